This design comes from an exercise in tuning for small area, a short achievable clock period and few clock cycles per item on the open sky130 flow, not from production work. Where RTL was checked, it was by simulation tests only, not by an equivalence proof against the original. Order is by start time. A run may have started before the one above it ended, and the first run may already hold edits. The series may have gaps, and a smaller design here may also do less where the tests do not look. The RTL of runs 8 to 24, 31 and 35 to 37 was laid out without a check of its function. Power and IR drop assume default switching activity.

$ cat flow/design.v
package mem_types;
    localparam NUM_SETS = 32;
    localparam NUM_ISETS= 32;
    typedef struct packed {  
        logic [(31-($clog2(NUM_SETS)+5)):00] tag;
        logic [($clog2(NUM_SETS)-1):00] set_addr;
        logic [04:00] offset;
        logic   [31:0]  ufp_addr;
        logic   [3:0]   ufp_rmask;
        logic   [3:0]   ufp_wmask;
        logic   [31:0]  ufp_wdata;
    } cache_t;
    typedef struct packed {  
        logic [(31-($clog2(NUM_ISETS)+5)):00] tag;
        logic [($clog2(NUM_ISETS)-1):00] set_addr;
        logic [04:00] offset;
        logic   [31:0]  ufp_addr;
        logic   [3:0]   ufp_rmask;
        logic   [3:0]   ufp_wmask;
        logic   [31:0]  ufp_wdata;
    } icache_t;
endpackage : mem_types
package rv32i_types;
    localparam NUM_ARCH_REG = 32;
    localparam NUM_ROB_ENTRIES = 8;
    localparam NUM_PHYS_REG = NUM_ROB_ENTRIES+ 32;
    localparam PHYS_REG_IDX = $clog2(NUM_PHYS_REG) - 1;
    localparam ARCH_REG_IDX = $clog2(NUM_ARCH_REG) - 1;
    localparam NUM_RS_ENTRIES = 2;
    localparam ST_Q_ENTRIES = 2;  
    localparam LD_RS_ENTRIES = 2;  
    localparam BRANCH_PRED_M = 1;
    localparam NUM_ORDER = 10;
    typedef struct packed {
        logic valid;
        logic [63:0] order;
        logic [31:0] inst;
        logic [ARCH_REG_IDX:0] rs1_addr, rs2_addr, rd_addr;
        logic [31:0] rs1_rdata, rs2_rdata, rd_wdata;
        logic [31:0] pc_rdata;
        logic [31:0] pc_wdata;
        logic [31:0] mem_addr;
        logic [3:0] mem_rmask;
        logic [3:0] mem_wmask;
        logic [31:0] mem_rdata;
        logic [31:0] mem_wdata;
    } rvfi_t;
    typedef struct packed {
        logic [ARCH_REG_IDX:0] rd;
        logic [PHYS_REG_IDX:0] pd;
        logic valid;
        logic [$clog2(NUM_ROB_ENTRIES)-1:0] rob_entry_idx;
        logic [31:0] rs1_value, rs2_value, value;
        logic [6:0]  opcode;
        logic [31:0] pc;
        logic [31:0] calculated_pc_next;
        logic [31:0] mem_addr;
        logic [3:0]  mem_rmask;
        logic [3:0]  mem_wmask;
        logic [31:0]  mem_rdata;
        logic [31:0]  mem_wdata;
    } cdb_entry_t; 
    typedef struct packed {
        logic   [31:0]  inst;  
        logic   [31:0]  pc;
        logic   [31:0]  pc_next;  
        logic           valid;  
        logic   [PHYS_REG_IDX:0]   ps1_s, ps2_s, pd_s;
        logic   [ARCH_REG_IDX:0]  rd_s, rs1_s, rs2_s;
        logic   ps1_valid, ps2_valid;
        logic   [2:0]   funct3;
        logic   [6:0]   funct7;
        logic   [6:0]   opcode;
        logic   [31:0]  imm;
        logic   [63:0]  order;
        logic   [BRANCH_PRED_M - 1:0]   br_hist;
        logic           regf_we;
    } decode_rename_to_dispatch_t;  
    typedef struct packed {
        logic [PHYS_REG_IDX:0] pd;
        logic [ARCH_REG_IDX:0] rs1, rs2, rd;
        logic           write_en;  
    } decode_rename_to_RAT_t;  
    typedef struct packed {
        logic [PHYS_REG_IDX:0] ps1, ps2;
        logic ps1_valid, ps2_valid;
    } RAT_to_decode_rename_t;  
    typedef struct packed {
        logic [ARCH_REG_IDX:0] rd;
        logic [PHYS_REG_IDX:0] pd;
        logic [31:0] pc;
        logic [31:0] pc_next;
        logic [63:0] order;
        logic [6:0] opcode;
        logic [31:0] calculated_pc_next;
        logic   [BRANCH_PRED_M - 1:0]   br_hist;
    } dispatch_to_ROB_only_data_t;  
    typedef struct packed {
        dispatch_to_ROB_only_data_t dispatch_to_ROB_only_data;  
        rvfi_t rvfi;
        logic enqueue_rob;
    } dispatch_to_ROB_t;
    typedef struct packed {
        logic commit;
        dispatch_to_ROB_only_data_t dispatch_data;
        rvfi_t rvfi;
    } ROB_entry_t;
    typedef struct packed {
        logic [($clog2(NUM_ROB_ENTRIES)-1):0] rob_entry_idx;
        logic is_rob_full;
    } ROB_to_dispatch_t;  
    typedef struct packed {
        ROB_entry_t rob_entry;
        logic is_rob_empty;
    } ROB_to_RRF_t;
    typedef struct packed {
        logic dequeue;
    } RRF_to_ROB_t;
    typedef struct packed {
        logic ps1_valid, ps2_valid;
        logic [PHYS_REG_IDX:0] ps1, ps2, pd;
        logic [ARCH_REG_IDX:0] rd;
        logic [2:0] funct3;
        logic [6:0] funct7;
        logic [6:0] opcode;
        logic [31:0] imm;
        logic [$clog2(NUM_ROB_ENTRIES)-1:0] rob_entry_idx;
        logic [31:0] pc;
        logic valid;
    } dispatch_to_rs_t;
    typedef struct packed {
        logic ps1_valid, ps2_valid;
        logic [PHYS_REG_IDX:0] ps1, ps2, pd;
        logic [ARCH_REG_IDX:0] rd;
        logic [2:0] funct3;
        logic [6:0] opcode;
        logic [31:0] imm;
        logic [$clog2(NUM_ROB_ENTRIES)-1:0] rob_entry_idx;
        logic [31:0] pc;
        logic valid;
    } dispatch_to_lsq_t;
    typedef struct packed {
        logic ps1_valid, ps2_valid;
        logic [PHYS_REG_IDX:0] ps1, ps2, pd;
        logic [ARCH_REG_IDX:0] rd;
        logic [2:0] funct3;
        logic [6:0] funct7;
        logic [6:0] opcode;
        logic [31:0] imm;
        logic [$clog2(NUM_ROB_ENTRIES)-1:0] rob_entry_idx;
        logic [31:0] pc;
        logic valid;
    } rs_to_alu_t;
       typedef struct packed {
        logic ps1_valid, ps2_valid;
        logic [PHYS_REG_IDX:0] ps1, ps2, pd;
        logic [ARCH_REG_IDX:0] rd;
        logic [2:0] funct3;
        logic [6:0] funct7;
        logic [6:0] opcode;
        logic [31:0] imm;
        logic [$clog2(NUM_ROB_ENTRIES)-1:0] rob_entry_idx;
        logic [31:0] pc;
        logic valid;
    } rs_to_br_t;
    typedef struct packed {
        logic ps1_valid, ps2_valid;
        logic [PHYS_REG_IDX:0] ps1, ps2, pd;
        logic [ARCH_REG_IDX:0] rd;
        logic [2:0] funct3;
        logic [6:0] funct7;
        logic [6:0] opcode;
        logic [31:0] imm;
        logic [$clog2(NUM_ROB_ENTRIES)-1:0] rob_entry_idx;
        logic [31:0] pc;
        logic valid;
    } rs_to_mult_t;
    typedef struct packed {
        logic ps1_valid, ps2_valid;
        logic [PHYS_REG_IDX:0] ps1, ps2, pd;
        logic [ARCH_REG_IDX:0] rd;
        logic [2:0] funct3;
        logic [6:0] funct7;
        logic [6:0] opcode;
        logic [31:0] imm;
        logic [$clog2(NUM_ROB_ENTRIES)-1:0] rob_entry_idx;
        logic [31:0] pc;
        logic valid;
    } rs_to_div_t;
    typedef struct packed {
        logic [PHYS_REG_IDX:0] pd;
        logic [ARCH_REG_IDX:0] rd;
        logic [2:0] funct3;
        logic [6:0] opcode;
        logic [$clog2(NUM_ROB_ENTRIES)-1:0] rob_entry_idx;
        logic [31:0] pc;
        logic valid;
    } mult_pipe_t;
    typedef struct packed {
        rs_to_alu_t data;
        logic [NUM_ORDER:0] order;
    } ALU_RS_entry_t;
    typedef struct packed {
        rs_to_alu_t data;
        logic [NUM_ORDER:0] order;
    } MUL_RS_entry_t;
    typedef struct packed {
        rs_to_br_t data;
        logic [NUM_ORDER:0] order;
    } BR_RS_entry_t;
    typedef struct packed {
        dispatch_to_lsq_t data;
        logic valid;
    } lsq_entry_t;
    typedef struct packed {
       logic   [31:0]  inst;
       logic   [31:0]  pc;
       logic   [31:0]  pc_next;
       logic   [63:0]  order;
       logic           valid;  
    } fetch_to_queue;  
    typedef enum logic [6:0] {
        op_b_lui       = 7'b0110111,  
        op_b_auipc     = 7'b0010111,  
        op_b_jal       = 7'b1101111,  
        op_b_jalr      = 7'b1100111,  
        op_b_br        = 7'b1100011,  
        op_b_load      = 7'b0000011,  
        op_b_store     = 7'b0100011,  
        op_b_imm       = 7'b0010011,  
        op_b_reg       = 7'b0110011   
    } rv32i_opcode;
    typedef enum logic [6:0] {
        base           = 7'b0000000,
        variant        = 7'b0100000,
        mult           = 7'b0000001
    } funct7_t;
    typedef enum logic [2:0] {
        arith_f3_add   = 3'b000,  
        arith_f3_sll   = 3'b001,
        arith_f3_slt   = 3'b010,
        arith_f3_sltu  = 3'b011,
        arith_f3_xor   = 3'b100,
        arith_f3_sr    = 3'b101,  
        arith_f3_or    = 3'b110,
        arith_f3_and   = 3'b111
    } arith_f3_t;
    typedef enum logic [2:0] {
        load_f3_lb     = 3'b000,
        load_f3_lh     = 3'b001,
        load_f3_lw     = 3'b010,
        load_f3_lbu    = 3'b100,
        load_f3_lhu    = 3'b101
    } load_f3_t;
    typedef enum logic [2:0] {
        store_f3_sb    = 3'b000,
        store_f3_sh    = 3'b001,
        store_f3_sw    = 3'b010
    } store_f3_t;
    typedef enum logic [2:0] { 
        branch_f3_beq  = 3'b000,
        branch_f3_bne  = 3'b001,
        branch_f3_blt  = 3'b100,
        branch_f3_bge  = 3'b101,
        branch_f3_bltu = 3'b110,
        branch_f3_bgeu = 3'b111
    } branch_f3_t;
    typedef enum logic [2:0] {
        alu_op_add     = 3'b000,
        alu_op_sll     = 3'b001,
        alu_op_sra     = 3'b010,
        alu_op_sub     = 3'b011,
        alu_op_xor     = 3'b100,
        alu_op_srl     = 3'b101,
        alu_op_or      = 3'b110,
        alu_op_and     = 3'b111
    } alu_ops;
    typedef enum logic [2:0] {
        mul_op_mul      = 3'b000,
        mul_op_mulh     = 3'b001,
        mul_op_mulhsu   = 3'b010,
        mul_op_mulhu    = 3'b011,
        mul_op_div      = 3'b100,
        mul_op_divu     = 3'b101,
        mul_op_rem      = 3'b110,
        mul_op_remu     = 3'b111
    } mul_ops;
    typedef union packed {
        logic [31:0] word;
        struct packed {
            logic [11:0] i_imm;
            logic [4:0]  rs1;
            logic [2:0]  funct3;
            logic [4:0]  rd;
            rv32i_opcode opcode;
        } i_type;
        struct packed {
            logic [6:0]  funct7;
            logic [4:0]  rs2;
            logic [4:0]  rs1;
            logic [2:0]  funct3;
            logic [4:0]  rd;
            rv32i_opcode opcode;
        } r_type;
        struct packed {
            logic [11:5] imm_s_top;
            logic [4:0]  rs2;
            logic [4:0]  rs1;
            logic [2:0]  funct3;
            logic [4:0]  imm_s_bot;
            rv32i_opcode opcode;
        } s_type;
        struct packed {
            logic [11:5] imm_s_top;
            logic [4:0]  rs2;
            logic [4:0]  rs1;
            logic [2:0]  funct3;
            logic [4:0]  imm_s_bot;
            rv32i_opcode opcode;
        } b_type;
        struct packed {
            logic [31:12] imm;
            logic [4:0]   rd;
            rv32i_opcode  opcode;
        } j_type;
    } instr_t;
endpackage : rv32i_types
module div_seq (
    input  logic        clk,
    input  logic        rst,
    input  logic        start,
    input  logic [32:0] a,
    input  logic [32:0] b,
    output logic        complete,
    output logic [32:0] quotient,
    output logic [32:0] remainder,
    output logic        divide_by_0
);
logic [5:0]  cnt;
logic [32:0] q_reg;      
logic [32:0] r_reg;      
logic [32:0] d_reg;      
logic        neg_q, neg_r, dbz;
logic [32:0] a_save;
logic [33:0] r_shift;
logic [34:0] r_sub;
assign r_shift = {r_reg, q_reg[32]};
assign r_sub   = {1'b0, r_shift} - {2'b00, d_reg};
always_ff @(posedge clk) begin
    if (rst) begin
        cnt <= '0;
    end else if (start) begin
        cnt    <= 6'd33;
        q_reg  <= a[32] ? (~a + 33'd1) : a;
        d_reg  <= b[32] ? (~b + 33'd1) : b;
        r_reg  <= '0;
        neg_q  <= a[32] ^ b[32];
        neg_r  <= a[32];
        dbz    <= (b == '0);
        a_save <= a;
    end else if (cnt != '0) begin
        cnt <= cnt - 6'd1;
        if (r_sub[34]) begin
            r_reg <= r_shift[32:0];
            q_reg <= {q_reg[31:0], 1'b0};
        end else begin
            r_reg <= r_sub[32:0];
            q_reg <= {q_reg[31:0], 1'b1};
        end
    end
end
assign complete    = (cnt == '0);
assign divide_by_0 = dbz;
assign quotient    = dbz ? '1 : (neg_q ? (~q_reg + 33'd1) : q_reg);
assign remainder   = dbz ? a_save : (neg_r ? (~r_reg + 33'd1) : r_reg);
endmodule
module divider_exec #(
    parameter NUM_STAGES = 33
)(
    input   rv32i_types::rs_to_div_t rs_to_div,
    input   logic [31: 0]   ps1_value,
    input   logic [31: 0]   ps2_value,
    input   logic           clk, rst,
    input   logic           cdb_arb_dequeue,           
    input   logic           res_station_select_from_RS,        
    output  rv32i_types::cdb_entry_t div_queue_result,
    output  logic           div_queue_is_full_to_CDB,       
    output  logic           div_is_ready_to_RS             
);
logic   [31: 0] div_queue_result_value;
rv32i_types::rs_to_div_t div_to_cdb_arb;
enum logic [1:0] {
    busy,
    not_busy = 2'b01,
    reset
} state;
logic [32:0] op_a;
logic [32:0] op_b;
logic [32:0] quotient;
logic [32:0] remainder;
logic divide_by_zero;
struct packed {
    rv32i_types::rs_to_div_t data;
    logic [31:0] ps1_value_shadow;
    logic [31:0] ps2_value_shadow;
} shadow_input;
logic shadow_overflow_flag;
assign shadow_overflow_flag = (shadow_input.ps1_value_shadow == 32'h80000000) && (shadow_input.ps2_value_shadow == '1);
logic div_is_done;
assign div_queue_is_full_to_CDB = div_is_done && state == busy;
always_ff @ (posedge clk) begin
    if(rst) begin
        state <= reset;
    end else begin
        case(state)
            busy: begin
                state <= cdb_arb_dequeue ? not_busy : state;
            end
            not_busy: begin
                state <= res_station_select_from_RS ? busy : state;
                shadow_input.data <= rs_to_div;
                shadow_input.ps1_value_shadow <= ps1_value;
                shadow_input.ps2_value_shadow <= ps2_value;
            end
            default: begin  
                state <= div_is_done ? not_busy : state;
                shadow_input <= '0;
            end
        endcase
    end
end
always_comb begin
    op_a = '0;
    op_b = '0;
    if(!rst) begin
        unique case(rs_to_div.funct3[0])
            1'b0: begin
                op_a = {ps1_value[31], ps1_value};
                op_b = {ps2_value[31], ps2_value};
            end
            1'b1: begin
                op_a = {1'b0, ps1_value};
                op_b = {1'b0, ps2_value};
            end
        endcase
    end
end
div_seq div_ip (
                .clk(clk),
                .rst(rst),
                .start(res_station_select_from_RS),
                .a(op_a),
                .b(op_b),
                .complete(div_is_done),
                .quotient(quotient),
                .remainder(remainder),
                .divide_by_0(divide_by_zero)
            );
always_comb begin
    div_to_cdb_arb = '0;
    div_is_ready_to_RS = '0; 
    div_queue_result_value = '0;
    if(!rst) begin
        unique case(state)
            busy: begin
                div_to_cdb_arb = shadow_input.data;
                div_is_ready_to_RS = '0;
            end
            not_busy: begin
                div_to_cdb_arb = '0;
                div_is_ready_to_RS = '1;            
            end
            default: begin
                div_to_cdb_arb = '0;
                div_is_ready_to_RS = '0;            
            end
        endcase
        unique case(shadow_input.data.funct3[1:0])
            2'b00: begin
                div_queue_result_value = divide_by_zero ? '1 : quotient[31:0];
                div_queue_result_value = shadow_overflow_flag ? 32'h80000000 : div_queue_result_value;
            end
            2'b01: begin
                div_queue_result_value = divide_by_zero ? '1 : quotient[31:0];
            end
            2'b10:begin
                div_queue_result_value = remainder[31:0];
                div_queue_result_value = shadow_overflow_flag ? 0 : div_queue_result_value;
            end
            2'b11: begin
                div_queue_result_value = remainder[31:0];
            end
        endcase
    end
    div_queue_result                = '0;
    div_queue_result.rd             = shadow_input.data.rd;
    div_queue_result.pd             = shadow_input.data.pd;
    div_queue_result.valid          = shadow_input.data.valid;
    div_queue_result.rob_entry_idx  = shadow_input.data.rob_entry_idx;
    div_queue_result.rs1_value      = shadow_input.ps1_value_shadow;
    div_queue_result.rs2_value      = shadow_input.ps2_value_shadow;
    div_queue_result.value          = div_queue_result_value;
    div_queue_result.pc            = shadow_input.data.pc;
    div_queue_result.calculated_pc_next = shadow_input.data.pc + 32'd4;
    div_queue_result.opcode        = shadow_input.data.opcode;
    div_queue_result.mem_addr      = '0;
    div_queue_result.mem_rmask     = '0;
    div_queue_result.mem_wmask     = '0;
    div_queue_result.mem_rdata     = '0;
    div_queue_result.mem_wdata     = '0;
end
endmodule
module div_unit
(
    input  logic        clk,
    input  logic        rst,
    input  logic        issue,           
    input  logic [2:0]  funct3,          
    input  logic [6:0]  opcode,
    input  logic [4:0]  rd,
    input  logic [5:0]  pd,
    input  logic [2:0]  rob_idx,
    input  logic [31:0] pc,
    input  logic [31:0] ps1_value,
    input  logic [31:0] ps2_value,
    output logic        ready,           
    input  logic        cdb_dequeue,     
    output logic        res_valid,
    output logic [4:0]  res_rd,
    output logic [5:0]  res_pd,
    output logic [2:0]  res_rob_idx,
    output logic [31:0] res_value,
    output logic [31:0] res_rs1_value,
    output logic [31:0] res_rs2_value,
    output logic [31:0] res_pc,
    output logic [31:0] res_pc_next,
    output logic [6:0]  res_opcode
);
rv32i_types::rs_to_div_t rs;
rv32i_types::cdb_entry_t res;
always_comb begin
    rs               = '0;
    rs.valid         = issue;
    rs.funct3        = funct3;
    rs.opcode        = opcode;
    rs.rd            = rd;
    rs.pd            = pd;
    rs.rob_entry_idx = rob_idx;
    rs.pc            = pc;
end
divider_exec div (
    .rs_to_div                  (rs),
    .ps1_value                  (ps1_value),
    .ps2_value                  (ps2_value),
    .clk                        (clk),
    .rst                        (rst),
    .cdb_arb_dequeue            (cdb_dequeue),
    .res_station_select_from_RS (issue),
    .div_queue_result           (res),
    .div_queue_is_full_to_CDB   (res_valid),
    .div_is_ready_to_RS         (ready)
);
assign res_rd        = res.rd;
assign res_pd        = res.pd;
assign res_rob_idx   = res.rob_entry_idx;
assign res_value     = res.value;
assign res_rs1_value = res.rs1_value;
assign res_rs2_value = res.rs2_value;
assign res_pc        = res.pc;
assign res_pc_next   = res.calculated_pc_next;
assign res_opcode    = res.opcode;
endmodule
$ cat flow/run.sh
#!/bin/bash
# synth_recipe.tcl (not shown) runs the flow's synth.tcl, then flattens the netlist and writes it again
# the make line also repeats each setting of config.mk as NAME=value (left out here)
make -C /OpenROAD-flow-scripts/flow DESIGN_CONFIG=/design/flow/config.mk WORK_HOME=/design/flow/orfs CLKGATE_MAP_FILE= SYNTH_SCRIPT=/design/flow/synth_recipe.tcl finish
$ cat flow/config.mk
export PLATFORM = sky130hd
export DESIGN_NAME = div_unit
export DESIGN_NICKNAME = div_unit
export VERILOG_FILES = /design/flow/design.v
export SDC_FILE = /design/flow/constraint.sdc
export NUM_CORES = 4
export LEC_CHECK = 0
export CAP_MARGIN = 20
export CORE_MARGIN = 2
export CORE_UTILIZATION = 40
export PLACE_DENSITY = 0.6
export SLEW_MARGIN = 20
$ cat flow/constraint.sdc
create_clock -name core_clock -period 5.5 [get_ports {clk}]
set_input_delay 1.1000 -clock core_clock [delete_from_list [all_inputs] [get_ports {clk}]]
set_output_delay 1.1000 -clock core_clock [all_outputs]
set_load 0.01 [all_outputs]
==> results of run 1 <==
layout make-up:
cell class              count  area [um2]  share of cell area
clock inverters            16         180             0.00874
multi-input cells        1213        7720               0.374
clock buffers              40         810              0.0393
inverters                  69         259              0.0126
flip-flops and latches    261        7760               0.376
repair buffers            326        3210               0.156
well taps                 539         674              0.0327
critical path: cells and delay by family (launching register included):
kind            cells  cell delay [ns]
buf+inv             1             0.62
flops               1             0.53
simple gates        5             1.87
compound gates      2             0.44
xor+xnor            1             0.15
routing by layer:
| layer | vias to the layer above | part of all wire | global-route usage |
|---|---|---|---|
| met3 | 87 | 0.056 | 0.0314 |
| met1 | 6374 | 0.44 | 0.312 |
| met2 | 429 | 0.47 | 0.373 |
| li1 | 6362 | - | - |
| met5 | - | 0 | 0 |
| met4 | 0 | 0.037 | 0.0814 |
power by group:
group	leakage, nW	internal [mW]	total, mW	switching [mW]
clock	0.489	1.22	2.06	0.843
sequential	2.51	2.66	3.03	0.370
combinational	4.67	1.20	2.60	1.40
total	7.67	5.07	7.69	2.61
synthesized netlist by cell type, types with 4 or more instances:
cell type / n / share of area
a211oi_1: 15 / 0.0067
a21o_1: 13 / 0.0058
a21oi_1: 105 / 0.031
a31oi_1: 6 / 0.0022
and2_1: 120 / 0.044
and3_1: 13 / 0.0048
and4_1: 5 / 0.0026
buf_1: 7 / 0.0016
buf_2: 7 / 0.0021
buf_4: 125 / 0.055
clkbuf_1: 60 / 0.013
dfxtp_1: 8 / 0.0095
edfxtp_1: 253 / 0.45
ha_1: 41 / 0.030
inv_1: 68 / 0.015
mux2_2: 5 / 0.0033
mux2i_1: 22 / 0.013
nand2_1: 107 / 0.024
nand2b_1: 16 / 0.0059
nand3_1: 25 / 0.0074
nand4_1: 21 / 0.0078
nand4b_1: 4 / 0.0021
nor2_1: 213 / 0.047
nor2b_1: 34 / 0.013
nor3_1: 27 / 0.0080
nor4_1: 23 / 0.0085
o21a_1: 15 / 0.0067
o21ai_0: 59 / 0.017
o21ai_1: 5 / 0.0015
o21bai_1: 5 / 0.0022
o22ai_1: 33 / 0.012
o31ai_1: 20 / 0.0089
o41ai_1: 6 / 0.0031
o41ai_2: 4 / 0.0038
or2_2: 4 / 0.0015
or3_1: 10 / 0.0037
or4_1: 11 / 0.0049
xnor2_1: 114 / 0.059
xor2_1: 62 / 0.032
placed cells by master (no fill, tap or decap), drive strengths merged, types with 8 or more instances in the layout:
cell type and n:
and3 13, a211oi 15, xnor2 114, nor3 30, nand2b 16, or4 13
nand4 21, nand3 25, a21oi 105, and2 120, clkbuf 40, nor2 213
clkinv 13, or3 11, xor2 62, inv 68, ha 41, o21a 18
buf 23, nor4 25, o31ai 23, o22ai 33, nand2 107, nor2b 34
a21o 13, mux2i 22, o21ai 67, edfxtp 253, clkdlybuf4s50 303, dfxtp 8
o41ai 10
worst paths after layout:
check,slack (ns),to,from,cells after the start
setup reg to reg,1.94,div.div_ip.r_reg[21]$_SDFFCE_PP0P_,div.div_ip.q_reg[32]$_DFFE_PP_,13
hold / removal,0.53,div.div_ip.cnt[4]$_SDFFE_PP0N_,div.div_ip.cnt[4]$_SDFFE_PP0N_,2
setup / recovery,0.24,res_value[31],div.div_ip.r_reg[2]$_SDFFCE_PP0P_,9
hold reg to reg,0.53,div.div_ip.cnt[4]$_SDFFE_PP0N_,div.div_ip.cnt[4]$_SDFFE_PP0N_,2
logic make-up after synthesis:
group | Yosys count
buf+inv | 268
compound gates | 319
simple gates | 649
fa+ha+maj | 42
mux | 27
flops | 261
xor+xnor | 176
metrics by stage:
stage               setup slack [ns]  power, mW   util  cell area, um2
detailed placement             0.824       5.65  0.469           19600
global route                  0.0750       8.08  0.492           20600
floorplan                     0.0799       4.73      -           16900
global placement               0.939       5.62  0.469           19600
CTS                            0.219       7.72  0.492           20600
finish                         0.235       7.69  0.492           20600
==> summary.txt, run 1 <==
Status = complete, no violations
Req. time, crit path = 4.40 ns
Leak = 7.67 nW
Die Wd = 210 um
Slew headroom = 0.340
Slowest-stage cell, CP = nor4_1
Cts hold-fix bufs = 0
First-pass GRT wire length = 77300 um
Residual DRC count = 0
I/O pin cnt = 307
First-pass DRT Iterations = 5
CP Cell Sequence = or3_1 -> nor4_1 -> nand4b_1 -> o31ai_1 -> xor2_1 -> nand2_1 -> a21oi_1 -> nor3_1 -> clkdlybuf4s50_1
# H-tree levels = 1
GR Util All Layers = 0.229
Routed wire per std cell = 20.6 um
PD cells = 373 mW/mm2
Vias = 13.3k
Core Area = 0.0419 mm2
Row count = 75
Layout Cells excl Fill = 2464
RePlAce Congestion = 0.924
Initial antenna violation count = 1
Final setup fails = 0
Post-synthesis adder-cell area fraction = 0.0315
Ant. Diodes = 0
Syn Area/Cell = 9.71 um2
Antenna-violating nets left = 0
Kind of end point of the critical path = output port
Initial drt markers = 1105
Yosys warning count = 3
Worst Setup Start Kind = register
Final hold vios = 0
Ratio of cells with drive above 1 in the final layout = 0.0535
Synth Area in Compound Gates = 0.121
Worst vdd ir = 240 uV
F_max = 0.190 GHz
EDFF count, synth = 253
Mux share of post-synthesis cell area = 0.0163
Tcrit/Tclk final = 0.957
CTS Buffer Depth = 3
Vias in the first global route = 12.8k
Sink Count = 261
Xor/xnor share of the synthesized area = 0.0911
Hold_ws = 0.533 ns
Die Span Y = 210 um
Number of CTS-inserted buffers = 31
Main synth FF type = edfxtp_1
Area Overhead vs Synth = 21.8%
RSZ-0062 raised after global routing = no
Setup Buffers After CTS = 0
Total grt overflow = 0
Post-CTS Resized = 0
Clock skew = 0.0127 ns
Post-layout min period = 5.26 ns
HP Class = reg2reg
Routed WL = 50600 um
Largest net degree at the start of global routing = 98
Sequential fraction of the synthesis area = 0.459
Worst skew pair latency = 0.58 ns
Worst Path Arrival = 4.16 ns
Flop and latch count out of synthesis = 261
Post-synthesis simple-gate area fraction = 0.194
Die area = 0.0440 mm2
Max reg flops = 119
Clock-pin slew on the worst setup and hold paths = 0.06 ns
Synthesized net count = 1908
Initial Util = 0.404
Yosys cell types = 69
Root buffer cell = clkbuf_16
Largest register by flop count = div.shadow_input
Post-synthesis cell count = 1742
TNS Setup = 0 ns
IO buf count = 305
Critical setup path kind = reg2out
Mapped Area = 0.0169 mm2
# placed instances = 2408
Max incr delay on CP = 0.66 ns
CTS tree = built
Post-layout nets = 2068
Vias per cell = 5.38
Largest family of logic cells by synthesized area = simple AND/OR/NAND/NOR gates
Post-detail-place hpwl = 38600 um
Max Slew Vio Count = 0
Maxcap violations = 0
CP Max Fanout = 8
# fillers = 3893
Synth async-reset ratio = 0
Tightest Pin Transition = 0.990 ns
Testbench counts, summed over its fixed seeds: cycles 112,000, ops 3,200.
==> inputs of run 2 (changes only) <==
--- a/flow/design.v
+++ b/flow/design.v
@@ -326,189 +326,4 @@
     } instr_t;
 endpackage : rv32i_types
-module div_seq (
-    input  logic        clk,
-    input  logic        rst,
-    input  logic        start,
-    input  logic [32:0] a,
-    input  logic [32:0] b,
-    output logic        complete,
-    output logic [32:0] quotient,
-    output logic [32:0] remainder,
-    output logic        divide_by_0
-);
-logic [5:0]  cnt;
-logic [32:0] q_reg;      
-logic [32:0] r_reg;      
-logic [32:0] d_reg;      
-logic        neg_q, neg_r, dbz;
-logic [32:0] a_save;
-logic [33:0] r_shift;
-logic [34:0] r_sub;
-assign r_shift = {r_reg, q_reg[32]};
-assign r_sub   = {1'b0, r_shift} - {2'b00, d_reg};
-always_ff @(posedge clk) begin
-    if (rst) begin
-        cnt <= '0;
-    end else if (start) begin
-        cnt    <= 6'd33;
-        q_reg  <= a[32] ? (~a + 33'd1) : a;
-        d_reg  <= b[32] ? (~b + 33'd1) : b;
-        r_reg  <= '0;
-        neg_q  <= a[32] ^ b[32];
-        neg_r  <= a[32];
-        dbz    <= (b == '0);
-        a_save <= a;
-    end else if (cnt != '0) begin
-        cnt <= cnt - 6'd1;
-        if (r_sub[34]) begin
-            r_reg <= r_shift[32:0];
-            q_reg <= {q_reg[31:0], 1'b0};
-        end else begin
-            r_reg <= r_sub[32:0];
-            q_reg <= {q_reg[31:0], 1'b1};
-        end
-    end
-end
-assign complete    = (cnt == '0);
-assign divide_by_0 = dbz;
-assign quotient    = dbz ? '1 : (neg_q ? (~q_reg + 33'd1) : q_reg);
-assign remainder   = dbz ? a_save : (neg_r ? (~r_reg + 33'd1) : r_reg);
-endmodule
-module divider_exec #(
-    parameter NUM_STAGES = 33
-)(
-    input   rv32i_types::rs_to_div_t rs_to_div,
-    input   logic [31: 0]   ps1_value,
-    input   logic [31: 0]   ps2_value,
-    input   logic           clk, rst,
-    input   logic           cdb_arb_dequeue,           
-    input   logic           res_station_select_from_RS,        
-    output  rv32i_types::cdb_entry_t div_queue_result,
-    output  logic           div_queue_is_full_to_CDB,       
-    output  logic           div_is_ready_to_RS             
-);
-logic   [31: 0] div_queue_result_value;
-rv32i_types::rs_to_div_t div_to_cdb_arb;
-enum logic [1:0] {
-    busy,
-    not_busy = 2'b01,
-    reset
-} state;
-logic [32:0] op_a;
-logic [32:0] op_b;
-logic [32:0] quotient;
-logic [32:0] remainder;
-logic divide_by_zero;
-struct packed {
-    rv32i_types::rs_to_div_t data;
-    logic [31:0] ps1_value_shadow;
-    logic [31:0] ps2_value_shadow;
-} shadow_input;
-logic shadow_overflow_flag;
-assign shadow_overflow_flag = (shadow_input.ps1_value_shadow == 32'h80000000) && (shadow_input.ps2_value_shadow == '1);
-logic div_is_done;
-assign div_queue_is_full_to_CDB = div_is_done && state == busy;
-always_ff @ (posedge clk) begin
-    if(rst) begin
-        state <= reset;
-    end else begin
-        case(state)
-            busy: begin
-                state <= cdb_arb_dequeue ? not_busy : state;
-            end
-            not_busy: begin
-                state <= res_station_select_from_RS ? busy : state;
-                shadow_input.data <= rs_to_div;
-                shadow_input.ps1_value_shadow <= ps1_value;
-                shadow_input.ps2_value_shadow <= ps2_value;
-            end
-            default: begin  
-                state <= div_is_done ? not_busy : state;
-                shadow_input <= '0;
-            end
-        endcase
-    end
-end
-always_comb begin
-    op_a = '0;
-    op_b = '0;
-    if(!rst) begin
-        unique case(rs_to_div.funct3[0])
-            1'b0: begin
-                op_a = {ps1_value[31], ps1_value};
-                op_b = {ps2_value[31], ps2_value};
-            end
-            1'b1: begin
-                op_a = {1'b0, ps1_value};
-                op_b = {1'b0, ps2_value};
-            end
-        endcase
-    end
-end
-div_seq div_ip (
-                .clk(clk),
-                .rst(rst),
-                .start(res_station_select_from_RS),
-                .a(op_a),
-                .b(op_b),
-                .complete(div_is_done),
-                .quotient(quotient),
-                .remainder(remainder),
-                .divide_by_0(divide_by_zero)
-            );
-always_comb begin
-    div_to_cdb_arb = '0;
-    div_is_ready_to_RS = '0; 
-    div_queue_result_value = '0;
-    if(!rst) begin
-        unique case(state)
-            busy: begin
-                div_to_cdb_arb = shadow_input.data;
-                div_is_ready_to_RS = '0;
-            end
-            not_busy: begin
-                div_to_cdb_arb = '0;
-                div_is_ready_to_RS = '1;            
-            end
-            default: begin
-                div_to_cdb_arb = '0;
-                div_is_ready_to_RS = '0;            
-            end
-        endcase
-        unique case(shadow_input.data.funct3[1:0])
-            2'b00: begin
-                div_queue_result_value = divide_by_zero ? '1 : quotient[31:0];
-                div_queue_result_value = shadow_overflow_flag ? 32'h80000000 : div_queue_result_value;
-            end
-            2'b01: begin
-                div_queue_result_value = divide_by_zero ? '1 : quotient[31:0];
-            end
-            2'b10:begin
-                div_queue_result_value = remainder[31:0];
-                div_queue_result_value = shadow_overflow_flag ? 0 : div_queue_result_value;
-            end
-            2'b11: begin
-                div_queue_result_value = remainder[31:0];
-            end
-        endcase
-    end
-    div_queue_result                = '0;
-    div_queue_result.rd             = shadow_input.data.rd;
-    div_queue_result.pd             = shadow_input.data.pd;
-    div_queue_result.valid          = shadow_input.data.valid;
-    div_queue_result.rob_entry_idx  = shadow_input.data.rob_entry_idx;
-    div_queue_result.rs1_value      = shadow_input.ps1_value_shadow;
-    div_queue_result.rs2_value      = shadow_input.ps2_value_shadow;
-    div_queue_result.value          = div_queue_result_value;
-    div_queue_result.pc            = shadow_input.data.pc;
-    div_queue_result.calculated_pc_next = shadow_input.data.pc + 32'd4;
-    div_queue_result.opcode        = shadow_input.data.opcode;
-    div_queue_result.mem_addr      = '0;
-    div_queue_result.mem_rmask     = '0;
-    div_queue_result.mem_wmask     = '0;
-    div_queue_result.mem_rdata     = '0;
-    div_queue_result.mem_wdata     = '0;
-end
-endmodule
 module div_unit
 (
@@ -537,36 +352,102 @@
     output logic [6:0]  res_opcode
 );
-rv32i_types::rs_to_div_t rs;
-rv32i_types::cdb_entry_t res;
-always_comb begin
-    rs               = '0;
-    rs.valid         = issue;
-    rs.funct3        = funct3;
-    rs.opcode        = opcode;
-    rs.rd            = rd;
-    rs.pd            = pd;
-    rs.rob_entry_idx = rob_idx;
-    rs.pc            = pc;
+function automatic logic [5:0] bitlen(input logic [31:0] x);
+    bitlen = 6'd0;
+    for (int i = 0; i < 32; i++)
+        if (x[i]) bitlen = i + 1;
+endfunction
+logic s_idle, s_setup, s_iter, s_fix, s_done;
+logic [31:0] a_r, b_r, pc_r;
+logic [6:0]  opcode_r;
+logic [4:0]  rd_r;
+logic [5:0]  pd_r;
+logic [2:0]  rob_r;
+logic        rem_r;       
+logic        sa_r, sb_r;  
+logic [5:0]  n_r;         
+logic [31:0] r_r;         
+logic [31:0] q_r;         
+logic        sgn_i, sa_i, sb_i, dbz_i, quick_i;
+logic [5:0]  la_i, lb_i;
+logic [6:0]  n_diff;
+logic [5:0]  n_i;
+assign sgn_i = ~funct3[0];
+assign sa_i  = sgn_i & ps1_value[31];
+assign sb_i  = sgn_i & ps2_value[31];
+assign dbz_i = (ps2_value == 32'd0);
+assign la_i  = bitlen(ps1_value ^ {32{sa_i}}) + {5'd0, sa_i};
+assign lb_i  = bitlen(ps2_value ^ {32{sb_i}});
+assign n_diff = {1'b0, la_i} - {1'b0, lb_i} + 7'd1;
+assign quick_i = dbz_i | n_diff[6] | (n_diff == 7'd0);
+assign n_i   = (n_diff[5] & ~n_diff[6]) ? 6'd32 : n_diff[5:0];
+logic [31:0] fx_in, fx_out;
+logic        fx_neg;
+assign fx_in  = s_setup ? a_r : (rem_r ? r_r : q_r);
+assign fx_neg = s_setup ? sa_r : (rem_r ? sa_r : (sa_r ^ sb_r));
+assign fx_out = (fx_in ^ {32{fx_neg}}) + {31'd0, fx_neg};
+logic [31:0] rot, lowmask;
+assign rot     = (fx_out >> n_r[4:0]) | (fx_out << (6'd32 - {1'b0, n_r[4:0]}));
+assign lowmask = 32'hffffffff >> n_r;
+logic [32:0] r_sh;
+logic [33:0] diff;
+logic        qbit;
+assign r_sh = {r_r, q_r[31]};
+assign diff = {1'b0, r_sh} + {2'b11, b_r ^ {32{~sb_r}}} + {33'd0, ~sb_r};
+assign qbit = ~diff[33];
+assign ready     = s_idle | (s_done & cdb_dequeue);
+assign res_valid = s_done;
+always_ff @(posedge clk) begin
+    if (rst) begin
+        s_idle  <= 1'b1;
+        s_setup <= 1'b0;
+        s_iter  <= 1'b0;
+        s_fix   <= 1'b0;
+        s_done  <= 1'b0;
+    end else begin
+        s_setup <= issue & ~quick_i;
+        s_iter  <= s_setup | (s_iter & (n_r != 6'd1));
+        s_fix   <= s_iter & (n_r == 6'd1);
+        s_done  <= (issue & quick_i) | s_fix | (s_done & ~cdb_dequeue);
+        s_idle  <= (s_idle & ~issue) | (s_done & cdb_dequeue & ~issue);
+    end
 end
-divider_exec div (
-    .rs_to_div                  (rs),
-    .ps1_value                  (ps1_value),
-    .ps2_value                  (ps2_value),
-    .clk                        (clk),
-    .rst                        (rst),
-    .cdb_arb_dequeue            (cdb_dequeue),
-    .res_station_select_from_RS (issue),
-    .div_queue_result           (res),
-    .div_queue_is_full_to_CDB   (res_valid),
-    .div_is_ready_to_RS         (ready)
-);
-assign res_rd        = res.rd;
-assign res_pd        = res.pd;
-assign res_rob_idx   = res.rob_entry_idx;
-assign res_value     = res.value;
-assign res_rs1_value = res.rs1_value;
-assign res_rs2_value = res.rs2_value;
-assign res_pc        = res.pc;
-assign res_pc_next   = res.calculated_pc_next;
-assign res_opcode    = res.opcode;
+always_ff @(posedge clk) begin
+    if (issue) begin
+        a_r      <= ps1_value;
+        b_r      <= ps2_value;
+        pc_r     <= pc;
+        opcode_r <= opcode;
+        rd_r     <= rd;
+        pd_r     <= pd;
+        rob_r    <= rob_idx;
+        rem_r    <= funct3[1];
+        sa_r     <= sa_i;
+        sb_r     <= sb_i;
+        n_r      <= n_i;
+    end else if (s_iter) begin
+        n_r      <= n_r - 6'd1;
+    end
+end
+always_ff @(posedge clk) begin
+    if (issue) begin
+        r_r <= funct3[1] ? ps1_value : {32{dbz_i}};
+    end else if (s_setup) begin
+        r_r <= rot & lowmask;
+        q_r <= rot & ~lowmask;
+    end else if (s_iter) begin
+        r_r <= qbit ? diff[31:0] : r_sh[31:0];
+        q_r <= {q_r[30:0], qbit};
+    end else if (s_fix) begin
+        r_r <= fx_out;
+    end
+end
+assign res_rd        = rd_r;
+assign res_pd        = pd_r;
+assign res_rob_idx   = rob_r;
+assign res_value     = r_r;
+assign res_rs1_value = a_r;
+assign res_rs2_value = b_r;
+assign res_pc        = pc_r;
+assign res_pc_next   = pc_r + 32'd4;
+assign res_opcode    = opcode_r;
 endmodule
==> summary.txt, run 2 <==
Post-layout min period = 5.31 ns
Initial antenna violation count = 3
Number of CTS-inserted buffers = 17
Main synth FF type = edfxtp_1
Post-detail-place hpwl = 74500 um
TNS Setup = 0 ns
Routed WL = 92200 um
Die Span Y = 220 um
Syn Area/Cell = 8.58 um2
RSZ-0062 raised after global routing = yes
PnR worst setup slack = 0.187 ns
RePlAce Congestion = 1.06
Most frequent cell after synthesis = nand2_1
Antenna-violating nets left = 0
Cts hold-fix bufs = 0
Most frequent cells in the layout = 309 x buf_4, 290 x clkdlybuf4s50_1, 216 x nand2_1
Slowest-stage cell, CP = or4_1
# placed instances = 3252
Tcrit/Tclk final = 0.966
Cell taking the most area after synthesis = edfxtp_1
CP Max Fanout = 7
PD cells = 433 mW/mm2
Die Wd = 220 um
EDFF count, synth = 190
Worst Setup Start Kind = register
Tightest Pin Transition = 1.03 ns
Final setup fails = 0
Kind of end point of the critical path = register
# H-tree levels = 4
HP Class = reg2reg
Routed wire per std cell = 28.0 um
Max Slew Vio Count = 0
Top Family by Delay on Critical Path = simple AND/OR/NAND/NOR gates
Yosys warning count = 1
Sink Count = 195
Die area = 0.0484 mm2
Design Power = 10.9 mW
Root buffer cell = clkbuf_16
Post-layout nets = 2851
Req. time, crit path = 5.75 ns
Worst Path Arrival = 5.56 ns
Row count = 79
Synth async-reset ratio = 0
Leak = 9.64 nW
F_max = 0.188 GHz
Layout Cells excl Fill = 3297
Area Overhead vs Synth = 34.9%
Largest net degree at the start of global routing = 64
Vias per cell = 6.24
# fillers = 4332
Total grt overflow = 0
Area share of the largest cell type after synthesis = 0.306
Maxcap violations = 0
Critical setup path kind = reg2reg
Max incr delay on CP = 0.68 ns
Buf/Inv on CP = 3
CP dominant cell by count = buf_4
Slew headroom = 0.308
CTS tree = built
IO buf count = 305
GR Util All Layers = 0.377
First-pass DRT Iterations = 6
CTS Buffer Depth = 2
Worst vdd ir = 255 uV
Synthesized net count = 2352
Ranking of synthesized cells by area = edfxtp_1 31%, xnor2_1 6.9%, a21oi_1 4.9%
Clock skew = 0.0168 ns
Initial drt markers = 2632
Vias = 20.6k
Initial Util = 0.403
Core Area = 0.0463 mm2
Mapped Area = 0.0187 mm2
Final hold vios = 0
CP Cell Sequence = buf_4 -> buf_4 -> mux2_2 -> mux2i_1 -> nand4_1 -> mux2_2 -> or3_1 -> or4_1 -> o211ai_2 -> buf_4 -> mux2i_2 -> mux2i_2 -> nor3_1 -> or4_1 -> a41o_1
Clock-pin slew on the worst setup and hold paths = 0.08 ns
Post-layout util = 0.544
First-pass GRT wire length = 131000 um
Residual DRC count = 0
Vias in the first global route = 19.4k
Synth cell count leaders = 220 x nand2_1, 212 x nor2_1, 190 x edfxtp_1
Post-synthesis cell count = 2174
Yosys cell types = 100
Ratio of cells with drive above 1 in the final layout = 0.195
Pre-CTS WS = -1.02 ns
Worst skew pair latency = 0.50 ns
Sequential fraction of the synthesis area = 0.311
I/O pin cnt = 307
Flop and latch count out of synthesis = 195
Commonest non-fill, non-tap cell in the layout = buf_4
Status = complete, no violations
-- run 2: stage by stage --
stage	hold WS [ns]	instance area, um2
2_1_floorplan	0.447	18700
3_3_place_gp	0.507	24200
3_5_place_dp	0.534	24200
4_1_cts	0.552	24900
5_1_grt	0.591	25200
6_report	0.555	25200
-- run 2: layer usage --
layer	GRT usage	routed length, um	vias to the layer above
met2	0.600	42200	1093
li1	-	-	9230
met1	0.477	36100	10011
met4	0.213	5790	2
met5	0	19	-
met3	0.0763	8120	227
-- run 2: cells by family (layout without fill, tap and decap cells) --
family | count (synthesis) | count (layout) | synth area share
AOI/OAI and AO/OA | 661 | 661 | 0.237
buffers and inverters | 194 | 706 | 0.0428
and+or+nand+nor | 761 | 761 | 0.194
muxes | 139 | 139 | 0.0975
xor gates and xnor gates | 170 | 170 | 0.0808
other | 0 | 4 | 0
DFF | 195 | 195 | 0.311
adders and majority gates | 54 | 54 | 0.0370
-- run 2: power breakdown --
group          switching (mW)  internal, mW
logic                    4.56          3.03
clock network           0.685         0.609
registers               0.184          1.85
total                    5.43          5.48
-- run 2: worst min-delay path, delay by kind of cell (launching register included) --
family             cells  cell delay [ns]
AOI/OAI and AO/OA      2             0.21
DFF                    1             0.32
-- run 2: final cells by class --
cell class / count / area, um2 / area share
tap: 607 / 759 / 0.0302
clock inverter: 15 / 161 / 0.00641
timing repair buffer: 616 / 5380 / 0.214
inverter: 58 / 220 / 0.00875
antenna: 4 / 10.0 / 0.000398
multi-input combinational: 1785 / 12400 / 0.493
clock buffer: 17 / 425 / 0.0169
sequential: 195 / 5810 / 0.231
-- run 2: timing repair --
item	4_1_cts	5_1_grt
endpoints found under the hold margin	0	0
gates resized for setup	24	75
pin swaps	21	31
buffers inserted	3	6
setup endpoints to repair	16	32
-- run 2: path summary, 6_finish.rpt --
path,start,endpoint,slack [ns],depth (start not counted)
hold reg to reg,s_idle$_SDFF_PP1_,s_idle$_SDFF_PP1_,0.55,2
setup reg to reg,rem_r$_DFFE_PP_,r_r[21]$_DFFE_PP_,0.19,15
setup / recovery,rem_r$_DFFE_PP_,r_r[21]$_DFFE_PP_,0.19,15
hold / removal,s_idle$_SDFF_PP1_,s_idle$_SDFF_PP1_,0.55,2
Testbench counts for the RTL of run 2, summed over its fixed seeds: cycles 31,479, ops 3,200.
==> inputs of run 3 (changes only) <==
--- a/flow/config.mk
+++ b/flow/config.mk
@@ -6,7 +6,9 @@
 export NUM_CORES = 4
 export LEC_CHECK = 0
+export ABC_CLOCK_PERIOD_IN_PS = 4000
 export CAP_MARGIN = 20
 export CORE_MARGIN = 2
 export CORE_UTILIZATION = 40
 export PLACE_DENSITY = 0.6
+export SETUP_SLACK_MARGIN = 1.5
 export SLEW_MARGIN = 20
==> summary.txt, run 3 <==
Routed wire per std cell = 28.9 um
Slowest-stage cell, CP = a221oi_2
Post-layout nets = 2912
Post-synthesis cell count = 2174
Main synth FF type = edfxtp_1
Core Area = 0.0463 mm2
# H-tree levels = 4
Clock-pin slew on the worst setup and hold paths = 0.08 ns
First-pass GRT wire length = 138000 um
Kind of end point of the critical path = register
Synth cell count leaders = 220 x nand2_1, 212 x nor2_1, 190 x edfxtp_1
Area share of the largest cell type after synthesis = 0.306
Synthesized net count = 2352
Tcrit/Tclk final = 0.966
Post-detail-place hpwl = 74700 um
Status = complete, no violations
Vias per cell = 6.37
Buf/Inv on CP = 1
Number of CTS-inserted buffers = 17
I/O pin cnt = 307
Root buffer cell = clkbuf_16
RePlAce Congestion = 1.03
Vias = 21.4k
Area Overhead vs Synth = 48.9%
Ranking of synthesized cells by area = edfxtp_1 31%, xnor2_1 6.9%, a21oi_1 4.9%
PD cells = 451 mW/mm2
Die Span Y = 220 um
Residual DRC count = 0
Cts hold-fix bufs = 0
Yosys cell types = 100
Worst vdd ir = 289 uV
Tightest Pin Transition = 1.04 ns
Initial Util = 0.403
Worst skew pair latency = 0.50 ns
Max incr delay on CP = 0.30 ns
Die area = 0.0484 mm2
Antenna-violating nets left = 0
Req. time, crit path = 5.76 ns
Multi-input gate area = 0.0142 mm2
CTS tree = built
Initial antenna violation count = 2
Top Family by Delay on Critical Path = compound AO/OA/AOI/OAI gates
Total grt overflow = 0
First-pass DRT Iterations = 6
Clock skew = 0.0180 ns
Sequential fraction of the synthesis area = 0.311
Final hold vios = 0
Worst Setup Start Kind = primary input
# fillers = 4097
Area occupied by registers = 0.00581 mm2
TNS Setup = 0 ns
CP Max Fanout = 3
Most frequent cell after synthesis = nand2_1
Ratio of cells with drive above 1 in the final layout = 0.300
IO buf count = 305
Commonest non-fill, non-tap cell in the layout = buf_4
Max Slew Vio Count = 0
Most frequent cells in the layout = 307 x buf_4, 272 x clkdlybuf4s50_1, 204 x nand2_1
Yosys warning count = 1
Critical setup path kind = in2reg
Design Power = 12.5 mW
Initial drt markers = 2700
Maxcap violations = 0
GR Util All Layers = 0.395
Row count = 79
Mapped Area = 0.0187 mm2
Worst Path Arrival = 5.57 ns
Slew headroom = 0.306
CTS Buffer Depth = 2
Vias in the first global route = 20.3k
Synth async-reset ratio = 0
HP Class = reg2reg
Syn Area/Cell = 8.58 um2
F_max = 0.188 GHz
Die Wd = 220 um
Cell taking the most area after synthesis = edfxtp_1
Final setup fails = 0
EDFF count, synth = 190
Post-layout min period = 5.32 ns
Flop and latch count out of synthesis = 195
RSZ-0062 raised after global routing = yes
Layout Cells excl Fill = 3355
Largest net degree at the start of global routing = 84
Routed WL = 96800 um
# placed instances = 3224
Leak = 10.5 nW
Sink Count = 195
[run 3: cell families (layout without fill, tap and decap cells)]
kind of cell	after synthesis	after routing	share of synthesized area
other	0	1	0
XOR/XNOR	170	170	0.0808
AO/OA/AOI/OAI	661	661	0.237
buffers and inverters	194	767	0.0428
flip-flops	195	195	0.311
AND/OR/NAND/NOR	761	761	0.194
adder cells (fa/ha/maj)	54	54	0.0370
multiplexers	139	139	0.0975
[run 3: what timing repair did]
item                                   CTS  global route
buffers inserted                        73            23
endpoints found under the hold margin    0             0
pin swaps                              133            99
setup endpoints to repair               91            81
cloned                                   2             0
resized for setup                      335           129
[run 3: cell type report]
cell class | count | area share
sequential | 195 | 0.209
timing repair buffer | 677 | 0.221
multi-input combinational | 1785 | 0.511
antenna | 1 | 0.0000901
clock buffer | 17 | 0.0153
tap | 607 | 0.0273
inverter | 58 | 0.00810
clock inverter | 15 | 0.00756
[run 3: metal layers]
metal / track usage / vias to the layer above / wire length, um
met2: 0.614 / 1248 / 43400
met4: 0.248 / 2 / 7020
met5: 0 / - / 8
met1: 0.507 / 10521 / 37900
met3: 0.0705 / 259 / 8510
li1: - / 9356 / -
[run 3: worst reg2reg max path, cell delays in order, from the launching register on]
cell and delay [ns]:
edfxtp_1 0.34, buf_6 0.16, buf_12 0.18, mux2_2 0.41, mux2i_2 0.35, nand4_1 0.28
mux2_4 0.36, or3_4 0.41, or4_4 0.51, o211ai_4 0.20, buf_6 0.17, buf_12 0.10
mux2i_4 0.08, buf_6 0.18, mux2i_4 0.24, nor3_2 0.07, or4_4 0.57, a41o_1 0.24
[run 3: final timing paths]
| path | endpoint | from | cells after the start | slack (ns) |
|---|---|---|---|---|
| min | s_idle$_SDFF_PP1_ | s_idle$_SDFF_PP1_ | 2 | 0.54 |
| max | n_r[4]$_DFFE_PP_ | ps1_value[1] | 26 | 0.18 |
| min reg2reg | s_idle$_SDFF_PP1_ | s_idle$_SDFF_PP1_ | 2 | 0.54 |
| max reg2reg | r_r[21]$_DFFE_PP_ | rem_r$_DFFE_PP_ | 17 | 0.44 |
[run 3: where the power goes]
part | internal (mW) | switching (mW) | leakage [nW]
Sequential | 1.85 | 0.232 | 1.89
Clock | 0.665 | 0.707 | 0.308
Combinational | 3.83 | 5.26 | 8.29
Total | 6.34 | 6.20 | 10.5
[run 3: metrics by stage]
step	setup WS, ns	hold slack (ns)	area (um2)	util
floorplan	0.145	0.447	19300	-
finish	0.185	0.537	27800	0.601
detailed placement	-0.771	0.519	24500	0.530
global route	-0.244	0.574	27800	0.601
global placement	-0.795	0.514	24500	0.530
CTS	0.259	0.542	27000	0.584
==> inputs of run 4 (changes only) <==
--- a/flow/config.mk
+++ b/flow/config.mk
@@ -6,9 +6,8 @@
 export NUM_CORES = 4
 export LEC_CHECK = 0
-export ABC_CLOCK_PERIOD_IN_PS = 4000
+export ABC_AREA = 1
 export CAP_MARGIN = 20
 export CORE_MARGIN = 2
 export CORE_UTILIZATION = 40
 export PLACE_DENSITY = 0.6
-export SETUP_SLACK_MARGIN = 1.5
 export SLEW_MARGIN = 20
==> summary.txt, run 4 <==
Status = complete, no violations
Vias = 19.0k
Multi-input gate area = 0.0107 mm2
First-pass DRT Iterations = 5
Max incr delay on CP = 0.33 ns
Worst vdd ir = 282 uV
Die Wd = 214 um
Tightest Pin Transition = 1.16 ns
Routed wire per std cell = 23.2 um
Residual DRC count = 0
Cts hold-fix bufs = 0
Largest net degree at the start of global routing = 91
Design Power = 9.36 mW
Post-synthesis adder-cell area fraction = 0.0392
F_max = 0.193 GHz
IO buf count = 305
CTS Buffer Depth = 2
Critical path origin = ps1_value[31]
GR Util All Layers = 0.332
Req. time, crit path = 5.74 ns
Area occupied by registers = 0.00581 mm2
Clock-pin slew on the worst setup and hold paths = 0.08 ns
Synth cell count leaders = 661 x nand2_1, 250 x nand3_1, 190 x edfxtp_1
Worst Min Path Start = s_fix$_SDFF_PP0_
Most frequent cells in the layout = 656 x nand2_1, 294 x clkdlybuf4s50_1, 243 x nand3_1
I/O pin cnt = 307
Hold_ws = 0.545 ns
Most frequent cell after synthesis = nand2_1
First-pass GRT wire length = 113000 um
Clock skew = 0.00839 ns
Largest family of logic cells by synthesized area = simple AND/OR/NAND/NOR gates
Kind of end point of the critical path = register
Worst skew pair latency = 0.49 ns
Flop and latch count out of synthesis = 195
Maxcap violations = 0
Post-detail-place hpwl = 64100 um
Slowest-stage cell, CP = ha_1
Ratio of cells with drive above 1 in the final layout = 0.104
CTS tree = built
Synthesized net count = 2630
Post-layout min period = 5.19 ns
Slew headroom = 0.221
Antenna-violating nets left = 0
# fillers = 4225
# H-tree levels = 4
EDFF count, synth = 190
Mux share of post-synthesis cell area = 0
R2r startpoint = rem_r$_DFFE_PP_
Yosys cell types = 66
Post-synthesis simple-gate area fraction = 0.302
CP Max Fanout = 5
Syn Area/Cell = 7.19 um2
Vias in the first global route = 17.6k
Sink Count = 195
Cell taking the most area after synthesis = edfxtp_1
Post-synthesis cell count = 2452
Tcrit/Tclk final = 0.944
Final hold vios = 0
Final setup fails = 0
HP Class = reg2reg
Core Area = 0.0433 mm2
Synth async-reset ratio = 0
Xor/xnor share of the synthesized area = 0.107
Root buffer cell = clkbuf_16
Synth Area in Compound Gates = 0.149
Leak = 9.49 nW
Vias per cell = 5.62
Area Overhead vs Synth = 28.8%
Worst Setup Start Kind = primary input
Die Span Y = 214 um
Row count = 76
Total grt overflow = 0
CP dominant cell by count = nand2_1
Ranking of synthesized cells by area = edfxtp_1 32%, nand2_1 14%, nand3_1 7.1%
Die area = 0.0458 mm2
Critical setup path kind = in2reg
Main synth FF type = edfxtp_1
Number of CTS-inserted buffers = 17
Mapped Area = 0.0176 mm2
Routed WL = 78700 um
Sequential fraction of the synthesis area = 0.329
Flop2flop setup slack = 0.41 ns
Area share of the largest cell type after synthesis = 0.323
Worst Path Arrival = 5.43 ns
Commonest non-fill, non-tap cell in the layout = nand2_1
PD cells = 412 mW/mm2
Max Slew Vio Count = 0
Yosys warning count = 1
Initial drt markers = 2108
Initial Util = 0.408
RePlAce Congestion = 1.01
Initial antenna violation count = 1
Post-layout nets = 2970
-- run 4: cell count changes in the layout (fill, tap and decap cells not counted), moves of 52 or more --
cell     delta
nand3_1   +187
buf_6      -52
buf_4     -183
o21ai_0    +69
xnor2_1    -67
xor2_1    +100
nand2_1   +452
inv_1     +133
-- run 4: area by class of cell --
| class | instances | area share |
|---|---|---|
| antenna | 1 | 0.000110 |
| clock buffer | 17 | 0.0187 |
| clock inverter | 15 | 0.00744 |
| inverter | 197 | 0.0331 |
| multi-input combinational | 1946 | 0.472 |
| sequential | 195 | 0.256 |
| tap | 585 | 0.0322 |
| timing repair buffer | 435 | 0.181 |
-- run 4: what timing repair did --
item                                    in CTS  in global routing
endpoints found under the setup margin       7                  9
gates resized for setup                     19                 48
setup buffers                                2                  5
pin swaps                                    3                 23
-- run 4: kinds of logic after synthesis --
kind of cell,after synthesis
AOI/OAI and AO/OA,470
adders and majority gates,54
and+or+nand+nor,1220
buffers and inverters,311
xor gates and xnor gates,202
DFF,195
-- run 4: per-layer routing --
metal,vias to the layer above,GRT usage,wire length (um)
met2,939,0.552,37300
met4,0,0.0953,2020
li1,8989,-,-
met5,-,0,0
met3,111,0.0605,6960
met1,9004,0.440,32400
-- run 4: path summary, 6_finish.rpt --
kind,end,depth (start not counted)
setup / recovery,n_r[1]$_DFFE_PP_,47
hold / removal,s_done$_SDFF_PP0_,2
setup reg to reg,q_r[0]$_DFFE_PP_,22
hold reg to reg,s_done$_SDFF_PP0_,2
-- run 4: critical path: cells and delay by family --
family                     cells  cell delay [ns]
adders and majority gates      4             0.93
AOI/OAI and AO/OA              3             0.36
and+or+nand+nor               35             2.28
xor gates and xnor gates       2             0.36
buffers and inverters          3             0.41
-- run 4: stage by stage --
step	utilization	setup WS, ns	TNS [ns]	cell area, um2	std cells
after floorplan	-	0.00487	0	17600	2452
after global placement	0.504	-0.982	-7.01	21800	3350
after detailed placement	0.504	-1.02	-7.25	21800	3350
after CTS	0.519	0.0929	0	22500	3384
after global routing	0.525	-0.106	-0.445	22700	3391
final	0.525	0.310	0	22700	3391
-- run 4: where the power goes --
| part | switching (mW) | total, mW | internal, mW |
|---|---|---|---|
| combinational | 4.07 | 5.98 | 1.92 |
| clock | 0.663 | 1.31 | 0.647 |
| sequential | 0.214 | 2.06 | 1.85 |
| total | 4.94 | 9.36 | 4.41 |
==> inputs of run 5 (changes only) <==
--- a/flow/design.v
+++ b/flow/design.v
@@ -380,5 +380,5 @@
 assign n_diff = {1'b0, la_i} - {1'b0, lb_i} + 7'd1;
 assign quick_i = dbz_i | n_diff[6] | (n_diff == 7'd0);
-assign n_i   = (n_diff[5] & ~n_diff[6]) ? 6'd32 : n_diff[5:0];
+assign n_i   = (n_diff[5] & ~n_diff[6]) ? 6'd32 : {n_diff[5:1] + {4'd0, n_diff[0]}, 1'b0};
 logic [31:0] fx_in, fx_out;
 logic        fx_neg;
@@ -386,13 +386,29 @@
 assign fx_neg = s_setup ? sa_r : (rem_r ? sa_r : (sa_r ^ sb_r));
 assign fx_out = (fx_in ^ {32{fx_neg}}) + {31'd0, fx_neg};
-logic [31:0] rot, lowmask;
-assign rot     = (fx_out >> n_r[4:0]) | (fx_out << (6'd32 - {1'b0, n_r[4:0]}));
+logic [31:0] rot1, rot2, rot3, rot, lowmask;
+assign rot1    = n_r[1] ? {fx_out[1:0],  fx_out[31:2]}  : fx_out;
+assign rot2    = n_r[2] ? {rot1[3:0],   rot1[31:4]}   : rot1;
+assign rot3    = n_r[3] ? {rot2[7:0],   rot2[31:8]}   : rot2;
+assign rot     = n_r[4] ? {rot3[15:0],  rot3[31:16]}  : rot3;
 assign lowmask = 32'hffffffff >> n_r;
-logic [32:0] r_sh;
-logic [33:0] diff;
-logic        qbit;
-assign r_sh = {r_r, q_r[31]};
-assign diff = {1'b0, r_sh} + {2'b11, b_r ^ {32{~sb_r}}} + {33'd0, ~sb_r};
-assign qbit = ~diff[33];
+logic [35:0] r4, nb1, nb2, d1, d2, d3, cs_s, cs_c;
+logic        c_b;
+logic [1:0]  qdig;
+logic [31:0] r_next;
+assign c_b  = ~sb_r;
+assign r4   = {2'b00, r_r, q_r[31:30]};
+assign nb1  = {4'b1111, b_r ^ {32{c_b}}};
+assign nb2  = {nb1[34:0], c_b};
+assign d1   = r4 + nb1 + {35'd0, c_b};
+assign d2   = r4 + nb2 + {35'd0, c_b};
+assign cs_s = r4 ^ nb1 ^ nb2;
+assign cs_c = {((r4[34:0] & nb1[34:0]) | (r4[34:0] & nb2[34:0]) | (nb1[34:0] & nb2[34:0])), c_b};
+assign d3   = cs_s + cs_c + {35'd0, c_b};
+always_comb begin
+    if (!d3[35])      begin qdig = 2'd3; r_next = d3[31:0]; end
+    else if (!d2[35]) begin qdig = 2'd2; r_next = d2[31:0]; end
+    else if (!d1[35]) begin qdig = 2'd1; r_next = d1[31:0]; end
+    else              begin qdig = 2'd0; r_next = r4[31:0]; end
+end
 assign ready     = s_idle | (s_done & cdb_dequeue);
 assign res_valid = s_done;
@@ -406,6 +422,6 @@
     end else begin
         s_setup <= issue & ~quick_i;
-        s_iter  <= s_setup | (s_iter & (n_r != 6'd1));
-        s_fix   <= s_iter & (n_r == 6'd1);
+        s_iter  <= s_setup | (s_iter & (n_r != 6'd2));
+        s_fix   <= s_iter & (n_r == 6'd2);
         s_done  <= (issue & quick_i) | s_fix | (s_done & ~cdb_dequeue);
         s_idle  <= (s_idle & ~issue) | (s_done & cdb_dequeue & ~issue);
@@ -426,5 +442,5 @@
         n_r      <= n_i;
     end else if (s_iter) begin
-        n_r      <= n_r - 6'd1;
+        n_r      <= n_r - 6'd2;
     end
 end
@@ -436,6 +452,6 @@
         q_r <= rot & ~lowmask;
     end else if (s_iter) begin
-        r_r <= qbit ? diff[31:0] : r_sh[31:0];
-        q_r <= {q_r[30:0], qbit};
+        r_r <= r_next;
+        q_r <= {q_r[29:0], qdig};
     end else if (s_fix) begin
         r_r <= fx_out;
==> summary.txt, run 5 <==
Tightest Pin Transition = 0.877 ns
Commonest non-fill, non-tap cell in the layout = nand2_1
I/O pin cnt = 307
Critical path origin = pc_r[2]$_DFFE_PP_
Initial drt markers = 2028
Worst Hold End = s_fix$_SDFF_PP0_
Residual DRC count = 0
Clock skew = 0.0193 ns
Maxcap violations = 0
Cts hold-fix bufs = 0
Routed WL = 90100 um
Sink Count = 194
Mapped Area = 0.0204 mm2
GR Util All Layers = 0.336
Post-layout min period = 5.15 ns
Max Slew Vio Count = 0
# placed instances = 3691
First-pass DRT Iterations = 6
RSZ-0062 raised after global routing = yes
CP Max Fanout = 5
Clock share of power = 0.114
Critical setup path kind = reg2out
Psw = 5.95 mW
Post-synthesis simple-gate area fraction = 0.247
Post-layout nets = 3323
R2r startpoint = sb_r$_DFFE_PP_
CP dominant cell by count = nand3_1
Synth cell count leaders = 553 x nand2_1, 229 x nand3_1, 210 x a21oi_1
CTS tree = built
Slowest-stage cell, CP = clkdlybuf4s50_1
# H-tree levels = 4
Slew headroom = 0.415
Row count = 82
Largest family of logic cells by synthesized area = simple AND/OR/NAND/NOR gates
Worst Min Path Start = s_iter$_SDFF_PP0_
Clock-pin slew on the worst setup and hold paths = 0.08 ns
Main synth FF type = edfxtp_1
First-pass GRT wire length = 131000 um
Layout Cells excl Fill = 3726
Synth async-reset ratio = 0
Final setup fails = 0
Antenna-violating nets left = 0
Worst Setup Start Kind = register
Most frequent cell after synthesis = nand2_1
Synth Area in Compound Gates = 0.172
Hold_ws = 0.478 ns
Flop2flop setup slack = 0.45 ns
Placed Instance Area = 0.0252 mm2
Status = complete, no violations
Initial Util = 0.407
Final hold vios = 0
FF-to-FF path depth = 23
Post-layout util = 0.517
Leak = 10.9 nW
Yosys warning count = 1
Hold path cells = 2
Core Area = 0.0503 mm2
Kind of end point of the critical path = output port
Ant. Diodes = 0
Cell taking the most area after synthesis = edfxtp_1
Yosys cell types = 69
RePlAce Congestion = 1.02
HP Class = reg2reg
Synthesized net count = 2925
Mux share of post-synthesis cell area = 0.00343
Post-synthesis cell count = 2643
Largest net degree at the start of global routing = 66
Sequential cell fraction of total power = 0.187
Max incr delay on CP = 0.56 ns
Power Internal = 5.29 mW
CP Cell Sequence = ha_1 -> nand3_1 -> nor3_1 -> nand3_1 -> nor4_1 -> buf_4 -> nand4_1 -> nor2_1 -> nand2_1 -> nor2_1 -> nand2_1 -> nor3_1 -> nand3_1 -> xnor2_1 -> clkdlybuf4s50_1
Total grt overflow = 0
Xor/xnor share of the synthesized area = 0.118
RR Endpoint = r_r[5]$_DFFE_PP_
Vias = 21.2k
Area Overhead vs Synth = 27.2%
Routed wire per std cell = 24.2 um
CTS Buffer Depth = 2
Die area = 0.0529 mm2
Area share of the largest cell type after synthesis = 0.278
Post-detail-place hpwl = 74200 um
Die Span Y = 230 um
Flop and latch count out of synthesis = 194
Most frequent cells in the layout = 545 x nand2_1, 294 x clkdlybuf4s50_1, 225 x nand3_1
Ratio of cells with drive above 1 in the final layout = 0.127
Sequential fraction of the synthesis area = 0.282
Number of CTS-inserted buffers = 17
Worst vdd ir = 264 uV
PD cells = 432 mW/mm2
IO buf count = 305
Post-synthesis adder-cell area fraction = 0.110
Combinational power share = 0.699
Req. time, crit path = 4.40 ns
Fin area = 0.0260 mm2
Ranking of synthesized cells by area = edfxtp_1 28%, nand2_1 10%, ha_1 7.5%
TNS Setup = 0 ns
EDFF count, synth = 189
Die Wd = 230 um
Root buffer cell = clkbuf_16
Initial antenna violation count = 3
Vias per cell = 5.69
Tcrit/Tclk final = 0.937
Vias in the first global route = 20.4k
Syn Area/Cell = 7.74 um2
Worst Path Arrival = 4.05 ns
F_max = 0.194 GHz
Switch share = 0.529
Worst skew pair latency = 0.50 ns
==> run 5: cell types whose count changed in the layout (fill, tap and decap cells not counted), sizes merged, moves of 16 or more <==
cell,change
buf,+48
o211ai,+37
ha,+71
a31oi,+16
fa,+33
nand2,-113
a21oi,+58
xnor2,+18
xor2,+32
inv,+23
==> run 5: through the flow <==
stage          power [mW]  worst slack (ns)
2_1_floorplan        7.03             0.185
3_3_place_gp         9.73            -0.678
3_5_place_dp         9.76            -0.755
4_1_cts              11.1           0.00495
5_1_grt              12.0           -0.0998
6_report             11.2             0.346
==> run 5: routing by layer <==
| layer | track usage | up-vias | wire [um] |
|---|---|---|---|
| met3 | 0.0806 | 151 | 7760 |
| met4 | 0.137 | 2 | 3750 |
| li1 | - | 9981 | - |
| met5 | 0 | - | 11 |
| met1 | 0.445 | 10140 | 38400 |
| met2 | 0.525 | 935 | 40200 |
==> run 5: kinds of logic (layout without fill, tap and decap cells) <==
| kind of cell | Yosys count | in the layout |
|---|---|---|
| multiplexers | 7 | 7 |
| flip-flops | 194 | 194 |
| XOR/XNOR | 252 | 252 |
| AND/OR/NAND/NOR | 1111 | 1111 |
| buffers and inverters | 320 | 731 |
| AO/OA/AOI/OAI | 601 | 601 |
| adder cells (fa/ha/maj) | 158 | 158 |
==> run 5: worst max path at each step <==
stage	endpoint	slack, ns	cells after the start
after floorplan	n_r[5]$_DFFE_PP_	0.19	43
after global placement	n_r[5]$_DFFE_PP_	-0.68	49
after detailed placement	n_r[5]$_DFFE_PP_	-0.76	47
after CTS	n_r[5]$_DFFE_PP_	0.005	51
after global routing	n_r[5]$_DFFE_PP_	-0.1	49
final	res_pc_next[30]	0.35	15
==> run 5: timing repair <==
| action | 4_1_cts | 5_1_grt |
|---|---|---|
| pin swaps | 3 | 16 |
| setup buffers | 0 | 3 |
| endpoints found under the setup margin | 7 | 9 |
| resized for setup | 16 | 49 |
==> run 5: layout make-up <==
type	instances	area, um2
fillers	4889	24300
multi-input cells	2129	13500
flip-flops and latches	194	5780
repair buffers	483	4480
well taps	672	841
inverters	216	830
clock buffers	18	429
clock inverters	14	165
==> run 5: power by group through the flow <==
stage | Clock (mW) | Combinational, mW | Sequential [mW]
floorplan | 0 | 4.94 | 2.09
global placement | 0 | 7.60 | 2.13
detailed placement | 0 | 7.62 | 2.13
CTS | 1.30 | 7.69 | 2.10
global route | 1.35 | 8.55 | 2.12
finish | 1.28 | 7.85 | 2.10
==> run 5: critical path: cells and delay by family (launching register included) <==
kind / cells / cell delay, ns
AND/OR/NAND/NOR: 11 / 2.02
buffers and inverters: 2 / 0.73
flip-flops: 1 / 0.42
adder cells (fa/ha/maj): 1 / 0.21
XOR/XNOR: 1 / 0.16
Testbench counts for the RTL of run 5, summed over its fixed seeds: cycles 19,868, ops 3,200.
==> inputs of run 6 (changes only) <==
--- a/flow/design.v
+++ b/flow/design.v
@@ -357,5 +357,5 @@
         if (x[i]) bitlen = i + 1;
 endfunction
-logic s_idle, s_setup, s_iter, s_fix, s_done;
+logic s_idle, s_setup, s_iter, s_done;
 logic [31:0] a_r, b_r, pc_r;
 logic [6:0]  opcode_r;
@@ -365,4 +365,5 @@
 logic        rem_r;       
 logic        sa_r, sb_r;  
+logic        quick_r;     
 logic [5:0]  n_r;         
 logic [31:0] r_r;         
@@ -384,5 +385,5 @@
 logic        fx_neg;
 assign fx_in  = s_setup ? a_r : (rem_r ? r_r : q_r);
-assign fx_neg = s_setup ? sa_r : (rem_r ? sa_r : (sa_r ^ sb_r));
+assign fx_neg = s_setup ? sa_r : (~quick_r & (rem_r ? sa_r : (sa_r ^ sb_r)));
 assign fx_out = (fx_in ^ {32{fx_neg}}) + {31'd0, fx_neg};
 logic [31:0] rot1, rot2, rot3, rot, lowmask;
@@ -418,11 +419,9 @@
         s_setup <= 1'b0;
         s_iter  <= 1'b0;
-        s_fix   <= 1'b0;
         s_done  <= 1'b0;
     end else begin
         s_setup <= issue & ~quick_i;
         s_iter  <= s_setup | (s_iter & (n_r != 6'd2));
-        s_fix   <= s_iter & (n_r == 6'd2);
-        s_done  <= (issue & quick_i) | s_fix | (s_done & ~cdb_dequeue);
+        s_done  <= (issue & quick_i) | (s_iter & (n_r == 6'd2)) | (s_done & ~cdb_dequeue);
         s_idle  <= (s_idle & ~issue) | (s_done & cdb_dequeue & ~issue);
     end
@@ -440,4 +439,5 @@
         sa_r     <= sa_i;
         sb_r     <= sb_i;
+        quick_r  <= quick_i;
         n_r      <= n_i;
     end else if (s_iter) begin
@@ -447,5 +447,6 @@
 always_ff @(posedge clk) begin
     if (issue) begin
-        r_r <= funct3[1] ? ps1_value : {32{dbz_i}};
+        r_r <= ps1_value;
+        q_r <= {32{dbz_i}};
     end else if (s_setup) begin
         r_r <= rot & lowmask;
@@ -454,6 +455,4 @@
         r_r <= r_next;
         q_r <= {q_r[29:0], qdig};
-    end else if (s_fix) begin
-        r_r <= fx_out;
     end
 end
@@ -461,5 +460,5 @@
 assign res_pd        = pd_r;
 assign res_rob_idx   = rob_r;
-assign res_value     = r_r;
+assign res_value     = fx_out;
 assign res_rs1_value = a_r;
 assign res_rs2_value = b_r;
==> flow/flow/run.sh (new file) <==
#!/bin/bash
export BUFFER_PORTS_ARGS="-buffer_cell sky130_fd_sc_hd__buf_1"
bash standard.sh > standard.log 2>&1
==> flow/standard.sh (new file) <==
#!/bin/bash
# synth_recipe.tcl (not shown) runs the flow's synth.tcl, then flattens the netlist and writes it again
# the make line also repeats each setting of config.mk as NAME=value (left out here)
make -C /OpenROAD-flow-scripts/flow DESIGN_CONFIG=/design/flow/config.mk WORK_HOME=/design/flow/orfs CLKGATE_MAP_FILE= SYNTH_SCRIPT=/design/flow/synth_recipe.tcl "${@:-finish}"
--- a/flow/config.mk
+++ b/flow/config.mk
@@ -11,3 +11,4 @@
 export CORE_UTILIZATION = 40
 export PLACE_DENSITY = 0.6
+export SETUP_SLACK_MARGIN = 0.3
 export SLEW_MARGIN = 20
removed: flow/run.sh
==> summary.txt, run 6 <==
Final hold vios = 0
Worst vdd ir = 305 uV
Slew headroom = 0.288
Post-layout min period = 5.29 ns
Sequential fraction of the synthesis area = 0.292
Area Overhead vs Synth = 16.7%
FF-to-FF path depth = 20
Vias in the first global route = 19.0k
Max incr delay on CP = 0.30 ns
Multi-input gate area = 0.0130 mm2
Maxcap violations = 0
I/O pin cnt = 307
Hold_ws = 0.495 ns
CP Max Fanout = 3
CTS Buffer Depth = 2
Synth cell count leaders = 659 x nand2_1, 262 x nand3_1, 208 x nor2_1
Row count = 81
Max Slew Vio Count = 0
Largest net degree at the start of global routing = 143
First-pass GRT wire length = 113000 um
Post-synthesis cell count = 2648
Flop and latch count out of synthesis = 194
Yosys cell types = 67
Core Area = 0.0490 mm2
Ratio of cells with drive above 1 in the final layout = 0.0910
Commonest non-fill, non-tap cell in the layout = nand2_1
Req. time, crit path = 5.69 ns
CTS tree = built
Worst Setup Start Kind = primary input
Xor/xnor share of the synthesized area = 0.116
Critical setup path kind = in2reg
Synth async-reset ratio = 0
Area occupied by registers = 0.00579 mm2
EDFF count, synth = 190
# H-tree levels = 4
Mapped Area = 0.0198 mm2
Layout Cells excl Fill = 3678
F_max = 0.189 GHz
Syn Area/Cell = 7.48 um2
Initial Util = 0.405
TNS Setup = 0 ns
Slowest-stage cell, CP = ha_1
PnR worst setup slack = 0.207 ns
# fillers = 4986
Yosys warning count = 1
PD cells = 624 mW/mm2
# placed instances = 3636
Tcrit/Tclk final = 0.962
Total grt overflow = 0
Design Power = 14.4 mW
Most frequent cells in the layout = 653 x nand2_1, 302 x buf_1, 259 x nand3_1
RSZ-0062 raised after global routing = yes
Die Wd = 227 um
Synthesized net count = 2930
Post-synthesis simple-gate area fraction = 0.271
Cell taking the most area after synthesis = edfxtp_1
Sink Count = 194
Number of CTS-inserted buffers = 17
Ranking of synthesized cells by area = edfxtp_1 29%, nand2_1 12%, ha_1 7.8%
Kind of end point of the critical path = register
HP Class = reg2reg
GR Util All Layers = 0.294
Die area = 0.0513 mm2
Initial drt markers = 1944
Area share of the largest cell type after synthesis = 0.288
Clock-pin slew on the worst setup and hold paths = 0.08 ns
Antenna-violating nets left = 0
First-pass DRT Iterations = 5
Post-layout nets = 3281
Tightest Pin Transition = 1.06 ns
Hold path cells = 2
Main synth FF type = edfxtp_1
Pre-CTS WS = -0.460 ns
Leak = 9.71 nW
Routed WL = 76200 um
Residual DRC count = 0
RePlAce Congestion = 0.981
Flop2flop setup slack = 0.59 ns
Post-synthesis adder-cell area fraction = 0.113
Routed wire per std cell = 20.7 um
CP dominant cell by count = nand2_1
IO buf count = 305
Largest family of logic cells by synthesized area = simple AND/OR/NAND/NOR gates
Root buffer cell = clkbuf_16
Clock skew = 0.0238 ns
Final setup fails = 0
Die Span Y = 227 um
Worst skew pair latency = 0.49 ns
Vias = 20.2k
Initial antenna violation count = 1
Synth Area in Compound Gates = 0.142
Most frequent cell after synthesis = nand2_1
Mux share of post-synthesis cell area = 0.00152
Status = complete, no violations
Post-detail-place hpwl = 61900 um
Worst Path Arrival = 5.48 ns
Vias per cell = 5.50
==> run 6: layout make-up <==
class                           instances  area share
Timing Repair Buffer                  430      0.0940
Multi-Input combinational cell       2151       0.560
Clock inverter                         13     0.00655
Tap cell                              664      0.0359
Clock buffer                           19      0.0187
Antenna cell                            2    0.000216
Inverter                              205      0.0340
Sequential cell                       194       0.250
==> run 6: final timing paths <==
kind,startpoint,endpoint
worst min register to register,s_iter$_SDFF_PP0_,s_iter$_SDFF_PP0_
worst min-delay path,s_iter$_SDFF_PP0_,s_iter$_SDFF_PP0_
worst max-delay path,funct3[0],n_r[5]$_DFFE_PP_
worst max register to register,sb_r$_DFFE_PP_,r_r[24]$_DFFE_PP_
==> run 6: per-stage QoR <==
step | instance area (um2) | utilization
after floorplan | 19800 | -
after global routing | 23100 | 0.472
after global placement | 22300 | 0.455
after CTS | 23000 | 0.471
final | 23100 | 0.472
after detailed placement | 22300 | 0.455
==> run 6: kinds of logic after synthesis <==
family | Yosys count
DFF | 194
muxes | 3
adders and majority gates | 158
and+or+nand+nor | 1245
buffers and inverters | 304
AOI/OAI and AO/OA | 493
xor gates and xnor gates | 251
==> run 6: power by group <==
group          internal, mW  switching, mW
registers              2.01          0.443
logic                  3.82           6.89
clock network         0.612          0.651
total                  6.45           7.99
==> run 6: critical path: cells and delay by family <==
kind / cells / cell delay (ns)
simple gates: 35 / 2.20
fa+ha+maj: 3 / 0.77
buf+inv: 6 / 0.52
compound gates: 4 / 0.43
xor+xnor: 2 / 0.42
==> run 6: timing repair <==
item | 4_1_cts | 5_1_grt
pin swaps | 18 | 20
cloned | 0 | 1
hold buffers | 0 | 0
resized for setup | 27 | 17
setup buffers | 6 | 1
endpoints found under the setup margin | 12 | 16
==> run 6: routing by layer <==
metal  track usage  vias to the layer above  share of wire
li1              -                     9773              -
met4        0.0963                        0          0.031
met3        0.0584                      121          0.083
met2         0.463                      906           0.45
met5             0                        -              0
met1         0.404                     9421           0.44
==> inputs of run 7 (changes only) <==
--- a/flow/design.v
+++ b/flow/design.v
@@ -357,4 +357,20 @@
         if (x[i]) bitlen = i + 1;
 endfunction
+function automatic logic [31:0] or_down(input logic [31:0] x);
+    or_down = x;
+    or_down = or_down | (or_down >> 1);
+    or_down = or_down | (or_down >> 2);
+    or_down = or_down | (or_down >> 4);
+    or_down = or_down | (or_down >> 8);
+    or_down = or_down | (or_down >> 16);
+endfunction
+function automatic logic [31:0] or_up(input logic [31:0] x);
+    or_up = x << 1;
+    or_up = or_up | (or_up << 1);
+    or_up = or_up | (or_up << 2);
+    or_up = or_up | (or_up << 4);
+    or_up = or_up | (or_up << 8);
+    or_up = or_up | (or_up << 16);
+endfunction
 logic s_idle, s_setup, s_iter, s_done;
 logic [31:0] a_r, b_r, pc_r;
@@ -366,31 +382,32 @@
 logic        sa_r, sb_r;  
 logic        quick_r;     
+logic [5:0]  lb_r;        
 logic [5:0]  n_r;         
 logic [31:0] r_r;         
 logic [31:0] q_r;         
 logic        sgn_i, sa_i, sb_i, dbz_i, quick_i;
-logic [5:0]  la_i, lb_i;
-logic [6:0]  n_diff;
-logic [5:0]  n_i;
+logic [31:0] ma_i, mb_i, pa_i;
 assign sgn_i = ~funct3[0];
 assign sa_i  = sgn_i & ps1_value[31];
 assign sb_i  = sgn_i & ps2_value[31];
 assign dbz_i = (ps2_value == 32'd0);
-assign la_i  = bitlen(ps1_value ^ {32{sa_i}}) + {5'd0, sa_i};
-assign lb_i  = bitlen(ps2_value ^ {32{sb_i}});
-assign n_diff = {1'b0, la_i} - {1'b0, lb_i} + 7'd1;
-assign quick_i = dbz_i | n_diff[6] | (n_diff == 7'd0);
-assign n_i   = (n_diff[5] & ~n_diff[6]) ? 6'd32 : {n_diff[5:1] + {4'd0, n_diff[0]}, 1'b0};
+assign ma_i  = ps1_value ^ {32{sa_i}};
+assign mb_i  = ps2_value ^ {32{sb_i}};
+assign pa_i  = or_down(ma_i);
+assign quick_i = dbz_i | (|(mb_i & ~(sa_i ? {pa_i[30:0], 1'b1} : pa_i)));
 logic [31:0] fx_in, fx_out;
 logic        fx_neg;
 assign fx_in  = s_setup ? a_r : (rem_r ? r_r : q_r);
 assign fx_neg = s_setup ? sa_r : (~quick_r & (rem_r ? sa_r : (sa_r ^ sb_r)));
-assign fx_out = (fx_in ^ {32{fx_neg}}) + {31'd0, fx_neg};
+assign fx_out = fx_in ^ ({32{fx_neg}} & or_up(fx_in));
+logic [5:0]  n_diff, n_set;
+assign n_diff = n_r - lb_r + 6'd1;
+assign n_set  = n_diff[5] ? 6'd32 : {n_diff[5:1] + {4'd0, n_diff[0]}, 1'b0};
 logic [31:0] rot1, rot2, rot3, rot, lowmask;
-assign rot1    = n_r[1] ? {fx_out[1:0],  fx_out[31:2]}  : fx_out;
-assign rot2    = n_r[2] ? {rot1[3:0],   rot1[31:4]}   : rot1;
-assign rot3    = n_r[3] ? {rot2[7:0],   rot2[31:8]}   : rot2;
-assign rot     = n_r[4] ? {rot3[15:0],  rot3[31:16]}  : rot3;
-assign lowmask = 32'hffffffff >> n_r;
+assign rot1    = n_set[1] ? {fx_out[1:0], fx_out[31:2]} : fx_out;
+assign rot2    = n_set[2] ? {rot1[3:0],   rot1[31:4]}   : rot1;
+assign rot3    = n_set[3] ? {rot2[7:0],   rot2[31:8]}   : rot2;
+assign rot     = n_set[4] ? {rot3[15:0],  rot3[31:16]}  : rot3;
+assign lowmask = 32'hffffffff >> n_set;
 logic [35:0] r4, nb1, nb2, d1, d2, d3, cs_s, cs_c;
 logic        c_b;
@@ -440,5 +457,8 @@
         sb_r     <= sb_i;
         quick_r  <= quick_i;
-        n_r      <= n_i;
+        lb_r     <= bitlen(mb_i);
+        n_r      <= bitlen(ma_i) + {5'd0, sa_i};
+    end else if (s_setup) begin
+        n_r      <= n_set;
     end else if (s_iter) begin
         n_r      <= n_r - 6'd2;
@@ -457,4 +477,6 @@
     end
 end
+logic [31:0] pc_carry;
+assign pc_carry = {~or_up(~{pc_r[31:2], 2'b11})};
 assign res_rd        = rd_r;
 assign res_pd        = pd_r;
@@ -464,5 +486,5 @@
 assign res_rs2_value = b_r;
 assign res_pc        = pc_r;
-assign res_pc_next   = pc_r + 32'd4;
+assign res_pc_next   = {pc_r[31:2] ^ pc_carry[31:2], pc_r[1:0]};
 assign res_opcode    = opcode_r;
 endmodule
==> summary.txt, run 7 <==
Sink Count = 201
Vias per cell = 5.60
CP Max Fanout = 22
Max incr delay on CP = 0.68 ns
Sequential cell fraction of total power = 0.173
Yosys cell types = 69
Post-layout min period = 4.90 ns
GR Util All Layers = 0.282
Antenna-violating nets left = 0
Yosys warning count = 1
CTS tree = built
Number of CTS-inserted buffers = 25
Clock share of power = 0.111
Initial drt markers = 1706
Kind of end point of the critical path = register
Psw = 7.75 mW
Routed WL = 73400 um
Req. time, crit path = 5.90 ns
Tightest Pin Transition = 1.06 ns
Mapped Area = 0.0194 mm2
Flop and latch count out of synthesis = 201
Syn Area/Cell = 7.73 um2
Area Overhead vs Synth = 14.5%
Routed wire per std cell = 21.3 um
Maxcap violations = 0
I/O pin cnt = 307
Most frequent cell after synthesis = nand2_1
PD cells = 641 mW/mm2
TNS Setup = 0 ns
Max Slew Vio Count = 0
Tcrit/Tclk final = 0.891
Combinational power share = 0.716
RePlAce Congestion = 0.994
Row count = 80
Largest net degree at the start of global routing = 74
Core Area = 0.0478 mm2
Post-detail-place hpwl = 60200 um
Post-layout util = 0.465
Sequential fraction of the synthesis area = 0.309
Vias in the first global route = 18.4k
Hold_ws = 0.480 ns
Post-layout nets = 3089
EDFF count, synth = 197
HP Class = reg2reg
Layout Cells excl Fill = 3451
Leak = 9.36 nW
Post-synthesis cell count = 2514
CTS Buffer Depth = 3
# placed instances = 3403
Clock skew = 0.0361 ns
Flop2flop setup slack = 0.60 ns
Ranking of synthesized cells by area = edfxtp_1 30%, nand2_1 12%, ha_1 7.3%
Final hold vios = 0
First-pass GRT wire length = 108000 um
Critical setup path kind = reg2reg
Die Wd = 224 um
# H-tree levels = 1
Root buffer cell = clkbuf_16
Power Internal = 6.51 mW
Area share of the largest cell type after synthesis = 0.305
Worst vdd ir = 359 uV
Switch share = 0.543
Clock-pin slew on the worst setup and hold paths = 0.06 ns
Final setup fails = 0
Commonest non-fill, non-tap cell in the layout = nand2_1
RSZ-0062 raised after global routing = no
Total grt overflow = 0
Initial antenna violation count = 0
Synthesized net count = 2786
Slew headroom = 0.291
Synth async-reset ratio = 0
Fin area = 0.0222 mm2
Die area = 0.0503 mm2
Slowest-stage cell, CP = xnor2_1
F_max = 0.204 GHz
Initial Util = 0.406
IO buf count = 305
First-pass DRT Iterations = 8
Vias = 19.3k
Status = complete, no violations
Synth cell count leaders = 603 x nand2_1, 224 x inv_1, 203 x a21oi_1
Die Span Y = 224 um
Worst skew pair latency = 0.57 ns
Residual DRC count = 0
CP Cell Sequence = buf_4 -> xnor2_1 -> ha_1 -> nand2_1 -> nor2_1 -> inv_1 -> nor3_1 -> a21oi_1 -> buf_4 -> inv_1 -> a31oi_1 -> o21ai_0 -> nand2_1 -> nand2_2 -> buf_4 -> o211ai_1 -> a221oi_1 -> a21oi_1 -> nand2_1
Placed Instance Area = 0.0214 mm2
Main synth FF type = edfxtp_1
Ratio of cells with drive above 1 in the final layout = 0.0635
Worst Setup Start Kind = register
Cell taking the most area after synthesis = edfxtp_1
Most frequent cells in the layout = 602 x nand2_1, 304 x buf_1, 224 x inv_1
Worst Path Arrival = 5.31 ns
run 7: cell count changes after synthesis, moves of 17 or more:
cell	previous run	this run
buf_2	23	6
nor2_1	208	135
o21ai_0	139	170
nand2_1	659	603
o21ai_1	20	44
inv_1	185	224
nand3_1	262	133
run 7: path summary, 6_finish.rpt:
kind | cells past startpoint | to | start
worst max register to register | 19 | r_r[19]$_DFFE_PP_ | sb_r$_DFFE_PP_
worst min-delay path | 2 | s_iter$_SDFF_PP0_ | s_iter$_SDFF_PP0_
worst min register to register | 2 | s_iter$_SDFF_PP0_ | s_iter$_SDFF_PP0_
worst max-delay path | 19 | r_r[19]$_DFFE_PP_ | sb_r$_DFFE_PP_
run 7: repair_timing:
action                                  4_1_cts  5_1_grt
setup buffers                                 2        0
gates cloned                                  0        0
hold buffers                                  0        0
resized for setup                             5        7
endpoints found under the setup margin       13        8
run 7: critical path: cells and delay by family (launching register included):
family,cells,cell delay [ns]
compound gates,6,1.49
simple gates,6,0.91
buf+inv,5,0.85
fa+ha+maj,1,0.33
flops,1,0.42
xor+xnor,1,0.68
run 7: power groups by stage:
stage | Combinational (mW) | Sequential (mW) | Clock (mW)
floorplan | 7.07 | 2.32 | 0
global placement | 9.92 | 2.50 | 0
finish | 10.2 | 2.47 | 1.59
global route | 11.2 | 2.49 | 1.68
detailed placement | 10.0 | 2.50 | 0
CTS | 10.1 | 2.47 | 1.61
run 7: area by class of cell:
class | instances | area (um2)
antenna | 1 | 2.50
tap | 615 | 769
clock buffer | 28 | 637
fill | 4806 | 25600
clock inverter | 17 | 151
inverter | 244 | 923
multi-input combinational | 1979 | 12100
timing repair buffer | 366 | 1660
sequential | 201 | 6000
run 7: per-stage QoR:
stage	setup WS [ns]	total power, mW
after floorplan	1.01	9.39
after global placement	0.244	12.4
after detailed placement	0.146	12.5
after CTS	0.453	14.1
after global routing	0.301	15.4
final	0.600	14.3
run 7: logic make-up (layout without fill, tap and decap cells):
kind of cell    Yosys count  count (layout)  share of synthesized area
other cells               0               1                          0
buf+inv                 334             655                     0.0719
fa+ha+maj               148             148                      0.109
xor+xnor                232             232                      0.105
simple gates            980             980                      0.214
mux                      18              18                    0.00927
flops                   201             201                      0.309
compound gates          601             601                      0.182
run 7: layer usage:
metal / global-route usage / vias to the layer above / part of all wire
met2: 0.482 / 850 / 0.47
met4: 0.0970 / 0 / 0.035
met3: 0.0350 / 115 / 0.076
li1: - / 9297 / -
met5: 0 / - / 0
met1: 0.369 / 9057 / 0.42
Testbench counts for the RTL of run 7, summed over its fixed seeds: cycles 17,896, ops 3,200.
==> inputs of run 8 (changes only) <==
--- a/flow/design.v
+++ b/flow/design.v
@@ -398,5 +398,5 @@
 logic [31:0] fx_in, fx_out;
 logic        fx_neg;
-assign fx_in  = s_setup ? a_r : (rem_r ? r_r : q_r);
+assign fx_in  = (s_setup | (quick_r & rem_r)) ? a_r : (rem_r ? r_r : q_r);
 assign fx_neg = s_setup ? sa_r : (~quick_r & (rem_r ? sa_r : (sa_r ^ sb_r)));
 assign fx_out = fx_in ^ ({32{fx_neg}} & or_up(fx_in));
@@ -467,5 +467,4 @@
 always_ff @(posedge clk) begin
     if (issue) begin
-        r_r <= ps1_value;
         q_r <= {32{dbz_i}};
     end else if (s_setup) begin
--- a/flow/config.mk
+++ b/flow/config.mk
@@ -11,4 +11,4 @@
 export CORE_UTILIZATION = 40
 export PLACE_DENSITY = 0.6
-export SETUP_SLACK_MARGIN = 0.3
+export SETUP_SLACK_MARGIN = 1.5
 export SLEW_MARGIN = 20
==> summary.txt, run 8 <==
Status = complete, no violations
Tightest Pin Transition = 0.953 ns
Most frequent cells in the layout = 485 x nand2_1, 270 x buf_1, 225 x inv_1
Worst vdd ir = 280 uV
Root buffer cell = clkbuf_16
Clock share of power = 0.152
Slowest-stage cell, CP = edfxtp_1
Die area = 0.0499 mm2
Cell taking the most area after synthesis = edfxtp_1
Hold path cells = 2
First-pass GRT wire length = 119000 um
Design Power = 10.8 mW
Largest net degree at the start of global routing = 73
Psw = 5.20 mW
RePlAce Congestion = 0.985
Antenna-violating nets left = 0
Ratio of cells with drive above 1 in the final layout = 0.280
Max Slew Vio Count = 0
Flop2flop setup slack = 1.13 ns
Core Area = 0.0476 mm2
Worst skew pair latency = 0.54 ns
RR Endpoint = q_r[0]$_DFFE_PP_
Total grt overflow = 0
Sequential cell fraction of total power = 0.188
Mapped Area = 0.0192 mm2
RSZ-0062 raised after global routing = yes
Vias per cell = 5.71
Synth async-reset ratio = 0
Row count = 80
Flop and latch count out of synthesis = 201
Leak = 11.4 nW
HP Class = reg2reg
Combinational power share = 0.660
Commonest non-fill, non-tap cell in the layout = nand2_1
Routed WL = 82300 um
CP dominant cell by count = buf_12
Worst Min Path Start = s_done$_SDFF_PP0_
Switch share = 0.483
Area Overhead vs Synth = 44.0%
Yosys cell types = 65
Initial Util = 0.404
GR Util All Layers = 0.313
Routed wire per std cell = 22.3 um
EDFF count, synth = 197
R2r startpoint = rem_r$_DFFE_PP_
Most frequent cell after synthesis = nand2_1
Max incr delay on CP = 0.38 ns
Clock-pin slew on the worst setup and hold paths = 0.06 ns
Ranking of synthesized cells by area = edfxtp_1 31%, nand2_1 11%, ha_1 7.3%
Sink Count = 201
Die Wd = 223 um
TNS Setup = 0 ns
Vias in the first global route = 20.3k
# H-tree levels = 1
Sequential fraction of the synthesis area = 0.311
F_max = 0.211 GHz
Yosys warning count = 1
# fillers = 4164
CP Cell Sequence = buf_6 -> a21oi_4 -> buf_12 -> buf_12 -> o211ai_1 -> o21ai_1 -> and2_1 -> nand3_1 -> inv_2 -> nand3_4 -> nor2_4 -> nand4_1 -> nand2_2 -> o21ai_2 -> xnor2_2 -> buf_2
Die Span Y = 223 um
Vias = 21.1k
Maxcap violations = 0
Synthesized net count = 2774
Req. time, crit path = 4.40 ns
IO buf count = 305
Critical setup path kind = reg2out
Tcrit/Tclk final = 0.861
CTS tree = built
Initial antenna violation count = 4
Power Internal = 5.56 mW
First-pass DRT Iterations = 6
Worst Setup Start Kind = register
WP depth = 16
PD cells = 388 mW/mm2
Top Family by Delay on Critical Path = simple AND/OR/NAND/NOR gates
Main synth FF type = edfxtp_1
Worst Hold End = s_done$_SDFF_PP0_
Post-layout min period = 4.73 ns
Kind of end point of the critical path = output port
Number of CTS-inserted buffers = 23
CP Max Fanout = 18
CTS Buffer Depth = 3
Initial drt markers = 1959
Post-synthesis cell count = 2502
Buf/Inv on CP = 5
Final setup fails = 0
Clock skew = 0.0176 ns
FF-to-FF path depth = 29
Post-layout nets = 3331
Synth cell count leaders = 555 x nand2_1, 240 x inv_1, 214 x nand3_1
Syn Area/Cell = 7.69 um2
Slew headroom = 0.365
Residual DRC count = 0
Worst Path Arrival = 3.63 ns
Area share of the largest cell type after synthesis = 0.307
I/O pin cnt = 307
Post-detail-place hpwl = 60400 um
Final hold vios = 0
## run 8: power groups by stage
stage | Combinational, mW | Sequential (mW) | Clock (mW)
floorplan | 3.61 | 2.00 | 0
global placement | 5.07 | 2.03 | 0
detailed placement | 5.11 | 2.03 | 0
CTS | 6.35 | 2.01 | 1.65
global route | 7.64 | 2.02 | 1.71
finish | 7.10 | 2.02 | 1.64
## run 8: repair_timing
action | CTS | global route
gates cloned | 14 | 3
gates resized for setup | 487 | 294
setup buffers | 182 | 71
setup endpoints to repair | 111 | 111
hold buffers | 0 | 0
pin swaps | 135 | 119
endpoints found under the hold margin | 0 | 0
## run 8: cell type report
| cell class | count | area, um2 | area share |
|---|---|---|---|
| Clock buffer | 25 | 583 | 0.0210 |
| Inverter | 253 | 990 | 0.0357 |
| Multi-Input combinational cell | 1961 | 14800 | 0.534 |
| Clock inverter | 15 | 205 | 0.00740 |
| Tap cell | 615 | 769 | 0.0278 |
| Timing Repair inverter | 2 | 12.5 | 0.000451 |
| Timing Repair Buffer | 617 | 4350 | 0.157 |
| Sequential cell | 201 | 6000 | 0.216 |
| Antenna cell | 1 | 2.50 | 0.0000903 |
## run 8: kinds of logic after synthesis
| kind of cell | count (synthesis) | synth area share |
|---|---|---|
| AOI/OAI and AO/OA | 560 | 0.172 |
| xor gates and xnor gates | 236 | 0.108 |
| adders and majority gates | 148 | 0.110 |
| buffers and inverters | 345 | 0.0719 |
| DFF | 201 | 0.311 |
| muxes | 6 | 0.00312 |
| and+or+nand+nor | 1006 | 0.224 |
## run 8: worst max path at each step
stage | start | to | slack [ns]
floorplan | sb_r$_DFFE_PP_ | r_r[28]$_DFFE_PP_ | 1.50
global placement | funct3[0] | s_done$_SDFF_PP0_ | 0.51
detailed placement | funct3[0] | s_done$_SDFF_PP0_ | 0.53
CTS | rem_r$_DFFE_PP_ | res_value[31] | 0.82
global route | rem_r$_DFFE_PP_ | res_value[29] | 0.67
finish | rem_r$_DFFE_PP_ | res_value[29] | 0.77
## run 8: tightest hold or removal path: stages (launching register included)
cell,delay [ns]
dfxtp_1,0.32
nand2_1,0.06
a31oi_1,0.06
## run 8: per-stage QoR
stage          cells  instance area [um2]  hold slack, ns  worst slack, ns  utilization
2_1_floorplan   2502                19300           0.454             1.50            -
3_3_place_gp    3379                21200           0.506            0.513        0.445
3_5_place_dp    3379                21200           0.503            0.525        0.445
4_1_cts         3615                25900           0.514            0.824        0.544
5_1_grt         3689                27700           0.553            0.670        0.582
6_report        3690                27700           0.503            0.767        0.582
## run 8: per-layer routing
metal / wire length, um / track usage / vias to the layer above
met5: 16 / 0 / -
met4: 4200 / 0.138 / 2
met3: 6160 / 0.0510 / 239
met2: 40400 / 0.550 / 934
met1: 31500 / 0.378 / 10155
li1: - / - / 9736
==> inputs of run 9 (changes only) <==
--- a/flow/config.mk
+++ b/flow/config.mk
@@ -11,4 +11,4 @@
 export CORE_UTILIZATION = 40
 export PLACE_DENSITY = 0.6
-export SETUP_SLACK_MARGIN = 1.5
+export SETUP_SLACK_MARGIN = 2.0
 export SLEW_MARGIN = 20
==> summary.txt, run 9 <==
Status = complete, no violations
CP Max Fanout = 12
I/O pin cnt = 307
Routed wire per std cell = 23.9 um
Clock skew = 0.0163 ns
F_max = 0.208 GHz
Die area = 0.0499 mm2
Row count = 80
Final setup fails = 0
Tcrit/Tclk final = 0.873
RSZ-0062 raised after global routing = yes
Post-layout nets = 3408
Layout Cells excl Fill = 3769
Routed WL = 90000 um
Main synth FF type = edfxtp_1
Synthesized net count = 2774
Ranking of synthesized cells by area = edfxtp_1 31%, nand2_1 11%, ha_1 7.3%
Maxcap violations = 0
Hold path cells = 2
Largest net degree at the start of global routing = 82
Sequential fraction of the synthesis area = 0.311
Commonest non-fill, non-tap cell in the layout = nand2_1
Worst skew pair latency = 0.55 ns
Sink Count = 201
R2r startpoint = rem_r$_DFFE_PP_
FF-to-FF path depth = 30
Die Wd = 223 um
Antenna-violating nets left = 0
CP Cell Sequence = buf_6 -> buf_6 -> bufbuf_16 -> nand2_2 -> o211ai_1 -> o21ai_1 -> nand2_2 -> nor2_4 -> nand2_4 -> nor2_8 -> nand3_4 -> nor2_4 -> nand4_1 -> buf_4 -> o21ai_4 -> xor2_2 -> buf_2
Kind of end point of the critical path = output port
Final hold vios = 0
PD cells = 392 mW/mm2
TNS Setup = 0 ns
Tightest Pin Transition = 1.20 ns
Most frequent cells in the layout = 469 x nand2_1, 259 x buf_1, 244 x buf_4
Worst Path Arrival = 3.70 ns
Design Power = 11.7 mW
Yosys cell types = 65
RePlAce Congestion = 1.02
Initial drt markers = 2171
Residual DRC count = 0
Ratio of cells with drive above 1 in the final layout = 0.333
Root buffer cell = clkbuf_16
Area share of the largest cell type after synthesis = 0.307
Vias in the first global route = 21.1k
RR Endpoint = q_r[31]$_DFFE_PP_
Leak = 12.3 nW
EDFF count, synth = 197
Max Slew Vio Count = 0
CTS tree = built
Flop and latch count out of synthesis = 201
Synth async-reset ratio = 0
Die Span Y = 223 um
First-pass GRT wire length = 127000 um
Flop2flop setup slack = 0.78 ns
Post-detail-place hpwl = 62700 um
Slew headroom = 0.195
Slowest-stage cell, CP = edfxtp_1
Initial Util = 0.404
Cell taking the most area after synthesis = edfxtp_1
Total grt overflow = 0
PnR worst setup slack = 0.698 ns
Pre-CTS WS = 0.450 ns
Post-layout min period = 4.80 ns
Req. time, crit path = 4.40 ns
Critical setup path kind = reg2out
Worst Hold End = s_done$_SDFF_PP0_
Initial antenna violation count = 1
Core Area = 0.0476 mm2
Most frequent cell after synthesis = nand2_1
Mapped Area = 0.0192 mm2
HP Class = reg2reg
IO buf count = 305
Post-synthesis cell count = 2502
Yosys warning count = 1
Synth cell count leaders = 555 x nand2_1, 240 x inv_1, 214 x nand3_1
Clock-pin slew on the worst setup and hold paths = 0.05 ns
Worst vdd ir = 293 uV
First-pass DRT Iterations = 8
Vias per cell = 5.83
# placed instances = 3370
Worst Min Path Start = s_iter$_SDFF_PP0_
# H-tree levels = 1
Cts hold-fix bufs = 0
Worst Setup Start Kind = register
Max incr delay on CP = 0.38 ns
CTS Buffer Depth = 3
GR Util All Layers = 0.335
Number of CTS-inserted buffers = 25
Syn Area/Cell = 7.69 um2
Vias = 22.0k
Area Overhead vs Synth = 54.8%
-- run 9: what timing repair did --
item	CTS	global route
endpoints found under the setup margin	122	121
setup buffers	231	94
pin swaps	167	182
gates cloned	21	8
gates resized for setup	627	316
-- run 9: cell type report --
class	count	area, um2
well taps	615	769
repair buffers	693	5370
fillers	3923	17900
flip-flops and latches	201	6000
diodes	1	2.50
repair inverters	2	12.5
inverters	253	995
multi-input cells	1960	15800
clock buffers	32	662
clock inverters	12	143
-- run 9: worst max-delay path by stage --
stage / start / end / slack, ns / cells past startpoint
6_report: rem_r$_DFFE_PP_ / res_value[27] / 0.70 / 17
3_3_place_gp: funct3[0] / s_done$_SDFF_PP0_ / 0.52 / 22
5_1_grt: rem_r$_DFFE_PP_ / res_value[27] / 0.56 / 21
3_5_place_dp: funct3[0] / s_done$_SDFF_PP0_ / 0.45 / 24
2_1_floorplan: sb_r$_DFFE_PP_ / r_r[30]$_DFFE_PP_ / 1.65 / 27
4_1_cts: rem_r$_DFFE_PP_ / res_value[29] / 0.85 / 19
-- run 9: power breakdown --
part / switching [mW] / leakage (nW) / internal (mW)
Combinational: 4.99 / 9.95 / 3.02
Sequential: 0.139 / 1.95 / 1.88
Clock: 0.673 / 0.391 / 0.988
Total: 5.80 / 12.3 / 5.88
-- run 9: metal layers --
metal	global-route usage	share of wire
met1	0.414	0.38
met2	0.567	0.48
met3	0.0664	0.085
met4	0.154	0.058
met5	0	0
-- run 9: worst max-delay path: cells and delay by family (launching register included) --
family / cells / cell delay (ns)
xor gates and xnor gates: 1 / 0.17
buffers and inverters: 5 / 0.93
and+or+nand+nor: 8 / 1.06
DFF: 1 / 0.38
AOI/OAI and AO/OA: 3 / 0.62
-- run 9: cell families after synthesis --
family          after synthesis  synth area share
xor+xnor                    236             0.108
simple gates               1006             0.224
fa+ha+maj                   148             0.110
compound gates              560             0.172
flops                       201             0.311
mux                           6           0.00312
buf+inv                     345            0.0719
-- run 9: through the flow --
stage	hold WS, ns	utilization	cell area [um2]
after floorplan	0.454	-	19800
final	0.522	0.625	29800
after detailed placement	0.517	0.451	21500
after global routing	0.531	0.625	29800
after global placement	0.513	0.451	21500
after CTS	0.522	0.577	27500
==> inputs of run 10 (changes only) <==
--- a/flow/design.v
+++ b/flow/design.v
@@ -374,5 +374,5 @@
 endfunction
 logic s_idle, s_setup, s_iter, s_done;
-logic [31:0] a_r, b_r, pc_r;
+logic [31:0] a_r, nb_r, pc_r;  
 logic [6:0]  opcode_r;
 logic [4:0]  rd_r;
@@ -382,4 +382,5 @@
 logic        sa_r, sb_r;  
 logic        quick_r;     
+logic        sel_a, sel_r, sel_q, neg_r;  
 logic [5:0]  lb_r;        
 logic [5:0]  n_r;         
@@ -398,6 +399,6 @@
 logic [31:0] fx_in, fx_out;
 logic        fx_neg;
-assign fx_in  = (s_setup | (quick_r & rem_r)) ? a_r : (rem_r ? r_r : q_r);
-assign fx_neg = s_setup ? sa_r : (~quick_r & (rem_r ? sa_r : (sa_r ^ sb_r)));
+assign fx_in  = ({32{sel_a}} & a_r) | ({32{sel_r}} & r_r) | ({32{sel_q}} & q_r);
+assign fx_neg = neg_r;
 assign fx_out = fx_in ^ ({32{fx_neg}} & or_up(fx_in));
 logic [5:0]  n_diff, n_set;
@@ -410,21 +411,21 @@
 assign rot     = n_set[4] ? {rot3[15:0],  rot3[31:16]}  : rot3;
 assign lowmask = 32'hffffffff >> n_set;
-logic [35:0] r4, nb1, nb2, d1, d2, d3, cs_s, cs_c;
+logic [34:0] r4, nb1, nb2, d1, d2, d3, cs_s, cs_c;
 logic        c_b;
 logic [1:0]  qdig;
 logic [31:0] r_next;
 assign c_b  = ~sb_r;
-assign r4   = {2'b00, r_r, q_r[31:30]};
-assign nb1  = {4'b1111, b_r ^ {32{c_b}}};
-assign nb2  = {nb1[34:0], c_b};
-assign d1   = r4 + nb1 + {35'd0, c_b};
-assign d2   = r4 + nb2 + {35'd0, c_b};
+assign r4   = {1'b0, r_r, q_r[31:30]};
+assign nb1  = {3'b111, nb_r};
+assign nb2  = {nb1[33:0], c_b};
+assign d1   = r4 + nb1 + {34'd0, c_b};
+assign d2   = r4 + nb2 + {34'd0, c_b};
 assign cs_s = r4 ^ nb1 ^ nb2;
-assign cs_c = {((r4[34:0] & nb1[34:0]) | (r4[34:0] & nb2[34:0]) | (nb1[34:0] & nb2[34:0])), c_b};
-assign d3   = cs_s + cs_c + {35'd0, c_b};
+assign cs_c = {((r4[33:0] & nb1[33:0]) | (r4[33:0] & nb2[33:0]) | (nb1[33:0] & nb2[33:0])), c_b};
+assign d3   = cs_s + cs_c + {34'd0, c_b};
 always_comb begin
-    if (!d3[35])      begin qdig = 2'd3; r_next = d3[31:0]; end
-    else if (!d2[35]) begin qdig = 2'd2; r_next = d2[31:0]; end
-    else if (!d1[35]) begin qdig = 2'd1; r_next = d1[31:0]; end
+    if (!d3[34])      begin qdig = 2'd3; r_next = d3[31:0]; end
+    else if (!d2[34]) begin qdig = 2'd2; r_next = d2[31:0]; end
+    else if (!d1[34]) begin qdig = 2'd1; r_next = d1[31:0]; end
     else              begin qdig = 2'd0; r_next = r4[31:0]; end
 end
@@ -447,5 +448,5 @@
     if (issue) begin
         a_r      <= ps1_value;
-        b_r      <= ps2_value;
+        nb_r     <= ps2_value ^ {32{~sb_i}};
         pc_r     <= pc;
         opcode_r <= opcode;
@@ -457,8 +458,16 @@
         sb_r     <= sb_i;
         quick_r  <= quick_i;
+        sel_a    <= ~quick_i | funct3[1];
+        sel_r    <= 1'b0;
+        sel_q    <= quick_i & ~funct3[1];
+        neg_r    <= ~quick_i & sa_i;
         lb_r     <= bitlen(mb_i);
         n_r      <= bitlen(ma_i) + {5'd0, sa_i};
     end else if (s_setup) begin
         n_r      <= n_set;
+        sel_a    <= 1'b0;
+        sel_r    <= rem_r;
+        sel_q    <= ~rem_r;
+        neg_r    <= rem_r ? sa_r : (sa_r ^ sb_r);
     end else if (s_iter) begin
         n_r      <= n_r - 6'd2;
@@ -483,5 +492,5 @@
 assign res_value     = fx_out;
 assign res_rs1_value = a_r;
-assign res_rs2_value = b_r;
+assign res_rs2_value = nb_r ^ {32{~sb_r}};
 assign res_pc        = pc_r;
 assign res_pc_next   = {pc_r[31:2] ^ pc_carry[31:2], pc_r[1:0]};
--- a/flow/config.mk
+++ b/flow/config.mk
@@ -11,4 +11,4 @@
 export CORE_UTILIZATION = 40
 export PLACE_DENSITY = 0.6
-export SETUP_SLACK_MARGIN = 2.0
+export SETUP_SLACK_MARGIN = 1.0
 export SLEW_MARGIN = 20
==> summary.txt, run 10 <==
CTS Buffer Depth = 3
Maxcap violations = 0
Initial Util = 0.404
PnR worst setup slack = 1.12 ns
RSZ-0062 raised after global routing = yes
Largest net degree at the start of global routing = 64
Post-layout min period = 4.38 ns
Tightest Pin Transition = 1.02 ns
Worst Path Arrival = 3.28 ns
Max Slew Vio Count = 0
Mapped Area = 0.0197 mm2
Worst vdd ir = 271 uV
Cts hold-fix bufs = 0
Post-synthesis cell count = 2547
EDFF count, synth = 199
Yosys cell types = 73
First-pass DRT Iterations = 6
Routed wire per std cell = 21.8 um
Die Wd = 226 um
Number of CTS-inserted buffers = 25
F_max = 0.229 GHz
I/O pin cnt = 307
Hold_ws = 0.532 ns
Xor/xnor share of the synthesized area = 0.113
Core Area = 0.0487 mm2
Synth cell count leaders = 649 x nand2_1, 200 x a21oi_1, 200 x inv_1
Largest family of logic cells by synthesized area = simple AND/OR/NAND/NOR gates
IO buf count = 305
Req. time, crit path = 4.40 ns
Post-detail-place hpwl = 62600 um
Tcrit/Tclk final = 0.796
Slowest-stage cell, CP = edfxtp_1
Clock-pin slew on the worst setup and hold paths = 0.06 ns
Most frequent cell after synthesis = nand2_1
Placed Instance Area = 0.0216 mm2
# fillers = 4942
Most frequent cells in the layout = 640 x nand2_1, 297 x buf_1, 199 x edfxtp_1
Sequential fraction of the synthesis area = 0.308
Worst skew pair latency = 0.55 ns
Routed WL = 78200 um
Kind of end point of the critical path = output port
Post-layout nets = 3173
Post-synthesis simple-gate area fraction = 0.241
Root buffer cell = clkbuf_16
Status = complete, no violations
Worst Setup Start Kind = register
Leak = 9.77 nW
Final hold vios = 0
Row count = 81
First-pass GRT wire length = 113000 um
CTS tree = built
Slew headroom = 0.317
Commonest non-fill, non-tap cell in the layout = nand2_1
Cell taking the most area after synthesis = edfxtp_1
Vias = 19.8k
Ranking of synthesized cells by area = edfxtp_1 30%, nand2_1 12%, ha_1 7.4%
Fin area = 0.0233 mm2
HP Class = reg2reg
Final setup fails = 0
Ratio of cells with drive above 1 in the final layout = 0.102
Flop and latch count out of synthesis = 204
CP Max Fanout = 7
Design Power = 8.91 mW
Antenna-violating nets left = 0
Pre-CTS WS = 0.601 ns
Critical setup path kind = reg2out
CP Cell Sequence = buf_12 -> nand2_4 -> nand3_4 -> nor2_4 -> nand4_4 -> inv_2 -> nand2_4 -> nor2_4 -> nand2_4 -> nor2_4 -> nand4_4 -> nor3_4 -> nand4_1 -> o21ai_2 -> buf_6 -> xor2_4 -> inv_2 -> buf_6
TNS Setup = 0 ns
Die Span Y = 226 um
Max incr delay on CP = 0.49 ns
Main synth FF type = edfxtp_1
Synthesized net count = 2825
Die area = 0.0511 mm2
Yosys warning count = 1
Area Overhead vs Synth = 18.1%
# H-tree levels = 1
Clock skew = 0.0198 ns
Syn Area/Cell = 7.74 um2
Initial antenna violation count = 0
Total grt overflow = 0
Mux share of post-synthesis cell area = 0.00559
Synth async-reset ratio = 0
Vias per cell = 5.52
Vias in the first global route = 18.9k
Post-synthesis adder-cell area fraction = 0.112
Sink Count = 204
PD cells = 383 mW/mm2
RePlAce Congestion = 0.970
Synth Area in Compound Gates = 0.156
Initial drt markers = 1519
GR Util All Layers = 0.295
Residual DRC count = 0
Area share of the largest cell type after synthesis = 0.303
## run 10: changes by cell type after synthesis, moves of 6 or more
cell / previous run / this run
nand2_1: 555 / 649
o211ai_1: 101 / 22
inv_1: 240 / 200
nand3_1: 214 / 174
a21oi_1: 174 / 200
o21ai_0: 162 / 188
nor2_1: 149 / 132
o21ai_1: 33 / 42
xor2_2: 1 / 10
buf_1: 18 / 10
buf_2: 20 / 12
nand2_2: 1 / 8
nand3_2: 1 / 7
## run 10: power breakdown
| part | internal (mW) | switching (mW) | total [mW] |
|---|---|---|---|
| Sequential | 1.92 | 0.206 | 2.12 |
| Clock | 0.897 | 0.697 | 1.59 |
| Combinational | 1.69 | 3.51 | 5.19 |
## run 10: timing repair
| item | 4_1_cts | 5_1_grt |
|---|---|---|
| setup endpoints to repair | 36 | 82 |
| cloned | 1 | 6 |
| gates resized for setup | 19 | 87 |
| setup buffers | 18 | 35 |
| pin swaps | 4 | 26 |
| hold endpoints to repair | 0 | 0 |
## run 10: per-layer routing
layer / track usage / vias to the layer above / wire length (um)
met3: 0.0396 / 179 / 4850
li1: - / 9386 / -
met1: 0.359 / 9394 / 31200
met4: 0.139 / 0 / 4280
met5: 0 / - / 0
met2: 0.515 / 802 / 37800
## run 10: layout make-up
type	count	area, um2	share of cell area
sequential	204	6080	0.261
timing repair buffer	403	2070	0.0888
multi-input combinational	2038	12700	0.544
timing repair inverter	2	12.5	0.000538
tap	664	831	0.0357
clock inverter	11	77.6	0.00333
antenna	1	2.50	0.000108
inverter	221	837	0.0360
clock buffer	34	699	0.0301
## run 10: cell families (layout without fill, tap and decap cells)
| group | after synthesis | count (layout) |
|---|---|---|
| simple gates | 1086 | 1087 |
| flops | 204 | 204 |
| mux | 11 | 11 |
| other cells | 0 | 1 |
| fa+ha+maj | 154 | 154 |
| xor+xnor | 242 | 242 |
| compound gates | 544 | 544 |
| buf+inv | 306 | 671 |
## run 10: final timing paths
kind	startpoint	end	slack (ns)	depth (start not counted)
setup / recovery	sel_q$_DFFE_PP_	res_value[27]	1.12	18
hold reg to reg	s_idle$_SDFF_PP1_	s_idle$_SDFF_PP1_	0.53	2
setup reg to reg	sb_r$_DFFE_PP_	r_r[7]$_DFFE_PP_	1.13	26
hold / removal	s_idle$_SDFF_PP1_	s_idle$_SDFF_PP1_	0.53	2
## run 10: worst max-delay path, delay by kind of cell, from the launching register on
family / cells / cell delay (ns)
buf+inv: 5 / 0.58
compound gates: 1 / 0.22
simple gates: 11 / 1.25
flops: 1 / 0.49
xor+xnor: 1 / 0.16
## run 10: stage by stage
stage / utilization / std cells
floorplan: - / 2547
global placement: 0.443 / 3472
detailed placement: 0.443 / 3472
CTS: 0.464 / 3536
global route: 0.477 / 3577
finish: 0.477 / 3578
==> inputs of run 11 (changes only) <==
--- a/flow/config.mk
+++ b/flow/config.mk
@@ -11,4 +11,4 @@
 export CORE_UTILIZATION = 40
 export PLACE_DENSITY = 0.6
-export SETUP_SLACK_MARGIN = 1.0
+export SETUP_SLACK_MARGIN = 1.3
 export SLEW_MARGIN = 20
==> summary.txt, run 11 <==
EDFF count, synth = 199
Most frequent cells in the layout = 627 x nand2_1, 287 x buf_1, 199 x edfxtp_1
Post-synthesis cell count = 2547
Yosys warning count = 1
Maxcap violations = 0
CTS Buffer Depth = 3
Ranking of synthesized cells by area = edfxtp_1 30%, nand2_1 12%, ha_1 7.4%
GR Util All Layers = 0.301
Tcrit/Tclk final = 0.776
Initial Util = 0.404
Core Area = 0.0487 mm2
Worst Min Path Start = s_done$_SDFF_PP0_
I/O pin cnt = 307
CP Max Fanout = 8
Clock-pin slew on the worst setup and hold paths = 0.05 ns
R2r startpoint = nb_r[0]$_DFFE_PP_
Post-layout util = 0.500
Main synth FF type = edfxtp_1
Yosys cell types = 73
First-pass DRT Iterations = 6
Post-detail-place hpwl = 62900 um
Vias in the first global route = 19.1k
Hold_ws = 0.510 ns
Worst skew pair latency = 0.55 ns
Antenna-violating nets left = 0
Flop and latch count out of synthesis = 204
HP Class = reg2reg
Leak = 10.3 nW
Post-layout nets = 3239
Worst vdd ir = 343 uV
Syn Area/Cell = 7.74 um2
Die Span Y = 226 um
Post-synthesis simple-gate area fraction = 0.241
Row count = 81
Die Wd = 226 um
Xor/xnor share of the synthesized area = 0.113
CTS tree = built
Fin area = 0.0244 mm2
Critical path origin = sel_a$_SDFFCE_PN0P_
# fillers = 4836
Synth async-reset ratio = 0
TNS Setup = 0 ns
Residual DRC count = 0
# placed instances = 3470
Ant. Diodes = 0
Kind of end point of the critical path = output port
Mapped Area = 0.0197 mm2
Number of CTS-inserted buffers = 25
Synthesized net count = 2825
Commonest non-fill, non-tap cell in the layout = nand2_1
Initial drt markers = 1848
Placed Instance Area = 0.0215 mm2
Mux share of post-synthesis cell area = 0.00559
Area share of the largest cell type after synthesis = 0.303
Die area = 0.0511 mm2
Tightest Pin Transition = 1.05 ns
Req. time, crit path = 4.40 ns
Largest family of logic cells by synthesized area = simple AND/OR/NAND/NOR gates
Initial antenna violation count = 2
Layout Cells excl Fill = 3644
Post-layout min period = 4.27 ns
Design Power = 9.42 mW
RePlAce Congestion = 0.965
Final hold vios = 0
Largest net degree at the start of global routing = 73
Max Slew Vio Count = 0
IO buf count = 305
Pre-CTS WS = 0.602 ns
Routed wire per std cell = 21.9 um
Vias per cell = 5.53
Worst Setup Start Kind = register
F_max = 0.234 GHz
Synth cell count leaders = 649 x nand2_1, 200 x a21oi_1, 200 x inv_1
Cts hold-fix bufs = 0
Synth Area in Compound Gates = 0.156
Slew headroom = 0.296
Post-synthesis adder-cell area fraction = 0.112
Critical setup path kind = reg2out
First-pass GRT wire length = 114000 um
Vias = 20.2k
Area Overhead vs Synth = 23.7%
Cell taking the most area after synthesis = edfxtp_1
Final setup fails = 0
# H-tree levels = 1
PD cells = 387 mW/mm2
Clock skew = 0.0212 ns
Routed WL = 79800 um
Most frequent cell after synthesis = nand2_1
Root buffer cell = clkbuf_16
RSZ-0062 raised after global routing = yes
Sink Count = 204
PnR worst setup slack = 1.23 ns
Worst Path Arrival = 3.17 ns
Total grt overflow = 0
Ratio of cells with drive above 1 in the final layout = 0.153
Sequential fraction of the synthesis area = 0.308
Status = complete, no violations
[run 11: layer usage]
| layer | up-vias | part of all wire | track usage |
|---|---|---|---|
| met3 | 219 | 0.063 | 0.0410 |
| met4 | 4 | 0.062 | 0.166 |
| met5 | - | 0.00036 | 0 |
| met2 | 839 | 0.49 | 0.518 |
| met1 | 9564 | 0.39 | 0.364 |
| li1 | 9537 | - | - |
[run 11: path summary, 6_finish.rpt]
check / to / slack (ns) / depth (start not counted)
setup reg to reg: r_r[14]$_DFFE_PP_ / 1.41 / 25
setup / recovery: res_value[31] / 1.23 / 12
hold reg to reg: s_done$_SDFF_PP0_ / 0.51 / 2
hold / removal: s_done$_SDFF_PP0_ / 0.51 / 2
[run 11: repair_timing]
item | 4_1_cts | 5_1_grt
pin swaps | 38 | 69
setup endpoints to repair | 84 | 92
gates resized for setup | 120 | 178
setup buffers | 55 | 61
gates cloned | 8 | 4
[run 11: power breakdown]
part	total (mW)	internal, mW	switching [mW]
sequential	2.11	1.92	0.199
clock	1.66	0.977	0.686
combinational	5.64	1.90	3.74
total	9.42	4.80	4.62
[run 11: area by class of cell]
| cell class | instances | area (um2) | area share |
|---|---|---|---|
| clock buffer | 30 | 644 | 0.0264 |
| clock inverter | 16 | 165 | 0.00678 |
| inverter | 221 | 848 | 0.0348 |
| multi-input combinational | 2041 | 13100 | 0.538 |
| sequential | 204 | 6080 | 0.249 |
| tap | 664 | 831 | 0.0341 |
| timing repair buffer | 465 | 2680 | 0.110 |
| timing repair inverter | 3 | 20.0 | 0.000822 |
[run 11: logic make-up (layout without fill, tap and decap cells)]
group                    after synthesis  after routing
XOR/XNOR                             242            242
multiplexers                          11             11
AO/OA/AOI/OAI                        544            545
AND/OR/NAND/NOR                     1086           1089
adder cells (fa/ha/maj)              154            154
flip-flops                           204            204
buffers and inverters                306            735
[run 11: worst max-delay path: stages (launching register included)]
cell,delay (ns)
edfxtp_1,0.43
buf_12,0.18
buf_12,0.13
nand2_1,0.07
nand3_1,0.23
nor2_1,0.29
inv_1,0.14
nor3_4,0.27
nand4_1,0.16
o21ai_2,0.25
nand2_2,0.10
xor2_2,0.19
buf_2,0.16
==> inputs of run 12 (changes only) <==
==> flow/design.v: back to that of run 8 <==
--- a/flow/config.mk
+++ b/flow/config.mk
@@ -10,5 +10,7 @@
 export CORE_MARGIN = 2
 export CORE_UTILIZATION = 40
+export CTS_BUF_LIST = sky130_fd_sc_hd__clkbuf_8 sky130_fd_sc_hd__clkbuf_16
+export CTS_CLUSTER_SIZE = 30
 export PLACE_DENSITY = 0.6
-export SETUP_SLACK_MARGIN = 1.3
+export SETUP_SLACK_MARGIN = 1.0
 export SLEW_MARGIN = 20
==> summary.txt, run 12 <==
Initial drt markers = 1646
Maxcap violations = 0
Post-layout min period = 4.89 ns
# H-tree levels = 1
Mux share of post-synthesis cell area = 0.00312
Ranking of synthesized cells by area = edfxtp_1 31%, nand2_1 11%, ha_1 7.3%
RSZ-0062 raised after global routing = yes
First-pass DRT Iterations = 6
Clock share of power = 0.154
Placed Instance Area = 0.0212 mm2
Switch share = 0.495
Vias in the first global route = 18.8k
EDFF count, synth = 197
Post-layout nets = 3157
Mapped Area = 0.0192 mm2
Routed WL = 76300 um
Core Area = 0.0476 mm2
Power Internal = 4.74 mW
Cts hold-fix bufs = 0
Ratio of cells with drive above 1 in the final layout = 0.136
Worst vdd ir = 241 uV
Die Span Y = 223 um
Combinational power share = 0.633
Flop and latch count out of synthesis = 201
Slew headroom = 0.278
Yosys warning count = 1
Synthesized net count = 2774
Vias per cell = 5.59
# fillers = 4687
Synth async-reset ratio = 0
Post-synthesis simple-gate area fraction = 0.224
Area share of the largest cell type after synthesis = 0.307
Clock skew = 0.0252 ns
Number of CTS-inserted buffers = 22
Commonest non-fill, non-tap cell in the layout = nand2_1
TNS Setup = 0 ns
Ant. Diodes = 0
PD cells = 392 mW/mm2
Most frequent cell after synthesis = nand2_1
RePlAce Congestion = 0.990
IO buf count = 305
Flop2flop setup slack = 0.68 ns
Area Overhead vs Synth = 24.3%
Final hold vios = 0
Worst Path Arrival = 3.79 ns
Post-detail-place hpwl = 61400 um
Status = complete, no violations
Hold_ws = 0.521 ns
Pre-CTS WS = 0.236 ns
Critical setup path kind = reg2out
Tightest Pin Transition = 1.08 ns
Vias = 19.6k
Die Wd = 223 um
Largest net degree at the start of global routing = 73
Yosys cell types = 65
Initial antenna violation count = 1
Row count = 80
GR Util All Layers = 0.291
RR Endpoint = q_r[31]$_DFFE_PP_
Leak = 9.98 nW
CTS Buffer Depth = 3
Syn Area/Cell = 7.69 um2
Routed wire per std cell = 21.7 um
Largest family of logic cells by synthesized area = simple AND/OR/NAND/NOR gates
Post-synthesis adder-cell area fraction = 0.110
Worst skew pair latency = 0.54 ns
Req. time, crit path = 4.40 ns
Most frequent cells in the layout = 544 x nand2_1, 291 x buf_1, 240 x inv_1
Psw = 4.65 mW
First-pass GRT wire length = 110000 um
CP Max Fanout = 17
Post-synthesis cell count = 2502
Root buffer cell = clkbuf_16
Initial Util = 0.404
Clock-pin slew on the worst setup and hold paths = 0.06 ns
Sequential fraction of the synthesis area = 0.311
Sequential cell fraction of total power = 0.213
Kind of end point of the critical path = output port
Tcrit/Tclk final = 0.889
F_max = 0.205 GHz
PnR worst setup slack = 0.613 ns
Die area = 0.0499 mm2
Final setup fails = 0
Fin area = 0.0239 mm2
I/O pin cnt = 307
FF-to-FF path depth = 25
Hold path cells = 2
Residual DRC count = 0
Synth cell count leaders = 555 x nand2_1, 240 x inv_1, 214 x nand3_1
CTS tree = built
Cell taking the most area after synthesis = edfxtp_1
Sink Count = 201
Worst Setup Start Kind = register
Worst Hold End = s_done$_SDFF_PP0_
Synth Area in Compound Gates = 0.172
Antenna-violating nets left = 0
R2r startpoint = rem_r$_DFFE_PP_
Xor/xnor share of the synthesized area = 0.108
Max Slew Vio Count = 0
HP Class = reg2reg
Total grt overflow = 0
Main synth FF type = edfxtp_1
Worst Min Path Start = s_iter$_SDFF_PP0_
run 12: cell types whose count changed in the layout (fill, tap and decap cells not counted), sizes merged, moves of 6 or more:
cell      change
nor3          -6
clkinv        -8
clkinvlp      -6
xor2          -8
a21oi        -26
clkbuf       -14
nand3        +34
nor2          +8
o21ai        -38
nand2       -101
o211ai       +80
inv          +41
run 12: power groups by stage:
stage                     clock (mW)  sequential, mW  combinational [mW]
after global routing            1.51            2.01                6.47
final                           1.45            2.00                5.94
after global placement             0            2.02                5.11
after floorplan                    0            2.00                3.59
after CTS                       1.47            1.99                5.35
after detailed placement           0            2.02                5.14
run 12: cells by family after synthesis:
| group | Yosys count |
|---|---|
| DFF | 201 |
| AOI/OAI and AO/OA | 560 |
| adders and majority gates | 148 |
| muxes | 6 |
| xor gates and xnor gates | 236 |
| buffers and inverters | 345 |
| and+or+nand+nor | 1006 |
run 12: per-layer routing:
metal / GRT usage / part of all wire
met1: 0.358 / 0.40
met2: 0.507 / 0.48
met3: 0.0551 / 0.070
met4: 0.109 / 0.042
met5: 0 / 0.00013
run 12: per-stage QoR:
stage | instances | util | total power, mW
3_3_place_gp | 3388 | 0.445 | 7.12
3_5_place_dp | 3388 | 0.445 | 7.16
6_report | 3512 | 0.502 | 9.39
4_1_cts | 3463 | 0.474 | 8.81
5_1_grt | 3512 | 0.502 | 9.99
2_1_floorplan | 2502 | - | 5.59
run 12: layout make-up:
cell class | count | area [um2] | area share
Clock buffer | 23 | 576 | 0.0241
Clock inverter | 13 | 106 | 0.00445
Inverter | 253 | 958 | 0.0401
Multi-Input combinational cell | 1956 | 13100 | 0.547
Sequential cell | 201 | 6000 | 0.251
Tap cell | 615 | 769 | 0.0322
Timing Repair Buffer | 451 | 2440 | 0.102
run 12: worst max-delay path by stage:
stage                          startpoint  cells after the start  slack, ns           endpoint
after floorplan            sb_r$_DFFE_PP_                     25       1.04  r_r[30]$_DFFE_PP_
after global placement     sb_r$_DFFE_PP_                     22       0.28  r_r[30]$_DFFE_PP_
after detailed placement   sb_r$_DFFE_PP_                     22       0.24  r_r[30]$_DFFE_PP_
after CTS                 rem_r$_DFFE_PP_                     19       0.72      res_value[31]
after global routing      rem_r$_DFFE_PP_                     14       0.54      res_value[27]
final                     rem_r$_DFFE_PP_                     14       0.61      res_value[27]
run 12: what timing repair did:
| item | 4_1_cts | 5_1_grt |
|---|---|---|
| gates resized for setup | 98 | 194 |
| buffers inserted | 39 | 47 |
| pin swaps | 19 | 49 |
| cloned | 0 | 2 |
| setup endpoints to repair | 61 | 89 |
run 12: critical path, stage by stage (launching register included):
cell      delay (ns)
edfxtp_1        0.37
buf_6           0.15
a21oi_4         0.40
buf_12          0.21
o211ai_1        0.25
o21ai_1         0.22
and2_1          0.20
nand3_1         0.10
inv_2           0.11
nand3_4         0.09
nor2_4          0.23
nand4_1         0.20
o21ai_2         0.25
xor2_2          0.25
buf_2           0.18
==> inputs of run 13 (changes only) <==
--- a/flow/config.mk
+++ b/flow/config.mk
@@ -6,10 +6,8 @@
 export NUM_CORES = 4
 export LEC_CHECK = 0
-export ABC_AREA = 1
+export ABC_AREA = 0
 export CAP_MARGIN = 20
 export CORE_MARGIN = 2
 export CORE_UTILIZATION = 40
-export CTS_BUF_LIST = sky130_fd_sc_hd__clkbuf_8 sky130_fd_sc_hd__clkbuf_16
-export CTS_CLUSTER_SIZE = 30
 export PLACE_DENSITY = 0.6
 export SETUP_SLACK_MARGIN = 1.0
==> summary.txt, run 13 <==
Status = complete, no violations
HP Class = reg2reg
Row count = 84
Design Power = 11.8 mW
Total grt overflow = 0
Synth Area in Compound Gates = 0.257
Placed Instance Area = 0.0235 mm2
Flop and latch count out of synthesis = 201
Area Overhead vs Synth = 21.3%
I/O pin cnt = 307
Main synth FF type = edfxtp_1
First-pass GRT wire length = 127000 um
Die Span Y = 234 um
Synth cell count leaders = 228 x nor2_1, 205 x nand2_1, 197 x edfxtp_1
Slew headroom = 0.138
Multi-input gate area = 0.0152 mm2
Sink Count = 201
Core Area = 0.0524 mm2
Commonest non-fill, non-tap cell in the layout = buf_1
Tcrit/Tclk final = 0.852
GR Util All Layers = 0.305
Post-layout nets = 3073
Worst Path Arrival = 4.99 ns
PD cells = 457 mW/mm2
Post-synthesis adder-cell area fraction = 0.0997
CTS tree = built
F_max = 0.213 GHz
Leak = 9.65 nW
Clock skew = 0.0328 ns
Fin area = 0.0257 mm2
Initial drt markers = 2447
Mapped Area = 0.0212 mm2
Vias per cell = 6.27
RePlAce Congestion = 0.977
Number of CTS-inserted buffers = 25
Yosys cell types = 103
Initial Util = 0.404
Area share of the largest cell type after synthesis = 0.279
Req. time, crit path = 5.80 ns
# fillers = 4943
Kind of end point of the critical path = register
Vias = 22.0k
Syn Area/Cell = 8.63 um2
Die Wd = 234 um
Routed wire per std cell = 25.0 um
TNS Setup = 0 ns
Cts hold-fix bufs = 0
Post-synthesis cell count = 2458
Root buffer cell = clkbuf_16
Post-synthesis simple-gate area fraction = 0.196
Area occupied by registers = 0.00600 mm2
CP Max Fanout = 13
Post-layout min period = 4.69 ns
CTS Buffer Depth = 3
Max Slew Vio Count = 0
Final setup fails = 0
Vias in the first global route = 20.4k
Synthesized net count = 2730
Most frequent cells in the layout = 301 x buf_1, 224 x nor2_1, 203 x nand2_1
EDFF count, synth = 197
Worst Setup Start Kind = register
Residual DRC count = 0
Routed WL = 87800 um
Largest net degree at the start of global routing = 71
Ratio of cells with drive above 1 in the final layout = 0.145
# placed instances = 3405
Largest family of logic cells by synthesized area = compound AO/OA/AOI/OAI gates
Cell taking the most area after synthesis = edfxtp_1
Final hold vios = 0
Worst vdd ir = 384 uV
Worst skew pair latency = 0.57 ns
Clock-pin slew on the worst setup and hold paths = 0.06 ns
Ranking of synthesized cells by area = edfxtp_1 28%, ha_1 6.7%, xnor2_1 5.9%
Maxcap violations = 0
IO buf count = 305
Sequential fraction of the synthesis area = 0.283
Mux share of post-synthesis cell area = 0.0389
Die area = 0.0549 mm2
Post-detail-place hpwl = 68000 um
First-pass DRT Iterations = 6
Antenna-violating nets left = 0
Initial antenna violation count = 3
Critical setup path kind = reg2reg
# H-tree levels = 1
Synth async-reset ratio = 0
Xor/xnor share of the synthesized area = 0.0804
Most frequent cell after synthesis = nor2_1
Hold_ws = 0.538 ns
Yosys warning count = 1
RSZ-0062 raised after global routing = yes
Tightest Pin Transition = 1.28 ns
Layout Cells excl Fill = 3510
[run 13: changes by cell type in the layout (fill, tap and decap cells not counted), sizes merged, moves of 34 or more]
cell / change
mux2i: +45
nand3: -143
o21ai: -62
xor2: -86
inv: -178
nand2b: +46
nand2: -353
xnor2: +43
and3: +34
nor2: +73
a21o: +58
o211ai: -66
nor3: +48
[run 13: cell families (layout without fill, tap and decap cells)]
kind of cell,count (synthesis),in the layout
adder cells (fa/ha/maj),148,148
buffers and inverters,220,580
AND/OR/NAND/NOR,838,839
XOR/XNOR,193,193
flip-flops,201,201
AO/OA/AOI/OAI,783,783
other,0,3
multiplexers,75,75
[run 13: area by class of cell]
class | instances | share of cell area
clock buffer | 31 | 0.0252
clock inverter | 14 | 0.00414
sequential | 201 | 0.233
inverter | 79 | 0.0117
timing repair buffer | 456 | 0.0991
tap | 688 | 0.0335
multi-input combinational | 2038 | 0.593
antenna | 3 | 0.000292
[run 13: through the flow]
step | utilization | worst slack (ns)
CTS | 0.473 | 0.868
global placement | 0.447 | 0.163
finish | 0.490 | 0.812
floorplan | - | 0.997
detailed placement | 0.447 | 0.117
global route | 0.490 | 0.685
[run 13: what timing repair did]
action | in CTS | in global routing
cloned | 2 | 2
setup buffers | 20 | 32
pin swaps | 16 | 35
setup endpoints to repair | 81 | 70
gates resized for setup | 86 | 116
[run 13: metal layers]
metal | GRT usage | part of all wire
met2 | 0.476 | 0.45
met5 | 0 | 0.00013
met1 | 0.415 | 0.41
met4 | 0.133 | 0.049
met3 | 0.0517 | 0.086
[run 13: power breakdown]
group	total, mW	internal [mW]	switching, mW
Combinational	8.04	3.07	4.97
Sequential	2.13	1.94	0.187
Clock	1.59	0.884	0.711
Total	11.8	5.89	5.86
[run 13: final timing paths]
kind / from / to / slack [ns] / cells past startpoint
worst max-delay path: sb_r$_DFFE_PP_ / r_r[12]$_DFFE_PP_ / 0.81 / 19
worst min-delay path: s_iter$_SDFF_PP0_ / s_iter$_SDFF_PP0_ / 0.54 / 2
worst max register to register: sb_r$_DFFE_PP_ / r_r[12]$_DFFE_PP_ / 0.81 / 19
worst min register to register: s_iter$_SDFF_PP0_ / s_iter$_SDFF_PP0_ / 0.54 / 2
[run 13: critical path, cell delays in order, from the launching register on]
cell,delay [ns]
edfxtp_1,0.43
buf_12,0.19
buf_12,0.16
xnor2_4,0.15
fa_1,0.59
ha_4,0.22
a21o_1,0.17
a21o_1,0.18
a211oi_2,0.25
nor2_1,0.07
o21a_1,0.20
o211ai_1,0.16
buf_4,0.16
a211oi_4,0.07
o2111a_2,0.32
a31oi_4,0.34
nand2_4,0.12
buf_12,0.18
a211o_1,0.25
a22o_1,0.22
==> inputs of run 14 (changes only) <==
--- a/flow/config.mk
+++ b/flow/config.mk
@@ -6,5 +6,5 @@
 export NUM_CORES = 4
 export LEC_CHECK = 0
-export ABC_AREA = 0
+export ABC_AREA = 1
 export CAP_MARGIN = 20
 export CORE_MARGIN = 2
==> summary.txt, run 14 <==
Post-layout min period = 4.88 ns
Critical setup path kind = reg2out
RR Endpoint = q_r[31]$_DFFE_PP_
Max Slew Vio Count = 0
Row count = 80
HP Class = reg2reg
Residual DRC count = 0
Final setup fails = 0
Yosys cell types = 65
Tightest Pin Transition = 1.09 ns
CP Max Fanout = 17
Routed wire per std cell = 21.7 um
Commonest non-fill, non-tap cell in the layout = nand2_1
Initial antenna violation count = 1
Synthesized net count = 2774
I/O pin cnt = 307
Largest net degree at the start of global routing = 73
Number of CTS-inserted buffers = 22
Leak = 9.96 nW
Most frequent cell after synthesis = nand2_1
F_max = 0.205 GHz
Worst skew pair latency = 0.54 ns
Die Wd = 223 um
Core Area = 0.0476 mm2
Final hold vios = 0
Req. time, crit path = 4.40 ns
Cts hold-fix bufs = 0
Fin area = 0.0239 mm2
Vias per cell = 5.57
CTS Buffer Depth = 3
Post-detail-place hpwl = 61400 um
IO buf count = 305
Slew headroom = 0.274
First-pass GRT wire length = 110000 um
Most frequent cells in the layout = 544 x nand2_1, 291 x buf_1, 234 x inv_1
EDFF count, synth = 197
Mapped Area = 0.0192 mm2
Main synth FF type = edfxtp_1
CTS tree = built
Vias = 19.6k
# H-tree levels = 1
Tcrit/Tclk final = 0.888
Sequential fraction of the synthesis area = 0.311
Placed Instance Area = 0.0212 mm2
Cell taking the most area after synthesis = edfxtp_1
Flop2flop setup slack = 0.71 ns
First-pass DRT Iterations = 5
Maxcap violations = 0
Post-synthesis cell count = 2502
Yosys warning count = 1
GR Util All Layers = 0.291
Vias in the first global route = 18.8k
Critical path origin = rem_r$_DFFE_PP_
Antenna-violating nets left = 0
Worst Min Path Start = s_done$_SDFF_PP0_
TNS Setup = 0 ns
Synth async-reset ratio = 0
Ant. Diodes = 0
Slowest-stage cell, CP = a21oi_4
Hold path cells = 2
Ratio of cells with drive above 1 in the final layout = 0.136
Initial Util = 0.404
FF-to-FF path depth = 25
PD cells = 393 mW/mm2
Initial drt markers = 1666
Die area = 0.0499 mm2
Syn Area/Cell = 7.69 um2
Worst vdd ir = 241 uV
RePlAce Congestion = 0.990
R2r startpoint = rem_r$_DFFE_PP_
Worst Hold End = s_done$_SDFF_PP0_
Ranking of synthesized cells by area = edfxtp_1 31%, nand2_1 11%, ha_1 7.3%
Clock-pin slew on the worst setup and hold paths = 0.06 ns
RSZ-0062 raised after global routing = yes
Worst Setup Start Kind = register
Die Span Y = 223 um
Flop and latch count out of synthesis = 201
Worst Path Arrival = 3.78 ns
Status = complete, no violations
Total grt overflow = 0
Area Overhead vs Synth = 24.3%
Root buffer cell = clkbuf_16
Kind of end point of the critical path = output port
Sink Count = 201
Area share of the largest cell type after synthesis = 0.307
CP Cell Sequence = buf_6 -> a21oi_4 -> buf_12 -> o211ai_1 -> o21ai_1 -> and2_1 -> nand3_1 -> inv_2 -> nand3_4 -> nor2_4 -> nand4_1 -> o21ai_2 -> xor2_2 -> buf_2
Routed WL = 76300 um
Synth cell count leaders = 555 x nand2_1, 240 x inv_1, 214 x nand3_1
Post-layout nets = 3157
Max incr delay on CP = 0.40 ns
Clock skew = 0.0233 ns
## run 14: cell types whose count changed in the layout (fill, tap and decap cells not counted), moves of 31 or more
| cell | change |
|---|---|
| nand2_1 | +341 |
| inv_1 | +158 |
| nand3_1 | +110 |
| nor2_1 | -87 |
| xor2_1 | +74 |
| o211ai_1 | +66 |
| a21o_1 | -58 |
| nor3_1 | -51 |
| xnor2_1 | -44 |
| nand2b_1 | -41 |
| mux2i_1 | -34 |
| and3_1 | -31 |
## run 14: final cells by class
class	instances	area, um2
fill	4685	23700
timing repair buffer	451	2440
clock inverter	7	83.8
multi-input combinational	1956	13100
tap	615	769
clock buffer	29	598
sequential	201	6000
inverter	253	958
## run 14: logic make-up (layout without fill, tap and decap cells)
family,count (synthesis),in the layout,share of synthesized area
AND/OR/NAND/NOR,1006,1006,0.224
AO/OA/AOI/OAI,560,560,0.172
buffers and inverters,345,740,0.0719
XOR/XNOR,236,236,0.108
flip-flops,201,201,0.311
adder cells (fa/ha/maj),148,148,0.110
multiplexers,6,6,0.00312
## run 14: metal layers
| metal | up-vias | track usage | routed length, um |
|---|---|---|---|
| li1 | 9360 | - | - |
| met2 | 720 | 0.507 | 36900 |
| met4 | 2 | 0.109 | 3250 |
| met1 | 9332 | 0.358 | 30800 |
| met3 | 152 | 0.0551 | 5250 |
| met5 | - | 0 | 10 |
## run 14: worst max-delay path by stage
stage	cells after the start	end	slack [ns]
2_1_floorplan	25	r_r[30]$_DFFE_PP_	1.04
3_3_place_gp	22	r_r[30]$_DFFE_PP_	0.28
3_5_place_dp	22	r_r[30]$_DFFE_PP_	0.24
4_1_cts	19	res_value[31]	0.72
5_1_grt	14	res_value[27]	0.54
6_report	14	res_value[27]	0.62
## run 14: report_power, final
part / internal (mW) / leakage [nW] / switching (mW)
Sequential: 1.88 / 1.95 / 0.121
Clock: 0.850 / 0.328 / 0.608
Combinational: 2.03 / 7.68 / 3.91
## run 14: timing repair
item                                    CTS  global route
pin swaps                                19            49
resized for setup                        98           194
cloned                                    0             2
buffers inserted                         39            47
endpoints found under the setup margin   61            89
## run 14: per-stage QoR
step	util	power [mW]	worst slack (ns)	hold WS, ns	std cells
after floorplan	-	5.59	1.04	0.454	2502
after global placement	0.445	7.12	0.283	0.502	3388
after detailed placement	0.445	7.16	0.236	0.503	3388
after CTS	0.474	8.82	0.721	0.523	3463
after global routing	0.502	10.0	0.543	0.538	3512
final	0.502	9.39	0.619	0.520	3512
## run 14: critical path: cells and delay by family (launching register included)
family	cells	cell delay, ns
DFF	1	0.37
buffers and inverters	4	0.65
and+or+nand+nor	5	0.82
xor gates and xnor gates	1	0.26
AOI/OAI and AO/OA	4	1.12
==> inputs of run 15 (changes only) <==
--- a/flow/design.v
+++ b/flow/design.v
@@ -374,5 +374,5 @@
 endfunction
 logic s_idle, s_setup, s_iter, s_done;
-logic [31:0] a_r, b_r, pc_r;
+logic [31:0] a_r, nb_r, pc_r;  
 logic [6:0]  opcode_r;
 logic [4:0]  rd_r;
@@ -381,5 +381,5 @@
 logic        rem_r;       
 logic        sa_r, sb_r;  
-logic        quick_r;     
+logic        sel_a, sel_r, sel_q, neg_r;  
 logic [5:0]  lb_r;        
 logic [5:0]  n_r;         
@@ -398,6 +398,6 @@
 logic [31:0] fx_in, fx_out;
 logic        fx_neg;
-assign fx_in  = (s_setup | (quick_r & rem_r)) ? a_r : (rem_r ? r_r : q_r);
-assign fx_neg = s_setup ? sa_r : (~quick_r & (rem_r ? sa_r : (sa_r ^ sb_r)));
+assign fx_in  = ({32{sel_a}} & a_r) | ({32{sel_r}} & r_r) | ({32{sel_q}} & q_r);
+assign fx_neg = neg_r;
 assign fx_out = fx_in ^ ({32{fx_neg}} & or_up(fx_in));
 logic [5:0]  n_diff, n_set;
@@ -405,26 +405,26 @@
 assign n_set  = n_diff[5] ? 6'd32 : {n_diff[5:1] + {4'd0, n_diff[0]}, 1'b0};
 logic [31:0] rot1, rot2, rot3, rot, lowmask;
-assign rot1    = n_set[1] ? {fx_out[1:0], fx_out[31:2]} : fx_out;
+assign rot1    = n_set[1] ? {q_r[1:0], q_r[31:2]} : q_r;
 assign rot2    = n_set[2] ? {rot1[3:0],   rot1[31:4]}   : rot1;
 assign rot3    = n_set[3] ? {rot2[7:0],   rot2[31:8]}   : rot2;
 assign rot     = n_set[4] ? {rot3[15:0],  rot3[31:16]}  : rot3;
 assign lowmask = 32'hffffffff >> n_set;
-logic [35:0] r4, nb1, nb2, d1, d2, d3, cs_s, cs_c;
+logic [34:0] r4, nb1, nb2, d1, d2, d3, cs_s, cs_c;
 logic        c_b;
 logic [1:0]  qdig;
 logic [31:0] r_next;
 assign c_b  = ~sb_r;
-assign r4   = {2'b00, r_r, q_r[31:30]};
-assign nb1  = {4'b1111, b_r ^ {32{c_b}}};
-assign nb2  = {nb1[34:0], c_b};
-assign d1   = r4 + nb1 + {35'd0, c_b};
-assign d2   = r4 + nb2 + {35'd0, c_b};
+assign r4   = {1'b0, r_r, q_r[31:30]};
+assign nb1  = {3'b111, nb_r};
+assign nb2  = {nb1[33:0], c_b};
+assign d1   = r4 + nb1 + {34'd0, c_b};
+assign d2   = r4 + nb2 + {34'd0, c_b};
 assign cs_s = r4 ^ nb1 ^ nb2;
-assign cs_c = {((r4[34:0] & nb1[34:0]) | (r4[34:0] & nb2[34:0]) | (nb1[34:0] & nb2[34:0])), c_b};
-assign d3   = cs_s + cs_c + {35'd0, c_b};
+assign cs_c = {((r4[33:0] & nb1[33:0]) | (r4[33:0] & nb2[33:0]) | (nb1[33:0] & nb2[33:0])), c_b};
+assign d3   = cs_s + cs_c + {34'd0, c_b};
 always_comb begin
-    if (!d3[35])      begin qdig = 2'd3; r_next = d3[31:0]; end
-    else if (!d2[35]) begin qdig = 2'd2; r_next = d2[31:0]; end
-    else if (!d1[35]) begin qdig = 2'd1; r_next = d1[31:0]; end
+    if (!d3[34])      begin qdig = 2'd3; r_next = d3[31:0]; end
+    else if (!d2[34]) begin qdig = 2'd2; r_next = d2[31:0]; end
+    else if (!d1[34]) begin qdig = 2'd1; r_next = d1[31:0]; end
     else              begin qdig = 2'd0; r_next = r4[31:0]; end
 end
@@ -447,5 +447,5 @@
     if (issue) begin
         a_r      <= ps1_value;
-        b_r      <= ps2_value;
+        nb_r     <= ps2_value ^ {32{~sb_i}};
         pc_r     <= pc;
         opcode_r <= opcode;
@@ -456,9 +456,15 @@
         sa_r     <= sa_i;
         sb_r     <= sb_i;
-        quick_r  <= quick_i;
+        sel_a    <= quick_i & funct3[1];
+        sel_r    <= 1'b0;
+        sel_q    <= quick_i & ~funct3[1] & dbz_i;
+        neg_r    <= 1'b0;
         lb_r     <= bitlen(mb_i);
         n_r      <= bitlen(ma_i) + {5'd0, sa_i};
     end else if (s_setup) begin
         n_r      <= n_set;
+        sel_r    <= rem_r;
+        sel_q    <= ~rem_r;
+        neg_r    <= rem_r ? sa_r : (sa_r ^ sb_r);
     end else if (s_iter) begin
         n_r      <= n_r - 6'd2;
@@ -467,5 +473,5 @@
 always_ff @(posedge clk) begin
     if (issue) begin
-        q_r <= {32{dbz_i}};
+        q_r <= dbz_i ? 32'hffffffff : (ps1_value ^ ({32{sa_i}} & or_up(ps1_value)));
     end else if (s_setup) begin
         r_r <= rot & lowmask;
@@ -483,5 +489,5 @@
 assign res_value     = fx_out;
 assign res_rs1_value = a_r;
-assign res_rs2_value = b_r;
+assign res_rs2_value = nb_r ^ {32{~sb_r}};
 assign res_pc        = pc_r;
 assign res_pc_next   = {pc_r[31:2] ^ pc_carry[31:2], pc_r[1:0]};
==> summary.txt, run 15 <==
Die area = 0.0521 mm2
IO buf count = 305
RSZ-0062 raised after global routing = yes
HP Class = reg2reg
Switch share = 0.481
First-pass DRT Iterations = 6
Antenna-violating nets left = 0
Critical path origin = sel_q$_DFFE_PP_
Clock share of power = 0.202
Cts hold-fix bufs = 0
CP Max Fanout = 6
Largest net degree at the start of global routing = 154
Core Area = 0.0499 mm2
Fin area = 0.0238 mm2
FF-to-FF path depth = 17
Layout Cells excl Fill = 3598
Ratio of cells with drive above 1 in the final layout = 0.0930
Flop2flop setup slack = 1.31 ns
Clock skew = 0.0532 ns
Routed WL = 76200 um
Ranking of synthesized cells by area = edfxtp_1 30%, nand2_1 10%, ha_1 7.3%
Main synth FF type = edfxtp_1
Commonest non-fill, non-tap cell in the layout = nand2_1
Mapped Area = 0.0201 mm2
PD cells = 373 mW/mm2
Area share of the largest cell type after synthesis = 0.296
Synth async-reset ratio = 0
Yosys warning count = 1
# placed instances = 3497
Max Slew Vio Count = 0
Die Span Y = 228 um
Clock-pin slew on the worst setup and hold paths = 0.06 ns
Cell taking the most area after synthesis = edfxtp_1
Worst setup path endpoint = res_value[30]
Sink Count = 204
Routed wire per std cell = 21.2 um
Sequential fraction of the synthesis area = 0.301
Post-layout min period = 5.02 ns
Leak = 9.86 nW
Slew headroom = 0.396
Final setup fails = 0
Status = complete, no violations
I/O pin cnt = 307
Vias = 19.8k
Req. time, crit path = 4.40 ns
# H-tree levels = 1
RePlAce Congestion = 0.967
Critical setup path kind = reg2out
Area Overhead vs Synth = 18.2%
Tcrit/Tclk final = 0.913
Design Power = 8.87 mW
Maxcap violations = 0
Die Wd = 228 um
CTS tree = built
Kind of end point of the critical path = output port
Initial antenna violation count = 0
Syn Area/Cell = 7.87 um2
Synthesized net count = 2836
Row count = 82
Residual DRC count = 0
Worst vdd ir = 242 uV
Combinational power share = 0.560
Worst Path Arrival = 3.92 ns
EDFF count, synth = 198
RR Endpoint = q_r[12]$_DFFE_PP_
CTS Buffer Depth = 3
Psw = 4.27 mW
Root buffer cell = clkbuf_16
Vias in the first global route = 19.2k
Sequential cell fraction of total power = 0.237
Total grt overflow = 0
Ant. Diodes = 0
Final hold vios = 0
Hold path cells = 2
Post-detail-place hpwl = 61500 um
Post-layout nets = 3185
Worst skew pair latency = 0.61 ns
Most frequent cells in the layout = 559 x nand2_1, 288 x buf_1, 231 x inv_1
TNS Setup = 0 ns
Power Internal = 4.60 mW
Post-synthesis cell count = 2557
Placed Instance Area = 0.0222 mm2
Initial drt markers = 1600
F_max = 0.199 GHz
Synth cell count leaders = 560 x nand2_1, 233 x inv_1, 231 x o21ai_0
Tightest Pin Transition = 0.907 ns
Vias per cell = 5.49
R2r startpoint = n_r[1]$_DFFE_PP_
Initial Util = 0.403
Flop and latch count out of synthesis = 204
GR Util All Layers = 0.281
Number of CTS-inserted buffers = 27
Most frequent cell after synthesis = nand2_1
Yosys cell types = 68
Post-layout util = 0.477
First-pass GRT wire length = 113000 um
Worst Setup Start Kind = register
==> run 15: changes by cell type in the layout (fill, tap and decap cells not counted), moves of 20 or more <==
cell,previous run,this run
nand3_1,179,91
o21ai_0,141,216
mux2i_1,5,62
o211ai_1,101,54
buf_4,126,93
xor2_1,120,147
xnor2_1,84,108
nand3_2,24,4
==> run 15: per-stage QoR <==
step | hold WS [ns] | setup WS, ns
6_report | 0.504 | 0.478
5_1_grt | 0.516 | 0.265
2_1_floorplan | 0.433 | 1.05
3_5_place_dp | 0.467 | 0.615
4_1_cts | 0.503 | 0.542
3_3_place_gp | 0.449 | 0.602
==> run 15: cell type report <==
class / instances / area [um2]
clock buffer: 33 / 718
clock inverter: 16 / 173
fill: 5027 / 26100
inverter: 255 / 977
multi-input combinational: 2012 / 13000
sequential: 204 / 6070
tap: 672 / 841
timing repair buffer: 406 / 2010
==> run 15: critical path: stages (launching register included) <==
cell and delay (ns):
edfxtp_1 0.47, nand2_1 0.13, nand3_2 0.10, nor2_4 0.13
inv_2 0.05, nor2_4 0.09, inv_2 0.05, nor3_2 0.18
inv_2 0.06, nor2_2 0.09, inv_2 0.05, nor2_4 0.09
inv_2 0.05, nor3_4 0.20, nand2_2 0.13, nor2_4 0.15
nand2_4 0.07, inv_4 0.06, nand3b_4 0.08, nor2_4 0.14
nand2_4 0.09, o21ai_4 0.14, inv_2 0.06, a21oi_4 0.12
inv_2 0.07, nor2_2 0.10, xor2_1 0.20, buf_2 0.16
==> run 15: kinds of logic after synthesis <==
family / Yosys count / synth area share
flip-flops: 204 / 0.301
AO/OA/AOI/OAI: 607 / 0.175
multiplexers: 63 / 0.0313
AND/OR/NAND/NOR: 926 / 0.201
buffers and inverters: 341 / 0.0669
adder cells (fa/ha/maj): 155 / 0.110
XOR/XNOR: 261 / 0.114
==> run 15: worst min path at each step <==
| stage | start | to | slack [ns] |
|---|---|---|---|
| 2_1_floorplan | s_iter$_SDFF_PP0_ | s_iter$_SDFF_PP0_ | 0.43 |
| 3_3_place_gp | s_iter$_SDFF_PP0_ | s_iter$_SDFF_PP0_ | 0.45 |
| 3_5_place_dp | s_iter$_SDFF_PP0_ | s_iter$_SDFF_PP0_ | 0.47 |
| 4_1_cts | s_iter$_SDFF_PP0_ | s_iter$_SDFF_PP0_ | 0.50 |
| 5_1_grt | s_iter$_SDFF_PP0_ | s_iter$_SDFF_PP0_ | 0.52 |
| 6_report | s_iter$_SDFF_PP0_ | s_iter$_SDFF_PP0_ | 0.50 |
==> run 15: routing by layer <==
metal | vias up | GRT usage | share of wire
met1 | 9426 | 0.383 | 0.44
met5 | - | 0 | 0
met4 | 0 | 0.105 | 0.039
met3 | 123 | 0.0248 | 0.057
li1 | 9506 | - | -
met2 | 698 | 0.464 | 0.46
==> run 15: power groups by stage <==
stage                     clock network (mW)  logic [mW]  registers, mW
after global placement                     0        4.69           2.14
final                                   1.80        4.97           2.10
after floorplan                            0        3.14           2.08
after detailed placement                   0        4.72           2.14
after CTS                               1.82        4.79           2.11
after global routing                    1.88        5.41           2.12
==> run 15: what timing repair did <==
action                                  CTS  global route
cloned                                    1             0
pin swaps                                15            22
resized for setup                        39            56
buffers inserted                         20            31
endpoints found under the setup margin   25            65
==> inputs of run 16 (changes only) <==
--- a/flow/config.mk
+++ b/flow/config.mk
@@ -11,4 +11,4 @@
 export CORE_UTILIZATION = 40
 export PLACE_DENSITY = 0.6
-export SETUP_SLACK_MARGIN = 1.0
+export SETUP_SLACK_MARGIN = 1.3
 export SLEW_MARGIN = 20
==> summary.txt, run 16 <==
Status = complete, no violations
Synth cell count leaders = 560 x nand2_1, 233 x inv_1, 231 x o21ai_0
Sequential fraction of the synthesis area = 0.301
Post-layout nets = 3247
Vias = 20.3k
CTS tree = built
Leak = 10.3 nW
Die Span Y = 228 um
Busiest metal layer after global routing = met2
Synth async-reset ratio = 0
Largest net degree at the start of global routing = 67
F_max = 0.204 GHz
Critical setup path kind = reg2out
CP dominant cell by count = inv_2
Clock skew = 0.0496 ns
I/O pin cnt = 307
Syn Area/Cell = 7.87 um2
Residual DRC count = 0
Post-synthesis cell count = 2557
CTS Buffer Depth = 3
Area occupied by registers = 0.00607 mm2
Yosys cell types = 68
# fillers = 4973
Routing usage on met2 = 0.471
Vias per cell = 5.56
Most frequent cell after synthesis = nand2_1
Sink Count = 204
PnR worst setup slack = 0.591 ns
Max Slew Vio Count = 0
Final setup fails = 0
Commonest non-fill, non-tap cell in the layout = nand2_1
Die Wd = 228 um
Ranking of synthesized cells by area = edfxtp_1 30%, nand2_1 10%, ha_1 7.3%
Initial antenna violation count = 2
Hold_ws = 0.514 ns
Routed wire per std cell = 21.3 um
TNS Setup = 0 ns
Final hold vios = 0
Slew headroom = 0.420
Root buffer cell = clkbuf_16
RePlAce Congestion = 0.992
Core Area = 0.0499 mm2
Worst vdd ir = 346 uV
Row count = 82
# H-tree levels = 1
Max incr delay on CP = 0.43 ns
Vias in the first global route = 19.4k
Ratio of cells with drive above 1 in the final layout = 0.137
Multi-input gate area = 0.0133 mm2
First-pass GRT wire length = 114000 um
Hold path cells = 2
Worst Setup Start Kind = register
Kind of end point of the critical path = output port
Tcrit/Tclk final = 0.893
Number of CTS-inserted buffers = 27
Initial Util = 0.403
Most frequent cells in the layout = 546 x nand2_1, 274 x buf_1, 227 x inv_1
Worst skew pair latency = 0.59 ns
Post-detail-place hpwl = 61700 um
FF-to-FF path depth = 18
Cell taking the most area after synthesis = edfxtp_1
Antenna-violating nets left = 0
Slowest-stage cell, CP = edfxtp_1
GR Util All Layers = 0.284
Area Overhead vs Synth = 22.5%
Maxcap violations = 0
Met3 Use GR = 0.0298
Flop and latch count out of synthesis = 204
Initial drt markers = 1879
Req. time, crit path = 4.40 ns
First-pass DRT Iterations = 6
Routed WL = 77900 um
Total grt overflow = 0
Ant. Diodes = 0
HP Class = reg2reg
Yosys warning count = 1
Worst Path Arrival = 3.81 ns
Tightest Pin Transition = 0.870 ns
CP Max Fanout = 6
EDFF count, synth = 198
PD cells = 372 mW/mm2
Pre-CTS WS = 0.471 ns
Clock-pin slew on the worst setup and hold paths = 0.06 ns
Die area = 0.0521 mm2
Area share of the largest cell type after synthesis = 0.296
Synthesized net count = 2836
RSZ-0062 raised after global routing = yes
Mapped Area = 0.0201 mm2
Post-layout min period = 4.91 ns
Post-layout util = 0.494
Design Power = 9.18 mW
Main synth FF type = edfxtp_1
IO buf count = 305
M1 GR Usage = 0.386
run 16: changes by cell type in the layout (fill, tap and decap cells not counted), sizes merged:
cell,delta
buf,+56
bufinv,-1
clkbuf,-1
clkinv,+2
clkinvlp,+5
nand2,+1
run 16: path summary, 6_finish.rpt:
path | startpoint | to | slack, ns
worst min register to register | s_iter$_SDFF_PP0_ | s_iter$_SDFF_PP0_ | 0.51
worst max register to register | nb_r[2]$_DFFE_PP_ | r_r[26]$_DFFE_PP_ | 1.42
worst min-delay path | s_iter$_SDFF_PP0_ | s_iter$_SDFF_PP0_ | 0.51
worst max-delay path | sel_a$_DFFE_PP_ | res_value[26] | 0.59
run 16: layout make-up:
type,instances,share of cell area
Timing Repair Buffer,464,0.102
Timing Repair inverter,3,0.000812
Inverter,255,0.0406
Clock inverter,19,0.00761
Multi-Input combinational cell,2013,0.541
Sequential cell,204,0.246
Clock buffer,30,0.0279
Tap cell,672,0.0341
run 16: per-stage QoR:
step	cell area, um2	std cells
CTS	23700	3599
global route	24600	3660
floorplan	20200	2557
detailed placement	22200	3498
finish	24600	3660
global placement	22200	3498
run 16: critical path, delay by kind of cell (launching register included):
kind            cells  cell delay, ns
compound gates      3            0.39
flops               1            0.43
simple gates       14            1.47
xor+xnor            1            0.13
buf+inv            10            0.78
run 16: layer usage:
layer	up-vias	share of wire
met2	803	0.47
met5	-	0.00017
met4	2	0.036
li1	9633	-
met1	9770	0.43
met3	130	0.064
run 16: cell families (layout without fill, tap and decap cells):
kind of cell             count (synthesis)  after routing  share of synthesized area
AO/OA/AOI/OAI                          607            607                      0.175
XOR/XNOR                               261            261                      0.114
adder cells (fa/ha/maj)                155            155                      0.110
buffers and inverters                  341            771                     0.0669
flip-flops                             204            204                      0.301
multiplexers                            63             63                     0.0313
AND/OR/NAND/NOR                        926            927                      0.201
run 16: where the power goes:
group | internal, mW | leakage, nW | switching, mW
logic | 1.78 | 7.87 | 3.57
clock network | 1.01 | 0.425 | 0.745
registers | 1.92 | 1.97 | 0.156
run 16: timing repair:
action	in CTS	in global routing
setup endpoints to repair	54	99
gates resized for setup	79	143
hold buffers	0	0
gates cloned	2	3
pin swaps	26	42
setup buffers	50	58
==> inputs of run 17 (changes only) <==
--- a/flow/design.v
+++ b/flow/design.v
@@ -396,9 +396,10 @@
 assign pa_i  = or_down(ma_i);
 assign quick_i = dbz_i | (|(mb_i & ~(sa_i ? {pa_i[30:0], 1'b1} : pa_i)));
-logic [31:0] fx_in, fx_out;
-logic        fx_neg;
-assign fx_in  = ({32{sel_a}} & a_r) | ({32{sel_r}} & r_r) | ({32{sel_q}} & q_r);
-assign fx_neg = neg_r;
-assign fx_out = fx_in ^ ({32{fx_neg}} & or_up(fx_in));
+logic [31:0] fx_out;
+div_signfix fix (
+    .a(a_r), .r(r_r), .q(q_r),
+    .sel_a(sel_a), .sel_r(sel_r), .sel_q(sel_q), .neg(neg_r),
+    .y(fx_out)
+);
 logic [5:0]  n_diff, n_set;
 assign n_diff = n_r - lb_r + 6'd1;
@@ -494,2 +495,25 @@
 assign res_opcode    = opcode_r;
 endmodule
+module div_signfix
+(
+    input  logic [31:0] a,
+    input  logic [31:0] r,
+    input  logic [31:0] q,
+    input  logic        sel_a,
+    input  logic        sel_r,
+    input  logic        sel_q,
+    input  logic        neg,
+    output logic [31:0] y
+);
+logic [31:0] x, lo;
+assign x = ({32{sel_a}} & a) | ({32{sel_r}} & r) | ({32{sel_q}} & q);
+always_comb begin
+    lo = x << 1;
+    lo = lo | (lo << 1);
+    lo = lo | (lo << 2);
+    lo = lo | (lo << 4);
+    lo = lo | (lo << 8);
+    lo = lo | (lo << 16);
+end
+assign y = x ^ ({32{neg}} & lo);
+endmodule
--- a/flow/config.mk
+++ b/flow/config.mk
@@ -11,4 +11,5 @@
 export CORE_UTILIZATION = 40
 export PLACE_DENSITY = 0.6
-export SETUP_SLACK_MARGIN = 1.3
+export SETUP_SLACK_MARGIN = 1.0
 export SLEW_MARGIN = 20
+export SYNTH_HIERARCHICAL = 1
==> summary.txt, run 17 <==
Tightest Pin Transition = 1.11 ns
Post-layout nets = 3321
Sink Count = 204
Kind of end point of the critical path = register
CTS Buffer Depth = 3
Residual DRC count = 0
Root buffer cell = clkbuf_16
Clock-pin slew on the worst setup and hold paths = 0.06 ns
TNS Setup = 0 ns
Flop and latch count out of synthesis = 204
Worst Path Arrival = 4.79 ns
Total grt overflow = 0
CP Max Fanout = 17
Core Area = 0.0513 mm2
Mapped Area = 0.0207 mm2
Largest net degree at the start of global routing = 139
Main synth FF type = edfxtp_1
Maxcap violations = 0
FF-to-FF path depth = 18
Row count = 83
Yosys warning count = 8
IO buf count = 305
RR Endpoint = q_r[5]$_DFFE_PP_
Final setup fails = 0
I/O pin cnt = 307
Max Slew Vio Count = 0
Slew headroom = 0.261
F_max = 0.221 GHz
Ranking of synthesized cells by area = edfxtp_1 29%, nand2_1 12%, ha_1 7.1%
Post-detail-place hpwl = 65500 um
Tcrit/Tclk final = 0.822
Worst Setup Start Kind = register
RePlAce Congestion = 1.00
Die Wd = 232 um
RSZ-0062 raised after global routing = yes
Routed wire per std cell = 21.5 um
Routed WL = 80500 um
Most frequent cells in the layout = 671 x nand2_1, 303 x buf_1, 252 x inv_1
HP Class = reg2reg
Initial antenna violation count = 0
Initial Util = 0.404
Antenna-violating nets left = 0
Vias in the first global route = 19.5k
Die Span Y = 232 um
Initial drt markers = 2011
Area Overhead vs Synth = 14.8%
Met3 Use GR = 0.0247
GR Util All Layers = 0.289
Worst Min Path Start = neg_r$_SDFFE_PP0P_
Worst vdd ir = 256 uV
R2r startpoint = n_r[1]$_DFFE_PP_
M1 GR Usage = 0.390
Yosys cell types = 61
# H-tree levels = 1
Post-layout min period = 4.52 ns
Cell taking the most area after synthesis = edfxtp_1
Ratio of cells with drive above 1 in the final layout = 0.0693
Clock skew = 0.0135 ns
Area share of the largest cell type after synthesis = 0.287
Busiest metal layer after global routing = met2
Worst skew pair latency = 0.56 ns
Final hold vios = 0
Status = complete, no violations
Die area = 0.0537 mm2
Synth cell count leaders = 671 x nand2_1, 255 x inv_1, 232 x o21ai_0
Post-synthesis cell count = 2738
Vias per cell = 5.53
Post-layout util = 0.464
# placed instances = 3671
Cts hold-fix bufs = 0
Routing usage on met2 = 0.484
CTS tree = built
Hold path cells = 2
Leak = 9.83 nW
Req. time, crit path = 5.77 ns
Commonest non-fill, non-tap cell in the layout = nand2_1
# fillers = 5258
Synthesized net count = 3017
Critical setup path kind = reg2reg
First-pass DRT Iterations = 6
Synth async-reset ratio = 0
First-pass GRT wire length = 118000 um
Most frequent cell after synthesis = nand2_1
EDFF count, synth = 198
PD cells = 369 mW/mm2
Syn Area/Cell = 7.58 um2
Vias = 20.7k
Sequential fraction of the synthesis area = 0.292
Number of CTS-inserted buffers = 26
Layout Cells excl Fill = 3740
Worst Hold End = neg_r$_SDFFE_PP0P_
Flop2flop setup slack = 0.98 ns
Hold_ws = 0.477 ns
## run 17: metrics by stage
stage          instance area, um2  setup WS, ns  power (mW)
3_5_place_dp                22700         0.653        6.84
6_report                    23800         0.979        8.78
5_1_grt                     23800         0.808        9.30
4_1_cts                     23500          1.03        8.63
3_3_place_gp                22700         0.742        6.81
2_1_floorplan               20800          1.01        5.18
## run 17: cell type report
| class | count | area [um2] | area share |
|---|---|---|---|
| multi-input combinational | 2173 | 13400 | 0.561 |
| sequential | 204 | 6070 | 0.255 |
| timing repair buffer | 364 | 1620 | 0.0679 |
| antenna | 1 | 2.50 | 0.000105 |
| tap | 680 | 851 | 0.0357 |
| inverter | 273 | 1030 | 0.0433 |
| clock buffer | 27 | 676 | 0.0284 |
| clock inverter | 18 | 206 | 0.00867 |
## run 17: report_power, final
group          leakage, nW  switching, mW  total (mW)  internal [mW]
sequential            1.97          0.206        2.12           1.91
combinational         7.43           3.30        4.88           1.58
clock                0.431          0.706        1.78           1.08
## run 17: metal layers
| layer | share of wire | vias up |
|---|---|---|
| met1 | 0.43 | 9727 |
| met3 | 0.062 | 148 |
| met2 | 0.47 | 827 |
| met4 | 0.037 | 0 |
| li1 | - | 9973 |
| met5 | 0 | - |
## run 17: worst max path at each step
stage,cells past startpoint,start,slack (ns),to
finish,18,n_r[1]$_DFFE_PP_,0.98,q_r[5]$_DFFE_PP_
global route,19,n_r[1]$_DFFE_PP_,0.81,q_r[10]$_DFFE_PP_
CTS,19,n_r[1]$_DFFE_PP_,1.03,q_r[10]$_DFFE_PP_
detailed placement,28,funct3[0],0.65,s_done$_SDFF_PP0_
global placement,28,funct3[0],0.74,s_done$_SDFF_PP0_
floorplan,43,ps1_value[31],1.01,n_r[4]$_DFFE_PP_
## run 17: what timing repair did
item / CTS / global route
cloned: 0 / 1
pin swaps: 0 / 4
setup endpoints to repair: 1 / 41
gates resized for setup: 1 / 44
buffers inserted: 1 / 21
## run 17: worst max-delay path: stages (launching register included)
cell and delay, ns:
edfxtp_1 0.32, inv_1 0.10, ha_1 0.30, inv_1 0.04, ha_1 0.20, fa_1 0.47
nand2_1 0.09, nand2_1 0.04, a21oi_1 0.19, xnor2_1 0.25, inv_1 0.17, nor2_4 0.37
buf_4 0.38, mux2i_1 0.33, mux2i_1 0.15, o21ai_0 0.55, nor2_1 0.08, nand3_1 0.11
o211ai_1 0.09
## run 17: kinds of logic (layout without fill, tap and decap cells)
family                     after synthesis  count (layout)  synth area share
and+or+nand+nor                       1128            1129             0.232
other                                    0               1                 0
muxes                                   79              79            0.0381
xor gates and xnor gates               233             233             0.101
AOI/OAI and AO/OA                      577             577             0.161
DFF                                    204             204             0.292
adders and majority gates              155             155             0.107
buffers and inverters                  362             682            0.0698
## run 17: per-module statistics from Yosys, one instance, submodules excluded
module | times used | cell area, um2 | flops+latches
div_unit | 1 | 19100 | 204
div_signfix | 1 | 1660 | 0
==> inputs of run 18 (changes only) <==
--- a/flow/design.v
+++ b/flow/design.v
@@ -396,10 +396,9 @@
 assign pa_i  = or_down(ma_i);
 assign quick_i = dbz_i | (|(mb_i & ~(sa_i ? {pa_i[30:0], 1'b1} : pa_i)));
-logic [31:0] fx_out;
-div_signfix fix (
-    .a(a_r), .r(r_r), .q(q_r),
-    .sel_a(sel_a), .sel_r(sel_r), .sel_q(sel_q), .neg(neg_r),
-    .y(fx_out)
-);
+logic [31:0] fx_in, fx_out;
+logic        fx_neg;
+assign fx_in  = ({32{sel_a}} & a_r) | ({32{sel_r}} & r_r) | ({32{sel_q}} & q_r);
+assign fx_neg = neg_r;
+assign fx_out = fx_in ^ ({32{fx_neg}} & or_up(fx_in));
 logic [5:0]  n_diff, n_set;
 assign n_diff = n_r - lb_r + 6'd1;
@@ -495,25 +494,2 @@
 assign res_opcode    = opcode_r;
 endmodule
-module div_signfix
-(
-    input  logic [31:0] a,
-    input  logic [31:0] r,
-    input  logic [31:0] q,
-    input  logic        sel_a,
-    input  logic        sel_r,
-    input  logic        sel_q,
-    input  logic        neg,
-    output logic [31:0] y
-);
-logic [31:0] x, lo;
-assign x = ({32{sel_a}} & a) | ({32{sel_r}} & r) | ({32{sel_q}} & q);
-always_comb begin
-    lo = x << 1;
-    lo = lo | (lo << 1);
-    lo = lo | (lo << 2);
-    lo = lo | (lo << 4);
-    lo = lo | (lo << 8);
-    lo = lo | (lo << 16);
-end
-assign y = x ^ ({32{neg}} & lo);
-endmodule
--- a/flow/config.mk
+++ b/flow/config.mk
@@ -9,7 +9,6 @@
 export CAP_MARGIN = 20
 export CORE_MARGIN = 2
-export CORE_UTILIZATION = 40
-export PLACE_DENSITY = 0.6
+export CORE_UTILIZATION = 55
+export PLACE_DENSITY = 0.7
 export SETUP_SLACK_MARGIN = 1.0
 export SLEW_MARGIN = 20
-export SYNTH_HIERARCHICAL = 1
==> summary.txt, run 18 <==
Final hold vios = 0
Routed WL = 70900 um
Worst vdd ir = 363 uV
Mapped Area = 0.0201 mm2
Cts hold-fix bufs = 0
Core Area = 0.0363 mm2
Critical setup path kind = reg2out
Yosys warning count = 1
Tcrit/Tclk final = 0.894
Power Internal = 4.55 mW
Number of CTS-inserted buffers = 25
Most frequent cell after synthesis = nand2_1
DR WL met2 = 33300 um
Synthesized net count = 2836
Vias in the first global route = 18.9k
Sink Count = 204
# H-tree levels = 1
Post-layout min period = 4.92 ns
Root buffer cell = clkbuf_16
Worst Setup Start Kind = register
Area Overhead vs Synth = 15.9%
CTS tree = built
Post-detail-place hpwl = 56500 um
Yosys cell types = 68
Max Slew Vio Count = 0
Kind of end point of the critical path = output port
CTS Buffer Depth = 3
Synth async-reset ratio = 0
Slew headroom = 0.482
Status = complete, no violations
Antenna-violating nets left = 0
First-pass DRT Iterations = 7
Tightest Pin Transition = 0.777 ns
TNS Setup = 0 ns
Initial Util = 0.554
Worst skew pair latency = 0.55 ns
Largest net degree at the start of global routing = 99
Commonest non-fill, non-tap cell in the layout = nand2_1
Row count = 70
First-pass GRT wire length = 107000 um
Initial antenna violation count = 0
IO buf count = 305
GR Util All Layers = 0.364
Ratio of cells with drive above 1 in the final layout = 0.0884
M1 wire length = 29400 um
Final setup fails = 0
Main synth FF type = edfxtp_1
Most frequent cells in the layout = 556 x nand2_1, 287 x buf_1, 232 x inv_1
CP Max Fanout = 8
HP Class = reg2reg
Maxcap violations = 0
Synth cell count leaders = 560 x nand2_1, 233 x inv_1, 231 x o21ai_0
Max layer used = met4
Residual DRC count = 0
Vias per cell = 5.96
Initial drt markers = 1752
Area share of the largest cell type after synthesis = 0.296
Max incr delay on CP = 0.45 ns
Total grt overflow = 0
Met3 Wirelength = 6140 um
Flop and latch count out of synthesis = 204
Clock share of power = 0.204
Switch share = 0.481
Fin area = 0.0233 mm2
Ranking of synthesized cells by area = edfxtp_1 30%, nand2_1 10%, ha_1 7.3%
Clock skew = 0.0116 ns
Routed wire per std cell = 21.0 um
Die area = 0.0381 mm2
Psw = 4.23 mW
Sequential fraction of the synthesis area = 0.301
Worst Path Arrival = 3.82 ns
FF-to-FF path depth = 22
CP dominant cell by count = inv_2
Cell taking the most area after synthesis = edfxtp_1
Vias = 20.1k
PD cells = 376 mW/mm2
EDFF count, synth = 198
Die Span Y = 195 um
# fillers = 3200
Post-layout nets = 3167
RePlAce Congestion = 0.989
Clock-pin slew on the worst setup and hold paths = 0.07 ns
Sequential cell fraction of total power = 0.238
Combinational power share = 0.558
Req. time, crit path = 4.40 ns
Placed Instance Area = 0.0218 mm2
Post-synthesis cell count = 2557
Syn Area/Cell = 7.87 um2
RSZ-0062 raised after global routing = yes
Die Wd = 195 um
Leak = 9.76 nW
F_max = 0.203 GHz
I/O pin cnt = 307
Hold path cells = 2
Slowest-stage cell, CP = edfxtp_1
run 18: changes by cell type after synthesis, moves of 12 or more:
| cell | previous run | this run |
|---|---|---|
| inv_1 | 255 | 233 |
| mux2i_1 | 79 | 63 |
| nand2_1 | 671 | 560 |
| nand3_1 | 107 | 94 |
| nand3_2 | 16 | 2 |
| nor2_1 | 215 | 152 |
| o21ai_1 | 7 | 19 |
| o31ai_1 | 25 | 13 |
| xor2_1 | 123 | 151 |
run 18: cell families after synthesis:
kind of cell / share of synthesized area
xor gates and xnor gates: 0.114
buffers and inverters: 0.0669
AOI/OAI and AO/OA: 0.175
muxes: 0.0313
DFF: 0.301
and+or+nand+nor: 0.201
adders and majority gates: 0.110
run 18: worst paths after layout:
check,start,end,slack (ns)
max,sel_a$_DFFE_PP_,res_value[30],0.58
min,s_iter$_SDFF_PP0_,s_iter$_SDFF_PP0_,0.46
max reg2reg,q_r[31]$_DFFE_PP_,r_r[27]$_DFFE_PP_,1.24
min reg2reg,s_iter$_SDFF_PP0_,s_iter$_SDFF_PP0_,0.46
run 18: layer usage:
metal,up-vias,GRT usage
met4,0,0.105
met1,9586,0.491
met3,104,0.0558
li1,9470,-
met5,-,0
met2,971,0.607
run 18: power groups by stage:
stage,Sequential [mW],Clock (mW),Combinational (mW)
finish,2.09,1.79,4.90
global route,2.10,1.84,5.30
CTS,2.10,1.79,4.67
detailed placement,2.13,0,4.62
global placement,2.12,0,4.58
floorplan,2.08,0,3.14
run 18: critical path, delay by kind of cell (launching register included):
| kind | cells | cell delay (ns) |
|---|---|---|
| compound gates | 2 | 0.30 |
| xor+xnor | 1 | 0.15 |
| buf+inv | 10 | 0.82 |
| flops | 1 | 0.45 |
| simple gates | 15 | 1.53 |
run 18: metrics by stage:
step                setup slack, ns  power, mW   util  hold WS (ns)  instances
finish                        0.583       8.78  0.642         0.463       3375
global route                  0.389       9.24  0.642         0.470       3374
CTS                           0.591       8.56  0.630         0.461       3342
detailed placement            0.686       6.74  0.600         0.452       3281
global placement              0.649       6.70  0.600         0.449       3281
floorplan                      1.05       5.22      -         0.433       2557
run 18: final cells by class:
class,count,area [um2],share of cell area
timing repair buffer,390,1870,0.0801
inverter,255,968,0.0415
sequential,204,6070,0.260
antenna,1,2.50,0.000107
multi-input combinational,2012,13000,0.556
tap,468,586,0.0251
clock inverter,15,201,0.00864
clock buffer,30,664,0.0285
run 18: what timing repair did:
item                                    CTS  global route
resized for setup                        34            53
cloned                                    1             0
buffers inserted                         15            32
endpoints found under the setup margin   21            60
pin swaps                                13            11
==> inputs of run 19 (changes only) <==
--- a/flow/design.v
+++ b/flow/design.v
@@ -374,5 +374,5 @@
 endfunction
 logic s_idle, s_setup, s_iter, s_done;
-logic [31:0] a_r, nb_r, pc_r;  
+logic [31:0] a_r, b_r, pc_r;
 logic [6:0]  opcode_r;
 logic [4:0]  rd_r;
@@ -396,35 +396,36 @@
 assign pa_i  = or_down(ma_i);
 assign quick_i = dbz_i | (|(mb_i & ~(sa_i ? {pa_i[30:0], 1'b1} : pa_i)));
-logic [31:0] fx_in, fx_out;
-logic        fx_neg;
-assign fx_in  = ({32{sel_a}} & a_r) | ({32{sel_r}} & r_r) | ({32{sel_q}} & q_r);
-assign fx_neg = neg_r;
-assign fx_out = fx_in ^ ({32{fx_neg}} & or_up(fx_in));
+logic [31:0] fx_out;
+div_signfix fix (
+    .a(a_r), .r(r_r), .q(q_r),
+    .sel_a(sel_a), .sel_r(sel_r), .sel_q(sel_q), .neg(neg_r),
+    .y(fx_out)
+);
 logic [5:0]  n_diff, n_set;
 assign n_diff = n_r - lb_r + 6'd1;
 assign n_set  = n_diff[5] ? 6'd32 : {n_diff[5:1] + {4'd0, n_diff[0]}, 1'b0};
 logic [31:0] rot1, rot2, rot3, rot, lowmask;
-assign rot1    = n_set[1] ? {q_r[1:0], q_r[31:2]} : q_r;
+assign rot1    = n_set[1] ? {fx_out[1:0], fx_out[31:2]} : fx_out;
 assign rot2    = n_set[2] ? {rot1[3:0],   rot1[31:4]}   : rot1;
 assign rot3    = n_set[3] ? {rot2[7:0],   rot2[31:8]}   : rot2;
 assign rot     = n_set[4] ? {rot3[15:0],  rot3[31:16]}  : rot3;
 assign lowmask = 32'hffffffff >> n_set;
-logic [34:0] r4, nb1, nb2, d1, d2, d3, cs_s, cs_c;
+logic [35:0] r4, nb1, nb2, d1, d2, d3, cs_s, cs_c;
 logic        c_b;
 logic [1:0]  qdig;
 logic [31:0] r_next;
 assign c_b  = ~sb_r;
-assign r4   = {1'b0, r_r, q_r[31:30]};
-assign nb1  = {3'b111, nb_r};
-assign nb2  = {nb1[33:0], c_b};
-assign d1   = r4 + nb1 + {34'd0, c_b};
-assign d2   = r4 + nb2 + {34'd0, c_b};
+assign r4   = {2'b00, r_r, q_r[31:30]};
+assign nb1  = {4'b1111, b_r ^ {32{c_b}}};
+assign nb2  = {nb1[34:0], c_b};
+assign d1   = r4 + nb1 + {35'd0, c_b};
+assign d2   = r4 + nb2 + {35'd0, c_b};
 assign cs_s = r4 ^ nb1 ^ nb2;
-assign cs_c = {((r4[33:0] & nb1[33:0]) | (r4[33:0] & nb2[33:0]) | (nb1[33:0] & nb2[33:0])), c_b};
-assign d3   = cs_s + cs_c + {34'd0, c_b};
+assign cs_c = {((r4[34:0] & nb1[34:0]) | (r4[34:0] & nb2[34:0]) | (nb1[34:0] & nb2[34:0])), c_b};
+assign d3   = cs_s + cs_c + {35'd0, c_b};
 always_comb begin
-    if (!d3[34])      begin qdig = 2'd3; r_next = d3[31:0]; end
-    else if (!d2[34]) begin qdig = 2'd2; r_next = d2[31:0]; end
-    else if (!d1[34]) begin qdig = 2'd1; r_next = d1[31:0]; end
+    if (!d3[35])      begin qdig = 2'd3; r_next = d3[31:0]; end
+    else if (!d2[35]) begin qdig = 2'd2; r_next = d2[31:0]; end
+    else if (!d1[35]) begin qdig = 2'd1; r_next = d1[31:0]; end
     else              begin qdig = 2'd0; r_next = r4[31:0]; end
 end
@@ -447,5 +448,5 @@
     if (issue) begin
         a_r      <= ps1_value;
-        nb_r     <= ps2_value ^ {32{~sb_i}};
+        b_r      <= ps2_value;
         pc_r     <= pc;
         opcode_r <= opcode;
@@ -456,12 +457,13 @@
         sa_r     <= sa_i;
         sb_r     <= sb_i;
-        sel_a    <= quick_i & funct3[1];
-        sel_r    <= 1'b0;
-        sel_q    <= quick_i & ~funct3[1] & dbz_i;
-        neg_r    <= 1'b0;
+        sel_a    <= ~quick_i;
+        sel_r    <= quick_i & funct3[1];
+        sel_q    <= quick_i & ~funct3[1];
+        neg_r    <= ~quick_i & sa_i;
         lb_r     <= bitlen(mb_i);
         n_r      <= bitlen(ma_i) + {5'd0, sa_i};
     end else if (s_setup) begin
         n_r      <= n_set;
+        sel_a    <= 1'b0;
         sel_r    <= rem_r;
         sel_q    <= ~rem_r;
@@ -473,5 +475,6 @@
 always_ff @(posedge clk) begin
     if (issue) begin
-        q_r <= dbz_i ? 32'hffffffff : (ps1_value ^ ({32{sa_i}} & or_up(ps1_value)));
+        r_r <= ps1_value;
+        q_r <= {32{dbz_i}};
     end else if (s_setup) begin
         r_r <= rot & lowmask;
@@ -489,7 +492,30 @@
 assign res_value     = fx_out;
 assign res_rs1_value = a_r;
-assign res_rs2_value = nb_r ^ {32{~sb_r}};
+assign res_rs2_value = b_r;
 assign res_pc        = pc_r;
 assign res_pc_next   = {pc_r[31:2] ^ pc_carry[31:2], pc_r[1:0]};
 assign res_opcode    = opcode_r;
 endmodule
+module div_signfix
+(
+    input  logic [31:0] a,
+    input  logic [31:0] r,
+    input  logic [31:0] q,
+    input  logic        sel_a,
+    input  logic        sel_r,
+    input  logic        sel_q,
+    input  logic        neg,
+    output logic [31:0] y
+);
+logic [31:0] x, lo;
+assign x = ({32{sel_a}} & a) | ({32{sel_r}} & r) | ({32{sel_q}} & q);
+always_comb begin
+    lo = x << 1;
+    lo = lo | (lo << 1);
+    lo = lo | (lo << 2);
+    lo = lo | (lo << 4);
+    lo = lo | (lo << 8);
+    lo = lo | (lo << 16);
+end
+assign y = x ^ ({32{neg}} & lo);
+endmodule
--- a/flow/config.mk
+++ b/flow/config.mk
@@ -9,6 +9,7 @@
 export CAP_MARGIN = 20
 export CORE_MARGIN = 2
-export CORE_UTILIZATION = 55
-export PLACE_DENSITY = 0.7
+export CORE_UTILIZATION = 40
+export PLACE_DENSITY = 0.6
 export SETUP_SLACK_MARGIN = 1.0
 export SLEW_MARGIN = 20
+export SYNTH_HIERARCHICAL = 1
==> summary.txt, run 19 <==
CTS Buffer Depth = 3
Main synth FF type = edfxtp_1
Routed wire per std cell = 21.3 um
Syn Area/Cell = 7.76 um2
PnR worst setup slack = 1.20 ns
Kind of end point of the critical path = register
Antenna-violating nets left = 0
Core Area = 0.0491 mm2
Commonest non-fill, non-tap cell in the layout = nand2_1
Die area = 0.0515 mm2
# fillers = 5047
Vias in the first global route = 18.7k
Post-synthesis cell count = 2564
EDFF count, synth = 200
Leak = 9.88 nW
Largest net degree at the start of global routing = 70
CP Cell Sequence = buf_12 -> xnor2_2 -> fa_1 -> ha_1 -> a21oi_1 -> o21ai_0 -> a21oi_1 -> o21ai_0 -> nand2_1 -> o2111ai_1 -> a31oi_4 -> buf_12 -> o21ai_0 -> o221ai_1 -> o221ai_1
Routed WL = 76000 um
Area occupied by registers = 0.00609 mm2
Worst Path Arrival = 4.59 ns
Clock skew = 0.0183 ns
Initial drt markers = 1901
HP Class = reg2reg
Critical setup path kind = reg2reg
Final setup fails = 0
Sequential fraction of the synthesis area = 0.306
Vias = 19.9k
Residual DRC count = 0
Synth Area in Compound Gates = 0.144
Worst Setup Start Kind = register
CP Max Fanout = 36
Pre-CTS WS = 0.479 ns
Synth cell count leaders = 675 x nand2_1, 227 x inv_1, 200 x edfxtp_1
F_max = 0.233 GHz
Yosys cell types = 68
Mapped Area = 0.0199 mm2
Post-detail-place hpwl = 61900 um
First-pass DRT Iterations = 8
Post-synthesis adder-cell area fraction = 0.106
Max Slew Vio Count = 0
Worst vdd ir = 309 uV
Row count = 81
Fin area = 0.0235 mm2
Post-synthesis simple-gate area fraction = 0.239
Ratio of cells with drive above 1 in the final layout = 0.0934
Slowest-stage cell, CP = fa_1
Largest family of logic cells by synthesized area = simple AND/OR/NAND/NOR gates
TNS Setup = 0 ns
Initial antenna violation count = 1
Ranking of synthesized cells by area = edfxtp_1 30%, nand2_1 13%, ha_1 7.1%
Number of CTS-inserted buffers = 26
Root buffer cell = clkbuf_16
Most frequent cells in the layout = 665 x nand2_1, 301 x buf_1, 222 x inv_1
Most frequent cell after synthesis = nand2_1
CP dominant cell by count = o21ai_0
Cell taking the most area after synthesis = edfxtp_1
Design Power = 14.2 mW
PD cells = 604 mW/mm2
Vias per cell = 5.57
Yosys warning count = 8
Max incr delay on CP = 0.48 ns
Worst skew pair latency = 0.56 ns
I/O pin cnt = 307
Req. time, crit path = 5.79 ns
First-pass GRT wire length = 110000 um
Tightest Pin Transition = 1.00 ns
Area share of the largest cell type after synthesis = 0.302
RSZ-0062 raised after global routing = yes
# H-tree levels = 1
Area Overhead vs Synth = 18.0%
Die Span Y = 227 um
CTS tree = built
Synthesized net count = 2836
Mux share of post-synthesis cell area = 0.0405
Xor/xnor share of the synthesized area = 0.0986
Die Wd = 227 um
Status = complete, no violations
Post-layout util = 0.478
Flop and latch count out of synthesis = 204
Final hold vios = 0
Total grt overflow = 0
RePlAce Congestion = 0.975
Post-layout min period = 4.30 ns
IO buf count = 305
Maxcap violations = 0
Post-layout nets = 3164
Sink Count = 204
Initial Util = 0.406
Tcrit/Tclk final = 0.782
Clock-pin slew on the worst setup and hold paths = 0.07 ns
Ant. Diodes = 0
Synth async-reset ratio = 0
Placed Instance Area = 0.0220 mm2
Multi-input gate area = 0.0129 mm2
Slew headroom = 0.331
GR Util All Layers = 0.285
run 19: cell types whose count changed after synthesis, sizes merged, moves of 11 or more:
cell,previous run,this run
a21oi,184,165
mux2i,63,76
xor2,153,123
buf,22,38
nor2,173,191
nand3,96,148
inv,251,239
o31ai,13,2
nand2,570,686
nor3,31,16
clkbuf,64,47
xnor2,108,94
o21ai,251,158
run 19: worst max-delay path, delay by kind of cell (launching register included):
kind | cells | cell delay (ns)
xor gates and xnor gates | 1 | 0.34
and+or+nand+nor | 1 | 0.12
AOI/OAI and AO/OA | 9 | 1.84
adders and majority gates | 2 | 0.84
buffers and inverters | 2 | 0.42
DFF | 1 | 0.43
run 19: cell families (layout without fill, tap and decap cells):
family | after synthesis | count (layout)
fa+ha+maj | 148 | 148
mux | 80 | 80
buf+inv | 327 | 672
simple gates | 1107 | 1109
flops | 204 | 204
compound gates | 481 | 481
xor+xnor | 217 | 217
run 19: worst paths after layout:
path	slack [ns]	startpoint	cells after the start	to
max	1.20	sb_r$_DFFE_PP_	15	r_r[1]$_DFFE_PP_
min reg2reg	0.47	s_iter$_SDFF_PP0_	2	s_iter$_SDFF_PP0_
min	0.47	s_iter$_SDFF_PP0_	2	s_iter$_SDFF_PP0_
max reg2reg	1.20	sb_r$_DFFE_PP_	15	r_r[1]$_DFFE_PP_
run 19: metrics by stage:
stage | hold WS (ns) | std cells
detailed placement | 0.467 | 3513
finish | 0.471 | 3575
global placement | 0.450 | 3513
CTS | 0.477 | 3561
global route | 0.501 | 3575
floorplan | 0.435 | 2564
run 19: cell type report:
type	instances	area share
tap	664	0.0354
clock buffer	29	0.0291
timing repair buffer	383	0.0776
clock inverter	18	0.00858
multi-input combinational	2035	0.551
inverter	242	0.0393
sequential	204	0.259
run 19: metal layers:
layer  up-vias  part of all wire  GRT usage
li1       9439                 -          -
met1      9524              0.43      0.390
met2       821              0.47      0.477
met3       115             0.070     0.0294
met4         0             0.030     0.0867
met5         -                 0          0
run 19: report_power, final:
part / total, mW / switching [mW] / internal [mW]
clock: 1.79 / 0.710 / 1.08
combinational: 9.91 / 6.29 / 3.62
sequential: 2.48 / 0.421 / 2.06
run 19: what timing repair did:
action,4_1_cts,5_1_grt
gates cloned,0,3
setup buffers,1,10
setup endpoints to repair,43,47
pin swaps,3,18
gates resized for setup,25,80
hold buffers,0,0
run 19: modules after synthesis (local to each module, per instance):
module / area [um2] / flops+latches / cells inside / times used
div_signfix: 1660 / 0 / 363 / 1
div_unit: 18200 / 204 / 2201 / 1
==> inputs of run 20 (changes only) <==
--- a/flow/config.mk
+++ b/flow/config.mk
@@ -11,5 +11,5 @@
 export CORE_UTILIZATION = 40
 export PLACE_DENSITY = 0.6
-export SETUP_SLACK_MARGIN = 1.0
+export SETUP_SLACK_MARGIN = 1.3
 export SLEW_MARGIN = 20
 export SYNTH_HIERARCHICAL = 1
==> summary.txt, run 20 <==
Worst skew pair latency = 0.58 ns
Cell taking the most area after synthesis = edfxtp_1
Yosys cell types = 68
Die Span Y = 227 um
Post-synthesis cell count = 2564
Residual DRC count = 0
Tcrit/Tclk final = 0.770
Synth Area in Compound Gates = 0.144
Synthesized net count = 2836
Post-synthesis adder-cell area fraction = 0.106
Total grt overflow = 0
Worst vdd ir = 386 uV
Xor/xnor share of the synthesized area = 0.0986
CP Cell Sequence = buf_6 -> bufbuf_16 -> xnor2_4 -> buf_4 -> fa_1 -> ha_1 -> nand4_1 -> nor2_2 -> and3_4 -> nand2_1 -> o2111ai_2 -> a31oi_4 -> buf_6 -> buf_4 -> buf_16 -> o22ai_1 -> o221ai_1
Clock-pin slew on the worst setup and hold paths = 0.06 ns
Tightest Pin Transition = 1.01 ns
Leak = 10.7 nW
Post-synthesis simple-gate area fraction = 0.239
Vias = 20.6k
Most frequent cell after synthesis = nand2_1
Final hold vios = 0
CP Max Fanout = 23
Initial Util = 0.406
Top Family by Delay on Critical Path = buffers and inverters
Row count = 81
Slowest-stage cell, CP = fa_1
Yosys warning count = 8
Area share of the largest cell type after synthesis = 0.302
Mux share of post-synthesis cell area = 0.0405
Routed wire per std cell = 21.8 um
Main synth FF type = edfxtp_1
Antenna-violating nets left = 0
Design Power = 16.0 mW
F_max = 0.236 GHz
Worst Setup Start Kind = register
CTS Buffer Depth = 3
Flop2flop setup slack = 1.26 ns
Most frequent cells in the layout = 641 x nand2_1, 294 x buf_1, 214 x inv_1
Max incr delay on CP = 0.41 ns
Commonest non-fill, non-tap cell in the layout = nand2_1
Vias per cell = 5.60
RSZ-0062 raised after global routing = yes
Buf/Inv on CP = 6
Die Wd = 227 um
Post-detail-place hpwl = 62700 um
Fin area = 0.0257 mm2
Status = complete, no violations
Sink Count = 204
CTS tree = built
Clock skew = 0.0371 ns
Area Overhead vs Synth = 29.2%
Post-layout nets = 3265
Routed WL = 80200 um
Ratio of cells with drive above 1 in the final layout = 0.177
Vias in the first global route = 19.6k
Initial drt markers = 1730
Post-layout min period = 4.24 ns
Syn Area/Cell = 7.76 um2
Hold_ws = 0.469 ns
Max Slew Vio Count = 0
RePlAce Congestion = 0.973
Synth cell count leaders = 675 x nand2_1, 227 x inv_1, 200 x edfxtp_1
Largest family of logic cells by synthesized area = simple AND/OR/NAND/NOR gates
GR Util All Layers = 0.297
First-pass GRT wire length = 114000 um
EDFF count, synth = 200
HP Class = reg2reg
Largest net degree at the start of global routing = 70
Flop and latch count out of synthesis = 204
Mapped Area = 0.0199 mm2
Root buffer cell = clkbuf_16
Initial antenna violation count = 2
Slew headroom = 0.327
Number of CTS-inserted buffers = 25
IO buf count = 305
Core Area = 0.0491 mm2
PD cells = 624 mW/mm2
# H-tree levels = 1
First-pass DRT Iterations = 6
Maxcap violations = 0
Sequential fraction of the synthesis area = 0.306
Die area = 0.0515 mm2
Req. time, crit path = 5.77 ns
Placed Instance Area = 0.0219 mm2
Worst Path Arrival = 4.51 ns
Synth async-reset ratio = 0
TNS Setup = 0 ns
Kind of end point of the critical path = register
I/O pin cnt = 307
Final setup fails = 0
Critical setup path kind = reg2reg
Ranking of synthesized cells by area = edfxtp_1 30%, nand2_1 13%, ha_1 7.1%
==> run 20: area by class of cell <==
cell class                 count  area, um2
clock buffer                  29        641
inverter                     242        940
tap                          664        831
multi-input combinational   2034      14000
antenna                        2       5.00
clock inverter                16        204
fill                        4760      23400
sequential                   204       6090
timing repair buffer         486       2980
==> run 20: final timing paths <==
path,startpoint,endpoint,cells after the start
setup / recovery,sb_r$_DFFE_PP_,r_r[2]$_DFFE_PP_,17
hold / removal,s_iter$_SDFF_PP0_,s_iter$_SDFF_PP0_,2
setup reg to reg,sb_r$_DFFE_PP_,r_r[2]$_DFFE_PP_,17
hold reg to reg,s_iter$_SDFF_PP0_,s_iter$_SDFF_PP0_,2
==> run 20: what timing repair did <==
item / 4_1_cts / 5_1_grt
setup endpoints to repair: 76 / 92
pin swaps: 23 / 91
setup buffers: 48 / 77
hold buffers: 0 / 0
gates resized for setup: 131 / 248
gates cloned: 5 / 3
==> run 20: routing by layer <==
metal  part of all wire  vias up  global-route usage
met5                  0        -                   0
met4              0.048        0               0.134
met3              0.089      179              0.0627
met2               0.46      905               0.480
met1               0.40     9862               0.383
li1                   -     9655                   -
==> run 20: kinds of logic after synthesis <==
kind of cell / Yosys count
simple gates: 1107
compound gates: 481
buf+inv: 327
xor+xnor: 217
flops: 204
fa+ha+maj: 148
mux: 80
==> run 20: per-module statistics from Yosys, one instance, submodules excluded <==
module       cell area (um2)  flip-flops and latches  copies in the design  cells
div_signfix             1660                       0                     1    363
div_unit               18200                     204                     1   2201
==> run 20: metrics by stage <==
step | cells | util | worst slack, ns
4_1_cts | 3595 | 0.490 | 1.24
3_5_place_dp | 3497 | 0.447 | 0.139
3_3_place_gp | 3497 | 0.447 | 0.244
5_1_grt | 3676 | 0.524 | 1.13
2_1_floorplan | 2564 | - | 1.34
6_report | 3677 | 0.524 | 1.26
==> run 20: worst min-delay path, cell delays in order, from the launching register on <==
cell and delay, ns:
dfxtp_1 0.31, nand2_1 0.06, a21oi_1 0.06
==> run 20: power breakdown <==
part	internal, mW	switching, mW
Sequential	2.06	0.443
Clock	1.03	0.697
Combinational	4.77	7.04
==> inputs of run 21 (changes only) <==
--- a/flow/design.v
+++ b/flow/design.v
@@ -374,5 +374,5 @@
 endfunction
 logic s_idle, s_setup, s_iter, s_done;
-logic [31:0] a_r, b_r, pc_r;
+logic [31:0] a_r, nb_r, pc_r;  
 logic [6:0]  opcode_r;
 logic [4:0]  rd_r;
@@ -396,9 +396,11 @@
 assign pa_i  = or_down(ma_i);
 assign quick_i = dbz_i | (|(mb_i & ~(sa_i ? {pa_i[30:0], 1'b1} : pa_i)));
-logic [31:0] fx_out;
-div_signfix fix (
+logic [31:0] fx_out, pc_next, b_out;
+div_outs outs (
     .a(a_r), .r(r_r), .q(q_r),
     .sel_a(sel_a), .sel_r(sel_r), .sel_q(sel_q), .neg(neg_r),
-    .y(fx_out)
+    .y(fx_out),
+    .pc(pc_r), .pc_next(pc_next),
+    .nb(nb_r), .sb(sb_r), .b(b_out)
 );
 logic [5:0]  n_diff, n_set;
@@ -417,5 +419,5 @@
 assign c_b  = ~sb_r;
 assign r4   = {2'b00, r_r, q_r[31:30]};
-assign nb1  = {4'b1111, b_r ^ {32{c_b}}};
+assign nb1  = {4'b1111, nb_r};
 assign nb2  = {nb1[34:0], c_b};
 assign d1   = r4 + nb1 + {35'd0, c_b};
@@ -448,5 +450,5 @@
     if (issue) begin
         a_r      <= ps1_value;
-        b_r      <= ps2_value;
+        nb_r     <= ps2_value ^ {32{~sb_i}};
         pc_r     <= pc;
         opcode_r <= opcode;
@@ -485,6 +487,4 @@
     end
 end
-logic [31:0] pc_carry;
-assign pc_carry = {~or_up(~{pc_r[31:2], 2'b11})};
 assign res_rd        = rd_r;
 assign res_pd        = pd_r;
@@ -492,10 +492,10 @@
 assign res_value     = fx_out;
 assign res_rs1_value = a_r;
-assign res_rs2_value = b_r;
+assign res_rs2_value = b_out;
 assign res_pc        = pc_r;
-assign res_pc_next   = {pc_r[31:2] ^ pc_carry[31:2], pc_r[1:0]};
+assign res_pc_next   = pc_next;
 assign res_opcode    = opcode_r;
 endmodule
-module div_signfix
+module div_outs
 (
     input  logic [31:0] a,
@@ -506,5 +506,10 @@
     input  logic        sel_q,
     input  logic        neg,
-    output logic [31:0] y
+    output logic [31:0] y,
+    input  logic [31:0] pc,
+    output logic [31:0] pc_next,
+    input  logic [31:0] nb,
+    input  logic        sb,
+    output logic [31:0] b
 );
 logic [31:0] x, lo;
@@ -519,3 +524,14 @@
 end
 assign y = x ^ ({32{neg}} & lo);
+logic [31:0] all1;    
+always_comb begin
+    all1 = {pc[30:2], 3'b111};
+    all1 = all1 & {all1[30:0], 1'b1};
+    all1 = all1 & {all1[29:0], 2'b11};
+    all1 = all1 & {all1[27:0], 4'hf};
+    all1 = all1 & {all1[23:0], 8'hff};
+    all1 = all1 & {all1[15:0], 16'hffff};
+end
+assign pc_next = {pc[31:2] ^ all1[31:2], pc[1:0]};
+assign b = nb ^ {32{~sb}};
 endmodule
--- a/flow/config.mk
+++ b/flow/config.mk
@@ -11,5 +11,5 @@
 export CORE_UTILIZATION = 40
 export PLACE_DENSITY = 0.6
-export SETUP_SLACK_MARGIN = 1.3
+export SETUP_SLACK_MARGIN = 1.0
 export SLEW_MARGIN = 20
 export SYNTH_HIERARCHICAL = 1
==> summary.txt, run 21 <==
Req. time, crit path = 5.81 ns
Kind of end point of the critical path = register
PD cells = 578 mW/mm2
Post-layout util = 0.473
Status = complete, no violations
Residual DRC count = 0
Most frequent cells in the layout = 692 x nand2_1, 304 x buf_1, 249 x inv_1
Clock skew = 0.0353 ns
Row count = 82
TNS Setup = 0 ns
Initial antenna violation count = 2
Xor/xnor share of the synthesized area = 0.0994
Die Wd = 228 um
RSZ-0062 raised after global routing = yes
Largest net degree at the start of global routing = 70
Worst vdd ir = 293 uV
CTS tree = built
RR Endpoint = r_r[10]$_DFFE_PP_
Total grt overflow = 0
Most frequent cell after synthesis = nand2_1
Synth Area in Compound Gates = 0.146
Mux share of post-synthesis cell area = 0.0373
Routed WL = 75800 um
Slew headroom = 0.340
Synth cell count leaders = 704 x nand2_1, 252 x inv_1, 200 x edfxtp_1
GR Util All Layers = 0.280
Placed Instance Area = 0.0221 mm2
Critical setup path kind = reg2reg
# fillers = 5069
Vias = 20.0k
Flop and latch count out of synthesis = 204
Final setup fails = 0
Worst Hold End = s_iter$_SDFF_PP0_
Initial drt markers = 1695
Cell taking the most area after synthesis = edfxtp_1
Vias per cell = 5.47
Antenna-violating nets left = 0
I/O pin cnt = 307
Routed wire per std cell = 20.7 um
Maxcap violations = 0
Sink Count = 204
Synthesized net count = 2908
IO buf count = 305
Ratio of cells with drive above 1 in the final layout = 0.0902
Post-layout min period = 4.35 ns
F_max = 0.230 GHz
Worst Min Path Start = s_iter$_SDFF_PP0_
Flop2flop setup slack = 1.15 ns
Commonest non-fill, non-tap cell in the layout = nand2_1
Ant. Diodes = 0
Worst Path Arrival = 4.66 ns
Number of CTS-inserted buffers = 24
Root buffer cell = clkbuf_16
Cts hold-fix bufs = 0
Mapped Area = 0.0202 mm2
R2r startpoint = q_r[30]$_DFFE_PP_
EDFF count, synth = 200
Clock-pin slew on the worst setup and hold paths = 0.06 ns
Die area = 0.0522 mm2
Area share of the largest cell type after synthesis = 0.298
Yosys warning count = 8
Final hold vios = 0
Initial Util = 0.403
Post-layout nets = 3251
First-pass GRT wire length = 112000 um
CP Max Fanout = 3
Post-synthesis adder-cell area fraction = 0.108
Vias in the first global route = 19.0k
Worst Setup Start Kind = register
Synth async-reset ratio = 0
Die Span Y = 228 um
Max Slew Vio Count = 0
Post-synthesis cell count = 2632
CTS Buffer Depth = 3
Ranking of synthesized cells by area = edfxtp_1 30%, nand2_1 13%, ha_1 7.2%
RePlAce Congestion = 0.966
Largest family of logic cells by synthesized area = simple AND/OR/NAND/NOR gates
Hold path cells = 2
# H-tree levels = 1
Tcrit/Tclk final = 0.790
Core Area = 0.0500 mm2
Main synth FF type = edfxtp_1
Syn Area/Cell = 7.66 um2
Post-synthesis simple-gate area fraction = 0.239
Sequential fraction of the synthesis area = 0.302
Fin area = 0.0236 mm2
First-pass DRT Iterations = 6
Area Overhead vs Synth = 17.2%
FF-to-FF path depth = 27
Worst skew pair latency = 0.57 ns
HP Class = reg2reg
Yosys cell types = 62
Post-detail-place hpwl = 60900 um
Tightest Pin Transition = 0.991 ns
Leak = 10.1 nW
-- run 21: cell count changes in the layout (fill, tap and decap cells not counted), sizes merged, moves of 11 or more --
cell,change
o21ai,+34
inv,+17
o221ai,-18
nor3,+12
clkbuf,-11
nand3,-20
buf,-73
o211ai,-14
o21bai,+26
nand2,+30
-- run 21: per-layer routing --
layer / up-vias / part of all wire / global-route usage
li1: 9606 / - / -
met1: 9493 / 0.42 / 0.363
met2: 813 / 0.47 / 0.474
met3: 134 / 0.079 / 0.0514
met4: 2 / 0.033 / 0.0858
met5: - / 0.00016 / 0
-- run 21: cell families (layout without fill, tap and decap cells) --
family | count (synthesis) | count (layout)
and+or+nand+nor | 1120 | 1120
muxes | 75 | 75
xor gates and xnor gates | 224 | 224
buffers and inverters | 346 | 707
AOI/OAI and AO/OA | 511 | 511
DFF | 204 | 204
adders and majority gates | 152 | 152
-- run 21: repair_timing --
item                       4_1_cts  5_1_grt
gates resized for setup         25       56
setup buffers                   29       22
setup endpoints to repair       36       39
pin swaps                       12       21
gates cloned                     1        1
-- run 21: final cells by class --
| cell class | count | area, um2 | share of cell area |
|---|---|---|---|
| multi-input cells | 2082 | 12900 | 0.547 |
| flip-flops and latches | 204 | 6090 | 0.258 |
| repair buffers | 403 | 1970 | 0.0835 |
| inverters | 260 | 990 | 0.0419 |
| well taps | 672 | 841 | 0.0356 |
| clock buffers | 26 | 608 | 0.0258 |
| clock inverters | 18 | 210 | 0.00890 |
-- run 21: power breakdown --
| group | switching, mW | total, mW | internal (mW) |
|---|---|---|---|
| clock | 0.728 | 1.68 | 0.955 |
| sequential | 0.468 | 2.52 | 2.05 |
| combinational | 5.87 | 9.44 | 3.56 |
-- run 21: per-module statistics from Yosys (local to each module, per instance) --
module	cells inside	copies in the design	cell area, um2
div_unit	2104	1	17500
div_outs	528	1	2680
-- run 21: through the flow --
| step | setup slack (ns) | cells | total power, mW | hold slack [ns] |
|---|---|---|---|---|
| global route | 0.930 | 3665 | 14.7 | 0.515 |
| floorplan | 1.15 | 2632 | 8.55 | 0.433 |
| detailed placement | 0.484 | 3567 | 11.0 | 0.453 |
| global placement | 0.521 | 3567 | 10.9 | 0.452 |
| finish | 1.15 | 3665 | 13.6 | 0.472 |
| CTS | 1.01 | 3641 | 13.2 | 0.476 |
-- run 21: worst max-delay path, cell delays in order, from the launching register on --
cell and delay (ns):
edfxtp_1 0.58, buf_6 0.17, inv_1 0.06, fa_2 0.37
inv_2 0.11, fa_2 0.22, nand3_1 0.08, nand3_2 0.10
a21boi_2 0.07, o21ai_2 0.17, a21boi_2 0.09, buf_4 0.14
buf_4 0.12, buf_4 0.12, buf_4 0.13, buf_4 0.12
buf_4 0.12, buf_4 0.12, buf_4 0.12, buf_4 0.12
buf_4 0.12, buf_4 0.12, buf_4 0.12, buf_4 0.12
buf_4 0.12, xnor2_1 0.12, o21ai_1 0.16, o21bai_1 0.08
-- run 21: worst max-delay path by stage --
stage                            from                end  depth (start not counted)
global route        q_r[30]$_DFFE_PP_  r_r[30]$_DFFE_PP_                         30
detailed placement  q_r[30]$_DFFE_PP_  r_r[28]$_DFFE_PP_                         21
CTS                 q_r[30]$_DFFE_PP_  r_r[30]$_DFFE_PP_                         30
global placement    q_r[30]$_DFFE_PP_  r_r[28]$_DFFE_PP_                         22
finish              q_r[30]$_DFFE_PP_  r_r[10]$_DFFE_PP_                         27
floorplan           nb_r[0]$_DFFE_PP_  r_r[28]$_DFFE_PP_                         22
==> inputs of run 22 (changes only) <==
--- a/flow/design.v
+++ b/flow/design.v
@@ -365,12 +365,4 @@
     or_down = or_down | (or_down >> 16);
 endfunction
-function automatic logic [31:0] or_up(input logic [31:0] x);
-    or_up = x << 1;
-    or_up = or_up | (or_up << 1);
-    or_up = or_up | (or_up << 2);
-    or_up = or_up | (or_up << 4);
-    or_up = or_up | (or_up << 8);
-    or_up = or_up | (or_up << 16);
-endfunction
 logic s_idle, s_setup, s_iter, s_done;
 logic [31:0] a_r, nb_r, pc_r;  
@@ -386,4 +378,5 @@
 logic [31:0] r_r;         
 logic [31:0] q_r;         
+logic [33:0] m3_r;        
 logic        sgn_i, sa_i, sb_i, dbz_i, quick_i;
 logic [31:0] ma_i, mb_i, pa_i;
@@ -413,21 +406,19 @@
 assign rot     = n_set[4] ? {rot3[15:0],  rot3[31:16]}  : rot3;
 assign lowmask = 32'hffffffff >> n_set;
-logic [35:0] r4, nb1, nb2, d1, d2, d3, cs_s, cs_c;
+logic [34:0] r4, nb1, nb2, d1, d2, d3;
 logic        c_b;
 logic [1:0]  qdig;
 logic [31:0] r_next;
 assign c_b  = ~sb_r;
-assign r4   = {2'b00, r_r, q_r[31:30]};
-assign nb1  = {4'b1111, nb_r};
-assign nb2  = {nb1[34:0], c_b};
-assign d1   = r4 + nb1 + {35'd0, c_b};
-assign d2   = r4 + nb2 + {35'd0, c_b};
-assign cs_s = r4 ^ nb1 ^ nb2;
-assign cs_c = {((r4[34:0] & nb1[34:0]) | (r4[34:0] & nb2[34:0]) | (nb1[34:0] & nb2[34:0])), c_b};
-assign d3   = cs_s + cs_c + {35'd0, c_b};
+assign r4   = {1'b0, r_r, q_r[31:30]};
+assign nb1  = {3'b111, nb_r};
+assign nb2  = {nb1[33:0], c_b};
+assign d1   = r4 + nb1 + {34'd0, c_b};
+assign d2   = r4 + nb2 + {34'd0, c_b};
+assign d3   = r4 + {1'b1, m3_r} + {34'd0, c_b};
 always_comb begin
-    if (!d3[35])      begin qdig = 2'd3; r_next = d3[31:0]; end
-    else if (!d2[35]) begin qdig = 2'd2; r_next = d2[31:0]; end
-    else if (!d1[35]) begin qdig = 2'd1; r_next = d1[31:0]; end
+    if (!d3[34])      begin qdig = 2'd3; r_next = d3[31:0]; end
+    else if (!d2[34]) begin qdig = 2'd2; r_next = d2[31:0]; end
+    else if (!d1[34]) begin qdig = 2'd1; r_next = d1[31:0]; end
     else              begin qdig = 2'd0; r_next = r4[31:0]; end
 end
@@ -459,7 +450,7 @@
         sa_r     <= sa_i;
         sb_r     <= sb_i;
-        sel_a    <= ~quick_i;
-        sel_r    <= quick_i & funct3[1];
-        sel_q    <= quick_i & ~funct3[1];
+        sel_a    <= ~quick_i | funct3[1];
+        sel_r    <= 1'b0;
+        sel_q    <= quick_i & ~funct3[1] & dbz_i;
         neg_r    <= ~quick_i & sa_i;
         lb_r     <= bitlen(mb_i);
@@ -477,7 +468,8 @@
 always_ff @(posedge clk) begin
     if (issue) begin
-        r_r <= ps1_value;
-        q_r <= {32{dbz_i}};
+        r_r <= {1'b1, ps2_value[31:1] ^ {31{~sb_i}}};
+        q_r <= {dbz_i ? 2'b11 : {ps2_value[0] ^ ~sb_i, ~sb_i}, {30{dbz_i}}};
     end else if (s_setup) begin
+        m3_r <= d1[33:0];
         r_r <= rot & lowmask;
         q_r <= rot & ~lowmask;
==> summary.txt, run 22 <==
Status = complete, no violations
Post-detail-place hpwl = 66000 um
Critical path origin = n_r[1]$_DFFE_PP_
Clock skew = 0.0459 ns
Max reg flops = 34
Placed Instance Area = 0.0229 mm2
CP Max Fanout = 33
Post-synthesis cell count = 2735
Core Area = 0.0515 mm2
Most frequent cells in the layout = 711 x nand2_1, 304 x buf_1, 259 x inv_1
Critical setup path kind = reg2reg
Number of CTS-inserted buffers = 30
Mapped Area = 0.0209 mm2
Initial drt markers = 2088
Switch share = 0.453
Vias in the first global route = 19.5k
Sequential cell fraction of total power = 0.261
Vias per cell = 5.56
Synth cell count leaders = 713 x nand2_1, 259 x inv_1, 232 x edfxtp_1
Main synth FF type = edfxtp_1
Area Overhead vs Synth = 15.2%
Yosys warning count = 8
Root buffer cell = clkbuf_16
PD cells = 392 mW/mm2
First-pass DRT Iterations = 6
Slew headroom = 0.287
Final hold vios = 0
RR Endpoint = r_r[30]$_DFFE_PP_
Initial Util = 0.406
Pre-CTS WS = 0.763 ns
Post-layout nets = 3274
Layout Cells excl Fill = 3736
Flop2flop setup slack = 1.18 ns
Worst Setup Start Kind = register
Maxcap violations = 0
Vias = 20.8k
GR Util All Layers = 0.287
Die Wd = 233 um
Tcrit/Tclk final = 0.785
Hold path cells = 2
RSZ-0062 raised after global routing = yes
Sequential fraction of the synthesis area = 0.339
# placed instances = 3674
Die Span Y = 233 um
Worst Path Arrival = 4.65 ns
CTS Buffer Depth = 3
Worst vdd ir = 318 uV
Power Internal = 5.18 mW
Routed WL = 80700 um
Tightest Pin Transition = 1.07 ns
Worst Min Path Start = s_iter$_SDFF_PP0_
Flop and latch count out of synthesis = 238
Fin area = 0.0241 mm2
Synthesized net count = 2977
Req. time, crit path = 5.83 ns
Ratio of cells with drive above 1 in the final layout = 0.0687
Clock-pin slew on the worst setup and hold paths = 0.06 ns
Ranking of synthesized cells by area = edfxtp_1 33%, nand2_1 13%, ha_1 6.7%
Worst Hold End = s_done$_SDFF_PP0_
IO buf count = 305
Commonest non-fill, non-tap cell in the layout = nand2_1
Initial antenna violation count = 0
Worst skew pair latency = 0.61 ns
FF-to-FF path depth = 19
First-pass GRT wire length = 117000 um
Routed wire per std cell = 21.6 um
Most frequent cell after synthesis = nand2_1
Synth async-reset ratio = 0
Combinational power share = 0.500
Antenna-violating nets left = 0
Post-layout min period = 4.32 ns
Cell taking the most area after synthesis = edfxtp_1
Die area = 0.0542 mm2
F_max = 0.231 GHz
EDFF count, synth = 232
Syn Area/Cell = 7.65 um2
Cts hold-fix bufs = 0
Kind of end point of the critical path = register
Largest register by flop count = m3_r
Psw = 4.28 mW
Yosys cell types = 70
Largest net degree at the start of global routing = 54
Ant. Diodes = 0
Area share of the largest cell type after synthesis = 0.333
Total grt overflow = 0
HP Class = reg2reg
TNS Setup = 0 ns
R2r startpoint = n_r[1]$_DFFE_PP_
# H-tree levels = 1
I/O pin cnt = 307
Leak = 10.3 nW
Final setup fails = 0
Residual DRC count = 0
RePlAce Congestion = 1.05
Clock share of power = 0.239
Sink Count = 238
Row count = 83
CTS tree = built
PnR worst setup slack = 1.18 ns
Max Slew Vio Count = 0
-- run 22: cell types whose count changed after synthesis, moves of 9 or more --
cell      previous run  this run
inv_2                3        20
xor2_1             124       108
edfxtp_1           200       232
nand3_1            118       139
o21ai_0            177       199
o21bai_1            28         5
o221ai_1             4        13
mux2i_1             75        57
xnor2_1             96       108
fa_1                36         6
nor2_1             164       202
clkbuf_1            51        60
nand2_1            704       713
-- run 22: worst max path at each step --
stage | cells past startpoint | to | slack (ns)
floorplan | 11 | r_r[30]$_DFFE_PP_ | 1.40
detailed placement | 24 | neg_r$_DFFE_PP_ | 0.76
global route | 19 | r_r[19]$_DFFE_PP_ | 0.89
global placement | 24 | neg_r$_DFFE_PP_ | 0.77
CTS | 11 | res_value[30] | 1.05
finish | 19 | r_r[30]$_DFFE_PP_ | 1.18
-- run 22: cell type report --
type	instances	area, um2
clock buffer	39	815
multi-input combinational	2127	12400
inverter	282	1060
sequential	238	7090
clock inverter	17	332
tap	680	851
fill	5243	27400
timing repair buffer	353	1530
-- run 22: worst max-delay path, cell delays in order (launching register included) --
cell and delay, ns:
edfxtp_1 0.32, inv_1 0.11, ha_1 0.29, inv_1 0.04
ha_1 0.21, fa_1 0.46, nand2_1 0.08, nand2_1 0.05
a21oi_1 0.16, xnor2_1 0.16, inv_1 0.12, nor2_2 0.04
inv_1 0.60, o21ai_0 0.29, mux2i_1 0.26, mux2i_1 0.11
o21ai_0 0.40, o22ai_1 0.18, inv_1 0.10, nand2_1 0.05
-- run 22: cells by family (layout without fill, tap and decap cells) --
family                   Yosys count  after routing  share of synthesized area
buffers and inverters            370            691                     0.0710
AND/OR/NAND/NOR                 1198           1198                      0.249
multiplexers                      57             57                     0.0273
flip-flops                       238            238                      0.339
XOR/XNOR                         225            225                     0.0974
adder cells (fa/ha/maj)          118            118                     0.0727
AO/OA/AOI/OAI                    529            529                      0.145
-- run 22: metrics by stage --
step | power, mW | util | hold slack (ns)
3_3_place_gp | 7.02 | 0.444 | 0.493
2_1_floorplan | 5.57 | - | 0.454
6_report | 9.46 | 0.468 | 0.501
3_5_place_dp | 7.08 | 0.444 | 0.492
5_1_grt | 10.0 | 0.468 | 0.519
4_1_cts | 9.36 | 0.467 | 0.498
-- run 22: layer usage --
metal  GRT usage  vias to the layer above  wire length [um]
li1            -                     9893                 -
met1       0.375                     9734             33400
met2       0.470                      997             36600
met3      0.0613                      164              7660
met4      0.0977                        0              3020
met5           0                        -                 0
-- run 22: power by group through the flow --
stage	sequential (mW)	combinational, mW	clock, mW
after floorplan	2.41	3.16	0
after global placement	2.50	4.52	0
after detailed placement	2.50	4.58	0
after CTS	2.46	4.60	2.30
after global routing	2.47	5.18	2.36
final	2.46	4.73	2.26
-- run 22: Yosys stat by module, one instance, submodules excluded --
| module | area (um2) | copies in the design | cells | flops+latches |
|---|---|---|---|---|
| div_outs | 2680 | 1 | 528 | 0 |
| div_unit | 18200 | 1 | 2207 | 238 |
-- run 22: timing repair --
item                       4_1_cts  5_1_grt
resized for setup                0       18
setup endpoints to repair        0       42
buffers inserted                 0        6
==> inputs of run 23 (changes only) <==
--- a/flow/design.v
+++ b/flow/design.v
@@ -352,18 +352,5 @@
     output logic [6:0]  res_opcode
 );
-function automatic logic [5:0] bitlen(input logic [31:0] x);
-    bitlen = 6'd0;
-    for (int i = 0; i < 32; i++)
-        if (x[i]) bitlen = i + 1;
-endfunction
-function automatic logic [31:0] or_down(input logic [31:0] x);
-    or_down = x;
-    or_down = or_down | (or_down >> 1);
-    or_down = or_down | (or_down >> 2);
-    or_down = or_down | (or_down >> 4);
-    or_down = or_down | (or_down >> 8);
-    or_down = or_down | (or_down >> 16);
-endfunction
-logic s_idle, s_setup, s_iter, s_done;
+logic s_idle, s_iter, s_done;
 logic [31:0] a_r, nb_r, pc_r;  
 logic [6:0]  opcode_r;
@@ -371,40 +358,18 @@
 logic [5:0]  pd_r;
 logic [2:0]  rob_r;
-logic        rem_r;       
-logic        sa_r, sb_r;  
-logic        sel_a, sel_r, sel_q, neg_r;  
-logic [5:0]  lb_r;        
+logic        sb_r;        
+logic        sel_a, sel_r, sel_q, ones_r, neg_r;  
 logic [5:0]  n_r;         
 logic [31:0] r_r;         
 logic [31:0] q_r;         
-logic [33:0] m3_r;        
-logic        sgn_i, sa_i, sb_i, dbz_i, quick_i;
-logic [31:0] ma_i, mb_i, pa_i;
-assign sgn_i = ~funct3[0];
-assign sa_i  = sgn_i & ps1_value[31];
-assign sb_i  = sgn_i & ps2_value[31];
-assign dbz_i = (ps2_value == 32'd0);
-assign ma_i  = ps1_value ^ {32{sa_i}};
-assign mb_i  = ps2_value ^ {32{sb_i}};
-assign pa_i  = or_down(ma_i);
-assign quick_i = dbz_i | (|(mb_i & ~(sa_i ? {pa_i[30:0], 1'b1} : pa_i)));
-logic [31:0] fx_out, pc_next, b_out;
-div_outs outs (
-    .a(a_r), .r(r_r), .q(q_r),
-    .sel_a(sel_a), .sel_r(sel_r), .sel_q(sel_q), .neg(neg_r),
-    .y(fx_out),
-    .pc(pc_r), .pc_next(pc_next),
-    .nb(nb_r), .sb(sb_r), .b(b_out)
+logic        sa_i, sb_i, dbz_i, quick_i;
+logic [5:0]  n_i;
+logic [31:0] r_i, q_i;
+div_align align (
+    .a(ps1_value), .b(ps2_value), .sgn(~funct3[0]),
+    .sa(sa_i), .sb(sb_i), .dbz(dbz_i), .quick(quick_i),
+    .n(n_i), .r(r_i), .q(q_i)
 );
-logic [5:0]  n_diff, n_set;
-assign n_diff = n_r - lb_r + 6'd1;
-assign n_set  = n_diff[5] ? 6'd32 : {n_diff[5:1] + {4'd0, n_diff[0]}, 1'b0};
-logic [31:0] rot1, rot2, rot3, rot, lowmask;
-assign rot1    = n_set[1] ? {fx_out[1:0], fx_out[31:2]} : fx_out;
-assign rot2    = n_set[2] ? {rot1[3:0],   rot1[31:4]}   : rot1;
-assign rot3    = n_set[3] ? {rot2[7:0],   rot2[31:8]}   : rot2;
-assign rot     = n_set[4] ? {rot3[15:0],  rot3[31:16]}  : rot3;
-assign lowmask = 32'hffffffff >> n_set;
-logic [34:0] r4, nb1, nb2, d1, d2, d3;
+logic [34:0] r4, nb1, nb2, d1, d2, d3, cs_s, cs_c;
 logic        c_b;
 logic [1:0]  qdig;
@@ -416,5 +381,7 @@
 assign d1   = r4 + nb1 + {34'd0, c_b};
 assign d2   = r4 + nb2 + {34'd0, c_b};
-assign d3   = r4 + {1'b1, m3_r} + {34'd0, c_b};
+assign cs_s = r4 ^ nb1 ^ nb2;
+assign cs_c = {((r4[33:0] & nb1[33:0]) | (r4[33:0] & nb2[33:0]) | (nb1[33:0] & nb2[33:0])), c_b};
+assign d3   = cs_s + cs_c + {34'd0, c_b};
 always_comb begin
     if (!d3[34])      begin qdig = 2'd3; r_next = d3[31:0]; end
@@ -428,10 +395,8 @@
     if (rst) begin
         s_idle  <= 1'b1;
-        s_setup <= 1'b0;
         s_iter  <= 1'b0;
         s_done  <= 1'b0;
     end else begin
-        s_setup <= issue & ~quick_i;
-        s_iter  <= s_setup | (s_iter & (n_r != 6'd2));
+        s_iter  <= (issue & ~quick_i) | (s_iter & (n_r != 6'd2));
         s_done  <= (issue & quick_i) | (s_iter & (n_r == 6'd2)) | (s_done & ~cdb_dequeue);
         s_idle  <= (s_idle & ~issue) | (s_done & cdb_dequeue & ~issue);
@@ -447,36 +412,27 @@
         pd_r     <= pd;
         rob_r    <= rob_idx;
-        rem_r    <= funct3[1];
-        sa_r     <= sa_i;
         sb_r     <= sb_i;
-        sel_a    <= ~quick_i | funct3[1];
-        sel_r    <= 1'b0;
-        sel_q    <= quick_i & ~funct3[1] & dbz_i;
-        neg_r    <= ~quick_i & sa_i;
-        lb_r     <= bitlen(mb_i);
-        n_r      <= bitlen(ma_i) + {5'd0, sa_i};
-    end else if (s_setup) begin
-        n_r      <= n_set;
-        sel_a    <= 1'b0;
-        sel_r    <= rem_r;
-        sel_q    <= ~rem_r;
-        neg_r    <= rem_r ? sa_r : (sa_r ^ sb_r);
+        sel_a    <= quick_i & funct3[1];
+        sel_r    <= ~quick_i & funct3[1];
+        sel_q    <= ~quick_i & ~funct3[1];
+        ones_r   <= quick_i & ~funct3[1] & dbz_i;
+        neg_r    <= ~quick_i & (funct3[1] ? sa_i : (sa_i ^ sb_i));
+        n_r      <= n_i;
+        r_r      <= r_i;
+        q_r      <= q_i;
     end else if (s_iter) begin
         n_r      <= n_r - 6'd2;
+        r_r      <= r_next;
+        q_r      <= {q_r[29:0], qdig};
     end
 end
-always_ff @(posedge clk) begin
-    if (issue) begin
-        r_r <= {1'b1, ps2_value[31:1] ^ {31{~sb_i}}};
-        q_r <= {dbz_i ? 2'b11 : {ps2_value[0] ^ ~sb_i, ~sb_i}, {30{dbz_i}}};
-    end else if (s_setup) begin
-        m3_r <= d1[33:0];
-        r_r <= rot & lowmask;
-        q_r <= rot & ~lowmask;
-    end else if (s_iter) begin
-        r_r <= r_next;
-        q_r <= {q_r[29:0], qdig};
-    end
-end
+logic [31:0] fx_out, pc_next, b_out;
+div_outs outs (
+    .a(a_r), .r(r_r), .q(q_r),
+    .sel_a(sel_a), .sel_r(sel_r), .sel_q(sel_q), .ones(ones_r), .neg(neg_r),
+    .y(fx_out),
+    .pc(pc_r), .pc_next(pc_next),
+    .nb(nb_r), .sb(sb_r), .b(b_out)
+);
 assign res_rd        = rd_r;
 assign res_pd        = pd_r;
@@ -489,4 +445,60 @@
 assign res_opcode    = opcode_r;
 endmodule
+module div_align
+(
+    input  logic [31:0] a,
+    input  logic [31:0] b,
+    input  logic        sgn,
+    output logic        sa,
+    output logic        sb,
+    output logic        dbz,
+    output logic        quick,
+    output logic [5:0]  n,
+    output logic [31:0] r,
+    output logic [31:0] q
+);
+function automatic logic [5:0] bitlen(input logic [31:0] x);
+    bitlen = 6'd0;
+    for (int i = 0; i < 32; i++)
+        if (x[i]) bitlen = i + 1;
+endfunction
+logic [31:0] ma, mb, pa, lo, amag;
+logic [5:0]  la, lb, n_diff;
+assign sa  = sgn & a[31];
+assign sb  = sgn & b[31];
+assign dbz = (b == 32'd0);
+assign ma  = a ^ {32{sa}};
+assign mb  = b ^ {32{sb}};
+always_comb begin
+    pa = ma;
+    pa = pa | (pa >> 1);
+    pa = pa | (pa >> 2);
+    pa = pa | (pa >> 4);
+    pa = pa | (pa >> 8);
+    pa = pa | (pa >> 16);
+end
+assign quick = dbz | (|(mb & ~(sa ? {pa[30:0], 1'b1} : pa)));
+assign la     = bitlen(ma) + {5'd0, sa};
+assign lb     = bitlen(mb);
+assign n_diff = la - lb + 6'd1;
+assign n      = n_diff[5] ? 6'd32 : {n_diff[5:1] + {4'd0, n_diff[0]}, 1'b0};
+always_comb begin
+    lo = a << 1;
+    lo = lo | (lo << 1);
+    lo = lo | (lo << 2);
+    lo = lo | (lo << 4);
+    lo = lo | (lo << 8);
+    lo = lo | (lo << 16);
+end
+assign amag = a ^ ({32{sa}} & lo);
+logic [31:0] rot1, rot2, rot3, rot, lowmask;
+assign rot1    = n[1] ? {amag[1:0], amag[31:2]} : amag;
+assign rot2    = n[2] ? {rot1[3:0],  rot1[31:4]}  : rot1;
+assign rot3    = n[3] ? {rot2[7:0],  rot2[31:8]}  : rot2;
+assign rot     = n[4] ? {rot3[15:0], rot3[31:16]} : rot3;
+assign lowmask = 32'hffffffff >> n;
+assign r = rot & lowmask;
+assign q = rot & ~lowmask;
+endmodule
 module div_outs
 (
@@ -497,4 +509,5 @@
     input  logic        sel_r,
     input  logic        sel_q,
+    input  logic        ones,
     input  logic        neg,
     output logic [31:0] y,
@@ -506,5 +519,5 @@
 );
 logic [31:0] x, lo;
-assign x = ({32{sel_a}} & a) | ({32{sel_r}} & r) | ({32{sel_q}} & q);
+assign x = ({32{sel_a}} & a) | ({32{sel_r}} & r) | ({32{sel_q}} & q) | {32{ones}};
 always_comb begin
     lo = x << 1;
==> summary.txt, run 23 <==
Status = failed layout checks
Layout Check Fails = negative setup slack
Synth cell count leaders = 1152 x nand2_1, 342 x inv_1, 342 x nor2_1
RePlAce Congestion = 1.01
Placed Instance Area = 0.0273 mm2
Slew headroom = 0.296
Antenna-violating nets left = 0
Routed wire per std cell = 20.4 um
Commonest non-fill, non-tap cell in the layout = nand2_1
Clock skew = 0.0261 ns
Die Span Y = 244 um
HP Class = reg2reg
Busiest metal layer after global routing = met2
Core Area = 0.0567 mm2
Sequential fraction of the synthesis area = 0.254
Leak = 13.5 nW
Post-layout util = 0.524
Post-layout min period = 5.76 ns
# placed instances = 4728
Clock-pin slew on the worst setup and hold paths = 0.08 ns
Most frequent cells in the layout = 1089 x nand2_1, 327 x inv_1, 307 x nor2_1
Number of CTS-inserted buffers = 17
EDFF count, synth = 193
Worst Path Arrival = 6.03 ns
Cell taking the most area after synthesis = edfxtp_1
Ratio of cells with drive above 1 in the final layout = 0.191
Mapped Area = 0.0231 mm2
Synth async-reset ratio = 0
CTS tree = built
Max Slew Vio Count = 0
Critical setup path kind = in2reg
Die Wd = 244 um
Initial Util = 0.406
Synthesized net count = 3727
Sink Count = 196
Residual DRC count = 0
Routed WL = 98400 um
Vias per cell = 5.30
Final hold vios = 0
Area share of the largest cell type after synthesis = 0.251
Post-detail-place hpwl = 81500 um
Total grt overflow = 0
Max incr delay on CP = 0.33 ns
Initial drt markers = 2321
Most frequent cell after synthesis = nand2_1
Final setup fails = 64
Vias = 25.5k
CTS Buffer Depth = 2
Maxcap violations = 0
TNS Setup = -9.54 ns
Ranking of synthesized cells by area = edfxtp_1 25%, nand2_1 19%, ha_1 6.2%
Initial antenna violation count = 2
First-pass DRT Iterations = 5
Yosys cell types = 66
Post-layout nets = 4326
Routing usage on met2 = 0.539
Fin area = 0.0297 mm2
Main synth FF type = edfxtp_1
Pre-CTS WS = -1.05 ns
Flop and latch count out of synthesis = 196
Vias in the first global route = 24.1k
Largest net degree at the start of global routing = 138
Tightest Pin Transition = 1.06 ns
RSZ-0062 raised after global routing = yes
PnR worst setup slack = -0.261 ns
Yosys warning count = 9
I/O pin cnt = 307
Die area = 0.0596 mm2
Layout Cells excl Fill = 4819
Hold_ws = 0.498 ns
Root buffer cell = clkbuf_16
Met3 Use GR = 0.0486
Worst skew pair latency = 0.52 ns
CP dominant cell by count = nand2_1
Kind of end point of the critical path = register
Req. time, crit path = 5.76 ns
Area Overhead vs Synth = 28.9%
CP Max Fanout = 8
PD cells = 569 mW/mm2
M1 GR Usage = 0.421
First-pass GRT wire length = 144000 um
Syn Area/Cell = 6.68 um2
# H-tree levels = 4
Tcrit/Tclk final = 1.05
F_max = 0.174 GHz
Worst Setup Start Kind = primary input
IO buf count = 305
Row count = 87
Design Power = 16.9 mW
Post-synthesis cell count = 3450
GR Util All Layers = 0.322
Worst vdd ir = 332 uV
Slowest-stage cell, CP = fa_2
==> run 23: cell types whose count changed in the layout (fill, tap and decap cells not counted), sizes merged, moves of 52 or more <==
cell / previous run / this run
nor2: 218 / 393
inv: 281 / 365
nand3: 149 / 243
o21ai: 221 / 169
nand2: 731 / 1187
buf: 352 / 669
==> run 23: final cells by class <==
type / instances / area, um2
Clock buffer: 17 / 425
Multi-Input combinational cell: 2798 / 16500
Antenna cell: 1 / 2.50
Timing Repair Buffer: 674 / 4410
Inverter: 360 / 1420
Sequential cell: 196 / 5860
Tap cell: 756 / 946
Clock inverter: 15 / 148
Timing Repair inverter: 2 / 22.5
Fill cell: 5922 / 27000
==> run 23: cell families after synthesis <==
logic type	after synthesis	synth area share
compound gates	427	0.108
xor+xnor	244	0.0930
fa+ha+maj	153	0.0954
buf+inv	456	0.0823
flops	196	0.254
mux	13	0.00564
other cells	1	0.000163
simple gates	1960	0.362
==> run 23: path summary, 6_finish.rpt <==
kind              cells after the start          startpoint  slack [ns]                 to
hold / removal                        2   s_iter$_SDFF_PP0_        0.50  s_iter$_SDFF_PP0_
hold reg to reg                       2   s_iter$_SDFF_PP0_        0.50  s_iter$_SDFF_PP0_
setup reg to reg                     14  nb_r[27]$_DFFE_PP_        1.14  r_r[26]$_DFFE_PN_
setup / recovery                     54        ps1_value[0]       -0.26  r_r[21]$_DFFE_PN_
==> run 23: worst max-delay path, delay by kind of cell <==
family | cells | cell delay [ns]
buffers and inverters | 5 | 0.66
XOR/XNOR | 1 | 0.17
adder cells (fa/ha/maj) | 4 | 0.94
multiplexers | 2 | 0.36
AO/OA/AOI/OAI | 3 | 0.35
AND/OR/NAND/NOR | 39 | 2.43
==> run 23: timing repair <==
item	in CTS	in global routing
hold buffers	0	0
cloned	5	4
setup buffers	26	23
gates resized for setup	154	186
endpoints found under the setup margin	76	76
pin swaps	58	71
hold endpoints to repair	0	0
==> run 23: routing by layer <==
| layer | wire length [um] | share of wire |
|---|---|---|
| met2 | 46100 | 0.47 |
| met5 | 0 | 0 |
| met4 | 3720 | 0.038 |
| met3 | 7460 | 0.076 |
| met1 | 41200 | 0.42 |
==> run 23: per-module statistics from Yosys, one instance, submodules excluded <==
module	flops+latches	times used	area, um2	cells inside
div_align	0	1	5010	991
div_outs	0	1	2990	592
div_unit	196	1	15100	1867
==> run 23: where the power goes <==
group / internal, mW / switching [mW]
sequential: 2.14 / 0.572
clock: 0.601 / 0.701
combinational: 4.85 / 8.07
==> inputs of run 24 (changes only) <==
--- a/flow/design.v
+++ b/flow/design.v
@@ -366,9 +366,48 @@
 logic [5:0]  n_i;
 logic [31:0] r_i, q_i;
-div_align align (
-    .a(ps1_value), .b(ps2_value), .sgn(~funct3[0]),
-    .sa(sa_i), .sb(sb_i), .dbz(dbz_i), .quick(quick_i),
-    .n(n_i), .r(r_i), .q(q_i)
-);
+function automatic logic [5:0] bitlen(input logic [31:0] x);
+    bitlen = 6'd0;
+    for (int i = 0; i < 32; i++)
+        if (x[i]) bitlen = i + 1;
+endfunction
+logic        sgn_i;
+logic [31:0] ma, mb, pa, lo, amag;
+logic [5:0]  la, lb, n_diff;
+assign sgn_i = ~funct3[0];
+assign sa_i  = sgn_i & ps1_value[31];
+assign sb_i  = sgn_i & ps2_value[31];
+assign dbz_i = (ps2_value == 32'd0);
+assign ma  = ps1_value ^ {32{sa_i}};
+assign mb  = ps2_value ^ {32{sb_i}};
+always_comb begin
+    pa = ma;
+    pa = pa | (pa >> 1);
+    pa = pa | (pa >> 2);
+    pa = pa | (pa >> 4);
+    pa = pa | (pa >> 8);
+    pa = pa | (pa >> 16);
+end
+assign quick_i = dbz_i | (|(mb & ~(sa_i ? {pa[30:0], 1'b1} : pa)));
+assign la     = bitlen(ma) + {5'd0, sa_i};
+assign lb     = bitlen(mb);
+assign n_diff = la - lb + 6'd1;
+assign n_i    = n_diff[5] ? 6'd32 : {n_diff[5:1] + {4'd0, n_diff[0]}, 1'b0};
+always_comb begin
+    lo = ps1_value << 1;
+    lo = lo | (lo << 1);
+    lo = lo | (lo << 2);
+    lo = lo | (lo << 4);
+    lo = lo | (lo << 8);
+    lo = lo | (lo << 16);
+end
+assign amag = ps1_value ^ ({32{sa_i}} & lo);
+logic [31:0] rot1, rot2, rot3, rot, lowmask;
+assign rot1    = n_i[1] ? {amag[1:0], amag[31:2]} : amag;
+assign rot2    = n_i[2] ? {rot1[3:0],  rot1[31:4]}  : rot1;
+assign rot3    = n_i[3] ? {rot2[7:0],  rot2[31:8]}  : rot2;
+assign rot     = n_i[4] ? {rot3[15:0], rot3[31:16]} : rot3;
+assign lowmask = 32'hffffffff >> n_i;
+assign r_i = rot & lowmask;
+assign q_i = rot & ~lowmask;
 logic [34:0] r4, nb1, nb2, d1, d2, d3, cs_s, cs_c;
 logic        c_b;
@@ -445,60 +484,4 @@
 assign res_opcode    = opcode_r;
 endmodule
-module div_align
-(
-    input  logic [31:0] a,
-    input  logic [31:0] b,
-    input  logic        sgn,
-    output logic        sa,
-    output logic        sb,
-    output logic        dbz,
-    output logic        quick,
-    output logic [5:0]  n,
-    output logic [31:0] r,
-    output logic [31:0] q
-);
-function automatic logic [5:0] bitlen(input logic [31:0] x);
-    bitlen = 6'd0;
-    for (int i = 0; i < 32; i++)
-        if (x[i]) bitlen = i + 1;
-endfunction
-logic [31:0] ma, mb, pa, lo, amag;
-logic [5:0]  la, lb, n_diff;
-assign sa  = sgn & a[31];
-assign sb  = sgn & b[31];
-assign dbz = (b == 32'd0);
-assign ma  = a ^ {32{sa}};
-assign mb  = b ^ {32{sb}};
-always_comb begin
-    pa = ma;
-    pa = pa | (pa >> 1);
-    pa = pa | (pa >> 2);
-    pa = pa | (pa >> 4);
-    pa = pa | (pa >> 8);
-    pa = pa | (pa >> 16);
-end
-assign quick = dbz | (|(mb & ~(sa ? {pa[30:0], 1'b1} : pa)));
-assign la     = bitlen(ma) + {5'd0, sa};
-assign lb     = bitlen(mb);
-assign n_diff = la - lb + 6'd1;
-assign n      = n_diff[5] ? 6'd32 : {n_diff[5:1] + {4'd0, n_diff[0]}, 1'b0};
-always_comb begin
-    lo = a << 1;
-    lo = lo | (lo << 1);
-    lo = lo | (lo << 2);
-    lo = lo | (lo << 4);
-    lo = lo | (lo << 8);
-    lo = lo | (lo << 16);
-end
-assign amag = a ^ ({32{sa}} & lo);
-logic [31:0] rot1, rot2, rot3, rot, lowmask;
-assign rot1    = n[1] ? {amag[1:0], amag[31:2]} : amag;
-assign rot2    = n[2] ? {rot1[3:0],  rot1[31:4]}  : rot1;
-assign rot3    = n[3] ? {rot2[7:0],  rot2[31:8]}  : rot2;
-assign rot     = n[4] ? {rot3[15:0], rot3[31:16]} : rot3;
-assign lowmask = 32'hffffffff >> n;
-assign r = rot & lowmask;
-assign q = rot & ~lowmask;
-endmodule
 module div_outs
 (
==> summary.txt, run 24 <==
Status = failed layout checks
Layout Check Fails = negative setup slack
Core Area = 0.0516 mm2
# H-tree levels = 4
IO buf count = 305
Sink Count = 195
Slew headroom = 0.282
First-pass GRT wire length = 131000 um
Clock-pin slew on the worst setup and hold paths = 0.09 ns
Max Slew Vio Count = 0
Number of CTS-inserted buffers = 17
Initial antenna violation count = 0
Area share of the largest cell type after synthesis = 0.275
Vias = 23.1k
Tcrit/Tclk final = 1.09
CTS tree = built
Row count = 83
Yosys warning count = 8
Residual DRC count = 0
Worst vdd ir = 387 uV
EDFF count, synth = 192
GR Util All Layers = 0.325
Flop2flop setup slack = 1.03 ns
Routed WL = 89600 um
Vias in the first global route = 22.2k
Slowest-stage cell, CP = nor2_4
Kind of end point of the critical path = register
Post-detail-place hpwl = 72900 um
Ratio of cells with drive above 1 in the final layout = 0.230
Worst skew pair latency = 0.52 ns
HP Class = reg2reg
Req. time, crit path = 5.78 ns
FF-to-FF path depth = 13
CP dominant cell by count = buf_4
Maxcap violations = 0
Ant. Diodes = 0
Sequential fraction of the synthesis area = 0.278
Commonest non-fill, non-tap cell in the layout = nand2_1
PnR worst setup slack = -0.520 ns
Cell taking the most area after synthesis = edfxtp_1
Die Wd = 233 um
Max incr delay on CP = 0.16 ns
Largest net degree at the start of global routing = 59
Most frequent cells in the layout = 776 x nand2_1, 302 x buf_1, 301 x buf_4
Design Power = 15.4 mW
Cts hold-fix bufs = 0
Initial drt markers = 1845
Worst Hold End = s_iter$_SDFF_PP0_
Final hold vios = 0
RePlAce Congestion = 0.981
I/O pin cnt = 307
Yosys cell types = 64
Synthesized net count = 3193
First-pass DRT Iterations = 5
Initial Util = 0.407
Critical setup path kind = in2reg
Post-layout min period = 6.02 ns
Post-synthesis cell count = 2915
Post-layout nets = 3768
Die area = 0.0543 mm2
Synth cell count leaders = 832 x nand2_1, 246 x nor2_1, 236 x nand3_1
CP Max Fanout = 9
Area Overhead vs Synth = 33.5%
CTS Buffer Depth = 2
Most frequent cell after synthesis = nand2_1
Worst Path Arrival = 6.30 ns
Pre-CTS WS = -1.04 ns
Root buffer cell = clkbuf_16
Die Span Y = 233 um
R2r startpoint = nb_r[17]$_DFFE_PP_
Syn Area/Cell = 7.20 um2
Main synth FF type = edfxtp_1
Worst Min Path Start = s_iter$_SDFF_PP0_
Clock skew = 0.0269 ns
Antenna-violating nets left = 0
Vias per cell = 5.53
Worst Setup Start Kind = primary input
Hold path cells = 2
Final setup fails = 70
Flop and latch count out of synthesis = 195
Total grt overflow = 0
Synth async-reset ratio = 0
RR Endpoint = r_r[20]$_DFFE_PP_
Leak = 11.9 nW
Routed wire per std cell = 21.4 um
Hold_ws = 0.506 ns
F_max = 0.166 GHz
Mapped Area = 0.0210 mm2
PD cells = 550 mW/mm2
Ranking of synthesized cells by area = edfxtp_1 27%, nand2_1 15%, ha_1 6.9%
RSZ-0062 raised after global routing = yes
Tightest Pin Transition = 1.08 ns
[run 24: cell type report]
cell class / count / area (um2)
Tap cell: 680 / 851
Timing Repair inverter: 1 / 8.76
Clock inverter: 15 / 238
Timing Repair Buffer: 646 / 4070
Sequential cell: 195 / 5830
Multi-Input combinational cell: 2397 / 15700
Inverter: 232 / 925
Clock buffer: 17 / 425
Fill cell: 4957 / 23600
[run 24: cell families (layout without fill, tap and decap cells)]
group | Yosys count | in the layout | synth area share
buf+inv | 323 | 911 | 0.0637
mux | 10 | 10 | 0.00495
flops | 195 | 195 | 0.278
xor+xnor | 229 | 229 | 0.0976
fa+ha+maj | 154 | 154 | 0.105
compound gates | 491 | 491 | 0.135
simple gates | 1513 | 1513 | 0.316
[run 24: worst max-delay path: cells and delay by family]
kind | cells | cell delay, ns
compound gates | 1 | 0.07
simple gates | 8 | 0.78
buf+inv | 37 | 4.34
[run 24: modules after synthesis (local to each module, per instance)]
module,flops+latches,cells inside,area (um2)
div_outs,0,592,2990
div_unit,195,2323,18000
[run 24: layer usage]
layer	GRT usage	part of all wire	vias up
met5	0	0	-
met4	0.149	0.049	0
met3	0.0469	0.060	191
met2	0.544	0.47	921
met1	0.414	0.42	10979
li1	-	-	11024
[run 24: power by group]
part           leakage [nW]  internal, mW  switching [mW]  total [mW]
sequential             1.93          2.12           0.551        2.67
clock                 0.319         0.653           0.773        1.43
combinational          9.70          4.35            6.96        11.3
total                  11.9          7.12            8.28        15.4
[run 24: worst max-delay path by stage]
stage                     startpoint                end  slack (ns)
after floorplan            funct3[0]   r_r[3]$_DFFE_PP_       -0.20
after global placement     funct3[0]   r_r[1]$_DFFE_PP_       -0.97
after detailed placement   funct3[0]   r_r[1]$_DFFE_PP_       -1.04
after CTS                  funct3[0]  r_r[23]$_DFFE_PP_       -0.27
after global routing       funct3[0]  q_r[18]$_DFFE_PP_       -0.77
final                      funct3[0]    sel_a$_DFFE_PP_       -0.52
[run 24: timing repair]
item	in CTS	in global routing
setup buffers	43	19
gates cloned	4	2
hold endpoints to repair	0	0
resized for setup	190	233
pin swaps	40	73
setup endpoints to repair	69	76
[run 24: stage by stage]
| stage | instances | TNS [ns] | instance area, um2 | utilization |
|---|---|---|---|---|
| 2_1_floorplan | 2915 | -8.64 | 21300 | - |
| 3_3_place_gp | 4082 | -56.38 | 24900 | 0.482 |
| 3_5_place_dp | 4083 | -62.24 | 24900 | 0.483 |
| 4_1_cts | 4162 | -11.69 | 26800 | 0.519 |
| 5_1_grt | 4183 | -47.43 | 28000 | 0.543 |
| 6_report | 4183 | -22.26 | 28000 | 0.543 |
==> inputs of run 25 (changes only) <==
==> flow/design.v: back to that of run 7 <==
--- a/flow/config.mk
+++ b/flow/config.mk
@@ -11,5 +11,4 @@
 export CORE_UTILIZATION = 40
 export PLACE_DENSITY = 0.6
-export SETUP_SLACK_MARGIN = 1.0
+export SETUP_SLACK_MARGIN = 0.8
 export SLEW_MARGIN = 20
-export SYNTH_HIERARCHICAL = 1
==> summary.txt, run 25 <==
Maxcap violations = 0
Ant. Diodes = 0
# fillers = 4775
Max incr delay on CP = 0.46 ns
Initial Util = 0.406
Cell taking the most area after synthesis = edfxtp_1
Worst Setup Start Kind = register
CTS Buffer Depth = 3
CP Max Fanout = 21
Slowest-stage cell, CP = edfxtp_1
Sequential fraction of the synthesis area = 0.309
Worst vdd ir = 369 uV
Multi-input gate area = 0.0124 mm2
Post-layout min period = 4.55 ns
Slew headroom = 0.285
Largest net degree at the start of global routing = 74
Die area = 0.0503 mm2
Post-detail-place hpwl = 60200 um
Post-synthesis cell count = 2514
M1 GR Usage = 0.370
Main synth FF type = edfxtp_1
Vias = 19.4k
Ranking of synthesized cells by area = edfxtp_1 30%, nand2_1 12%, ha_1 7.3%
Routed wire per std cell = 21.3 um
Routing usage on met2 = 0.482
Sink Count = 201
Synthesized net count = 2786
Leak = 9.46 nW
Residual DRC count = 0
Vias in the first global route = 18.4k
Status = complete, no violations
IO buf count = 305
HP Class = reg2reg
Synth async-reset ratio = 0
Tcrit/Tclk final = 0.827
Area occupied by registers = 0.00600 mm2
Most frequent cell after synthesis = nand2_1
Worst skew pair latency = 0.57 ns
Number of CTS-inserted buffers = 25
Mapped Area = 0.0194 mm2
Met3 Use GR = 0.0338
Area Overhead vs Synth = 16.0%
Cts hold-fix bufs = 0
GR Util All Layers = 0.282
Final setup fails = 0
TNS Setup = 0 ns
Initial drt markers = 1650
Vias per cell = 5.61
Post-layout nets = 3091
Req. time, crit path = 4.40 ns
Commonest non-fill, non-tap cell in the layout = nand2_1
PD cells = 641 mW/mm2
Hold_ws = 0.479 ns
Die Span Y = 224 um
Busiest metal layer after global routing = met2
Synth cell count leaders = 603 x nand2_1, 224 x inv_1, 203 x a21oi_1
CP Cell Sequence = buf_4 -> buf_4 -> or2_2 -> o211ai_1 -> o21ai_2 -> nor2_2 -> nand4_2 -> nor2_8 -> nand2_1 -> o21ai_2 -> nand2_2 -> a21oi_2 -> xnor2_2 -> buf_1
Buf/Inv on CP = 3
Yosys cell types = 69
F_max = 0.220 GHz
RePlAce Congestion = 0.994
First-pass DRT Iterations = 5
Die Wd = 224 um
Kind of end point of the critical path = output port
Area share of the largest cell type after synthesis = 0.305
Initial antenna violation count = 0
CTS tree = built
Clock-pin slew on the worst setup and hold paths = 0.06 ns
Final hold vios = 0
I/O pin cnt = 307
RSZ-0062 raised after global routing = yes
Row count = 80
Core Area = 0.0478 mm2
Root buffer cell = clkbuf_16
# H-tree levels = 1
Routed WL = 73600 um
Tightest Pin Transition = 1.07 ns
Yosys warning count = 1
Most frequent cells in the layout = 602 x nand2_1, 303 x buf_1, 223 x inv_1
First-pass GRT wire length = 108000 um
Worst Path Arrival = 3.45 ns
Antenna-violating nets left = 0
Ratio of cells with drive above 1 in the final layout = 0.0775
Max Slew Vio Count = 0
EDFF count, synth = 197
Flop and latch count out of synthesis = 201
Syn Area/Cell = 7.73 um2
Top Family by Delay on Critical Path = simple AND/OR/NAND/NOR gates
Clock skew = 0.0358 ns
Critical setup path kind = reg2out
Total grt overflow = 0
## run 25: changes by cell type in the layout (fill, tap and decap cells not counted), sizes merged, moves of 15 or more
cell / previous run / this run
xnor2: 92 / 107
buf: 642 / 366
o21ai: 196 / 226
nand2: 862 / 610
o211ai: 31 / 46
a21oi: 165 / 205
nor2: 290 / 142
nand3: 246 / 136
## run 25: layout make-up
| type | count | share of cell area |
|---|---|---|
| clock inverters | 17 | 0.00672 |
| repair buffers | 368 | 0.0745 |
| clock buffers | 28 | 0.0283 |
| well taps | 615 | 0.0341 |
| multi-input cells | 1979 | 0.549 |
| inverters | 244 | 0.0415 |
| flip-flops and latches | 201 | 0.266 |
## run 25: path summary, 6_finish.rpt
kind | startpoint | endpoint | slack [ns] | cells past startpoint
min | s_iter$_SDFF_PP0_ | s_iter$_SDFF_PP0_ | 0.48 | 2
min reg2reg | s_iter$_SDFF_PP0_ | s_iter$_SDFF_PP0_ | 0.48 | 2
max reg2reg | sb_r$_DFFE_PP_ | r_r[19]$_DFFE_PP_ | 1.03 | 20
max | rem_r$_DFFE_PP_ | res_value[31] | 0.95 | 14
## run 25: per-layer routing
layer / wire [um] / part of all wire
met5: 0 / 0
met4: 2730 / 0.037
met2: 34800 / 0.47
met3: 5630 / 0.076
met1: 30500 / 0.41
## run 25: worst reg2reg max path, stage by stage, from the launching register on
cell and delay [ns]:
edfxtp_1 0.43, buf_6 0.21, xnor2_1 0.41, ha_1 0.38
a21oi_1 0.23, inv_1 0.07, a31oi_1 0.23, o211ai_1 0.14
a21oi_1 0.16, buf_4 0.17, inv_1 0.07, a31oi_2 0.26
o21ai_2 0.13, nand2_1 0.13, nand2_4 0.12, buf_4 0.25
nand2_1 0.08, o211ai_1 0.10, a221oi_1 0.55, a21oi_1 0.09
nand2_1 0.10
## run 25: logic make-up after synthesis
family / count (synthesis) / share of synthesized area
buffers and inverters: 334 / 0.0719
AND/OR/NAND/NOR: 980 / 0.214
multiplexers: 18 / 0.00927
adder cells (fa/ha/maj): 148 / 0.109
flip-flops: 201 / 0.309
XOR/XNOR: 232 / 0.105
AO/OA/AOI/OAI: 601 / 0.182
## run 25: metrics by stage
step           cells   util  total power [mW]  setup slack [ns]  cell area, um2
6_report        3452  0.471              14.4             0.952           22500
5_1_grt         3452  0.471              15.6             0.727           22500
4_1_cts         3452  0.466              14.2             0.789           22300
3_5_place_dp    3403  0.447              12.5             0.146           21400
3_3_place_gp    3403  0.447              12.4             0.244           21400
2_1_floorplan   2514      -              9.39              1.01           19400
## run 25: repair_timing
item,4_1_cts,5_1_grt
gates resized for setup,21,48
endpoints found under the setup margin,44,39
pin swaps,0,3
setup buffers,4,0
gates cloned,0,0
## run 25: report_power, final
group | internal [mW] | switching [mW] | leakage (nW) | total, mW
clock network | 0.927 | 0.660 | 0.375 | 1.59
registers | 2.04 | 0.430 | 1.99 | 2.47
logic | 3.62 | 6.76 | 7.10 | 10.4
Testbench counts for the RTL of run 25, summed over its fixed seeds: cycles 17,896, ops 3,200.
==> inputs of run 26 (changes only) <==
--- a/flow/config.mk
+++ b/flow/config.mk
@@ -11,4 +11,4 @@
 export CORE_UTILIZATION = 40
 export PLACE_DENSITY = 0.6
-export SETUP_SLACK_MARGIN = 0.8
+export SETUP_SLACK_MARGIN = 1.2
 export SLEW_MARGIN = 20
==> summary.txt, run 26 <==
Status = complete, no violations
Post-layout nets = 3175
Worst vdd ir = 356 uV
Kind of end point of the critical path = output port
Worst skew pair latency = 0.57 ns
First-pass GRT wire length = 110000 um
Vias per cell = 5.70
Tightest Pin Transition = 1.05 ns
Req. time, crit path = 4.40 ns
CP Max Fanout = 7
Multi-input gate area = 0.0133 mm2
GR Util All Layers = 0.287
Largest net degree at the start of global routing = 81
Syn Area/Cell = 7.73 um2
Antenna-violating nets left = 0
Clock skew = 0.0383 ns
Initial Util = 0.406
Cts hold-fix bufs = 0
Sink Count = 201
CTS tree = built
HP Class = reg2reg
Main synth FF type = edfxtp_1
Tcrit/Tclk final = 0.769
Commonest non-fill, non-tap cell in the layout = nand2_1
Yosys warning count = 1
Busiest metal layer after global routing = met2
Leak = 10.1 nW
RePlAce Congestion = 1.00
CTS Buffer Depth = 3
Routed WL = 77100 um
I/O pin cnt = 307
Flop and latch count out of synthesis = 201
Final setup fails = 0
Post-synthesis cell count = 2514
Met3 Use GR = 0.0342
Initial drt markers = 1574
TNS Setup = 0 ns
Core Area = 0.0478 mm2
Max Slew Vio Count = 0
Final hold vios = 0
Worst Setup Start Kind = register
Total grt overflow = 0
Sequential fraction of the synthesis area = 0.309
Most frequent cells in the layout = 588 x nand2_1, 295 x buf_1, 218 x inv_1
Post-layout min period = 4.23 ns
Die area = 0.0503 mm2
Ratio of cells with drive above 1 in the final layout = 0.155
Worst Path Arrival = 3.13 ns
EDFF count, synth = 197
# H-tree levels = 1
Yosys cell types = 69
Maxcap violations = 0
Ranking of synthesized cells by area = edfxtp_1 30%, nand2_1 12%, ha_1 7.3%
Synth cell count leaders = 603 x nand2_1, 224 x inv_1, 203 x a21oi_1
Placed Instance Area = 0.0214 mm2
Row count = 80
CP Cell Sequence = buf_12 -> buf_12 -> nand2_2 -> nand3_2 -> o21ai_4 -> nand2_2 -> nor2_4 -> nand4_4 -> nor2_4 -> nand2_4 -> nor2_8 -> nand3_2 -> o21ai_1 -> xor2_2 -> buf_1
Number of CTS-inserted buffers = 26
IO buf count = 305
Max incr delay on CP = 0.41 ns
Critical setup path kind = reg2out
Vias in the first global route = 18.9k
PD cells = 663 mW/mm2
Post-detail-place hpwl = 60500 um
F_max = 0.237 GHz
Root buffer cell = clkbuf_16
Area share of the largest cell type after synthesis = 0.305
Die Wd = 224 um
Vias = 20.2k
Area Overhead vs Synth = 25.4%
First-pass DRT Iterations = 6
Most frequent cell after synthesis = nand2_1
Clock-pin slew on the worst setup and hold paths = 0.06 ns
Synth async-reset ratio = 0
M1 GR Usage = 0.372
Routed wire per std cell = 21.8 um
Initial antenna violation count = 1
Cell taking the most area after synthesis = edfxtp_1
RSZ-0062 raised after global routing = yes
Die Span Y = 224 um
Fin area = 0.0244 mm2
Slew headroom = 0.303
Routing usage on met2 = 0.493
Residual DRC count = 0
Area occupied by registers = 0.00600 mm2
# fillers = 4621
Synthesized net count = 2786
Flop2flop setup slack = 1.32 ns
Mapped Area = 0.0194 mm2
Slowest-stage cell, CP = edfxtp_1
## run 26: cell counts after synthesis
Identical to the previous run, type by type.
## run 26: worst max-delay path, delay by kind of cell, from the launching register on
kind                   cells  cell delay, ns
buffers and inverters      3            0.48
AND/OR/NAND/NOR            9            1.08
AO/OA/AOI/OAI              2            0.36
XOR/XNOR                   1            0.22
flip-flops                 1            0.41
## run 26: cell type report
cell class                      instances  share of cell area
Multi-Input combinational cell       1980               0.546
Sequential cell                       201               0.246
Timing Repair Buffer                  450               0.105
Inverter                              244              0.0389
Tap cell                              615              0.0316
Clock buffer                           30              0.0273
Clock inverter                         18             0.00560
Antenna cell                            2            0.000205
## run 26: metrics by stage
stage	cells	util	power (mW)	setup WS [ns]	hold WS, ns
2_1_floorplan	2514	-	9.39	1.25	0.442
6_report	3540	0.509	16.1	1.27	0.482
5_1_grt	3539	0.509	17.3	1.09	0.501
4_1_cts	3485	0.479	14.5	1.19	0.478
3_3_place_gp	3404	0.447	12.3	0.354	0.465
3_5_place_dp	3404	0.447	12.4	0.300	0.469
## run 26: repair_timing
item                       CTS  global route
setup endpoints to repair   73            71
gates resized for setup    116           214
pin swaps                   32            64
buffers inserted            32            46
cloned                       1             7
## run 26: layer usage
metal / vias up / part of all wire
met5: - / 0
met4: 0 / 0.045
met3: 182 / 0.073
met2: 942 / 0.47
met1: 9571 / 0.41
li1: 9482 / -
## run 26: power by group
| group | switching (mW) | total [mW] | leakage, nW | internal [mW] |
|---|---|---|---|---|
| Sequential | 0.443 | 2.49 | 1.99 | 2.04 |
| Clock | 0.705 | 1.62 | 0.380 | 0.918 |
| Combinational | 7.42 | 12.0 | 7.77 | 4.62 |
## run 26: kinds of logic after synthesis
| logic type | count (synthesis) | synth area share |
|---|---|---|
| AO/OA/AOI/OAI | 601 | 0.182 |
| XOR/XNOR | 232 | 0.105 |
| adder cells (fa/ha/maj) | 148 | 0.109 |
| buffers and inverters | 334 | 0.0719 |
| flip-flops | 201 | 0.309 |
| multiplexers | 18 | 0.00927 |
| AND/OR/NAND/NOR | 980 | 0.214 |
## run 26: path summary, 6_finish.rpt
kind,startpoint,end,cells past startpoint
hold reg to reg,s_iter$_SDFF_PP0_,s_iter$_SDFF_PP0_,2
hold / removal,s_iter$_SDFF_PP0_,s_iter$_SDFF_PP0_,2
setup / recovery,rem_r$_DFFE_PP_,res_value[30],15
setup reg to reg,sb_r$_DFFE_PP_,r_r[21]$_DFFE_PP_,22
==> inputs of run 27 (changes only) <==
--- a/flow/config.mk
+++ b/flow/config.mk
@@ -10,5 +10,6 @@
 export CORE_MARGIN = 2
 export CORE_UTILIZATION = 40
+export CTS_BUF_LIST = sky130_fd_sc_hd__clkbuf_4 sky130_fd_sc_hd__clkbuf_8
 export PLACE_DENSITY = 0.6
-export SETUP_SLACK_MARGIN = 1.2
+export SETUP_SLACK_MARGIN = 1.0
 export SLEW_MARGIN = 20
==> summary.txt, run 27 <==
Post-layout nets = 3147
# H-tree levels = 2
Row count = 80
M1 GR Usage = 0.367
HP Class = reg2reg
Syn Area/Cell = 7.73 um2
EDFF count, synth = 197
Leak = 9.85 nW
Cell taking the most area after synthesis = edfxtp_1
First-pass GRT wire length = 109000 um
Top Family by Delay on Critical Path = compound AO/OA/AOI/OAI gates
Critical setup path kind = reg2out
Die area = 0.0503 mm2
Synth cell count leaders = 603 x nand2_1, 224 x inv_1, 203 x a21oi_1
Sink Count = 201
Worst Path Arrival = 3.30 ns
Routed wire per std cell = 21.3 um
First-pass DRT Iterations = 6
CTS tree = built
Flop and latch count out of synthesis = 201
Largest net degree at the start of global routing = 74
Antenna-violating nets left = 0
Synth async-reset ratio = 0
Clock-pin slew on the worst setup and hold paths = 0.07 ns
Initial drt markers = 1688
PnR worst setup slack = 1.10 ns
I/O pin cnt = 307
Ratio of cells with drive above 1 in the final layout = 0.117
Sequential cell fraction of total power = 0.167
Die Span Y = 224 um
Ant. Diodes = 0
Routed WL = 75000 um
Initial antenna violation count = 0
Hold_ws = 0.478 ns
Commonest non-fill, non-tap cell in the layout = nand2_1
Area share of the largest cell type after synthesis = 0.305
Worst vdd ir = 316 uV
Ranking of synthesized cells by area = edfxtp_1 30%, nand2_1 12%, ha_1 7.3%
Routing usage on met2 = 0.485
Core Area = 0.0478 mm2
Psw = 8.08 mW
Buf/Inv on CP = 4
Most frequent cell after synthesis = nand2_1
Slew headroom = 0.282
Final setup fails = 0
Clock skew = 0.0536 ns
Main synth FF type = edfxtp_1
Tightest Pin Transition = 1.08 ns
Area Overhead vs Synth = 20.2%
Tcrit/Tclk final = 0.801
GR Util All Layers = 0.286
Final hold vios = 0
Total grt overflow = 0
Power Internal = 6.79 mW
Initial Util = 0.406
Worst Setup Start Kind = register
Busiest metal layer after global routing = met2
Synthesized net count = 2786
Combinational power share = 0.722
Yosys warning count = 1
Post-synthesis cell count = 2514
PD cells = 636 mW/mm2
TNS Setup = 0 ns
Root buffer cell = clkbuf_8
Mapped Area = 0.0194 mm2
Die Wd = 224 um
RePlAce Congestion = 0.994
Kind of end point of the critical path = output port
Vias in the first global route = 18.7k
Vias = 19.7k
Req. time, crit path = 4.40 ns
IO buf count = 305
RSZ-0062 raised after global routing = yes
CP Max Fanout = 10
Yosys cell types = 69
Cts hold-fix bufs = 0
Clock share of power = 0.111
Met3 Use GR = 0.0427
Vias per cell = 5.60
Switch share = 0.543
Placed Instance Area = 0.0214 mm2
Residual DRC count = 0
Max incr delay on CP = 0.51 ns
F_max = 0.227 GHz
Sequential fraction of the synthesis area = 0.309
Post-layout min period = 4.40 ns
Worst skew pair latency = 0.63 ns
Post-detail-place hpwl = 60200 um
Status = complete, no violations
Maxcap violations = 0
Slowest-stage cell, CP = edfxtp_1
Max Slew Vio Count = 0
Fin area = 0.0234 mm2
CP Cell Sequence = buf_6 -> buf_4 -> clkbuf_16 -> o21ai_0 -> o21ai_1 -> nand4_4 -> nor2_8 -> nand2_4 -> o21ai_4 -> nand2_2 -> a21oi_4 -> xnor2_2 -> buf_2
Number of CTS-inserted buffers = 39
CTS Buffer Depth = 3
Most frequent cells in the layout = 598 x nand2_1, 299 x buf_1, 222 x inv_1
Pre-CTS WS = 0.146 ns
Post-layout util = 0.488
==> run 27: cell count changes in the layout (fill, tap and decap cells not counted), moves of 9 or more <==
cell / delta
nand2_2: -9
ha_1: +20
clkbuf_4: +10
clkbuf_16: -30
nand2_1: +10
ha_4: -13
nand3_1: +9
a21oi_2: -20
a21oi_1: +23
clkbuf_8: +41
nand3_2: -9
o21ai_0: +19
buf_4: -28
==> run 27: logic make-up (layout without fill, tap and decap cells) <==
| family | Yosys count | in the layout | share of synthesized area |
|---|---|---|---|
| AO/OA/AOI/OAI | 601 | 601 | 0.182 |
| AND/OR/NAND/NOR | 980 | 980 | 0.214 |
| flip-flops | 201 | 201 | 0.309 |
| adder cells (fa/ha/maj) | 148 | 148 | 0.109 |
| XOR/XNOR | 232 | 232 | 0.105 |
| buffers and inverters | 334 | 724 | 0.0719 |
| multiplexers | 18 | 18 | 0.00927 |
==> run 27: worst register-to-register path, stage by stage, from the launching register on <==
cell      delay [ns]
edfxtp_1        0.45
buf_12          0.20
buf_4           0.16
nand2_1         0.07
nand2_1         0.08
inv_1           0.12
fa_1            0.48
fa_2            0.44
a31oi_4         0.18
o21ai_2         0.09
nand3_1         0.07
nand2_1         0.08
nand3_1         0.07
nand2_1         0.11
a21oi_2         0.21
o21ai_2         0.10
nand4_1         0.10
nand3_2         0.10
a21oi_2         0.21
xor2_1          0.17
o21ai_1         0.13
a22oi_1         0.25
o31ai_1         0.11
==> run 27: metal layers <==
layer  up-vias  wire [um]
met3       157       5990
li1       9415          -
met5         -          0
met2       872      34900
met4         0       3140
met1      9250      31000
==> run 27: power by group through the flow <==
stage / logic (mW) / registers (mW) / clock network (mW)
finish: 10.7 / 2.48 / 1.65
global route: 11.7 / 2.50 / 1.75
CTS: 10.2 / 2.47 / 1.68
detailed placement: 10.0 / 2.50 / 0
global placement: 9.92 / 2.50 / 0
floorplan: 7.07 / 2.32 / 0
==> run 27: layout make-up <==
class                           instances  area [um2]
Fill cell                            4740       24500
Sequential cell                       201        6000
Tap cell                              615         769
Multi-Input combinational cell       1979       12700
Clock buffer                           52         647
Timing Repair Buffer                  410        2070
Inverter                              244         942
Clock inverter                         18         205
==> run 27: worst paths after layout <==
kind                           from           endpoint  slack [ns]  depth (start not counted)
setup / recovery    rem_r$_DFFE_PP_      res_value[31]        1.10                         13
hold reg to reg   s_iter$_SDFF_PP0_  s_iter$_SDFF_PP0_        0.48                          2
setup reg to reg     sb_r$_DFFE_PP_  r_r[24]$_DFFE_PP_        1.20                         22
hold / removal    s_iter$_SDFF_PP0_  s_iter$_SDFF_PP0_        0.48                          2
==> run 27: timing repair <==
item,in CTS,in global routing
buffers inserted,12,32
cloned,0,2
endpoints found under the setup margin,58,80
pin swaps,7,34
gates resized for setup,58,105
==> run 27: through the flow <==
step	std cells	total power, mW
4_1_cts	3485	14.4
2_1_floorplan	2514	9.39
3_5_place_dp	3403	12.5
5_1_grt	3519	16.0
3_3_place_gp	3403	12.4
6_report	3519	14.9
==> inputs of run 28 (changes only) <==
--- a/flow/config.mk
+++ b/flow/config.mk
@@ -10,5 +10,4 @@
 export CORE_MARGIN = 2
 export CORE_UTILIZATION = 40
-export CTS_BUF_LIST = sky130_fd_sc_hd__clkbuf_4 sky130_fd_sc_hd__clkbuf_8
 export PLACE_DENSITY = 0.6
 export SETUP_SLACK_MARGIN = 1.0
==> summary.txt, run 28 <==
Cts hold-fix bufs = 0
Post-layout min period = 4.39 ns
Clock share of power = 0.108
Sequential fraction of the synthesis area = 0.309
Worst Path Arrival = 3.29 ns
CP Max Fanout = 6
CTS Buffer Depth = 3
Synthesized net count = 2786
Vias in the first global route = 18.5k
# H-tree levels = 1
Area share of the largest cell type after synthesis = 0.305
EDFF count, synth = 197
Max Slew Vio Count = 0
Sink Count = 201
Clock-pin slew on the worst setup and hold paths = 0.06 ns
Mapped Area = 0.0194 mm2
Syn Area/Cell = 7.73 um2
Post-detail-place hpwl = 60200 um
TNS Setup = 0 ns
Req. time, crit path = 4.40 ns
Ant. Diodes = 0
RR Endpoint = r_r[12]$_DFFE_PP_
Die Span Y = 224 um
First-pass DRT Iterations = 8
Leak = 9.69 nW
CTS tree = built
Largest net degree at the start of global routing = 74
Worst setup path endpoint = res_value[31]
Sequential cell fraction of total power = 0.168
Post-layout nets = 3118
Worst skew pair latency = 0.57 ns
Tcrit/Tclk final = 0.799
Die Wd = 224 um
Tightest Pin Transition = 1.08 ns
Vias = 19.5k
Clock skew = 0.0331 ns
Area Overhead vs Synth = 18.8%
Slew headroom = 0.281
Synth cell count leaders = 603 x nand2_1, 224 x inv_1, 203 x a21oi_1
Most frequent cell after synthesis = nand2_1
Synth async-reset ratio = 0
Antenna-violating nets left = 0
Maxcap violations = 0
Post-layout util = 0.482
Most frequent cells in the layout = 600 x nand2_1, 300 x buf_1, 222 x inv_1
Post-synthesis cell count = 2514
I/O pin cnt = 307
Main synth FF type = edfxtp_1
Commonest non-fill, non-tap cell in the layout = nand2_1
Cell taking the most area after synthesis = edfxtp_1
R2r startpoint = sb_r$_DFFE_PP_
Initial drt markers = 1663
Flop2flop setup slack = 1.20 ns
Kind of end point of the critical path = output port
Final hold vios = 0
Combinational power share = 0.724
Critical setup path kind = reg2out
Flop and latch count out of synthesis = 201
RePlAce Congestion = 0.994
Power Internal = 6.74 mW
RSZ-0062 raised after global routing = yes
First-pass GRT wire length = 109000 um
FF-to-FF path depth = 19
Status = complete, no violations
Total grt overflow = 0
Number of CTS-inserted buffers = 25
HP Class = reg2reg
GR Util All Layers = 0.283
Initial Util = 0.406
Routed wire per std cell = 21.3 um
Row count = 80
Worst vdd ir = 320 uV
Residual DRC count = 0
IO buf count = 305
Core Area = 0.0478 mm2
Ratio of cells with drive above 1 in the final layout = 0.100
Die area = 0.0503 mm2
Routed WL = 74200 um
Vias per cell = 5.59
Yosys cell types = 69
Switch share = 0.542
Initial antenna violation count = 0
PD cells = 638 mW/mm2
Critical path origin = rem_r$_DFFE_PP_
F_max = 0.228 GHz
Root buffer cell = clkbuf_16
# fillers = 4749
Final setup fails = 0
Psw = 7.98 mW
Ranking of synthesized cells by area = edfxtp_1 30%, nand2_1 12%, ha_1 7.3%
Worst Setup Start Kind = register
Yosys warning count = 1
run 28: timing repair:
action                                  in CTS  in global routing
pin swaps                                    5                 23
gates resized for setup                     50                 92
setup buffers                                9                 22
endpoints found under the setup margin      57                 76
run 28: worst min-delay path by stage:
stage / start / cells after the start / end / slack, ns
final: s_iter$_SDFF_PP0_ / 2 / s_iter$_SDFF_PP0_ / 0.48
after global routing: s_iter$_SDFF_PP0_ / 2 / s_iter$_SDFF_PP0_ / 0.50
after CTS: s_iter$_SDFF_PP0_ / 2 / s_iter$_SDFF_PP0_ / 0.48
after detailed placement: s_iter$_SDFF_PP0_ / 2 / s_iter$_SDFF_PP0_ / 0.47
after global placement: s_iter$_SDFF_PP0_ / 2 / s_iter$_SDFF_PP0_ / 0.47
after floorplan: s_iter$_SDFF_PP0_ / 2 / s_iter$_SDFF_PP0_ / 0.44
run 28: layout make-up:
type,count,area (um2),share of cell area
clock inverter,17,151,0.00656
multi-input combinational,1979,12700,0.550
sequential,201,6000,0.260
clock buffer,28,637,0.0276
timing repair buffer,395,1900,0.0824
inverter,244,940,0.0407
tap,615,769,0.0333
run 28: logic make-up (layout without fill, tap and decap cells):
kind of cell / Yosys count / in the layout / share of synthesized area
flip-flops: 201 / 201 / 0.309
multiplexers: 18 / 18 / 0.00927
buffers and inverters: 334 / 684 / 0.0719
AO/OA/AOI/OAI: 601 / 601 / 0.182
AND/OR/NAND/NOR: 980 / 980 / 0.214
adder cells (fa/ha/maj): 148 / 148 / 0.109
XOR/XNOR: 232 / 232 / 0.105
run 28: routing by layer:
| layer | vias up | share of wire | track usage |
|---|---|---|---|
| met3 | 134 | 0.078 | 0.0333 |
| li1 | 9351 | - | - |
| met2 | 842 | 0.47 | 0.485 |
| met1 | 9135 | 0.41 | 0.371 |
| met4 | 0 | 0.039 | 0.0961 |
| met5 | - | 0 | 0 |
run 28: power groups by stage:
stage / clock network, mW / registers (mW) / logic [mW]
6_report: 1.59 / 2.48 / 10.7
3_3_place_gp: 0 / 2.50 / 9.92
5_1_grt: 1.68 / 2.50 / 11.7
4_1_cts: 1.61 / 2.47 / 10.2
2_1_floorplan: 0 / 2.32 / 7.07
3_5_place_dp: 0 / 2.50 / 10.0
run 28: through the flow:
step                      instance area (um2)  hold slack, ns  setup slack, ns  power, mW  cells
after floorplan                         19400           0.442             1.01       9.39   2514
after global placement                  21400           0.467            0.244       12.4   3403
after detailed placement                21400           0.471            0.146       12.5   3403
after CTS                               22500           0.479             1.00       14.3   3457
after global routing                    23100           0.500            0.930       15.9   3479
final                                   23100           0.478             1.11       14.7   3479
run 28: worst max-delay path, stage by stage, from the launching register on:
cell and delay, ns:
edfxtp_1 0.50, buf_6 0.19, buf_4 0.13, nand2_1 0.07
nand3_2 0.10, o21ai_4 0.12, nand2_2 0.11, nor2_4 0.16
nand4_4 0.11, nor2_4 0.18, nand2_4 0.10, nor2_8 0.15
nand2_4 0.07, o21ai_4 0.18, nand2_2 0.10, a21oi_4 0.14
xnor2_2 0.14, buf_2 0.16
==> inputs of run 29 (changes only) <==
--- a/flow/config.mk
+++ b/flow/config.mk
@@ -7,8 +7,8 @@
 export LEC_CHECK = 0
 export ABC_AREA = 1
-export CAP_MARGIN = 20
+export CAP_MARGIN = 5
 export CORE_MARGIN = 2
 export CORE_UTILIZATION = 40
 export PLACE_DENSITY = 0.6
 export SETUP_SLACK_MARGIN = 1.0
-export SLEW_MARGIN = 20
+export SLEW_MARGIN = 5
==> summary.txt, run 29 <==
Status = complete, no violations
Largest net degree at the start of global routing = 74
Ratio of cells with drive above 1 in the final layout = 0.100
Initial drt markers = 1663
CP Max Fanout = 6
Vias per cell = 5.59
Cell taking the most area after synthesis = edfxtp_1
Slew headroom = 0.281
Tightest Pin Transition = 1.08 ns
Clock share of power = 0.108
HP Class = reg2reg
Die area = 0.0503 mm2
Sink Count = 201
First-pass GRT wire length = 109000 um
Commonest non-fill, non-tap cell in the layout = nand2_1
Flop and latch count out of synthesis = 201
Worst Min Path Start = s_iter$_SDFF_PP0_
Post-layout min period = 4.39 ns
Clock skew = 0.0331 ns
Switch share = 0.542
Clock-pin slew on the worst setup and hold paths = 0.06 ns
Worst vdd ir = 320 uV
Most frequent cells in the layout = 600 x nand2_1, 300 x buf_1, 222 x inv_1
# H-tree levels = 1
Maxcap violations = 0
Core Area = 0.0478 mm2
Worst Setup Start Kind = register
Worst Hold End = s_iter$_SDFF_PP0_
Synth async-reset ratio = 0
Hold path cells = 2
Yosys cell types = 69
Psw = 7.98 mW
Main synth FF type = edfxtp_1
Root buffer cell = clkbuf_16
Routed WL = 74200 um
FF-to-FF path depth = 19
Area Overhead vs Synth = 18.8%
Vias = 19.5k
Routed wire per std cell = 21.3 um
R2r startpoint = sb_r$_DFFE_PP_
Power Internal = 6.74 mW
IO buf count = 305
Synth cell count leaders = 603 x nand2_1, 224 x inv_1, 203 x a21oi_1
Row count = 80
Max Slew Vio Count = 0
Die Wd = 224 um
Worst Path Arrival = 3.29 ns
Vias in the first global route = 18.5k
RePlAce Congestion = 0.994
Initial Util = 0.406
CTS Buffer Depth = 3
Worst skew pair latency = 0.57 ns
CP Cell Sequence = buf_6 -> buf_4 -> nand2_1 -> nand3_2 -> o21ai_4 -> nand2_2 -> nor2_4 -> nand4_4 -> nor2_4 -> nand2_4 -> nor2_8 -> nand2_4 -> o21ai_4 -> nand2_2 -> a21oi_4 -> xnor2_2 -> buf_2
Sequential fraction of the synthesis area = 0.309
Critical setup path kind = reg2out
Leak = 9.69 nW
Initial antenna violation count = 0
GR Util All Layers = 0.283
Sequential cell fraction of total power = 0.168
TNS Setup = 0 ns
RSZ-0062 raised after global routing = yes
Synthesized net count = 2786
First-pass DRT Iterations = 8
Most frequent cell after synthesis = nand2_1
Mapped Area = 0.0194 mm2
Post-layout nets = 3118
Die Span Y = 224 um
Req. time, crit path = 4.40 ns
PnR worst setup slack = 1.11 ns
RR Endpoint = r_r[12]$_DFFE_PP_
PD cells = 638 mW/mm2
Post-synthesis cell count = 2514
Ranking of synthesized cells by area = edfxtp_1 30%, nand2_1 12%, ha_1 7.3%
Tcrit/Tclk final = 0.799
Combinational power share = 0.724
Residual DRC count = 0
Pre-CTS WS = 0.146 ns
Flop2flop setup slack = 1.20 ns
I/O pin cnt = 307
F_max = 0.228 GHz
Total grt overflow = 0
EDFF count, synth = 197
Yosys warning count = 1
Antenna-violating nets left = 0
Final setup fails = 0
Max incr delay on CP = 0.50 ns
Number of CTS-inserted buffers = 25
Post-detail-place hpwl = 60200 um
Final hold vios = 0
CTS tree = built
Slowest-stage cell, CP = edfxtp_1
Hold_ws = 0.478 ns
Syn Area/Cell = 7.73 um2
Area share of the largest cell type after synthesis = 0.305
Ant. Diodes = 0
Kind of end point of the critical path = output port
==> run 29: how the worst max path moves through the flow <==
stage	from	end	slack, ns	cells after the start
after floorplan	sb_r$_DFFE_PP_	r_r[30]$_DFFE_PP_	1.01	26
after global placement	sb_r$_DFFE_PP_	r_r[30]$_DFFE_PP_	0.24	24
after detailed placement	sb_r$_DFFE_PP_	r_r[13]$_DFFE_PP_	0.15	22
after CTS	sb_r$_DFFE_PP_	r_r[24]$_DFFE_PP_	1.00	22
after global routing	sb_r$_DFFE_PP_	r_r[30]$_DFFE_PP_	0.93	25
final	rem_r$_DFFE_PP_	res_value[31]	1.11	17
==> run 29: cell families after synthesis <==
group                      synth area share
AOI/OAI and AO/OA                     0.182
xor gates and xnor gates              0.105
and+or+nand+nor                       0.214
muxes                               0.00927
DFF                                   0.309
buffers and inverters                0.0719
adders and majority gates             0.109
==> run 29: power by group through the flow <==
| stage | Combinational, mW | Sequential (mW) | Clock (mW) |
|---|---|---|---|
| global route | 11.7 | 2.50 | 1.68 |
| global placement | 9.92 | 2.50 | 0 |
| floorplan | 7.07 | 2.32 | 0 |
| finish | 10.7 | 2.48 | 1.59 |
| detailed placement | 10.0 | 2.50 | 0 |
| CTS | 10.2 | 2.47 | 1.61 |
==> run 29: worst max-delay path: cells and delay by family (launching register included) <==
kind / cells / cell delay (ns)
AOI/OAI and AO/OA: 3 / 0.44
xor gates and xnor gates: 1 / 0.14
buffers and inverters: 3 / 0.48
DFF: 1 / 0.50
and+or+nand+nor: 10 / 1.15
==> run 29: final cells by class <==
| class | instances | area [um2] |
|---|---|---|
| clock buffers | 28 | 637 |
| clock inverters | 17 | 151 |
| fillers | 4749 | 24800 |
| inverters | 244 | 940 |
| multi-input cells | 1979 | 12700 |
| flip-flops and latches | 201 | 6000 |
| well taps | 615 | 769 |
| repair buffers | 395 | 1900 |
==> run 29: repair_timing <==
| action | CTS | global route |
|---|---|---|
| hold buffers | 0 | 0 |
| setup buffers | 9 | 22 |
| endpoints found under the hold margin | 0 | 0 |
| pin swaps | 5 | 23 |
| endpoints found under the setup margin | 57 | 76 |
| resized for setup | 50 | 92 |
==> run 29: layer usage <==
metal / GRT usage / part of all wire / wire (um)
met2: 0.485 / 0.47 / 34900
met3: 0.0333 / 0.078 / 5810
met1: 0.371 / 0.41 / 30500
met5: 0 / 0 / 0
met4: 0.0961 / 0.039 / 2900
==> run 29: through the flow <==
| stage | power, mW | area, um2 | std cells | utilization |
|---|---|---|---|---|
| after global placement | 12.4 | 21400 | 3403 | 0.447 |
| after detailed placement | 12.5 | 21400 | 3403 | 0.447 |
| after global routing | 15.9 | 23100 | 3479 | 0.482 |
| after CTS | 14.3 | 22500 | 3457 | 0.470 |
| final | 14.7 | 23100 | 3479 | 0.482 |
| after floorplan | 9.39 | 19400 | 2514 | - |
==> inputs of run 30 (changes only) <==
--- a/flow/config.mk
+++ b/flow/config.mk
@@ -7,8 +7,8 @@
 export LEC_CHECK = 0
 export ABC_AREA = 1
-export CAP_MARGIN = 5
+export CAP_MARGIN = 20
 export CORE_MARGIN = 2
-export CORE_UTILIZATION = 40
-export PLACE_DENSITY = 0.6
+export CORE_UTILIZATION = 60
+export PLACE_DENSITY = 0.75
 export SETUP_SLACK_MARGIN = 1.0
-export SLEW_MARGIN = 5
+export SLEW_MARGIN = 20
==> summary.txt, run 30 <==
Clock-pin slew on the worst setup and hold paths = 0.07 ns
Die area = 0.0338 mm2
F_max = 0.226 GHz
Worst Setup Start Kind = register
Vias per cell = 6.27
Initial Util = 0.613
Flop and latch count out of synthesis = 201
Core Area = 0.0317 mm2
Worst skew pair latency = 0.55 ns
Status = complete, no violations
Post-synthesis cell count = 2514
Initial antenna violation count = 0
Worst Min Path Start = s_iter$_SDFF_PP0_
Area Overhead vs Synth = 17.2%
EDFF count, synth = 197
IO buf count = 305
Synth cell count leaders = 603 x nand2_1, 224 x inv_1, 203 x a21oi_1
Ranking of synthesized cells by area = edfxtp_1 30%, nand2_1 12%, ha_1 7.3%
Die Wd = 184 um
GR Util All Layers = 0.403
Yosys warning count = 1
Sequential fraction of the synthesis area = 0.309
Design Power = 14.7 mW
Row count = 65
Hold path cells = 2
# fillers = 2551
Final hold vios = 0
Synthesized net count = 2786
Residual DRC count = 0
Slew headroom = 0.403
Yosys cell types = 69
Cts hold-fix bufs = 0
Cell taking the most area after synthesis = edfxtp_1
Clock skew = 0.0191 ns
Routed WL = 71600 um
CTS tree = built
Final setup fails = 0
Vias in the first global route = 18.7k
First-pass GRT wire length = 104000 um
CP Max Fanout = 45
RSZ-0062 raised after global routing = yes
Main synth FF type = edfxtp_1
Syn Area/Cell = 7.73 um2
Sequential cell fraction of total power = 0.169
# H-tree levels = 1
Critical setup path kind = reg2out
# placed instances = 3170
Sink Count = 201
Combinational power share = 0.731
Mapped Area = 0.0194 mm2
Post-layout nets = 3089
Kind of end point of the critical path = output port
Clock share of power = 0.100
Maxcap violations = 0
RR Endpoint = r_r[10]$_DFFE_PP_
Initial drt markers = 2532
RePlAce Congestion = 1.09
Hold_ws = 0.482 ns
First-pass DRT Iterations = 6
Commonest non-fill, non-tap cell in the layout = nand2_1
Psw = 8.04 mW
Most frequent cells in the layout = 601 x nand2_1, 301 x buf_1, 223 x inv_1
Power Internal = 6.64 mW
Largest net degree at the start of global routing = 65
Vias = 20.3k
Worst Hold End = s_iter$_SDFF_PP0_
CTS Buffer Depth = 3
Root buffer cell = clkbuf_16
R2r startpoint = sb_r$_DFFE_PP_
Ratio of cells with drive above 1 in the final layout = 0.0910
Post-detail-place hpwl = 55300 um
Die Span Y = 184 um
Flop2flop setup slack = 1.17 ns
Synth async-reset ratio = 0
Leak = 9.61 nW
Area share of the largest cell type after synthesis = 0.305
Number of CTS-inserted buffers = 23
Most frequent cell after synthesis = nand2_1
TNS Setup = 0 ns
Worst Path Arrival = 3.32 ns
Worst vdd ir = 372 uV
PD cells = 645 mW/mm2
Post-layout util = 0.718
I/O pin cnt = 307
Req. time, crit path = 4.40 ns
Total grt overflow = 0
Layout Cells excl Fill = 3237
Tightest Pin Transition = 0.886 ns
FF-to-FF path depth = 21
Max Slew Vio Count = 0
Routed wire per std cell = 22.1 um
HP Class = reg2reg
Tcrit/Tclk final = 0.804
Switch share = 0.547
Antenna-violating nets left = 0
Post-layout min period = 4.42 ns
## run 30: cell counts after synthesis
No cell type changed its count.
## run 30: power by group through the flow
stage                     combinational (mW)  sequential (mW)  clock (mW)
after floorplan                         7.07             2.32           0
after global placement                  9.56             2.47           0
after detailed placement                9.72             2.48           0
after CTS                               9.85             2.45        1.47
after global routing                    11.7             2.49        1.53
final                                   10.7             2.48        1.47
## run 30: through the flow
step / area [um2] / worst slack [ns]
floorplan: 19400 / 1.01
global placement: 21000 / 0.466
detailed placement: 21000 / 0.414
CTS: 21800 / 0.942
global route: 22800 / 0.929
finish: 22800 / 1.08
## run 30: worst max path at each step
stage                     slack, ns  cells after the start                 to               start
final                          1.08                     12      res_value[31]  s_setup$_SDFF_PP0_
after global placement         0.47                     24  r_r[30]$_DFFE_PP_      sb_r$_DFFE_PP_
after detailed placement       0.41                     22  r_r[29]$_DFFE_PP_      sb_r$_DFFE_PP_
after CTS                      0.94                     18  r_r[29]$_DFFE_PP_      sb_r$_DFFE_PP_
after global routing           0.93                     15    res_pc_next[29]   pc_r[2]$_DFFE_PP_
after floorplan                1.01                     26  r_r[30]$_DFFE_PP_      sb_r$_DFFE_PP_
## run 30: repair_timing
item                                    in CTS  in global routing
endpoints found under the setup margin      47                 73
cloned                                       0                  8
buffers inserted                             4                 12
resized for setup                           30                129
pin swaps                                    1                 15
## run 30: logic make-up after synthesis
| kind of cell | after synthesis | synth area share |
|---|---|---|
| AND/OR/NAND/NOR | 980 | 0.214 |
| multiplexers | 18 | 0.00927 |
| flip-flops | 201 | 0.309 |
| buffers and inverters | 334 | 0.0719 |
| XOR/XNOR | 232 | 0.105 |
| adder cells (fa/ha/maj) | 148 | 0.109 |
| AO/OA/AOI/OAI | 601 | 0.182 |
## run 30: final cells by class
class | instances | area [um2] | area share
Timing Repair Buffer | 366 | 1790 | 0.0788
Tap cell | 402 | 503 | 0.0221
Inverter | 244 | 955 | 0.0419
Sequential cell | 201 | 6000 | 0.263
Antenna cell | 1 | 2.50 | 0.000110
Clock buffer | 31 | 626 | 0.0275
Multi-Input combinational cell | 1980 | 12800 | 0.563
Timing Repair inverter | 1 | 5.00 | 0.000220
Clock inverter | 11 | 78.8 | 0.00346
## run 30: per-layer routing
layer / GRT usage / wire, um / part of all wire
met1: 0.516 / 26300 / 0.37
met2: 0.654 / 32000 / 0.45
met3: 0.0640 / 8550 / 0.12
met4: 0.220 / 4680 / 0.065
met5: 0 / 0 / 0
## run 30: critical path, cell delays in order, from the launching register on
cell and delay (ns):
dfxtp_1 0.32, bufinv_8 0.40, buf_4 0.29, nand3_1 0.09, o21ai_1 0.28, nand4_2 0.25, nor2_8 0.22, nand2_1 0.08
o21ai_2 0.18, nand2_2 0.10, a21oi_2 0.15, xnor2_2 0.18, buf_2 0.20
==> inputs of run 31 (changes only) <==
--- a/flow/design.v
+++ b/flow/design.v
@@ -374,5 +374,5 @@
 endfunction
 logic s_idle, s_setup, s_iter, s_done;
-logic [31:0] a_r, b_r, pc_r;
+logic [31:0] a_r, nb_r, pc_r;  
 logic [6:0]  opcode_r;
 logic [4:0]  rd_r;
@@ -410,21 +410,21 @@
 assign rot     = n_set[4] ? {rot3[15:0],  rot3[31:16]}  : rot3;
 assign lowmask = 32'hffffffff >> n_set;
-logic [35:0] r4, nb1, nb2, d1, d2, d3, cs_s, cs_c;
+logic [34:0] r4, nb1, nb2, d1, d2, d3, cs_s, cs_c;
 logic        c_b;
 logic [1:0]  qdig;
 logic [31:0] r_next;
 assign c_b  = ~sb_r;
-assign r4   = {2'b00, r_r, q_r[31:30]};
-assign nb1  = {4'b1111, b_r ^ {32{c_b}}};
-assign nb2  = {nb1[34:0], c_b};
-assign d1   = r4 + nb1 + {35'd0, c_b};
-assign d2   = r4 + nb2 + {35'd0, c_b};
+assign r4   = {1'b0, r_r, q_r[31:30]};
+assign nb1  = {3'b111, nb_r};
+assign nb2  = {nb1[33:0], c_b};
+assign d1   = r4 + nb1 + {34'd0, c_b};
+assign d2   = r4 + nb2 + {34'd0, c_b};
 assign cs_s = r4 ^ nb1 ^ nb2;
-assign cs_c = {((r4[34:0] & nb1[34:0]) | (r4[34:0] & nb2[34:0]) | (nb1[34:0] & nb2[34:0])), c_b};
-assign d3   = cs_s + cs_c + {35'd0, c_b};
+assign cs_c = {((r4[33:0] & nb1[33:0]) | (r4[33:0] & nb2[33:0]) | (nb1[33:0] & nb2[33:0])), c_b};
+assign d3   = cs_s + cs_c + {34'd0, c_b};
 always_comb begin
-    if (!d3[35])      begin qdig = 2'd3; r_next = d3[31:0]; end
-    else if (!d2[35]) begin qdig = 2'd2; r_next = d2[31:0]; end
-    else if (!d1[35]) begin qdig = 2'd1; r_next = d1[31:0]; end
+    if (!d3[34])      begin qdig = 2'd3; r_next = d3[31:0]; end
+    else if (!d2[34]) begin qdig = 2'd2; r_next = d2[31:0]; end
+    else if (!d1[34]) begin qdig = 2'd1; r_next = d1[31:0]; end
     else              begin qdig = 2'd0; r_next = r4[31:0]; end
 end
@@ -447,5 +447,5 @@
     if (issue) begin
         a_r      <= ps1_value;
-        b_r      <= ps2_value;
+        nb_r     <= ps2_value ^ {32{~sb_i}};
         pc_r     <= pc;
         opcode_r <= opcode;
@@ -484,5 +484,5 @@
 assign res_value     = fx_out;
 assign res_rs1_value = a_r;
-assign res_rs2_value = b_r;
+assign res_rs2_value = nb_r ^ {32{~sb_r}};
 assign res_pc        = pc_r;
 assign res_pc_next   = {pc_r[31:2] ^ pc_carry[31:2], pc_r[1:0]};
--- a/flow/config.mk
+++ b/flow/config.mk
@@ -9,6 +9,6 @@
 export CAP_MARGIN = 20
 export CORE_MARGIN = 2
-export CORE_UTILIZATION = 60
-export PLACE_DENSITY = 0.75
+export CORE_UTILIZATION = 50
+export PLACE_DENSITY = 0.65
 export SETUP_SLACK_MARGIN = 1.0
 export SLEW_MARGIN = 20
==> summary.txt, run 31 <==
Xor/xnor share of the synthesized area = 0.106
First-pass DRT Iterations = 7
TNS Setup = 0 ns
F_max = 0.214 GHz
Flop2flop setup slack = 1.12 ns
RePlAce Congestion = 0.989
Die area = 0.0413 mm2
Yosys warning count = 1
Ant. Diodes = 0
Worst setup path endpoint = res_value[31]
Main synth FF type = edfxtp_1
Ratio of cells with drive above 1 in the final layout = 0.0931
Kind of end point of the critical path = output port
Area share of the largest cell type after synthesis = 0.298
Synth Area in Compound Gates = 0.160
Die Wd = 203 um
Tcrit/Tclk final = 0.850
Max Slew Vio Count = 0
First-pass GRT wire length = 112000 um
Post-synthesis cell count = 2618
Vias = 20.6k
GR Util All Layers = 0.359
Most frequent cells in the layout = 587 x nand2_1, 289 x buf_1, 241 x nand3_1
Row count = 72
CTS Buffer Depth = 3
Synthesized net count = 2896
RSZ-0062 raised after global routing = yes
Post-layout min period = 4.68 ns
Post-layout nets = 3232
RR Endpoint = r_r[4]$_DFFE_PP_
Mux share of post-synthesis cell area = 0.00454
Worst Setup Start Kind = register
Routed WL = 77100 um
Synth cell count leaders = 594 x nand2_1, 244 x nand3_1, 229 x inv_1
Final hold vios = 0
Status = complete, no violations
Yosys cell types = 63
Hold path cells = 2
Clock skew = 0.0369 ns
Flop and latch count out of synthesis = 201
Residual DRC count = 0
Initial drt markers = 2070
Clock-pin slew on the worst setup and hold paths = 0.06 ns
Die Span Y = 203 um
Cts hold-fix bufs = 0
Post-synthesis simple-gate area fraction = 0.250
Commonest non-fill, non-tap cell in the layout = nand2_1
Antenna-violating nets left = 0
EDFF count, synth = 197
Ranking of synthesized cells by area = edfxtp_1 30%, nand2_1 11%, ha_1 7.4%
Vias in the first global route = 19.1k
Tightest Pin Transition = 1.08 ns
Area Overhead vs Synth = 17.6%
Core Area = 0.0389 mm2
Routed wire per std cell = 22.1 um
PD cells = 594 mW/mm2
Req. time, crit path = 4.40 ns
Maxcap violations = 0
I/O pin cnt = 307
Cell taking the most area after synthesis = edfxtp_1
Critical setup path kind = reg2out
Number of CTS-inserted buffers = 26
R2r startpoint = rem_r$_DFFE_PP_
Initial antenna violation count = 0
Worst Path Arrival = 3.58 ns
Largest net degree at the start of global routing = 71
Total grt overflow = 0
Post-synthesis adder-cell area fraction = 0.111
HP Class = reg2reg
Post-layout util = 0.600
Worst skew pair latency = 0.58 ns
Initial Util = 0.510
Vias per cell = 5.89
Sink Count = 201
Root buffer cell = clkbuf_16
FF-to-FF path depth = 23
# H-tree levels = 1
Syn Area/Cell = 7.58 um2
IO buf count = 305
Mapped Area = 0.0199 mm2
Leak = 9.85 nW
Sequential fraction of the synthesis area = 0.302
Slew headroom = 0.280
Most frequent cell after synthesis = nand2_1
Largest family of logic cells by synthesized area = simple AND/OR/NAND/NOR gates
Critical path origin = rem_r$_DFFE_PP_
Final setup fails = 0
Synth async-reset ratio = 0
Post-detail-place hpwl = 60700 um
CTS tree = built
Worst vdd ir = 323 uV
CP Max Fanout = 13
-- run 31: logic make-up after synthesis --
kind of cell / after synthesis
AOI/OAI and AO/OA: 547
adders and majority gates: 154
and+or+nand+nor: 1141
muxes: 9
DFF: 201
xor gates and xnor gates: 234
buffers and inverters: 332
-- run 31: critical path, cell delays in order (launching register included) --
cell and delay, ns:
edfxtp_1 0.46, buf_6 0.18, buf_12 0.14, buf_4 0.16, bufbuf_16 0.28, nand2_1 0.07
nand3_1 0.10, o21ai_1 0.31, nand2_1 0.11, nor2_1 0.21, inv_1 0.08, o21ai_2 0.17
o21ai_2 0.13, a211oi_2 0.24, xor2_2 0.20, buf_2 0.16
-- run 31: layout make-up --
class                   instances  area, um2
clock buffers                  29        683
clock inverters                19        155
fillers                      3709      15600
inverters                     239        922
multi-input cells            2086      12900
flip-flops and latches        201       6000
well taps                     518        648
repair buffers                399       2010
repair inverters                1       8.76
-- run 31: metrics by stage --
stage	worst slack, ns	total power, mW	cell area, um2	hold WS, ns	instances
after detailed placement	0.631	11.6	21600	0.459	3390
final	0.823	13.9	23300	0.467	3492
after global placement	0.647	11.5	21600	0.451	3390
after floorplan	1.29	8.84	19900	0.435	2618
after CTS	0.856	13.5	22900	0.466	3462
after global routing	0.730	14.9	23300	0.496	3492
-- run 31: timing repair --
action,4_1_cts,5_1_grt
gates resized for setup,47,73
pin swaps,13,20
setup buffers,22,28
setup endpoints to repair,25,43
cloned,2,2
-- run 31: how the worst min path moves through the flow --
stage / start / slack, ns / endpoint
global placement: s_iter$_SDFF_PP0_ / 0.45 / s_iter$_SDFF_PP0_
CTS: s_iter$_SDFF_PP0_ / 0.47 / s_iter$_SDFF_PP0_
finish: s_iter$_SDFF_PP0_ / 0.47 / s_iter$_SDFF_PP0_
floorplan: s_iter$_SDFF_PP0_ / 0.43 / s_iter$_SDFF_PP0_
global route: s_iter$_SDFF_PP0_ / 0.50 / s_iter$_SDFF_PP0_
detailed placement: s_iter$_SDFF_PP0_ / 0.46 / s_iter$_SDFF_PP0_
-- run 31: report_power, final --
group / internal (mW) / switching (mW)
registers: 2.03 / 0.457
clock network: 0.989 / 0.719
logic: 3.33 / 6.35
-- run 31: metal layers --
layer  global-route usage  share of wire  vias to the layer above
met5               0.0214         0.0016                        -
met4                0.172          0.050                        2
met3               0.0847           0.10                      208
met2                0.562           0.44                     1088
met1                0.467           0.40                     9585
li1                     -              -                     9692
==> inputs of run 32 (changes only) <==
--- a/flow/design.v
+++ b/flow/design.v
@@ -374,5 +374,5 @@
 endfunction
 logic s_idle, s_setup, s_iter, s_done;
-logic [31:0] a_r, nb_r, pc_r;  
+logic [31:0] a_r, b_r, pc_r;
 logic [6:0]  opcode_r;
 logic [4:0]  rd_r;
@@ -410,21 +410,21 @@
 assign rot     = n_set[4] ? {rot3[15:0],  rot3[31:16]}  : rot3;
 assign lowmask = 32'hffffffff >> n_set;
-logic [34:0] r4, nb1, nb2, d1, d2, d3, cs_s, cs_c;
+logic [35:0] r4, nb1, nb2, d1, d2, d3, cs_s, cs_c;
 logic        c_b;
 logic [1:0]  qdig;
 logic [31:0] r_next;
 assign c_b  = ~sb_r;
-assign r4   = {1'b0, r_r, q_r[31:30]};
-assign nb1  = {3'b111, nb_r};
-assign nb2  = {nb1[33:0], c_b};
-assign d1   = r4 + nb1 + {34'd0, c_b};
-assign d2   = r4 + nb2 + {34'd0, c_b};
+assign r4   = {2'b00, r_r, q_r[31:30]};
+assign nb1  = {4'b1111, b_r ^ {32{c_b}}};
+assign nb2  = {nb1[34:0], c_b};
+assign d1   = r4 + nb1 + {35'd0, c_b};
+assign d2   = r4 + nb2 + {35'd0, c_b};
 assign cs_s = r4 ^ nb1 ^ nb2;
-assign cs_c = {((r4[33:0] & nb1[33:0]) | (r4[33:0] & nb2[33:0]) | (nb1[33:0] & nb2[33:0])), c_b};
-assign d3   = cs_s + cs_c + {34'd0, c_b};
+assign cs_c = {((r4[34:0] & nb1[34:0]) | (r4[34:0] & nb2[34:0]) | (nb1[34:0] & nb2[34:0])), c_b};
+assign d3   = cs_s + cs_c + {35'd0, c_b};
 always_comb begin
-    if (!d3[34])      begin qdig = 2'd3; r_next = d3[31:0]; end
-    else if (!d2[34]) begin qdig = 2'd2; r_next = d2[31:0]; end
-    else if (!d1[34]) begin qdig = 2'd1; r_next = d1[31:0]; end
+    if (!d3[35])      begin qdig = 2'd3; r_next = d3[31:0]; end
+    else if (!d2[35]) begin qdig = 2'd2; r_next = d2[31:0]; end
+    else if (!d1[35]) begin qdig = 2'd1; r_next = d1[31:0]; end
     else              begin qdig = 2'd0; r_next = r4[31:0]; end
 end
@@ -447,5 +447,5 @@
     if (issue) begin
         a_r      <= ps1_value;
-        nb_r     <= ps2_value ^ {32{~sb_i}};
+        b_r      <= ps2_value;
         pc_r     <= pc;
         opcode_r <= opcode;
@@ -484,5 +484,5 @@
 assign res_value     = fx_out;
 assign res_rs1_value = a_r;
-assign res_rs2_value = nb_r ^ {32{~sb_r}};
+assign res_rs2_value = b_r;
 assign res_pc        = pc_r;
 assign res_pc_next   = {pc_r[31:2] ^ pc_carry[31:2], pc_r[1:0]};
==> summary.txt, run 32 <==
Ratio of cells with drive above 1 in the final layout = 0.0947
Slew headroom = 0.366
I/O pin cnt = 307
Ant. Diodes = 0
Ranking of synthesized cells by area = edfxtp_1 30%, nand2_1 12%, ha_1 7.3%
Met3 Use GR = 0.0426
Syn Area/Cell = 7.73 um2
Final hold vios = 0
Worst skew pair latency = 0.54 ns
Mux share of post-synthesis cell area = 0.00927
Post-synthesis simple-gate area fraction = 0.214
Initial drt markers = 1877
Xor/xnor share of the synthesized area = 0.105
First-pass GRT wire length = 105000 um
Cts hold-fix bufs = 0
Residual DRC count = 0
Routing usage on met2 = 0.562
Row count = 72
Antenna-violating nets left = 0
Leak = 9.61 nW
Max Slew Vio Count = 0
Routed wire per std cell = 21.2 um
Placed Instance Area = 0.0212 mm2
Root buffer cell = clkbuf_16
Die Wd = 201 um
Clock skew = 0.0287 ns
Most frequent cell after synthesis = nand2_1
# fillers = 3637
Vias in the first global route = 18.2k
Die Span Y = 201 um
# H-tree levels = 1
Synth cell count leaders = 603 x nand2_1, 224 x inv_1, 203 x a21oi_1
Largest family of logic cells by synthesized area = simple AND/OR/NAND/NOR gates
Worst vdd ir = 322 uV
Tcrit/Tclk final = 0.791
RePlAce Congestion = 0.991
PnR worst setup slack = 1.15 ns
Worst Setup Start Kind = register
Cell taking the most area after synthesis = edfxtp_1
Die area = 0.0404 mm2
Kind of end point of the critical path = output port
Final setup fails = 0
Initial Util = 0.505
Main synth FF type = edfxtp_1
Hold_ws = 0.472 ns
Pre-CTS WS = 0.341 ns
Synth async-reset ratio = 0
Synthesized net count = 2786
PD cells = 633 mW/mm2
Vias per cell = 5.81
Sequential fraction of the synthesis area = 0.309
Flop and latch count out of synthesis = 201
Area share of the largest cell type after synthesis = 0.305
Post-layout nets = 3098
Number of CTS-inserted buffers = 24
Critical path origin = rem_r$_DFFE_PP_
F_max = 0.230 GHz
CP Max Fanout = 28
Synth Area in Compound Gates = 0.182
Status = complete, no violations
Maxcap violations = 0
Core Area = 0.0385 mm2
EDFF count, synth = 197
Critical setup path kind = reg2out
Post-detail-place hpwl = 57500 um
Post-synthesis cell count = 2514
Commonest non-fill, non-tap cell in the layout = nand2_1
First-pass DRT Iterations = 6
Sink Count = 201
Req. time, crit path = 4.40 ns
Worst Min Path Start = s_iter$_SDFF_PP0_
Routed WL = 71300 um
Largest net degree at the start of global routing = 73
Post-synthesis adder-cell area fraction = 0.109
Clock-pin slew on the worst setup and hold paths = 0.06 ns
Vias = 19.5k
RSZ-0062 raised after global routing = yes
CTS tree = built
# placed instances = 3300
TNS Setup = 0 ns
Post-layout min period = 4.35 ns
M1 GR Usage = 0.452
Post-layout util = 0.596
Busiest metal layer after global routing = met2
Mapped Area = 0.0194 mm2
Yosys warning count = 1
Tightest Pin Transition = 0.950 ns
Worst Path Arrival = 3.25 ns
Yosys cell types = 69
Flop2flop setup slack = 1.22 ns
IO buf count = 305
Design Power = 14.5 mW
CTS Buffer Depth = 3
Fin area = 0.0229 mm2
HP Class = reg2reg
R2r startpoint = sb_r$_DFFE_PP_
Layout Cells excl Fill = 3360
Area Overhead vs Synth = 18.1%
GR Util All Layers = 0.338
Initial antenna violation count = 2
Total grt overflow = 0
Most frequent cells in the layout = 601 x nand2_1, 301 x buf_1, 223 x inv_1
## run 32: path summary, 6_finish.rpt
path | endpoint | depth (start not counted)
setup reg to reg | r_r[30]$_DFFE_PP_ | 26
setup / recovery | res_value[31] | 16
hold reg to reg | s_iter$_SDFF_PP0_ | 2
hold / removal | s_iter$_SDFF_PP0_ | 2
## run 32: report_power, final
group	leakage, nW	switching [mW]	total [mW]	internal (mW)
clock	0.339	0.621	1.45	0.826
sequential	1.99	0.438	2.48	2.04
combinational	7.28	6.85	10.6	3.76
## run 32: area by class of cell
class                      instances  area, um2  area share
multi-input combinational       1979      12900       0.561
clock inverter                    11       56.3     0.00245
clock buffer                      31        648      0.0283
timing repair buffer             376       1800      0.0783
inverter                         244        932      0.0406
tap                              518        648      0.0283
sequential                       201       6000       0.261
## run 32: worst max-delay path, stage by stage, from the launching register on
cell	delay [ns]
edfxtp_1	0.38
buf_12	0.20
inv_6	0.09
buf_6	0.18
nand2_1	0.07
nand3_1	0.08
o21ai_2	0.16
nand2_2	0.13
nor2_4	0.18
nand4_4	0.12
nor2_8	0.20
nand2_1	0.08
o21ai_2	0.18
nand2_2	0.10
a21oi_2	0.15
xnor2_2	0.19
buf_2	0.20
## run 32: metal layers
layer | up-vias | routed length (um) | part of all wire
li1 | 9323 | - | -
met1 | 9112 | 29000 | 0.41
met4 | 2 | 3080 | 0.043
met2 | 955 | 33100 | 0.46
met3 | 141 | 6120 | 0.086
met5 | - | 8 | 0.00011
## run 32: timing repair
item | CTS | global route
setup buffers | 3 | 14
endpoints found under the setup margin | 46 | 77
gates cloned | 0 | 1
pin swaps | 1 | 18
resized for setup | 36 | 135
## run 32: cells by family after synthesis
kind of cell	after synthesis
buf+inv	334
flops	201
xor+xnor	232
fa+ha+maj	148
compound gates	601
simple gates	980
mux	18
Testbench counts for the RTL of run 32, summed over its fixed seeds: cycles 17,896, ops 3,200.
==> inputs of run 33 (changes only) <==
--- a/flow/config.mk
+++ b/flow/config.mk
@@ -11,4 +11,4 @@
 export CORE_UTILIZATION = 50
 export PLACE_DENSITY = 0.65
-export SETUP_SLACK_MARGIN = 1.0
+export SETUP_SLACK_MARGIN = 1.1
 export SLEW_MARGIN = 20
==> summary.txt, run 33 <==
Req. time, crit path = 4.40 ns
First-pass DRT Iterations = 6
Maxcap violations = 0
Residual DRC count = 0
Vias per cell = 5.83
Most frequent cells in the layout = 596 x nand2_1, 297 x buf_1, 220 x inv_1
Post-synthesis cell count = 2514
Post-layout nets = 3155
Kind of end point of the critical path = output port
Total grt overflow = 0
Synthesized net count = 2786
Clock-pin slew on the worst setup and hold paths = 0.06 ns
Yosys warning count = 1
RSZ-0062 raised after global routing = yes
HP Class = reg2reg
Final hold vios = 0
Worst Path Arrival = 3.30 ns
Core Area = 0.0385 mm2
Tightest Pin Transition = 0.901 ns
Cell taking the most area after synthesis = edfxtp_1
# H-tree levels = 1
Synth cell count leaders = 603 x nand2_1, 224 x inv_1, 203 x a21oi_1
Cts hold-fix bufs = 0
I/O pin cnt = 307
Slew headroom = 0.399
Leak = 10.1 nW
Clock skew = 0.0192 ns
Largest net degree at the start of global routing = 68
CTS tree = built
TNS Setup = 0 ns
Ranking of synthesized cells by area = edfxtp_1 30%, nand2_1 12%, ha_1 7.3%
Mapped Area = 0.0194 mm2
M1 wire length = 29600 um
Root buffer cell = clkbuf_16
Max incr delay on CP = 0.50 ns
Layout Cells excl Fill = 3419
Met3 Wirelength = 6570 um
CP dominant cell by count = nand2_2
Routed WL = 73100 um
F_max = 0.227 GHz
Worst skew pair latency = 0.55 ns
Post-synthesis simple-gate area fraction = 0.214
Routed wire per std cell = 21.4 um
Max Slew Vio Count = 0
Die area = 0.0404 mm2
Post-synthesis adder-cell area fraction = 0.109
EDFF count, synth = 197
Area share of the largest cell type after synthesis = 0.305
Die Span Y = 201 um
Most frequent cell after synthesis = nand2_1
First-pass GRT wire length = 107000 um
Post-detail-place hpwl = 57200 um
Ant. Diodes = 0
Ratio of cells with drive above 1 in the final layout = 0.125
# placed instances = 3306
Flop and latch count out of synthesis = 201
Number of CTS-inserted buffers = 24
Sequential fraction of the synthesis area = 0.309
RePlAce Congestion = 1.01
Final setup fails = 0
Main synth FF type = edfxtp_1
Row count = 72
Die Wd = 201 um
Slowest-stage cell, CP = edfxtp_1
GR Util All Layers = 0.344
Worst Setup Start Kind = register
Worst vdd ir = 298 uV
Syn Area/Cell = 7.73 um2
Initial Util = 0.505
CP Cell Sequence = clkinv_4 -> buf_12 -> buf_4 -> nand2_1 -> nand3_1 -> o21ai_1 -> nand4_2 -> nor2_8 -> nand2_2 -> o21ai_2 -> nand2_2 -> a21oi_2 -> xnor2_2 -> buf_2
Xor/xnor share of the synthesized area = 0.105
Vias = 19.9k
Tcrit/Tclk final = 0.801
# fillers = 3480
Initial drt markers = 2006
DR WL met2 = 33500 um
Area Overhead vs Synth = 22.5%
Largest family of logic cells by synthesized area = simple AND/OR/NAND/NOR gates
Mux share of post-synthesis cell area = 0.00927
CP Max Fanout = 8
Synth async-reset ratio = 0
Antenna-violating nets left = 0
Max layer used = met4
Commonest non-fill, non-tap cell in the layout = nand2_1
PD cells = 642 mW/mm2
CTS Buffer Depth = 3
Vias in the first global route = 18.8k
Status = complete, no violations
Critical setup path kind = reg2out
Synth Area in Compound Gates = 0.182
Initial antenna violation count = 0
IO buf count = 305
Post-layout min period = 4.40 ns
Yosys cell types = 69
Sink Count = 201
[run 33: cell counts after synthesis]
Identical to the previous run, type by type.
[run 33: metal layers]
metal,global-route usage,vias up
met5,0,-
met4,0.145,0
met3,0.0492,162
met2,0.565,1024
met1,0.456,9316
li1,-,9431
[run 33: timing repair]
item                       CTS  global route
gates resized for setup     56           163
setup endpoints to repair   65            87
hold endpoints to repair     0             0
buffers inserted            13            51
pin swaps                   10            40
gates cloned                 0             5
[run 33: cell type report]
cell class                 instances  area [um2]  area share
timing repair buffer             431        2290      0.0961
clock inverter                    16         220     0.00926
sequential                       201        6000       0.252
tap                              518         648      0.0272
timing repair inverter             1        7.51    0.000316
multi-input combinational       1980       13000       0.548
clock buffer                      28         637      0.0268
inverter                         244         960      0.0403
[run 33: critical path: cells and delay by family, from the launching register on]
kind,cells,cell delay (ns)
buffers and inverters,4,0.64
AOI/OAI and AO/OA,3,0.67
xor gates and xnor gates,1,0.17
DFF,1,0.50
and+or+nand+nor,6,0.77
[run 33: final timing paths]
| check | start | endpoint | slack [ns] | cells after the start |
|---|---|---|---|---|
| max | rem_r$_DFFE_PP_ | res_value[31] | 1.10 | 14 |
| min | s_iter$_SDFF_PP0_ | s_iter$_SDFF_PP0_ | 0.49 | 2 |
| max reg2reg | sb_r$_DFFE_PP_ | r_r[29]$_DFFE_PP_ | 1.26 | 18 |
| min reg2reg | s_iter$_SDFF_PP0_ | s_iter$_SDFF_PP0_ | 0.49 | 2 |
[run 33: cell families after synthesis]
kind of cell,count (synthesis)
XOR/XNOR,232
AO/OA/AOI/OAI,601
adder cells (fa/ha/maj),148
multiplexers,18
buffers and inverters,334
flip-flops,201
AND/OR/NAND/NOR,980
[run 33: power breakdown]
part | total (mW) | internal [mW] | leakage, nW | switching, mW
Clock | 1.75 | 1.07 | 0.421 | 0.684
Sequential | 2.48 | 2.04 | 1.99 | 0.438
Combinational | 11.0 | 4.09 | 7.65 | 6.96
[run 33: stage by stage]
stage | hold slack (ns) | area, um2 | util | power, mW | setup WS, ns
global placement | 0.466 | 21200 | 0.552 | 12.3 | 0.309
global route | 0.519 | 23800 | 0.618 | 16.5 | 0.988
finish | 0.486 | 23800 | 0.618 | 15.3 | 1.10
floorplan | 0.442 | 19400 | - | 9.39 | 1.14
detailed placement | 0.473 | 21200 | 0.552 | 12.4 | 0.301
CTS | 0.482 | 22500 | 0.584 | 14.4 | 1.02
==> inputs of run 34 (changes only) <==
--- a/flow/config.mk
+++ b/flow/config.mk
@@ -10,5 +10,6 @@
 export CORE_MARGIN = 2
 export CORE_UTILIZATION = 50
+export GPL_ROUTABILITY_DRIVEN = 0
 export PLACE_DENSITY = 0.65
-export SETUP_SLACK_MARGIN = 1.1
+export SETUP_SLACK_MARGIN = 1.0
 export SLEW_MARGIN = 20
==> summary.txt, run 34 <==
Post-layout nets = 3099
PD cells = 645 mW/mm2
Critical setup path kind = reg2reg
F_max = 0.228 GHz
Clock-pin slew on the worst setup and hold paths = 0.06 ns
Slew headroom = 0.345
Commonest non-fill, non-tap cell in the layout = nand2_1
Sequential fraction of the synthesis area = 0.309
CP Cell Sequence = buf_12 -> xnor2_1 -> ha_1 -> a21oi_1 -> inv_1 -> a31oi_1 -> o211ai_1 -> a21oi_2 -> inv_1 -> a31oi_4 -> o21ai_2 -> nand2_1 -> nand2_4 -> buf_6 -> o21ai_0 -> o21ai_0 -> mux2i_1 -> o221ai_1
CTS Buffer Depth = 3
Worst skew pair latency = 0.56 ns
Synthesized net count = 2786
Most frequent cell after synthesis = nand2_1
Maxcap violations = 0
Vias = 19.8k
Yosys cell types = 69
Slowest-stage cell, CP = edfxtp_1
I/O pin cnt = 307
Tcrit/Tclk final = 0.798
Worst Path Arrival = 4.67 ns
Final setup fails = 0
# H-tree levels = 1
Post-layout min period = 4.39 ns
Number of CTS-inserted buffers = 24
Initial drt markers = 1931
Req. time, crit path = 5.78 ns
Max Slew Vio Count = 0
Synth cell count leaders = 603 x nand2_1, 224 x inv_1, 203 x a21oi_1
Area Overhead vs Synth = 17.3%
Largest net degree at the start of global routing = 73
CP Max Fanout = 17
HP Class = reg2reg
PnR worst setup slack = 1.11 ns
Area share of the largest cell type after synthesis = 0.305
Max incr delay on CP = 0.44 ns
Worst vdd ir = 415 uV
Sink Count = 201
Post-synthesis cell count = 2514
Leak = 9.61 nW
Worst Setup Start Kind = register
Routed WL = 70300 um
Initial Util = 0.505
Residual DRC count = 0
Flop and latch count out of synthesis = 201
Syn Area/Cell = 7.73 um2
First-pass GRT wire length = 104000 um
Core Area = 0.0385 mm2
Die Wd = 201 um
RSZ-0062 raised after global routing = yes
Tightest Pin Transition = 0.982 ns
Mapped Area = 0.0194 mm2
Ratio of cells with drive above 1 in the final layout = 0.0947
Initial antenna violation count = 0
Post-detail-place hpwl = 55400 um
Die Span Y = 201 um
Vias in the first global route = 18.3k
Post-layout util = 0.592
Cell taking the most area after synthesis = edfxtp_1
Total grt overflow = 0
Synth async-reset ratio = 0
Routed wire per std cell = 20.9 um
Final hold vios = 0
Most frequent cells in the layout = 600 x nand2_1, 302 x buf_1, 222 x inv_1
Die area = 0.0404 mm2
CTS tree = built
Status = complete, no violations
Kind of end point of the critical path = register
First-pass DRT Iterations = 8
EDFF count, synth = 197
Vias per cell = 5.89
Row count = 72
Ranking of synthesized cells by area = edfxtp_1 30%, nand2_1 12%, ha_1 7.3%
Ant. Diodes = 0
Clock skew = 0.0438 ns
Antenna-violating nets left = 0
Pre-CTS WS = 0.416 ns
GR Util All Layers = 0.334
Yosys warning count = 1
Main synth FF type = edfxtp_1
Root buffer cell = clkbuf_16
IO buf count = 305
TNS Setup = 0 ns
run 34: cell types whose count changed in the layout (fill, tap and decap cells not counted), sizes merged:
cell,delta
clkinvlp,+5
bufbuf,+1
bufinv,-3
nand2,-1
clkbuf,-6
clkinv,-3
inv,-1
buf,-52
run 34: logic make-up (layout without fill, tap and decap cells):
family / after synthesis / after routing / synth area share
and+or+nand+nor: 980 / 980 / 0.214
AOI/OAI and AO/OA: 601 / 601 / 0.182
buffers and inverters: 334 / 661 / 0.0719
xor gates and xnor gates: 232 / 232 / 0.105
DFF: 201 / 201 / 0.309
adders and majority gates: 148 / 148 / 0.109
muxes: 18 / 18 / 0.00927
run 34: layout make-up:
type | count | area [um2]
fill | 3563 | 15700
timing repair inverter | 3 | 18.8
tap | 518 | 648
inverter | 244 | 945
multi-input combinational | 1979 | 12600
sequential | 201 | 6000
clock buffer | 28 | 626
timing repair buffer | 374 | 1770
clock inverter | 12 | 164
run 34: final timing paths:
kind              cells after the start           endpoint               from  slack (ns)
setup / recovery                     18   r_r[4]$_DFFE_PP_     sb_r$_DFFE_PP_        1.11
hold / removal                        2  s_iter$_SDFF_PP0_  s_iter$_SDFF_PP0_        0.48
setup reg to reg                     18   r_r[4]$_DFFE_PP_     sb_r$_DFFE_PP_        1.11
hold reg to reg                       2  s_iter$_SDFF_PP0_  s_iter$_SDFF_PP0_        0.48
run 34: per-stage QoR:
| stage | area (um2) | instances | total power [mW] | hold WS (ns) |
|---|---|---|---|---|
| floorplan | 19400 | 2514 | 9.39 | 0.442 |
| global placement | 21100 | 3291 | 12.1 | 0.464 |
| detailed placement | 21100 | 3291 | 12.2 | 0.467 |
| CTS | 22200 | 3336 | 14.0 | 0.477 |
| global route | 22800 | 3359 | 15.8 | 0.494 |
| finish | 22800 | 3359 | 14.7 | 0.477 |
run 34: repair_timing:
action                     CTS  global route
resized for setup           45           100
hold buffers                 0             0
setup endpoints to repair   43            86
buffers inserted             4            20
pin swaps                    3            15
cloned                       1             3
run 34: layer usage:
layer	vias to the layer above	GRT usage	share of wire
li1	9305	-	-
met1	9214	0.443	0.40
met2	1090	0.542	0.46
met3	175	0.0471	0.097
met4	0	0.152	0.048
met5	-	0	0
run 34: where the power goes:
part,switching [mW],internal (mW),total (mW)
combinational,6.83,3.79,10.6
sequential,0.426,2.04,2.47
clock,0.660,0.956,1.62
total,7.91,6.79,14.7
run 34: critical path: cells and delay by family (launching register included):
kind	cells	cell delay, ns
adder cells (fa/ha/maj)	1	0.38
AND/OR/NAND/NOR	2	0.25
multiplexers	1	0.34
buffers and inverters	4	0.62
AO/OA/AOI/OAI	9	1.64
flip-flops	1	0.44
XOR/XNOR	1	0.41
==> inputs of run 35 (changes only) <==
--- a/flow/design.v
+++ b/flow/design.v
@@ -381,5 +381,5 @@
 logic        rem_r;       
 logic        sa_r, sb_r;  
-logic        quick_r;     
+logic        sel_a, sel_r, sel_q, neg_r;  
 logic [5:0]  lb_r;        
 logic [5:0]  n_r;         
@@ -396,9 +396,10 @@
 assign pa_i  = or_down(ma_i);
 assign quick_i = dbz_i | (|(mb_i & ~(sa_i ? {pa_i[30:0], 1'b1} : pa_i)));
-logic [31:0] fx_in, fx_out;
-logic        fx_neg;
-assign fx_in  = s_setup ? a_r : (rem_r ? r_r : q_r);
-assign fx_neg = s_setup ? sa_r : (~quick_r & (rem_r ? sa_r : (sa_r ^ sb_r)));
-assign fx_out = fx_in ^ ({32{fx_neg}} & or_up(fx_in));
+logic [31:0] fx_out;
+div_signfix fix (
+    .a(a_r), .r(r_r), .q(q_r),
+    .sel_a(sel_a), .sel_r(sel_r), .sel_q(sel_q), .neg(neg_r),
+    .y(fx_out)
+);
 logic [5:0]  n_diff, n_set;
 assign n_diff = n_r - lb_r + 6'd1;
@@ -456,9 +457,16 @@
         sa_r     <= sa_i;
         sb_r     <= sb_i;
-        quick_r  <= quick_i;
+        sel_a    <= ~quick_i | funct3[1];
+        sel_r    <= 1'b0;
+        sel_q    <= quick_i & ~funct3[1];
+        neg_r    <= ~quick_i & sa_i;
         lb_r     <= bitlen(mb_i);
         n_r      <= bitlen(ma_i) + {5'd0, sa_i};
     end else if (s_setup) begin
         n_r      <= n_set;
+        sel_a    <= 1'b0;
+        sel_r    <= rem_r;
+        sel_q    <= ~rem_r;
+        neg_r    <= rem_r ? sa_r : (sa_r ^ sb_r);
     end else if (s_iter) begin
         n_r      <= n_r - 6'd2;
@@ -467,5 +475,4 @@
 always_ff @(posedge clk) begin
     if (issue) begin
-        r_r <= ps1_value;
         q_r <= {32{dbz_i}};
     end else if (s_setup) begin
@@ -489,2 +496,25 @@
 assign res_opcode    = opcode_r;
 endmodule
+module div_signfix
+(
+    input  logic [31:0] a,
+    input  logic [31:0] r,
+    input  logic [31:0] q,
+    input  logic        sel_a,
+    input  logic        sel_r,
+    input  logic        sel_q,
+    input  logic        neg,
+    output logic [31:0] y
+);
+logic [31:0] x, lo;
+assign x = ({32{sel_a}} & a) | ({32{sel_r}} & r) | ({32{sel_q}} & q);
+always_comb begin
+    lo = x << 1;
+    lo = lo | (lo << 1);
+    lo = lo | (lo << 2);
+    lo = lo | (lo << 4);
+    lo = lo | (lo << 8);
+    lo = lo | (lo << 16);
+end
+assign y = x ^ ({32{neg}} & lo);
+endmodule
--- a/flow/config.mk
+++ b/flow/config.mk
@@ -10,6 +10,6 @@
 export CORE_MARGIN = 2
 export CORE_UTILIZATION = 50
-export GPL_ROUTABILITY_DRIVEN = 0
 export PLACE_DENSITY = 0.65
 export SETUP_SLACK_MARGIN = 1.0
 export SLEW_MARGIN = 20
+export SYNTH_HIERARCHICAL = 1
==> summary.txt, run 35 <==
Ant. Diodes = 0
Maxcap violations = 0
Die area = 0.0407 mm2
Routed WL = 72400 um
Clock skew = 0.0422 ns
Most frequent cells in the layout = 619 x nand2_1, 301 x buf_1, 217 x inv_1
CP Cell Sequence = ha_2 -> nand4_1 -> inv_1 -> nand3_1 -> inv_1 -> nand3_1 -> inv_1 -> nand3_1 -> nand3b_1 -> buf_4 -> nor4b_4 -> nand3_2 -> nor3_2 -> nand3_1 -> xnor2_1 -> clkbuf_2
Ranking of synthesized cells by area = edfxtp_1 31%, nand2_1 12%, ha_1 7.2%
Flop and latch count out of synthesis = 204
FF-to-FF path depth = 23
Number of CTS-inserted buffers = 24
Slowest-stage cell, CP = edfxtp_1
PD cells = 403 mW/mm2
Worst skew pair latency = 0.56 ns
Req. time, crit path = 4.40 ns
Vias in the first global route = 18.7k
RePlAce Congestion = 0.997
Synthesized net count = 2770
RSZ-0062 raised after global routing = yes
Tcrit/Tclk final = 0.806
HP Class = reg2reg
Post-detail-place hpwl = 57800 um
Worst Path Arrival = 3.34 ns
Leak = 9.69 nW
Synth async-reset ratio = 0
IO buf count = 305
CP dominant cell by count = nand3_1
Pre-CTS WS = 0.386 ns
RR Endpoint = r_r[8]$_DFFE_PP_
Fin area = 0.0229 mm2
R2r startpoint = sb_r$_DFFE_PP_
Flop2flop setup slack = 1.18 ns
Routed wire per std cell = 21.5 um
Kind of end point of the critical path = output port
Final setup fails = 0
EDFF count, synth = 199
First-pass DRT Iterations = 6
Commonest non-fill, non-tap cell in the layout = nand2_1
Die Span Y = 202 um
Worst Min Path Start = s_iter$_SDFF_PP0_
Post-layout nets = 3109
Sequential fraction of the synthesis area = 0.311
Sink Count = 204
Initial Util = 0.506
Layout Cells excl Fill = 3372
Initial antenna violation count = 1
# H-tree levels = 1
Mapped Area = 0.0196 mm2
Worst Hold End = s_iter$_SDFF_PP0_
Root buffer cell = clkbuf_16
Worst Setup Start Kind = register
Post-layout min period = 4.44 ns
Syn Area/Cell = 7.83 um2
Core Area = 0.0386 mm2
Most frequent cell after synthesis = nand2_1
TNS Setup = 0 ns
Synth cell count leaders = 625 x nand2_1, 219 x inv_1, 199 x edfxtp_1
Yosys cell types = 68
Largest net degree at the start of global routing = 72
Clock-pin slew on the worst setup and hold paths = 0.06 ns
Post-synthesis cell count = 2498
Area share of the largest cell type after synthesis = 0.306
Vias per cell = 5.79
Design Power = 9.24 mW
Ratio of cells with drive above 1 in the final layout = 0.0974
PnR worst setup slack = 1.06 ns
Status = complete, no violations
# placed instances = 3289
Worst vdd ir = 307 uV
CTS tree = built
Row count = 72
Residual DRC count = 0
Critical setup path kind = reg2out
Die Wd = 202 um
Initial drt markers = 1704
Hold path cells = 2
Final hold vios = 0
First-pass GRT wire length = 107000 um
Tightest Pin Transition = 1.00 ns
Area Overhead vs Synth = 17.2%
Antenna-violating nets left = 0
Max incr delay on CP = 0.40 ns
Vias = 19.5k
Slew headroom = 0.332
Total grt overflow = 0
CTS Buffer Depth = 3
Max Slew Vio Count = 0
Buf/Inv on CP = 5
CP Max Fanout = 3
GR Util All Layers = 0.341
Placed Instance Area = 0.0213 mm2
Cell taking the most area after synthesis = edfxtp_1
I/O pin cnt = 307
Top Family by Delay on Critical Path = simple AND/OR/NAND/NOR gates
F_max = 0.225 GHz
Main synth FF type = edfxtp_1
Yosys warning count = 8
[run 35: layout make-up]
type                            instances  area, um2
Sequential cell                       204       6080
Clock inverter                         12       96.3
Timing Repair Buffer                  393       1910
Inverter                              229        873
Fill cell                            3566      15700
Tap cell                              518        648
Multi-Input combinational cell       1985      12700
Clock buffer                           31        637
[run 35: how the worst max path moves through the flow]
stage | from | endpoint | slack, ns | depth (start not counted)
2_1_floorplan | sb_r$_DFFE_PP_ | r_r[28]$_DFFE_PP_ | 1.00 | 24
3_3_place_gp | sb_r$_DFFE_PP_ | r_r[30]$_DFFE_PP_ | 0.49 | 21
3_5_place_dp | sb_r$_DFFE_PP_ | r_r[30]$_DFFE_PP_ | 0.39 | 21
4_1_cts | n_r[1]$_DFFE_PP_ | q_r[15]$_DFFE_PP_ | 1.00 | 18
5_1_grt | pc_r[3]$_DFFE_PP_ | res_pc_next[28] | 0.84 | 16
6_report | pc_r[3]$_DFFE_PP_ | res_pc_next[28] | 1.06 | 16
[run 35: routing by layer]
metal  GRT usage  share of wire  wire [um]  up-vias
li1            -              -          -     9225
met1       0.446           0.40      29100     9167
met2       0.575           0.47      33800      919
met3      0.0556          0.087       6290      203
met4       0.114          0.045       3260        2
met5           0        0.00018         13        -
[run 35: cells by family (layout without fill, tap and decap cells)]
group                      Yosys count  count (layout)  share of synthesized area
AOI/OAI and AO/OA                  515             515                      0.151
buffers and inverters              310             665                     0.0661
DFF                                204             204                      0.311
xor gates and xnor gates           218             218                      0.100
muxes                               77              77                     0.0394
and+or+nand+nor                   1026            1027                      0.225
adders and majority gates          148             148                      0.108
[run 35: what timing repair did]
action,CTS,global route
hold buffers,0,0
gates resized for setup,36,100
gates cloned,0,4
pin swaps,1,22
endpoints found under the setup margin,40,62
setup buffers,4,31
[run 35: report_power, final]
part           switching (mW)  leakage, nW  total, mW  internal, mW
sequential              0.134         1.98       2.04          1.90
combinational            3.73         7.35       5.70          1.97
clock                   0.673        0.351       1.50         0.828
[run 35: modules after synthesis (local to each module, per instance)]
| module | flip-flops and latches | cell area (um2) | copies in the design |
|---|---|---|---|
| div_unit | 204 | 17900 | 1 |
| div_signfix | 0 | 1660 | 1 |
[run 35: worst min-delay path: stages (launching register included)]
cell and delay, ns:
dfxtp_1 0.31, nand2_1 0.06, a21oi_1 0.05
[run 35: per-stage QoR]
step / util / hold WS, ns
floorplan: - / 0.435
global placement: 0.552 / 0.451
detailed placement: 0.552 / 0.456
CTS: 0.576 / 0.465
global route: 0.593 / 0.496
finish: 0.593 / 0.464
==> inputs of run 36 (changes only) <==
--- a/flow/config.mk
+++ b/flow/config.mk
@@ -13,3 +13,2 @@
 export SETUP_SLACK_MARGIN = 1.0
 export SLEW_MARGIN = 20
-export SYNTH_HIERARCHICAL = 1
==> summary.txt, run 36 <==
Worst Path Arrival = 3.27 ns
Syn Area/Cell = 7.72 um2
Vias in the first global route = 18.4k
Tcrit/Tclk final = 0.795
# H-tree levels = 1
F_max = 0.229 GHz
Cell taking the most area after synthesis = edfxtp_1
GR Util All Layers = 0.346
RePlAce Congestion = 1.01
Row count = 71
Mapped Area = 0.0193 mm2
# placed instances = 3268
Yosys cell types = 75
Final hold vios = 0
Post-layout min period = 4.37 ns
PD cells = 416 mW/mm2
Most frequent cell after synthesis = nand2_1
Root buffer cell = clkbuf_16
Number of CTS-inserted buffers = 24
Worst vdd ir = 270 uV
Synth cell count leaders = 609 x nand2_1, 221 x inv_1, 216 x a21oi_1
Clock share of power = 0.178
TNS Setup = 0 ns
Initial Util = 0.509
CTS Buffer Depth = 3
Flop2flop setup slack = 1.19 ns
Max Slew Vio Count = 0
First-pass DRT Iterations = 6
CP Max Fanout = 4
EDFF count, synth = 199
First-pass GRT wire length = 107000 um
Vias = 19.4k
Flop and latch count out of synthesis = 204
Yosys warning count = 2
Residual DRC count = 0
Clock-pin slew on the worst setup and hold paths = 0.06 ns
Sequential cell fraction of total power = 0.216
Initial antenna violation count = 0
Die Wd = 200 um
Switch share = 0.496
Die Span Y = 200 um
Critical setup path kind = reg2out
Post-synthesis cell count = 2495
Area share of the largest cell type after synthesis = 0.310
Initial drt markers = 1923
Sink Count = 204
Power Internal = 4.80 mW
Ranking of synthesized cells by area = edfxtp_1 31%, nand2_1 12%, ha_1 7.3%
Sequential fraction of the synthesis area = 0.315
Status = complete, no violations
Combinational power share = 0.606
Leak = 9.64 nW
Req. time, crit path = 4.40 ns
Area Overhead vs Synth = 18.7%
Worst skew pair latency = 0.54 ns
Tightest Pin Transition = 1.06 ns
Maxcap violations = 0
Psw = 4.71 mW
Slew headroom = 0.293
I/O pin cnt = 307
Vias per cell = 5.77
Ratio of cells with drive above 1 in the final layout = 0.0980
Post-layout nets = 3102
Synthesized net count = 2767
Main synth FF type = edfxtp_1
Total grt overflow = 0
IO buf count = 305
Layout Cells excl Fill = 3359
Most frequent cells in the layout = 609 x nand2_1, 299 x buf_1, 217 x inv_1
Kind of end point of the critical path = output port
Clock skew = 0.0168 ns
Largest net degree at the start of global routing = 51
Routed wire per std cell = 21.8 um
RSZ-0062 raised after global routing = yes
HP Class = reg2reg
Hold_ws = 0.492 ns
Synth async-reset ratio = 0
Die area = 0.0401 mm2
Worst Setup Start Kind = register
Core Area = 0.0378 mm2
Post-detail-place hpwl = 58500 um
Antenna-violating nets left = 0
Ant. Diodes = 0
CTS tree = built
Routed WL = 73300 um
Commonest non-fill, non-tap cell in the layout = nand2_1
Cts hold-fix bufs = 0
Final setup fails = 0
-- run 36: changes by cell type in the layout (fill, tap and decap cells not counted), moves of 11 or more --
| cell | previous run | this run |
|---|---|---|
| o211ai_1 | 53 | 39 |
| a21oi_1 | 168 | 202 |
| nand3_1 | 121 | 148 |
| o21ai_1 | 26 | 49 |
| nor2_1 | 169 | 135 |
| xor2_1 | 104 | 143 |
| xnor2_1 | 100 | 76 |
| mux2i_1 | 68 | 15 |
| nor3_1 | 8 | 19 |
-- run 36: path summary, 6_finish.rpt --
check | start | to | cells past startpoint
setup / recovery | pc_r[2]$_DFFE_PP_ | res_pc_next[26] | 13
hold / removal | s_iter$_SDFF_PP0_ | s_iter$_SDFF_PP0_ | 2
setup reg to reg | sb_r$_DFFE_PP_ | r_r[28]$_DFFE_PP_ | 29
hold reg to reg | s_iter$_SDFF_PP0_ | s_iter$_SDFF_PP0_ | 2
-- run 36: final cells by class --
type / instances / area (um2)
fill: 3519 / 15000
multi-input combinational: 1975 / 12500
sequential: 204 / 6080
timing repair buffer: 392 / 1930
inverter: 231 / 877
tap: 511 / 639
clock buffer: 28 / 637
clock inverter: 16 / 194
timing repair inverter: 2 / 15.0
-- run 36: through the flow --
stage               worst slack [ns]   util  total power [mW]  cell area [um2]
floorplan                       1.08      -              5.70            19300
finish                          1.13  0.604              9.51            22900
global placement               0.673  0.556              7.36            21000
detailed placement             0.599  0.556              7.38            21000
global route                   0.873  0.604              10.1            22900
CTS                            0.944  0.584              9.14            22100
-- run 36: power groups by stage --
stage	registers, mW	logic [mW]	clock network, mW
floorplan	2.05	3.65	0
global placement	2.08	5.28	0
detailed placement	2.09	5.30	0
CTS	2.05	5.38	1.71
global route	2.06	6.31	1.77
finish	2.05	5.76	1.69
-- run 36: kinds of logic (layout without fill, tap and decap cells) --
group / Yosys count / in the layout / synth area share
AO/OA/AOI/OAI: 570 / 570 / 0.169
adder cells (fa/ha/maj): 148 / 148 / 0.110
buffers and inverters: 317 / 669 / 0.0659
multiplexers: 16 / 16 / 0.00832
AND/OR/NAND/NOR: 1001 / 1002 / 0.222
flip-flops: 204 / 204 / 0.315
XOR/XNOR: 239 / 239 / 0.109
-- run 36: timing repair --
action	CTS	global route
endpoints found under the setup margin	54	90
pin swaps	5	29
cloned	0	5
setup buffers	9	33
gates resized for setup	33	101
endpoints found under the hold margin	0	0
-- run 36: routing by layer --
| metal | track usage | vias to the layer above | routed length, um |
|---|---|---|---|
| li1 | - | 9218 | - |
| met1 | 0.443 | 9163 | 29200 |
| met2 | 0.598 | 858 | 35600 |
| met3 | 0.0482 | 158 | 5700 |
| met4 | 0.121 | 0 | 2740 |
| met5 | 0 | - | 0 |
-- run 36: worst max-delay path, stage by stage, from the launching register on --
cell and delay (ns):
edfxtp_1 0.41, ha_2 0.21, nand3_2 0.12, nor3_4 0.22
nand4_1 0.09, buf_4 0.17, nor4b_4 0.22, nand4_1 0.18
nor3_2 0.29, nand3_2 0.19, nor3_4 0.21, buf_4 0.13
xor2_1 0.15, buf_2 0.15
==> inputs of run 37 (changes only) <==
--- a/flow/design.v
+++ b/flow/design.v
@@ -381,10 +381,11 @@
 logic        rem_r;       
 logic        sa_r, sb_r;  
-logic        sel_a, sel_r, sel_q, neg_r;  
+logic        quick_r;     
+logic        qneg_r;      
 logic [5:0]  lb_r;        
 logic [5:0]  n_r;         
 logic [31:0] r_r;         
 logic [31:0] q_r;         
-logic        sgn_i, sa_i, sb_i, dbz_i, quick_i;
+logic        sgn_i, sa_i, sb_i, dbz_i, one_i, quick_i;
 logic [31:0] ma_i, mb_i, pa_i;
 assign sgn_i = ~funct3[0];
@@ -392,14 +393,14 @@
 assign sb_i  = sgn_i & ps2_value[31];
 assign dbz_i = (ps2_value == 32'd0);
+assign one_i = (ps2_value == 32'd1) | (sgn_i & (ps2_value == 32'hffffffff));
 assign ma_i  = ps1_value ^ {32{sa_i}};
 assign mb_i  = ps2_value ^ {32{sb_i}};
 assign pa_i  = or_down(ma_i);
-assign quick_i = dbz_i | (|(mb_i & ~(sa_i ? {pa_i[30:0], 1'b1} : pa_i)));
-logic [31:0] fx_out;
-div_signfix fix (
-    .a(a_r), .r(r_r), .q(q_r),
-    .sel_a(sel_a), .sel_r(sel_r), .sel_q(sel_q), .neg(neg_r),
-    .y(fx_out)
-);
+assign quick_i = dbz_i | one_i | (|(mb_i & ~(sa_i ? {pa_i[30:0], 1'b1} : pa_i)));
+logic [31:0] fx_in, fx_out;
+logic        fx_neg;
+assign fx_in  = s_setup ? a_r : (rem_r ? r_r : q_r);
+assign fx_neg = s_setup ? sa_r : (quick_r ? qneg_r : (rem_r ? sa_r : (sa_r ^ sb_r)));
+assign fx_out = fx_in ^ ({32{fx_neg}} & or_up(fx_in));
 logic [5:0]  n_diff, n_set;
 assign n_diff = n_r - lb_r + 6'd1;
@@ -457,16 +458,10 @@
         sa_r     <= sa_i;
         sb_r     <= sb_i;
-        sel_a    <= ~quick_i | funct3[1];
-        sel_r    <= 1'b0;
-        sel_q    <= quick_i & ~funct3[1];
-        neg_r    <= ~quick_i & sa_i;
+        quick_r  <= quick_i;
+        qneg_r   <= one_i & sb_i;
         lb_r     <= bitlen(mb_i);
         n_r      <= bitlen(ma_i) + {5'd0, sa_i};
     end else if (s_setup) begin
         n_r      <= n_set;
-        sel_a    <= 1'b0;
-        sel_r    <= rem_r;
-        sel_q    <= ~rem_r;
-        neg_r    <= rem_r ? sa_r : (sa_r ^ sb_r);
     end else if (s_iter) begin
         n_r      <= n_r - 6'd2;
@@ -475,5 +470,6 @@
 always_ff @(posedge clk) begin
     if (issue) begin
-        q_r <= {32{dbz_i}};
+        r_r <= one_i ? 32'd0 : ps1_value;
+        q_r <= one_i ? ps1_value : {32{dbz_i}};
     end else if (s_setup) begin
         r_r <= rot & lowmask;
@@ -496,25 +492,2 @@
 assign res_opcode    = opcode_r;
 endmodule
-module div_signfix
-(
-    input  logic [31:0] a,
-    input  logic [31:0] r,
-    input  logic [31:0] q,
-    input  logic        sel_a,
-    input  logic        sel_r,
-    input  logic        sel_q,
-    input  logic        neg,
-    output logic [31:0] y
-);
-logic [31:0] x, lo;
-assign x = ({32{sel_a}} & a) | ({32{sel_r}} & r) | ({32{sel_q}} & q);
-always_comb begin
-    lo = x << 1;
-    lo = lo | (lo << 1);
-    lo = lo | (lo << 2);
-    lo = lo | (lo << 4);
-    lo = lo | (lo << 8);
-    lo = lo | (lo << 16);
-end
-assign y = x ^ ({32{neg}} & lo);
-endmodule
==> summary.txt, run 37 <==
Routed wire per std cell = 22.5 um
Ratio of cells with drive above 1 in the final layout = 0.109
Vias per cell = 5.91
Initial drt markers = 2179
Worst Hold End = s_iter$_SDFF_PP0_
Initial Util = 0.505
Number of CTS-inserted buffers = 25
Main synth FF type = edfxtp_1
FF-to-FF path depth = 18
RePlAce Congestion = 1.00
Ranking of synthesized cells by area = edfxtp_1 29%, nand2_1 11%, ha_1 6.9%
Final setup fails = 0
Core Area = 0.0406 mm2
CP Max Fanout = 8
PD cells = 609 mW/mm2
GR Util All Layers = 0.356
TNS Setup = 0 ns
Initial antenna violation count = 0
Synth cell count leaders = 601 x nand2_1, 234 x inv_1, 210 x a21oi_1
Root buffer cell = clkbuf_16
Fin area = 0.0242 mm2
Total grt overflow = 0
Max incr delay on CP = 0.46 ns
IO buf count = 305
Worst vdd ir = 340 uV
Most frequent cell after synthesis = nand2_1
Ant. Diodes = 0
Area share of the largest cell type after synthesis = 0.290
Final hold vios = 0
RSZ-0062 raised after global routing = yes
Yosys warning count = 1
Worst Min Path Start = s_iter$_SDFF_PP0_
Clock skew = 0.0390 ns
HP Class = reg2reg
Hold path cells = 2
Post-layout util = 0.596
Critical setup path kind = reg2out
Yosys cell types = 72
Tightest Pin Transition = 0.969 ns
Worst Setup Start Kind = register
Die Wd = 207 um
Die area = 0.0427 mm2
Post-detail-place hpwl = 62800 um
Cell taking the most area after synthesis = edfxtp_1
Slowest-stage cell, CP = dfxtp_4
Psw = 8.07 mW
I/O pin cnt = 307
R2r startpoint = sb_r$_DFFE_PP_
Maxcap violations = 0
Post-layout min period = 4.40 ns
Sequential fraction of the synthesis area = 0.293
Worst skew pair latency = 0.57 ns
Flop and latch count out of synthesis = 202
Antenna-violating nets left = 0
Sequential cell fraction of total power = 0.166
Power Internal = 6.70 mW
Post-layout nets = 3286
F_max = 0.227 GHz
Area Overhead vs Synth = 18.0%
First-pass DRT Iterations = 6
Routed WL = 80000 um
Worst Path Arrival = 3.30 ns
Die Span Y = 207 um
Largest net degree at the start of global routing = 72
Flop2flop setup slack = 1.13 ns
CTS tree = built
Max Slew Vio Count = 0
Combinational power share = 0.731
RR Endpoint = r_r[8]$_DFFE_PP_
Sink Count = 202
CP dominant cell by count = nor2_4
Cts hold-fix bufs = 0
Synthesized net count = 2954
# fillers = 3905
Most frequent cells in the layout = 595 x nand2_1, 300 x buf_1, 233 x inv_1
Leak = 9.99 nW
Placed Instance Area = 0.0223 mm2
EDFF count, synth = 198
Vias = 21.1k
Clock share of power = 0.103
Mapped Area = 0.0205 mm2
Synth async-reset ratio = 0
First-pass GRT wire length = 114000 um
Kind of end point of the critical path = output port
# H-tree levels = 1
Status = complete, no violations
Post-synthesis cell count = 2682
Row count = 74
Vias in the first global route = 19.0k
CTS Buffer Depth = 3
Syn Area/Cell = 7.66 um2
Residual DRC count = 0
Tcrit/Tclk final = 0.800
Clock-pin slew on the worst setup and hold paths = 0.06 ns
CP Cell Sequence = buf_4 -> nor3_1 -> a21oi_2 -> nand3_2 -> nor2_4 -> nand4_4 -> nor2_4 -> nand2_2 -> nor2_4 -> inv_4 -> o21ai_4 -> xor2_2 -> buf_2
Slew headroom = 0.354
Req. time, crit path = 4.40 ns
Commonest non-fill, non-tap cell in the layout = nand2_1
Switch share = 0.547
## run 37: cell types whose count changed after synthesis, moves of 9 or more
cell      before  now
o211ai_1      39   94
o21ai_0      175  157
nor2_1       141  162
xor2_1       146  119
nand3_1      151  181
nand4_1       15   36
xnor2_1       91  107
o21ai_1       45   59
inv_1        221  234
buf_1         13    4
inv_2          6   20
## run 37: how the worst max path moves through the flow
stage,from,endpoint,slack [ns],depth (start not counted)
final,s_setup$_SDFF_PP0_,res_value[30],1.10,13
after global routing,n_r[1]$_DFFE_PP_,r_r[17]$_DFFE_PP_,0.94,19
after CTS,sb_r$_DFFE_PP_,r_r[8]$_DFFE_PP_,1.0,18
after detailed placement,sb_r$_DFFE_PP_,r_r[24]$_DFFE_PP_,0.56,21
after global placement,sb_r$_DFFE_PP_,r_r[30]$_DFFE_PP_,0.67,23
after floorplan,sb_r$_DFFE_PP_,r_r[28]$_DFFE_PP_,1.15,24
## run 37: cells by family (layout without fill, tap and decap cells)
group,after synthesis,after routing,synth area share
DFF,202,202,0.293
AOI/OAI and AO/OA,628,628,0.182
muxes,15,15,0.00731
and+or+nand+nor,1092,1092,0.236
buffers and inverters,358,707,0.0723
adders and majority gates,148,148,0.103
xor gates and xnor gates,239,239,0.107
## run 37: cell type report
cell class	count	area, um2	share of cell area
inverters	262	1020	0.0422
flip-flops and latches	202	6030	0.249
repair buffers	399	2020	0.0834
clock inverters	14	81.3	0.00336
clock buffers	30	644	0.0266
repair inverters	2	13.8	0.000568
multi-input cells	2122	13800	0.568
well taps	532	666	0.0275
## run 37: critical path, delay by kind of cell (launching register included)
kind	cells	cell delay [ns]
flip-flops	1	0.46
buffers and inverters	3	0.51
AO/OA/AOI/OAI	2	0.38
XOR/XNOR	1	0.24
AND/OR/NAND/NOR	7	1.14
## run 37: repair_timing
item,4_1_cts,5_1_grt
gates cloned,0,6
setup buffers,5,32
resized for setup,47,111
pin swaps,3,26
setup endpoints to repair,62,78
endpoints found under the hold margin,0,0
## run 37: stage by stage
stage	setup WS [ns]	std cells	power, mW	hold WS, ns
after floorplan	1.15	2682	9.33	0.435
final	1.10	3563	14.8	0.476
after global placement	0.669	3476	12.3	0.449
after global routing	0.935	3563	15.8	0.498
after detailed placement	0.560	3476	12.4	0.469
after CTS	0.995	3525	14.0	0.478
## run 37: power groups by stage
stage	sequential [mW]	clock (mW)	combinational, mW
after global routing	2.48	1.58	11.8
after global placement	2.47	0	9.79
after detailed placement	2.47	0	9.89
after floorplan	2.31	0	7.02
after CTS	2.44	1.53	10.1
final	2.46	1.52	10.8
## run 37: per-layer routing
metal	routed length [um]	track usage	vias to the layer above
met2	36300	0.573	983
li1	-	-	9916
met5	0	0	-
met4	3060	0.126	0
met3	7460	0.0700	153
met1	33200	0.478	10010
==> inputs of run 38 (changes only) <==
--- a/flow/design.v
+++ b/flow/design.v
@@ -380,13 +380,13 @@
 logic [2:0]  rob_r;
 logic        rem_r;       
+logic        pow2_r;      
 logic        sa_r, sb_r;  
-logic        quick_r;     
-logic        qneg_r;      
+logic        sel_a, sel_r, sel_q, neg_r;  
 logic [5:0]  lb_r;        
 logic [5:0]  n_r;         
 logic [31:0] r_r;         
 logic [31:0] q_r;         
-logic        sgn_i, sa_i, sb_i, dbz_i, one_i, quick_i;
-logic [31:0] ma_i, mb_i, pa_i;
+logic        sgn_i, sa_i, sb_i, dbz_i, one_i, pow2_i, quick_i;
+logic [31:0] ma_i, mb_i, pa_i, lob_i;
 assign sgn_i = ~funct3[0];
 assign sa_i  = sgn_i & ps1_value[31];
@@ -394,22 +394,29 @@
 assign dbz_i = (ps2_value == 32'd0);
 assign one_i = (ps2_value == 32'd1) | (sgn_i & (ps2_value == 32'hffffffff));
+assign lob_i  = or_up(ps2_value);
+assign pow2_i = ~|((ps2_value ^ {32{sb_i}}) & lob_i);
 assign ma_i  = ps1_value ^ {32{sa_i}};
 assign mb_i  = ps2_value ^ {32{sb_i}};
 assign pa_i  = or_down(ma_i);
 assign quick_i = dbz_i | one_i | (|(mb_i & ~(sa_i ? {pa_i[30:0], 1'b1} : pa_i)));
-logic [31:0] fx_in, fx_out;
-logic        fx_neg;
-assign fx_in  = s_setup ? a_r : (rem_r ? r_r : q_r);
-assign fx_neg = s_setup ? sa_r : (quick_r ? qneg_r : (rem_r ? sa_r : (sa_r ^ sb_r)));
-assign fx_out = fx_in ^ ({32{fx_neg}} & or_up(fx_in));
-logic [5:0]  n_diff, n_set;
+logic [31:0] fx_out;
+div_signfix fix (
+    .a(a_r), .r(r_r), .q(q_r),
+    .sel_a(sel_a), .sel_r(sel_r), .sel_q(sel_q), .neg(neg_r),
+    .y(fx_out)
+);
+logic [5:0]  n_diff, n_set, k, n_rot, n_mask;
 assign n_diff = n_r - lb_r + 6'd1;
 assign n_set  = n_diff[5] ? 6'd32 : {n_diff[5:1] + {4'd0, n_diff[0]}, 1'b0};
-logic [31:0] rot1, rot2, rot3, rot, lowmask;
-assign rot1    = n_set[1] ? {fx_out[1:0], fx_out[31:2]} : fx_out;
-assign rot2    = n_set[2] ? {rot1[3:0],   rot1[31:4]}   : rot1;
-assign rot3    = n_set[3] ? {rot2[7:0],   rot2[31:8]}   : rot2;
-assign rot     = n_set[4] ? {rot3[15:0],  rot3[31:16]}  : rot3;
-assign lowmask = 32'hffffffff >> n_set;
+assign k      = sb_r ? lb_r : lb_r - 6'd1;
+assign n_rot  = pow2_r ? (rem_r ? 6'd0 : k) : n_set;
+assign n_mask = pow2_r ? (rem_r ? 6'd32 - k : k) : n_set;
+logic [31:0] rot0, rot1, rot2, rot3, rot, lowmask;
+assign rot0    = n_rot[0] ? {fx_out[0], fx_out[31:1]} : fx_out;
+assign rot1    = n_rot[1] ? {rot0[1:0], rot0[31:2]} : rot0;
+assign rot2    = n_rot[2] ? {rot1[3:0],   rot1[31:4]}   : rot1;
+assign rot3    = n_rot[3] ? {rot2[7:0],   rot2[31:8]}   : rot2;
+assign rot     = n_rot[4] ? {rot3[15:0],  rot3[31:16]}  : rot3;
+assign lowmask = 32'hffffffff >> n_mask;
 logic [35:0] r4, nb1, nb2, d1, d2, d3, cs_s, cs_c;
 logic        c_b;
@@ -441,6 +448,7 @@
     end else begin
         s_setup <= issue & ~quick_i;
-        s_iter  <= s_setup | (s_iter & (n_r != 6'd2));
-        s_done  <= (issue & quick_i) | (s_iter & (n_r == 6'd2)) | (s_done & ~cdb_dequeue);
+        s_iter  <= (s_setup & ~pow2_r) | (s_iter & (n_r != 6'd2));
+        s_done  <= (issue & quick_i) | (s_setup & pow2_r) | (s_iter & (n_r == 6'd2)) |
+                   (s_done & ~cdb_dequeue);
         s_idle  <= (s_idle & ~issue) | (s_done & cdb_dequeue & ~issue);
     end
@@ -456,12 +464,19 @@
         rob_r    <= rob_idx;
         rem_r    <= funct3[1];
+        pow2_r   <= pow2_i;
         sa_r     <= sa_i;
         sb_r     <= sb_i;
-        quick_r  <= quick_i;
-        qneg_r   <= one_i & sb_i;
+        sel_a    <= ~quick_i | (funct3[1] ^ one_i);
+        sel_r    <= 1'b0;
+        sel_q    <= quick_i & ~funct3[1] & ~one_i;
+        neg_r    <= ~quick_i ? sa_i : (one_i & ~funct3[1] & sb_i);
         lb_r     <= bitlen(mb_i);
         n_r      <= bitlen(ma_i) + {5'd0, sa_i};
     end else if (s_setup) begin
         n_r      <= n_set;
+        sel_a    <= 1'b0;
+        sel_r    <= rem_r | pow2_r;
+        sel_q    <= ~rem_r & ~pow2_r;
+        neg_r    <= rem_r ? sa_r : (sa_r ^ sb_r);
     end else if (s_iter) begin
         n_r      <= n_r - 6'd2;
@@ -470,6 +485,5 @@
 always_ff @(posedge clk) begin
     if (issue) begin
-        r_r <= one_i ? 32'd0 : ps1_value;
-        q_r <= one_i ? ps1_value : {32{dbz_i}};
+        q_r <= {32{dbz_i}};
     end else if (s_setup) begin
         r_r <= rot & lowmask;
@@ -492,2 +506,25 @@
 assign res_opcode    = opcode_r;
 endmodule
+module div_signfix
+(
+    input  logic [31:0] a,
+    input  logic [31:0] r,
+    input  logic [31:0] q,
+    input  logic        sel_a,
+    input  logic        sel_r,
+    input  logic        sel_q,
+    input  logic        neg,
+    output logic [31:0] y
+);
+logic [31:0] x, lo;
+assign x = ({32{sel_a}} & a) | ({32{sel_r}} & r) | ({32{sel_q}} & q);
+always_comb begin
+    lo = x << 1;
+    lo = lo | (lo << 1);
+    lo = lo | (lo << 2);
+    lo = lo | (lo << 4);
+    lo = lo | (lo << 8);
+    lo = lo | (lo << 16);
+end
+assign y = x ^ ({32{neg}} & lo);
+endmodule
==> summary.txt, run 38 <==
Status = complete, no violations
Fin area = 0.0247 mm2
Die Wd = 207 um
# H-tree levels = 1
Number of CTS-inserted buffers = 25
Cell taking the most area after synthesis = edfxtp_1
Sequential cell fraction of total power = 0.236
Worst Setup Start Kind = register
Power Internal = 4.53 mW
Largest family of logic cells by synthesized area = simple AND/OR/NAND/NOR gates
Vias per cell = 5.93
F_max = 0.223 GHz
Final hold vios = 0
CTS Buffer Depth = 3
IO buf count = 305
First-pass DRT Iterations = 6
CP Max Fanout = 5
Yosys cell types = 61
Die Span Y = 207 um
Kind of end point of the critical path = output port
First-pass GRT wire length = 117000 um
Main synth FF type = edfxtp_1
Clock-pin slew on the worst setup and hold paths = 0.06 ns
Routed WL = 81500 um
Tcrit/Tclk final = 0.815
Vias in the first global route = 20.2k
Sink Count = 205
Worst setup path endpoint = res_value[20]
Synth cell count leaders = 677 x nand2_1, 305 x nand3_1, 223 x inv_1
Combinational power share = 0.577
Synth async-reset ratio = 0
Largest net degree at the start of global routing = 77
HP Class = reg2reg
Die area = 0.0427 mm2
Area Overhead vs Synth = 20.1%
Design Power = 8.61 mW
RePlAce Congestion = 1.04
Most frequent cell after synthesis = nand2_1
Ratio of cells with drive above 1 in the final layout = 0.108
Worst skew pair latency = 0.57 ns
I/O pin cnt = 307
Critical path origin = sel_a$_SDFFCE_PN0P_
Initial antenna violation count = 2
Mapped Area = 0.0205 mm2
Flop and latch count out of synthesis = 205
Critical setup path kind = reg2out
RR Endpoint = r_r[7]$_DFFE_PP_
RSZ-0062 raised after global routing = yes
Commonest non-fill, non-tap cell in the layout = nand2_1
Synthesized net count = 3079
# fillers = 3854
Worst vdd ir = 329 uV
R2r startpoint = lb_r[1]$_SDFFCE_PP0P_
Sequential fraction of the synthesis area = 0.297
PD cells = 349 mW/mm2
Ranking of synthesized cells by area = edfxtp_1 29%, nand2_1 12%, nand3_1 7.4%
Post-layout min period = 4.48 ns
Xor/xnor share of the synthesized area = 0.103
Cts hold-fix bufs = 0
Switch share = 0.474
Flop2flop setup slack = 1.09 ns
Tightest Pin Transition = 1.20 ns
Routed wire per std cell = 21.9 um
Max Slew Vio Count = 0
Core Area = 0.0407 mm2
Post-detail-place hpwl = 64000 um
Clock skew = 0.0158 ns
Worst Path Arrival = 3.38 ns
TNS Setup = 0 ns
Maxcap violations = 0
CP Cell Sequence = nand2_2 -> nand3_4 -> nor2_2 -> nand2_2 -> nor2_1 -> nand2_1 -> nor2_2 -> inv_2 -> nor2_4 -> nand2_2 -> inv_2 -> nand3_2 -> inv_2 -> nand2_4 -> nor2_4 -> nand2_4 -> o31ai_4 -> xor2_1 -> inv_1 -> buf_2
Final setup fails = 0
Placed Instance Area = 0.0224 mm2
Req. time, crit path = 4.40 ns
Max incr delay on CP = 0.49 ns
Root buffer cell = clkbuf_16
Pre-CTS WS = 0.563 ns
Synth Area in Compound Gates = 0.153
Initial Util = 0.504
Initial drt markers = 2209
Psw = 4.08 mW
PnR worst setup slack = 1.02 ns
FF-to-FF path depth = 20
Post-synthesis cell count = 2804
Antenna-violating nets left = 0
Leak = 10.4 nW
Syn Area/Cell = 7.33 um2
Post-synthesis adder-cell area fraction = 0.105
Yosys warning count = 2
GR Util All Layers = 0.366
Residual DRC count = 0
Mux share of post-synthesis cell area = 0.00195
Most frequent cells in the layout = 656 x nand2_1, 297 x nand3_1, 294 x buf_1
EDFF count, synth = 200
Clock share of power = 0.186
Slew headroom = 0.197
Vias = 22.1k
Row count = 74
CTS tree = built
Post-layout util = 0.606
Total grt overflow = 0
Post-synthesis simple-gate area fraction = 0.277
Post-layout nets = 3449
Slowest-stage cell, CP = edfxtp_1
Area share of the largest cell type after synthesis = 0.292
run 38: cell types whose count changed after synthesis, sizes merged, moves of 11 or more:
| cell | before | now |
|---|---|---|
| xnor2 | 110 | 96 |
| xor2 | 129 | 142 |
| nand3 | 184 | 311 |
| nand2 | 610 | 682 |
| o21ai | 228 | 210 |
| nor2 | 181 | 213 |
| inv | 255 | 230 |
| o211ai | 94 | 20 |
| mux2i | 15 | 4 |
run 38: critical path, delay by kind of cell, from the launching register on:
| family | cells | cell delay (ns) |
|---|---|---|
| AND/OR/NAND/NOR | 13 | 1.45 |
| XOR/XNOR | 1 | 0.23 |
| flip-flops | 1 | 0.49 |
| buffers and inverters | 5 | 0.43 |
| AO/OA/AOI/OAI | 1 | 0.20 |
run 38: area by class of cell:
| class | count | area [um2] | area share |
|---|---|---|---|
| sequential | 205 | 6110 | 0.248 |
| antenna | 1 | 2.50 | 0.000101 |
| inverter | 234 | 897 | 0.0364 |
| clock inverter | 14 | 121 | 0.00492 |
| tap | 532 | 666 | 0.0270 |
| clock buffer | 31 | 648 | 0.0263 |
| multi-input combinational | 2269 | 13900 | 0.562 |
| timing repair buffer | 439 | 2370 | 0.0959 |
run 38: worst min-delay path by stage:
stage	start	to	slack, ns	cells after the start
3_5_place_dp	s_iter$_SDFF_PP0_	s_iter$_SDFF_PP0_	0.47	2
4_1_cts	s_iter$_SDFF_PP0_	s_iter$_SDFF_PP0_	0.48	2
3_3_place_gp	s_iter$_SDFF_PP0_	s_iter$_SDFF_PP0_	0.45	2
2_1_floorplan	s_iter$_SDFF_PP0_	s_iter$_SDFF_PP0_	0.43	2
5_1_grt	s_iter$_SDFF_PP0_	s_iter$_SDFF_PP0_	0.50	2
6_report	s_iter$_SDFF_PP0_	s_iter$_SDFF_PP0_	0.48	2
run 38: metrics by stage:
step / cells / hold WS [ns]
2_1_floorplan: 2804 / 0.435
3_3_place_gp: 3604 / 0.449
3_5_place_dp: 3604 / 0.468
4_1_cts: 3667 / 0.478
5_1_grt: 3724 / 0.497
6_report: 3725 / 0.479
run 38: cells by family after synthesis:
| family | Yosys count |
|---|---|
| simple gates | 1322 |
| buf+inv | 330 |
| xor+xnor | 238 |
| mux | 4 |
| flops | 205 |
| compound gates | 554 |
| fa+ha+maj | 151 |
run 38: power groups by stage:
stage | Sequential [mW] | Clock, mW | Combinational [mW]
3_5_place_dp | 2.06 | 0 | 4.48
5_1_grt | 2.05 | 1.67 | 5.41
6_report | 2.03 | 1.60 | 4.97
4_1_cts | 2.03 | 1.62 | 4.58
2_1_floorplan | 2.04 | 0 | 3.09
3_3_place_gp | 2.05 | 0 | 4.42
run 38: routing by layer:
metal  track usage  vias up  wire (um)
met4         0.174        2       4510
li1              -    10439          -
met3        0.0619      219       7200
met2         0.574     1100      36200
met1         0.493    10343      33600
met5             0        -         15
run 38: repair_timing:
action | CTS | global route
resized for setup | 69 | 115
endpoints found under the hold margin | 0 | 0
gates cloned | 1 | 3
pin swaps | 7 | 49
endpoints found under the setup margin | 57 | 76
setup buffers | 17 | 52
Testbench counts for the RTL of run 38, summed over its fixed seeds: cycles 14,719, ops 3,200.
==> inputs of run 39 (changes only) <==
--- a/flow/design.v
+++ b/flow/design.v
@@ -380,5 +380,4 @@
 logic [2:0]  rob_r;
 logic        rem_r;       
-logic        pow2_r;      
 logic        sa_r, sb_r;  
 logic        sel_a, sel_r, sel_q, neg_r;  
@@ -387,6 +386,6 @@
 logic [31:0] r_r;         
 logic [31:0] q_r;         
-logic        sgn_i, sa_i, sb_i, dbz_i, one_i, pow2_i, quick_i;
-logic [31:0] ma_i, mb_i, pa_i, lob_i;
+logic        sgn_i, sa_i, sb_i, dbz_i, one_i, quick_i;
+logic [31:0] ma_i, mb_i, pa_i;
 assign sgn_i = ~funct3[0];
 assign sa_i  = sgn_i & ps1_value[31];
@@ -394,6 +393,4 @@
 assign dbz_i = (ps2_value == 32'd0);
 assign one_i = (ps2_value == 32'd1) | (sgn_i & (ps2_value == 32'hffffffff));
-assign lob_i  = or_up(ps2_value);
-assign pow2_i = ~|((ps2_value ^ {32{sb_i}}) & lob_i);
 assign ma_i  = ps1_value ^ {32{sa_i}};
 assign mb_i  = ps2_value ^ {32{sb_i}};
@@ -406,17 +403,13 @@
     .y(fx_out)
 );
-logic [5:0]  n_diff, n_set, k, n_rot, n_mask;
+logic [5:0]  n_diff, n_set;
 assign n_diff = n_r - lb_r + 6'd1;
 assign n_set  = n_diff[5] ? 6'd32 : {n_diff[5:1] + {4'd0, n_diff[0]}, 1'b0};
-assign k      = sb_r ? lb_r : lb_r - 6'd1;
-assign n_rot  = pow2_r ? (rem_r ? 6'd0 : k) : n_set;
-assign n_mask = pow2_r ? (rem_r ? 6'd32 - k : k) : n_set;
-logic [31:0] rot0, rot1, rot2, rot3, rot, lowmask;
-assign rot0    = n_rot[0] ? {fx_out[0], fx_out[31:1]} : fx_out;
-assign rot1    = n_rot[1] ? {rot0[1:0], rot0[31:2]} : rot0;
-assign rot2    = n_rot[2] ? {rot1[3:0],   rot1[31:4]}   : rot1;
-assign rot3    = n_rot[3] ? {rot2[7:0],   rot2[31:8]}   : rot2;
-assign rot     = n_rot[4] ? {rot3[15:0],  rot3[31:16]}  : rot3;
-assign lowmask = 32'hffffffff >> n_mask;
+logic [31:0] rot1, rot2, rot3, rot, lowmask;
+assign rot1    = n_set[1] ? {fx_out[1:0], fx_out[31:2]} : fx_out;
+assign rot2    = n_set[2] ? {rot1[3:0],   rot1[31:4]}   : rot1;
+assign rot3    = n_set[3] ? {rot2[7:0],   rot2[31:8]}   : rot2;
+assign rot     = n_set[4] ? {rot3[15:0],  rot3[31:16]}  : rot3;
+assign lowmask = 32'hffffffff >> n_set;
 logic [35:0] r4, nb1, nb2, d1, d2, d3, cs_s, cs_c;
 logic        c_b;
@@ -448,7 +441,6 @@
     end else begin
         s_setup <= issue & ~quick_i;
-        s_iter  <= (s_setup & ~pow2_r) | (s_iter & (n_r != 6'd2));
-        s_done  <= (issue & quick_i) | (s_setup & pow2_r) | (s_iter & (n_r == 6'd2)) |
-                   (s_done & ~cdb_dequeue);
+        s_iter  <= s_setup | (s_iter & (n_r != 6'd2));
+        s_done  <= (issue & quick_i) | (s_iter & (n_r == 6'd2)) | (s_done & ~cdb_dequeue);
         s_idle  <= (s_idle & ~issue) | (s_done & cdb_dequeue & ~issue);
     end
@@ -464,5 +456,4 @@
         rob_r    <= rob_idx;
         rem_r    <= funct3[1];
-        pow2_r   <= pow2_i;
         sa_r     <= sa_i;
         sb_r     <= sb_i;
@@ -476,6 +467,6 @@
         n_r      <= n_set;
         sel_a    <= 1'b0;
-        sel_r    <= rem_r | pow2_r;
-        sel_q    <= ~rem_r & ~pow2_r;
+        sel_r    <= rem_r;
+        sel_q    <= ~rem_r;
         neg_r    <= rem_r ? sa_r : (sa_r ^ sb_r);
     end else if (s_iter) begin
==> summary.txt, run 39 <==
CP Max Fanout = 32
PD cells = 401 mW/mm2
Routed wire per std cell = 22.0 um
Synth async-reset ratio = 0
Psw = 4.56 mW
Routed WL = 76100 um
F_max = 0.230 GHz
Synthesized net count = 2859
Combinational power share = 0.604
Final setup fails = 0
Row count = 72
Number of CTS-inserted buffers = 24
Clock skew = 0.0295 ns
Tightest Pin Transition = 0.998 ns
Area share of the largest cell type after synthesis = 0.302
Ranking of synthesized cells by area = edfxtp_1 30%, nand2_1 12%, ha_1 7.2%
Worst setup path endpoint = res_value[31]
Sequential fraction of the synthesis area = 0.307
Post-synthesis cell count = 2586
RePlAce Congestion = 1.01
Req. time, crit path = 4.40 ns
I/O pin cnt = 307
Post-layout nets = 3196
RR Endpoint = r_r[28]$_DFFE_PP_
Total grt overflow = 0
# H-tree levels = 1
Most frequent cells in the layout = 629 x nand2_1, 302 x buf_1, 236 x inv_1
Main synth FF type = edfxtp_1
Largest net degree at the start of global routing = 76
Flop2flop setup slack = 1.16 ns
Area Overhead vs Synth = 16.8%
Die Wd = 203 um
Worst skew pair latency = 0.57 ns
Kind of end point of the critical path = output port
Slowest-stage cell, CP = edfxtp_1
Mapped Area = 0.0198 mm2
Status = complete, no violations
FF-to-FF path depth = 31
Initial antenna violation count = 3
Synth cell count leaders = 650 x nand2_1, 242 x inv_1, 220 x a21oi_1
Post-detail-place hpwl = 61700 um
Antenna-violating nets left = 0
Sink Count = 204
CP dominant cell by count = nand2_2
Vias = 20.2k
Vias per cell = 5.85
Vias in the first global route = 19.0k
Multi-input gate area = 0.0127 mm2
Worst Setup Start Kind = register
Hold_ws = 0.465 ns
Critical path origin = sel_a$_SDFFCE_PN0P_
CTS Buffer Depth = 3
Yosys cell types = 74
Placed Instance Area = 0.0216 mm2
Tcrit/Tclk final = 0.790
Max Slew Vio Count = 0
RSZ-0062 raised after global routing = yes
Most frequent cell after synthesis = nand2_1
Area occupied by registers = 0.00608 mm2
Ratio of cells with drive above 1 in the final layout = 0.0928
Slew headroom = 0.334
Yosys warning count = 2
Cts hold-fix bufs = 0
Initial Util = 0.509
EDFF count, synth = 199
Leak = 9.81 nW
Critical setup path kind = reg2out
Final hold vios = 0
Worst Path Arrival = 3.24 ns
Power Internal = 4.70 mW
Syn Area/Cell = 7.64 um2
Switch share = 0.492
Flop and latch count out of synthesis = 204
Pre-CTS WS = 0.455 ns
Sequential cell fraction of total power = 0.219
Layout Cells excl Fill = 3460
# placed instances = 3385
Residual DRC count = 0
Root buffer cell = clkbuf_16
Die Span Y = 203 um
# fillers = 3616
R2r startpoint = sb_r$_DFFE_PP_
Commonest non-fill, non-tap cell in the layout = nand2_1
IO buf count = 305
First-pass DRT Iterations = 6
GR Util All Layers = 0.359
HP Class = reg2reg
Clock-pin slew on the worst setup and hold paths = 0.06 ns
Max incr delay on CP = 0.37 ns
PnR worst setup slack = 1.16 ns
Fin area = 0.0231 mm2
Cell taking the most area after synthesis = edfxtp_1
TNS Setup = 0 ns
Worst vdd ir = 318 uV
Maxcap violations = 0
Post-layout min period = 4.34 ns
First-pass GRT wire length = 112000 um
Core Area = 0.0388 mm2
CTS tree = built
CP Cell Sequence = buf_6 -> nand2_2 -> nand3_1 -> inv_1 -> nand4_2 -> nor2_2 -> nand2_2 -> nor2_2 -> nand2_2 -> nor2_4 -> nand2_4 -> nor2_8 -> a31oi_4 -> a21oi_2 -> xnor2_2 -> buf_2
Die area = 0.0411 mm2
Clock share of power = 0.177
Initial drt markers = 2141
-- run 39: cell count changes after synthesis, sizes merged, moves of 6 or more --
cell / before / now
a21oi: 208 / 222
a211oi: 12 / 5
nand3: 311 / 148
inv: 230 / 249
o21ai: 210 / 225
mux2i: 4 / 11
nand2: 682 / 664
o221ai: 13 / 6
a22oi: 1 / 7
nand4: 47 / 31
o211ai: 20 / 30
nor2: 213 / 159
-- run 39: logic make-up after synthesis --
group | after synthesis | share of synthesized area
compound gates | 575 | 0.165
xor+xnor | 242 | 0.108
fa+ha+maj | 149 | 0.108
buf+inv | 339 | 0.0734
flops | 204 | 0.307
mux | 11 | 0.00557
simple gates | 1066 | 0.233
-- run 39: metal layers --
layer	wire length [um]	GRT usage
met5	30	0
met4	4290	0.183
met3	7180	0.0613
met2	34600	0.573
met1	30000	0.469
-- run 39: area by class of cell --
class	instances	share of cell area
timing repair inverter	1	0.000325
tap	518	0.0281
antenna	1	0.000108
clock buffer	28	0.0267
timing repair buffer	397	0.0824
multi-input combinational	2044	0.550
inverter	251	0.0412
clock inverter	16	0.00808
sequential	204	0.263
-- run 39: stage by stage --
step / util / power [mW]
after global routing: 0.595 / 9.84
after global placement: 0.555 / 7.15
final: 0.595 / 9.26
after detailed placement: 0.555 / 7.21
after CTS: 0.580 / 8.91
after floorplan: - / 5.61
-- run 39: how the worst min path moves through the flow --
stage	cells after the start	start	end
final	2	s_iter$_SDFF_PP0_	s_iter$_SDFF_PP0_
after global routing	2	s_iter$_SDFF_PP0_	s_iter$_SDFF_PP0_
after CTS	2	s_iter$_SDFF_PP0_	s_iter$_SDFF_PP0_
after detailed placement	2	s_iter$_SDFF_PP0_	s_iter$_SDFF_PP0_
after global placement	2	s_iter$_SDFF_PP0_	s_iter$_SDFF_PP0_
after floorplan	2	s_iter$_SDFF_PP0_	s_iter$_SDFF_PP0_
-- run 39: worst max-delay path: cells and delay by family, from the launching register on --
family	cells	cell delay, ns
and+or+nand+nor	10	1.27
DFF	1	0.37
AOI/OAI and AO/OA	2	0.32
buffers and inverters	3	0.53
xor gates and xnor gates	1	0.19
-- run 39: power by group through the flow --
stage	clock network (mW)	registers, mW	logic, mW
2_1_floorplan	0	2.04	3.57
3_3_place_gp	0	2.06	5.09
3_5_place_dp	0	2.06	5.16
4_1_cts	1.66	2.02	5.22
5_1_grt	1.71	2.04	6.09
6_report	1.64	2.03	5.59
-- run 39: what timing repair did --
item                                    4_1_cts  5_1_grt
gates resized for setup                      29      105
endpoints found under the hold margin         0        0
setup buffers                                 8       19
endpoints found under the setup margin       42       79
pin swaps                                     1       20
gates cloned                                  0        2
Testbench counts for the RTL of run 39, summed over its fixed seeds: cycles 16,505, ops 3,200.
==> inputs of run 40 (changes only) <==
==> flow/design.v: back to that of run 38 <==
--- a/flow/config.mk
+++ b/flow/config.mk
@@ -9,6 +9,6 @@
 export CAP_MARGIN = 20
 export CORE_MARGIN = 2
-export CORE_UTILIZATION = 50
-export PLACE_DENSITY = 0.65
+export CORE_UTILIZATION = 60
+export PLACE_DENSITY = 0.75
 export SETUP_SLACK_MARGIN = 1.0
 export SLEW_MARGIN = 20
==> summary.txt, run 40 <==
Vias in the first global route = 21.3k
Initial Util = 0.611
Total grt overflow = 0
Most frequent cell after synthesis = nand2_1
Max incr delay on CP = 0.51 ns
EDFF count, synth = 200
Vias = 22.9k
Area Overhead vs Synth = 17.9%
Synth async-reset ratio = 0
Routed wire per std cell = 22.1 um
Maxcap violations = 0
Syn Area/Cell = 7.33 um2
IO buf count = 305
Sink Count = 205
Core Area = 0.0336 mm2
Row count = 67
M1 wire length = 28600 um
Kind of end point of the critical path = output port
Ratio of cells with drive above 1 in the final layout = 0.0885
PD cells = 358 mW/mm2
Largest net degree at the start of global routing = 71
Buf/Inv on CP = 4
F_max = 0.222 GHz
CTS Buffer Depth = 3
RePlAce Congestion = 1.03
Met3 Wirelength = 9030 um
DR WL met2 = 37300 um
CP Max Fanout = 7
CTS tree = built
First-pass DRT Iterations = 6
Die Span Y = 189 um
Worst Setup Start Kind = register
Ranking of synthesized cells by area = edfxtp_1 29%, nand2_1 12%, nand3_1 7.4%
Post-layout nets = 3421
Worst vdd ir = 297 uV
Initial drt markers = 2776
Antenna-violating nets left = 0
Post-layout util = 0.721
Placed Instance Area = 0.0223 mm2
Routed WL = 79900 um
Commonest non-fill, non-tap cell in the layout = nand2_1
Layout Cells excl Fill = 3613
Final hold vios = 0
Final setup fails = 0
Top Family by Delay on Critical Path = simple AND/OR/NAND/NOR gates
Max Slew Vio Count = 0
Tightest Pin Transition = 1.06 ns
Residual DRC count = 0
Area share of the largest cell type after synthesis = 0.292
Sequential fraction of the synthesis area = 0.297
Flop and latch count out of synthesis = 205
Synthesized net count = 3079
Leak = 10.2 nW
Worst Path Arrival = 3.41 ns
Fin area = 0.0242 mm2
Root buffer cell = clkbuf_16
Clock skew = 0.0346 ns
Cell taking the most area after synthesis = edfxtp_1
Yosys cell types = 61
Post-detail-place hpwl = 61400 um
Number of CTS-inserted buffers = 25
Mapped Area = 0.0205 mm2
# H-tree levels = 1
Vias per cell = 6.35
Design Power = 8.68 mW
Post-layout min period = 4.51 ns
Req. time, crit path = 4.40 ns
Max layer used = met5
# placed instances = 3519
Most frequent cells in the layout = 666 x nand2_1, 302 x nand3_1, 300 x buf_1
RSZ-0062 raised after global routing = yes
Synth cell count leaders = 677 x nand2_1, 305 x nand3_1, 223 x inv_1
First-pass GRT wire length = 117000 um
Slew headroom = 0.291
Yosys warning count = 2
Main synth FF type = edfxtp_1
Initial antenna violation count = 3
TNS Setup = 0 ns
Post-synthesis cell count = 2804
Critical setup path kind = reg2out
Slowest-stage cell, CP = edfxtp_1
CP Cell Sequence = nand2_1 -> nand2_2 -> a21oi_4 -> nand2_2 -> nor2_2 -> nand2_1 -> nor2_2 -> inv_2 -> nor2_4 -> nand2_2 -> inv_2 -> nand3_2 -> inv_2 -> nand2_4 -> nor2_4 -> nand3b_4 -> o21ai_4 -> o21ai_2 -> nand4_1 -> nand2_1 -> buf_2
Clock-pin slew on the worst setup and hold paths = 0.06 ns
Die Wd = 189 um
I/O pin cnt = 307
HP Class = reg2reg
Tcrit/Tclk final = 0.819
Worst skew pair latency = 0.55 ns
GR Util All Layers = 0.421
Die area = 0.0357 mm2
Status = complete, no violations
==> run 40: per-layer routing <==
metal	GRT usage	vias to the layer above
met2	0.702	1565
met3	0.0764	356
met1	0.521	10632
met5	0	-
met4	0.221	4
li1	-	10370
==> run 40: cells by family after synthesis <==
kind of cell | share of synthesized area
buffers and inverters | 0.0636
xor gates and xnor gates | 0.103
and+or+nand+nor | 0.277
muxes | 0.00195
AOI/OAI and AO/OA | 0.153
DFF | 0.297
adders and majority gates | 0.105
==> run 40: what timing repair did <==
item | CTS | global route
cloned | 0 | 4
endpoints found under the setup margin | 63 | 76
pin swaps | 2 | 30
hold buffers | 0 | 0
setup buffers | 6 | 38
gates resized for setup | 40 | 99
==> run 40: report_power, final <==
part | switching (mW) | leakage (nW) | internal (mW)
sequential | 0.122 | 1.99 | 1.91
combinational | 3.23 | 7.80 | 1.70
clock | 0.716 | 0.398 | 0.999
total | 4.07 | 10.2 | 4.60
==> run 40: layout make-up <==
cell class / count / area [um2]
Inverter: 234 / 882
Clock inverter: 13 / 161
Tap cell: 448 / 561
Clock buffer: 32 / 662
Sequential cell: 205 / 6110
Antenna cell: 1 / 2.50
Multi-Input combinational cell: 2269 / 13800
Fill cell: 2619 / 9390
Timing Repair Buffer: 410 / 2060
Timing Repair inverter: 1 / 5.00
==> run 40: metrics by stage <==
stage | hold WS (ns) | setup WS, ns
after detailed placement | 0.488 | 0.485
after floorplan | 0.435 | 1.07
after global placement | 0.448 | 0.609
after global routing | 0.525 | 0.827
final | 0.497 | 0.993
after CTS | 0.497 | 0.904
==> run 40: worst reg2reg max path, cell delays in order (launching register included) <==
cell and delay (ns):
edfxtp_1 0.42, buf_4 0.16, buf_6 0.12, clkinv_1 0.04, buf_4 0.16, nand2_1 0.07, nand2_1 0.11, inv_1 0.08
fa_1 0.48, buf_4 0.16, ha_1 0.22, a21oi_1 0.22, nand2_1 0.28, a21oi_1 0.37, inv_1 0.09, a21oi_1 0.31
o21ai_0 0.19, nand3_1 0.11, nand2_1 0.08, nand3_1 0.08, nand2_1 0.06, xor2_1 0.14, nand2_1 0.06, nand2_1 0.05
nand2_1 0.07, nand2_1 0.05
==> run 40: path summary, 6_finish.rpt <==
path	start	to	depth (start not counted)	slack, ns
worst max-delay path	sel_a$_SDFFCE_PN0P_	res_value[29]	21	0.99
worst max register to register	sb_r$_DFFE_PP_	r_r[17]$_DFFE_PP_	25	1.06
worst min-delay path	s_iter$_SDFF_PP0_	s_iter$_SDFF_PP0_	2	0.50
worst min register to register	s_iter$_SDFF_PP0_	s_iter$_SDFF_PP0_	2	0.50
Testbench counts for the RTL of run 40, summed over its fixed seeds: cycles 14,719, ops 3,200.
==> inputs of run 41 (changes only) <==
--- a/flow/config.mk
+++ b/flow/config.mk
@@ -9,6 +9,6 @@
 export CAP_MARGIN = 20
 export CORE_MARGIN = 2
-export CORE_UTILIZATION = 60
-export PLACE_DENSITY = 0.75
-export SETUP_SLACK_MARGIN = 1.0
+export CORE_UTILIZATION = 50
+export PLACE_DENSITY = 0.65
+export SETUP_SLACK_MARGIN = 0.85
 export SLEW_MARGIN = 20
==> summary.txt, run 41 <==
Hold_ws = 0.471 ns
Vias = 21.9k
Final setup fails = 0
Final hold vios = 0
CTS Buffer Depth = 3
Vias in the first global route = 20.1k
Yosys cell types = 61
Xor/xnor share of the synthesized area = 0.103
Antenna-violating nets left = 0
Routed WL = 80400 um
Die area = 0.0427 mm2
Post-detail-place hpwl = 64500 um
Post-synthesis cell count = 2804
Largest family of logic cells by synthesized area = simple AND/OR/NAND/NOR gates
Initial antenna violation count = 1
IO buf count = 305
Clock skew = 0.0331 ns
Die Span Y = 207 um
Synth Area in Compound Gates = 0.153
Synthesized net count = 3079
RSZ-0062 raised after global routing = yes
# placed instances = 3601
Tightest Pin Transition = 1.07 ns
Area Overhead vs Synth = 16.9%
Slew headroom = 0.284
PD cells = 358 mW/mm2
Pre-CTS WS = 0.555 ns
Max Slew Vio Count = 0
Vias per cell = 5.95
R2r startpoint = sb_r$_DFFE_PP_
Combinational power share = 0.555
Commonest non-fill, non-tap cell in the layout = nand2_1
Post-layout min period = 4.54 ns
Die Wd = 207 um
Worst vdd ir = 324 uV
Area share of the largest cell type after synthesis = 0.292
Post-synthesis simple-gate area fraction = 0.277
Core Area = 0.0407 mm2
Root buffer cell = clkbuf_16
Most frequent cells in the layout = 663 x nand2_1, 304 x nand3_1, 300 x buf_1
CP Max Fanout = 20
Worst Setup Start Kind = register
Layout Cells excl Fill = 3675
Worst Min Path Start = s_iter$_SDFF_PP0_
Status = complete, no violations
Ratio of cells with drive above 1 in the final layout = 0.0802
TNS Setup = 0 ns
Maxcap violations = 0
Cts hold-fix bufs = 0
EDFF count, synth = 200
GR Util All Layers = 0.364
Worst skew pair latency = 0.57 ns
I/O pin cnt = 307
Routed wire per std cell = 21.9 um
Sequential fraction of the synthesis area = 0.297
FF-to-FF path depth = 17
Clock share of power = 0.210
Sink Count = 205
HP Class = reg2reg
Power Internal = 4.58 mW
Yosys warning count = 2
Post-synthesis adder-cell area fraction = 0.105
# fillers = 3923
Total grt overflow = 0
Synth cell count leaders = 677 x nand2_1, 305 x nand3_1, 223 x inv_1
# H-tree levels = 1
Synth async-reset ratio = 0
Ranking of synthesized cells by area = edfxtp_1 29%, nand2_1 12%, nand3_1 7.4%
Flop and latch count out of synthesis = 205
Tcrit/Tclk final = 0.826
Number of CTS-inserted buffers = 25
Residual DRC count = 0
Switch share = 0.467
Hold path cells = 2
Mux share of post-synthesis cell area = 0.00195
Initial drt markers = 2352
Critical setup path kind = reg2out
Clock-pin slew on the worst setup and hold paths = 0.06 ns
RR Endpoint = r_r[22]$_DFFE_PP_
Initial Util = 0.504
CTS tree = built
Worst Hold End = s_iter$_SDFF_PP0_
Row count = 74
Sequential cell fraction of total power = 0.235
RePlAce Congestion = 1.01
First-pass GRT wire length = 116000 um
F_max = 0.220 GHz
Cell taking the most area after synthesis = edfxtp_1
Syn Area/Cell = 7.33 um2
Post-layout nets = 3398
Psw = 4.02 mW
First-pass DRT Iterations = 6
PnR worst setup slack = 0.959 ns
Flop2flop setup slack = 0.96 ns
Main synth FF type = edfxtp_1
Most frequent cell after synthesis = nand2_1
Worst Path Arrival = 3.44 ns
Kind of end point of the critical path = output port
Mapped Area = 0.0205 mm2
Leak = 10.0 nW
Largest net degree at the start of global routing = 69
Req. time, crit path = 4.40 ns
run 41: changes by cell type in the layout (fill, tap and decap cells not counted), moves of 3 or more:
cell        before  now
nand2_1        666  663
o21ai_2         19   15
inv_1          221  218
buf_4           93   74
clkinvlp_4       3    6
nor2_2          12   15
xnor2_4          9    2
xnor2_2          2    7
o21ai_0        155  160
run 41: power by group through the flow:
| stage | Sequential, mW | Combinational [mW] | Clock (mW) |
|---|---|---|---|
| 2_1_floorplan | 2.04 | 3.09 | 0 |
| 3_3_place_gp | 2.05 | 4.44 | 0 |
| 3_5_place_dp | 2.05 | 4.51 | 0 |
| 4_1_cts | 2.02 | 4.56 | 1.82 |
| 5_1_grt | 2.03 | 5.21 | 1.88 |
| 6_report | 2.02 | 4.78 | 1.81 |
run 41: final cells by class:
class,instances,area [um2],area share
multi-input combinational,2269,13600,0.567
sequential,205,6110,0.254
timing repair buffer,388,1850,0.0770
inverter,234,896,0.0373
clock buffer,33,676,0.0281
tap,532,666,0.0277
clock inverter,13,210,0.00875
antenna,1,2.50,0.000104
run 41: worst max path at each step:
stage | start | end | cells after the start | slack [ns]
floorplan | sb_r$_DFFE_PP_ | r_r[30]$_DFFE_PP_ | 25 | 0.96
global placement | sb_r$_DFFE_PP_ | r_r[30]$_DFFE_PP_ | 24 | 0.65
detailed placement | sb_r$_DFFE_PP_ | r_r[8]$_DFFE_PP_ | 20 | 0.56
CTS | sb_r$_DFFE_PP_ | r_r[30]$_DFFE_PP_ | 28 | 0.86
global route | sb_r$_DFFE_PP_ | r_r[30]$_DFFE_PP_ | 24 | 0.73
finish | sel_q$_DFFE_PP_ | res_value[29] | 21 | 0.96
run 41: routing by layer:
metal,vias up,global-route usage,part of all wire
met5,-,0,0
met4,0,0.166,0.052
met3,195,0.0548,0.086
met2,1059,0.579,0.45
met1,10294,0.490,0.41
li1,10327,-,-
run 41: logic make-up (layout without fill, tap and decap cells):
family / count (synthesis) / in the layout
buffers and inverters: 330 / 668
AO/OA/AOI/OAI: 554 / 554
AND/OR/NAND/NOR: 1322 / 1322
multiplexers: 4 / 4
other: 0 / 1
flip-flops: 205 / 205
adder cells (fa/ha/maj): 151 / 151
XOR/XNOR: 238 / 238
run 41: stage by stage:
step | area, um2 | utilization | power [mW]
6_report | 24000 | 0.589 | 8.61
5_1_grt | 24000 | 0.589 | 9.13
4_1_cts | 23500 | 0.577 | 8.40
3_5_place_dp | 22400 | 0.551 | 6.56
3_3_place_gp | 22400 | 0.551 | 6.49
2_1_floorplan | 20500 | - | 5.13
run 41: worst max-delay path: stages (launching register included):
cell,delay [ns]
edfxtp_1,0.43
buf_4,0.19
buf_6,0.17
nand2_1,0.08
nand3_1,0.12
inv_1,0.08
nand2_1,0.07
nor2_2,0.15
inv_2,0.06
nor2_2,0.11
nand2_2,0.08
inv_2,0.06
nand3_2,0.07
inv_2,0.07
nand2_2,0.08
nor2_4,0.22
nand3b_4,0.13
o21ai_4,0.24
o21ai_2,0.10
nand4_1,0.16
nand2_1,0.07
buf_2,0.14
run 41: repair_timing:
item,in CTS,in global routing
endpoints found under the setup margin,47,66
pin swaps,0,18
buffers inserted,4,22
resized for setup,31,87
gates cloned,0,1
hold endpoints to repair,0,0

## static timing again, ports no longer ideal
No port has a modelled driver above. Below, the same layouts with a new extraction and two added sets of constraints.
Step 1 sets driving cells, clkbuf_16 on the clock port and buf_2 on the other inputs (assumed; they add their load-dependent delay and slew).
Step 2 times the ports against the registers' clock, not the clock port: input delays grow and output delays shrink by t, the midpoint of the rising clock arrivals with the driver on.
Slacks: ideal / step 1 / step 2; pairs: ideal / step 1.
| run | t (ns) | slack for setup (ns) | worst slew at a driven data input, ns |
|---|---|---|---|
| run 1 | 0.619 | 0.235 / 0.185 / 0.804 | 0.08 |
| run 2 | 0.554 | 0.187 / 0.187 / -0.293 | 0.08 |
| run 3 | 0.558 | 0.185 / 0.157 / -0.401 | 0.10 |
| run 4 | 0.541 | 0.310 / 0.309 / -0.232 | 0.11 |
| run 5 | 0.554 | 0.346 / 0.282 / -0.133 | 0.07 |
| run 6 | 0.532 | 0.207 / 0.139 / -0.394 | 0.17 |
| run 7 | 0.600 | 0.600 / 0.574 / 0.456 | 0.08 |
| run 8 | 0.583 | 0.767 / 0.712 / 1.033 | 0.08 |
| run 9 | 0.597 | 0.698 / 0.640 / 0.780 | 0.09 |
| run 10 | 0.593 | 1.124 / 1.071 / 0.679 | 0.09 |
| run 11 | 0.595 | 1.232 / 1.178 / 1.007 | 0.07 |
| run 12 | 0.582 | 0.613 / 0.560 / 0.678 | 0.09 |
| run 13 | 0.614 | 0.812 / 0.812 / 0.812 | 0.09 |
| run 14 | 0.583 | 0.619 / 0.565 / 0.705 | 0.08 |
| run 15 | 0.645 | 0.478 / 0.415 / 0.745 | 0.09 |
| run 16 | 0.627 | 0.591 / 0.532 / 1.009 | 0.07 |
| run 17 | 0.601 | 0.979 / 0.979 / 0.808 | 0.07 |
| run 18 | 0.606 | 0.583 / 0.524 / 0.740 | 0.04 |
| run 19 | 0.607 | 1.200 / 1.163 / 0.626 | 0.09 |
| run 20 | 0.623 | 1.264 / 1.264 / 0.878 | 0.08 |
| run 21 | 0.612 | 1.153 / 1.153 / 0.757 | 0.06 |
| run 22 | 0.643 | 1.180 / 1.139 / 0.795 | 0.05 |
| run 23 | 0.562 | -0.261 / -0.245 / -0.807 | 0.07 |
| run 24 | 0.562 | -0.520 / -0.499 / -1.062 | 0.06 |
| run 25 | 0.601 | 0.952 / 0.899 / 0.636 | 0.09 |
| run 26 | 0.607 | 1.273 / 1.217 / 0.953 | 0.07 |
| run 27 | 0.652 | 1.096 / 1.048 / 0.754 | 0.08 |
| run 28 | 0.605 | 1.106 / 1.054 / 0.761 | 0.08 |
| run 29 | 0.605 | 1.106 / 1.054 / 0.761 | 0.08 |
| run 30 | 0.591 | 1.080 / 1.025 / 0.821 | 0.05 |
| run 31 | 0.621 | 0.823 / 0.762 / 0.751 | 0.06 |
| run 32 | 0.583 | 1.151 / 1.096 / 0.795 | 0.07 |
| run 33 | 0.591 | 1.096 / 1.041 / 0.843 | 0.06 |
| run 34 | 0.597 | 1.112 / 1.086 / 0.787 | 0.06 |
| run 35 | 0.578 | 1.065 / 1.025 / 0.856 | 0.08 |
| run 36 | 0.585 | 1.126 / 1.075 / 0.726 | 0.08 |
| run 37 | 0.607 | 1.101 / 1.044 / 0.979 | 0.07 |
| run 38 | 0.623 | 1.016 / 0.955 / 0.845 | 0.08 |
| run 39 | 0.605 | 1.155 / 1.102 / 0.835 | 0.10 |
| run 40 | 0.597 | 0.993 / 0.932 / 0.753 | 0.10 |
| run 41 | 0.611 | 0.959 / 0.901 / 0.827 | 0.07 |
Met with ideal ports but missed after step 2: setup timing in 5 of these runs. For run 6, which loses most, drivers alone change the setup slack by -0.068 ns; drivers and shift together by -0.601 ns.
